Source: an optimization exercise on an open RTL-to-GDS flow (aim: small area). Production flows keep margins and buffers that such runs may drop. At most, simulation tests tie the RTL to the original design; equivalence was not proved. The runs stand in the order in which they began. Some may have run side by side, so a run need not build on the results above it, and the first need not be the original design. Not every run is shown, and edits may drop behaviour that the tests do not exercise. Function not checked in run 3: the RTL went through the layout flow alone. Power figures rest on the tool's default switching activity, not on a simulated workload.

[design/flow/constraint.sdc]
create_clock -name core_clock -period 25.0 [get_ports {clock}]
set_input_delay 5.0000 -clock core_clock [delete_from_list [all_inputs] [get_ports {clock}]]
set_output_delay 5.0000 -clock core_clock [all_outputs]
set_load 0.01 [all_outputs]
[design/flow/config.mk]
export PLATFORM = sky130hd
export DESIGN_NAME = ysyx_23060336
export DESIGN_NICKNAME = ysyx_23060336
export VERILOG_FILES = /design/flow/design.v
export SDC_FILE = /design/flow/constraint.sdc
export NUM_CORES = 4
export LEC_CHECK = 0
export CAP_MARGIN = 20
export CORE_MARGIN = 2
export CORE_UTILIZATION = 40
export PLACE_DENSITY = 0.6
export SLEW_MARGIN = 20
[design/flow/design.v]
module ysyx_23060336_IFU(
  input         clock,
                reset,
                io_out_ready,
  output        io_out_valid,
  output [31:0] io_out_bits_pc,
                io_out_bits_inst,
  input         io_axi_arready,
  output        io_axi_arvalid,
  output [31:0] io_axi_araddr,
  output        io_axi_rready,
  input         io_axi_rvalid,
  input  [31:0] io_axi_rdata,
                io_dnpc,
  input         io_exu_valid,
                io_isRAW_control
);
  reg  [31:0] PC;
  reg  [31:0] finst;
  reg  [2:0]  state;
  wire        _PC_T_9 = state == 3'h2;
  wire        _io_axi_rready_T_5 = state == 3'h1;
  wire        _io_axi_arvalid_T_4 = state == 3'h4;
  wire        _PC_T_13 = state == 3'h3;
  wire        _io_axi_arvalid_T_6 = state == 3'h6;
  wire        _io_axi_arvalid_T_2 = state == 3'h5;
  wire [31:0] io_axi_araddr_0 =
    reset
      ? 32'h80000000
      : _io_axi_arvalid_T_2 | ~(_io_axi_arvalid_T_4 | _io_axi_arvalid_T_6 & io_exu_valid)
          ? PC
          : io_dnpc;
  wire        io_axi_arvalid_0 =
    ~reset
    & (~(|state) | _io_axi_arvalid_T_2 | _io_axi_arvalid_T_4 | _io_axi_arvalid_T_6
       & io_exu_valid);
  wire [31:0] _PC_T_16 = PC + 32'h4;
  wire [2:0]  _state_T_9 = io_out_ready ? 3'h0 : 3'h3;
  wire [2:0]  _state_T_10 = {1'h0, ~io_out_ready, 1'h0};
  always @(posedge clock) begin
    if (reset) begin
      PC <= 32'h80000000;
      finst <= 32'h0;
      state <= 3'h5;
    end
    else begin
      if (reset)
        PC <= 32'h80000000;
      else if (io_exu_valid & _io_axi_arvalid_T_6)
        PC <= io_dnpc;
      else if (_io_axi_arvalid_T_4 & io_axi_rvalid & io_out_ready)
        PC <= _PC_T_16;
      else if (_io_axi_arvalid_T_4)
        PC <= io_dnpc;
      else if ((_PC_T_9 | _io_axi_rready_T_5 & io_axi_rvalid | _PC_T_13) & io_out_ready)
        PC <= _PC_T_16;
      if (io_axi_rvalid)
        finst <= io_axi_rdata;
      if (state == 3'h2)
        state <= io_isRAW_control ? 3'h4 : _state_T_10;
      else if (state == 3'h3)
        state <= _state_T_9;
      else if (state == 3'h4)
        state <= io_axi_rvalid ? _state_T_9 : 3'h4;
      else if (state == 3'h1)
        state <= io_axi_rvalid ? (io_isRAW_control ? 3'h4 : _state_T_10) : 3'h1;
      else if (|state) begin
        if (state == 3'h6)
          state <= io_exu_valid ? 3'h1 : 3'h6;
        else if (state == 3'h5)
          state <= io_axi_arready ? 3'h6 : 3'h5;
        else
          state <= 3'h0;
      end
      else
        state <= io_axi_arready ? (io_axi_rvalid ? 3'h2 : 3'h1) : 3'h0;
    end
  end  
  assign io_out_valid =
    (_PC_T_9 | _io_axi_rready_T_5 & io_axi_rvalid & io_out_ready) & ~io_isRAW_control
    | _io_axi_arvalid_T_4 & io_axi_rvalid & io_out_ready | _PC_T_13 | _io_axi_arvalid_T_6
    & io_axi_rvalid;
  assign io_out_bits_pc = PC;
  assign io_out_bits_inst = io_axi_rvalid & io_out_ready ? io_axi_rdata : finst;
  assign io_axi_arvalid = io_axi_arvalid_0;
  assign io_axi_araddr = io_axi_araddr_0;
  assign io_axi_rready =
    ~(|state) | _io_axi_rready_T_5 | _io_axi_arvalid_T_6 | _io_axi_arvalid_T_4;
endmodule
module ysyx_23060336_IDU(
  input         clock,
                reset,
  output        io_in_ready,
  input         io_in_valid,
  input  [31:0] io_in_bits_pc,
                io_in_bits_inst,
  input         io_out_ready,
  output        io_out_valid,
  output [31:0] io_out_bits_pc,
                io_out_bits_src1,
                io_out_bits_rezimm,
                io_out_bits_rers1,
                io_out_bits_imm,
                io_out_bits_mtvec,
                io_out_bits_mepc,
  output [1:0]  io_out_bits_pcmux,
  output [3:0]  io_out_bits_AluSel,
                io_out_bits_AluMux,
  output        io_out_bits_branch,
                io_out_bits_mret,
                io_out_bits_lsu_MemWr,
                io_out_bits_lsu_MemtoReg,
  output [2:0]  io_out_bits_lsu_awsize,
                io_out_bits_lsu_arsize,
                io_out_bits_lsu_RegNum,
  output [3:0]  io_out_bits_lsu_wstrb,
  output [31:0] io_out_bits_lsu_src2,
                io_out_bits_lsu_csrdata,
  output        io_out_bits_lsu_wbu_ebreak,
                io_out_bits_lsu_wbu_ecall,
                io_out_bits_lsu_wbu_RegWr,
                io_out_bits_lsu_wbu_CsrWr,
                io_out_bits_lsu_wbu_isRAW_data,
  output [2:0]  io_out_bits_lsu_wbu_instType,
  output [4:0]  io_out_bits_lsu_wbu_rd,
  output [11:0] io_out_bits_lsu_wbu_csr,
  output [4:0]  io_reg_rs1,
                io_reg_rs2,
  input  [31:0] io_reg_src1,
                io_reg_src2,
                io_csr_mepc,
                io_csr_mtvec,
                io_csr_csrdata,
  output [11:0] io_csr_csr,
  input  [4:0]  io_exu_rd,
                io_lsu_rd,
                io_wbu_rd
);
  wire [2:0]  instType_plaOutput;
  reg         state;
  wire        _Imm_T = instType_plaOutput == 3'h0;
  wire        _Imm_T_1 = instType_plaOutput == 3'h1;
  wire        _Imm_T_2 = instType_plaOutput == 3'h2;
  wire        _isRAW_data_b_T_14 = instType_plaOutput == 3'h5;
  wire        isRAW_data =
    ((io_in_bits_inst[19:15] == io_exu_rd & (|(io_in_bits_inst[19:15]))
      | io_in_bits_inst[19:15] == io_lsu_rd & (|(io_in_bits_inst[19:15]))
      | io_in_bits_inst[19:15] == io_wbu_rd & (|(io_in_bits_inst[19:15])))
     & (_Imm_T | _Imm_T_1 | _Imm_T_2 | _isRAW_data_b_T_14)
     | (io_in_bits_inst[24:20] == io_exu_rd & (|(io_in_bits_inst[24:20]))
        | io_in_bits_inst[24:20] == io_lsu_rd & (|(io_in_bits_inst[24:20]))
        | io_in_bits_inst[24:20] == io_wbu_rd & (|(io_in_bits_inst[24:20])))
     & (_Imm_T_1 | _Imm_T_2 | _isRAW_data_b_T_14)) & state;
  wire [6:0]  immNum_invInputs = ~{io_in_bits_inst[13:12], io_in_bits_inst[6:2]};
  wire [4:0]  instType_invInputs = ~(io_in_bits_inst[6:2]);
  wire [5:0]  _instType_andMatrixOutputs_T_2 =
    {io_in_bits_inst[0],
     io_in_bits_inst[1],
     instType_invInputs[0],
     instType_invInputs[1],
     instType_invInputs[3],
     instType_invInputs[4]};
  wire [6:0]  _instType_andMatrixOutputs_T_3 =
    {io_in_bits_inst[0],
     io_in_bits_inst[1],
     io_in_bits_inst[2],
     io_in_bits_inst[3],
     instType_invInputs[2],
     instType_invInputs[3],
     instType_invInputs[4]};
  wire [5:0]  _instType_andMatrixOutputs_T_7 =
    {io_in_bits_inst[0],
     io_in_bits_inst[1],
     io_in_bits_inst[2],
     instType_invInputs[2],
     io_in_bits_inst[5],
     io_in_bits_inst[6]};
  wire        _instType_invMatrixOutputs_T_1 =
    {&_instType_andMatrixOutputs_T_2,
     &_instType_andMatrixOutputs_T_3,
     &{io_in_bits_inst[0],
       io_in_bits_inst[1],
       instType_invInputs[0],
       instType_invInputs[1],
       io_in_bits_inst[5],
       io_in_bits_inst[6]},
     &_instType_andMatrixOutputs_T_7} == 4'h0;
  wire        _instType_invMatrixOutputs_T_3 =
    {&{io_in_bits_inst[0],
       io_in_bits_inst[1],
       instType_invInputs[0],
       instType_invInputs[1],
       instType_invInputs[4]},
     &_instType_andMatrixOutputs_T_3,
     &_instType_andMatrixOutputs_T_7} == 3'h0;
  wire        _instType_invMatrixOutputs_T_5 =
    {&{io_in_bits_inst[0],
       io_in_bits_inst[1],
       instType_invInputs[0],
       instType_invInputs[1],
       instType_invInputs[2],
       instType_invInputs[4]},
     &_instType_andMatrixOutputs_T_2,
     &_instType_andMatrixOutputs_T_3,
     &{io_in_bits_inst[0],
       io_in_bits_inst[1],
       io_in_bits_inst[2],
       instType_invInputs[1],
       io_in_bits_inst[4],
       instType_invInputs[4]},
     &{io_in_bits_inst[0],
       io_in_bits_inst[1],
       instType_invInputs[1],
       instType_invInputs[2],
       io_in_bits_inst[5],
       io_in_bits_inst[6]}} == 5'h0;
  assign instType_plaOutput =
    {_instType_invMatrixOutputs_T_5,
     _instType_invMatrixOutputs_T_3,
     _instType_invMatrixOutputs_T_1};
  wire [4:0]  AluMuxa_invInputs = ~(io_in_bits_inst[6:2]);
  wire [5:0]  _AluMuxa_andMatrixOutputs_T_3 =
    {io_in_bits_inst[0],
     io_in_bits_inst[1],
     AluMuxa_invInputs[1],
     io_in_bits_inst[4],
     io_in_bits_inst[5],
     AluMuxa_invInputs[4]};
  wire [6:0]  _AluMuxa_andMatrixOutputs_T_5 =
    {io_in_bits_inst[0],
     io_in_bits_inst[1],
     AluMuxa_invInputs[0],
     AluMuxa_invInputs[1],
     AluMuxa_invInputs[2],
     io_in_bits_inst[5],
     io_in_bits_inst[6]};
  wire [7:0]  _GEN = {io_in_bits_inst[14:12], io_in_bits_inst[6:2]};
  wire [7:0]  AluMuxb_invInputs = ~_GEN;
  wire [8:0]  _AluMuxb_andMatrixOutputs_T_1 =
    {io_in_bits_inst[0],
     io_in_bits_inst[1],
     AluMuxb_invInputs[0],
     AluMuxb_invInputs[1],
     io_in_bits_inst[4],
     io_in_bits_inst[5],
     io_in_bits_inst[6],
     io_in_bits_inst[13],
     AluMuxb_invInputs[7]};
  wire [8:0]  _AluMuxb_andMatrixOutputs_T_3 =
    {io_in_bits_inst[0],
     io_in_bits_inst[1],
     AluMuxb_invInputs[0],
     AluMuxb_invInputs[1],
     io_in_bits_inst[4],
     io_in_bits_inst[5],
     io_in_bits_inst[6],
     io_in_bits_inst[13],
     io_in_bits_inst[14]};
  wire [14:0] AluSela_invInputs =
    ~{io_in_bits_inst[31:25], io_in_bits_inst[14:12], io_in_bits_inst[6:2]};
  wire [15:0] _AluSela_andMatrixOutputs_T =
    {io_in_bits_inst[0],
     io_in_bits_inst[1],
     AluSela_invInputs[0],
     AluSela_invInputs[1],
     io_in_bits_inst[4],
     AluSela_invInputs[4],
     io_in_bits_inst[12],
     AluSela_invInputs[6],
     AluSela_invInputs[7],
     AluSela_invInputs[8],
     AluSela_invInputs[9],
     AluSela_invInputs[10],
     AluSela_invInputs[11],
     AluSela_invInputs[12],
     AluSela_invInputs[13],
     AluSela_invInputs[14]};
  wire [16:0] _AluSela_andMatrixOutputs_T_1 =
    {io_in_bits_inst[0],
     io_in_bits_inst[1],
     AluSela_invInputs[0],
     AluSela_invInputs[1],
     io_in_bits_inst[4],
     io_in_bits_inst[5],
     AluSela_invInputs[4],
     AluSela_invInputs[5],
     io_in_bits_inst[13],
     AluSela_invInputs[7],
     AluSela_invInputs[8],
     AluSela_invInputs[9],
     AluSela_invInputs[10],
     AluSela_invInputs[11],
     AluSela_invInputs[12],
     AluSela_invInputs[13],
     AluSela_invInputs[14]};
  wire [16:0] _AluSela_andMatrixOutputs_T_2 =
    {io_in_bits_inst[0],
     io_in_bits_inst[1],
     AluSela_invInputs[0],
     AluSela_invInputs[1],
     io_in_bits_inst[4],
     io_in_bits_inst[5],
     AluSela_invInputs[4],
     io_in_bits_inst[12],
     io_in_bits_inst[13],
     AluSela_invInputs[7],
     AluSela_invInputs[8],
     AluSela_invInputs[9],
     AluSela_invInputs[10],
     AluSela_invInputs[11],
     AluSela_invInputs[12],
     AluSela_invInputs[13],
     AluSela_invInputs[14]};
  wire [16:0] _AluSela_andMatrixOutputs_T_6 =
    {io_in_bits_inst[0],
     io_in_bits_inst[1],
     AluSela_invInputs[0],
     AluSela_invInputs[1],
     io_in_bits_inst[4],
     io_in_bits_inst[5],
     AluSela_invInputs[4],
     io_in_bits_inst[12],
     io_in_bits_inst[13],
     io_in_bits_inst[14],
     AluSela_invInputs[8],
     AluSela_invInputs[9],
     AluSela_invInputs[10],
     AluSela_invInputs[11],
     AluSela_invInputs[12],
     AluSela_invInputs[13],
     AluSela_invInputs[14]};
  wire [15:0] _AluSela_andMatrixOutputs_T_8 =
    {io_in_bits_inst[0],
     io_in_bits_inst[1],
     AluSela_invInputs[0],
     AluSela_invInputs[1],
     io_in_bits_inst[4],
     AluSela_invInputs[4],
     io_in_bits_inst[12],
     AluSela_invInputs[6],
     io_in_bits_inst[14],
     AluSela_invInputs[8],
     AluSela_invInputs[9],
     AluSela_invInputs[10],
     AluSela_invInputs[11],
     AluSela_invInputs[12],
     io_in_bits_inst[30],
     AluSela_invInputs[14]};
  wire [7:0]  AluSelb_invInputs = ~_GEN;
  wire [8:0]  _AluSelb_andMatrixOutputs_T_1 =
    {io_in_bits_inst[0],
     io_in_bits_inst[1],
     AluSelb_invInputs[0],
     AluSelb_invInputs[1],
     AluSelb_invInputs[2],
     io_in_bits_inst[5],
     io_in_bits_inst[6],
     AluSelb_invInputs[6],
     AluSelb_invInputs[7]};
  wire [9:0]  _AluSelb_andMatrixOutputs_T_3 =
    {io_in_bits_inst[0],
     io_in_bits_inst[1],
     AluSelb_invInputs[0],
     AluSelb_invInputs[1],
     io_in_bits_inst[4],
     AluSelb_invInputs[3],
     AluSelb_invInputs[4],
     AluSelb_invInputs[5],
     io_in_bits_inst[13],
     AluSelb_invInputs[7]};
  wire [9:0]  _AluSelb_andMatrixOutputs_T_5 =
    {io_in_bits_inst[0],
     io_in_bits_inst[1],
     AluSelb_invInputs[0],
     AluSelb_invInputs[1],
     io_in_bits_inst[4],
     AluSelb_invInputs[3],
     AluSelb_invInputs[4],
     io_in_bits_inst[12],
     io_in_bits_inst[13],
     AluSelb_invInputs[7]};
  wire [8:0]  _AluSelb_andMatrixOutputs_T_6 =
    {io_in_bits_inst[0],
     io_in_bits_inst[1],
     AluSelb_invInputs[0],
     AluSelb_invInputs[1],
     io_in_bits_inst[4],
     io_in_bits_inst[5],
     io_in_bits_inst[6],
     io_in_bits_inst[12],
     io_in_bits_inst[13]};
  wire [8:0]  _AluSelb_andMatrixOutputs_T_9 =
    {io_in_bits_inst[0],
     io_in_bits_inst[1],
     AluSelb_invInputs[0],
     AluSelb_invInputs[1],
     AluSelb_invInputs[2],
     io_in_bits_inst[5],
     io_in_bits_inst[6],
     AluSelb_invInputs[6],
     io_in_bits_inst[14]};
  wire [9:0]  _AluSelb_andMatrixOutputs_T_10 =
    {io_in_bits_inst[0],
     io_in_bits_inst[1],
     AluSelb_invInputs[0],
     AluSelb_invInputs[1],
     AluSelb_invInputs[2],
     io_in_bits_inst[5],
     io_in_bits_inst[6],
     AluSelb_invInputs[5],
     io_in_bits_inst[13],
     io_in_bits_inst[14]};
  wire [9:0]  _AluSelb_andMatrixOutputs_T_11 =
    {io_in_bits_inst[0],
     io_in_bits_inst[1],
     AluSelb_invInputs[0],
     AluSelb_invInputs[1],
     io_in_bits_inst[4],
     AluSelb_invInputs[3],
     AluSelb_invInputs[4],
     io_in_bits_inst[12],
     io_in_bits_inst[13],
     io_in_bits_inst[14]};
  wire [9:0]  _AluSelb_andMatrixOutputs_T_12 =
    {io_in_bits_inst[0],
     io_in_bits_inst[1],
     AluSelb_invInputs[0],
     AluSelb_invInputs[1],
     AluSelb_invInputs[2],
     io_in_bits_inst[5],
     io_in_bits_inst[6],
     io_in_bits_inst[12],
     io_in_bits_inst[13],
     io_in_bits_inst[14]};
  wire [1:0]  recsr_invInputs = ~(io_in_bits_inst[3:2]);
  wire [8:0]  _recsr_andMatrixOutputs_T =
    {io_in_bits_inst[0],
     io_in_bits_inst[1],
     recsr_invInputs[0],
     recsr_invInputs[1],
     io_in_bits_inst[4],
     io_in_bits_inst[5],
     io_in_bits_inst[6],
     io_in_bits_inst[12],
     io_in_bits_inst[13]};
  wire [2:0]  branch_invInputs = ~(io_in_bits_inst[4:2]);
  wire [2:0]  pcmux_invInputs = ~(io_in_bits_inst[4:2]);
  wire [29:0] mret_invInputs = ~(io_in_bits_inst[31:2]);
  wire [2:0]  _GEN_0 =
    {_instType_invMatrixOutputs_T_5,
     _instType_invMatrixOutputs_T_3,
     _instType_invMatrixOutputs_T_1};
  wire [31:0] Imm =
    _Imm_T
      ? {{20{io_in_bits_inst[31]}}, io_in_bits_inst[31:20]}
      : _Imm_T_1
          ? {{20{io_in_bits_inst[31]}}, io_in_bits_inst[31:25], io_in_bits_inst[11:7]}
          : _Imm_T_2
              ? {{20{io_in_bits_inst[31]}},
                 io_in_bits_inst[7],
                 io_in_bits_inst[30:25],
                 io_in_bits_inst[11:8],
                 1'h0}
              : _GEN_0 == 3'h3
                  ? {io_in_bits_inst[31:12], 12'h0}
                  : _GEN_0 == 3'h4
                      ? {{12{io_in_bits_inst[31]}},
                         io_in_bits_inst[19:12],
                         io_in_bits_inst[20],
                         io_in_bits_inst[30:21],
                         1'h0}
                      : 32'h0;
  wire [4:0]  io_out_bits_lsu_MemWr_invInputs = ~(io_in_bits_inst[6:2]);
  wire [4:0]  io_out_bits_lsu_MemtoReg_invInputs = ~(io_in_bits_inst[6:2]);
  wire [7:0]  io_out_bits_lsu_wstrb_invInputs = ~_GEN;
  wire [8:0]  _io_out_bits_lsu_wstrb_andMatrixOutputs_T =
    {io_in_bits_inst[0],
     io_in_bits_inst[1],
     io_out_bits_lsu_wstrb_invInputs[0],
     io_out_bits_lsu_wstrb_invInputs[1],
     io_out_bits_lsu_wstrb_invInputs[2],
     io_in_bits_inst[5],
     io_out_bits_lsu_wstrb_invInputs[4],
     io_out_bits_lsu_wstrb_invInputs[6],
     io_out_bits_lsu_wstrb_invInputs[7]};
  wire [7:0]  io_out_bits_lsu_awsize_invInputs = ~_GEN;
  wire [8:0]  _io_out_bits_lsu_awsize_andMatrixOutputs_T =
    {io_in_bits_inst[0],
     io_in_bits_inst[1],
     io_out_bits_lsu_awsize_invInputs[0],
     io_out_bits_lsu_awsize_invInputs[1],
     io_out_bits_lsu_awsize_invInputs[2],
     io_in_bits_inst[5],
     io_out_bits_lsu_awsize_invInputs[4],
     io_out_bits_lsu_awsize_invInputs[5],
     io_out_bits_lsu_awsize_invInputs[7]};
  wire [8:0]  _io_out_bits_lsu_awsize_andMatrixOutputs_T_1 =
    {io_in_bits_inst[0],
     io_in_bits_inst[1],
     io_out_bits_lsu_awsize_invInputs[0],
     io_out_bits_lsu_awsize_invInputs[1],
     io_out_bits_lsu_awsize_invInputs[2],
     io_in_bits_inst[5],
     io_out_bits_lsu_awsize_invInputs[4],
     io_out_bits_lsu_awsize_invInputs[6],
     io_out_bits_lsu_awsize_invInputs[7]};
  wire [7:0]  io_out_bits_lsu_arsize_invInputs = ~_GEN;
  wire [7:0]  _io_out_bits_lsu_arsize_andMatrixOutputs_T =
    {io_in_bits_inst[0],
     io_in_bits_inst[1],
     io_out_bits_lsu_arsize_invInputs[0],
     io_out_bits_lsu_arsize_invInputs[1],
     io_out_bits_lsu_arsize_invInputs[2],
     io_out_bits_lsu_arsize_invInputs[3],
     io_out_bits_lsu_arsize_invInputs[4],
     io_out_bits_lsu_arsize_invInputs[6]};
  wire [8:0]  _io_out_bits_lsu_arsize_andMatrixOutputs_T_2 =
    {io_in_bits_inst[0],
     io_in_bits_inst[1],
     io_out_bits_lsu_arsize_invInputs[0],
     io_out_bits_lsu_arsize_invInputs[1],
     io_out_bits_lsu_arsize_invInputs[2],
     io_out_bits_lsu_arsize_invInputs[3],
     io_out_bits_lsu_arsize_invInputs[4],
     io_out_bits_lsu_arsize_invInputs[5],
     io_out_bits_lsu_arsize_invInputs[7]};
  wire [7:0]  io_out_bits_lsu_RegNum_invInputs = ~_GEN;
  wire [8:0]  _io_out_bits_lsu_RegNum_andMatrixOutputs_T_1 =
    {io_in_bits_inst[0],
     io_in_bits_inst[1],
     io_out_bits_lsu_RegNum_invInputs[0],
     io_out_bits_lsu_RegNum_invInputs[1],
     io_out_bits_lsu_RegNum_invInputs[2],
     io_out_bits_lsu_RegNum_invInputs[3],
     io_out_bits_lsu_RegNum_invInputs[4],
     io_out_bits_lsu_RegNum_invInputs[5],
     io_out_bits_lsu_RegNum_invInputs[7]};
  wire [8:0]  _io_out_bits_lsu_RegNum_andMatrixOutputs_T_2 =
    {io_in_bits_inst[0],
     io_in_bits_inst[1],
     io_out_bits_lsu_RegNum_invInputs[0],
     io_out_bits_lsu_RegNum_invInputs[1],
     io_out_bits_lsu_RegNum_invInputs[2],
     io_out_bits_lsu_RegNum_invInputs[3],
     io_out_bits_lsu_RegNum_invInputs[4],
     io_out_bits_lsu_RegNum_invInputs[6],
     io_out_bits_lsu_RegNum_invInputs[7]};
  wire [9:0]  _io_out_bits_lsu_RegNum_andMatrixOutputs_T_3 =
    {io_in_bits_inst[0],
     io_in_bits_inst[1],
     io_out_bits_lsu_RegNum_invInputs[0],
     io_out_bits_lsu_RegNum_invInputs[1],
     io_out_bits_lsu_RegNum_invInputs[2],
     io_out_bits_lsu_RegNum_invInputs[3],
     io_out_bits_lsu_RegNum_invInputs[4],
     io_in_bits_inst[12],
     io_out_bits_lsu_RegNum_invInputs[6],
     io_in_bits_inst[14]};
  wire [29:0] io_out_bits_lsu_wbu_ecall_invInputs = ~(io_in_bits_inst[31:2]);
  wire [29:0] io_out_bits_lsu_wbu_ebreak_invInputs = ~(io_in_bits_inst[31:2]);
  wire [4:0]  io_out_bits_lsu_wbu_RegWr_invInputs = ~(io_in_bits_inst[6:2]);
  wire [1:0]  io_out_bits_lsu_wbu_RegWr_invInputs_1 = ~(io_in_bits_inst[3:2]);
  wire [1:0]  io_out_bits_lsu_wbu_CsrWr_invInputs = ~(io_in_bits_inst[3:2]);
  always @(posedge clock) begin
    if (reset)
      state <= 1'h0;
    else if (state)
      state <= isRAW_data | ~io_out_ready;
    else
      state <= io_in_valid;
  end  
  assign io_in_ready = ~state;
  assign io_out_valid = state;
  assign io_out_bits_pc = io_in_bits_pc;
  assign io_out_bits_src1 = io_reg_src1;
  assign io_out_bits_rezimm =
    (&_recsr_andMatrixOutputs_T)
      ? {27'h7FFFFFF, ~(io_in_bits_inst[19:15])}
      : {27'h0, io_in_bits_inst[19:15]};
  assign io_out_bits_rers1 = {32{&_recsr_andMatrixOutputs_T}} ^ io_reg_src1;
  assign io_out_bits_imm =
    (&{io_in_bits_inst[0],
       io_in_bits_inst[1],
       immNum_invInputs[0],
       immNum_invInputs[1],
       io_in_bits_inst[4],
       immNum_invInputs[3],
       immNum_invInputs[4],
       io_in_bits_inst[12],
       immNum_invInputs[6]})
      ? {{27{Imm[4]}}, Imm[4:0]}
      : Imm;
  assign io_out_bits_mtvec = io_csr_mtvec;
  assign io_out_bits_mepc = io_csr_mepc;
  assign io_out_bits_pcmux =
    {&{io_in_bits_inst[0],
       io_in_bits_inst[1],
       io_in_bits_inst[2],
       pcmux_invInputs[1],
       pcmux_invInputs[2],
       io_in_bits_inst[5],
       io_in_bits_inst[6]},
     |{&{io_in_bits_inst[0],
         io_in_bits_inst[1],
         pcmux_invInputs[0],
         pcmux_invInputs[1],
         pcmux_invInputs[2],
         io_in_bits_inst[5],
         io_in_bits_inst[6]},
       &{io_in_bits_inst[0],
         io_in_bits_inst[1],
         io_in_bits_inst[2],
         io_in_bits_inst[3],
         pcmux_invInputs[2],
         io_in_bits_inst[5],
         io_in_bits_inst[6]}}};
  assign io_out_bits_AluSel =
    {|{&_AluSela_andMatrixOutputs_T_1,
       &_AluSela_andMatrixOutputs_T_2,
       &{io_in_bits_inst[0],
         io_in_bits_inst[1],
         AluSela_invInputs[0],
         AluSela_invInputs[1],
         io_in_bits_inst[4],
         AluSela_invInputs[4],
         io_in_bits_inst[12],
         AluSela_invInputs[6],
         io_in_bits_inst[14],
         AluSela_invInputs[8],
         AluSela_invInputs[9],
         AluSela_invInputs[10],
         AluSela_invInputs[11],
         AluSela_invInputs[12],
         AluSela_invInputs[13],
         AluSela_invInputs[14]}},
     |{&_AluSela_andMatrixOutputs_T,
       &{io_in_bits_inst[0],
         io_in_bits_inst[1],
         AluSela_invInputs[0],
         AluSela_invInputs[1],
         io_in_bits_inst[4],
         io_in_bits_inst[5],
         AluSela_invInputs[4],
         AluSela_invInputs[5],
         io_in_bits_inst[14],
         AluSela_invInputs[8],
         AluSela_invInputs[9],
         AluSela_invInputs[10],
         AluSela_invInputs[11],
         AluSela_invInputs[12],
         AluSela_invInputs[13],
         AluSela_invInputs[14]},
       &_AluSela_andMatrixOutputs_T_8},
     |{&_AluSela_andMatrixOutputs_T,
       &_AluSela_andMatrixOutputs_T_2,
       &_AluSela_andMatrixOutputs_T_6,
       &_AluSela_andMatrixOutputs_T_8},
     |{&_AluSela_andMatrixOutputs_T,
       &_AluSela_andMatrixOutputs_T_1,
       &{io_in_bits_inst[0],
         io_in_bits_inst[1],
         AluSela_invInputs[0],
         AluSela_invInputs[1],
         io_in_bits_inst[4],
         io_in_bits_inst[5],
         AluSela_invInputs[4],
         AluSela_invInputs[5],
         AluSela_invInputs[6],
         io_in_bits_inst[14],
         AluSela_invInputs[8],
         AluSela_invInputs[9],
         AluSela_invInputs[10],
         AluSela_invInputs[11],
         AluSela_invInputs[12],
         AluSela_invInputs[13],
         AluSela_invInputs[14]},
       &_AluSela_andMatrixOutputs_T_6,
       &{io_in_bits_inst[0],
         io_in_bits_inst[1],
         AluSela_invInputs[0],
         AluSela_invInputs[1],
         io_in_bits_inst[4],
         io_in_bits_inst[5],
         AluSela_invInputs[4],
         AluSela_invInputs[5],
         AluSela_invInputs[6],
         AluSela_invInputs[7],
         AluSela_invInputs[8],
         AluSela_invInputs[9],
         AluSela_invInputs[10],
         AluSela_invInputs[11],
         AluSela_invInputs[12],
         io_in_bits_inst[30],
         AluSela_invInputs[14]}}}
    | {|{&_AluSelb_andMatrixOutputs_T_1,
         &_AluSelb_andMatrixOutputs_T_3,
         &_AluSelb_andMatrixOutputs_T_5,
         &_AluSelb_andMatrixOutputs_T_9,
         &_AluSelb_andMatrixOutputs_T_10,
         &_AluSelb_andMatrixOutputs_T_12},
       |{&_AluSelb_andMatrixOutputs_T_1,
         &{io_in_bits_inst[0],
           io_in_bits_inst[1],
           AluSelb_invInputs[0],
           AluSelb_invInputs[1],
           io_in_bits_inst[4],
           io_in_bits_inst[5],
           io_in_bits_inst[6],
           AluSelb_invInputs[5],
           io_in_bits_inst[13]},
         &{io_in_bits_inst[0],
           io_in_bits_inst[1],
           AluSelb_invInputs[0],
           AluSelb_invInputs[1],
           io_in_bits_inst[4],
           AluSelb_invInputs[3],
           AluSelb_invInputs[4],
           AluSelb_invInputs[5],
           io_in_bits_inst[14]},
         &_AluSelb_andMatrixOutputs_T_12},
       |{&{io_in_bits_inst[0],
           io_in_bits_inst[1],
           AluSelb_invInputs[0],
           AluSelb_invInputs[1],
           AluSelb_invInputs[2],
           io_in_bits_inst[5],
           io_in_bits_inst[6],
           io_in_bits_inst[12],
           AluSelb_invInputs[6]},
         &_AluSelb_andMatrixOutputs_T_5,
         &_AluSelb_andMatrixOutputs_T_6,
         &_AluSelb_andMatrixOutputs_T_10,
         &_AluSelb_andMatrixOutputs_T_11},
       |{&{io_in_bits_inst[0],
           io_in_bits_inst[1],
           AluSelb_invInputs[0],
           AluSelb_invInputs[1],
           AluSelb_invInputs[2],
           io_in_bits_inst[5],
           io_in_bits_inst[6],
           AluSelb_invInputs[5],
           AluSelb_invInputs[6]},
         &_AluSelb_andMatrixOutputs_T_3,
         &_AluSelb_andMatrixOutputs_T_6,
         &{io_in_bits_inst[0],
           io_in_bits_inst[1],
           AluSelb_invInputs[0],
           AluSelb_invInputs[1],
           io_in_bits_inst[4],
           AluSelb_invInputs[3],
           AluSelb_invInputs[4],
           AluSelb_invInputs[5],
           AluSelb_invInputs[6],
           io_in_bits_inst[14]},
         &_AluSelb_andMatrixOutputs_T_9,
         &_AluSelb_andMatrixOutputs_T_11}};
  assign io_out_bits_AluMux =
    {&{io_in_bits_inst[0],
       io_in_bits_inst[1],
       AluMuxb_invInputs[0],
       AluMuxb_invInputs[1],
       io_in_bits_inst[4],
       io_in_bits_inst[5],
       io_in_bits_inst[6],
       io_in_bits_inst[12],
       AluMuxb_invInputs[6]},
     (|{&{io_in_bits_inst[0],
          io_in_bits_inst[1],
          io_in_bits_inst[2],
          AluMuxa_invInputs[1],
          io_in_bits_inst[4],
          AluMuxa_invInputs[3],
          AluMuxa_invInputs[4]},
        &{io_in_bits_inst[0],
          io_in_bits_inst[1],
          AluMuxa_invInputs[0],
          AluMuxa_invInputs[1],
          io_in_bits_inst[4],
          io_in_bits_inst[5],
          AluMuxa_invInputs[4]},
        &_AluMuxa_andMatrixOutputs_T_5})
       | (|{&_AluMuxb_andMatrixOutputs_T_1, &_AluMuxb_andMatrixOutputs_T_3}),
     (|{&_AluMuxa_andMatrixOutputs_T_3,
        &_AluMuxa_andMatrixOutputs_T_5,
        &{io_in_bits_inst[0],
          io_in_bits_inst[1],
          io_in_bits_inst[2],
          AluMuxa_invInputs[2],
          io_in_bits_inst[5],
          io_in_bits_inst[6]}}) | (&_AluMuxb_andMatrixOutputs_T_3),
     (|{&{io_in_bits_inst[0],
          io_in_bits_inst[1],
          AluMuxa_invInputs[0],
          AluMuxa_invInputs[1],
          AluMuxa_invInputs[4]},
        &{io_in_bits_inst[0],
          io_in_bits_inst[1],
          io_in_bits_inst[2],
          io_in_bits_inst[3],
          AluMuxa_invInputs[2],
          AluMuxa_invInputs[3],
          AluMuxa_invInputs[4]},
        &_AluMuxa_andMatrixOutputs_T_3,
        &_AluMuxa_andMatrixOutputs_T_5})
       | (|{&_AluMuxb_andMatrixOutputs_T_1,
            &{io_in_bits_inst[0],
              io_in_bits_inst[1],
              AluMuxb_invInputs[0],
              AluMuxb_invInputs[1],
              io_in_bits_inst[4],
              io_in_bits_inst[5],
              io_in_bits_inst[6],
              io_in_bits_inst[12],
              AluMuxb_invInputs[6],
              io_in_bits_inst[14]}})};
  assign io_out_bits_branch =
    &{io_in_bits_inst[0],
      io_in_bits_inst[1],
      branch_invInputs[0],
      branch_invInputs[1],
      branch_invInputs[2],
      io_in_bits_inst[5],
      io_in_bits_inst[6]};
  assign io_out_bits_mret =
    &{io_in_bits_inst[0],
      io_in_bits_inst[1],
      mret_invInputs[0],
      mret_invInputs[1],
      io_in_bits_inst[4],
      io_in_bits_inst[5],
      io_in_bits_inst[6],
      mret_invInputs[5],
      mret_invInputs[6],
      mret_invInputs[7],
      mret_invInputs[8],
      mret_invInputs[9],
      mret_invInputs[10],
      mret_invInputs[11],
      mret_invInputs[12],
      mret_invInputs[13],
      mret_invInputs[14],
      mret_invInputs[15],
      mret_invInputs[16],
      mret_invInputs[17],
      mret_invInputs[18],
      io_in_bits_inst[21],
      mret_invInputs[20],
      mret_invInputs[21],
      mret_invInputs[22],
      mret_invInputs[23],
      mret_invInputs[24],
      mret_invInputs[25],
      io_in_bits_inst[28],
      io_in_bits_inst[29],
      mret_invInputs[28],
      mret_invInputs[29]};
  assign io_out_bits_lsu_MemWr =
    ~isRAW_data
    & (&{io_in_bits_inst[0],
         io_in_bits_inst[1],
         io_out_bits_lsu_MemWr_invInputs[0],
         io_out_bits_lsu_MemWr_invInputs[1],
         io_out_bits_lsu_MemWr_invInputs[2],
         io_in_bits_inst[5],
         io_out_bits_lsu_MemWr_invInputs[4]});
  assign io_out_bits_lsu_MemtoReg =
    ~isRAW_data
    & (&{io_in_bits_inst[0],
         io_in_bits_inst[1],
         io_out_bits_lsu_MemtoReg_invInputs[0],
         io_out_bits_lsu_MemtoReg_invInputs[1],
         io_out_bits_lsu_MemtoReg_invInputs[2],
         io_out_bits_lsu_MemtoReg_invInputs[3],
         io_out_bits_lsu_MemtoReg_invInputs[4]});
  assign io_out_bits_lsu_awsize =
    {{&_io_out_bits_lsu_awsize_andMatrixOutputs_T,
      &_io_out_bits_lsu_awsize_andMatrixOutputs_T_1} == 2'h0,
     ~(&_io_out_bits_lsu_awsize_andMatrixOutputs_T_1),
     ~(&_io_out_bits_lsu_awsize_andMatrixOutputs_T)};
  assign io_out_bits_lsu_arsize =
    {{&_io_out_bits_lsu_arsize_andMatrixOutputs_T,
      &_io_out_bits_lsu_arsize_andMatrixOutputs_T_2} == 2'h0,
     ~(&_io_out_bits_lsu_arsize_andMatrixOutputs_T),
     {&{io_in_bits_inst[0],
        io_in_bits_inst[1],
        io_out_bits_lsu_arsize_invInputs[0],
        io_out_bits_lsu_arsize_invInputs[1],
        io_out_bits_lsu_arsize_invInputs[2],
        io_out_bits_lsu_arsize_invInputs[3],
        io_out_bits_lsu_arsize_invInputs[4],
        io_out_bits_lsu_arsize_invInputs[5],
        io_out_bits_lsu_arsize_invInputs[6]},
      &_io_out_bits_lsu_arsize_andMatrixOutputs_T_2} == 2'h0};
  assign io_out_bits_lsu_RegNum =
    {{&{io_in_bits_inst[0],
        io_in_bits_inst[1],
        io_out_bits_lsu_RegNum_invInputs[0],
        io_out_bits_lsu_RegNum_invInputs[1],
        io_out_bits_lsu_RegNum_invInputs[2],
        io_out_bits_lsu_RegNum_invInputs[3],
        io_out_bits_lsu_RegNum_invInputs[4],
        io_out_bits_lsu_RegNum_invInputs[5],
        io_out_bits_lsu_RegNum_invInputs[6]},
      &_io_out_bits_lsu_RegNum_andMatrixOutputs_T_1,
      &_io_out_bits_lsu_RegNum_andMatrixOutputs_T_2} == 3'h0,
     {&_io_out_bits_lsu_RegNum_andMatrixOutputs_T_2,
      &_io_out_bits_lsu_RegNum_andMatrixOutputs_T_3} == 2'h0,
     {&_io_out_bits_lsu_RegNum_andMatrixOutputs_T_1,
      &_io_out_bits_lsu_RegNum_andMatrixOutputs_T_3} == 2'h0};
  assign io_out_bits_lsu_wstrb =
    {~(&_io_out_bits_lsu_wstrb_andMatrixOutputs_T),
     ~(&_io_out_bits_lsu_wstrb_andMatrixOutputs_T),
     {io_in_bits_inst[0],
      io_in_bits_inst[1],
      io_out_bits_lsu_wstrb_invInputs[0],
      io_out_bits_lsu_wstrb_invInputs[1],
      io_out_bits_lsu_wstrb_invInputs[2],
      io_in_bits_inst[5],
      io_out_bits_lsu_wstrb_invInputs[4],
      io_out_bits_lsu_wstrb_invInputs[5],
      io_out_bits_lsu_wstrb_invInputs[6],
      io_out_bits_lsu_wstrb_invInputs[7]} != 10'h3FF,
     1'h1};
  assign io_out_bits_lsu_src2 = io_reg_src2;
  assign io_out_bits_lsu_csrdata = io_csr_csrdata;
  assign io_out_bits_lsu_wbu_ebreak =
    ~isRAW_data
    & (&{io_in_bits_inst[0],
         io_in_bits_inst[1],
         io_out_bits_lsu_wbu_ebreak_invInputs[0],
         io_out_bits_lsu_wbu_ebreak_invInputs[1],
         io_in_bits_inst[4],
         io_in_bits_inst[5],
         io_in_bits_inst[6],
         io_out_bits_lsu_wbu_ebreak_invInputs[5],
         io_out_bits_lsu_wbu_ebreak_invInputs[6],
         io_out_bits_lsu_wbu_ebreak_invInputs[7],
         io_out_bits_lsu_wbu_ebreak_invInputs[8],
         io_out_bits_lsu_wbu_ebreak_invInputs[9],
         io_out_bits_lsu_wbu_ebreak_invInputs[10],
         io_out_bits_lsu_wbu_ebreak_invInputs[11],
         io_out_bits_lsu_wbu_ebreak_invInputs[12],
         io_out_bits_lsu_wbu_ebreak_invInputs[13],
         io_out_bits_lsu_wbu_ebreak_invInputs[14],
         io_out_bits_lsu_wbu_ebreak_invInputs[15],
         io_out_bits_lsu_wbu_ebreak_invInputs[16],
         io_out_bits_lsu_wbu_ebreak_invInputs[17],
         io_in_bits_inst[20],
         io_out_bits_lsu_wbu_ebreak_invInputs[19],
         io_out_bits_lsu_wbu_ebreak_invInputs[20],
         io_out_bits_lsu_wbu_ebreak_invInputs[21],
         io_out_bits_lsu_wbu_ebreak_invInputs[22],
         io_out_bits_lsu_wbu_ebreak_invInputs[23],
         io_out_bits_lsu_wbu_ebreak_invInputs[24],
         io_out_bits_lsu_wbu_ebreak_invInputs[25],
         io_out_bits_lsu_wbu_ebreak_invInputs[26],
         io_out_bits_lsu_wbu_ebreak_invInputs[27],
         io_out_bits_lsu_wbu_ebreak_invInputs[28],
         io_out_bits_lsu_wbu_ebreak_invInputs[29]});
  assign io_out_bits_lsu_wbu_ecall =
    ~isRAW_data
    & (&{io_in_bits_inst[0],
         io_in_bits_inst[1],
         io_out_bits_lsu_wbu_ecall_invInputs[0],
         io_out_bits_lsu_wbu_ecall_invInputs[1],
         io_in_bits_inst[4],
         io_in_bits_inst[5],
         io_in_bits_inst[6],
         io_out_bits_lsu_wbu_ecall_invInputs[5],
         io_out_bits_lsu_wbu_ecall_invInputs[6],
         io_out_bits_lsu_wbu_ecall_invInputs[7],
         io_out_bits_lsu_wbu_ecall_invInputs[8],
         io_out_bits_lsu_wbu_ecall_invInputs[9],
         io_out_bits_lsu_wbu_ecall_invInputs[10],
         io_out_bits_lsu_wbu_ecall_invInputs[11],
         io_out_bits_lsu_wbu_ecall_invInputs[12],
         io_out_bits_lsu_wbu_ecall_invInputs[13],
         io_out_bits_lsu_wbu_ecall_invInputs[14],
         io_out_bits_lsu_wbu_ecall_invInputs[15],
         io_out_bits_lsu_wbu_ecall_invInputs[16],
         io_out_bits_lsu_wbu_ecall_invInputs[17],
         io_out_bits_lsu_wbu_ecall_invInputs[18],
         io_out_bits_lsu_wbu_ecall_invInputs[19],
         io_out_bits_lsu_wbu_ecall_invInputs[20],
         io_out_bits_lsu_wbu_ecall_invInputs[21],
         io_out_bits_lsu_wbu_ecall_invInputs[22],
         io_out_bits_lsu_wbu_ecall_invInputs[23],
         io_out_bits_lsu_wbu_ecall_invInputs[24],
         io_out_bits_lsu_wbu_ecall_invInputs[25],
         io_out_bits_lsu_wbu_ecall_invInputs[26],
         io_out_bits_lsu_wbu_ecall_invInputs[27],
         io_out_bits_lsu_wbu_ecall_invInputs[28],
         io_out_bits_lsu_wbu_ecall_invInputs[29]});
  assign io_out_bits_lsu_wbu_RegWr =
    ~isRAW_data
    & ((|{&{io_in_bits_inst[0],
            io_in_bits_inst[1],
            io_out_bits_lsu_wbu_RegWr_invInputs[0],
            io_out_bits_lsu_wbu_RegWr_invInputs[1],
            io_out_bits_lsu_wbu_RegWr_invInputs[3],
            io_out_bits_lsu_wbu_RegWr_invInputs[4]},
          &{io_in_bits_inst[0],
            io_in_bits_inst[1],
            io_out_bits_lsu_wbu_RegWr_invInputs[1],
            io_in_bits_inst[4],
            io_out_bits_lsu_wbu_RegWr_invInputs[4]},
          &{io_in_bits_inst[0],
            io_in_bits_inst[1],
            io_in_bits_inst[2],
            io_out_bits_lsu_wbu_RegWr_invInputs[2],
            io_in_bits_inst[5],
            io_in_bits_inst[6]}})
       | (|{&{io_in_bits_inst[0],
              io_in_bits_inst[1],
              io_out_bits_lsu_wbu_RegWr_invInputs_1[0],
              io_out_bits_lsu_wbu_RegWr_invInputs_1[1],
              io_in_bits_inst[4],
              io_in_bits_inst[5],
              io_in_bits_inst[6],
              io_in_bits_inst[12]},
            &{io_in_bits_inst[0],
              io_in_bits_inst[1],
              io_out_bits_lsu_wbu_RegWr_invInputs_1[0],
              io_out_bits_lsu_wbu_RegWr_invInputs_1[1],
              io_in_bits_inst[4],
              io_in_bits_inst[5],
              io_in_bits_inst[6],
              io_in_bits_inst[13]}}));
  assign io_out_bits_lsu_wbu_CsrWr =
    ~isRAW_data
    & (|{&{io_in_bits_inst[0],
           io_in_bits_inst[1],
           io_out_bits_lsu_wbu_CsrWr_invInputs[0],
           io_out_bits_lsu_wbu_CsrWr_invInputs[1],
           io_in_bits_inst[4],
           io_in_bits_inst[5],
           io_in_bits_inst[6],
           io_in_bits_inst[12]},
         &{io_in_bits_inst[0],
           io_in_bits_inst[1],
           io_out_bits_lsu_wbu_CsrWr_invInputs[0],
           io_out_bits_lsu_wbu_CsrWr_invInputs[1],
           io_in_bits_inst[4],
           io_in_bits_inst[5],
           io_in_bits_inst[6],
           io_in_bits_inst[13]}});
  assign io_out_bits_lsu_wbu_isRAW_data = isRAW_data;
  assign io_out_bits_lsu_wbu_instType =
    {_instType_invMatrixOutputs_T_5,
     _instType_invMatrixOutputs_T_3,
     _instType_invMatrixOutputs_T_1};
  assign io_out_bits_lsu_wbu_rd = isRAW_data ? 5'h0 : io_in_bits_inst[11:7];
  assign io_out_bits_lsu_wbu_csr = io_in_bits_inst[31:20];
  assign io_reg_rs1 = io_in_bits_inst[19:15];
  assign io_reg_rs2 = io_in_bits_inst[24:20];
  assign io_csr_csr = io_in_bits_inst[31:20];
endmodule
module ysyx_23060336_AddSub(
  input         io_cin,
  input  [31:0] io_ina,
                io_inb,
  output [31:0] io_result,
  output        io_zero,
                io_carry,
                io_overflow
);
  wire [31:0] t_no_cin = {32{io_cin}} ^ io_inb;
  wire [32:0] _sum_T_1 = {1'h0, io_ina} + {1'h0, t_no_cin} + {32'h0, io_cin};
  assign io_result = _sum_T_1[31:0];
  assign io_zero = _sum_T_1[31:0] == 32'h0;
  assign io_carry = _sum_T_1[32];
  assign io_overflow = io_ina[31] == t_no_cin[31] & _sum_T_1[31] != io_ina[31];
endmodule
module ysyx_23060336_SHIFT(
  input  [31:0] io_in,
  input  [4:0]  io_shamt,
  input         io_isLeft,
                io_izArith,
  output [31:0] io_out
);
  wire       leftIn = io_izArith & io_in[31];
  wire [1:0] io_out_sel = {io_isLeft, io_shamt[4]};
  wire [1:0] io_out_sel_1 = {io_isLeft, io_shamt[3]};
  reg        casez_tmp;
  always_comb begin
    casez (io_out_sel)
      2'b00:
        casez_tmp = io_in[0];
      2'b01:
        casez_tmp = io_in[16];
      2'b10:
        casez_tmp = io_in[0];
      default:
        casez_tmp = 1'h0;
    endcase
  end  
  reg        casez_tmp_0;
  always_comb begin
    casez (io_out_sel)
      2'b00:
        casez_tmp_0 = io_in[8];
      2'b01:
        casez_tmp_0 = io_in[24];
      2'b10:
        casez_tmp_0 = io_in[8];
      default:
        casez_tmp_0 = 1'h0;
    endcase
  end  
  reg        casez_tmp_1;
  always_comb begin
    casez (io_out_sel)
      2'b00:
        casez_tmp_1 = io_in[1];
      2'b01:
        casez_tmp_1 = io_in[17];
      2'b10:
        casez_tmp_1 = io_in[1];
      default:
        casez_tmp_1 = 1'h0;
    endcase
  end  
  reg        casez_tmp_2;
  always_comb begin
    casez (io_out_sel)
      2'b00:
        casez_tmp_2 = io_in[9];
      2'b01:
        casez_tmp_2 = io_in[25];
      2'b10:
        casez_tmp_2 = io_in[9];
      default:
        casez_tmp_2 = 1'h0;
    endcase
  end  
  reg        casez_tmp_3;
  always_comb begin
    casez (io_out_sel)
      2'b00:
        casez_tmp_3 = io_in[2];
      2'b01:
        casez_tmp_3 = io_in[18];
      2'b10:
        casez_tmp_3 = io_in[2];
      default:
        casez_tmp_3 = 1'h0;
    endcase
  end  
  reg        casez_tmp_4;
  always_comb begin
    casez (io_out_sel)
      2'b00:
        casez_tmp_4 = io_in[10];
      2'b01:
        casez_tmp_4 = io_in[26];
      2'b10:
        casez_tmp_4 = io_in[10];
      default:
        casez_tmp_4 = 1'h0;
    endcase
  end  
  reg        casez_tmp_5;
  always_comb begin
    casez (io_out_sel)
      2'b00:
        casez_tmp_5 = io_in[3];
      2'b01:
        casez_tmp_5 = io_in[19];
      2'b10:
        casez_tmp_5 = io_in[3];
      default:
        casez_tmp_5 = 1'h0;
    endcase
  end  
  reg        casez_tmp_6;
  always_comb begin
    casez (io_out_sel)
      2'b00:
        casez_tmp_6 = io_in[11];
      2'b01:
        casez_tmp_6 = io_in[27];
      2'b10:
        casez_tmp_6 = io_in[11];
      default:
        casez_tmp_6 = 1'h0;
    endcase
  end  
  reg        casez_tmp_7;
  always_comb begin
    casez (io_out_sel)
      2'b00:
        casez_tmp_7 = io_in[4];
      2'b01:
        casez_tmp_7 = io_in[20];
      2'b10:
        casez_tmp_7 = io_in[4];
      default:
        casez_tmp_7 = 1'h0;
    endcase
  end  
  reg        casez_tmp_8;
  always_comb begin
    casez (io_out_sel)
      2'b00:
        casez_tmp_8 = io_in[12];
      2'b01:
        casez_tmp_8 = io_in[28];
      2'b10:
        casez_tmp_8 = io_in[12];
      default:
        casez_tmp_8 = 1'h0;
    endcase
  end  
  reg        casez_tmp_9;
  always_comb begin
    casez (io_out_sel)
      2'b00:
        casez_tmp_9 = io_in[5];
      2'b01:
        casez_tmp_9 = io_in[21];
      2'b10:
        casez_tmp_9 = io_in[5];
      default:
        casez_tmp_9 = 1'h0;
    endcase
  end  
  reg        casez_tmp_10;
  always_comb begin
    casez (io_out_sel)
      2'b00:
        casez_tmp_10 = io_in[13];
      2'b01:
        casez_tmp_10 = io_in[29];
      2'b10:
        casez_tmp_10 = io_in[13];
      default:
        casez_tmp_10 = 1'h0;
    endcase
  end  
  reg        casez_tmp_11;
  always_comb begin
    casez (io_out_sel)
      2'b00:
        casez_tmp_11 = io_in[6];
      2'b01:
        casez_tmp_11 = io_in[22];
      2'b10:
        casez_tmp_11 = io_in[6];
      default:
        casez_tmp_11 = 1'h0;
    endcase
  end  
  reg        casez_tmp_12;
  always_comb begin
    casez (io_out_sel)
      2'b00:
        casez_tmp_12 = io_in[14];
      2'b01:
        casez_tmp_12 = io_in[30];
      2'b10:
        casez_tmp_12 = io_in[14];
      default:
        casez_tmp_12 = 1'h0;
    endcase
  end  
  reg        casez_tmp_13;
  always_comb begin
    casez (io_out_sel)
      2'b00:
        casez_tmp_13 = io_in[7];
      2'b01:
        casez_tmp_13 = io_in[23];
      2'b10:
        casez_tmp_13 = io_in[7];
      default:
        casez_tmp_13 = 1'h0;
    endcase
  end  
  reg        casez_tmp_14;
  always_comb begin
    casez (io_out_sel)
      2'b00:
        casez_tmp_14 = io_in[15];
      2'b01:
        casez_tmp_14 = io_in[31];
      2'b10:
        casez_tmp_14 = io_in[15];
      default:
        casez_tmp_14 = 1'h0;
    endcase
  end  
  reg        casez_tmp_15;
  always_comb begin
    casez (io_out_sel)
      2'b00:
        casez_tmp_15 = io_in[16];
      2'b01:
        casez_tmp_15 = leftIn;
      2'b10:
        casez_tmp_15 = io_in[16];
      default:
        casez_tmp_15 = io_in[0];
    endcase
  end  
  reg        casez_tmp_16;
  always_comb begin
    casez (io_out_sel)
      2'b00:
        casez_tmp_16 = io_in[17];
      2'b01:
        casez_tmp_16 = leftIn;
      2'b10:
        casez_tmp_16 = io_in[17];
      default:
        casez_tmp_16 = io_in[1];
    endcase
  end  
  reg        casez_tmp_17;
  always_comb begin
    casez (io_out_sel)
      2'b00:
        casez_tmp_17 = io_in[18];
      2'b01:
        casez_tmp_17 = leftIn;
      2'b10:
        casez_tmp_17 = io_in[18];
      default:
        casez_tmp_17 = io_in[2];
    endcase
  end  
  reg        casez_tmp_18;
  always_comb begin
    casez (io_out_sel)
      2'b00:
        casez_tmp_18 = io_in[19];
      2'b01:
        casez_tmp_18 = leftIn;
      2'b10:
        casez_tmp_18 = io_in[19];
      default:
        casez_tmp_18 = io_in[3];
    endcase
  end  
  reg        casez_tmp_19;
  always_comb begin
    casez (io_out_sel)
      2'b00:
        casez_tmp_19 = io_in[20];
      2'b01:
        casez_tmp_19 = leftIn;
      2'b10:
        casez_tmp_19 = io_in[20];
      default:
        casez_tmp_19 = io_in[4];
    endcase
  end  
  reg        casez_tmp_20;
  always_comb begin
    casez (io_out_sel)
      2'b00:
        casez_tmp_20 = io_in[21];
      2'b01:
        casez_tmp_20 = leftIn;
      2'b10:
        casez_tmp_20 = io_in[21];
      default:
        casez_tmp_20 = io_in[5];
    endcase
  end  
  reg        casez_tmp_21;
  always_comb begin
    casez (io_out_sel)
      2'b00:
        casez_tmp_21 = io_in[22];
      2'b01:
        casez_tmp_21 = leftIn;
      2'b10:
        casez_tmp_21 = io_in[22];
      default:
        casez_tmp_21 = io_in[6];
    endcase
  end  
  reg        casez_tmp_22;
  always_comb begin
    casez (io_out_sel)
      2'b00:
        casez_tmp_22 = io_in[23];
      2'b01:
        casez_tmp_22 = leftIn;
      2'b10:
        casez_tmp_22 = io_in[23];
      default:
        casez_tmp_22 = io_in[7];
    endcase
  end  
  reg        casez_tmp_23;
  always_comb begin
    casez (io_out_sel)
      2'b00:
        casez_tmp_23 = io_in[24];
      2'b01:
        casez_tmp_23 = leftIn;
      2'b10:
        casez_tmp_23 = io_in[24];
      default:
        casez_tmp_23 = io_in[8];
    endcase
  end  
  reg        casez_tmp_24;
  always_comb begin
    casez (io_out_sel)
      2'b00:
        casez_tmp_24 = io_in[25];
      2'b01:
        casez_tmp_24 = leftIn;
      2'b10:
        casez_tmp_24 = io_in[25];
      default:
        casez_tmp_24 = io_in[9];
    endcase
  end  
  reg        casez_tmp_25;
  always_comb begin
    casez (io_out_sel)
      2'b00:
        casez_tmp_25 = io_in[26];
      2'b01:
        casez_tmp_25 = leftIn;
      2'b10:
        casez_tmp_25 = io_in[26];
      default:
        casez_tmp_25 = io_in[10];
    endcase
  end  
  reg        casez_tmp_26;
  always_comb begin
    casez (io_out_sel)
      2'b00:
        casez_tmp_26 = io_in[27];
      2'b01:
        casez_tmp_26 = leftIn;
      2'b10:
        casez_tmp_26 = io_in[27];
      default:
        casez_tmp_26 = io_in[11];
    endcase
  end  
  reg        casez_tmp_27;
  always_comb begin
    casez (io_out_sel)
      2'b00:
        casez_tmp_27 = io_in[28];
      2'b01:
        casez_tmp_27 = leftIn;
      2'b10:
        casez_tmp_27 = io_in[28];
      default:
        casez_tmp_27 = io_in[12];
    endcase
  end  
  reg        casez_tmp_28;
  always_comb begin
    casez (io_out_sel)
      2'b00:
        casez_tmp_28 = io_in[29];
      2'b01:
        casez_tmp_28 = leftIn;
      2'b10:
        casez_tmp_28 = io_in[29];
      default:
        casez_tmp_28 = io_in[13];
    endcase
  end  
  reg        casez_tmp_29;
  always_comb begin
    casez (io_out_sel)
      2'b00:
        casez_tmp_29 = io_in[30];
      2'b01:
        casez_tmp_29 = leftIn;
      2'b10:
        casez_tmp_29 = io_in[30];
      default:
        casez_tmp_29 = io_in[14];
    endcase
  end  
  reg        casez_tmp_30;
  always_comb begin
    casez (io_out_sel)
      2'b00:
        casez_tmp_30 = io_in[31];
      2'b01:
        casez_tmp_30 = leftIn;
      2'b10:
        casez_tmp_30 = io_in[31];
      default:
        casez_tmp_30 = io_in[15];
    endcase
  end  
  wire [1:0] io_out_sel_2 = {io_isLeft, io_shamt[2]};
  reg        casez_tmp_31;
  always_comb begin
    casez (io_out_sel_1)
      2'b00:
        casez_tmp_31 = casez_tmp;
      2'b01:
        casez_tmp_31 = casez_tmp_0;
      2'b10:
        casez_tmp_31 = casez_tmp;
      default:
        casez_tmp_31 = 1'h0;
    endcase
  end  
  reg        casez_tmp_32;
  always_comb begin
    casez (io_out_sel_1)
      2'b00:
        casez_tmp_32 = casez_tmp_7;
      2'b01:
        casez_tmp_32 = casez_tmp_8;
      2'b10:
        casez_tmp_32 = casez_tmp_7;
      default:
        casez_tmp_32 = 1'h0;
    endcase
  end  
  reg        casez_tmp_33;
  always_comb begin
    casez (io_out_sel_1)
      2'b00:
        casez_tmp_33 = casez_tmp_1;
      2'b01:
        casez_tmp_33 = casez_tmp_2;
      2'b10:
        casez_tmp_33 = casez_tmp_1;
      default:
        casez_tmp_33 = 1'h0;
    endcase
  end  
  reg        casez_tmp_34;
  always_comb begin
    casez (io_out_sel_1)
      2'b00:
        casez_tmp_34 = casez_tmp_9;
      2'b01:
        casez_tmp_34 = casez_tmp_10;
      2'b10:
        casez_tmp_34 = casez_tmp_9;
      default:
        casez_tmp_34 = 1'h0;
    endcase
  end  
  reg        casez_tmp_35;
  always_comb begin
    casez (io_out_sel_1)
      2'b00:
        casez_tmp_35 = casez_tmp_3;
      2'b01:
        casez_tmp_35 = casez_tmp_4;
      2'b10:
        casez_tmp_35 = casez_tmp_3;
      default:
        casez_tmp_35 = 1'h0;
    endcase
  end  
  reg        casez_tmp_36;
  always_comb begin
    casez (io_out_sel_1)
      2'b00:
        casez_tmp_36 = casez_tmp_11;
      2'b01:
        casez_tmp_36 = casez_tmp_12;
      2'b10:
        casez_tmp_36 = casez_tmp_11;
      default:
        casez_tmp_36 = 1'h0;
    endcase
  end  
  reg        casez_tmp_37;
  always_comb begin
    casez (io_out_sel_1)
      2'b00:
        casez_tmp_37 = casez_tmp_5;
      2'b01:
        casez_tmp_37 = casez_tmp_6;
      2'b10:
        casez_tmp_37 = casez_tmp_5;
      default:
        casez_tmp_37 = 1'h0;
    endcase
  end  
  reg        casez_tmp_38;
  always_comb begin
    casez (io_out_sel_1)
      2'b00:
        casez_tmp_38 = casez_tmp_13;
      2'b01:
        casez_tmp_38 = casez_tmp_14;
      2'b10:
        casez_tmp_38 = casez_tmp_13;
      default:
        casez_tmp_38 = 1'h0;
    endcase
  end  
  reg        casez_tmp_39;
  always_comb begin
    casez (io_out_sel_1)
      2'b00:
        casez_tmp_39 = casez_tmp_0;
      2'b01:
        casez_tmp_39 = casez_tmp_15;
      2'b10:
        casez_tmp_39 = casez_tmp_0;
      default:
        casez_tmp_39 = casez_tmp;
    endcase
  end  
  reg        casez_tmp_40;
  always_comb begin
    casez (io_out_sel_1)
      2'b00:
        casez_tmp_40 = casez_tmp_2;
      2'b01:
        casez_tmp_40 = casez_tmp_16;
      2'b10:
        casez_tmp_40 = casez_tmp_2;
      default:
        casez_tmp_40 = casez_tmp_1;
    endcase
  end  
  reg        casez_tmp_41;
  always_comb begin
    casez (io_out_sel_1)
      2'b00:
        casez_tmp_41 = casez_tmp_4;
      2'b01:
        casez_tmp_41 = casez_tmp_17;
      2'b10:
        casez_tmp_41 = casez_tmp_4;
      default:
        casez_tmp_41 = casez_tmp_3;
    endcase
  end  
  reg        casez_tmp_42;
  always_comb begin
    casez (io_out_sel_1)
      2'b00:
        casez_tmp_42 = casez_tmp_6;
      2'b01:
        casez_tmp_42 = casez_tmp_18;
      2'b10:
        casez_tmp_42 = casez_tmp_6;
      default:
        casez_tmp_42 = casez_tmp_5;
    endcase
  end  
  reg        casez_tmp_43;
  always_comb begin
    casez (io_out_sel_1)
      2'b00:
        casez_tmp_43 = casez_tmp_8;
      2'b01:
        casez_tmp_43 = casez_tmp_19;
      2'b10:
        casez_tmp_43 = casez_tmp_8;
      default:
        casez_tmp_43 = casez_tmp_7;
    endcase
  end  
  reg        casez_tmp_44;
  always_comb begin
    casez (io_out_sel_1)
      2'b00:
        casez_tmp_44 = casez_tmp_10;
      2'b01:
        casez_tmp_44 = casez_tmp_20;
      2'b10:
        casez_tmp_44 = casez_tmp_10;
      default:
        casez_tmp_44 = casez_tmp_9;
    endcase
  end  
  reg        casez_tmp_45;
  always_comb begin
    casez (io_out_sel_1)
      2'b00:
        casez_tmp_45 = casez_tmp_12;
      2'b01:
        casez_tmp_45 = casez_tmp_21;
      2'b10:
        casez_tmp_45 = casez_tmp_12;
      default:
        casez_tmp_45 = casez_tmp_11;
    endcase
  end  
  reg        casez_tmp_46;
  always_comb begin
    casez (io_out_sel_1)
      2'b00:
        casez_tmp_46 = casez_tmp_14;
      2'b01:
        casez_tmp_46 = casez_tmp_22;
      2'b10:
        casez_tmp_46 = casez_tmp_14;
      default:
        casez_tmp_46 = casez_tmp_13;
    endcase
  end  
  reg        casez_tmp_47;
  always_comb begin
    casez (io_out_sel_1)
      2'b00:
        casez_tmp_47 = casez_tmp_15;
      2'b01:
        casez_tmp_47 = casez_tmp_23;
      2'b10:
        casez_tmp_47 = casez_tmp_15;
      default:
        casez_tmp_47 = casez_tmp_0;
    endcase
  end  
  reg        casez_tmp_48;
  always_comb begin
    casez (io_out_sel_1)
      2'b00:
        casez_tmp_48 = casez_tmp_16;
      2'b01:
        casez_tmp_48 = casez_tmp_24;
      2'b10:
        casez_tmp_48 = casez_tmp_16;
      default:
        casez_tmp_48 = casez_tmp_2;
    endcase
  end  
  reg        casez_tmp_49;
  always_comb begin
    casez (io_out_sel_1)
      2'b00:
        casez_tmp_49 = casez_tmp_17;
      2'b01:
        casez_tmp_49 = casez_tmp_25;
      2'b10:
        casez_tmp_49 = casez_tmp_17;
      default:
        casez_tmp_49 = casez_tmp_4;
    endcase
  end  
  reg        casez_tmp_50;
  always_comb begin
    casez (io_out_sel_1)
      2'b00:
        casez_tmp_50 = casez_tmp_18;
      2'b01:
        casez_tmp_50 = casez_tmp_26;
      2'b10:
        casez_tmp_50 = casez_tmp_18;
      default:
        casez_tmp_50 = casez_tmp_6;
    endcase
  end  
  reg        casez_tmp_51;
  always_comb begin
    casez (io_out_sel_1)
      2'b00:
        casez_tmp_51 = casez_tmp_19;
      2'b01:
        casez_tmp_51 = casez_tmp_27;
      2'b10:
        casez_tmp_51 = casez_tmp_19;
      default:
        casez_tmp_51 = casez_tmp_8;
    endcase
  end  
  reg        casez_tmp_52;
  always_comb begin
    casez (io_out_sel_1)
      2'b00:
        casez_tmp_52 = casez_tmp_20;
      2'b01:
        casez_tmp_52 = casez_tmp_28;
      2'b10:
        casez_tmp_52 = casez_tmp_20;
      default:
        casez_tmp_52 = casez_tmp_10;
    endcase
  end  
  reg        casez_tmp_53;
  always_comb begin
    casez (io_out_sel_1)
      2'b00:
        casez_tmp_53 = casez_tmp_21;
      2'b01:
        casez_tmp_53 = casez_tmp_29;
      2'b10:
        casez_tmp_53 = casez_tmp_21;
      default:
        casez_tmp_53 = casez_tmp_12;
    endcase
  end  
  reg        casez_tmp_54;
  always_comb begin
    casez (io_out_sel_1)
      2'b00:
        casez_tmp_54 = casez_tmp_22;
      2'b01:
        casez_tmp_54 = casez_tmp_30;
      2'b10:
        casez_tmp_54 = casez_tmp_22;
      default:
        casez_tmp_54 = casez_tmp_14;
    endcase
  end  
  reg        casez_tmp_55;
  always_comb begin
    casez (io_out_sel_1)
      2'b00:
        casez_tmp_55 = casez_tmp_23;
      2'b01:
        casez_tmp_55 = leftIn;
      2'b10:
        casez_tmp_55 = casez_tmp_23;
      default:
        casez_tmp_55 = casez_tmp_15;
    endcase
  end  
  reg        casez_tmp_56;
  always_comb begin
    casez (io_out_sel_1)
      2'b00:
        casez_tmp_56 = casez_tmp_24;
      2'b01:
        casez_tmp_56 = leftIn;
      2'b10:
        casez_tmp_56 = casez_tmp_24;
      default:
        casez_tmp_56 = casez_tmp_16;
    endcase
  end  
  reg        casez_tmp_57;
  always_comb begin
    casez (io_out_sel_1)
      2'b00:
        casez_tmp_57 = casez_tmp_25;
      2'b01:
        casez_tmp_57 = leftIn;
      2'b10:
        casez_tmp_57 = casez_tmp_25;
      default:
        casez_tmp_57 = casez_tmp_17;
    endcase
  end  
  reg        casez_tmp_58;
  always_comb begin
    casez (io_out_sel_1)
      2'b00:
        casez_tmp_58 = casez_tmp_26;
      2'b01:
        casez_tmp_58 = leftIn;
      2'b10:
        casez_tmp_58 = casez_tmp_26;
      default:
        casez_tmp_58 = casez_tmp_18;
    endcase
  end  
  reg        casez_tmp_59;
  always_comb begin
    casez (io_out_sel_1)
      2'b00:
        casez_tmp_59 = casez_tmp_27;
      2'b01:
        casez_tmp_59 = leftIn;
      2'b10:
        casez_tmp_59 = casez_tmp_27;
      default:
        casez_tmp_59 = casez_tmp_19;
    endcase
  end  
  reg        casez_tmp_60;
  always_comb begin
    casez (io_out_sel_1)
      2'b00:
        casez_tmp_60 = casez_tmp_28;
      2'b01:
        casez_tmp_60 = leftIn;
      2'b10:
        casez_tmp_60 = casez_tmp_28;
      default:
        casez_tmp_60 = casez_tmp_20;
    endcase
  end  
  reg        casez_tmp_61;
  always_comb begin
    casez (io_out_sel_1)
      2'b00:
        casez_tmp_61 = casez_tmp_29;
      2'b01:
        casez_tmp_61 = leftIn;
      2'b10:
        casez_tmp_61 = casez_tmp_29;
      default:
        casez_tmp_61 = casez_tmp_21;
    endcase
  end  
  reg        casez_tmp_62;
  always_comb begin
    casez (io_out_sel_1)
      2'b00:
        casez_tmp_62 = casez_tmp_30;
      2'b01:
        casez_tmp_62 = leftIn;
      2'b10:
        casez_tmp_62 = casez_tmp_30;
      default:
        casez_tmp_62 = casez_tmp_22;
    endcase
  end  
  wire [1:0] io_out_sel_3 = {io_isLeft, io_shamt[1]};
  reg        casez_tmp_63;
  always_comb begin
    casez (io_out_sel_2)
      2'b00:
        casez_tmp_63 = casez_tmp_31;
      2'b01:
        casez_tmp_63 = casez_tmp_32;
      2'b10:
        casez_tmp_63 = casez_tmp_31;
      default:
        casez_tmp_63 = 1'h0;
    endcase
  end  
  reg        casez_tmp_64;
  always_comb begin
    casez (io_out_sel_2)
      2'b00:
        casez_tmp_64 = casez_tmp_35;
      2'b01:
        casez_tmp_64 = casez_tmp_36;
      2'b10:
        casez_tmp_64 = casez_tmp_35;
      default:
        casez_tmp_64 = 1'h0;
    endcase
  end  
  reg        casez_tmp_65;
  always_comb begin
    casez (io_out_sel_2)
      2'b00:
        casez_tmp_65 = casez_tmp_33;
      2'b01:
        casez_tmp_65 = casez_tmp_34;
      2'b10:
        casez_tmp_65 = casez_tmp_33;
      default:
        casez_tmp_65 = 1'h0;
    endcase
  end  
  reg        casez_tmp_66;
  always_comb begin
    casez (io_out_sel_2)
      2'b00:
        casez_tmp_66 = casez_tmp_37;
      2'b01:
        casez_tmp_66 = casez_tmp_38;
      2'b10:
        casez_tmp_66 = casez_tmp_37;
      default:
        casez_tmp_66 = 1'h0;
    endcase
  end  
  reg        casez_tmp_67;
  always_comb begin
    casez (io_out_sel_2)
      2'b00:
        casez_tmp_67 = casez_tmp_32;
      2'b01:
        casez_tmp_67 = casez_tmp_39;
      2'b10:
        casez_tmp_67 = casez_tmp_32;
      default:
        casez_tmp_67 = casez_tmp_31;
    endcase
  end  
  reg        casez_tmp_68;
  always_comb begin
    casez (io_out_sel_2)
      2'b00:
        casez_tmp_68 = casez_tmp_34;
      2'b01:
        casez_tmp_68 = casez_tmp_40;
      2'b10:
        casez_tmp_68 = casez_tmp_34;
      default:
        casez_tmp_68 = casez_tmp_33;
    endcase
  end  
  reg        casez_tmp_69;
  always_comb begin
    casez (io_out_sel_2)
      2'b00:
        casez_tmp_69 = casez_tmp_36;
      2'b01:
        casez_tmp_69 = casez_tmp_41;
      2'b10:
        casez_tmp_69 = casez_tmp_36;
      default:
        casez_tmp_69 = casez_tmp_35;
    endcase
  end  
  reg        casez_tmp_70;
  always_comb begin
    casez (io_out_sel_2)
      2'b00:
        casez_tmp_70 = casez_tmp_38;
      2'b01:
        casez_tmp_70 = casez_tmp_42;
      2'b10:
        casez_tmp_70 = casez_tmp_38;
      default:
        casez_tmp_70 = casez_tmp_37;
    endcase
  end  
  reg        casez_tmp_71;
  always_comb begin
    casez (io_out_sel_2)
      2'b00:
        casez_tmp_71 = casez_tmp_39;
      2'b01:
        casez_tmp_71 = casez_tmp_43;
      2'b10:
        casez_tmp_71 = casez_tmp_39;
      default:
        casez_tmp_71 = casez_tmp_32;
    endcase
  end  
  reg        casez_tmp_72;
  always_comb begin
    casez (io_out_sel_2)
      2'b00:
        casez_tmp_72 = casez_tmp_40;
      2'b01:
        casez_tmp_72 = casez_tmp_44;
      2'b10:
        casez_tmp_72 = casez_tmp_40;
      default:
        casez_tmp_72 = casez_tmp_34;
    endcase
  end  
  reg        casez_tmp_73;
  always_comb begin
    casez (io_out_sel_2)
      2'b00:
        casez_tmp_73 = casez_tmp_41;
      2'b01:
        casez_tmp_73 = casez_tmp_45;
      2'b10:
        casez_tmp_73 = casez_tmp_41;
      default:
        casez_tmp_73 = casez_tmp_36;
    endcase
  end  
  reg        casez_tmp_74;
  always_comb begin
    casez (io_out_sel_2)
      2'b00:
        casez_tmp_74 = casez_tmp_42;
      2'b01:
        casez_tmp_74 = casez_tmp_46;
      2'b10:
        casez_tmp_74 = casez_tmp_42;
      default:
        casez_tmp_74 = casez_tmp_38;
    endcase
  end  
  reg        casez_tmp_75;
  always_comb begin
    casez (io_out_sel_2)
      2'b00:
        casez_tmp_75 = casez_tmp_43;
      2'b01:
        casez_tmp_75 = casez_tmp_47;
      2'b10:
        casez_tmp_75 = casez_tmp_43;
      default:
        casez_tmp_75 = casez_tmp_39;
    endcase
  end  
  reg        casez_tmp_76;
  always_comb begin
    casez (io_out_sel_2)
      2'b00:
        casez_tmp_76 = casez_tmp_44;
      2'b01:
        casez_tmp_76 = casez_tmp_48;
      2'b10:
        casez_tmp_76 = casez_tmp_44;
      default:
        casez_tmp_76 = casez_tmp_40;
    endcase
  end  
  reg        casez_tmp_77;
  always_comb begin
    casez (io_out_sel_2)
      2'b00:
        casez_tmp_77 = casez_tmp_45;
      2'b01:
        casez_tmp_77 = casez_tmp_49;
      2'b10:
        casez_tmp_77 = casez_tmp_45;
      default:
        casez_tmp_77 = casez_tmp_41;
    endcase
  end  
  reg        casez_tmp_78;
  always_comb begin
    casez (io_out_sel_2)
      2'b00:
        casez_tmp_78 = casez_tmp_46;
      2'b01:
        casez_tmp_78 = casez_tmp_50;
      2'b10:
        casez_tmp_78 = casez_tmp_46;
      default:
        casez_tmp_78 = casez_tmp_42;
    endcase
  end  
  reg        casez_tmp_79;
  always_comb begin
    casez (io_out_sel_2)
      2'b00:
        casez_tmp_79 = casez_tmp_47;
      2'b01:
        casez_tmp_79 = casez_tmp_51;
      2'b10:
        casez_tmp_79 = casez_tmp_47;
      default:
        casez_tmp_79 = casez_tmp_43;
    endcase
  end  
  reg        casez_tmp_80;
  always_comb begin
    casez (io_out_sel_2)
      2'b00:
        casez_tmp_80 = casez_tmp_48;
      2'b01:
        casez_tmp_80 = casez_tmp_52;
      2'b10:
        casez_tmp_80 = casez_tmp_48;
      default:
        casez_tmp_80 = casez_tmp_44;
    endcase
  end  
  reg        casez_tmp_81;
  always_comb begin
    casez (io_out_sel_2)
      2'b00:
        casez_tmp_81 = casez_tmp_49;
      2'b01:
        casez_tmp_81 = casez_tmp_53;
      2'b10:
        casez_tmp_81 = casez_tmp_49;
      default:
        casez_tmp_81 = casez_tmp_45;
    endcase
  end  
  reg        casez_tmp_82;
  always_comb begin
    casez (io_out_sel_2)
      2'b00:
        casez_tmp_82 = casez_tmp_50;
      2'b01:
        casez_tmp_82 = casez_tmp_54;
      2'b10:
        casez_tmp_82 = casez_tmp_50;
      default:
        casez_tmp_82 = casez_tmp_46;
    endcase
  end  
  reg        casez_tmp_83;
  always_comb begin
    casez (io_out_sel_2)
      2'b00:
        casez_tmp_83 = casez_tmp_51;
      2'b01:
        casez_tmp_83 = casez_tmp_55;
      2'b10:
        casez_tmp_83 = casez_tmp_51;
      default:
        casez_tmp_83 = casez_tmp_47;
    endcase
  end  
  reg        casez_tmp_84;
  always_comb begin
    casez (io_out_sel_2)
      2'b00:
        casez_tmp_84 = casez_tmp_52;
      2'b01:
        casez_tmp_84 = casez_tmp_56;
      2'b10:
        casez_tmp_84 = casez_tmp_52;
      default:
        casez_tmp_84 = casez_tmp_48;
    endcase
  end  
  reg        casez_tmp_85;
  always_comb begin
    casez (io_out_sel_2)
      2'b00:
        casez_tmp_85 = casez_tmp_53;
      2'b01:
        casez_tmp_85 = casez_tmp_57;
      2'b10:
        casez_tmp_85 = casez_tmp_53;
      default:
        casez_tmp_85 = casez_tmp_49;
    endcase
  end  
  reg        casez_tmp_86;
  always_comb begin
    casez (io_out_sel_2)
      2'b00:
        casez_tmp_86 = casez_tmp_54;
      2'b01:
        casez_tmp_86 = casez_tmp_58;
      2'b10:
        casez_tmp_86 = casez_tmp_54;
      default:
        casez_tmp_86 = casez_tmp_50;
    endcase
  end  
  reg        casez_tmp_87;
  always_comb begin
    casez (io_out_sel_2)
      2'b00:
        casez_tmp_87 = casez_tmp_55;
      2'b01:
        casez_tmp_87 = casez_tmp_59;
      2'b10:
        casez_tmp_87 = casez_tmp_55;
      default:
        casez_tmp_87 = casez_tmp_51;
    endcase
  end  
  reg        casez_tmp_88;
  always_comb begin
    casez (io_out_sel_2)
      2'b00:
        casez_tmp_88 = casez_tmp_56;
      2'b01:
        casez_tmp_88 = casez_tmp_60;
      2'b10:
        casez_tmp_88 = casez_tmp_56;
      default:
        casez_tmp_88 = casez_tmp_52;
    endcase
  end  
  reg        casez_tmp_89;
  always_comb begin
    casez (io_out_sel_2)
      2'b00:
        casez_tmp_89 = casez_tmp_57;
      2'b01:
        casez_tmp_89 = casez_tmp_61;
      2'b10:
        casez_tmp_89 = casez_tmp_57;
      default:
        casez_tmp_89 = casez_tmp_53;
    endcase
  end  
  reg        casez_tmp_90;
  always_comb begin
    casez (io_out_sel_2)
      2'b00:
        casez_tmp_90 = casez_tmp_58;
      2'b01:
        casez_tmp_90 = casez_tmp_62;
      2'b10:
        casez_tmp_90 = casez_tmp_58;
      default:
        casez_tmp_90 = casez_tmp_54;
    endcase
  end  
  reg        casez_tmp_91;
  always_comb begin
    casez (io_out_sel_2)
      2'b00:
        casez_tmp_91 = casez_tmp_59;
      2'b01:
        casez_tmp_91 = leftIn;
      2'b10:
        casez_tmp_91 = casez_tmp_59;
      default:
        casez_tmp_91 = casez_tmp_55;
    endcase
  end  
  reg        casez_tmp_92;
  always_comb begin
    casez (io_out_sel_2)
      2'b00:
        casez_tmp_92 = casez_tmp_60;
      2'b01:
        casez_tmp_92 = leftIn;
      2'b10:
        casez_tmp_92 = casez_tmp_60;
      default:
        casez_tmp_92 = casez_tmp_56;
    endcase
  end  
  reg        casez_tmp_93;
  always_comb begin
    casez (io_out_sel_2)
      2'b00:
        casez_tmp_93 = casez_tmp_61;
      2'b01:
        casez_tmp_93 = leftIn;
      2'b10:
        casez_tmp_93 = casez_tmp_61;
      default:
        casez_tmp_93 = casez_tmp_57;
    endcase
  end  
  reg        casez_tmp_94;
  always_comb begin
    casez (io_out_sel_2)
      2'b00:
        casez_tmp_94 = casez_tmp_62;
      2'b01:
        casez_tmp_94 = leftIn;
      2'b10:
        casez_tmp_94 = casez_tmp_62;
      default:
        casez_tmp_94 = casez_tmp_58;
    endcase
  end  
  wire [1:0] io_out_sel_4 = {io_isLeft, io_shamt[0]};
  reg        casez_tmp_95;
  always_comb begin
    casez (io_out_sel_3)
      2'b00:
        casez_tmp_95 = casez_tmp_63;
      2'b01:
        casez_tmp_95 = casez_tmp_64;
      2'b10:
        casez_tmp_95 = casez_tmp_63;
      default:
        casez_tmp_95 = 1'h0;
    endcase
  end  
  reg        casez_tmp_96;
  always_comb begin
    casez (io_out_sel_3)
      2'b00:
        casez_tmp_96 = casez_tmp_65;
      2'b01:
        casez_tmp_96 = casez_tmp_66;
      2'b10:
        casez_tmp_96 = casez_tmp_65;
      default:
        casez_tmp_96 = 1'h0;
    endcase
  end  
  reg        casez_tmp_97;
  always_comb begin
    casez (io_out_sel_3)
      2'b00:
        casez_tmp_97 = casez_tmp_64;
      2'b01:
        casez_tmp_97 = casez_tmp_67;
      2'b10:
        casez_tmp_97 = casez_tmp_64;
      default:
        casez_tmp_97 = casez_tmp_63;
    endcase
  end  
  reg        casez_tmp_98;
  always_comb begin
    casez (io_out_sel_3)
      2'b00:
        casez_tmp_98 = casez_tmp_66;
      2'b01:
        casez_tmp_98 = casez_tmp_68;
      2'b10:
        casez_tmp_98 = casez_tmp_66;
      default:
        casez_tmp_98 = casez_tmp_65;
    endcase
  end  
  reg        casez_tmp_99;
  always_comb begin
    casez (io_out_sel_3)
      2'b00:
        casez_tmp_99 = casez_tmp_67;
      2'b01:
        casez_tmp_99 = casez_tmp_69;
      2'b10:
        casez_tmp_99 = casez_tmp_67;
      default:
        casez_tmp_99 = casez_tmp_64;
    endcase
  end  
  reg        casez_tmp_100;
  always_comb begin
    casez (io_out_sel_3)
      2'b00:
        casez_tmp_100 = casez_tmp_68;
      2'b01:
        casez_tmp_100 = casez_tmp_70;
      2'b10:
        casez_tmp_100 = casez_tmp_68;
      default:
        casez_tmp_100 = casez_tmp_66;
    endcase
  end  
  reg        casez_tmp_101;
  always_comb begin
    casez (io_out_sel_3)
      2'b00:
        casez_tmp_101 = casez_tmp_69;
      2'b01:
        casez_tmp_101 = casez_tmp_71;
      2'b10:
        casez_tmp_101 = casez_tmp_69;
      default:
        casez_tmp_101 = casez_tmp_67;
    endcase
  end  
  reg        casez_tmp_102;
  always_comb begin
    casez (io_out_sel_3)
      2'b00:
        casez_tmp_102 = casez_tmp_70;
      2'b01:
        casez_tmp_102 = casez_tmp_72;
      2'b10:
        casez_tmp_102 = casez_tmp_70;
      default:
        casez_tmp_102 = casez_tmp_68;
    endcase
  end  
  reg        casez_tmp_103;
  always_comb begin
    casez (io_out_sel_3)
      2'b00:
        casez_tmp_103 = casez_tmp_71;
      2'b01:
        casez_tmp_103 = casez_tmp_73;
      2'b10:
        casez_tmp_103 = casez_tmp_71;
      default:
        casez_tmp_103 = casez_tmp_69;
    endcase
  end  
  reg        casez_tmp_104;
  always_comb begin
    casez (io_out_sel_3)
      2'b00:
        casez_tmp_104 = casez_tmp_72;
      2'b01:
        casez_tmp_104 = casez_tmp_74;
      2'b10:
        casez_tmp_104 = casez_tmp_72;
      default:
        casez_tmp_104 = casez_tmp_70;
    endcase
  end  
  reg        casez_tmp_105;
  always_comb begin
    casez (io_out_sel_3)
      2'b00:
        casez_tmp_105 = casez_tmp_73;
      2'b01:
        casez_tmp_105 = casez_tmp_75;
      2'b10:
        casez_tmp_105 = casez_tmp_73;
      default:
        casez_tmp_105 = casez_tmp_71;
    endcase
  end  
  reg        casez_tmp_106;
  always_comb begin
    casez (io_out_sel_3)
      2'b00:
        casez_tmp_106 = casez_tmp_74;
      2'b01:
        casez_tmp_106 = casez_tmp_76;
      2'b10:
        casez_tmp_106 = casez_tmp_74;
      default:
        casez_tmp_106 = casez_tmp_72;
    endcase
  end  
  reg        casez_tmp_107;
  always_comb begin
    casez (io_out_sel_3)
      2'b00:
        casez_tmp_107 = casez_tmp_75;
      2'b01:
        casez_tmp_107 = casez_tmp_77;
      2'b10:
        casez_tmp_107 = casez_tmp_75;
      default:
        casez_tmp_107 = casez_tmp_73;
    endcase
  end  
  reg        casez_tmp_108;
  always_comb begin
    casez (io_out_sel_3)
      2'b00:
        casez_tmp_108 = casez_tmp_76;
      2'b01:
        casez_tmp_108 = casez_tmp_78;
      2'b10:
        casez_tmp_108 = casez_tmp_76;
      default:
        casez_tmp_108 = casez_tmp_74;
    endcase
  end  
  reg        casez_tmp_109;
  always_comb begin
    casez (io_out_sel_3)
      2'b00:
        casez_tmp_109 = casez_tmp_77;
      2'b01:
        casez_tmp_109 = casez_tmp_79;
      2'b10:
        casez_tmp_109 = casez_tmp_77;
      default:
        casez_tmp_109 = casez_tmp_75;
    endcase
  end  
  reg        casez_tmp_110;
  always_comb begin
    casez (io_out_sel_3)
      2'b00:
        casez_tmp_110 = casez_tmp_78;
      2'b01:
        casez_tmp_110 = casez_tmp_80;
      2'b10:
        casez_tmp_110 = casez_tmp_78;
      default:
        casez_tmp_110 = casez_tmp_76;
    endcase
  end  
  reg        casez_tmp_111;
  always_comb begin
    casez (io_out_sel_3)
      2'b00:
        casez_tmp_111 = casez_tmp_79;
      2'b01:
        casez_tmp_111 = casez_tmp_81;
      2'b10:
        casez_tmp_111 = casez_tmp_79;
      default:
        casez_tmp_111 = casez_tmp_77;
    endcase
  end  
  reg        casez_tmp_112;
  always_comb begin
    casez (io_out_sel_3)
      2'b00:
        casez_tmp_112 = casez_tmp_80;
      2'b01:
        casez_tmp_112 = casez_tmp_82;
      2'b10:
        casez_tmp_112 = casez_tmp_80;
      default:
        casez_tmp_112 = casez_tmp_78;
    endcase
  end  
  reg        casez_tmp_113;
  always_comb begin
    casez (io_out_sel_3)
      2'b00:
        casez_tmp_113 = casez_tmp_81;
      2'b01:
        casez_tmp_113 = casez_tmp_83;
      2'b10:
        casez_tmp_113 = casez_tmp_81;
      default:
        casez_tmp_113 = casez_tmp_79;
    endcase
  end  
  reg        casez_tmp_114;
  always_comb begin
    casez (io_out_sel_3)
      2'b00:
        casez_tmp_114 = casez_tmp_82;
      2'b01:
        casez_tmp_114 = casez_tmp_84;
      2'b10:
        casez_tmp_114 = casez_tmp_82;
      default:
        casez_tmp_114 = casez_tmp_80;
    endcase
  end  
  reg        casez_tmp_115;
  always_comb begin
    casez (io_out_sel_3)
      2'b00:
        casez_tmp_115 = casez_tmp_83;
      2'b01:
        casez_tmp_115 = casez_tmp_85;
      2'b10:
        casez_tmp_115 = casez_tmp_83;
      default:
        casez_tmp_115 = casez_tmp_81;
    endcase
  end  
  reg        casez_tmp_116;
  always_comb begin
    casez (io_out_sel_3)
      2'b00:
        casez_tmp_116 = casez_tmp_84;
      2'b01:
        casez_tmp_116 = casez_tmp_86;
      2'b10:
        casez_tmp_116 = casez_tmp_84;
      default:
        casez_tmp_116 = casez_tmp_82;
    endcase
  end  
  reg        casez_tmp_117;
  always_comb begin
    casez (io_out_sel_3)
      2'b00:
        casez_tmp_117 = casez_tmp_85;
      2'b01:
        casez_tmp_117 = casez_tmp_87;
      2'b10:
        casez_tmp_117 = casez_tmp_85;
      default:
        casez_tmp_117 = casez_tmp_83;
    endcase
  end  
  reg        casez_tmp_118;
  always_comb begin
    casez (io_out_sel_3)
      2'b00:
        casez_tmp_118 = casez_tmp_86;
      2'b01:
        casez_tmp_118 = casez_tmp_88;
      2'b10:
        casez_tmp_118 = casez_tmp_86;
      default:
        casez_tmp_118 = casez_tmp_84;
    endcase
  end  
  reg        casez_tmp_119;
  always_comb begin
    casez (io_out_sel_3)
      2'b00:
        casez_tmp_119 = casez_tmp_87;
      2'b01:
        casez_tmp_119 = casez_tmp_89;
      2'b10:
        casez_tmp_119 = casez_tmp_87;
      default:
        casez_tmp_119 = casez_tmp_85;
    endcase
  end  
  reg        casez_tmp_120;
  always_comb begin
    casez (io_out_sel_3)
      2'b00:
        casez_tmp_120 = casez_tmp_88;
      2'b01:
        casez_tmp_120 = casez_tmp_90;
      2'b10:
        casez_tmp_120 = casez_tmp_88;
      default:
        casez_tmp_120 = casez_tmp_86;
    endcase
  end  
  reg        casez_tmp_121;
  always_comb begin
    casez (io_out_sel_3)
      2'b00:
        casez_tmp_121 = casez_tmp_89;
      2'b01:
        casez_tmp_121 = casez_tmp_91;
      2'b10:
        casez_tmp_121 = casez_tmp_89;
      default:
        casez_tmp_121 = casez_tmp_87;
    endcase
  end  
  reg        casez_tmp_122;
  always_comb begin
    casez (io_out_sel_3)
      2'b00:
        casez_tmp_122 = casez_tmp_90;
      2'b01:
        casez_tmp_122 = casez_tmp_92;
      2'b10:
        casez_tmp_122 = casez_tmp_90;
      default:
        casez_tmp_122 = casez_tmp_88;
    endcase
  end  
  reg        casez_tmp_123;
  always_comb begin
    casez (io_out_sel_3)
      2'b00:
        casez_tmp_123 = casez_tmp_91;
      2'b01:
        casez_tmp_123 = casez_tmp_93;
      2'b10:
        casez_tmp_123 = casez_tmp_91;
      default:
        casez_tmp_123 = casez_tmp_89;
    endcase
  end  
  reg        casez_tmp_124;
  always_comb begin
    casez (io_out_sel_3)
      2'b00:
        casez_tmp_124 = casez_tmp_92;
      2'b01:
        casez_tmp_124 = casez_tmp_94;
      2'b10:
        casez_tmp_124 = casez_tmp_92;
      default:
        casez_tmp_124 = casez_tmp_90;
    endcase
  end  
  reg        casez_tmp_125;
  always_comb begin
    casez (io_out_sel_3)
      2'b00:
        casez_tmp_125 = casez_tmp_93;
      2'b01:
        casez_tmp_125 = leftIn;
      2'b10:
        casez_tmp_125 = casez_tmp_93;
      default:
        casez_tmp_125 = casez_tmp_91;
    endcase
  end  
  reg        casez_tmp_126;
  always_comb begin
    casez (io_out_sel_3)
      2'b00:
        casez_tmp_126 = casez_tmp_94;
      2'b01:
        casez_tmp_126 = leftIn;
      2'b10:
        casez_tmp_126 = casez_tmp_94;
      default:
        casez_tmp_126 = casez_tmp_92;
    endcase
  end  
  reg        casez_tmp_127;
  always_comb begin
    casez (io_out_sel_4)
      2'b00:
        casez_tmp_127 = casez_tmp_96;
      2'b01:
        casez_tmp_127 = casez_tmp_97;
      2'b10:
        casez_tmp_127 = casez_tmp_96;
      default:
        casez_tmp_127 = casez_tmp_95;
    endcase
  end  
  reg        casez_tmp_128;
  always_comb begin
    casez (io_out_sel_4)
      2'b00:
        casez_tmp_128 = casez_tmp_95;
      2'b01:
        casez_tmp_128 = casez_tmp_96;
      2'b10:
        casez_tmp_128 = casez_tmp_95;
      default:
        casez_tmp_128 = 1'h0;
    endcase
  end  
  reg        casez_tmp_129;
  always_comb begin
    casez (io_out_sel_4)
      2'b00:
        casez_tmp_129 = casez_tmp_98;
      2'b01:
        casez_tmp_129 = casez_tmp_99;
      2'b10:
        casez_tmp_129 = casez_tmp_98;
      default:
        casez_tmp_129 = casez_tmp_97;
    endcase
  end  
  reg        casez_tmp_130;
  always_comb begin
    casez (io_out_sel_4)
      2'b00:
        casez_tmp_130 = casez_tmp_97;
      2'b01:
        casez_tmp_130 = casez_tmp_98;
      2'b10:
        casez_tmp_130 = casez_tmp_97;
      default:
        casez_tmp_130 = casez_tmp_96;
    endcase
  end  
  reg        casez_tmp_131;
  always_comb begin
    casez (io_out_sel_4)
      2'b00:
        casez_tmp_131 = casez_tmp_100;
      2'b01:
        casez_tmp_131 = casez_tmp_101;
      2'b10:
        casez_tmp_131 = casez_tmp_100;
      default:
        casez_tmp_131 = casez_tmp_99;
    endcase
  end  
  reg        casez_tmp_132;
  always_comb begin
    casez (io_out_sel_4)
      2'b00:
        casez_tmp_132 = casez_tmp_99;
      2'b01:
        casez_tmp_132 = casez_tmp_100;
      2'b10:
        casez_tmp_132 = casez_tmp_99;
      default:
        casez_tmp_132 = casez_tmp_98;
    endcase
  end  
  reg        casez_tmp_133;
  always_comb begin
    casez (io_out_sel_4)
      2'b00:
        casez_tmp_133 = casez_tmp_102;
      2'b01:
        casez_tmp_133 = casez_tmp_103;
      2'b10:
        casez_tmp_133 = casez_tmp_102;
      default:
        casez_tmp_133 = casez_tmp_101;
    endcase
  end  
  reg        casez_tmp_134;
  always_comb begin
    casez (io_out_sel_4)
      2'b00:
        casez_tmp_134 = casez_tmp_101;
      2'b01:
        casez_tmp_134 = casez_tmp_102;
      2'b10:
        casez_tmp_134 = casez_tmp_101;
      default:
        casez_tmp_134 = casez_tmp_100;
    endcase
  end  
  reg        casez_tmp_135;
  always_comb begin
    casez (io_out_sel_4)
      2'b00:
        casez_tmp_135 = casez_tmp_104;
      2'b01:
        casez_tmp_135 = casez_tmp_105;
      2'b10:
        casez_tmp_135 = casez_tmp_104;
      default:
        casez_tmp_135 = casez_tmp_103;
    endcase
  end  
  reg        casez_tmp_136;
  always_comb begin
    casez (io_out_sel_4)
      2'b00:
        casez_tmp_136 = casez_tmp_103;
      2'b01:
        casez_tmp_136 = casez_tmp_104;
      2'b10:
        casez_tmp_136 = casez_tmp_103;
      default:
        casez_tmp_136 = casez_tmp_102;
    endcase
  end  
  reg        casez_tmp_137;
  always_comb begin
    casez (io_out_sel_4)
      2'b00:
        casez_tmp_137 = casez_tmp_106;
      2'b01:
        casez_tmp_137 = casez_tmp_107;
      2'b10:
        casez_tmp_137 = casez_tmp_106;
      default:
        casez_tmp_137 = casez_tmp_105;
    endcase
  end  
  reg        casez_tmp_138;
  always_comb begin
    casez (io_out_sel_4)
      2'b00:
        casez_tmp_138 = casez_tmp_105;
      2'b01:
        casez_tmp_138 = casez_tmp_106;
      2'b10:
        casez_tmp_138 = casez_tmp_105;
      default:
        casez_tmp_138 = casez_tmp_104;
    endcase
  end  
  reg        casez_tmp_139;
  always_comb begin
    casez (io_out_sel_4)
      2'b00:
        casez_tmp_139 = casez_tmp_108;
      2'b01:
        casez_tmp_139 = casez_tmp_109;
      2'b10:
        casez_tmp_139 = casez_tmp_108;
      default:
        casez_tmp_139 = casez_tmp_107;
    endcase
  end  
  reg        casez_tmp_140;
  always_comb begin
    casez (io_out_sel_4)
      2'b00:
        casez_tmp_140 = casez_tmp_107;
      2'b01:
        casez_tmp_140 = casez_tmp_108;
      2'b10:
        casez_tmp_140 = casez_tmp_107;
      default:
        casez_tmp_140 = casez_tmp_106;
    endcase
  end  
  reg        casez_tmp_141;
  always_comb begin
    casez (io_out_sel_4)
      2'b00:
        casez_tmp_141 = casez_tmp_110;
      2'b01:
        casez_tmp_141 = casez_tmp_111;
      2'b10:
        casez_tmp_141 = casez_tmp_110;
      default:
        casez_tmp_141 = casez_tmp_109;
    endcase
  end  
  reg        casez_tmp_142;
  always_comb begin
    casez (io_out_sel_4)
      2'b00:
        casez_tmp_142 = casez_tmp_109;
      2'b01:
        casez_tmp_142 = casez_tmp_110;
      2'b10:
        casez_tmp_142 = casez_tmp_109;
      default:
        casez_tmp_142 = casez_tmp_108;
    endcase
  end  
  reg        casez_tmp_143;
  always_comb begin
    casez (io_out_sel_4)
      2'b00:
        casez_tmp_143 = casez_tmp_112;
      2'b01:
        casez_tmp_143 = casez_tmp_113;
      2'b10:
        casez_tmp_143 = casez_tmp_112;
      default:
        casez_tmp_143 = casez_tmp_111;
    endcase
  end  
  reg        casez_tmp_144;
  always_comb begin
    casez (io_out_sel_4)
      2'b00:
        casez_tmp_144 = casez_tmp_111;
      2'b01:
        casez_tmp_144 = casez_tmp_112;
      2'b10:
        casez_tmp_144 = casez_tmp_111;
      default:
        casez_tmp_144 = casez_tmp_110;
    endcase
  end  
  reg        casez_tmp_145;
  always_comb begin
    casez (io_out_sel_4)
      2'b00:
        casez_tmp_145 = casez_tmp_114;
      2'b01:
        casez_tmp_145 = casez_tmp_115;
      2'b10:
        casez_tmp_145 = casez_tmp_114;
      default:
        casez_tmp_145 = casez_tmp_113;
    endcase
  end  
  reg        casez_tmp_146;
  always_comb begin
    casez (io_out_sel_4)
      2'b00:
        casez_tmp_146 = casez_tmp_113;
      2'b01:
        casez_tmp_146 = casez_tmp_114;
      2'b10:
        casez_tmp_146 = casez_tmp_113;
      default:
        casez_tmp_146 = casez_tmp_112;
    endcase
  end  
  reg        casez_tmp_147;
  always_comb begin
    casez (io_out_sel_4)
      2'b00:
        casez_tmp_147 = casez_tmp_116;
      2'b01:
        casez_tmp_147 = casez_tmp_117;
      2'b10:
        casez_tmp_147 = casez_tmp_116;
      default:
        casez_tmp_147 = casez_tmp_115;
    endcase
  end  
  reg        casez_tmp_148;
  always_comb begin
    casez (io_out_sel_4)
      2'b00:
        casez_tmp_148 = casez_tmp_115;
      2'b01:
        casez_tmp_148 = casez_tmp_116;
      2'b10:
        casez_tmp_148 = casez_tmp_115;
      default:
        casez_tmp_148 = casez_tmp_114;
    endcase
  end  
  reg        casez_tmp_149;
  always_comb begin
    casez (io_out_sel_4)
      2'b00:
        casez_tmp_149 = casez_tmp_118;
      2'b01:
        casez_tmp_149 = casez_tmp_119;
      2'b10:
        casez_tmp_149 = casez_tmp_118;
      default:
        casez_tmp_149 = casez_tmp_117;
    endcase
  end  
  reg        casez_tmp_150;
  always_comb begin
    casez (io_out_sel_4)
      2'b00:
        casez_tmp_150 = casez_tmp_117;
      2'b01:
        casez_tmp_150 = casez_tmp_118;
      2'b10:
        casez_tmp_150 = casez_tmp_117;
      default:
        casez_tmp_150 = casez_tmp_116;
    endcase
  end  
  reg        casez_tmp_151;
  always_comb begin
    casez (io_out_sel_4)
      2'b00:
        casez_tmp_151 = casez_tmp_120;
      2'b01:
        casez_tmp_151 = casez_tmp_121;
      2'b10:
        casez_tmp_151 = casez_tmp_120;
      default:
        casez_tmp_151 = casez_tmp_119;
    endcase
  end  
  reg        casez_tmp_152;
  always_comb begin
    casez (io_out_sel_4)
      2'b00:
        casez_tmp_152 = casez_tmp_119;
      2'b01:
        casez_tmp_152 = casez_tmp_120;
      2'b10:
        casez_tmp_152 = casez_tmp_119;
      default:
        casez_tmp_152 = casez_tmp_118;
    endcase
  end  
  reg        casez_tmp_153;
  always_comb begin
    casez (io_out_sel_4)
      2'b00:
        casez_tmp_153 = casez_tmp_122;
      2'b01:
        casez_tmp_153 = casez_tmp_123;
      2'b10:
        casez_tmp_153 = casez_tmp_122;
      default:
        casez_tmp_153 = casez_tmp_121;
    endcase
  end  
  reg        casez_tmp_154;
  always_comb begin
    casez (io_out_sel_4)
      2'b00:
        casez_tmp_154 = casez_tmp_121;
      2'b01:
        casez_tmp_154 = casez_tmp_122;
      2'b10:
        casez_tmp_154 = casez_tmp_121;
      default:
        casez_tmp_154 = casez_tmp_120;
    endcase
  end  
  reg        casez_tmp_155;
  always_comb begin
    casez (io_out_sel_4)
      2'b00:
        casez_tmp_155 = casez_tmp_124;
      2'b01:
        casez_tmp_155 = casez_tmp_125;
      2'b10:
        casez_tmp_155 = casez_tmp_124;
      default:
        casez_tmp_155 = casez_tmp_123;
    endcase
  end  
  reg        casez_tmp_156;
  always_comb begin
    casez (io_out_sel_4)
      2'b00:
        casez_tmp_156 = casez_tmp_123;
      2'b01:
        casez_tmp_156 = casez_tmp_124;
      2'b10:
        casez_tmp_156 = casez_tmp_123;
      default:
        casez_tmp_156 = casez_tmp_122;
    endcase
  end  
  reg        casez_tmp_157;
  always_comb begin
    casez (io_out_sel_4)
      2'b00:
        casez_tmp_157 = casez_tmp_126;
      2'b01:
        casez_tmp_157 = leftIn;
      2'b10:
        casez_tmp_157 = casez_tmp_126;
      default:
        casez_tmp_157 = casez_tmp_125;
    endcase
  end  
  reg        casez_tmp_158;
  always_comb begin
    casez (io_out_sel_4)
      2'b00:
        casez_tmp_158 = casez_tmp_125;
      2'b01:
        casez_tmp_158 = casez_tmp_126;
      2'b10:
        casez_tmp_158 = casez_tmp_125;
      default:
        casez_tmp_158 = casez_tmp_124;
    endcase
  end  
  assign io_out =
    {casez_tmp_157,
     casez_tmp_158,
     casez_tmp_155,
     casez_tmp_156,
     casez_tmp_153,
     casez_tmp_154,
     casez_tmp_151,
     casez_tmp_152,
     casez_tmp_149,
     casez_tmp_150,
     casez_tmp_147,
     casez_tmp_148,
     casez_tmp_145,
     casez_tmp_146,
     casez_tmp_143,
     casez_tmp_144,
     casez_tmp_141,
     casez_tmp_142,
     casez_tmp_139,
     casez_tmp_140,
     casez_tmp_137,
     casez_tmp_138,
     casez_tmp_135,
     casez_tmp_136,
     casez_tmp_133,
     casez_tmp_134,
     casez_tmp_131,
     casez_tmp_132,
     casez_tmp_129,
     casez_tmp_130,
     casez_tmp_127,
     casez_tmp_128};
endmodule
module ysyx_23060336_ALU(
  input  [3:0]  io_sel,
  input  [31:0] io_ina,
                io_inb,
  output [31:0] io_result
);
  wire [31:0] _shift_io_out;
  wire [31:0] _addsub_io_result;
  wire        _addsub_io_zero;
  wire        _addsub_io_carry;
  wire        _addsub_io_overflow;
  wire        cin = io_sel[0] | io_sel[3];
  wire        _out13_T_1 = cin ^ _addsub_io_carry;
  ysyx_23060336_AddSub addsub (
    .io_cin      (cin),
    .io_ina      (io_ina),
    .io_inb      (io_inb),
    .io_result   (_addsub_io_result),
    .io_zero     (_addsub_io_zero),
    .io_carry    (_addsub_io_carry),
    .io_overflow (_addsub_io_overflow)
  );
  ysyx_23060336_SHIFT shift (
    .io_in      (io_ina),
    .io_shamt   (io_inb[4:0]),
    .io_isLeft  (io_sel[0]),
    .io_izArith (io_sel[1]),
    .io_out     (_shift_io_out)
  );
  assign io_result =
    io_sel == 4'h0 | io_sel == 4'h1
      ? _addsub_io_result
      : io_sel == 4'h2
          ? ~io_ina
          : io_sel == 4'h3
              ? io_ina & io_inb
              : io_sel == 4'h4
                  ? io_ina | io_inb
                  : io_sel == 4'h5
                      ? io_ina ^ io_inb
                      : io_sel == 4'h6 | io_sel == 4'h7 | io_sel == 4'h8
                          ? _shift_io_out
                          : {31'h0,
                             io_sel == 4'h9
                               ? _addsub_io_result[31] ^ _addsub_io_overflow
                               : io_sel == 4'hA
                                   ? _out13_T_1
                                   : io_sel == 4'hB
                                       ? _addsub_io_result[31] ^ ~_addsub_io_overflow
                                         | _addsub_io_zero
                                       : io_sel == 4'hC
                                           ? ~_out13_T_1
                                           : _addsub_io_zero ^ io_sel != 4'hD};
endmodule
module ysyx_23060336_EXU(
  input         clock,
                reset,
  output        io_in_ready,
  input         io_in_valid,
  input  [31:0] io_in_bits_pc,
                io_in_bits_src1,
                io_in_bits_rezimm,
                io_in_bits_rers1,
                io_in_bits_imm,
                io_in_bits_mtvec,
                io_in_bits_mepc,
  input  [1:0]  io_in_bits_pcmux,
  input  [3:0]  io_in_bits_AluSel,
                io_in_bits_AluMux,
  input         io_in_bits_branch,
                io_in_bits_mret,
                io_in_bits_lsu_MemWr,
                io_in_bits_lsu_MemtoReg,
  input  [2:0]  io_in_bits_lsu_awsize,
                io_in_bits_lsu_arsize,
                io_in_bits_lsu_RegNum,
  input  [3:0]  io_in_bits_lsu_wstrb,
  input  [31:0] io_in_bits_lsu_src2,
                io_in_bits_lsu_csrdata,
  input         io_in_bits_lsu_wbu_ebreak,
                io_in_bits_lsu_wbu_ecall,
                io_in_bits_lsu_wbu_RegWr,
                io_in_bits_lsu_wbu_CsrWr,
                io_in_bits_lsu_wbu_isRAW_data,
  input  [2:0]  io_in_bits_lsu_wbu_instType,
  input  [4:0]  io_in_bits_lsu_wbu_rd,
  input  [11:0] io_in_bits_lsu_wbu_csr,
  input         io_out_ready,
  output        io_out_valid,
  output [31:0] io_out_bits_result,
  output        io_out_bits_lsu_MemWr,
                io_out_bits_lsu_MemtoReg,
  output [2:0]  io_out_bits_lsu_awsize,
                io_out_bits_lsu_arsize,
                io_out_bits_lsu_RegNum,
  output [3:0]  io_out_bits_lsu_wstrb,
  output [31:0] io_out_bits_lsu_src2,
                io_out_bits_lsu_csrdata,
  output        io_out_bits_lsu_wbu_ebreak,
                io_out_bits_lsu_wbu_ecall,
                io_out_bits_lsu_wbu_RegWr,
                io_out_bits_lsu_wbu_CsrWr,
                io_out_bits_lsu_wbu_isRAW_data,
  output [2:0]  io_out_bits_lsu_wbu_instType,
  output [4:0]  io_out_bits_lsu_wbu_rd,
  output [11:0] io_out_bits_lsu_wbu_csr,
  output [31:0] io_out_bits_exu_pc,
                io_out_bits_exu_dnpc,
                io_dnpc,
  output [4:0]  io_exu_rd,
  output        io_exu_valid,
                io_isRAW_control
);
  wire [31:0] _alu_io_result;
  reg         state;
  wire        _inb_T = io_in_bits_AluMux == 4'h7;
  wire        _inb_T_1 = io_in_bits_AluMux == 4'h1;
  wire        _inb_T_2 = io_in_bits_AluMux == 4'h2;
  wire        _inb_T_3 = io_in_bits_AluMux == 4'h3;
  wire        _inb_T_6 = io_in_bits_AluMux == 4'h4;
  wire        _inb_T_4 = io_in_bits_AluMux == 4'h5;
  wire        _inb_T_5 = io_in_bits_AluMux == 4'h6;
  wire [3:0]  PCMux = {io_in_bits_branch, _alu_io_result[0], io_in_bits_pcmux};
  wire        _pcb_T = PCMux == 4'h2;
  wire        _pcb_T_1 = PCMux == 4'h6;
  wire [31:0] io_dnpc_0 =
    reset
      ? 32'h80000000
      : io_in_bits_lsu_wbu_ecall
          ? io_in_bits_mtvec
          : io_in_bits_mret
              ? io_in_bits_mepc
              : (_pcb_T | _pcb_T_1 ? io_in_bits_src1 : io_in_bits_pc)
                + (_pcb_T | _pcb_T_1 | PCMux == 4'h1 | PCMux == 4'h5 | PCMux == 4'hD
                     ? io_in_bits_imm
                     : 32'h4);
  always @(posedge clock) begin
    if (reset)
      state <= 1'h0;
    else if (state)
      state <= ~io_out_ready;
    else
      state <= io_in_valid;
  end  
  ysyx_23060336_ALU alu (
    .io_sel    (io_in_bits_AluSel),
    .io_ina
      (_inb_T | _inb_T_1
         ? io_in_bits_src1
         : _inb_T_2
             ? io_in_bits_pc
             : _inb_T_3
                 ? 32'h0
                 : _inb_T_6
                     ? io_in_bits_pc
                     : _inb_T_4 | io_in_bits_AluMux == 4'h8
                         ? io_in_bits_rers1
                         : io_in_bits_AluMux == 4'h9 | _inb_T_5
                             ? io_in_bits_rezimm
                             : 32'h0),
    .io_inb
      (_inb_T
         ? io_in_bits_lsu_src2
         : _inb_T_1
             ? io_in_bits_imm
             : _inb_T_2
                 ? 32'h4
                 : _inb_T_3
                     ? io_in_bits_imm
                     : _inb_T_4 | _inb_T_5
                         ? io_in_bits_lsu_csrdata
                         : _inb_T_6 ? io_in_bits_imm : 32'h0),
    .io_result (_alu_io_result)
  );
  assign io_in_ready = ~state;
  assign io_out_valid = state;
  assign io_out_bits_result = _alu_io_result;
  assign io_out_bits_lsu_MemWr = io_in_bits_lsu_MemWr;
  assign io_out_bits_lsu_MemtoReg = io_in_bits_lsu_MemtoReg;
  assign io_out_bits_lsu_awsize = io_in_bits_lsu_awsize;
  assign io_out_bits_lsu_arsize = io_in_bits_lsu_arsize;
  assign io_out_bits_lsu_RegNum = io_in_bits_lsu_RegNum;
  assign io_out_bits_lsu_wstrb = io_in_bits_lsu_wstrb;
  assign io_out_bits_lsu_src2 = io_in_bits_lsu_src2;
  assign io_out_bits_lsu_csrdata = io_in_bits_lsu_csrdata;
  assign io_out_bits_lsu_wbu_ebreak = io_in_bits_lsu_wbu_ebreak;
  assign io_out_bits_lsu_wbu_ecall = io_in_bits_lsu_wbu_ecall;
  assign io_out_bits_lsu_wbu_RegWr = io_in_bits_lsu_wbu_RegWr;
  assign io_out_bits_lsu_wbu_CsrWr = io_in_bits_lsu_wbu_CsrWr;
  assign io_out_bits_lsu_wbu_isRAW_data = io_in_bits_lsu_wbu_isRAW_data;
  assign io_out_bits_lsu_wbu_instType = io_in_bits_lsu_wbu_instType;
  assign io_out_bits_lsu_wbu_rd = io_in_bits_lsu_wbu_rd;
  assign io_out_bits_lsu_wbu_csr = io_in_bits_lsu_wbu_csr;
  assign io_out_bits_exu_pc = io_in_bits_pc;
  assign io_out_bits_exu_dnpc = io_dnpc_0;
  assign io_dnpc = io_dnpc_0;
  assign io_exu_rd = io_in_bits_lsu_wbu_rd;
  assign io_exu_valid = state;
  assign io_isRAW_control = io_in_bits_pc + 32'h4 != io_dnpc_0;
endmodule
module ysyx_23060336_LSU(
  input         clock,
                reset,
                io_axi_awready,
  output        io_axi_awvalid,
  output [31:0] io_axi_awaddr,
  output [2:0]  io_axi_awsize,
  input         io_axi_wready,
  output        io_axi_wvalid,
  output [31:0] io_axi_wdata,
  output [3:0]  io_axi_wstrb,
  output        io_axi_wlast,
  input         io_axi_bvalid,
                io_axi_arready,
  output        io_axi_arvalid,
  output [31:0] io_axi_araddr,
  output [2:0]  io_axi_arsize,
  output        io_axi_rready,
  input         io_axi_rvalid,
  input  [31:0] io_axi_rdata,
  output        io_in_ready,
  input         io_in_valid,
  input  [31:0] io_in_bits_result,
  input         io_in_bits_lsu_MemWr,
                io_in_bits_lsu_MemtoReg,
  input  [2:0]  io_in_bits_lsu_awsize,
                io_in_bits_lsu_arsize,
                io_in_bits_lsu_RegNum,
  input  [3:0]  io_in_bits_lsu_wstrb,
  input  [31:0] io_in_bits_lsu_src2,
                io_in_bits_lsu_csrdata,
  input         io_in_bits_lsu_wbu_ebreak,
                io_in_bits_lsu_wbu_ecall,
                io_in_bits_lsu_wbu_RegWr,
                io_in_bits_lsu_wbu_CsrWr,
                io_in_bits_lsu_wbu_isRAW_data,
  input  [2:0]  io_in_bits_lsu_wbu_instType,
  input  [4:0]  io_in_bits_lsu_wbu_rd,
  input  [11:0] io_in_bits_lsu_wbu_csr,
  input  [31:0] io_in_bits_exu_pc,
                io_in_bits_exu_dnpc,
  input         io_out_ready,
  output        io_out_valid,
  output [31:0] io_out_bits_regdata,
                io_out_bits_csrdata,
  output        io_out_bits_wbu_ebreak,
                io_out_bits_wbu_ecall,
                io_out_bits_wbu_RegWr,
                io_out_bits_wbu_CsrWr,
                io_out_bits_wbu_isRAW_data,
  output [2:0]  io_out_bits_wbu_instType,
  output [4:0]  io_out_bits_wbu_rd,
  output [11:0] io_out_bits_wbu_csr,
  output [31:0] io_out_bits_exu_pc,
                io_out_bits_exu_dnpc,
  output [4:0]  io_lsu_rd
);
  wire [31:0] rdata;
  wire        prepare;
  reg  [31:0] regdata;
  reg  [2:0]  state;
  reg  [2:0]  casez_tmp;
  wire [2:0]  _state_T_8 = io_out_ready ? 3'h0 : 3'h3;
  wire [2:0]  _state_T_10 = ~(|state) & io_in_valid ? 3'h5 : 3'h0;
  always_comb begin
    casez (state)
      3'b000:
        casez_tmp = _state_T_10;
      3'b001:
        casez_tmp = io_axi_arready ? (io_axi_rvalid ? 3'h3 : 3'h4) : 3'h1;
      3'b010:
        casez_tmp = io_axi_wready ? 3'h4 : 3'h2;
      3'b011:
        casez_tmp = _state_T_8;
      3'b100:
        casez_tmp = prepare ? _state_T_8 : 3'h4;
      3'b101:
        casez_tmp = io_in_bits_lsu_MemtoReg ? 3'h1 : {2'h1, ~io_in_bits_lsu_MemWr};
      3'b110:
        casez_tmp = _state_T_10;
      default:
        casez_tmp = _state_T_10;
    endcase
  end  
  wire        _io_axi_rready_T_3 = state == 3'h4;
  wire [31:0] _GEN = {16'h0, io_axi_rdata[31:16]};
  reg  [31:0] casez_tmp_0;
  always_comb begin
    casez (io_in_bits_result[1:0])
      2'b00:
        casez_tmp_0 = io_axi_rdata;
      2'b01:
        casez_tmp_0 = {8'h0, io_axi_rdata[31:8]};
      2'b10:
        casez_tmp_0 = _GEN;
      default:
        casez_tmp_0 = {24'h0, io_axi_rdata[31:24]};
    endcase
  end  
  reg  [31:0] casez_tmp_1;
  always_comb begin
    casez (io_in_bits_result[1:0])
      2'b00:
        casez_tmp_1 = {24'h0, io_in_bits_lsu_src2[7:0]};
      2'b01:
        casez_tmp_1 = {16'h0, io_in_bits_lsu_src2[7:0], 8'h0};
      2'b10:
        casez_tmp_1 = {8'h0, io_in_bits_lsu_src2[7:0], 16'h0};
      default:
        casez_tmp_1 = {io_in_bits_lsu_src2[7:0], 24'h0};
    endcase
  end  
  wire [3:0]  _GEN_0 = {io_in_bits_lsu_wstrb[1:0], 2'h0};
  reg  [3:0]  casez_tmp_2;
  always_comb begin
    casez (io_in_bits_result[1:0])
      2'b00:
        casez_tmp_2 = io_in_bits_lsu_wstrb;
      2'b01:
        casez_tmp_2 = {io_in_bits_lsu_wstrb[2:0], 1'h0};
      2'b10:
        casez_tmp_2 = _GEN_0;
      default:
        casez_tmp_2 = {io_in_bits_lsu_wstrb[0], 3'h0};
    endcase
  end  
  assign prepare =
    io_in_bits_lsu_MemtoReg & io_axi_rvalid | io_in_bits_lsu_MemWr & io_axi_bvalid;
  wire [31:0] DataOut =
    io_in_bits_lsu_MemtoReg
      ? (io_in_bits_lsu_arsize == 3'h0
           ? casez_tmp_0
           : io_in_bits_lsu_arsize == 3'h1
               ? (io_in_bits_result[1:0] == 2'h2
                    ? _GEN
                    : (|(io_in_bits_result[1:0])) ? 32'h0 : io_axi_rdata)
               : io_axi_rdata)
      : io_in_bits_result;
  wire        _io_axi_rready_T_1 = state == 3'h1;
  assign rdata =
    io_in_bits_lsu_wbu_CsrWr
      ? io_in_bits_lsu_csrdata
      : io_in_bits_lsu_RegNum == 3'h2 | io_in_bits_lsu_RegNum == 3'h5
          ? DataOut
          : io_in_bits_lsu_RegNum == 3'h3
              ? {24'h0, DataOut[7:0]}
              : io_in_bits_lsu_RegNum == 3'h4
                  ? {16'h0, DataOut[15:0]}
                  : io_in_bits_lsu_RegNum == 3'h0
                      ? {{24{DataOut[7]}}, DataOut[7:0]}
                      : io_in_bits_lsu_RegNum == 3'h1
                          ? {{16{DataOut[15]}}, DataOut[15:0]}
                          : DataOut;
  wire        _io_axi_wlast_T = state == 3'h2;
  wire        io_axi_awvalid_0 = ~reset & io_in_bits_lsu_MemWr & _io_axi_wlast_T;
  wire        _io_axi_wstrb_T = io_in_bits_lsu_awsize == 3'h0;
  wire        _io_axi_wstrb_T_1 = io_in_bits_lsu_awsize == 3'h1;
  wire [31:0] io_axi_wdata_0 =
    _io_axi_wstrb_T
      ? casez_tmp_1
      : _io_axi_wstrb_T_1
          ? (io_in_bits_result[1:0] == 2'h2
               ? {io_in_bits_lsu_src2[15:0], 16'h0}
               : (|(io_in_bits_result[1:0])) ? 32'h0 : io_in_bits_lsu_src2)
          : io_in_bits_lsu_src2;
  wire        io_axi_arvalid_0 = ~reset & _io_axi_rready_T_1 & io_in_bits_lsu_MemtoReg;
  wire        io_axi_rready_0 = ~(|state) | _io_axi_rready_T_1 | _io_axi_rready_T_3;
  always @(posedge clock) begin
    if (reset) begin
      regdata <= 32'h0;
      state <= 3'h0;
    end
    else begin
      if (io_axi_rvalid & io_axi_rready_0)
        regdata <= rdata;
      state <= casez_tmp;
    end
  end  
  assign io_axi_awvalid = io_axi_awvalid_0;
  assign io_axi_awaddr = io_in_bits_result;
  assign io_axi_awsize = io_in_bits_lsu_awsize;
  assign io_axi_wvalid = ~reset & io_in_bits_lsu_MemWr & _io_axi_wlast_T;
  assign io_axi_wdata = io_axi_wdata_0;
  assign io_axi_wstrb =
    _io_axi_wstrb_T
      ? casez_tmp_2
      : _io_axi_wstrb_T_1
          ? (io_in_bits_result[1:0] == 2'h2
               ? _GEN_0
               : (|(io_in_bits_result[1:0])) ? 4'h0 : io_in_bits_lsu_wstrb)
          : io_in_bits_lsu_wstrb;
  assign io_axi_wlast = io_in_bits_lsu_MemWr & _io_axi_wlast_T;
  assign io_axi_arvalid = io_axi_arvalid_0;
  assign io_axi_araddr = io_in_bits_result;
  assign io_axi_arsize = io_in_bits_lsu_arsize;
  assign io_axi_rready = io_axi_rready_0;
  assign io_in_ready = ~(|state);
  assign io_out_valid = state == 3'h3 | _io_axi_rready_T_3 & prepare & io_out_ready;
  assign io_out_bits_regdata =
    _io_axi_rready_T_1 | ~io_in_bits_lsu_MemtoReg & ~io_in_bits_lsu_MemWr
      ? rdata
      : regdata;
  assign io_out_bits_csrdata = io_in_bits_result;
  assign io_out_bits_wbu_ebreak = io_in_bits_lsu_wbu_ebreak;
  assign io_out_bits_wbu_ecall = io_in_bits_lsu_wbu_ecall;
  assign io_out_bits_wbu_RegWr = io_in_bits_lsu_wbu_RegWr;
  assign io_out_bits_wbu_CsrWr = io_in_bits_lsu_wbu_CsrWr;
  assign io_out_bits_wbu_isRAW_data = io_in_bits_lsu_wbu_isRAW_data;
  assign io_out_bits_wbu_instType = io_in_bits_lsu_wbu_instType;
  assign io_out_bits_wbu_rd = io_in_bits_lsu_wbu_rd;
  assign io_out_bits_wbu_csr = io_in_bits_lsu_wbu_csr;
  assign io_out_bits_exu_pc = io_in_bits_exu_pc;
  assign io_out_bits_exu_dnpc = io_in_bits_exu_dnpc;
  assign io_lsu_rd = io_in_bits_lsu_wbu_rd;
endmodule
module ysyx_23060336_WBU(
  input         clock,
                io_in_next_CsrWr,
                reset,
  output        io_in_ready,
  input         io_in_valid,
  input  [31:0] io_in_bits_regdata,
                io_in_bits_csrdata,
  input         io_in_bits_wbu_ebreak,
                io_in_bits_wbu_ecall,
                io_in_bits_wbu_RegWr,
                io_in_bits_wbu_CsrWr,
                io_in_bits_wbu_isRAW_data,
  input  [2:0]  io_in_bits_wbu_instType,
  input  [4:0]  io_in_bits_wbu_rd,
  input  [11:0] io_in_bits_wbu_csr,
  input  [31:0] io_in_bits_exu_pc,
                io_in_bits_exu_dnpc,
  output        io_reg_wen,
  output [4:0]  io_reg_waddr,
  output [31:0] io_reg_wdata,
  output        io_csr_wen,
                io_csr_ecall,
  output [31:0] io_csr_waddr,
                io_csr_wdata,
                io_csr_mepc,
  output [4:0]  io_wbu_rd
);
  reg  [1:0] state;
  wire       _io_reg_wen_T = state == 2'h2;
  always @(posedge clock) begin
    if (reset)
      state <= 2'h0;
    else if (state == 2'h2)
      state <= 2'h0;
    else if (state == 2'h1)
      state <= 2'h2;
    else if (~(|state) & io_in_valid)
      state <= io_in_next_CsrWr ? 2'h1 : 2'h2;
    else
      state <= 2'h0;
  end  
  assign io_in_ready = ~(|state);
  assign io_reg_wen = io_in_bits_wbu_RegWr & _io_reg_wen_T;
  assign io_reg_waddr = io_in_bits_wbu_rd;
  assign io_reg_wdata = io_in_bits_regdata;
  assign io_csr_wen = io_in_bits_wbu_CsrWr & state == 2'h1;
  assign io_csr_ecall = io_in_bits_wbu_ecall & _io_reg_wen_T;
  assign io_csr_waddr = {20'h0, io_in_bits_wbu_csr};
  assign io_csr_wdata = io_in_bits_csrdata;
  assign io_csr_mepc = io_in_bits_exu_pc;
  assign io_wbu_rd = io_in_bits_wbu_rd;
endmodule
module ysyx_23060336_regs_16x32(
  input  [3:0]  R0_addr,
  input         R0_en,
                R0_clk,
  output [31:0] R0_data,
  input  [3:0]  R1_addr,
  input         R1_en,
                R1_clk,
  output [31:0] R1_data,
  input  [3:0]  W0_addr,
  input         W0_en,
                W0_clk,
  input  [31:0] W0_data
);
  reg [31:0] Memory[0:15];
  always @(posedge W0_clk) begin
    if (W0_en & 1'h1)
      Memory[W0_addr] <= W0_data;
  end  
  assign R0_data = R0_en ? Memory[R0_addr] : 32'bx;
  assign R1_data = R1_en ? Memory[R1_addr] : 32'bx;
endmodule
module ysyx_23060336_REG(
  input         clock,
  input  [4:0]  io_reg_idu_data_rs1,
                io_reg_idu_data_rs2,
  output [31:0] io_reg_idu_data_src1,
                io_reg_idu_data_src2,
  input         io_reg_wbu_data_wen,
  input  [4:0]  io_reg_wbu_data_waddr,
  input  [31:0] io_reg_wbu_data_wdata
);
  wire [31:0] _ysyx_23060336_regs_ext_R0_data;
  wire [31:0] _ysyx_23060336_regs_ext_R1_data;
  ysyx_23060336_regs_16x32 ysyx_23060336_regs_ext (
    .R0_addr (io_reg_idu_data_rs2[3:0]),
    .R0_en   (1'h1),
    .R0_clk  (clock),
    .R0_data (_ysyx_23060336_regs_ext_R0_data),
    .R1_addr (io_reg_idu_data_rs1[3:0]),
    .R1_en   (1'h1),
    .R1_clk  (clock),
    .R1_data (_ysyx_23060336_regs_ext_R1_data),
    .W0_addr (io_reg_wbu_data_waddr[3:0]),
    .W0_en   (io_reg_wbu_data_wen & (|io_reg_wbu_data_waddr)),
    .W0_clk  (clock),
    .W0_data (io_reg_wbu_data_wdata)
  );
  assign io_reg_idu_data_src1 =
    (|io_reg_idu_data_rs1) ? _ysyx_23060336_regs_ext_R1_data : 32'h0;
  assign io_reg_idu_data_src2 =
    (|io_reg_idu_data_rs2) ? _ysyx_23060336_regs_ext_R0_data : 32'h0;
endmodule
module ysyx_23060336_CSR(
  input         clock,
                reset,
  output [31:0] io_csr_idu_data_mepc,
                io_csr_idu_data_mtvec,
                io_csr_idu_data_csrdata,
  input  [11:0] io_csr_idu_data_csr,
  input         io_csr_wbu_data_wen,
                io_csr_wbu_data_ecall,
  input  [31:0] io_csr_wbu_data_waddr,
                io_csr_wbu_data_wdata,
                io_csr_wbu_data_mepc
);
  reg  [31:0] mstatus;
  reg  [31:0] mtvec;
  reg  [31:0] mepc;
  reg  [31:0] mcause;
  wire        _GEN = io_csr_wbu_data_waddr == 32'h305;
  wire        _GEN_0 = io_csr_wbu_data_waddr == 32'h300;
  wire        _GEN_1 = io_csr_wbu_data_waddr == 32'h341;
  always @(posedge clock) begin
    if (reset) begin
      mstatus <= 32'h1800;
      mtvec <= 32'h0;
      mepc <= 32'h0;
      mcause <= 32'h0;
    end
    else begin
      if (~io_csr_wbu_data_wen | _GEN | ~_GEN_0) begin
      end
      else
        mstatus <= io_csr_wbu_data_wdata;
      if (io_csr_wbu_data_wen & _GEN)
        mtvec <= io_csr_wbu_data_wdata;
      if (~io_csr_wbu_data_wen | _GEN | _GEN_0 | ~_GEN_1) begin
        if (io_csr_wbu_data_ecall)
          mepc <= io_csr_wbu_data_mepc;
      end
      else
        mepc <= io_csr_wbu_data_wdata;
      if (~io_csr_wbu_data_wen | _GEN | _GEN_0 | _GEN_1
          | io_csr_wbu_data_waddr != 32'h342) begin
        if (io_csr_wbu_data_ecall)
          mcause <= 32'hB;
      end
      else
        mcause <= io_csr_wbu_data_wdata;
    end
  end  
  assign io_csr_idu_data_mepc = mepc;
  assign io_csr_idu_data_mtvec = mtvec;
  assign io_csr_idu_data_csrdata =
    io_csr_idu_data_csr == 12'h341
      ? mepc
      : io_csr_idu_data_csr == 12'h342
          ? mcause
          : io_csr_idu_data_csr == 12'h300
              ? mstatus
              : {22'h0, {20'h0, io_csr_idu_data_csr} == mtvec ? 10'h305 : 10'h0};
endmodule
module ysyx_23060336_ARBITER(
  input         clock,
                reset,
  output        io_ifu_arready,
  input         io_ifu_arvalid,
  input  [31:0] io_ifu_araddr,
  input         io_ifu_rready,
  output        io_ifu_rvalid,
  output [31:0] io_ifu_rdata,
  output        io_lsu_awready,
  input         io_lsu_awvalid,
  input  [31:0] io_lsu_awaddr,
  input  [2:0]  io_lsu_awsize,
  output        io_lsu_wready,
  input         io_lsu_wvalid,
  input  [31:0] io_lsu_wdata,
  input  [3:0]  io_lsu_wstrb,
  input         io_lsu_wlast,
  output        io_lsu_bvalid,
                io_lsu_arready,
  input         io_lsu_arvalid,
  input  [31:0] io_lsu_araddr,
  input  [2:0]  io_lsu_arsize,
  input         io_lsu_rready,
  output        io_lsu_rvalid,
  output [31:0] io_lsu_rdata,
  input         io_axi_awready,
  output        io_axi_awvalid,
  output [31:0] io_axi_awaddr,
  output [2:0]  io_axi_awsize,
  input         io_axi_wready,
  output        io_axi_wvalid,
  output [31:0] io_axi_wdata,
  output [3:0]  io_axi_wstrb,
  output        io_axi_wlast,
  input         io_axi_bvalid,
                io_axi_arready,
  output        io_axi_arvalid,
  output [31:0] io_axi_araddr,
  output [3:0]  io_axi_arid,
  output [2:0]  io_axi_arsize,
  output        io_axi_rready,
  input         io_axi_rvalid,
  input  [31:0] io_axi_rdata
);
  reg  [1:0] state;
  wire       _GEN = ~(|state) | state == 2'h2 & io_lsu_arvalid;
  always @(posedge clock) begin
    if (reset)
      state <= 2'h1;
    else if (state == 2'h1)
      state <= io_axi_rvalid ? 2'h2 : 2'h1;
    else if (|state) begin
      if (state == 2'h2)
        state <= io_lsu_arvalid ? 2'h0 : io_ifu_arvalid ? 2'h1 : 2'h2;
      else
        state <= 2'h2;
    end
    else
      state <= {io_axi_rvalid, 1'h0};
  end  
  assign io_ifu_arready = io_axi_arready & state == 2'h1;
  assign io_ifu_rvalid = ~_GEN & io_axi_rvalid;
  assign io_ifu_rdata = io_axi_rdata;
  assign io_lsu_awready = io_axi_awready;
  assign io_lsu_wready = io_axi_wready;
  assign io_lsu_bvalid = io_axi_bvalid;
  assign io_lsu_arready = io_axi_arready & ~(|state);
  assign io_lsu_rvalid = _GEN & io_axi_rvalid;
  assign io_lsu_rdata = io_axi_rdata;
  assign io_axi_awvalid = io_lsu_awvalid;
  assign io_axi_awaddr = io_lsu_awaddr;
  assign io_axi_awsize = io_lsu_awsize;
  assign io_axi_wvalid = io_lsu_wvalid;
  assign io_axi_wdata = io_lsu_wdata;
  assign io_axi_wstrb = io_lsu_wstrb;
  assign io_axi_wlast = io_lsu_wlast;
  assign io_axi_arvalid = ~(|state) & io_lsu_arvalid | state == 2'h1 & io_ifu_arvalid;
  assign io_axi_araddr = _GEN ? io_lsu_araddr : io_ifu_araddr;
  assign io_axi_arid = _GEN ? 4'h2 : 4'h1;
  assign io_axi_arsize = _GEN ? io_lsu_arsize : 3'h2;
  assign io_axi_rready = _GEN ? io_lsu_rready : io_ifu_rready;
endmodule
module ysyx_23060336_XBAR(
  output        io_slave_awready,
  input         io_slave_awvalid,
  input  [31:0] io_slave_awaddr,
  input  [2:0]  io_slave_awsize,
  output        io_slave_wready,
  input         io_slave_wvalid,
  input  [31:0] io_slave_wdata,
  input  [3:0]  io_slave_wstrb,
  input         io_slave_wlast,
  output        io_slave_bvalid,
                io_slave_arready,
  input         io_slave_arvalid,
  input  [31:0] io_slave_araddr,
  input  [3:0]  io_slave_arid,
  input  [2:0]  io_slave_arsize,
  input         io_slave_rready,
  output        io_slave_rvalid,
  output [31:0] io_slave_rdata,
  input         io_master_awready,
  output        io_master_awvalid,
  output [31:0] io_master_awaddr,
  output [2:0]  io_master_awsize,
  input         io_master_wready,
  output        io_master_wvalid,
  output [31:0] io_master_wdata,
  output [3:0]  io_master_wstrb,
  output        io_master_wlast,
  input         io_master_bvalid,
                io_master_arready,
  output        io_master_arvalid,
  output [31:0] io_master_araddr,
  output [3:0]  io_master_arid,
  output [2:0]  io_master_arsize,
  output        io_master_rready,
  input         io_master_rvalid,
  input  [31:0] io_master_rdata,
  input         io_clint_arready,
  output        io_clint_arvalid,
  output [31:0] io_clint_araddr,
  input         io_clint_rvalid,
  input  [31:0] io_clint_rdata
);
  wire _GEN = (|(io_slave_araddr[31:25])) & io_slave_araddr < 32'h2010000;
  assign io_slave_awready = io_master_awready;
  assign io_slave_wready = io_master_wready;
  assign io_slave_bvalid = io_master_bvalid;
  assign io_slave_arready = _GEN ? io_clint_arready : io_master_arready;
  assign io_slave_rvalid = _GEN ? io_clint_rvalid : io_master_rvalid;
  assign io_slave_rdata = _GEN ? io_clint_rdata : io_master_rdata;
  assign io_master_awvalid = io_slave_awvalid;
  assign io_master_awaddr = io_slave_awaddr;
  assign io_master_awsize = io_slave_awsize;
  assign io_master_wvalid = io_slave_wvalid;
  assign io_master_wdata = io_slave_wdata;
  assign io_master_wstrb = io_slave_wstrb;
  assign io_master_wlast = io_slave_wlast;
  assign io_master_arvalid = ~_GEN & io_slave_arvalid;
  assign io_master_araddr = io_slave_araddr;
  assign io_master_arid = io_slave_arid;
  assign io_master_arsize = io_slave_arsize;
  assign io_master_rready = io_slave_rready;
  assign io_clint_arvalid = _GEN & io_slave_arvalid;
  assign io_clint_araddr = io_slave_araddr;
endmodule
module ysyx_23060336_CLINT(
  input         clock,
                reset,
  output        io_axi_arready,
  input         io_axi_arvalid,
  input  [31:0] io_axi_araddr,
  output        io_axi_rvalid,
  output [31:0] io_axi_rdata
);
  reg [31:0] mtimel;
  reg [31:0] mtimeh;
  always @(posedge clock) begin
    if (reset) begin
      mtimel <= 32'h0;
      mtimeh <= 32'h0;
    end
    else begin
      mtimel <= mtimel + 32'h1;
      if (&mtimel)
        mtimeh <= mtimeh + 32'h1;
    end
  end  
  assign io_axi_arready = ~reset;
  assign io_axi_rvalid = io_axi_arvalid;
  assign io_axi_rdata = io_axi_araddr == 32'h2000000 ? mtimel : mtimeh;
endmodule
module ysyx_23060336_tag_16x26(
  input  [3:0]  R0_addr,
  input         R0_en,
                R0_clk,
  output [25:0] R0_data,
  input  [3:0]  W0_addr,
  input         W0_en,
                W0_clk,
  input  [25:0] W0_data
);
  reg [25:0] Memory[0:15];
  always @(posedge W0_clk) begin
    if (W0_en & 1'h1)
      Memory[W0_addr] <= W0_data;
  end  
  assign R0_data = R0_en ? Memory[R0_addr] : 26'bx;
endmodule
module ysyx_23060336_data_16x32(
  input  [3:0]  R0_addr,
  input         R0_en,
                R0_clk,
  output [31:0] R0_data,
  input  [3:0]  W0_addr,
  input         W0_en,
                W0_clk,
  input  [31:0] W0_data
);
  reg [31:0] Memory[0:15];
  always @(posedge W0_clk) begin
    if (W0_en & 1'h1)
      Memory[W0_addr] <= W0_data;
  end  
  assign R0_data = R0_en ? Memory[R0_addr] : 32'bx;
endmodule
module ysyx_23060336_valid_16x1(
  input  [3:0] R0_addr,
  input        R0_en,
               R0_clk,
  output       R0_data,
  input  [3:0] W0_addr,
  input        W0_en,
               W0_clk,
               W0_data,
  input        reset
);
  reg [15:0] Memory;
  always @(posedge W0_clk) begin
    if (reset)
      Memory <= 16'h0;
    else if (W0_en & 1'h1)
      Memory[W0_addr] <= W0_data;
  end  
  assign R0_data = Memory[R0_addr];
endmodule
module ysyx_23060336_ICACHE_METADATA(
  input         clock,
                reset,
                io_wen,
  input  [15:0] io_in_index,
  input  [31:0] io_in_data,
  input  [25:0] io_in_tag,
  input         io_in_valid,
  output [31:0] io_out_data,
  output [25:0] io_out_tag,
  output        io_out_valid
);
  ysyx_23060336_tag_16x26 ysyx_23060336_tag_ext (
    .R0_addr (io_in_index[3:0]),
    .R0_en   (1'h1),
    .R0_clk  (clock),
    .R0_data (io_out_tag),
    .W0_addr (io_in_index[3:0]),
    .W0_en   (io_wen),
    .W0_clk  (clock),
    .W0_data (io_in_tag)
  );
  ysyx_23060336_data_16x32 ysyx_23060336_data_ext (
    .R0_addr (io_in_index[3:0]),
    .R0_en   (1'h1),
    .R0_clk  (clock),
    .R0_data (io_out_data),
    .W0_addr (io_in_index[3:0]),
    .W0_en   (io_wen),
    .W0_clk  (clock),
    .W0_data (io_in_data)
  );
  ysyx_23060336_valid_16x1 ysyx_23060336_valid_ext (
    .R0_addr (io_in_index[3:0]),
    .R0_en   (1'h1),
    .R0_clk  (clock),
    .R0_data (io_out_valid),
    .W0_addr (io_in_index[3:0]),
    .W0_en   (io_wen),
    .W0_clk  (clock),
    .W0_data (io_in_valid),
    .reset   (reset)
  );
endmodule
module ysyx_23060336_ICACHE(
  input         clock,
                reset,
                io_master_arready,
  output        io_master_arvalid,
  output [31:0] io_master_araddr,
  output        io_master_rready,
  input         io_master_rvalid,
  input  [31:0] io_master_rdata,
  output        io_slave_arready,
  input         io_slave_arvalid,
  input  [31:0] io_slave_araddr,
  input         io_slave_rready,
  output        io_slave_rvalid,
  output [31:0] io_slave_rdata,
  input         io_awvalid,
  input  [31:0] io_awaddr
);
  wire [25:0] slave_tag;
  wire [31:0] _icache_io_out_data;
  wire [25:0] _icache_io_out_tag;
  wire        _icache_io_out_valid;
  reg  [31:0] araddr;
  wire        skip_addr = io_slave_araddr > 32'hEFFFFFF & io_slave_araddr < 32'h10000001;
  reg  [2:0]  state;
  reg  [2:0]  casez_tmp;
  wire [2:0]  _state_T_9 = {~io_slave_rready, 2'h0};
  wire [2:0]  _state_T_11 = ~(|state) & io_slave_arvalid ? {skip_addr, 2'h1} : 3'h0;
  always_comb begin
    casez (state)
      3'b000:
        casez_tmp = _state_T_11;
      3'b001:
        casez_tmp = slave_tag == _icache_io_out_tag & _icache_io_out_valid ? 3'h4 : 3'h2;
      3'b010:
        casez_tmp = io_master_arready ? (io_master_rvalid ? _state_T_9 : 3'h3) : 3'h2;
      3'b011:
        casez_tmp = io_master_rvalid ? _state_T_9 : 3'h3;
      3'b100:
        casez_tmp = _state_T_9;
      3'b101:
        casez_tmp = io_master_rvalid ? 3'h0 : 3'h5;
      3'b110:
        casez_tmp = _state_T_11;
      default:
        casez_tmp = _state_T_11;
    endcase
  end  
  wire        _io_master_rready_T = state == 3'h2;
  wire        _io_master_rready_T_3 = io_slave_arvalid & skip_addr;
  wire        io_master_arvalid_0 = _io_master_rready_T | _io_master_rready_T_3;
  wire        _io_master_rready_T_1 = state == 3'h3;
  wire        _io_master_rready_T_5 = state == 3'h5;
  wire        _io_slave_rdata_T = state == 3'h4;
  assign slave_tag = araddr[31:6];
  wire        _GEN = _io_master_rready_T_1 & io_master_rvalid;
  wire        io_slave_rvalid_0 =
    _io_slave_rdata_T
    | (_io_master_rready_T_5 | _io_master_rready_T_1 | _io_master_rready_T)
    & io_master_rvalid & io_slave_rready;
  always @(posedge clock) begin
    if (reset) begin
      araddr <= 32'h0;
      state <= 3'h0;
    end
    else begin
      if (io_slave_arvalid)
        araddr <= io_slave_araddr;
      state <= casez_tmp;
    end
  end  
  ysyx_23060336_ICACHE_METADATA icache (
    .clock        (clock),
    .reset        (reset),
    .io_wen       (_GEN | io_awvalid),
    .io_in_index  ({12'h0, io_awvalid & ~_GEN ? io_awaddr[5:2] : araddr[5:2]}),
    .io_in_data   (io_master_rdata),
    .io_in_tag    (_GEN | ~io_awvalid ? slave_tag : io_awaddr[31:6]),
    .io_in_valid  (_GEN | ~io_awvalid),
    .io_out_data  (_icache_io_out_data),
    .io_out_tag   (_icache_io_out_tag),
    .io_out_valid (_icache_io_out_valid)
  );
  assign io_master_arvalid = io_master_arvalid_0;
  assign io_master_araddr = araddr;
  assign io_master_rready =
    _io_master_rready_T | _io_master_rready_T_1 | _io_master_rready_T_3
    | _io_master_rready_T_5;
  assign io_slave_arready = ~(|state);
  assign io_slave_rvalid = io_slave_rvalid_0;
  assign io_slave_rdata = _io_slave_rdata_T ? _icache_io_out_data : io_master_rdata;
endmodule
module ysyx_23060336(
  input         clock,
                reset,
                io_interrupt,
                io_master_awready,
  output        io_master_awvalid,
  output [31:0] io_master_awaddr,
  output [3:0]  io_master_awid,
  output [7:0]  io_master_awlen,
  output [2:0]  io_master_awsize,
  output [1:0]  io_master_awburst,
  input         io_master_wready,
  output        io_master_wvalid,
  output [31:0] io_master_wdata,
  output [3:0]  io_master_wstrb,
  output        io_master_wlast,
                io_master_bready,
  input         io_master_bvalid,
  input  [1:0]  io_master_bresp,
  input  [3:0]  io_master_bid,
  input         io_master_arready,
  output        io_master_arvalid,
  output [31:0] io_master_araddr,
  output [3:0]  io_master_arid,
  output [7:0]  io_master_arlen,
  output [2:0]  io_master_arsize,
  output [1:0]  io_master_arburst,
  output        io_master_rready,
  input         io_master_rvalid,
  input  [1:0]  io_master_rresp,
  input  [31:0] io_master_rdata,
  input         io_master_rlast,
  input  [3:0]  io_master_rid,
  output        io_slave_awready,
  input         io_slave_awvalid,
  input  [31:0] io_slave_awaddr,
  input  [3:0]  io_slave_awid,
  input  [7:0]  io_slave_awlen,
  input  [2:0]  io_slave_awsize,
  input  [1:0]  io_slave_awburst,
  output        io_slave_wready,
  input         io_slave_wvalid,
  input  [31:0] io_slave_wdata,
  input  [3:0]  io_slave_wstrb,
  input         io_slave_wlast,
                io_slave_bready,
  output        io_slave_bvalid,
  output [1:0]  io_slave_bresp,
  output [3:0]  io_slave_bid,
  output        io_slave_arready,
  input         io_slave_arvalid,
  input  [31:0] io_slave_araddr,
  input  [3:0]  io_slave_arid,
  input  [7:0]  io_slave_arlen,
  input  [2:0]  io_slave_arsize,
  input  [1:0]  io_slave_arburst,
  input         io_slave_rready,
  output        io_slave_rvalid,
  output [1:0]  io_slave_rresp,
  output [31:0] io_slave_rdata,
  output [3:0]  io_slave_rid,
  output        io_slave_rlast
);
  wire        _icache_io_master_arvalid;
  wire [31:0] _icache_io_master_araddr;
  wire        _icache_io_master_rready;
  wire        _icache_io_slave_arready;
  wire        _icache_io_slave_rvalid;
  wire [31:0] _icache_io_slave_rdata;
  wire        _clint_io_axi_arready;
  wire        _clint_io_axi_rvalid;
  wire [31:0] _clint_io_axi_rdata;
  wire        _xbar_io_slave_awready;
  wire        _xbar_io_slave_wready;
  wire        _xbar_io_slave_bvalid;
  wire        _xbar_io_slave_arready;
  wire        _xbar_io_slave_rvalid;
  wire [31:0] _xbar_io_slave_rdata;
  wire        _xbar_io_master_awvalid;
  wire [31:0] _xbar_io_master_awaddr;
  wire [2:0]  _xbar_io_master_awsize;
  wire        _xbar_io_master_wvalid;
  wire [31:0] _xbar_io_master_wdata;
  wire [3:0]  _xbar_io_master_wstrb;
  wire        _xbar_io_master_wlast;
  wire        _xbar_io_master_arvalid;
  wire [31:0] _xbar_io_master_araddr;
  wire [3:0]  _xbar_io_master_arid;
  wire [2:0]  _xbar_io_master_arsize;
  wire        _xbar_io_master_rready;
  wire        _xbar_io_clint_arvalid;
  wire [31:0] _xbar_io_clint_araddr;
  wire        _arbiter_io_ifu_arready;
  wire        _arbiter_io_ifu_rvalid;
  wire [31:0] _arbiter_io_ifu_rdata;
  wire        _arbiter_io_lsu_awready;
  wire        _arbiter_io_lsu_wready;
  wire        _arbiter_io_lsu_bvalid;
  wire        _arbiter_io_lsu_arready;
  wire        _arbiter_io_lsu_rvalid;
  wire [31:0] _arbiter_io_lsu_rdata;
  wire        _arbiter_io_axi_awvalid;
  wire [31:0] _arbiter_io_axi_awaddr;
  wire [2:0]  _arbiter_io_axi_awsize;
  wire        _arbiter_io_axi_wvalid;
  wire [31:0] _arbiter_io_axi_wdata;
  wire [3:0]  _arbiter_io_axi_wstrb;
  wire        _arbiter_io_axi_wlast;
  wire        _arbiter_io_axi_arvalid;
  wire [31:0] _arbiter_io_axi_araddr;
  wire [3:0]  _arbiter_io_axi_arid;
  wire [2:0]  _arbiter_io_axi_arsize;
  wire        _arbiter_io_axi_rready;
  wire [31:0] _csr_io_csr_idu_data_mepc;
  wire [31:0] _csr_io_csr_idu_data_mtvec;
  wire [31:0] _csr_io_csr_idu_data_csrdata;
  wire [31:0] _reg_io_reg_idu_data_src1;
  wire [31:0] _reg_io_reg_idu_data_src2;
  wire        _wbu_io_in_ready;
  wire        _wbu_io_reg_wen;
  wire [4:0]  _wbu_io_reg_waddr;
  wire [31:0] _wbu_io_reg_wdata;
  wire        _wbu_io_csr_wen;
  wire        _wbu_io_csr_ecall;
  wire [31:0] _wbu_io_csr_waddr;
  wire [31:0] _wbu_io_csr_wdata;
  wire [31:0] _wbu_io_csr_mepc;
  wire [4:0]  _wbu_io_wbu_rd;
  wire        _lsu_io_axi_awvalid;
  wire [31:0] _lsu_io_axi_awaddr;
  wire [2:0]  _lsu_io_axi_awsize;
  wire        _lsu_io_axi_wvalid;
  wire [31:0] _lsu_io_axi_wdata;
  wire [3:0]  _lsu_io_axi_wstrb;
  wire        _lsu_io_axi_wlast;
  wire        _lsu_io_axi_arvalid;
  wire [31:0] _lsu_io_axi_araddr;
  wire [2:0]  _lsu_io_axi_arsize;
  wire        _lsu_io_axi_rready;
  wire        _lsu_io_in_ready;
  wire        _lsu_io_out_valid;
  wire [31:0] _lsu_io_out_bits_regdata;
  wire [31:0] _lsu_io_out_bits_csrdata;
  wire        _lsu_io_out_bits_wbu_ebreak;
  wire        _lsu_io_out_bits_wbu_ecall;
  wire        _lsu_io_out_bits_wbu_RegWr;
  wire        _lsu_io_out_bits_wbu_CsrWr;
  wire        _lsu_io_out_bits_wbu_isRAW_data;
  wire [2:0]  _lsu_io_out_bits_wbu_instType;
  wire [4:0]  _lsu_io_out_bits_wbu_rd;
  wire [11:0] _lsu_io_out_bits_wbu_csr;
  wire [31:0] _lsu_io_out_bits_exu_pc;
  wire [31:0] _lsu_io_out_bits_exu_dnpc;
  wire [4:0]  _lsu_io_lsu_rd;
  wire        _exu_io_in_ready;
  wire        _exu_io_out_valid;
  wire [31:0] _exu_io_out_bits_result;
  wire        _exu_io_out_bits_lsu_MemWr;
  wire        _exu_io_out_bits_lsu_MemtoReg;
  wire [2:0]  _exu_io_out_bits_lsu_awsize;
  wire [2:0]  _exu_io_out_bits_lsu_arsize;
  wire [2:0]  _exu_io_out_bits_lsu_RegNum;
  wire [3:0]  _exu_io_out_bits_lsu_wstrb;
  wire [31:0] _exu_io_out_bits_lsu_src2;
  wire [31:0] _exu_io_out_bits_lsu_csrdata;
  wire        _exu_io_out_bits_lsu_wbu_ebreak;
  wire        _exu_io_out_bits_lsu_wbu_ecall;
  wire        _exu_io_out_bits_lsu_wbu_RegWr;
  wire        _exu_io_out_bits_lsu_wbu_CsrWr;
  wire        _exu_io_out_bits_lsu_wbu_isRAW_data;
  wire [2:0]  _exu_io_out_bits_lsu_wbu_instType;
  wire [4:0]  _exu_io_out_bits_lsu_wbu_rd;
  wire [11:0] _exu_io_out_bits_lsu_wbu_csr;
  wire [31:0] _exu_io_out_bits_exu_pc;
  wire [31:0] _exu_io_out_bits_exu_dnpc;
  wire [31:0] _exu_io_dnpc;
  wire [4:0]  _exu_io_exu_rd;
  wire        _exu_io_exu_valid;
  wire        _exu_io_isRAW_control;
  wire        _idu_io_in_ready;
  wire        _idu_io_out_valid;
  wire [31:0] _idu_io_out_bits_pc;
  wire [31:0] _idu_io_out_bits_src1;
  wire [31:0] _idu_io_out_bits_rezimm;
  wire [31:0] _idu_io_out_bits_rers1;
  wire [31:0] _idu_io_out_bits_imm;
  wire [31:0] _idu_io_out_bits_mtvec;
  wire [31:0] _idu_io_out_bits_mepc;
  wire [1:0]  _idu_io_out_bits_pcmux;
  wire [3:0]  _idu_io_out_bits_AluSel;
  wire [3:0]  _idu_io_out_bits_AluMux;
  wire        _idu_io_out_bits_branch;
  wire        _idu_io_out_bits_mret;
  wire        _idu_io_out_bits_lsu_MemWr;
  wire        _idu_io_out_bits_lsu_MemtoReg;
  wire [2:0]  _idu_io_out_bits_lsu_awsize;
  wire [2:0]  _idu_io_out_bits_lsu_arsize;
  wire [2:0]  _idu_io_out_bits_lsu_RegNum;
  wire [3:0]  _idu_io_out_bits_lsu_wstrb;
  wire [31:0] _idu_io_out_bits_lsu_src2;
  wire [31:0] _idu_io_out_bits_lsu_csrdata;
  wire        _idu_io_out_bits_lsu_wbu_ebreak;
  wire        _idu_io_out_bits_lsu_wbu_ecall;
  wire        _idu_io_out_bits_lsu_wbu_RegWr;
  wire        _idu_io_out_bits_lsu_wbu_CsrWr;
  wire        _idu_io_out_bits_lsu_wbu_isRAW_data;
  wire [2:0]  _idu_io_out_bits_lsu_wbu_instType;
  wire [4:0]  _idu_io_out_bits_lsu_wbu_rd;
  wire [11:0] _idu_io_out_bits_lsu_wbu_csr;
  wire [4:0]  _idu_io_reg_rs1;
  wire [4:0]  _idu_io_reg_rs2;
  wire [11:0] _idu_io_csr_csr;
  wire        _ifu_io_out_valid;
  wire [31:0] _ifu_io_out_bits_pc;
  wire [31:0] _ifu_io_out_bits_inst;
  wire        _ifu_io_axi_arvalid;
  wire [31:0] _ifu_io_axi_araddr;
  wire        _ifu_io_axi_rready;
  reg  [31:0] idu_io_in_bits_r_pc;
  reg  [31:0] idu_io_in_bits_r_inst;
  reg  [31:0] exu_io_in_bits_r_pc;
  reg  [31:0] exu_io_in_bits_r_src1;
  reg  [31:0] exu_io_in_bits_r_rezimm;
  reg  [31:0] exu_io_in_bits_r_rers1;
  reg  [31:0] exu_io_in_bits_r_imm;
  reg  [31:0] exu_io_in_bits_r_mtvec;
  reg  [31:0] exu_io_in_bits_r_mepc;
  reg  [1:0]  exu_io_in_bits_r_pcmux;
  reg  [3:0]  exu_io_in_bits_r_AluSel;
  reg  [3:0]  exu_io_in_bits_r_AluMux;
  reg         exu_io_in_bits_r_branch;
  reg         exu_io_in_bits_r_mret;
  reg         exu_io_in_bits_r_lsu_MemWr;
  reg         exu_io_in_bits_r_lsu_MemtoReg;
  reg  [2:0]  exu_io_in_bits_r_lsu_awsize;
  reg  [2:0]  exu_io_in_bits_r_lsu_arsize;
  reg  [2:0]  exu_io_in_bits_r_lsu_RegNum;
  reg  [3:0]  exu_io_in_bits_r_lsu_wstrb;
  reg  [31:0] exu_io_in_bits_r_lsu_src2;
  reg  [31:0] exu_io_in_bits_r_lsu_csrdata;
  reg         exu_io_in_bits_r_lsu_wbu_ebreak;
  reg         exu_io_in_bits_r_lsu_wbu_ecall;
  reg         exu_io_in_bits_r_lsu_wbu_RegWr;
  reg         exu_io_in_bits_r_lsu_wbu_CsrWr;
  reg         exu_io_in_bits_r_lsu_wbu_isRAW_data;
  reg  [2:0]  exu_io_in_bits_r_lsu_wbu_instType;
  reg  [4:0]  exu_io_in_bits_r_lsu_wbu_rd;
  reg  [11:0] exu_io_in_bits_r_lsu_wbu_csr;
  reg  [31:0] lsu_io_in_bits_r_result;
  reg         lsu_io_in_bits_r_lsu_MemWr;
  reg         lsu_io_in_bits_r_lsu_MemtoReg;
  reg  [2:0]  lsu_io_in_bits_r_lsu_awsize;
  reg  [2:0]  lsu_io_in_bits_r_lsu_arsize;
  reg  [2:0]  lsu_io_in_bits_r_lsu_RegNum;
  reg  [3:0]  lsu_io_in_bits_r_lsu_wstrb;
  reg  [31:0] lsu_io_in_bits_r_lsu_src2;
  reg  [31:0] lsu_io_in_bits_r_lsu_csrdata;
  reg         lsu_io_in_bits_r_lsu_wbu_ebreak;
  reg         lsu_io_in_bits_r_lsu_wbu_ecall;
  reg         lsu_io_in_bits_r_lsu_wbu_RegWr;
  reg         lsu_io_in_bits_r_lsu_wbu_CsrWr;
  reg         lsu_io_in_bits_r_lsu_wbu_isRAW_data;
  reg  [2:0]  lsu_io_in_bits_r_lsu_wbu_instType;
  reg  [4:0]  lsu_io_in_bits_r_lsu_wbu_rd;
  reg  [11:0] lsu_io_in_bits_r_lsu_wbu_csr;
  reg  [31:0] lsu_io_in_bits_r_exu_pc;
  reg  [31:0] lsu_io_in_bits_r_exu_dnpc;
  reg  [31:0] wbu_io_in_bits_r_regdata;
  reg  [31:0] wbu_io_in_bits_r_csrdata;
  reg         wbu_io_in_bits_r_wbu_ebreak;
  reg         wbu_io_in_bits_r_wbu_ecall;
  reg         wbu_io_in_bits_r_wbu_RegWr;
  reg         wbu_io_in_bits_r_wbu_CsrWr;
  reg         wbu_io_in_bits_r_wbu_isRAW_data;
  reg  [2:0]  wbu_io_in_bits_r_wbu_instType;
  reg  [4:0]  wbu_io_in_bits_r_wbu_rd;
  reg  [11:0] wbu_io_in_bits_r_wbu_csr;
  reg  [31:0] wbu_io_in_bits_r_exu_pc;
  reg  [31:0] wbu_io_in_bits_r_exu_dnpc;
  always @(posedge clock) begin
    if (_ifu_io_out_valid & _idu_io_in_ready) begin
      idu_io_in_bits_r_pc <= _ifu_io_out_bits_pc;
      idu_io_in_bits_r_inst <= _ifu_io_out_bits_inst;
    end
    if (_idu_io_out_valid & _exu_io_in_ready) begin
      exu_io_in_bits_r_pc <= _idu_io_out_bits_pc;
      exu_io_in_bits_r_src1 <= _idu_io_out_bits_src1;
      exu_io_in_bits_r_rezimm <= _idu_io_out_bits_rezimm;
      exu_io_in_bits_r_rers1 <= _idu_io_out_bits_rers1;
      exu_io_in_bits_r_imm <= _idu_io_out_bits_imm;
      exu_io_in_bits_r_mtvec <= _idu_io_out_bits_mtvec;
      exu_io_in_bits_r_mepc <= _idu_io_out_bits_mepc;
      exu_io_in_bits_r_pcmux <= _idu_io_out_bits_pcmux;
      exu_io_in_bits_r_AluSel <= _idu_io_out_bits_AluSel;
      exu_io_in_bits_r_AluMux <= _idu_io_out_bits_AluMux;
      exu_io_in_bits_r_branch <= _idu_io_out_bits_branch;
      exu_io_in_bits_r_mret <= _idu_io_out_bits_mret;
      exu_io_in_bits_r_lsu_MemWr <= _idu_io_out_bits_lsu_MemWr;
      exu_io_in_bits_r_lsu_MemtoReg <= _idu_io_out_bits_lsu_MemtoReg;
      exu_io_in_bits_r_lsu_awsize <= _idu_io_out_bits_lsu_awsize;
      exu_io_in_bits_r_lsu_arsize <= _idu_io_out_bits_lsu_arsize;
      exu_io_in_bits_r_lsu_RegNum <= _idu_io_out_bits_lsu_RegNum;
      exu_io_in_bits_r_lsu_wstrb <= _idu_io_out_bits_lsu_wstrb;
      exu_io_in_bits_r_lsu_src2 <= _idu_io_out_bits_lsu_src2;
      exu_io_in_bits_r_lsu_csrdata <= _idu_io_out_bits_lsu_csrdata;
      exu_io_in_bits_r_lsu_wbu_ebreak <= _idu_io_out_bits_lsu_wbu_ebreak;
      exu_io_in_bits_r_lsu_wbu_ecall <= _idu_io_out_bits_lsu_wbu_ecall;
      exu_io_in_bits_r_lsu_wbu_RegWr <= _idu_io_out_bits_lsu_wbu_RegWr;
      exu_io_in_bits_r_lsu_wbu_CsrWr <= _idu_io_out_bits_lsu_wbu_CsrWr;
      exu_io_in_bits_r_lsu_wbu_isRAW_data <= _idu_io_out_bits_lsu_wbu_isRAW_data;
      exu_io_in_bits_r_lsu_wbu_instType <= _idu_io_out_bits_lsu_wbu_instType;
      exu_io_in_bits_r_lsu_wbu_rd <= _idu_io_out_bits_lsu_wbu_rd;
      exu_io_in_bits_r_lsu_wbu_csr <= _idu_io_out_bits_lsu_wbu_csr;
    end
    if (_exu_io_out_valid & _lsu_io_in_ready) begin
      lsu_io_in_bits_r_result <= _exu_io_out_bits_result;
      lsu_io_in_bits_r_lsu_MemWr <= _exu_io_out_bits_lsu_MemWr;
      lsu_io_in_bits_r_lsu_MemtoReg <= _exu_io_out_bits_lsu_MemtoReg;
      lsu_io_in_bits_r_lsu_awsize <= _exu_io_out_bits_lsu_awsize;
      lsu_io_in_bits_r_lsu_arsize <= _exu_io_out_bits_lsu_arsize;
      lsu_io_in_bits_r_lsu_RegNum <= _exu_io_out_bits_lsu_RegNum;
      lsu_io_in_bits_r_lsu_wstrb <= _exu_io_out_bits_lsu_wstrb;
      lsu_io_in_bits_r_lsu_src2 <= _exu_io_out_bits_lsu_src2;
      lsu_io_in_bits_r_lsu_csrdata <= _exu_io_out_bits_lsu_csrdata;
      lsu_io_in_bits_r_lsu_wbu_ebreak <= _exu_io_out_bits_lsu_wbu_ebreak;
      lsu_io_in_bits_r_lsu_wbu_ecall <= _exu_io_out_bits_lsu_wbu_ecall;
      lsu_io_in_bits_r_lsu_wbu_RegWr <= _exu_io_out_bits_lsu_wbu_RegWr;
      lsu_io_in_bits_r_lsu_wbu_CsrWr <= _exu_io_out_bits_lsu_wbu_CsrWr;
      lsu_io_in_bits_r_lsu_wbu_isRAW_data <= _exu_io_out_bits_lsu_wbu_isRAW_data;
      lsu_io_in_bits_r_lsu_wbu_instType <= _exu_io_out_bits_lsu_wbu_instType;
      lsu_io_in_bits_r_lsu_wbu_rd <= _exu_io_out_bits_lsu_wbu_rd;
      lsu_io_in_bits_r_lsu_wbu_csr <= _exu_io_out_bits_lsu_wbu_csr;
      lsu_io_in_bits_r_exu_pc <= _exu_io_out_bits_exu_pc;
      lsu_io_in_bits_r_exu_dnpc <= _exu_io_out_bits_exu_dnpc;
    end
    if (_lsu_io_out_valid & _wbu_io_in_ready) begin
      wbu_io_in_bits_r_regdata <= _lsu_io_out_bits_regdata;
      wbu_io_in_bits_r_csrdata <= _lsu_io_out_bits_csrdata;
      wbu_io_in_bits_r_wbu_ebreak <= _lsu_io_out_bits_wbu_ebreak;
      wbu_io_in_bits_r_wbu_ecall <= _lsu_io_out_bits_wbu_ecall;
      wbu_io_in_bits_r_wbu_RegWr <= _lsu_io_out_bits_wbu_RegWr;
      wbu_io_in_bits_r_wbu_CsrWr <= _lsu_io_out_bits_wbu_CsrWr;
      wbu_io_in_bits_r_wbu_isRAW_data <= _lsu_io_out_bits_wbu_isRAW_data;
      wbu_io_in_bits_r_wbu_instType <= _lsu_io_out_bits_wbu_instType;
      wbu_io_in_bits_r_wbu_rd <= _lsu_io_out_bits_wbu_rd;
      wbu_io_in_bits_r_wbu_csr <= _lsu_io_out_bits_wbu_csr;
      wbu_io_in_bits_r_exu_pc <= _lsu_io_out_bits_exu_pc;
      wbu_io_in_bits_r_exu_dnpc <= _lsu_io_out_bits_exu_dnpc;
    end
  end  
  ysyx_23060336_IFU ifu (
    .clock            (clock),
    .reset            (reset),
    .io_out_ready     (_idu_io_in_ready),
    .io_out_valid     (_ifu_io_out_valid),
    .io_out_bits_pc   (_ifu_io_out_bits_pc),
    .io_out_bits_inst (_ifu_io_out_bits_inst),
    .io_axi_arready   (_icache_io_slave_arready),
    .io_axi_arvalid   (_ifu_io_axi_arvalid),
    .io_axi_araddr    (_ifu_io_axi_araddr),
    .io_axi_rready    (_ifu_io_axi_rready),
    .io_axi_rvalid    (_icache_io_slave_rvalid),
    .io_axi_rdata     (_icache_io_slave_rdata),
    .io_dnpc          (_exu_io_dnpc),
    .io_exu_valid     (_exu_io_exu_valid),
    .io_isRAW_control (_exu_io_isRAW_control)
  );
  ysyx_23060336_IDU idu (
    .clock                          (clock),
    .reset                          (reset),
    .io_in_ready                    (_idu_io_in_ready),
    .io_in_valid                    (_ifu_io_out_valid),
    .io_in_bits_pc                  (idu_io_in_bits_r_pc),
    .io_in_bits_inst                (idu_io_in_bits_r_inst),
    .io_out_ready                   (_exu_io_in_ready),
    .io_out_valid                   (_idu_io_out_valid),
    .io_out_bits_pc                 (_idu_io_out_bits_pc),
    .io_out_bits_src1               (_idu_io_out_bits_src1),
    .io_out_bits_rezimm             (_idu_io_out_bits_rezimm),
    .io_out_bits_rers1              (_idu_io_out_bits_rers1),
    .io_out_bits_imm                (_idu_io_out_bits_imm),
    .io_out_bits_mtvec              (_idu_io_out_bits_mtvec),
    .io_out_bits_mepc               (_idu_io_out_bits_mepc),
    .io_out_bits_pcmux              (_idu_io_out_bits_pcmux),
    .io_out_bits_AluSel             (_idu_io_out_bits_AluSel),
    .io_out_bits_AluMux             (_idu_io_out_bits_AluMux),
    .io_out_bits_branch             (_idu_io_out_bits_branch),
    .io_out_bits_mret               (_idu_io_out_bits_mret),
    .io_out_bits_lsu_MemWr          (_idu_io_out_bits_lsu_MemWr),
    .io_out_bits_lsu_MemtoReg       (_idu_io_out_bits_lsu_MemtoReg),
    .io_out_bits_lsu_awsize         (_idu_io_out_bits_lsu_awsize),
    .io_out_bits_lsu_arsize         (_idu_io_out_bits_lsu_arsize),
    .io_out_bits_lsu_RegNum         (_idu_io_out_bits_lsu_RegNum),
    .io_out_bits_lsu_wstrb          (_idu_io_out_bits_lsu_wstrb),
    .io_out_bits_lsu_src2           (_idu_io_out_bits_lsu_src2),
    .io_out_bits_lsu_csrdata        (_idu_io_out_bits_lsu_csrdata),
    .io_out_bits_lsu_wbu_ebreak     (_idu_io_out_bits_lsu_wbu_ebreak),
    .io_out_bits_lsu_wbu_ecall      (_idu_io_out_bits_lsu_wbu_ecall),
    .io_out_bits_lsu_wbu_RegWr      (_idu_io_out_bits_lsu_wbu_RegWr),
    .io_out_bits_lsu_wbu_CsrWr      (_idu_io_out_bits_lsu_wbu_CsrWr),
    .io_out_bits_lsu_wbu_isRAW_data (_idu_io_out_bits_lsu_wbu_isRAW_data),
    .io_out_bits_lsu_wbu_instType   (_idu_io_out_bits_lsu_wbu_instType),
    .io_out_bits_lsu_wbu_rd         (_idu_io_out_bits_lsu_wbu_rd),
    .io_out_bits_lsu_wbu_csr        (_idu_io_out_bits_lsu_wbu_csr),
    .io_reg_rs1                     (_idu_io_reg_rs1),
    .io_reg_rs2                     (_idu_io_reg_rs2),
    .io_reg_src1                    (_reg_io_reg_idu_data_src1),
    .io_reg_src2                    (_reg_io_reg_idu_data_src2),
    .io_csr_mepc                    (_csr_io_csr_idu_data_mepc),
    .io_csr_mtvec                   (_csr_io_csr_idu_data_mtvec),
    .io_csr_csrdata                 (_csr_io_csr_idu_data_csrdata),
    .io_csr_csr                     (_idu_io_csr_csr),
    .io_exu_rd                      (_exu_io_exu_rd),
    .io_lsu_rd                      (_lsu_io_lsu_rd),
    .io_wbu_rd                      (_wbu_io_wbu_rd)
  );
  ysyx_23060336_EXU exu (
    .clock                          (clock),
    .reset                          (reset),
    .io_in_ready                    (_exu_io_in_ready),
    .io_in_valid                    (_idu_io_out_valid),
    .io_in_bits_pc                  (exu_io_in_bits_r_pc),
    .io_in_bits_src1                (exu_io_in_bits_r_src1),
    .io_in_bits_rezimm              (exu_io_in_bits_r_rezimm),
    .io_in_bits_rers1               (exu_io_in_bits_r_rers1),
    .io_in_bits_imm                 (exu_io_in_bits_r_imm),
    .io_in_bits_mtvec               (exu_io_in_bits_r_mtvec),
    .io_in_bits_mepc                (exu_io_in_bits_r_mepc),
    .io_in_bits_pcmux               (exu_io_in_bits_r_pcmux),
    .io_in_bits_AluSel              (exu_io_in_bits_r_AluSel),
    .io_in_bits_AluMux              (exu_io_in_bits_r_AluMux),
    .io_in_bits_branch              (exu_io_in_bits_r_branch),
    .io_in_bits_mret                (exu_io_in_bits_r_mret),
    .io_in_bits_lsu_MemWr           (exu_io_in_bits_r_lsu_MemWr),
    .io_in_bits_lsu_MemtoReg        (exu_io_in_bits_r_lsu_MemtoReg),
    .io_in_bits_lsu_awsize          (exu_io_in_bits_r_lsu_awsize),
    .io_in_bits_lsu_arsize          (exu_io_in_bits_r_lsu_arsize),
    .io_in_bits_lsu_RegNum          (exu_io_in_bits_r_lsu_RegNum),
    .io_in_bits_lsu_wstrb           (exu_io_in_bits_r_lsu_wstrb),
    .io_in_bits_lsu_src2            (exu_io_in_bits_r_lsu_src2),
    .io_in_bits_lsu_csrdata         (exu_io_in_bits_r_lsu_csrdata),
    .io_in_bits_lsu_wbu_ebreak      (exu_io_in_bits_r_lsu_wbu_ebreak),
    .io_in_bits_lsu_wbu_ecall       (exu_io_in_bits_r_lsu_wbu_ecall),
    .io_in_bits_lsu_wbu_RegWr       (exu_io_in_bits_r_lsu_wbu_RegWr),
    .io_in_bits_lsu_wbu_CsrWr       (exu_io_in_bits_r_lsu_wbu_CsrWr),
    .io_in_bits_lsu_wbu_isRAW_data  (exu_io_in_bits_r_lsu_wbu_isRAW_data),
    .io_in_bits_lsu_wbu_instType    (exu_io_in_bits_r_lsu_wbu_instType),
    .io_in_bits_lsu_wbu_rd          (exu_io_in_bits_r_lsu_wbu_rd),
    .io_in_bits_lsu_wbu_csr         (exu_io_in_bits_r_lsu_wbu_csr),
    .io_out_ready                   (_lsu_io_in_ready),
    .io_out_valid                   (_exu_io_out_valid),
    .io_out_bits_result             (_exu_io_out_bits_result),
    .io_out_bits_lsu_MemWr          (_exu_io_out_bits_lsu_MemWr),
    .io_out_bits_lsu_MemtoReg       (_exu_io_out_bits_lsu_MemtoReg),
    .io_out_bits_lsu_awsize         (_exu_io_out_bits_lsu_awsize),
    .io_out_bits_lsu_arsize         (_exu_io_out_bits_lsu_arsize),
    .io_out_bits_lsu_RegNum         (_exu_io_out_bits_lsu_RegNum),
    .io_out_bits_lsu_wstrb          (_exu_io_out_bits_lsu_wstrb),
    .io_out_bits_lsu_src2           (_exu_io_out_bits_lsu_src2),
    .io_out_bits_lsu_csrdata        (_exu_io_out_bits_lsu_csrdata),
    .io_out_bits_lsu_wbu_ebreak     (_exu_io_out_bits_lsu_wbu_ebreak),
    .io_out_bits_lsu_wbu_ecall      (_exu_io_out_bits_lsu_wbu_ecall),
    .io_out_bits_lsu_wbu_RegWr      (_exu_io_out_bits_lsu_wbu_RegWr),
    .io_out_bits_lsu_wbu_CsrWr      (_exu_io_out_bits_lsu_wbu_CsrWr),
    .io_out_bits_lsu_wbu_isRAW_data (_exu_io_out_bits_lsu_wbu_isRAW_data),
    .io_out_bits_lsu_wbu_instType   (_exu_io_out_bits_lsu_wbu_instType),
    .io_out_bits_lsu_wbu_rd         (_exu_io_out_bits_lsu_wbu_rd),
    .io_out_bits_lsu_wbu_csr        (_exu_io_out_bits_lsu_wbu_csr),
    .io_out_bits_exu_pc             (_exu_io_out_bits_exu_pc),
    .io_out_bits_exu_dnpc           (_exu_io_out_bits_exu_dnpc),
    .io_dnpc                        (_exu_io_dnpc),
    .io_exu_rd                      (_exu_io_exu_rd),
    .io_exu_valid                   (_exu_io_exu_valid),
    .io_isRAW_control               (_exu_io_isRAW_control)
  );
  ysyx_23060336_LSU lsu (
    .clock                         (clock),
    .reset                         (reset),
    .io_axi_awready                (_arbiter_io_lsu_awready),
    .io_axi_awvalid                (_lsu_io_axi_awvalid),
    .io_axi_awaddr                 (_lsu_io_axi_awaddr),
    .io_axi_awsize                 (_lsu_io_axi_awsize),
    .io_axi_wready                 (_arbiter_io_lsu_wready),
    .io_axi_wvalid                 (_lsu_io_axi_wvalid),
    .io_axi_wdata                  (_lsu_io_axi_wdata),
    .io_axi_wstrb                  (_lsu_io_axi_wstrb),
    .io_axi_wlast                  (_lsu_io_axi_wlast),
    .io_axi_bvalid                 (_arbiter_io_lsu_bvalid),
    .io_axi_arready                (_arbiter_io_lsu_arready),
    .io_axi_arvalid                (_lsu_io_axi_arvalid),
    .io_axi_araddr                 (_lsu_io_axi_araddr),
    .io_axi_arsize                 (_lsu_io_axi_arsize),
    .io_axi_rready                 (_lsu_io_axi_rready),
    .io_axi_rvalid                 (_arbiter_io_lsu_rvalid),
    .io_axi_rdata                  (_arbiter_io_lsu_rdata),
    .io_in_ready                   (_lsu_io_in_ready),
    .io_in_valid                   (_exu_io_out_valid),
    .io_in_bits_result             (lsu_io_in_bits_r_result),
    .io_in_bits_lsu_MemWr          (lsu_io_in_bits_r_lsu_MemWr),
    .io_in_bits_lsu_MemtoReg       (lsu_io_in_bits_r_lsu_MemtoReg),
    .io_in_bits_lsu_awsize         (lsu_io_in_bits_r_lsu_awsize),
    .io_in_bits_lsu_arsize         (lsu_io_in_bits_r_lsu_arsize),
    .io_in_bits_lsu_RegNum         (lsu_io_in_bits_r_lsu_RegNum),
    .io_in_bits_lsu_wstrb          (lsu_io_in_bits_r_lsu_wstrb),
    .io_in_bits_lsu_src2           (lsu_io_in_bits_r_lsu_src2),
    .io_in_bits_lsu_csrdata        (lsu_io_in_bits_r_lsu_csrdata),
    .io_in_bits_lsu_wbu_ebreak     (lsu_io_in_bits_r_lsu_wbu_ebreak),
    .io_in_bits_lsu_wbu_ecall      (lsu_io_in_bits_r_lsu_wbu_ecall),
    .io_in_bits_lsu_wbu_RegWr      (lsu_io_in_bits_r_lsu_wbu_RegWr),
    .io_in_bits_lsu_wbu_CsrWr      (lsu_io_in_bits_r_lsu_wbu_CsrWr),
    .io_in_bits_lsu_wbu_isRAW_data (lsu_io_in_bits_r_lsu_wbu_isRAW_data),
    .io_in_bits_lsu_wbu_instType   (lsu_io_in_bits_r_lsu_wbu_instType),
    .io_in_bits_lsu_wbu_rd         (lsu_io_in_bits_r_lsu_wbu_rd),
    .io_in_bits_lsu_wbu_csr        (lsu_io_in_bits_r_lsu_wbu_csr),
    .io_in_bits_exu_pc             (lsu_io_in_bits_r_exu_pc),
    .io_in_bits_exu_dnpc           (lsu_io_in_bits_r_exu_dnpc),
    .io_out_ready                  (_wbu_io_in_ready),
    .io_out_valid                  (_lsu_io_out_valid),
    .io_out_bits_regdata           (_lsu_io_out_bits_regdata),
    .io_out_bits_csrdata           (_lsu_io_out_bits_csrdata),
    .io_out_bits_wbu_ebreak        (_lsu_io_out_bits_wbu_ebreak),
    .io_out_bits_wbu_ecall         (_lsu_io_out_bits_wbu_ecall),
    .io_out_bits_wbu_RegWr         (_lsu_io_out_bits_wbu_RegWr),
    .io_out_bits_wbu_CsrWr         (_lsu_io_out_bits_wbu_CsrWr),
    .io_out_bits_wbu_isRAW_data    (_lsu_io_out_bits_wbu_isRAW_data),
    .io_out_bits_wbu_instType      (_lsu_io_out_bits_wbu_instType),
    .io_out_bits_wbu_rd            (_lsu_io_out_bits_wbu_rd),
    .io_out_bits_wbu_csr           (_lsu_io_out_bits_wbu_csr),
    .io_out_bits_exu_pc            (_lsu_io_out_bits_exu_pc),
    .io_out_bits_exu_dnpc          (_lsu_io_out_bits_exu_dnpc),
    .io_lsu_rd                     (_lsu_io_lsu_rd)
  );
  ysyx_23060336_WBU wbu (
    .clock                     (clock),
    .io_in_next_CsrWr (_lsu_io_out_bits_wbu_CsrWr),
    .reset                     (reset),
    .io_in_ready               (_wbu_io_in_ready),
    .io_in_valid               (_lsu_io_out_valid),
    .io_in_bits_regdata        (wbu_io_in_bits_r_regdata),
    .io_in_bits_csrdata        (wbu_io_in_bits_r_csrdata),
    .io_in_bits_wbu_ebreak     (wbu_io_in_bits_r_wbu_ebreak),
    .io_in_bits_wbu_ecall      (wbu_io_in_bits_r_wbu_ecall),
    .io_in_bits_wbu_RegWr      (wbu_io_in_bits_r_wbu_RegWr),
    .io_in_bits_wbu_CsrWr      (wbu_io_in_bits_r_wbu_CsrWr),
    .io_in_bits_wbu_isRAW_data (wbu_io_in_bits_r_wbu_isRAW_data),
    .io_in_bits_wbu_instType   (wbu_io_in_bits_r_wbu_instType),
    .io_in_bits_wbu_rd         (wbu_io_in_bits_r_wbu_rd),
    .io_in_bits_wbu_csr        (wbu_io_in_bits_r_wbu_csr),
    .io_in_bits_exu_pc         (wbu_io_in_bits_r_exu_pc),
    .io_in_bits_exu_dnpc       (wbu_io_in_bits_r_exu_dnpc),
    .io_reg_wen                (_wbu_io_reg_wen),
    .io_reg_waddr              (_wbu_io_reg_waddr),
    .io_reg_wdata              (_wbu_io_reg_wdata),
    .io_csr_wen                (_wbu_io_csr_wen),
    .io_csr_ecall              (_wbu_io_csr_ecall),
    .io_csr_waddr              (_wbu_io_csr_waddr),
    .io_csr_wdata              (_wbu_io_csr_wdata),
    .io_csr_mepc               (_wbu_io_csr_mepc),
    .io_wbu_rd                 (_wbu_io_wbu_rd)
  );
  ysyx_23060336_REG reg_0 (
    .clock                 (clock),
    .io_reg_idu_data_rs1   (_idu_io_reg_rs1),
    .io_reg_idu_data_rs2   (_idu_io_reg_rs2),
    .io_reg_idu_data_src1  (_reg_io_reg_idu_data_src1),
    .io_reg_idu_data_src2  (_reg_io_reg_idu_data_src2),
    .io_reg_wbu_data_wen   (_wbu_io_reg_wen),
    .io_reg_wbu_data_waddr (_wbu_io_reg_waddr),
    .io_reg_wbu_data_wdata (_wbu_io_reg_wdata)
  );
  ysyx_23060336_CSR csr (
    .clock                   (clock),
    .reset                   (reset),
    .io_csr_idu_data_mepc    (_csr_io_csr_idu_data_mepc),
    .io_csr_idu_data_mtvec   (_csr_io_csr_idu_data_mtvec),
    .io_csr_idu_data_csrdata (_csr_io_csr_idu_data_csrdata),
    .io_csr_idu_data_csr     (_idu_io_csr_csr),
    .io_csr_wbu_data_wen     (_wbu_io_csr_wen),
    .io_csr_wbu_data_ecall   (_wbu_io_csr_ecall),
    .io_csr_wbu_data_waddr   (_wbu_io_csr_waddr),
    .io_csr_wbu_data_wdata   (_wbu_io_csr_wdata),
    .io_csr_wbu_data_mepc    (_wbu_io_csr_mepc)
  );
  ysyx_23060336_ARBITER arbiter (
    .clock          (clock),
    .reset          (reset),
    .io_ifu_arready (_arbiter_io_ifu_arready),
    .io_ifu_arvalid (_icache_io_master_arvalid),
    .io_ifu_araddr  (_icache_io_master_araddr),
    .io_ifu_rready  (_icache_io_master_rready),
    .io_ifu_rvalid  (_arbiter_io_ifu_rvalid),
    .io_ifu_rdata   (_arbiter_io_ifu_rdata),
    .io_lsu_awready (_arbiter_io_lsu_awready),
    .io_lsu_awvalid (_lsu_io_axi_awvalid),
    .io_lsu_awaddr  (_lsu_io_axi_awaddr),
    .io_lsu_awsize  (_lsu_io_axi_awsize),
    .io_lsu_wready  (_arbiter_io_lsu_wready),
    .io_lsu_wvalid  (_lsu_io_axi_wvalid),
    .io_lsu_wdata   (_lsu_io_axi_wdata),
    .io_lsu_wstrb   (_lsu_io_axi_wstrb),
    .io_lsu_wlast   (_lsu_io_axi_wlast),
    .io_lsu_bvalid  (_arbiter_io_lsu_bvalid),
    .io_lsu_arready (_arbiter_io_lsu_arready),
    .io_lsu_arvalid (_lsu_io_axi_arvalid),
    .io_lsu_araddr  (_lsu_io_axi_araddr),
    .io_lsu_arsize  (_lsu_io_axi_arsize),
    .io_lsu_rready  (_lsu_io_axi_rready),
    .io_lsu_rvalid  (_arbiter_io_lsu_rvalid),
    .io_lsu_rdata   (_arbiter_io_lsu_rdata),
    .io_axi_awready (_xbar_io_slave_awready),
    .io_axi_awvalid (_arbiter_io_axi_awvalid),
    .io_axi_awaddr  (_arbiter_io_axi_awaddr),
    .io_axi_awsize  (_arbiter_io_axi_awsize),
    .io_axi_wready  (_xbar_io_slave_wready),
    .io_axi_wvalid  (_arbiter_io_axi_wvalid),
    .io_axi_wdata   (_arbiter_io_axi_wdata),
    .io_axi_wstrb   (_arbiter_io_axi_wstrb),
    .io_axi_wlast   (_arbiter_io_axi_wlast),
    .io_axi_bvalid  (_xbar_io_slave_bvalid),
    .io_axi_arready (_xbar_io_slave_arready),
    .io_axi_arvalid (_arbiter_io_axi_arvalid),
    .io_axi_araddr  (_arbiter_io_axi_araddr),
    .io_axi_arid    (_arbiter_io_axi_arid),
    .io_axi_arsize  (_arbiter_io_axi_arsize),
    .io_axi_rready  (_arbiter_io_axi_rready),
    .io_axi_rvalid  (_xbar_io_slave_rvalid),
    .io_axi_rdata   (_xbar_io_slave_rdata)
  );
  ysyx_23060336_XBAR xbar (
    .io_slave_awready  (_xbar_io_slave_awready),
    .io_slave_awvalid  (_arbiter_io_axi_awvalid),
    .io_slave_awaddr   (_arbiter_io_axi_awaddr),
    .io_slave_awsize   (_arbiter_io_axi_awsize),
    .io_slave_wready   (_xbar_io_slave_wready),
    .io_slave_wvalid   (_arbiter_io_axi_wvalid),
    .io_slave_wdata    (_arbiter_io_axi_wdata),
    .io_slave_wstrb    (_arbiter_io_axi_wstrb),
    .io_slave_wlast    (_arbiter_io_axi_wlast),
    .io_slave_bvalid   (_xbar_io_slave_bvalid),
    .io_slave_arready  (_xbar_io_slave_arready),
    .io_slave_arvalid  (_arbiter_io_axi_arvalid),
    .io_slave_araddr   (_arbiter_io_axi_araddr),
    .io_slave_arid     (_arbiter_io_axi_arid),
    .io_slave_arsize   (_arbiter_io_axi_arsize),
    .io_slave_rready   (_arbiter_io_axi_rready),
    .io_slave_rvalid   (_xbar_io_slave_rvalid),
    .io_slave_rdata    (_xbar_io_slave_rdata),
    .io_master_awready (io_master_awready),
    .io_master_awvalid (_xbar_io_master_awvalid),
    .io_master_awaddr  (_xbar_io_master_awaddr),
    .io_master_awsize  (_xbar_io_master_awsize),
    .io_master_wready  (io_master_wready),
    .io_master_wvalid  (_xbar_io_master_wvalid),
    .io_master_wdata   (_xbar_io_master_wdata),
    .io_master_wstrb   (_xbar_io_master_wstrb),
    .io_master_wlast   (_xbar_io_master_wlast),
    .io_master_bvalid  (io_master_bvalid),
    .io_master_arready (io_master_arready),
    .io_master_arvalid (_xbar_io_master_arvalid),
    .io_master_araddr  (_xbar_io_master_araddr),
    .io_master_arid    (_xbar_io_master_arid),
    .io_master_arsize  (_xbar_io_master_arsize),
    .io_master_rready  (_xbar_io_master_rready),
    .io_master_rvalid  (io_master_rvalid),
    .io_master_rdata   (io_master_rdata),
    .io_clint_arready  (_clint_io_axi_arready),
    .io_clint_arvalid  (_xbar_io_clint_arvalid),
    .io_clint_araddr   (_xbar_io_clint_araddr),
    .io_clint_rvalid   (_clint_io_axi_rvalid),
    .io_clint_rdata    (_clint_io_axi_rdata)
  );
  ysyx_23060336_CLINT clint (
    .clock          (clock),
    .reset          (reset),
    .io_axi_arready (_clint_io_axi_arready),
    .io_axi_arvalid (_xbar_io_clint_arvalid),
    .io_axi_araddr  (_xbar_io_clint_araddr),
    .io_axi_rvalid  (_clint_io_axi_rvalid),
    .io_axi_rdata   (_clint_io_axi_rdata)
  );
  ysyx_23060336_ICACHE icache (
    .clock             (clock),
    .reset             (reset),
    .io_master_arready (_arbiter_io_ifu_arready),
    .io_master_arvalid (_icache_io_master_arvalid),
    .io_master_araddr  (_icache_io_master_araddr),
    .io_master_rready  (_icache_io_master_rready),
    .io_master_rvalid  (_arbiter_io_ifu_rvalid),
    .io_master_rdata   (_arbiter_io_ifu_rdata),
    .io_slave_arready  (_icache_io_slave_arready),
    .io_slave_arvalid  (_ifu_io_axi_arvalid),
    .io_slave_araddr   (_ifu_io_axi_araddr),
    .io_slave_rready   (_ifu_io_axi_rready),
    .io_slave_rvalid   (_icache_io_slave_rvalid),
    .io_slave_rdata    (_icache_io_slave_rdata),
    .io_awvalid        (_lsu_io_axi_awvalid),
    .io_awaddr         (_lsu_io_axi_awaddr)
  );
  assign io_master_awvalid = _xbar_io_master_awvalid;
  assign io_master_awaddr = _xbar_io_master_awaddr;
  assign io_master_awid = 4'h2;
  assign io_master_awlen = 8'h0;
  assign io_master_awsize = _xbar_io_master_awsize;
  assign io_master_awburst = 2'h1;
  assign io_master_wvalid = _xbar_io_master_wvalid;
  assign io_master_wdata = _xbar_io_master_wdata;
  assign io_master_wstrb = _xbar_io_master_wstrb;
  assign io_master_wlast = _xbar_io_master_wlast;
  assign io_master_bready = 1'h1;
  assign io_master_arvalid = _xbar_io_master_arvalid;
  assign io_master_araddr = _xbar_io_master_araddr;
  assign io_master_arid = _xbar_io_master_arid;
  assign io_master_arlen = 8'h0;
  assign io_master_arsize = _xbar_io_master_arsize;
  assign io_master_arburst = 2'h1;
  assign io_master_rready = _xbar_io_master_rready;
  assign io_slave_awready = 1'h0;
  assign io_slave_wready = 1'h0;
  assign io_slave_bvalid = 1'h0;
  assign io_slave_bresp = 2'h0;
  assign io_slave_bid = 4'h0;
  assign io_slave_arready = 1'h0;
  assign io_slave_rvalid = 1'h0;
  assign io_slave_rresp = 2'h0;
  assign io_slave_rdata = 32'h0;
  assign io_slave_rid = 4'h0;
  assign io_slave_rlast = 1'h0;
endmodule
[design/flow/run.sh]
#!/bin/bash
# synth_recipe.tcl (not shown) runs the flow's synth.tcl, then flattens the netlist and writes it again
# the make line also repeats each setting of config.mk as NAME=value (left out here)
make -C /OpenROAD-flow-scripts/flow DESIGN_CONFIG=/design/flow/config.mk WORK_HOME=/design/flow/orfs CLKGATE_MAP_FILE= SYNTH_SCRIPT=/design/flow/synth_recipe.tcl finish
==> metrics.md, run 1 <==
| Metric | Value |
|---|---|
| Status | complete, no violations |
| # setup viols final | 0 |
| Gr usage total | 0.2772 |
| Count of cell types in the netlist | 126 |
| Post-layout util | 0.4517 |
| Routed vias | 88140 |
| Critical path class | register to primary output |
| Dominant cells by area after synthesis | edfxtp_1, mux4_2, dfxtp_1 |
| Vias in the first global route | 81700 |
| Hold_buf cts | 0 |
| TNS Setup | 0 ps |
| Cell Rows | 200 |
| Worst slew pin tran | 1223 ps |
| Post-synth top flop | edfxtp_1 |
| Area leader, netlist | edfxtp_1 |
| Pleak | 45.41 nW |
| R2R Setup Slk | 6910 ps |
| Post-DRT Antenna Nets | 0 |
| Die Y | 549.0 um |
| Input/output buffers | 150 |
| Total Routed Length | 430200 um |
| Power Dens Cells | 86.17 nW/um2 |
| Initial antenna violation count | 50 |
| CTS H-tree depth | 5 |
| CTS sink count | 2441 |
| Slew headroom | 0.1775 |
| Most frequent cells in the layout | edfxtp_1, nand2_1, nor2_1 |
| Cell Area, Synth | 118800 um2 |
| Critical path endpoint category | primary output |
| Most common cell after layout, fill and taps aside | edfxtp_1 |
| Max Root-Sink Buffers | 4 |
| Final hold vios | 0 |
| # DRC | 0 |
| Worst VDD drop | 0.00005442 V |
| Critical Path Max Stage Delay | 910 ps |
| Post-CTS setup buffers | 0 |
| Async S/R FF share, synth | 0 |
| RSZ-0062 raised after global routing | no |
| Core area | 296300 um2 |
| Tcrit/Tclk final | 0.8051 |
| IO Pins | 383 |
| Syn Area/Cell | 11.75 um2 |
| Largest net degree at the start of global routing | 182 |
| Post-synth EDFFs | 2086 |
| Post-Layout Cell Count | 14290 |
| Crit path DAT | 15130 ps |
| Post-synthesis register bit count | 2441 |
| Min Hold Slack | 388.7 ps |
| # nets final | 10450 |
| Max Cap Viol | 0 |
| Share of layout cells above drive strength 1 | 0.1238 |
| GRT overflow | 0 |
| Clk root buf | clkbuf_16 |
| Fin crit period | 20130 ps |
| Final slew viol count | 0 |
| TritonRoute pass-1 iters | 7 |
| Global-route wire length before repair | 604600 um |
| Yosys Warn Count | 15 |
| Area grow syn2layout | 12.63% |
| Drt initial violations | 12010 |
| Hold WC Path Type | register to register |
| Slowest library cell on the worst path | a211oi_1 |
| Dpl hpwl | 283200 um |
| Placed cells | 13780 |
| Die width | 549.0 um |
| Clk latency of the worst-skew pair | 870 ps |
| Vias per inst | 6.168 |
| GP Congestion | 0.9874 |
| # resized after CTS | 0 |
| DIE AREA | 301500 um2 |
| FMAX | 49.68 MHz |
| Num CTS Buffers | 277 |
| Startpoint types | register |
| Share of the synthesized area in the top cell type | 0.5271 |
| Synth Instances | 10120 |
| Sequential cell area fraction in the yosys report | 0.5870 |
| Critical path peak fanout | 82 |
| CTS tree | built |
| Crit path required time | 20000 ps |
| Clock skew | 50.16 ps |
| Clk slew on worst S/H paths | 60 ps |
| Drt wl/cell | 30.11 um |
| Initial Utilization | 0.4011 |
layer usage:
layer  wire length, um  track usage
met1            176700       0.3915
met2            187800       0.4113
met3             46270      0.05922
met4             19300       0.1195
met5                95            0
cell usage after synthesis, types with 48 or more instances:
library cell  number
o21ai_0          502
nor2_1           714
o211ai_1         100
nand4_1           66
mux4_2           321
nand2_1         1447
buf_1            126
a21o_1            48
a31oi_1           51
o22ai_1           62
dfxtp_1          355
xor2_1           107
buf_4            100
nor3_1           156
and2_1            82
nor2b_1          114
ha_1             138
nand3_1          508
a211oi_1         197
mux2i_1          272
clkbuf_1         446
buf_2            108
or3_1             59
mux2_2            87
edfxtp_1        2086
a21oi_1          569
xnor2_1          164
inv_1            200
a22oi_1           91
per-stage QoR:
step	instance area (um2)	setup WS (ps)	power [mW]
after global routing	133800	4492	11.89
after global placement	124800	5911	7.436
after floorplan	119100	9968	6.528
after detailed placement	124800	5784	7.463
final	133800	4872	11.53
after CTS	133700	4823	11.51
cells by family (layout without fill, tap and decap cells):
| group | count (synthesis) | count (layout) | synth area share |
|---|---|---|---|
| buffers and inverters | 998 | 1135 | 0.03659 |
| other | 2 | 101 | 0.00006320 |
| DFF | 2441 | 2441 | 0.5870 |
| AOI/OAI and AO/OA | 2169 | 2169 | 0.1198 |
| and+or+nand+nor | 3407 | 3407 | 0.1292 |
| adders and majority gates | 145 | 145 | 0.01529 |
| xor gates and xnor gates | 271 | 271 | 0.01997 |
| muxes | 682 | 682 | 0.09222 |
critical path, delay by kind of cell, from the launching register on:
family / cells / cell delay, ps
XOR/XNOR: 1 / 140
flip-flops: 1 / 350
adder cells (fa/ha/maj): 3 / 1150
AO/OA/AOI/OAI: 16 / 6250
buffers and inverters: 5 / 1390
AND/OR/NAND/NOR: 13 / 4130
multiplexers: 2 / 760
layout make-up:
| class | count | area (um2) |
|---|---|---|
| sequential | 2441 | 69760 |
| tap | 3939 | 4928 |
| clock buffer | 356 | 7604 |
| inverter | 207 | 797.0 |
| multi-input combinational | 6751 | 45570 |
| antenna | 24 | 60.06 |
| clock inverter | 132 | 1364 |
| timing repair buffer | 440 | 3761 |
| fill | 26780 | 162400 |
power by group:
part | switching, mW | internal [mW] | total, mW
Sequential | 0.183 | 4.64 | 4.83
Clock | 1.69 | 2.39 | 4.08
Combinational | 1.77 | 0.849 | 2.62
worst paths after layout:
check	from	endpoint	cells after the start
worst min-delay path	lsu_io_in_bits_r_lsu_wbu_csr[2]	wbu_io_in_bits_r_wbu_csr[2]	0
worst max-delay path	exu_io_in_bits_r_AluMux[0]	io_master_arvalid	40
worst max register to register	exu_io_in_bits_r_AluMux[0]	register	42
worst min register to register	lsu_io_in_bits_r_lsu_wbu_csr[2]	wbu_io_in_bits_r_wbu_csr[2]	0
==> inputs of run 2 (changes only) <==
--- a/design/flow/design.v
+++ b/design/flow/design.v
@@ -3253,531 +3253,4 @@
                                            : _addsub_io_zero ^ io_sel != 4'hD};
 endmodule
-module ysyx_23060336_EXU(
-  input         clock,
-                reset,
-  output        io_in_ready,
-  input         io_in_valid,
-  input  [31:0] io_in_bits_pc,
-                io_in_bits_src1,
-                io_in_bits_rezimm,
-                io_in_bits_rers1,
-                io_in_bits_imm,
-                io_in_bits_mtvec,
-                io_in_bits_mepc,
-  input  [1:0]  io_in_bits_pcmux,
-  input  [3:0]  io_in_bits_AluSel,
-                io_in_bits_AluMux,
-  input         io_in_bits_branch,
-                io_in_bits_mret,
-                io_in_bits_lsu_MemWr,
-                io_in_bits_lsu_MemtoReg,
-  input  [2:0]  io_in_bits_lsu_awsize,
-                io_in_bits_lsu_arsize,
-                io_in_bits_lsu_RegNum,
-  input  [3:0]  io_in_bits_lsu_wstrb,
-  input  [31:0] io_in_bits_lsu_src2,
-                io_in_bits_lsu_csrdata,
-  input         io_in_bits_lsu_wbu_ebreak,
-                io_in_bits_lsu_wbu_ecall,
-                io_in_bits_lsu_wbu_RegWr,
-                io_in_bits_lsu_wbu_CsrWr,
-                io_in_bits_lsu_wbu_isRAW_data,
-  input  [2:0]  io_in_bits_lsu_wbu_instType,
-  input  [4:0]  io_in_bits_lsu_wbu_rd,
-  input  [11:0] io_in_bits_lsu_wbu_csr,
-  input         io_out_ready,
-  output        io_out_valid,
-  output [31:0] io_out_bits_result,
-  output        io_out_bits_lsu_MemWr,
-                io_out_bits_lsu_MemtoReg,
-  output [2:0]  io_out_bits_lsu_awsize,
-                io_out_bits_lsu_arsize,
-                io_out_bits_lsu_RegNum,
-  output [3:0]  io_out_bits_lsu_wstrb,
-  output [31:0] io_out_bits_lsu_src2,
-                io_out_bits_lsu_csrdata,
-  output        io_out_bits_lsu_wbu_ebreak,
-                io_out_bits_lsu_wbu_ecall,
-                io_out_bits_lsu_wbu_RegWr,
-                io_out_bits_lsu_wbu_CsrWr,
-                io_out_bits_lsu_wbu_isRAW_data,
-  output [2:0]  io_out_bits_lsu_wbu_instType,
-  output [4:0]  io_out_bits_lsu_wbu_rd,
-  output [11:0] io_out_bits_lsu_wbu_csr,
-  output [31:0] io_out_bits_exu_pc,
-                io_out_bits_exu_dnpc,
-                io_dnpc,
-  output [4:0]  io_exu_rd,
-  output        io_exu_valid,
-                io_isRAW_control
-);
-  wire [31:0] _alu_io_result;
-  reg         state;
-  wire        _inb_T = io_in_bits_AluMux == 4'h7;
-  wire        _inb_T_1 = io_in_bits_AluMux == 4'h1;
-  wire        _inb_T_2 = io_in_bits_AluMux == 4'h2;
-  wire        _inb_T_3 = io_in_bits_AluMux == 4'h3;
-  wire        _inb_T_6 = io_in_bits_AluMux == 4'h4;
-  wire        _inb_T_4 = io_in_bits_AluMux == 4'h5;
-  wire        _inb_T_5 = io_in_bits_AluMux == 4'h6;
-  wire [3:0]  PCMux = {io_in_bits_branch, _alu_io_result[0], io_in_bits_pcmux};
-  wire        _pcb_T = PCMux == 4'h2;
-  wire        _pcb_T_1 = PCMux == 4'h6;
-  wire [31:0] io_dnpc_0 =
-    reset
-      ? 32'h80000000
-      : io_in_bits_lsu_wbu_ecall
-          ? io_in_bits_mtvec
-          : io_in_bits_mret
-              ? io_in_bits_mepc
-              : (_pcb_T | _pcb_T_1 ? io_in_bits_src1 : io_in_bits_pc)
-                + (_pcb_T | _pcb_T_1 | PCMux == 4'h1 | PCMux == 4'h5 | PCMux == 4'hD
-                     ? io_in_bits_imm
-                     : 32'h4);
-  always @(posedge clock) begin
-    if (reset)
-      state <= 1'h0;
-    else if (state)
-      state <= ~io_out_ready;
-    else
-      state <= io_in_valid;
-  end  
-  ysyx_23060336_ALU alu (
-    .io_sel    (io_in_bits_AluSel),
-    .io_ina
-      (_inb_T | _inb_T_1
-         ? io_in_bits_src1
-         : _inb_T_2
-             ? io_in_bits_pc
-             : _inb_T_3
-                 ? 32'h0
-                 : _inb_T_6
-                     ? io_in_bits_pc
-                     : _inb_T_4 | io_in_bits_AluMux == 4'h8
-                         ? io_in_bits_rers1
-                         : io_in_bits_AluMux == 4'h9 | _inb_T_5
-                             ? io_in_bits_rezimm
-                             : 32'h0),
-    .io_inb
-      (_inb_T
-         ? io_in_bits_lsu_src2
-         : _inb_T_1
-             ? io_in_bits_imm
-             : _inb_T_2
-                 ? 32'h4
-                 : _inb_T_3
-                     ? io_in_bits_imm
-                     : _inb_T_4 | _inb_T_5
-                         ? io_in_bits_lsu_csrdata
-                         : _inb_T_6 ? io_in_bits_imm : 32'h0),
-    .io_result (_alu_io_result)
-  );
-  assign io_in_ready = ~state;
-  assign io_out_valid = state;
-  assign io_out_bits_result = _alu_io_result;
-  assign io_out_bits_lsu_MemWr = io_in_bits_lsu_MemWr;
-  assign io_out_bits_lsu_MemtoReg = io_in_bits_lsu_MemtoReg;
-  assign io_out_bits_lsu_awsize = io_in_bits_lsu_awsize;
-  assign io_out_bits_lsu_arsize = io_in_bits_lsu_arsize;
-  assign io_out_bits_lsu_RegNum = io_in_bits_lsu_RegNum;
-  assign io_out_bits_lsu_wstrb = io_in_bits_lsu_wstrb;
-  assign io_out_bits_lsu_src2 = io_in_bits_lsu_src2;
-  assign io_out_bits_lsu_csrdata = io_in_bits_lsu_csrdata;
-  assign io_out_bits_lsu_wbu_ebreak = io_in_bits_lsu_wbu_ebreak;
-  assign io_out_bits_lsu_wbu_ecall = io_in_bits_lsu_wbu_ecall;
-  assign io_out_bits_lsu_wbu_RegWr = io_in_bits_lsu_wbu_RegWr;
-  assign io_out_bits_lsu_wbu_CsrWr = io_in_bits_lsu_wbu_CsrWr;
-  assign io_out_bits_lsu_wbu_isRAW_data = io_in_bits_lsu_wbu_isRAW_data;
-  assign io_out_bits_lsu_wbu_instType = io_in_bits_lsu_wbu_instType;
-  assign io_out_bits_lsu_wbu_rd = io_in_bits_lsu_wbu_rd;
-  assign io_out_bits_lsu_wbu_csr = io_in_bits_lsu_wbu_csr;
-  assign io_out_bits_exu_pc = io_in_bits_pc;
-  assign io_out_bits_exu_dnpc = io_dnpc_0;
-  assign io_dnpc = io_dnpc_0;
-  assign io_exu_rd = io_in_bits_lsu_wbu_rd;
-  assign io_exu_valid = state;
-  assign io_isRAW_control = io_in_bits_pc + 32'h4 != io_dnpc_0;
-endmodule
-module ysyx_23060336_LSU(
-  input         clock,
-                reset,
-                io_axi_awready,
-  output        io_axi_awvalid,
-  output [31:0] io_axi_awaddr,
-  output [2:0]  io_axi_awsize,
-  input         io_axi_wready,
-  output        io_axi_wvalid,
-  output [31:0] io_axi_wdata,
-  output [3:0]  io_axi_wstrb,
-  output        io_axi_wlast,
-  input         io_axi_bvalid,
-                io_axi_arready,
-  output        io_axi_arvalid,
-  output [31:0] io_axi_araddr,
-  output [2:0]  io_axi_arsize,
-  output        io_axi_rready,
-  input         io_axi_rvalid,
-  input  [31:0] io_axi_rdata,
-  output        io_in_ready,
-  input         io_in_valid,
-  input  [31:0] io_in_bits_result,
-  input         io_in_bits_lsu_MemWr,
-                io_in_bits_lsu_MemtoReg,
-  input  [2:0]  io_in_bits_lsu_awsize,
-                io_in_bits_lsu_arsize,
-                io_in_bits_lsu_RegNum,
-  input  [3:0]  io_in_bits_lsu_wstrb,
-  input  [31:0] io_in_bits_lsu_src2,
-                io_in_bits_lsu_csrdata,
-  input         io_in_bits_lsu_wbu_ebreak,
-                io_in_bits_lsu_wbu_ecall,
-                io_in_bits_lsu_wbu_RegWr,
-                io_in_bits_lsu_wbu_CsrWr,
-                io_in_bits_lsu_wbu_isRAW_data,
-  input  [2:0]  io_in_bits_lsu_wbu_instType,
-  input  [4:0]  io_in_bits_lsu_wbu_rd,
-  input  [11:0] io_in_bits_lsu_wbu_csr,
-  input  [31:0] io_in_bits_exu_pc,
-                io_in_bits_exu_dnpc,
-  input         io_out_ready,
-  output        io_out_valid,
-  output [31:0] io_out_bits_regdata,
-                io_out_bits_csrdata,
-  output        io_out_bits_wbu_ebreak,
-                io_out_bits_wbu_ecall,
-                io_out_bits_wbu_RegWr,
-                io_out_bits_wbu_CsrWr,
-                io_out_bits_wbu_isRAW_data,
-  output [2:0]  io_out_bits_wbu_instType,
-  output [4:0]  io_out_bits_wbu_rd,
-  output [11:0] io_out_bits_wbu_csr,
-  output [31:0] io_out_bits_exu_pc,
-                io_out_bits_exu_dnpc,
-  output [4:0]  io_lsu_rd
-);
-  wire [31:0] rdata;
-  wire        prepare;
-  reg  [31:0] regdata;
-  reg  [2:0]  state;
-  reg  [2:0]  casez_tmp;
-  wire [2:0]  _state_T_8 = io_out_ready ? 3'h0 : 3'h3;
-  wire [2:0]  _state_T_10 = ~(|state) & io_in_valid ? 3'h5 : 3'h0;
-  always_comb begin
-    casez (state)
-      3'b000:
-        casez_tmp = _state_T_10;
-      3'b001:
-        casez_tmp = io_axi_arready ? (io_axi_rvalid ? 3'h3 : 3'h4) : 3'h1;
-      3'b010:
-        casez_tmp = io_axi_wready ? 3'h4 : 3'h2;
-      3'b011:
-        casez_tmp = _state_T_8;
-      3'b100:
-        casez_tmp = prepare ? _state_T_8 : 3'h4;
-      3'b101:
-        casez_tmp = io_in_bits_lsu_MemtoReg ? 3'h1 : {2'h1, ~io_in_bits_lsu_MemWr};
-      3'b110:
-        casez_tmp = _state_T_10;
-      default:
-        casez_tmp = _state_T_10;
-    endcase
-  end  
-  wire        _io_axi_rready_T_3 = state == 3'h4;
-  wire [31:0] _GEN = {16'h0, io_axi_rdata[31:16]};
-  reg  [31:0] casez_tmp_0;
-  always_comb begin
-    casez (io_in_bits_result[1:0])
-      2'b00:
-        casez_tmp_0 = io_axi_rdata;
-      2'b01:
-        casez_tmp_0 = {8'h0, io_axi_rdata[31:8]};
-      2'b10:
-        casez_tmp_0 = _GEN;
-      default:
-        casez_tmp_0 = {24'h0, io_axi_rdata[31:24]};
-    endcase
-  end  
-  reg  [31:0] casez_tmp_1;
-  always_comb begin
-    casez (io_in_bits_result[1:0])
-      2'b00:
-        casez_tmp_1 = {24'h0, io_in_bits_lsu_src2[7:0]};
-      2'b01:
-        casez_tmp_1 = {16'h0, io_in_bits_lsu_src2[7:0], 8'h0};
-      2'b10:
-        casez_tmp_1 = {8'h0, io_in_bits_lsu_src2[7:0], 16'h0};
-      default:
-        casez_tmp_1 = {io_in_bits_lsu_src2[7:0], 24'h0};
-    endcase
-  end  
-  wire [3:0]  _GEN_0 = {io_in_bits_lsu_wstrb[1:0], 2'h0};
-  reg  [3:0]  casez_tmp_2;
-  always_comb begin
-    casez (io_in_bits_result[1:0])
-      2'b00:
-        casez_tmp_2 = io_in_bits_lsu_wstrb;
-      2'b01:
-        casez_tmp_2 = {io_in_bits_lsu_wstrb[2:0], 1'h0};
-      2'b10:
-        casez_tmp_2 = _GEN_0;
-      default:
-        casez_tmp_2 = {io_in_bits_lsu_wstrb[0], 3'h0};
-    endcase
-  end  
-  assign prepare =
-    io_in_bits_lsu_MemtoReg & io_axi_rvalid | io_in_bits_lsu_MemWr & io_axi_bvalid;
-  wire [31:0] DataOut =
-    io_in_bits_lsu_MemtoReg
-      ? (io_in_bits_lsu_arsize == 3'h0
-           ? casez_tmp_0
-           : io_in_bits_lsu_arsize == 3'h1
-               ? (io_in_bits_result[1:0] == 2'h2
-                    ? _GEN
-                    : (|(io_in_bits_result[1:0])) ? 32'h0 : io_axi_rdata)
-               : io_axi_rdata)
-      : io_in_bits_result;
-  wire        _io_axi_rready_T_1 = state == 3'h1;
-  assign rdata =
-    io_in_bits_lsu_wbu_CsrWr
-      ? io_in_bits_lsu_csrdata
-      : io_in_bits_lsu_RegNum == 3'h2 | io_in_bits_lsu_RegNum == 3'h5
-          ? DataOut
-          : io_in_bits_lsu_RegNum == 3'h3
-              ? {24'h0, DataOut[7:0]}
-              : io_in_bits_lsu_RegNum == 3'h4
-                  ? {16'h0, DataOut[15:0]}
-                  : io_in_bits_lsu_RegNum == 3'h0
-                      ? {{24{DataOut[7]}}, DataOut[7:0]}
-                      : io_in_bits_lsu_RegNum == 3'h1
-                          ? {{16{DataOut[15]}}, DataOut[15:0]}
-                          : DataOut;
-  wire        _io_axi_wlast_T = state == 3'h2;
-  wire        io_axi_awvalid_0 = ~reset & io_in_bits_lsu_MemWr & _io_axi_wlast_T;
-  wire        _io_axi_wstrb_T = io_in_bits_lsu_awsize == 3'h0;
-  wire        _io_axi_wstrb_T_1 = io_in_bits_lsu_awsize == 3'h1;
-  wire [31:0] io_axi_wdata_0 =
-    _io_axi_wstrb_T
-      ? casez_tmp_1
-      : _io_axi_wstrb_T_1
-          ? (io_in_bits_result[1:0] == 2'h2
-               ? {io_in_bits_lsu_src2[15:0], 16'h0}
-               : (|(io_in_bits_result[1:0])) ? 32'h0 : io_in_bits_lsu_src2)
-          : io_in_bits_lsu_src2;
-  wire        io_axi_arvalid_0 = ~reset & _io_axi_rready_T_1 & io_in_bits_lsu_MemtoReg;
-  wire        io_axi_rready_0 = ~(|state) | _io_axi_rready_T_1 | _io_axi_rready_T_3;
-  always @(posedge clock) begin
-    if (reset) begin
-      regdata <= 32'h0;
-      state <= 3'h0;
-    end
-    else begin
-      if (io_axi_rvalid & io_axi_rready_0)
-        regdata <= rdata;
-      state <= casez_tmp;
-    end
-  end  
-  assign io_axi_awvalid = io_axi_awvalid_0;
-  assign io_axi_awaddr = io_in_bits_result;
-  assign io_axi_awsize = io_in_bits_lsu_awsize;
-  assign io_axi_wvalid = ~reset & io_in_bits_lsu_MemWr & _io_axi_wlast_T;
-  assign io_axi_wdata = io_axi_wdata_0;
-  assign io_axi_wstrb =
-    _io_axi_wstrb_T
-      ? casez_tmp_2
-      : _io_axi_wstrb_T_1
-          ? (io_in_bits_result[1:0] == 2'h2
-               ? _GEN_0
-               : (|(io_in_bits_result[1:0])) ? 4'h0 : io_in_bits_lsu_wstrb)
-          : io_in_bits_lsu_wstrb;
-  assign io_axi_wlast = io_in_bits_lsu_MemWr & _io_axi_wlast_T;
-  assign io_axi_arvalid = io_axi_arvalid_0;
-  assign io_axi_araddr = io_in_bits_result;
-  assign io_axi_arsize = io_in_bits_lsu_arsize;
-  assign io_axi_rready = io_axi_rready_0;
-  assign io_in_ready = ~(|state);
-  assign io_out_valid = state == 3'h3 | _io_axi_rready_T_3 & prepare & io_out_ready;
-  assign io_out_bits_regdata =
-    _io_axi_rready_T_1 | ~io_in_bits_lsu_MemtoReg & ~io_in_bits_lsu_MemWr
-      ? rdata
-      : regdata;
-  assign io_out_bits_csrdata = io_in_bits_result;
-  assign io_out_bits_wbu_ebreak = io_in_bits_lsu_wbu_ebreak;
-  assign io_out_bits_wbu_ecall = io_in_bits_lsu_wbu_ecall;
-  assign io_out_bits_wbu_RegWr = io_in_bits_lsu_wbu_RegWr;
-  assign io_out_bits_wbu_CsrWr = io_in_bits_lsu_wbu_CsrWr;
-  assign io_out_bits_wbu_isRAW_data = io_in_bits_lsu_wbu_isRAW_data;
-  assign io_out_bits_wbu_instType = io_in_bits_lsu_wbu_instType;
-  assign io_out_bits_wbu_rd = io_in_bits_lsu_wbu_rd;
-  assign io_out_bits_wbu_csr = io_in_bits_lsu_wbu_csr;
-  assign io_out_bits_exu_pc = io_in_bits_exu_pc;
-  assign io_out_bits_exu_dnpc = io_in_bits_exu_dnpc;
-  assign io_lsu_rd = io_in_bits_lsu_wbu_rd;
-endmodule
-module ysyx_23060336_WBU(
-  input         clock,
-                io_in_next_CsrWr,
-                reset,
-  output        io_in_ready,
-  input         io_in_valid,
-  input  [31:0] io_in_bits_regdata,
-                io_in_bits_csrdata,
-  input         io_in_bits_wbu_ebreak,
-                io_in_bits_wbu_ecall,
-                io_in_bits_wbu_RegWr,
-                io_in_bits_wbu_CsrWr,
-                io_in_bits_wbu_isRAW_data,
-  input  [2:0]  io_in_bits_wbu_instType,
-  input  [4:0]  io_in_bits_wbu_rd,
-  input  [11:0] io_in_bits_wbu_csr,
-  input  [31:0] io_in_bits_exu_pc,
-                io_in_bits_exu_dnpc,
-  output        io_reg_wen,
-  output [4:0]  io_reg_waddr,
-  output [31:0] io_reg_wdata,
-  output        io_csr_wen,
-                io_csr_ecall,
-  output [31:0] io_csr_waddr,
-                io_csr_wdata,
-                io_csr_mepc,
-  output [4:0]  io_wbu_rd
-);
-  reg  [1:0] state;
-  wire       _io_reg_wen_T = state == 2'h2;
-  always @(posedge clock) begin
-    if (reset)
-      state <= 2'h0;
-    else if (state == 2'h2)
-      state <= 2'h0;
-    else if (state == 2'h1)
-      state <= 2'h2;
-    else if (~(|state) & io_in_valid)
-      state <= io_in_next_CsrWr ? 2'h1 : 2'h2;
-    else
-      state <= 2'h0;
-  end  
-  assign io_in_ready = ~(|state);
-  assign io_reg_wen = io_in_bits_wbu_RegWr & _io_reg_wen_T;
-  assign io_reg_waddr = io_in_bits_wbu_rd;
-  assign io_reg_wdata = io_in_bits_regdata;
-  assign io_csr_wen = io_in_bits_wbu_CsrWr & state == 2'h1;
-  assign io_csr_ecall = io_in_bits_wbu_ecall & _io_reg_wen_T;
-  assign io_csr_waddr = {20'h0, io_in_bits_wbu_csr};
-  assign io_csr_wdata = io_in_bits_csrdata;
-  assign io_csr_mepc = io_in_bits_exu_pc;
-  assign io_wbu_rd = io_in_bits_wbu_rd;
-endmodule
-module ysyx_23060336_regs_16x32(
-  input  [3:0]  R0_addr,
-  input         R0_en,
-                R0_clk,
-  output [31:0] R0_data,
-  input  [3:0]  R1_addr,
-  input         R1_en,
-                R1_clk,
-  output [31:0] R1_data,
-  input  [3:0]  W0_addr,
-  input         W0_en,
-                W0_clk,
-  input  [31:0] W0_data
-);
-  reg [31:0] Memory[0:15];
-  always @(posedge W0_clk) begin
-    if (W0_en & 1'h1)
-      Memory[W0_addr] <= W0_data;
-  end  
-  assign R0_data = R0_en ? Memory[R0_addr] : 32'bx;
-  assign R1_data = R1_en ? Memory[R1_addr] : 32'bx;
-endmodule
-module ysyx_23060336_REG(
-  input         clock,
-  input  [4:0]  io_reg_idu_data_rs1,
-                io_reg_idu_data_rs2,
-  output [31:0] io_reg_idu_data_src1,
-                io_reg_idu_data_src2,
-  input         io_reg_wbu_data_wen,
-  input  [4:0]  io_reg_wbu_data_waddr,
-  input  [31:0] io_reg_wbu_data_wdata
-);
-  wire [31:0] _ysyx_23060336_regs_ext_R0_data;
-  wire [31:0] _ysyx_23060336_regs_ext_R1_data;
-  ysyx_23060336_regs_16x32 ysyx_23060336_regs_ext (
-    .R0_addr (io_reg_idu_data_rs2[3:0]),
-    .R0_en   (1'h1),
-    .R0_clk  (clock),
-    .R0_data (_ysyx_23060336_regs_ext_R0_data),
-    .R1_addr (io_reg_idu_data_rs1[3:0]),
-    .R1_en   (1'h1),
-    .R1_clk  (clock),
-    .R1_data (_ysyx_23060336_regs_ext_R1_data),
-    .W0_addr (io_reg_wbu_data_waddr[3:0]),
-    .W0_en   (io_reg_wbu_data_wen & (|io_reg_wbu_data_waddr)),
-    .W0_clk  (clock),
-    .W0_data (io_reg_wbu_data_wdata)
-  );
-  assign io_reg_idu_data_src1 =
-    (|io_reg_idu_data_rs1) ? _ysyx_23060336_regs_ext_R1_data : 32'h0;
-  assign io_reg_idu_data_src2 =
-    (|io_reg_idu_data_rs2) ? _ysyx_23060336_regs_ext_R0_data : 32'h0;
-endmodule
-module ysyx_23060336_CSR(
-  input         clock,
-                reset,
-  output [31:0] io_csr_idu_data_mepc,
-                io_csr_idu_data_mtvec,
-                io_csr_idu_data_csrdata,
-  input  [11:0] io_csr_idu_data_csr,
-  input         io_csr_wbu_data_wen,
-                io_csr_wbu_data_ecall,
-  input  [31:0] io_csr_wbu_data_waddr,
-                io_csr_wbu_data_wdata,
-                io_csr_wbu_data_mepc
-);
-  reg  [31:0] mstatus;
-  reg  [31:0] mtvec;
-  reg  [31:0] mepc;
-  reg  [31:0] mcause;
-  wire        _GEN = io_csr_wbu_data_waddr == 32'h305;
-  wire        _GEN_0 = io_csr_wbu_data_waddr == 32'h300;
-  wire        _GEN_1 = io_csr_wbu_data_waddr == 32'h341;
-  always @(posedge clock) begin
-    if (reset) begin
-      mstatus <= 32'h1800;
-      mtvec <= 32'h0;
-      mepc <= 32'h0;
-      mcause <= 32'h0;
-    end
-    else begin
-      if (~io_csr_wbu_data_wen | _GEN | ~_GEN_0) begin
-      end
-      else
-        mstatus <= io_csr_wbu_data_wdata;
-      if (io_csr_wbu_data_wen & _GEN)
-        mtvec <= io_csr_wbu_data_wdata;
-      if (~io_csr_wbu_data_wen | _GEN | _GEN_0 | ~_GEN_1) begin
-        if (io_csr_wbu_data_ecall)
-          mepc <= io_csr_wbu_data_mepc;
-      end
-      else
-        mepc <= io_csr_wbu_data_wdata;
-      if (~io_csr_wbu_data_wen | _GEN | _GEN_0 | _GEN_1
-          | io_csr_wbu_data_waddr != 32'h342) begin
-        if (io_csr_wbu_data_ecall)
-          mcause <= 32'hB;
-      end
-      else
-        mcause <= io_csr_wbu_data_wdata;
-    end
-  end  
-  assign io_csr_idu_data_mepc = mepc;
-  assign io_csr_idu_data_mtvec = mtvec;
-  assign io_csr_idu_data_csrdata =
-    io_csr_idu_data_csr == 12'h341
-      ? mepc
-      : io_csr_idu_data_csr == 12'h342
-          ? mcause
-          : io_csr_idu_data_csr == 12'h300
-              ? mstatus
-              : {22'h0, {20'h0, io_csr_idu_data_csr} == mtvec ? 10'h305 : 10'h0};
-endmodule
 module ysyx_23060336_ARBITER(
   input         clock,
@@ -3954,101 +3427,302 @@
   assign io_axi_rdata = io_axi_araddr == 32'h2000000 ? mtimel : mtimeh;
 endmodule
-module ysyx_23060336_tag_16x26(
-  input  [3:0]  R0_addr,
-  input         R0_en,
-                R0_clk,
-  output [25:0] R0_data,
-  input  [3:0]  W0_addr,
-  input         W0_en,
-                W0_clk,
-  input  [25:0] W0_data
+module ysyx_23060336_EXU(
+  input         clock,
+                reset,
+  output        io_in_ready,
+  input         io_in_valid,
+  input  [31:0] io_in_bits_pc,
+                io_in_bits_src1,
+                io_in_bits_imm,
+                io_in_bits_d2,
+  input  [1:0]  io_in_bits_pcmux,
+  input  [3:0]  io_in_bits_AluSel,
+                io_in_bits_AluMux,
+  input         io_in_bits_branch,
+                io_in_bits_mret,
+                io_in_bits_ecall,
+  input         io_out_ready,
+  output        io_out_valid,
+  output [31:0] io_out_bits_result,
+                io_dnpc,
+  output        io_exu_valid,
+                io_isRAW_control
 );
-  reg [25:0] Memory[0:15];
-  always @(posedge W0_clk) begin
-    if (W0_en & 1'h1)
-      Memory[W0_addr] <= W0_data;
-  end  
-  assign R0_data = R0_en ? Memory[R0_addr] : 26'bx;
+  wire [31:0] _alu_io_result;
+  reg         state;
+  wire        recsr = (io_in_bits_AluMux == 4'h5 | io_in_bits_AluMux == 4'h6)
+                      & io_in_bits_AluSel == 4'h3;
+  wire [31:0] rers1 = {32{recsr}} ^ io_in_bits_src1;
+  wire [31:0] rezimm = {32{recsr}} ^ io_in_bits_imm;
+  wire        _inb_T = io_in_bits_AluMux == 4'h7;
+  wire        _inb_T_1 = io_in_bits_AluMux == 4'h1;
+  wire        _inb_T_2 = io_in_bits_AluMux == 4'h2;
+  wire        _inb_T_3 = io_in_bits_AluMux == 4'h3;
+  wire        _inb_T_6 = io_in_bits_AluMux == 4'h4;
+  wire        _inb_T_4 = io_in_bits_AluMux == 4'h5;
+  wire        _inb_T_5 = io_in_bits_AluMux == 4'h6;
+  wire [3:0]  PCMux = {io_in_bits_branch, _alu_io_result[0], io_in_bits_pcmux};
+  wire        _pcb_T = PCMux == 4'h2;
+  wire        _pcb_T_1 = PCMux == 4'h6;
+  wire [31:0] io_dnpc_0 =
+    io_in_bits_ecall | io_in_bits_mret
+      ? io_in_bits_d2
+      : (_pcb_T | _pcb_T_1 ? io_in_bits_src1 : io_in_bits_pc)
+        + (_pcb_T | _pcb_T_1 | PCMux == 4'h1 | PCMux == 4'h5 | PCMux == 4'hD
+             ? io_in_bits_imm
+             : 32'h4);
+  always @(posedge clock) begin
+    if (reset)
+      state <= 1'h0;
+    else if (state)
+      state <= ~io_out_ready;
+    else
+      state <= io_in_valid;
+  end
+  ysyx_23060336_ALU alu (
+    .io_sel    (io_in_bits_AluSel),
+    .io_ina
+      (_inb_T | _inb_T_1
+         ? io_in_bits_src1
+         : _inb_T_2 | _inb_T_6
+             ? io_in_bits_pc
+             : _inb_T_4 | io_in_bits_AluMux == 4'h8
+                 ? rers1
+                 : io_in_bits_AluMux == 4'h9 | _inb_T_5
+                     ? rezimm
+                     : 32'h0),
+    .io_inb
+      (_inb_T | _inb_T_4 | _inb_T_5
+         ? io_in_bits_d2
+         : _inb_T_1 | _inb_T_3 | _inb_T_6
+             ? io_in_bits_imm
+             : _inb_T_2
+                 ? 32'h4
+                 : 32'h0),
+    .io_result (_alu_io_result)
+  );
+  assign io_in_ready = ~state;
+  assign io_out_valid = state;
+  assign io_out_bits_result = _alu_io_result;
+  assign io_dnpc = io_dnpc_0;
+  assign io_exu_valid = state;
+  assign io_isRAW_control = io_in_bits_pc + 32'h4 != io_dnpc_0;
 endmodule
-module ysyx_23060336_data_16x32(
-  input  [3:0]  R0_addr,
-  input         R0_en,
-                R0_clk,
-  output [31:0] R0_data,
-  input  [3:0]  W0_addr,
-  input         W0_en,
-                W0_clk,
-  input  [31:0] W0_data
+module ysyx_23060336_LSU(
+  input         clock,
+                reset,
+  output        io_axi_awvalid,
+  output [31:0] io_axi_awaddr,
+  output [2:0]  io_axi_awsize,
+  input         io_axi_wready,
+  output        io_axi_wvalid,
+  output [31:0] io_axi_wdata,
+  output [3:0]  io_axi_wstrb,
+  output        io_axi_wlast,
+  input         io_axi_bvalid,
+                io_axi_arready,
+  output        io_axi_arvalid,
+  output [31:0] io_axi_araddr,
+  output [2:0]  io_axi_arsize,
+  output        io_axi_rready,
+  input         io_axi_rvalid,
+  input  [31:0] io_axi_rdata,
+  output        io_in_ready,
+  input         io_in_valid,
+  input  [31:0] io_in_bits_result,
+  input         io_in_bits_MemWr,
+                io_in_bits_MemtoReg,
+  input  [2:0]  io_in_bits_fn,
+  input  [31:0] io_in_bits_data,
+  input         io_in_bits_CsrWr,
+  input         io_out_ready,
+  output        io_out_valid,
+  output [31:0] io_out_bits_regdata
 );
-  reg [31:0] Memory[0:15];
-  always @(posedge W0_clk) begin
-    if (W0_en & 1'h1)
-      Memory[W0_addr] <= W0_data;
-  end  
-  assign R0_data = R0_en ? Memory[R0_addr] : 32'bx;
+  wire        prepare;
+  reg  [31:0] regdata;
+  reg  [2:0]  state;
+  reg  [2:0]  casez_tmp;
+  wire [1:0]  a = io_in_bits_result[1:0];
+  wire [1:0]  size = io_in_bits_fn[1:0];
+  wire [2:0]  _state_T_8 = io_out_ready ? 3'h0 : 3'h3;
+  wire [2:0]  _state_T_10 = ~(|state) & io_in_valid ? 3'h5 : 3'h0;
+  always_comb begin
+    casez (state)
+      3'b000:
+        casez_tmp = _state_T_10;
+      3'b001:
+        casez_tmp = io_axi_arready ? (io_axi_rvalid ? 3'h3 : 3'h4) : 3'h1;
+      3'b010:
+        casez_tmp = io_axi_wready ? 3'h4 : 3'h2;
+      3'b011:
+        casez_tmp = _state_T_8;
+      3'b100:
+        casez_tmp = prepare ? _state_T_8 : 3'h4;
+      3'b101:
+        casez_tmp = io_in_bits_MemtoReg ? 3'h1 : {2'h1, ~io_in_bits_MemWr};
+      default:
+        casez_tmp = _state_T_10;
+    endcase
+  end
+  wire        _io_axi_rready_T_3 = state == 3'h4;
+  wire        _io_axi_rready_T_1 = state == 3'h1;
+  wire        _io_axi_wlast_T = state == 3'h2;
+  assign prepare =
+    io_in_bits_MemtoReg & io_axi_rvalid | io_in_bits_MemWr & io_axi_bvalid;
+  wire [31:0] sh = io_axi_rdata >> {a, 3'b000};
+  wire [31:0] DataOut =
+    size == 2'h0 ? sh
+    : size == 2'h1 ? (a == 2'h2 ? sh : (|a) ? 32'h0 : io_axi_rdata)
+    : io_axi_rdata;
+  wire        sext = ~io_in_bits_fn[2];
+  wire [31:0] ldata =
+    size == 2'h0 ? {{24{sext & DataOut[7]}}, DataOut[7:0]}
+    : size == 2'h1 ? {{16{sext & DataOut[15]}}, DataOut[15:0]}
+    : DataOut;
+  wire [31:0] rdata =
+    io_in_bits_CsrWr
+      ? io_in_bits_data
+      : io_in_bits_MemtoReg ? ldata : io_in_bits_result;
+  wire [31:0] src2 = io_in_bits_data;
+  wire [31:0] io_axi_wdata_0 =
+    size == 2'h0
+      ? {24'h0, src2[7:0]} << {a, 3'b000}
+      : size == 2'h1
+          ? (a == 2'h2 ? {src2[15:0], 16'h0} : (|a) ? 32'h0 : src2)
+          : src2;
+  wire [3:0]  wstrb = size == 2'h0 ? 4'h1 : size == 2'h1 ? 4'h3 : 4'hF;
+  wire        io_axi_rready_0 = ~(|state) | _io_axi_rready_T_1 | _io_axi_rready_T_3;
+  always @(posedge clock) begin
+    if (reset) begin
+      regdata <= 32'h0;
+      state <= 3'h0;
+    end
+    else begin
+      if (io_axi_rvalid & io_axi_rready_0)
+        regdata <= rdata;
+      state <= casez_tmp;
+    end
+  end
+  assign io_axi_awvalid = ~reset & io_in_bits_MemWr & _io_axi_wlast_T;
+  assign io_axi_awaddr = io_in_bits_result;
+  assign io_axi_awsize = {1'b0, size};
+  assign io_axi_wvalid = ~reset & io_in_bits_MemWr & _io_axi_wlast_T;
+  assign io_axi_wdata = io_axi_wdata_0;
+  assign io_axi_wstrb =
+    size == 2'h0
+      ? wstrb << a
+      : size == 2'h1
+          ? (a == 2'h2 ? 4'hC : (|a) ? 4'h0 : 4'h3)
+          : 4'hF;
+  assign io_axi_wlast = io_in_bits_MemWr & _io_axi_wlast_T;
+  assign io_axi_arvalid = ~reset & _io_axi_rready_T_1 & io_in_bits_MemtoReg;
+  assign io_axi_araddr = io_in_bits_result;
+  assign io_axi_arsize = {1'b0, size};
+  assign io_axi_rready = io_axi_rready_0;
+  assign io_in_ready = ~(|state);
+  assign io_out_valid = state == 3'h3 | _io_axi_rready_T_3 & prepare & io_out_ready;
+  assign io_out_bits_regdata =
+    _io_axi_rready_T_1 | ~io_in_bits_MemtoReg & ~io_in_bits_MemWr
+      ? rdata
+      : regdata;
 endmodule
-module ysyx_23060336_valid_16x1(
-  input  [3:0] R0_addr,
-  input        R0_en,
-               R0_clk,
-  output       R0_data,
-  input  [3:0] W0_addr,
-  input        W0_en,
-               W0_clk,
-               W0_data,
-  input        reset
+module ysyx_23060336_WBU(
+  input         clock,
+                io_in_next_CsrWr,
+                reset,
+  output        io_in_ready,
+  input         io_in_valid,
+  input         io_in_bits_ecall,
+                io_in_bits_RegWr,
+                io_in_bits_CsrWr,
+  output        io_reg_wen,
+                io_csr_wen,
+                io_csr_ecall
 );
-  reg [15:0] Memory;
-  always @(posedge W0_clk) begin
+  reg  [1:0] state;
+  wire       _io_reg_wen_T = state == 2'h2;
+  always @(posedge clock) begin
     if (reset)
-      Memory <= 16'h0;
-    else if (W0_en & 1'h1)
-      Memory[W0_addr] <= W0_data;
-  end  
-  assign R0_data = Memory[R0_addr];
+      state <= 2'h0;
+    else if (state == 2'h2)
+      state <= 2'h0;
+    else if (state == 2'h1)
+      state <= 2'h2;
+    else if (~(|state) & io_in_valid)
+      state <= io_in_next_CsrWr ? 2'h1 : 2'h2;
+    else
+      state <= 2'h0;
+  end
+  assign io_in_ready = ~(|state);
+  assign io_reg_wen = io_in_bits_RegWr & _io_reg_wen_T;
+  assign io_csr_wen = io_in_bits_CsrWr & state == 2'h1;
+  assign io_csr_ecall = io_in_bits_ecall & _io_reg_wen_T;
 endmodule
-module ysyx_23060336_ICACHE_METADATA(
+module ysyx_23060336_REG(
+  input         clock,
+  input  [4:0]  io_rs1,
+                io_rs2,
+  output [31:0] io_src1,
+                io_src2,
+  input         io_wen,
+  input  [3:0]  io_waddr,
+  input  [31:0] io_wdata
+);
+  reg [31:0] rf [1:15];
+  always @(posedge clock) begin
+    if (io_wen & (|io_waddr))
+      rf[io_waddr] <= io_wdata;
+  end
+  assign io_src1 = (|io_rs1) ? rf[io_rs1[3:0]] : 32'h0;
+  assign io_src2 = (|io_rs2) ? rf[io_rs2[3:0]] : 32'h0;
+endmodule
+module ysyx_23060336_CSR(
   input         clock,
                 reset,
-                io_wen,
-  input  [15:0] io_in_index,
-  input  [31:0] io_in_data,
-  input  [25:0] io_in_tag,
-  input         io_in_valid,
-  output [31:0] io_out_data,
-  output [25:0] io_out_tag,
-  output        io_out_valid
+  output [31:0] io_mepc,
+                io_mtvec,
+                io_csrdata,
+  input  [11:0] io_csr,
+  input         io_wen,
+                io_ecall,
+  input  [2:0]  io_wsel,
+  input  [31:0] io_wdata
 );
-  ysyx_23060336_tag_16x26 ysyx_23060336_tag_ext (
-    .R0_addr (io_in_index[3:0]),
-    .R0_en   (1'h1),
-    .R0_clk  (clock),
-    .R0_data (io_out_tag),
-    .W0_addr (io_in_index[3:0]),
-    .W0_en   (io_wen),
-    .W0_clk  (clock),
-    .W0_data (io_in_tag)
-  );
-  ysyx_23060336_data_16x32 ysyx_23060336_data_ext (
-    .R0_addr (io_in_index[3:0]),
-    .R0_en   (1'h1),
-    .R0_clk  (clock),
-    .R0_data (io_out_data),
-    .W0_addr (io_in_index[3:0]),
-    .W0_en   (io_wen),
-    .W0_clk  (clock),
-    .W0_data (io_in_data)
-  );
-  ysyx_23060336_valid_16x1 ysyx_23060336_valid_ext (
-    .R0_addr (io_in_index[3:0]),
-    .R0_en   (1'h1),
-    .R0_clk  (clock),
-    .R0_data (io_out_valid),
-    .W0_addr (io_in_index[3:0]),
-    .W0_en   (io_wen),
-    .W0_clk  (clock),
-    .W0_data (io_in_valid),
-    .reset   (reset)
-  );
+  reg  [31:0] mstatus;
+  reg  [31:0] mtvec;
+  reg  [31:0] mepc;
+  reg  [31:0] mcause;
+  wire        w = io_wen & io_wsel[2];
+  always @(posedge clock) begin
+    if (reset) begin
+      mstatus <= 32'h1800;
+      mtvec <= 32'h0;
+      mepc <= 32'h0;
+      mcause <= 32'h0;
+    end
+    else begin
+      if (w & io_wsel[1:0] == 2'h1)
+        mstatus <= io_wdata;
+      if (w & io_wsel[1:0] == 2'h0)
+        mtvec <= io_wdata;
+      if (w & io_wsel[1:0] == 2'h2 | io_ecall)
+        mepc <= io_wdata;
+      if (w & io_wsel[1:0] == 2'h3)
+        mcause <= io_wdata;
+      else if (io_ecall)
+        mcause <= 32'hB;
+    end
+  end
+  assign io_mepc = mepc;
+  assign io_mtvec = mtvec;
+  assign io_csrdata =
+    io_csr == 12'h341
+      ? mepc
+      : io_csr == 12'h342
+          ? mcause
+          : io_csr == 12'h300
+              ? mstatus
+              : {22'h0, {20'h0, io_csr} == mtvec ? 10'h305 : 10'h0};
 endmodule
 module ysyx_23060336_ICACHE(
@@ -4070,12 +3744,18 @@
   input  [31:0] io_awaddr
 );
-  wire [25:0] slave_tag;
-  wire [31:0] _icache_io_out_data;
-  wire [25:0] _icache_io_out_tag;
-  wire        _icache_io_out_valid;
+  reg  [25:0] tags [0:15];
+  reg  [31:0] datas [0:15];
+  reg  [15:0] valids;
   reg  [31:0] araddr;
+  wire [25:0] slave_tag = araddr[31:6];
   wire        skip_addr = io_slave_araddr > 32'hEFFFFFF & io_slave_araddr < 32'h10000001;
   reg  [2:0]  state;
   reg  [2:0]  casez_tmp;
+  wire        refill = state == 3'h3 & io_master_rvalid;
+  wire        inval = io_awvalid & ~refill;
+  wire [3:0]  idx = inval ? io_awaddr[5:2] : araddr[5:2];
+  wire [25:0] out_tag = tags[idx];
+  wire [31:0] out_data = datas[idx];
+  wire        out_valid = valids[idx];
   wire [2:0]  _state_T_9 = {~io_slave_rready, 2'h0};
   wire [2:0]  _state_T_11 = ~(|state) & io_slave_arvalid ? {skip_addr, 2'h1} : 3'h0;
@@ -4085,5 +3765,5 @@
         casez_tmp = _state_T_11;
       3'b001:
-        casez_tmp = slave_tag == _icache_io_out_tag & _icache_io_out_valid ? 3'h4 : 3'h2;
+        casez_tmp = slave_tag == out_tag & out_valid ? 3'h4 : 3'h2;
       3'b010:
         casez_tmp = io_master_arready ? (io_master_rvalid ? _state_T_9 : 3'h3) : 3'h2;
@@ -4094,26 +3774,18 @@
       3'b101:
         casez_tmp = io_master_rvalid ? 3'h0 : 3'h5;
-      3'b110:
-        casez_tmp = _state_T_11;
       default:
         casez_tmp = _state_T_11;
     endcase
-  end  
+  end
   wire        _io_master_rready_T = state == 3'h2;
   wire        _io_master_rready_T_3 = io_slave_arvalid & skip_addr;
-  wire        io_master_arvalid_0 = _io_master_rready_T | _io_master_rready_T_3;
   wire        _io_master_rready_T_1 = state == 3'h3;
   wire        _io_master_rready_T_5 = state == 3'h5;
   wire        _io_slave_rdata_T = state == 3'h4;
-  assign slave_tag = araddr[31:6];
-  wire        _GEN = _io_master_rready_T_1 & io_master_rvalid;
-  wire        io_slave_rvalid_0 =
-    _io_slave_rdata_T
-    | (_io_master_rready_T_5 | _io_master_rready_T_1 | _io_master_rready_T)
-    & io_master_rvalid & io_slave_rready;
   always @(posedge clock) begin
     if (reset) begin
       araddr <= 32'h0;
       state <= 3'h0;
+      valids <= 16'h0;
     end
     else begin
@@ -4121,19 +3793,15 @@
         araddr <= io_slave_araddr;
       state <= casez_tmp;
+      if (refill | io_awvalid)
+        valids[idx] <= ~inval;
     end
-  end  
-  ysyx_23060336_ICACHE_METADATA icache (
-    .clock        (clock),
-    .reset        (reset),
-    .io_wen       (_GEN | io_awvalid),
-    .io_in_index  ({12'h0, io_awvalid & ~_GEN ? io_awaddr[5:2] : araddr[5:2]}),
-    .io_in_data   (io_master_rdata),
-    .io_in_tag    (_GEN | ~io_awvalid ? slave_tag : io_awaddr[31:6]),
-    .io_in_valid  (_GEN | ~io_awvalid),
-    .io_out_data  (_icache_io_out_data),
-    .io_out_tag   (_icache_io_out_tag),
-    .io_out_valid (_icache_io_out_valid)
-  );
-  assign io_master_arvalid = io_master_arvalid_0;
+  end
+  always @(posedge clock) begin
+    if (refill)
+      tags[araddr[5:2]] <= slave_tag;
+    if (refill | io_awvalid)
+      datas[idx] <= io_master_rdata;
+  end
+  assign io_master_arvalid = _io_master_rready_T | _io_master_rready_T_3;
   assign io_master_araddr = araddr;
   assign io_master_rready =
@@ -4141,6 +3809,9 @@
     | _io_master_rready_T_5;
   assign io_slave_arready = ~(|state);
-  assign io_slave_rvalid = io_slave_rvalid_0;
-  assign io_slave_rdata = _io_slave_rdata_T ? _icache_io_out_data : io_master_rdata;
+  assign io_slave_rvalid =
+    _io_slave_rdata_T
+    | (_io_master_rready_T_5 | _io_master_rready_T_1 | _io_master_rready_T)
+    & io_master_rvalid & io_slave_rready;
+  assign io_slave_rdata = _io_slave_rdata_T ? out_data : io_master_rdata;
 endmodule
 module ysyx_23060336(
@@ -4207,4 +3878,10 @@
   output        io_slave_rlast
 );
+  wire        _ifu_io_out_valid;
+  wire [31:0] _ifu_io_out_bits_pc;
+  wire [31:0] _ifu_io_out_bits_inst;
+  wire        _ifu_io_axi_arvalid;
+  wire [31:0] _ifu_io_axi_araddr;
+  wire        _ifu_io_axi_rready;
   wire        _icache_io_master_arvalid;
   wire [31:0] _icache_io_master_araddr;
@@ -4213,123 +3890,7 @@
   wire        _icache_io_slave_rvalid;
   wire [31:0] _icache_io_slave_rdata;
-  wire        _clint_io_axi_arready;
-  wire        _clint_io_axi_rvalid;
-  wire [31:0] _clint_io_axi_rdata;
-  wire        _xbar_io_slave_awready;
-  wire        _xbar_io_slave_wready;
-  wire        _xbar_io_slave_bvalid;
-  wire        _xbar_io_slave_arready;
-  wire        _xbar_io_slave_rvalid;
-  wire [31:0] _xbar_io_slave_rdata;
-  wire        _xbar_io_master_awvalid;
-  wire [31:0] _xbar_io_master_awaddr;
-  wire [2:0]  _xbar_io_master_awsize;
-  wire        _xbar_io_master_wvalid;
-  wire [31:0] _xbar_io_master_wdata;
-  wire [3:0]  _xbar_io_master_wstrb;
-  wire        _xbar_io_master_wlast;
-  wire        _xbar_io_master_arvalid;
-  wire [31:0] _xbar_io_master_araddr;
-  wire [3:0]  _xbar_io_master_arid;
-  wire [2:0]  _xbar_io_master_arsize;
-  wire        _xbar_io_master_rready;
-  wire        _xbar_io_clint_arvalid;
-  wire [31:0] _xbar_io_clint_araddr;
-  wire        _arbiter_io_ifu_arready;
-  wire        _arbiter_io_ifu_rvalid;
-  wire [31:0] _arbiter_io_ifu_rdata;
-  wire        _arbiter_io_lsu_awready;
-  wire        _arbiter_io_lsu_wready;
-  wire        _arbiter_io_lsu_bvalid;
-  wire        _arbiter_io_lsu_arready;
-  wire        _arbiter_io_lsu_rvalid;
-  wire [31:0] _arbiter_io_lsu_rdata;
-  wire        _arbiter_io_axi_awvalid;
-  wire [31:0] _arbiter_io_axi_awaddr;
-  wire [2:0]  _arbiter_io_axi_awsize;
-  wire        _arbiter_io_axi_wvalid;
-  wire [31:0] _arbiter_io_axi_wdata;
-  wire [3:0]  _arbiter_io_axi_wstrb;
-  wire        _arbiter_io_axi_wlast;
-  wire        _arbiter_io_axi_arvalid;
-  wire [31:0] _arbiter_io_axi_araddr;
-  wire [3:0]  _arbiter_io_axi_arid;
-  wire [2:0]  _arbiter_io_axi_arsize;
-  wire        _arbiter_io_axi_rready;
-  wire [31:0] _csr_io_csr_idu_data_mepc;
-  wire [31:0] _csr_io_csr_idu_data_mtvec;
-  wire [31:0] _csr_io_csr_idu_data_csrdata;
-  wire [31:0] _reg_io_reg_idu_data_src1;
-  wire [31:0] _reg_io_reg_idu_data_src2;
-  wire        _wbu_io_in_ready;
-  wire        _wbu_io_reg_wen;
-  wire [4:0]  _wbu_io_reg_waddr;
-  wire [31:0] _wbu_io_reg_wdata;
-  wire        _wbu_io_csr_wen;
-  wire        _wbu_io_csr_ecall;
-  wire [31:0] _wbu_io_csr_waddr;
-  wire [31:0] _wbu_io_csr_wdata;
-  wire [31:0] _wbu_io_csr_mepc;
-  wire [4:0]  _wbu_io_wbu_rd;
-  wire        _lsu_io_axi_awvalid;
-  wire [31:0] _lsu_io_axi_awaddr;
-  wire [2:0]  _lsu_io_axi_awsize;
-  wire        _lsu_io_axi_wvalid;
-  wire [31:0] _lsu_io_axi_wdata;
-  wire [3:0]  _lsu_io_axi_wstrb;
-  wire        _lsu_io_axi_wlast;
-  wire        _lsu_io_axi_arvalid;
-  wire [31:0] _lsu_io_axi_araddr;
-  wire [2:0]  _lsu_io_axi_arsize;
-  wire        _lsu_io_axi_rready;
-  wire        _lsu_io_in_ready;
-  wire        _lsu_io_out_valid;
-  wire [31:0] _lsu_io_out_bits_regdata;
-  wire [31:0] _lsu_io_out_bits_csrdata;
-  wire        _lsu_io_out_bits_wbu_ebreak;
-  wire        _lsu_io_out_bits_wbu_ecall;
-  wire        _lsu_io_out_bits_wbu_RegWr;
-  wire        _lsu_io_out_bits_wbu_CsrWr;
-  wire        _lsu_io_out_bits_wbu_isRAW_data;
-  wire [2:0]  _lsu_io_out_bits_wbu_instType;
-  wire [4:0]  _lsu_io_out_bits_wbu_rd;
-  wire [11:0] _lsu_io_out_bits_wbu_csr;
-  wire [31:0] _lsu_io_out_bits_exu_pc;
-  wire [31:0] _lsu_io_out_bits_exu_dnpc;
-  wire [4:0]  _lsu_io_lsu_rd;
-  wire        _exu_io_in_ready;
-  wire        _exu_io_out_valid;
-  wire [31:0] _exu_io_out_bits_result;
-  wire        _exu_io_out_bits_lsu_MemWr;
-  wire        _exu_io_out_bits_lsu_MemtoReg;
-  wire [2:0]  _exu_io_out_bits_lsu_awsize;
-  wire [2:0]  _exu_io_out_bits_lsu_arsize;
-  wire [2:0]  _exu_io_out_bits_lsu_RegNum;
-  wire [3:0]  _exu_io_out_bits_lsu_wstrb;
-  wire [31:0] _exu_io_out_bits_lsu_src2;
-  wire [31:0] _exu_io_out_bits_lsu_csrdata;
-  wire        _exu_io_out_bits_lsu_wbu_ebreak;
-  wire        _exu_io_out_bits_lsu_wbu_ecall;
-  wire        _exu_io_out_bits_lsu_wbu_RegWr;
-  wire        _exu_io_out_bits_lsu_wbu_CsrWr;
-  wire        _exu_io_out_bits_lsu_wbu_isRAW_data;
-  wire [2:0]  _exu_io_out_bits_lsu_wbu_instType;
-  wire [4:0]  _exu_io_out_bits_lsu_wbu_rd;
-  wire [11:0] _exu_io_out_bits_lsu_wbu_csr;
-  wire [31:0] _exu_io_out_bits_exu_pc;
-  wire [31:0] _exu_io_out_bits_exu_dnpc;
-  wire [31:0] _exu_io_dnpc;
-  wire [4:0]  _exu_io_exu_rd;
-  wire        _exu_io_exu_valid;
-  wire        _exu_io_isRAW_control;
   wire        _idu_io_in_ready;
   wire        _idu_io_out_valid;
-  wire [31:0] _idu_io_out_bits_pc;
-  wire [31:0] _idu_io_out_bits_src1;
-  wire [31:0] _idu_io_out_bits_rezimm;
-  wire [31:0] _idu_io_out_bits_rers1;
   wire [31:0] _idu_io_out_bits_imm;
-  wire [31:0] _idu_io_out_bits_mtvec;
-  wire [31:0] _idu_io_out_bits_mepc;
   wire [1:0]  _idu_io_out_bits_pcmux;
   wire [3:0]  _idu_io_out_bits_AluSel;
@@ -4339,159 +3900,150 @@
   wire        _idu_io_out_bits_lsu_MemWr;
   wire        _idu_io_out_bits_lsu_MemtoReg;
-  wire [2:0]  _idu_io_out_bits_lsu_awsize;
-  wire [2:0]  _idu_io_out_bits_lsu_arsize;
-  wire [2:0]  _idu_io_out_bits_lsu_RegNum;
-  wire [3:0]  _idu_io_out_bits_lsu_wstrb;
-  wire [31:0] _idu_io_out_bits_lsu_src2;
-  wire [31:0] _idu_io_out_bits_lsu_csrdata;
-  wire        _idu_io_out_bits_lsu_wbu_ebreak;
   wire        _idu_io_out_bits_lsu_wbu_ecall;
   wire        _idu_io_out_bits_lsu_wbu_RegWr;
   wire        _idu_io_out_bits_lsu_wbu_CsrWr;
-  wire        _idu_io_out_bits_lsu_wbu_isRAW_data;
   wire [2:0]  _idu_io_out_bits_lsu_wbu_instType;
   wire [4:0]  _idu_io_out_bits_lsu_wbu_rd;
-  wire [11:0] _idu_io_out_bits_lsu_wbu_csr;
-  wire [4:0]  _idu_io_reg_rs1;
-  wire [4:0]  _idu_io_reg_rs2;
-  wire [11:0] _idu_io_csr_csr;
-  wire        _ifu_io_out_valid;
-  wire [31:0] _ifu_io_out_bits_pc;
-  wire [31:0] _ifu_io_out_bits_inst;
-  wire        _ifu_io_axi_arvalid;
-  wire [31:0] _ifu_io_axi_araddr;
-  wire        _ifu_io_axi_rready;
-  reg  [31:0] idu_io_in_bits_r_pc;
-  reg  [31:0] idu_io_in_bits_r_inst;
-  reg  [31:0] exu_io_in_bits_r_pc;
-  reg  [31:0] exu_io_in_bits_r_src1;
-  reg  [31:0] exu_io_in_bits_r_rezimm;
-  reg  [31:0] exu_io_in_bits_r_rers1;
-  reg  [31:0] exu_io_in_bits_r_imm;
-  reg  [31:0] exu_io_in_bits_r_mtvec;
-  reg  [31:0] exu_io_in_bits_r_mepc;
-  reg  [1:0]  exu_io_in_bits_r_pcmux;
-  reg  [3:0]  exu_io_in_bits_r_AluSel;
-  reg  [3:0]  exu_io_in_bits_r_AluMux;
-  reg         exu_io_in_bits_r_branch;
-  reg         exu_io_in_bits_r_mret;
-  reg         exu_io_in_bits_r_lsu_MemWr;
-  reg         exu_io_in_bits_r_lsu_MemtoReg;
-  reg  [2:0]  exu_io_in_bits_r_lsu_awsize;
-  reg  [2:0]  exu_io_in_bits_r_lsu_arsize;
-  reg  [2:0]  exu_io_in_bits_r_lsu_RegNum;
-  reg  [3:0]  exu_io_in_bits_r_lsu_wstrb;
-  reg  [31:0] exu_io_in_bits_r_lsu_src2;
-  reg  [31:0] exu_io_in_bits_r_lsu_csrdata;
-  reg         exu_io_in_bits_r_lsu_wbu_ebreak;
-  reg         exu_io_in_bits_r_lsu_wbu_ecall;
-  reg         exu_io_in_bits_r_lsu_wbu_RegWr;
-  reg         exu_io_in_bits_r_lsu_wbu_CsrWr;
-  reg         exu_io_in_bits_r_lsu_wbu_isRAW_data;
-  reg  [2:0]  exu_io_in_bits_r_lsu_wbu_instType;
-  reg  [4:0]  exu_io_in_bits_r_lsu_wbu_rd;
-  reg  [11:0] exu_io_in_bits_r_lsu_wbu_csr;
-  reg  [31:0] lsu_io_in_bits_r_result;
-  reg         lsu_io_in_bits_r_lsu_MemWr;
-  reg         lsu_io_in_bits_r_lsu_MemtoReg;
-  reg  [2:0]  lsu_io_in_bits_r_lsu_awsize;
-  reg  [2:0]  lsu_io_in_bits_r_lsu_arsize;
-  reg  [2:0]  lsu_io_in_bits_r_lsu_RegNum;
-  reg  [3:0]  lsu_io_in_bits_r_lsu_wstrb;
-  reg  [31:0] lsu_io_in_bits_r_lsu_src2;
-  reg  [31:0] lsu_io_in_bits_r_lsu_csrdata;
-  reg         lsu_io_in_bits_r_lsu_wbu_ebreak;
-  reg         lsu_io_in_bits_r_lsu_wbu_ecall;
-  reg         lsu_io_in_bits_r_lsu_wbu_RegWr;
-  reg         lsu_io_in_bits_r_lsu_wbu_CsrWr;
-  reg         lsu_io_in_bits_r_lsu_wbu_isRAW_data;
-  reg  [2:0]  lsu_io_in_bits_r_lsu_wbu_instType;
-  reg  [4:0]  lsu_io_in_bits_r_lsu_wbu_rd;
-  reg  [11:0] lsu_io_in_bits_r_lsu_wbu_csr;
-  reg  [31:0] lsu_io_in_bits_r_exu_pc;
-  reg  [31:0] lsu_io_in_bits_r_exu_dnpc;
-  reg  [31:0] wbu_io_in_bits_r_regdata;
-  reg  [31:0] wbu_io_in_bits_r_csrdata;
-  reg         wbu_io_in_bits_r_wbu_ebreak;
-  reg         wbu_io_in_bits_r_wbu_ecall;
-  reg         wbu_io_in_bits_r_wbu_RegWr;
-  reg         wbu_io_in_bits_r_wbu_CsrWr;
-  reg         wbu_io_in_bits_r_wbu_isRAW_data;
-  reg  [2:0]  wbu_io_in_bits_r_wbu_instType;
-  reg  [4:0]  wbu_io_in_bits_r_wbu_rd;
-  reg  [11:0] wbu_io_in_bits_r_wbu_csr;
-  reg  [31:0] wbu_io_in_bits_r_exu_pc;
-  reg  [31:0] wbu_io_in_bits_r_exu_dnpc;
+  wire [31:0] _reg_src1;
+  wire [31:0] _reg_src2;
+  wire [31:0] _csr_mepc;
+  wire [31:0] _csr_mtvec;
+  wire [31:0] _csr_csrdata;
+  wire        _exu_io_in_ready;
+  wire        _exu_io_out_valid;
+  wire [31:0] _exu_io_out_bits_result;
+  wire [31:0] _exu_io_dnpc;
+  wire        _exu_io_exu_valid;
+  wire        _exu_io_isRAW_control;
+  wire        _lsu_io_in_ready;
+  wire        _lsu_io_out_valid;
+  wire [31:0] _lsu_io_out_bits_regdata;
+  wire        _lsu_io_axi_awvalid;
+  wire [31:0] _lsu_io_axi_awaddr;
+  wire [2:0]  _lsu_io_axi_awsize;
+  wire        _lsu_io_axi_wvalid;
+  wire [31:0] _lsu_io_axi_wdata;
+  wire [3:0]  _lsu_io_axi_wstrb;
+  wire        _lsu_io_axi_wlast;
+  wire        _lsu_io_axi_arvalid;
+  wire [31:0] _lsu_io_axi_araddr;
+  wire [2:0]  _lsu_io_axi_arsize;
+  wire        _lsu_io_axi_rready;
+  wire        _wbu_io_in_ready;
+  wire        _wbu_io_reg_wen;
+  wire        _wbu_io_csr_wen;
+  wire        _wbu_io_csr_ecall;
+  wire        _arbiter_io_ifu_arready;
+  wire        _arbiter_io_ifu_rvalid;
+  wire [31:0] _arbiter_io_ifu_rdata;
+  wire        _arbiter_io_lsu_wready;
+  wire        _arbiter_io_lsu_bvalid;
+  wire        _arbiter_io_lsu_arready;
+  wire        _arbiter_io_lsu_rvalid;
+  wire [31:0] _arbiter_io_lsu_rdata;
+  wire        _arbiter_io_axi_arvalid;
+  wire [31:0] _arbiter_io_axi_araddr;
+  wire [3:0]  _arbiter_io_axi_arid;
+  wire [2:0]  _arbiter_io_axi_arsize;
+  wire        _arbiter_io_axi_rready;
+  wire        _xbar_io_slave_arready;
+  wire        _xbar_io_slave_rvalid;
+  wire [31:0] _xbar_io_slave_rdata;
+  wire        _clint_io_axi_arready;
+  wire        _clint_io_axi_rvalid;
+  wire [31:0] _clint_io_axi_rdata;
+  wire        _xbar_io_clint_arvalid;
+  wire [31:0] _xbar_io_clint_araddr;
+  reg  [31:0] idu_pc;
+  reg  [31:0] idu_inst;
+  reg  [31:0] exu_pc;
+  reg  [31:0] exu_src1;
+  reg  [31:0] exu_imm;
+  reg  [31:0] exu_d2;
+  reg  [1:0]  exu_pcmux;
+  reg  [3:0]  exu_AluSel;
+  reg  [3:0]  exu_AluMux;
+  reg         exu_branch;
+  reg         exu_mret;
+  reg         exu_MemWr;
+  reg         exu_MemtoReg;
+  reg  [2:0]  exu_fn;
+  reg         exu_ecall;
+  reg         exu_RegWr;
+  reg         exu_CsrWr;
+  reg  [3:0]  exu_rd;
+  reg  [2:0]  exu_csrsel;
+  reg  [31:0] lsu_result;
+  reg  [31:0] lsu_data;
+  reg         lsu_MemWr;
+  reg         lsu_MemtoReg;
+  reg  [2:0]  lsu_fn;
+  reg         lsu_ecall;
+  reg         lsu_RegWr;
+  reg         lsu_CsrWr;
+  reg  [3:0]  lsu_rd;
+  reg  [2:0]  lsu_csrsel;
+  reg  [31:0] wbu_regdata;
+  reg  [31:0] wbu_csrdata;
+  reg         wbu_ecall;
+  reg         wbu_RegWr;
+  reg         wbu_CsrWr;
+  reg  [3:0]  wbu_rd;
+  reg  [2:0]  wbu_csrsel;
+  wire [11:0] csr = idu_inst[31:20];
+  wire        sys = _idu_io_out_bits_lsu_wbu_instType == 3'h6;
+  wire [31:0] sysdata =
+    (|idu_inst[14:12]) ? _csr_csrdata : idu_inst[21] ? _csr_mepc : _csr_mtvec;
+  wire [2:0]  csrsel =
+    csr == 12'h305 ? 3'h4
+    : csr == 12'h300 ? 3'h5
+    : csr == 12'h341 ? 3'h6
+    : csr == 12'h342 ? 3'h7 : 3'h0;
   always @(posedge clock) begin
     if (_ifu_io_out_valid & _idu_io_in_ready) begin
-      idu_io_in_bits_r_pc <= _ifu_io_out_bits_pc;
-      idu_io_in_bits_r_inst <= _ifu_io_out_bits_inst;
+      idu_pc <= _ifu_io_out_bits_pc;
+      idu_inst <= _ifu_io_out_bits_inst;
     end
     if (_idu_io_out_valid & _exu_io_in_ready) begin
-      exu_io_in_bits_r_pc <= _idu_io_out_bits_pc;
-      exu_io_in_bits_r_src1 <= _idu_io_out_bits_src1;
-      exu_io_in_bits_r_rezimm <= _idu_io_out_bits_rezimm;
-      exu_io_in_bits_r_rers1 <= _idu_io_out_bits_rers1;
-      exu_io_in_bits_r_imm <= _idu_io_out_bits_imm;
-      exu_io_in_bits_r_mtvec <= _idu_io_out_bits_mtvec;
-      exu_io_in_bits_r_mepc <= _idu_io_out_bits_mepc;
-      exu_io_in_bits_r_pcmux <= _idu_io_out_bits_pcmux;
-      exu_io_in_bits_r_AluSel <= _idu_io_out_bits_AluSel;
-      exu_io_in_bits_r_AluMux <= _idu_io_out_bits_AluMux;
-      exu_io_in_bits_r_branch <= _idu_io_out_bits_branch;
-      exu_io_in_bits_r_mret <= _idu_io_out_bits_mret;
-      exu_io_in_bits_r_lsu_MemWr <= _idu_io_out_bits_lsu_MemWr;
-      exu_io_in_bits_r_lsu_MemtoReg <= _idu_io_out_bits_lsu_MemtoReg;
-      exu_io_in_bits_r_lsu_awsize <= _idu_io_out_bits_lsu_awsize;
-      exu_io_in_bits_r_lsu_arsize <= _idu_io_out_bits_lsu_arsize;
-      exu_io_in_bits_r_lsu_RegNum <= _idu_io_out_bits_lsu_RegNum;
-      exu_io_in_bits_r_lsu_wstrb <= _idu_io_out_bits_lsu_wstrb;
-      exu_io_in_bits_r_lsu_src2 <= _idu_io_out_bits_lsu_src2;
-      exu_io_in_bits_r_lsu_csrdata <= _idu_io_out_bits_lsu_csrdata;
-      exu_io_in_bits_r_lsu_wbu_ebreak <= _idu_io_out_bits_lsu_wbu_ebreak;
-      exu_io_in_bits_r_lsu_wbu_ecall <= _idu_io_out_bits_lsu_wbu_ecall;
-      exu_io_in_bits_r_lsu_wbu_RegWr <= _idu_io_out_bits_lsu_wbu_RegWr;
-      exu_io_in_bits_r_lsu_wbu_CsrWr <= _idu_io_out_bits_lsu_wbu_CsrWr;
-      exu_io_in_bits_r_lsu_wbu_isRAW_data <= _idu_io_out_bits_lsu_wbu_isRAW_data;
-      exu_io_in_bits_r_lsu_wbu_instType <= _idu_io_out_bits_lsu_wbu_instType;
-      exu_io_in_bits_r_lsu_wbu_rd <= _idu_io_out_bits_lsu_wbu_rd;
-      exu_io_in_bits_r_lsu_wbu_csr <= _idu_io_out_bits_lsu_wbu_csr;
+      exu_pc <= idu_pc;
+      exu_src1 <= _reg_src1;
+      exu_imm <= _idu_io_out_bits_imm | {27'h0, sys ? idu_inst[19:15] : 5'h0};
+      exu_d2 <= sys ? sysdata : _reg_src2;
+      exu_pcmux <= _idu_io_out_bits_pcmux;
+      exu_AluSel <= _idu_io_out_bits_AluSel;
+      exu_AluMux <= _idu_io_out_bits_lsu_wbu_ecall ? 4'h4 : _idu_io_out_bits_AluMux;
+      exu_branch <= _idu_io_out_bits_branch;
+      exu_mret <= _idu_io_out_bits_mret;
+      exu_MemWr <= _idu_io_out_bits_lsu_MemWr;
+      exu_MemtoReg <= _idu_io_out_bits_lsu_MemtoReg;
+      exu_fn <= idu_inst[14:12];
+      exu_ecall <= _idu_io_out_bits_lsu_wbu_ecall;
+      exu_RegWr <= _idu_io_out_bits_lsu_wbu_RegWr;
+      exu_CsrWr <= _idu_io_out_bits_lsu_wbu_CsrWr;
+      exu_rd <= _idu_io_out_bits_lsu_wbu_rd[4] ? 4'h0 : _idu_io_out_bits_lsu_wbu_rd[3:0];
+      exu_csrsel <= csrsel;
     end
     if (_exu_io_out_valid & _lsu_io_in_ready) begin
-      lsu_io_in_bits_r_result <= _exu_io_out_bits_result;
-      lsu_io_in_bits_r_lsu_MemWr <= _exu_io_out_bits_lsu_MemWr;
-      lsu_io_in_bits_r_lsu_MemtoReg <= _exu_io_out_bits_lsu_MemtoReg;
-      lsu_io_in_bits_r_lsu_awsize <= _exu_io_out_bits_lsu_awsize;
-      lsu_io_in_bits_r_lsu_arsize <= _exu_io_out_bits_lsu_arsize;
-      lsu_io_in_bits_r_lsu_RegNum <= _exu_io_out_bits_lsu_RegNum;
-      lsu_io_in_bits_r_lsu_wstrb <= _exu_io_out_bits_lsu_wstrb;
-      lsu_io_in_bits_r_lsu_src2 <= _exu_io_out_bits_lsu_src2;
-      lsu_io_in_bits_r_lsu_csrdata <= _exu_io_out_bits_lsu_csrdata;
-      lsu_io_in_bits_r_lsu_wbu_ebreak <= _exu_io_out_bits_lsu_wbu_ebreak;
-      lsu_io_in_bits_r_lsu_wbu_ecall <= _exu_io_out_bits_lsu_wbu_ecall;
-      lsu_io_in_bits_r_lsu_wbu_RegWr <= _exu_io_out_bits_lsu_wbu_RegWr;
-      lsu_io_in_bits_r_lsu_wbu_CsrWr <= _exu_io_out_bits_lsu_wbu_CsrWr;
-      lsu_io_in_bits_r_lsu_wbu_isRAW_data <= _exu_io_out_bits_lsu_wbu_isRAW_data;
-      lsu_io_in_bits_r_lsu_wbu_instType <= _exu_io_out_bits_lsu_wbu_instType;
-      lsu_io_in_bits_r_lsu_wbu_rd <= _exu_io_out_bits_lsu_wbu_rd;
-      lsu_io_in_bits_r_lsu_wbu_csr <= _exu_io_out_bits_lsu_wbu_csr;
-      lsu_io_in_bits_r_exu_pc <= _exu_io_out_bits_exu_pc;
-      lsu_io_in_bits_r_exu_dnpc <= _exu_io_out_bits_exu_dnpc;
+      lsu_result <= _exu_io_out_bits_result;
+      lsu_data <= exu_d2;
+      lsu_MemWr <= exu_MemWr;
+      lsu_MemtoReg <= exu_MemtoReg;
+      lsu_fn <= exu_fn;
+      lsu_ecall <= exu_ecall;
+      lsu_RegWr <= exu_RegWr;
+      lsu_CsrWr <= exu_CsrWr;
+      lsu_rd <= exu_rd;
+      lsu_csrsel <= exu_csrsel;
     end
     if (_lsu_io_out_valid & _wbu_io_in_ready) begin
-      wbu_io_in_bits_r_regdata <= _lsu_io_out_bits_regdata;
-      wbu_io_in_bits_r_csrdata <= _lsu_io_out_bits_csrdata;
-      wbu_io_in_bits_r_wbu_ebreak <= _lsu_io_out_bits_wbu_ebreak;
-      wbu_io_in_bits_r_wbu_ecall <= _lsu_io_out_bits_wbu_ecall;
-      wbu_io_in_bits_r_wbu_RegWr <= _lsu_io_out_bits_wbu_RegWr;
-      wbu_io_in_bits_r_wbu_CsrWr <= _lsu_io_out_bits_wbu_CsrWr;
-      wbu_io_in_bits_r_wbu_isRAW_data <= _lsu_io_out_bits_wbu_isRAW_data;
-      wbu_io_in_bits_r_wbu_instType <= _lsu_io_out_bits_wbu_instType;
-      wbu_io_in_bits_r_wbu_rd <= _lsu_io_out_bits_wbu_rd;
-      wbu_io_in_bits_r_wbu_csr <= _lsu_io_out_bits_wbu_csr;
-      wbu_io_in_bits_r_exu_pc <= _lsu_io_out_bits_exu_pc;
-      wbu_io_in_bits_r_exu_dnpc <= _lsu_io_out_bits_exu_dnpc;
+      wbu_regdata <= _lsu_io_out_bits_regdata;
+      wbu_csrdata <= lsu_result;
+      wbu_ecall <= lsu_ecall;
+      wbu_RegWr <= lsu_RegWr;
+      wbu_CsrWr <= lsu_CsrWr;
+      wbu_rd <= lsu_rd;
+      wbu_csrsel <= lsu_csrsel;
     end
-  end  
+  end
   ysyx_23060336_IFU ifu (
     .clock            (clock),
@@ -4516,15 +4068,15 @@
     .io_in_ready                    (_idu_io_in_ready),
     .io_in_valid                    (_ifu_io_out_valid),
-    .io_in_bits_pc                  (idu_io_in_bits_r_pc),
-    .io_in_bits_inst                (idu_io_in_bits_r_inst),
+    .io_in_bits_pc                  (idu_pc),
+    .io_in_bits_inst                (idu_inst),
     .io_out_ready                   (_exu_io_in_ready),
     .io_out_valid                   (_idu_io_out_valid),
-    .io_out_bits_pc                 (_idu_io_out_bits_pc),
-    .io_out_bits_src1               (_idu_io_out_bits_src1),
-    .io_out_bits_rezimm             (_idu_io_out_bits_rezimm),
-    .io_out_bits_rers1              (_idu_io_out_bits_rers1),
+    .io_out_bits_pc                 (),
+    .io_out_bits_src1               (),
+    .io_out_bits_rezimm             (),
+    .io_out_bits_rers1              (),
     .io_out_bits_imm                (_idu_io_out_bits_imm),
-    .io_out_bits_mtvec              (_idu_io_out_bits_mtvec),
-    .io_out_bits_mepc               (_idu_io_out_bits_mepc),
+    .io_out_bits_mtvec              (),
+    .io_out_bits_mepc               (),
     .io_out_bits_pcmux              (_idu_io_out_bits_pcmux),
     .io_out_bits_AluSel             (_idu_io_out_bits_AluSel),
@@ -4534,196 +4086,117 @@
     .io_out_bits_lsu_MemWr          (_idu_io_out_bits_lsu_MemWr),
     .io_out_bits_lsu_MemtoReg       (_idu_io_out_bits_lsu_MemtoReg),
-    .io_out_bits_lsu_awsize         (_idu_io_out_bits_lsu_awsize),
-    .io_out_bits_lsu_arsize         (_idu_io_out_bits_lsu_arsize),
-    .io_out_bits_lsu_RegNum         (_idu_io_out_bits_lsu_RegNum),
-    .io_out_bits_lsu_wstrb          (_idu_io_out_bits_lsu_wstrb),
-    .io_out_bits_lsu_src2           (_idu_io_out_bits_lsu_src2),
-    .io_out_bits_lsu_csrdata        (_idu_io_out_bits_lsu_csrdata),
-    .io_out_bits_lsu_wbu_ebreak     (_idu_io_out_bits_lsu_wbu_ebreak),
+    .io_out_bits_lsu_awsize         (),
+    .io_out_bits_lsu_arsize         (),
+    .io_out_bits_lsu_RegNum         (),
+    .io_out_bits_lsu_wstrb          (),
+    .io_out_bits_lsu_src2           (),
+    .io_out_bits_lsu_csrdata        (),
+    .io_out_bits_lsu_wbu_ebreak     (),
     .io_out_bits_lsu_wbu_ecall      (_idu_io_out_bits_lsu_wbu_ecall),
     .io_out_bits_lsu_wbu_RegWr      (_idu_io_out_bits_lsu_wbu_RegWr),
     .io_out_bits_lsu_wbu_CsrWr      (_idu_io_out_bits_lsu_wbu_CsrWr),
-    .io_out_bits_lsu_wbu_isRAW_data (_idu_io_out_bits_lsu_wbu_isRAW_data),
+    .io_out_bits_lsu_wbu_isRAW_data (),
     .io_out_bits_lsu_wbu_instType   (_idu_io_out_bits_lsu_wbu_instType),
     .io_out_bits_lsu_wbu_rd         (_idu_io_out_bits_lsu_wbu_rd),
-    .io_out_bits_lsu_wbu_csr        (_idu_io_out_bits_lsu_wbu_csr),
-    .io_reg_rs1                     (_idu_io_reg_rs1),
-    .io_reg_rs2                     (_idu_io_reg_rs2),
-    .io_reg_src1                    (_reg_io_reg_idu_data_src1),
-    .io_reg_src2                    (_reg_io_reg_idu_data_src2),
-    .io_csr_mepc                    (_csr_io_csr_idu_data_mepc),
-    .io_csr_mtvec                   (_csr_io_csr_idu_data_mtvec),
-    .io_csr_csrdata                 (_csr_io_csr_idu_data_csrdata),
-    .io_csr_csr                     (_idu_io_csr_csr),
-    .io_exu_rd                      (_exu_io_exu_rd),
-    .io_lsu_rd                      (_lsu_io_lsu_rd),
-    .io_wbu_rd                      (_wbu_io_wbu_rd)
+    .io_out_bits_lsu_wbu_csr        (),
+    .io_reg_rs1                     (),
+    .io_reg_rs2                     (),
+    .io_reg_src1                    (32'h0),
+    .io_reg_src2                    (32'h0),
+    .io_csr_mepc                    (32'h0),
+    .io_csr_mtvec                   (32'h0),
+    .io_csr_csrdata                 (32'h0),
+    .io_csr_csr                     (),
+    .io_exu_rd                      ({1'b0, exu_rd}),
+    .io_lsu_rd                      ({1'b0, lsu_rd}),
+    .io_wbu_rd                      ({1'b0, wbu_rd})
   );
   ysyx_23060336_EXU exu (
-    .clock                          (clock),
-    .reset                          (reset),
-    .io_in_ready                    (_exu_io_in_ready),
-    .io_in_valid                    (_idu_io_out_valid),
-    .io_in_bits_pc                  (exu_io_in_bits_r_pc),
-    .io_in_bits_src1                (exu_io_in_bits_r_src1),
-    .io_in_bits_rezimm              (exu_io_in_bits_r_rezimm),
-    .io_in_bits_rers1               (exu_io_in_bits_r_rers1),
-    .io_in_bits_imm                 (exu_io_in_bits_r_imm),
-    .io_in_bits_mtvec               (exu_io_in_bits_r_mtvec),
-    .io_in_bits_mepc                (exu_io_in_bits_r_mepc),
-    .io_in_bits_pcmux               (exu_io_in_bits_r_pcmux),
-    .io_in_bits_AluSel              (exu_io_in_bits_r_AluSel),
-    .io_in_bits_AluMux              (exu_io_in_bits_r_AluMux),
-    .io_in_bits_branch              (exu_io_in_bits_r_branch),
-    .io_in_bits_mret                (exu_io_in_bits_r_mret),
-    .io_in_bits_lsu_MemWr           (exu_io_in_bits_r_lsu_MemWr),
-    .io_in_bits_lsu_MemtoReg        (exu_io_in_bits_r_lsu_MemtoReg),
-    .io_in_bits_lsu_awsize          (exu_io_in_bits_r_lsu_awsize),
-    .io_in_bits_lsu_arsize          (exu_io_in_bits_r_lsu_arsize),
-    .io_in_bits_lsu_RegNum          (exu_io_in_bits_r_lsu_RegNum),
-    .io_in_bits_lsu_wstrb           (exu_io_in_bits_r_lsu_wstrb),
-    .io_in_bits_lsu_src2            (exu_io_in_bits_r_lsu_src2),
-    .io_in_bits_lsu_csrdata         (exu_io_in_bits_r_lsu_csrdata),
-    .io_in_bits_lsu_wbu_ebreak      (exu_io_in_bits_r_lsu_wbu_ebreak),
-    .io_in_bits_lsu_wbu_ecall       (exu_io_in_bits_r_lsu_wbu_ecall),
-    .io_in_bits_lsu_wbu_RegWr       (exu_io_in_bits_r_lsu_wbu_RegWr),
-    .io_in_bits_lsu_wbu_CsrWr       (exu_io_in_bits_r_lsu_wbu_CsrWr),
-    .io_in_bits_lsu_wbu_isRAW_data  (exu_io_in_bits_r_lsu_wbu_isRAW_data),
-    .io_in_bits_lsu_wbu_instType    (exu_io_in_bits_r_lsu_wbu_instType),
-    .io_in_bits_lsu_wbu_rd          (exu_io_in_bits_r_lsu_wbu_rd),
-    .io_in_bits_lsu_wbu_csr         (exu_io_in_bits_r_lsu_wbu_csr),
-    .io_out_ready                   (_lsu_io_in_ready),
-    .io_out_valid                   (_exu_io_out_valid),
-    .io_out_bits_result             (_exu_io_out_bits_result),
-    .io_out_bits_lsu_MemWr          (_exu_io_out_bits_lsu_MemWr),
-    .io_out_bits_lsu_MemtoReg       (_exu_io_out_bits_lsu_MemtoReg),
-    .io_out_bits_lsu_awsize         (_exu_io_out_bits_lsu_awsize),
-    .io_out_bits_lsu_arsize         (_exu_io_out_bits_lsu_arsize),
-    .io_out_bits_lsu_RegNum         (_exu_io_out_bits_lsu_RegNum),
-    .io_out_bits_lsu_wstrb          (_exu_io_out_bits_lsu_wstrb),
-    .io_out_bits_lsu_src2           (_exu_io_out_bits_lsu_src2),
-    .io_out_bits_lsu_csrdata        (_exu_io_out_bits_lsu_csrdata),
-    .io_out_bits_lsu_wbu_ebreak     (_exu_io_out_bits_lsu_wbu_ebreak),
-    .io_out_bits_lsu_wbu_ecall      (_exu_io_out_bits_lsu_wbu_ecall),
-    .io_out_bits_lsu_wbu_RegWr      (_exu_io_out_bits_lsu_wbu_RegWr),
-    .io_out_bits_lsu_wbu_CsrWr      (_exu_io_out_bits_lsu_wbu_CsrWr),
-    .io_out_bits_lsu_wbu_isRAW_data (_exu_io_out_bits_lsu_wbu_isRAW_data),
-    .io_out_bits_lsu_wbu_instType   (_exu_io_out_bits_lsu_wbu_instType),
-    .io_out_bits_lsu_wbu_rd         (_exu_io_out_bits_lsu_wbu_rd),
-    .io_out_bits_lsu_wbu_csr        (_exu_io_out_bits_lsu_wbu_csr),
-    .io_out_bits_exu_pc             (_exu_io_out_bits_exu_pc),
-    .io_out_bits_exu_dnpc           (_exu_io_out_bits_exu_dnpc),
-    .io_dnpc                        (_exu_io_dnpc),
-    .io_exu_rd                      (_exu_io_exu_rd),
-    .io_exu_valid                   (_exu_io_exu_valid),
-    .io_isRAW_control               (_exu_io_isRAW_control)
+    .clock              (clock),
+    .reset              (reset),
+    .io_in_ready        (_exu_io_in_ready),
+    .io_in_valid        (_idu_io_out_valid),
+    .io_in_bits_pc      (exu_pc),
+    .io_in_bits_src1    (exu_src1),
+    .io_in_bits_imm     (exu_imm),
+    .io_in_bits_d2      (exu_d2),
+    .io_in_bits_pcmux   (exu_pcmux),
+    .io_in_bits_AluSel  (exu_AluSel),
+    .io_in_bits_AluMux  (exu_AluMux),
+    .io_in_bits_branch  (exu_branch),
+    .io_in_bits_mret    (exu_mret),
+    .io_in_bits_ecall   (exu_ecall),
+    .io_out_ready       (_lsu_io_in_ready),
+    .io_out_valid       (_exu_io_out_valid),
+    .io_out_bits_result (_exu_io_out_bits_result),
+    .io_dnpc            (_exu_io_dnpc),
+    .io_exu_valid       (_exu_io_exu_valid),
+    .io_isRAW_control   (_exu_io_isRAW_control)
   );
   ysyx_23060336_LSU lsu (
-    .clock                         (clock),
-    .reset                         (reset),
-    .io_axi_awready                (_arbiter_io_lsu_awready),
-    .io_axi_awvalid                (_lsu_io_axi_awvalid),
-    .io_axi_awaddr                 (_lsu_io_axi_awaddr),
-    .io_axi_awsize                 (_lsu_io_axi_awsize),
-    .io_axi_wready                 (_arbiter_io_lsu_wready),
-    .io_axi_wvalid                 (_lsu_io_axi_wvalid),
-    .io_axi_wdata                  (_lsu_io_axi_wdata),
-    .io_axi_wstrb                  (_lsu_io_axi_wstrb),
-    .io_axi_wlast                  (_lsu_io_axi_wlast),
-    .io_axi_bvalid                 (_arbiter_io_lsu_bvalid),
-    .io_axi_arready                (_arbiter_io_lsu_arready),
-    .io_axi_arvalid                (_lsu_io_axi_arvalid),
-    .io_axi_araddr                 (_lsu_io_axi_araddr),
-    .io_axi_arsize                 (_lsu_io_axi_arsize),
-    .io_axi_rready                 (_lsu_io_axi_rready),
-    .io_axi_rvalid                 (_arbiter_io_lsu_rvalid),
-    .io_axi_rdata                  (_arbiter_io_lsu_rdata),
-    .io_in_ready                   (_lsu_io_in_ready),
-    .io_in_valid                   (_exu_io_out_valid),
-    .io_in_bits_result             (lsu_io_in_bits_r_result),
-    .io_in_bits_lsu_MemWr          (lsu_io_in_bits_r_lsu_MemWr),
-    .io_in_bits_lsu_MemtoReg       (lsu_io_in_bits_r_lsu_MemtoReg),
-    .io_in_bits_lsu_awsize         (lsu_io_in_bits_r_lsu_awsize),
-    .io_in_bits_lsu_arsize         (lsu_io_in_bits_r_lsu_arsize),
-    .io_in_bits_lsu_RegNum         (lsu_io_in_bits_r_lsu_RegNum),
-    .io_in_bits_lsu_wstrb          (lsu_io_in_bits_r_lsu_wstrb),
-    .io_in_bits_lsu_src2           (lsu_io_in_bits_r_lsu_src2),
-    .io_in_bits_lsu_csrdata        (lsu_io_in_bits_r_lsu_csrdata),
-    .io_in_bits_lsu_wbu_ebreak     (lsu_io_in_bits_r_lsu_wbu_ebreak),
-    .io_in_bits_lsu_wbu_ecall      (lsu_io_in_bits_r_lsu_wbu_ecall),
-    .io_in_bits_lsu_wbu_RegWr      (lsu_io_in_bits_r_lsu_wbu_RegWr),
-    .io_in_bits_lsu_wbu_CsrWr      (lsu_io_in_bits_r_lsu_wbu_CsrWr),
-    .io_in_bits_lsu_wbu_isRAW_data (lsu_io_in_bits_r_lsu_wbu_isRAW_data),
-    .io_in_bits_lsu_wbu_instType   (lsu_io_in_bits_r_lsu_wbu_instType),
-    .io_in_bits_lsu_wbu_rd         (lsu_io_in_bits_r_lsu_wbu_rd),
-    .io_in_bits_lsu_wbu_csr        (lsu_io_in_bits_r_lsu_wbu_csr),
-    .io_in_bits_exu_pc             (lsu_io_in_bits_r_exu_pc),
-    .io_in_bits_exu_dnpc           (lsu_io_in_bits_r_exu_dnpc),
-    .io_out_ready                  (_wbu_io_in_ready),
-    .io_out_valid                  (_lsu_io_out_valid),
-    .io_out_bits_regdata           (_lsu_io_out_bits_regdata),
-    .io_out_bits_csrdata           (_lsu_io_out_bits_csrdata),
-    .io_out_bits_wbu_ebreak        (_lsu_io_out_bits_wbu_ebreak),
-    .io_out_bits_wbu_ecall         (_lsu_io_out_bits_wbu_ecall),
-    .io_out_bits_wbu_RegWr         (_lsu_io_out_bits_wbu_RegWr),
-    .io_out_bits_wbu_CsrWr         (_lsu_io_out_bits_wbu_CsrWr),
-    .io_out_bits_wbu_isRAW_data    (_lsu_io_out_bits_wbu_isRAW_data),
-    .io_out_bits_wbu_instType      (_lsu_io_out_bits_wbu_instType),
-    .io_out_bits_wbu_rd            (_lsu_io_out_bits_wbu_rd),
-    .io_out_bits_wbu_csr           (_lsu_io_out_bits_wbu_csr),
-    .io_out_bits_exu_pc            (_lsu_io_out_bits_exu_pc),
-    .io_out_bits_exu_dnpc          (_lsu_io_out_bits_exu_dnpc),
-    .io_lsu_rd                     (_lsu_io_lsu_rd)
+    .clock               (clock),
+    .reset               (reset),
+    .io_axi_awvalid      (_lsu_io_axi_awvalid),
+    .io_axi_awaddr       (_lsu_io_axi_awaddr),
+    .io_axi_awsize       (_lsu_io_axi_awsize),
+    .io_axi_wready       (_arbiter_io_lsu_wready),
+    .io_axi_wvalid       (_lsu_io_axi_wvalid),
+    .io_axi_wdata        (_lsu_io_axi_wdata),
+    .io_axi_wstrb        (_lsu_io_axi_wstrb),
+    .io_axi_wlast        (_lsu_io_axi_wlast),
+    .io_axi_bvalid       (_arbiter_io_lsu_bvalid),
+    .io_axi_arready      (_arbiter_io_lsu_arready),
+    .io_axi_arvalid      (_lsu_io_axi_arvalid),
+    .io_axi_araddr       (_lsu_io_axi_araddr),
+    .io_axi_arsize       (_lsu_io_axi_arsize),
+    .io_axi_rready       (_lsu_io_axi_rready),
+    .io_axi_rvalid       (_arbiter_io_lsu_rvalid),
+    .io_axi_rdata        (_arbiter_io_lsu_rdata),
+    .io_in_ready         (_lsu_io_in_ready),
+    .io_in_valid         (_exu_io_out_valid),
+    .io_in_bits_result   (lsu_result),
+    .io_in_bits_MemWr    (lsu_MemWr),
+    .io_in_bits_MemtoReg (lsu_MemtoReg),
+    .io_in_bits_fn       (lsu_fn),
+    .io_in_bits_data     (lsu_data),
+    .io_in_bits_CsrWr    (lsu_CsrWr),
+    .io_out_ready        (_wbu_io_in_ready),
+    .io_out_valid        (_lsu_io_out_valid),
+    .io_out_bits_regdata (_lsu_io_out_bits_regdata)
   );
   ysyx_23060336_WBU wbu (
-    .clock                     (clock),
-    .io_in_next_CsrWr (_lsu_io_out_bits_wbu_CsrWr),
-    .reset                     (reset),
-    .io_in_ready               (_wbu_io_in_ready),
-    .io_in_valid               (_lsu_io_out_valid),
-    .io_in_bits_regdata        (wbu_io_in_bits_r_regdata),
-    .io_in_bits_csrdata        (wbu_io_in_bits_r_csrdata),
-    .io_in_bits_wbu_ebreak     (wbu_io_in_bits_r_wbu_ebreak),
-    .io_in_bits_wbu_ecall      (wbu_io_in_bits_r_wbu_ecall),
-    .io_in_bits_wbu_RegWr      (wbu_io_in_bits_r_wbu_RegWr),
-    .io_in_bits_wbu_CsrWr      (wbu_io_in_bits_r_wbu_CsrWr),
-    .io_in_bits_wbu_isRAW_data (wbu_io_in_bits_r_wbu_isRAW_data),
-    .io_in_bits_wbu_instType   (wbu_io_in_bits_r_wbu_instType),
-    .io_in_bits_wbu_rd         (wbu_io_in_bits_r_wbu_rd),
-    .io_in_bits_wbu_csr        (wbu_io_in_bits_r_wbu_csr),
-    .io_in_bits_exu_pc         (wbu_io_in_bits_r_exu_pc),
-    .io_in_bits_exu_dnpc       (wbu_io_in_bits_r_exu_dnpc),
-    .io_reg_wen                (_wbu_io_reg_wen),
-    .io_reg_waddr              (_wbu_io_reg_waddr),
-    .io_reg_wdata              (_wbu_io_reg_wdata),
-    .io_csr_wen                (_wbu_io_csr_wen),
-    .io_csr_ecall              (_wbu_io_csr_ecall),
-    .io_csr_waddr              (_wbu_io_csr_waddr),
-    .io_csr_wdata              (_wbu_io_csr_wdata),
-    .io_csr_mepc               (_wbu_io_csr_mepc),
-    .io_wbu_rd                 (_wbu_io_wbu_rd)
+    .clock            (clock),
+    .io_in_next_CsrWr (lsu_CsrWr),
+    .reset            (reset),
+    .io_in_ready      (_wbu_io_in_ready),
+    .io_in_valid      (_lsu_io_out_valid),
+    .io_in_bits_ecall (wbu_ecall),
+    .io_in_bits_RegWr (wbu_RegWr),
+    .io_in_bits_CsrWr (wbu_CsrWr),
+    .io_reg_wen       (_wbu_io_reg_wen),
+    .io_csr_wen       (_wbu_io_csr_wen),
+    .io_csr_ecall     (_wbu_io_csr_ecall)
   );
   ysyx_23060336_REG reg_0 (
-    .clock                 (clock),
-    .io_reg_idu_data_rs1   (_idu_io_reg_rs1),
-    .io_reg_idu_data_rs2   (_idu_io_reg_rs2),
-    .io_reg_idu_data_src1  (_reg_io_reg_idu_data_src1),
-    .io_reg_idu_data_src2  (_reg_io_reg_idu_data_src2),
-    .io_reg_wbu_data_wen   (_wbu_io_reg_wen),
-    .io_reg_wbu_data_waddr (_wbu_io_reg_waddr),
-    .io_reg_wbu_data_wdata (_wbu_io_reg_wdata)
+    .clock    (clock),
+    .io_rs1   (idu_inst[19:15]),
+    .io_rs2   (idu_inst[24:20]),
+    .io_src1  (_reg_src1),
+    .io_src2  (_reg_src2),
+    .io_wen   (_wbu_io_reg_wen),
+    .io_waddr (wbu_rd),
+    .io_wdata (wbu_regdata)
   );
-  ysyx_23060336_CSR csr (
-    .clock                   (clock),
-    .reset                   (reset),
-    .io_csr_idu_data_mepc    (_csr_io_csr_idu_data_mepc),
-    .io_csr_idu_data_mtvec   (_csr_io_csr_idu_data_mtvec),
-    .io_csr_idu_data_csrdata (_csr_io_csr_idu_data_csrdata),
-    .io_csr_idu_data_csr     (_idu_io_csr_csr),
-    .io_csr_wbu_data_wen     (_wbu_io_csr_wen),
-    .io_csr_wbu_data_ecall   (_wbu_io_csr_ecall),
-    .io_csr_wbu_data_waddr   (_wbu_io_csr_waddr),
-    .io_csr_wbu_data_wdata   (_wbu_io_csr_wdata),
-    .io_csr_wbu_data_mepc    (_wbu_io_csr_mepc)
+  ysyx_23060336_CSR csr_0 (
+    .clock      (clock),
+    .reset      (reset),
+    .io_mepc    (_csr_mepc),
+    .io_mtvec   (_csr_mtvec),
+    .io_csrdata (_csr_csrdata),
+    .io_csr     (csr),
+    .io_wen     (_wbu_io_csr_wen),
+    .io_ecall   (_wbu_io_csr_ecall),
+    .io_wsel    (wbu_csrsel),
+    .io_wdata   (wbu_csrdata)
   );
   ysyx_23060336_ARBITER arbiter (
@@ -4736,5 +4209,5 @@
     .io_ifu_rvalid  (_arbiter_io_ifu_rvalid),
     .io_ifu_rdata   (_arbiter_io_ifu_rdata),
-    .io_lsu_awready (_arbiter_io_lsu_awready),
+    .io_lsu_awready (),
     .io_lsu_awvalid (_lsu_io_axi_awvalid),
     .io_lsu_awaddr  (_lsu_io_axi_awaddr),
@@ -4753,14 +4226,14 @@
     .io_lsu_rvalid  (_arbiter_io_lsu_rvalid),
     .io_lsu_rdata   (_arbiter_io_lsu_rdata),
-    .io_axi_awready (_xbar_io_slave_awready),
-    .io_axi_awvalid (_arbiter_io_axi_awvalid),
-    .io_axi_awaddr  (_arbiter_io_axi_awaddr),
-    .io_axi_awsize  (_arbiter_io_axi_awsize),
-    .io_axi_wready  (_xbar_io_slave_wready),
-    .io_axi_wvalid  (_arbiter_io_axi_wvalid),
-    .io_axi_wdata   (_arbiter_io_axi_wdata),
-    .io_axi_wstrb   (_arbiter_io_axi_wstrb),
-    .io_axi_wlast   (_arbiter_io_axi_wlast),
-    .io_axi_bvalid  (_xbar_io_slave_bvalid),
+    .io_axi_awready (io_master_awready),
+    .io_axi_awvalid (),
+    .io_axi_awaddr  (),
+    .io_axi_awsize  (),
+    .io_axi_wready  (io_master_wready),
+    .io_axi_wvalid  (),
+    .io_axi_wdata   (),
+    .io_axi_wstrb   (),
+    .io_axi_wlast   (),
+    .io_axi_bvalid  (io_master_bvalid),
     .io_axi_arready (_xbar_io_slave_arready),
     .io_axi_arvalid (_arbiter_io_axi_arvalid),
@@ -4773,14 +4246,14 @@
   );
   ysyx_23060336_XBAR xbar (
-    .io_slave_awready  (_xbar_io_slave_awready),
-    .io_slave_awvalid  (_arbiter_io_axi_awvalid),
-    .io_slave_awaddr   (_arbiter_io_axi_awaddr),
-    .io_slave_awsize   (_arbiter_io_axi_awsize),
-    .io_slave_wready   (_xbar_io_slave_wready),
-    .io_slave_wvalid   (_arbiter_io_axi_wvalid),
-    .io_slave_wdata    (_arbiter_io_axi_wdata),
-    .io_slave_wstrb    (_arbiter_io_axi_wstrb),
-    .io_slave_wlast    (_arbiter_io_axi_wlast),
-    .io_slave_bvalid   (_xbar_io_slave_bvalid),
+    .io_slave_awready  (),
+    .io_slave_awvalid  (1'b0),
+    .io_slave_awaddr   (32'h0),
+    .io_slave_awsize   (3'h0),
+    .io_slave_wready   (),
+    .io_slave_wvalid   (1'b0),
+    .io_slave_wdata    (32'h0),
+    .io_slave_wstrb    (4'h0),
+    .io_slave_wlast    (1'b0),
+    .io_slave_bvalid   (),
     .io_slave_arready  (_xbar_io_slave_arready),
     .io_slave_arvalid  (_arbiter_io_axi_arvalid),
@@ -4792,19 +4265,19 @@
     .io_slave_rdata    (_xbar_io_slave_rdata),
     .io_master_awready (io_master_awready),
-    .io_master_awvalid (_xbar_io_master_awvalid),
-    .io_master_awaddr  (_xbar_io_master_awaddr),
-    .io_master_awsize  (_xbar_io_master_awsize),
+    .io_master_awvalid (),
+    .io_master_awaddr  (),
+    .io_master_awsize  (),
     .io_master_wready  (io_master_wready),
-    .io_master_wvalid  (_xbar_io_master_wvalid),
-    .io_master_wdata   (_xbar_io_master_wdata),
-    .io_master_wstrb   (_xbar_io_master_wstrb),
-    .io_master_wlast   (_xbar_io_master_wlast),
+    .io_master_wvalid  (),
+    .io_master_wdata   (),
+    .io_master_wstrb   (),
+    .io_master_wlast   (),
     .io_master_bvalid  (io_master_bvalid),
     .io_master_arready (io_master_arready),
-    .io_master_arvalid (_xbar_io_master_arvalid),
-    .io_master_araddr  (_xbar_io_master_araddr),
-    .io_master_arid    (_xbar_io_master_arid),
-    .io_master_arsize  (_xbar_io_master_arsize),
-    .io_master_rready  (_xbar_io_master_rready),
+    .io_master_arvalid (io_master_arvalid),
+    .io_master_araddr  (io_master_araddr),
+    .io_master_arid    (io_master_arid),
+    .io_master_arsize  (io_master_arsize),
+    .io_master_rready  (io_master_rready),
     .io_master_rvalid  (io_master_rvalid),
     .io_master_rdata   (io_master_rdata),
@@ -4842,22 +4315,17 @@
     .io_awaddr         (_lsu_io_axi_awaddr)
   );
-  assign io_master_awvalid = _xbar_io_master_awvalid;
-  assign io_master_awaddr = _xbar_io_master_awaddr;
+  assign io_master_awvalid = _lsu_io_axi_awvalid;
+  assign io_master_awaddr = _lsu_io_axi_awaddr;
   assign io_master_awid = 4'h2;
   assign io_master_awlen = 8'h0;
-  assign io_master_awsize = _xbar_io_master_awsize;
+  assign io_master_awsize = _lsu_io_axi_awsize;
   assign io_master_awburst = 2'h1;
-  assign io_master_wvalid = _xbar_io_master_wvalid;
-  assign io_master_wdata = _xbar_io_master_wdata;
-  assign io_master_wstrb = _xbar_io_master_wstrb;
-  assign io_master_wlast = _xbar_io_master_wlast;
+  assign io_master_wvalid = _lsu_io_axi_wvalid;
+  assign io_master_wdata = _lsu_io_axi_wdata;
+  assign io_master_wstrb = _lsu_io_axi_wstrb;
+  assign io_master_wlast = _lsu_io_axi_wlast;
   assign io_master_bready = 1'h1;
-  assign io_master_arvalid = _xbar_io_master_arvalid;
-  assign io_master_araddr = _xbar_io_master_araddr;
-  assign io_master_arid = _xbar_io_master_arid;
   assign io_master_arlen = 8'h0;
-  assign io_master_arsize = _xbar_io_master_arsize;
   assign io_master_arburst = 2'h1;
-  assign io_master_rready = _xbar_io_master_rready;
   assign io_slave_awready = 1'h0;
   assign io_slave_wready = 1'h0;
==> run 2 against run 1 <==
Against the previous run:
- still clean
- cell area shrank 9.9%
- combinational power about the same
- core utilization shrank 0.077 points
- non-clock buffer count fell by 25
- maximum frequency shrank 0.96%
- die area shrank 9.6%
- global-route usage increased by 1.1 points
- routed wire length decreased by 6.2%
- largest cell class unchanged
- critical path type unchanged
- clock skew up 69 ps
- total power shrank 10%
- first-iteration DRC count is 8.5% lower
- via count fell by 6.6%
==> metrics.md, run 2 <==
| Metric | Value |
|---|---|
| Status | complete, no violations |
| RSZ-0062 raised after global routing | no |
| Crit path DAT | 15320 ps (+190 ps) |
| Tot Pwr | 10.33 mW (-10%) |
| Hold_buf cts | 0 (unchanged) |
| Final hold vios | 0 (unchanged) |
| Drt wl/cell | 30.58 um (+1.6%) |
| FMAX | 49.20 MHz (-0.96%) |
| TNS Setup | 0 ps (unchanged) |
| Syn Area/Cell | 11.29 um2 (-3.9%) |
| Clk latency of the worst-skew pair | 940 ps (+70 ps) |
| Slowest library cell on the worst path | a21oi_1 |
| Hold WC Path Type | register to register |
| Pleak | 40.75 nW (-10%) |
| Cell with the most instances after synthesis | edfxtp_1 |
| Post-synth top flop | edfxtp_1 |
| Placed cell area | 112800 um2 (-9.6%) |
| Initial Utilization | 0.4012 (about the same) |
| Register share of total power | 0.406 (-0.013) |
| # nets final | 9754 (-6.7%) |
| Gr usage total | 0.2883 (+0.01109) |
| # setup viols final | 0 (unchanged) |
| Critical path peak fanout | 41 (-50%) |
| Global-route wire length before repair | 568500 um (-6.0%) |
| Critical path class | register to primary output |
| Slew headroom | 0.1685 (-0.008927) |
| Async S/R FF share, synth | 0 (unchanged) |
| Most frequent CP cell | nor2b_1 |
| Worst slew pin tran | 1236 ps (+12.96 ps) |
| Core area | 267400 um2 (-9.7%) |
| Input/output buffers | 148 (-1.3%) |
| CTS tree | built |
| Num CTS Buffers | 218 (-21%) |
| Die Y | 521.9 um (-4.9%) |
| Int Power | 6.916 mW (-12%) |
| Min Hold Slack | 392.1 ps (+3.365 ps) |
| Total Routed Length | 403400 um (-6.2%) |
| Die width | 521.9 um (-4.9%) |
| Most frequent cells in the layout | edfxtp_1, nand2_1, nor2_1 |
| Worst VDD drop | 0.00008310 V (+53%) |
| Area grow syn2layout | 12.40% |
| Cell Area, Synth | 107300 um2 (-9.7%) |
| Clk pwr share | 0.338 (-0.016) |
| GRT overflow | 0 (unchanged) |
| Post-CTS setup buffers | 0 (unchanged) |
| Max Root-Sink Buffers | 3 (-1) |
| Dpl hpwl | 262600 um (-7.3%) |
| Sequential cell area fraction in the yosys report | 0.5644 (-0.02259) |
| # resized after CTS | 0 (unchanged) |
| IO Pins | 383 (unchanged) |
| Post-synthesis register bit count | 2135 (-13%) |
| TritonRoute pass-1 iters | 8 (+1) |
| Crit path required time | 20000 ps (about the same) |
| Area leader, netlist | edfxtp_1 |
| Most common cell after layout, fill and taps aside | edfxtp_1 |
| Switching power total | 3.414 mW (-6.3%) |
| Cell Rows | 190 (-5.0%) |
| Count of cell types in the netlist | 120 (-4.8%) |
| Fin crit period | 20320 ps (+196.0 ps) |
| Drt initial violations | 10980 (-8.5%) |
| Tcrit/Tclk final | 0.8129 (+0.007840) |
| Max Cap Viol | 0 (unchanged) |
| Clock skew | 119.0 ps (+68.88 ps) |
| # DRC | 0 (unchanged) |
| Power share of the combinational group | 0.257 (+0.030) |
| Routed vias | 82360 (-6.6%) |
| Switching Share | 0.3305 (+0.01447) |
| Startpoint types | register |
| Largest net degree at the start of global routing | 170 (-6.6%) |
| GP Congestion | 0.9929 (+0.56%) |
| Synth Instances | 9503 (-6.1%) |
| CTS H-tree depth | 4 (-1) |
| Post-synth EDFFs | 1780 (-15%) |
| Share of layout cells above drive strength 1 | 0.1178 (-0.005959) |
| Power Dens Cells | 85.66 nW/um2 (-0.60%) |
| Vias per inst | 6.243 (+1.2%) |
| Post-DRT Antenna Nets | 0 (unchanged) |
| Share of the synthesized area in the top cell type | 0.4981 (-0.02901) |
| Vias in the first global route | 76670 (-6.2%) |
| Clk root buf | clkbuf_16 |
| DIE AREA | 272400 um2 (-9.6%) |
| Critical path endpoint category | primary output |
| Reg with most FFs | icache.datas |
| Dominant cells by area after synthesis | edfxtp_1, dfxtp_1, mux4_2 |
| Cell area after layout | 120600 um2 (-9.9%) |
| Critical Path Max Stage Delay | 850 ps (-60 ps) |
| Max reg flops | 512 |
| Yosys Warn Count | 12 (-3) |
| Initial antenna violation count | 27 (-46%) |
| Clk slew on worst S/H paths | 60 ps (about the same) |
| Final slew viol count | 0 (unchanged) |
| Top cells by count, synth | edfxtp_1, nand2_1, nor2_1 |
| CTS sink count | 2135 (-13%) |
## run 2: area by class of cell
cell class / count / area (um2)
Fill cell: 24120 / 146800
Sequential cell: 2135 / 60570
Multi-Input combinational cell: 6467 / 43480
Clock buffer: 271 / 5886
Tap cell: 3552 / 4444
Timing Repair Buffer: 415 / 3581
Clock inverter: 138 / 1866
Inverter: 184 / 703.2
Antenna cell: 29 / 72.57
## run 2: path summary, 6_finish.rpt
kind / start / endpoint / slack (ps) / cells past startpoint
max: exu_AluMux[2] / io_master_arvalid / 4680 / 38
min: idu_pc[17] / exu_pc[17] / 390 / 0
max reg2reg: exu_AluMux[2] / idu_inst[19] / 6420 / 47
min reg2reg: idu_pc[17] / exu_pc[17] / 390 / 0
## run 2: metrics by stage
step	worst slack [ps]	utilization	std cells
2_1_floorplan	10920	-	9580
3_3_place_gp	5880	0.4215	12750
5_1_grt	4187	0.4508	13170
6_report	4676	0.4510	13190
3_5_place_dp	5998	0.4216	12750
4_1_cts	5001	0.4506	13160
## run 2: logic make-up after synthesis
| family | count (synthesis) | synth area share |
|---|---|---|
| fa+ha+maj | 140 | 0.01646 |
| xor+xnor | 240 | 0.01973 |
| buf+inv | 978 | 0.03987 |
| flops | 2135 | 0.5644 |
| compound gates | 2347 | 0.1465 |
| other cells | 2 | 0.00006999 |
| simple gates | 3092 | 0.1307 |
| mux | 569 | 0.08231 |
## run 2: power by group through the flow
stage | Combinational (mW) | Clock [mW] | Sequential [mW]
final | 2.65 | 3.49 | 4.19
after global routing | 2.84 | 3.67 | 4.20
after CTS | 2.63 | 3.53 | 4.18
after detailed placement | 2.62 | 0 | 4.26
after global placement | 2.59 | 0 | 4.26
after floorplan | 1.72 | 0 | 4.21
## run 2: critical path, delay by kind of cell (launching register included)
kind	cells	cell delay, ps
AOI/OAI and AO/OA	19	7310
xor gates and xnor gates	1	190
adders and majority gates	2	910
buffers and inverters	4	1920
DFF	1	670
muxes	1	300
and+or+nand+nor	11	3070
## run 2: layer usage
metal | vias to the layer above | global-route usage | part of all wire | wire length (um)
li1 | 35640 | - | - | -
met1 | 41370 | 0.3881 | 0.40 | 162300
met2 | 4477 | 0.4378 | 0.44 | 179400
met3 | 854 | 0.04532 | 0.085 | 34280
met4 | 16 | 0.1758 | 0.068 | 27290
met5 | - | 0 | 0.00026 | 104
==> inputs of run 3 (changes only) <==
--- a/design/flow/design.v
+++ b/design/flow/design.v
@@ -35,5 +35,12 @@
     & (~(|state) | _io_axi_arvalid_T_2 | _io_axi_arvalid_T_4 | _io_axi_arvalid_T_6
        & io_exu_valid);
-  wire [31:0] _PC_T_16 = PC + 32'h4;
+  wire [31:0] _PC_T_16;
+  assign _PC_T_16[1:0] = PC[1:0];
+  ysyx_23060336_INC #(30) pcinc (
+    .a  (PC[31:2]),
+    .ci (1'h1),
+    .s  (_PC_T_16[31:2]),
+    .co ()
+  );
   wire [2:0]  _state_T_9 = io_out_ready ? 3'h0 : 3'h3;
   wire [2:0]  _state_T_10 = {1'h0, ~io_out_ready, 1'h0};
@@ -1056,4 +1063,39 @@
   assign io_csr_csr = io_in_bits_inst[31:20];
 endmodule
+module ysyx_23060336_RCA #(parameter W = 32) (
+  input  [W-1:0] a,
+                 b,
+  input          ci,
+  output [W-1:0] s,
+  output         co
+);
+  wire [W:0] c;
+  assign c[0] = ci;
+  genvar i;
+  generate
+    for (i = 0; i < W; i = i + 1) begin : g
+      assign s[i] = a[i] ^ b[i] ^ c[i];
+      assign c[i+1] = a[i] & b[i] | c[i] & (a[i] ^ b[i]);
+    end
+  endgenerate
+  assign co = c[W];
+endmodule
+module ysyx_23060336_INC #(parameter W = 30) (
+  input  [W-1:0] a,
+  input          ci,
+  output [W-1:0] s,
+  output         co
+);
+  wire [W:0] c;
+  assign c[0] = ci;
+  genvar i;
+  generate
+    for (i = 0; i < W; i = i + 1) begin : g
+      assign s[i] = a[i] ^ c[i];
+      assign c[i+1] = a[i] & c[i];
+    end
+  endgenerate
+  assign co = c[W];
+endmodule
 module ysyx_23060336_AddSub(
   input         io_cin,
@@ -1066,5 +1108,12 @@
 );
   wire [31:0] t_no_cin = {32{io_cin}} ^ io_inb;
-  wire [32:0] _sum_T_1 = {1'h0, io_ina} + {1'h0, t_no_cin} + {32'h0, io_cin};
+  wire [32:0] _sum_T_1;
+  ysyx_23060336_RCA #(32) rca (
+    .a  (io_ina),
+    .b  (t_no_cin),
+    .ci (io_cin),
+    .s  (_sum_T_1[31:0]),
+    .co (_sum_T_1[32])
+  );
   assign io_result = _sum_T_1[31:0];
   assign io_zero = _sum_T_1[31:0] == 32'h0;
@@ -3379,5 +3428,5 @@
   input  [31:0] io_clint_rdata
 );
-  wire _GEN = (|(io_slave_araddr[31:25])) & io_slave_araddr < 32'h2010000;
+  wire _GEN = io_slave_araddr[31:16] == 16'h0200;
   assign io_slave_awready = io_master_awready;
   assign io_slave_wready = io_master_wready;
@@ -3412,4 +3461,11 @@
   reg [31:0] mtimel;
   reg [31:0] mtimeh;
+  wire [63:0] mtime_inc;
+  ysyx_23060336_INC #(64) inc (
+    .a  ({mtimeh, mtimel}),
+    .ci (1'h1),
+    .s  (mtime_inc),
+    .co ()
+  );
   always @(posedge clock) begin
     if (reset) begin
@@ -3418,7 +3474,6 @@
     end
     else begin
-      mtimel <= mtimel + 32'h1;
-      if (&mtimel)
-        mtimeh <= mtimeh + 32'h1;
+      mtimel <= mtime_inc[31:0];
+      mtimeh <= mtime_inc[63:32];
     end
   end  
@@ -3462,14 +3517,26 @@
   wire        _inb_T_4 = io_in_bits_AluMux == 4'h5;
   wire        _inb_T_5 = io_in_bits_AluMux == 4'h6;
-  wire [3:0]  PCMux = {io_in_bits_branch, _alu_io_result[0], io_in_bits_pcmux};
-  wire        _pcb_T = PCMux == 4'h2;
-  wire        _pcb_T_1 = PCMux == 4'h6;
+  wire [31:0] pc4;
+  assign pc4[1:0] = io_in_bits_pc[1:0];
+  ysyx_23060336_INC #(30) pcinc (
+    .a  (io_in_bits_pc[31:2]),
+    .ci (1'h1),
+    .s  (pc4[31:2]),
+    .co ()
+  );
+  wire [31:0] target;
+  ysyx_23060336_RCA #(32) tadd (
+    .a  (io_in_bits_pcmux[1] ? io_in_bits_src1 : io_in_bits_pc),
+    .b  (io_in_bits_imm),
+    .ci (1'h0),
+    .s  (target),
+    .co ()
+  );
+  wire        useimm =
+    io_in_bits_pcmux[1] | io_in_bits_pcmux[0] & (~io_in_bits_branch | _alu_io_result[0]);
   wire [31:0] io_dnpc_0 =
     io_in_bits_ecall | io_in_bits_mret
       ? io_in_bits_d2
-      : (_pcb_T | _pcb_T_1 ? io_in_bits_src1 : io_in_bits_pc)
-        + (_pcb_T | _pcb_T_1 | PCMux == 4'h1 | PCMux == 4'h5 | PCMux == 4'hD
-             ? io_in_bits_imm
-             : 32'h4);
+      : useimm ? target : pc4;
   always @(posedge clock) begin
     if (reset)
@@ -3507,5 +3574,5 @@
   assign io_dnpc = io_dnpc_0;
   assign io_exu_valid = state;
-  assign io_isRAW_control = io_in_bits_pc + 32'h4 != io_dnpc_0;
+  assign io_isRAW_control = pc4 != io_dnpc_0;
 endmodule
 module ysyx_23060336_LSU(
@@ -3675,6 +3742,16 @@
       rf[io_waddr] <= io_wdata;
   end
-  assign io_src1 = (|io_rs1) ? rf[io_rs1[3:0]] : 32'h0;
-  assign io_src2 = (|io_rs2) ? rf[io_rs2[3:0]] : 32'h0;
+  reg [31:0] r1, r2;
+  integer i;
+  always @(*) begin
+    r1 = 32'h0;
+    r2 = 32'h0;
+    for (i = 1; i < 16; i = i + 1) begin
+      r1 = r1 | {32{io_rs1 == i}} & rf[i];
+      r2 = r2 | {32{io_rs2 == i}} & rf[i];
+    end
+  end
+  assign io_src1 = r1;
+  assign io_src2 = r2;
 endmodule
 module ysyx_23060336_CSR(
@@ -3749,5 +3826,5 @@
   reg  [31:0] araddr;
   wire [25:0] slave_tag = araddr[31:6];
-  wire        skip_addr = io_slave_araddr > 32'hEFFFFFF & io_slave_araddr < 32'h10000001;
+  wire        skip_addr = io_slave_araddr[31:24] == 8'h0F | io_slave_araddr == 32'h10000000;
   reg  [2:0]  state;
   reg  [2:0]  casez_tmp;
@@ -3755,6 +3832,15 @@
   wire        inval = io_awvalid & ~refill;
   wire [3:0]  idx = inval ? io_awaddr[5:2] : araddr[5:2];
-  wire [25:0] out_tag = tags[idx];
-  wire [31:0] out_data = datas[idx];
+  reg  [25:0] out_tag;
+  reg  [31:0] out_data;
+  integer i;
+  always @(*) begin
+    out_tag = 26'h0;
+    out_data = 32'h0;
+    for (i = 0; i < 16; i = i + 1) begin
+      out_tag = out_tag | {26{idx == i}} & tags[i];
+      out_data = out_data | {32{idx == i}} & datas[i];
+    end
+  end
   wire        out_valid = valids[idx];
   wire [2:0]  _state_T_9 = {~io_slave_rready, 2'h0};
==> design/flow/flow/run.sh (new file) <==
#!/bin/bash
# Standard ORFS layout, except: synthesis maps the logic with an area-oriented
# abc script (flow/abc_area.script, via flow/mysynth.tcl), and CTS uses
# smaller clock buffers and no dummy loads.  Each step's output goes to a log
# file in this folder.
set -euo pipefail
W=$(pwd)
export MY_ABC_SCRIPT=$W/flow/abc_area.script
CTS="-sink_clustering_enable -repair_clock_nets -dont_use_dummy_load -buf_list sky130_fd_sc_hd__clkbuf_8 -sink_clustering_size 15 -sink_clustering_max_diameter 50"
M=(make -C "$FLOW_HOME" DESIGN_CONFIG=$W/config.mk WORK_HOME=$W/orfs CLKGATE_MAP_FILE= SYNTH_SCRIPT=$W/flow/mysynth.tcl)
"${M[@]}" synth > $W/synth.log 2>&1
CTS_ARGS="$CTS" "${M[@]}" CTS_ARGS="$CTS" finish > $W/layout.log 2>&1
R=$W/orfs/results/$FLOW_PLATFORM/ysyx_23060336/base
: # left out here: write the final layout as DEF
==> design/flow/flow/abc_area.script (new file) <==
strash
&get -n
&fraig -x
&put
scorr
dc2
dc2
strash
&get -n
&dch -f
&nf
&put
==> design/flow/flow/mysynth.tcl (new file) <==
proc synth {args} { yosys synth -nofsm -noshare {*}$args }
# technology mapping with an area-oriented abc script and no delay target
proc abc {args} {
  set out {}
  set i 0
  while {$i < [llength $args]} {
    set a [lindex $args $i]
    if {$a eq "-script"} {
      lappend out -script $::env(MY_ABC_SCRIPT)
      incr i 2
    } elseif {$a eq "-D" || $a eq "-constr"} {
      incr i 2
    } else {
      lappend out $a
      incr i
    }
  }
  yosys abc {*}$out
}
source $::env(SCRIPTS_DIR)/synth.tcl
# left out here: clear keep_hierarchy, flatten, clean up, hide names made inside functions, write 1_2_yosys.v
==> design/flow/standard.sh (new file) <==
#!/bin/bash
# synth_recipe.tcl (not shown) runs the flow's synth.tcl, then flattens the netlist and writes it again
# the make line also repeats each setting of config.mk as NAME=value (left out here)
make -C /OpenROAD-flow-scripts/flow DESIGN_CONFIG=/design/flow/config.mk WORK_HOME=/design/flow/orfs CLKGATE_MAP_FILE= SYNTH_SCRIPT=/design/flow/synth_recipe.tcl "${@:-finish}"
removed: design/flow/run.sh
==> run 3 against run 2 <==
Against the previous run:
- hold slack got worse by 62 ps
- still clean
- sequential power decreased by 1%
- clock skew increased by 84 ps
- sequential cell count decreased by 4
- total power decreased by 27%
- routed wire length decreased by 10%
- count of clock-buffer cells in the layout decreased by 68
- register-to-register slack got worse by 4300 ps
- non-clock buffer count increased by 46
==> metrics.md, run 3 <==
| Metric | Value |
|---|---|
| Status | complete, no violations |
| Pleak | 33.65 nW (-17%) |
| Hold WC Path Type | register to register |
| Total Routed Length | 362100 um (-10%) |
| Cell area after layout | 103800 um2 (-14%) |
| Critical path peak fanout | 12 (-71%) |
| Input/output buffers | 148 (unchanged) |
| # nets final | 8040 (-18%) |
| Global-route wire length before repair | 502100 um (-12%) |
| GRT overflow | 0 (unchanged) |
| Clock skew | 202.9 ps (+83.91 ps) |
| Die width | 484.1 um (-7.3%) |
| Worst VDD drop | 0.00005006 V (-40%) |
| Wl on met1 | 144400 um (-11%) |
| Cell with the most instances after synthesis | edfxtp_1 |
| Yosys Warn Count | 12 (unchanged) |
| Hold_buf cts | 0 (unchanged) |
| Die Y | 484.1 um (-7.3%) |
| Area grow syn2layout | 12.63% |
| Sequential cell area fraction in the yosys report | 0.6560 (+0.09162) |
| Initial Utilization | 0.4014 (about the same) |
| # DRC | 0 (unchanged) |
| Drt initial violations | 12550 (+14%) |
| DIE AREA | 234300 um2 (-14%) |
| Startpoint types | register |
| Num CTS Buffers | 203 (-6.9%) |
| Routed wl met3 | 46630 um (+36%) |
| Post-Layout Cell Count | 10640 (-19%) |
| CTS tree | built |
| GP Congestion | 0.9646 (-2.9%) |
| Reg with most FFs | icache.datas |
| TritonRoute pass-1 iters | 12 (+4) |
| Power Dens Cells | 73.01 nW/um2 (-15%) |
| Clk slew on worst S/H paths | 90 ps (+30 ps) |
| Count of cell types in the netlist | 70 (-42%) |
| Placed cell area | 100800 um2 (-11%) |
| Gr usage total | 0.2985 (+0.01024) |
| Crit path DAT | 19470 ps (+4150 ps) |
| Post-synth top flop | edfxtp_1 |
| Worst slack, placed | 551.9 ps (-5446 ps) |
| Initial antenna violation count | 27 (unchanged) |
| Final worst setup slack | 531.7 ps (-4145 ps) |
| Syn Area/Cell | 13.29 um2 (+18%) |
| Tcrit/Tclk final | 0.9787 (+0.1658) |
| Share of the synthesized area in the top cell type | 0.5798 (+0.08164) |
| Crit path required time | 20000 ps (about the same) |
| Cell Area, Synth | 92190 um2 (-14%) |
| Most frequent cells in the layout | edfxtp_1, nand2_1, nor2_1 |
| Core area | 229700 um2 (-14%) |
| Crit path depth | 68 (+79%) |
| FF-to-FF path depth | 80 (+70%) |
| Post-synthesis register bit count | 2131 (-0.19%) |
| TNS Setup | 0 ps (unchanged) |
| Slew headroom | 0.1906 (+0.02210) |
| Placed cells | 10410 (-18%) |
| Post-DRT Antenna Nets | 0 (unchanged) |
| Top cells by count, synth | edfxtp_1, nand2_1, nor2_1 |
| Clk root buf | clkbuf_8 |
| Final hold vios | 0 (unchanged) |
| IO Pins | 383 (unchanged) |
| Min Hold Slack | 329.6 ps (-62.46 ps) |
| Drt wl/cell | 34.05 um (+11%) |
| Area leader, netlist | edfxtp_1 |
| WL met2 | 153100 um (-15%) |
| Max reg flops | 512 (unchanged) |
| CP bufs+invs | 9 (+5) |
| # setup viols final | 0 (unchanged) |
| FMAX | 40.87 MHz (-17%) |
| Synth Instances | 6939 (-27%) |
| Highest metal used | met5 |
| Dpl hpwl | 225900 um (-14%) |
| CTS sink count | 2131 (-0.19%) |
| Async S/R FF share, synth | 0 (unchanged) |
| Cell Rows | 176 (-7.4%) |
| Final slew viol count | 0 (unchanged) |
| Routed vias | 70570 (-14%) |
| Post-synth EDFFs | 1780 (unchanged) |
| Fill count | 20620 (-14%) |
| CTS H-tree depth | 4 (unchanged) |
| Clk latency of the worst-skew pair | 1080 ps (+140 ps) |
| Most frequent CP cell | fa_2 |
| Worst slew pin tran | 1214 ps (-21.75 ps) |
| Vias in the first global route | 66030 (-14%) |
| Critical path's top delay family | adder cells |
| Critical path endpoint category | primary output |
| Share of layout cells above drive strength 1 | 0.09570 (-0.02210) |
| Dominant cells by area after synthesis | edfxtp_1, dfxtp_1, a22oi_1 |
| Vias per inst | 6.636 (+6.3%) |
| Max Cap Viol | 0 (unchanged) |
| Hold depth | 0 (unchanged) |
| Most common cell after layout, fill and taps aside | edfxtp_1 |
| Max Root-Sink Buffers | 3 (unchanged) |
| Critical Path Max Stage Delay | 640 ps (-210 ps) |
| Largest net degree at the start of global routing | 156 (-8.2%) |
| Slowest library cell on the worst path | nor4bb_4 |
| Fin crit period | 24470 ps (+4145 ps) |
| Critical path class | register to primary output |
==> run 3: cell types whose count changed after synthesis, sizes merged, moves of 219 or more <==
cell,delta
a222oi,+324
a21oi,-256
nand2,-677
buf,-219
a22oi,+383
clkbuf,-492
mux4,-238
==> run 3: kinds of logic (layout without fill, tap and decap cells) <==
family                   after synthesis  in the layout  share of synthesized area
adder cells (fa/ha/maj)              248            248                    0.03862
AND/OR/NAND/NOR                     1894           1894                    0.09552
buffers and inverters                248            829                    0.01348
flip-flops                          2131           2131                     0.6560
AO/OA/AOI/OAI                       2196           2196                     0.1733
multiplexers                         103            103                    0.01192
other                                  2             91                 0.00008146
XOR/XNOR                             117            117                    0.01112
==> run 3: where the power goes <==
part / switching [mW] / total [mW] / internal (mW)
Clock: 1.13 / 1.85 / 0.716
Sequential: 0.145 / 4.13 / 3.99
Combinational: 1.07 / 1.60 / 0.529
==> run 3: path summary, 6_finish.rpt <==
| path | start | slack, ps | endpoint |
|---|---|---|---|
| hold / removal | exu_RegWr | 330 | lsu_RegWr |
| hold reg to reg | exu_RegWr | 330 | lsu_RegWr |
| setup / recovery | exu_AluSel[2] | 530 | io_master_arvalid |
| setup reg to reg | exu_AluSel[2] | 2130 | icache.state[2] |
==> run 3: layout make-up <==
class,instances,area [um2],area share
clock buffers,203,2794,0.02691
flip-flops and latches,2131,60480,0.5824
diodes,12,30.03,0.0002892
well taps,3026,3786,0.03646
multi-input cells,4637,31990,0.3080
repair buffers,461,4130,0.03978
inverters,165,630.6,0.006073
==> run 3: timing repair <==
item / CTS / global route
resized for setup: 9 / 20
setup buffers: 4 / 6
setup endpoints to repair: 2 / 2
pin swaps: 1 / 14
==> run 3: metrics by stage <==
step           power (mW)  utilization
6_report            7.581       0.4521
5_1_grt             7.830       0.4520
4_1_cts             7.558       0.4514
3_5_place_dp        5.765       0.4389
3_3_place_gp        5.739       0.4385
2_1_floorplan       5.036            -
==> run 3: layer usage <==
metal,vias to the layer above,global-route usage
li1,29340,-
met1,35210,0.4215
met2,5169,0.4324
met3,850,0.07843
met4,10,0.1285
met5,-,0.001021
==> inputs of run 4 (changes only) <==
--- a/design/flow/design.v
+++ b/design/flow/design.v
@@ -26,9 +26,7 @@
   wire        _io_axi_arvalid_T_2 = state == 3'h5;
   wire [31:0] io_axi_araddr_0 =
-    reset
-      ? 32'h80000000
-      : _io_axi_arvalid_T_2 | ~(_io_axi_arvalid_T_4 | _io_axi_arvalid_T_6 & io_exu_valid)
-          ? PC
-          : io_dnpc;
+    _io_axi_arvalid_T_2 | ~(_io_axi_arvalid_T_4 | _io_axi_arvalid_T_6 & io_exu_valid)
+      ? PC
+      : io_dnpc;
   wire        io_axi_arvalid_0 =
     ~reset
@@ -46,7 +44,10 @@
   wire [2:0]  _state_T_10 = {1'h0, ~io_out_ready, 1'h0};
   always @(posedge clock) begin
+    if (io_axi_rvalid)
+      finst <= io_axi_rdata;
+  end
+  always @(posedge clock) begin
     if (reset) begin
       PC <= 32'h80000000;
-      finst <= 32'h0;
       state <= 3'h5;
     end
@@ -62,6 +63,4 @@
       else if ((_PC_T_9 | _io_axi_rready_T_5 & io_axi_rvalid | _PC_T_13) & io_out_ready)
         PC <= _PC_T_16;
-      if (io_axi_rvalid)
-        finst <= io_axi_rdata;
       if (state == 3'h2)
         state <= io_isRAW_control ? 3'h4 : _state_T_10;
@@ -3639,8 +3638,5 @@
     io_in_bits_MemtoReg & io_axi_rvalid | io_in_bits_MemWr & io_axi_bvalid;
   wire [31:0] sh = io_axi_rdata >> {a, 3'b000};
-  wire [31:0] DataOut =
-    size == 2'h0 ? sh
-    : size == 2'h1 ? (a == 2'h2 ? sh : (|a) ? 32'h0 : io_axi_rdata)
-    : io_axi_rdata;
+  wire [31:0] DataOut = size[1] ? io_axi_rdata : sh;
   wire        sext = ~io_in_bits_fn[2];
   wire [31:0] ldata =
@@ -3654,10 +3650,8 @@
   wire [31:0] src2 = io_in_bits_data;
   wire [31:0] io_axi_wdata_0 =
-    size == 2'h0
-      ? {24'h0, src2[7:0]} << {a, 3'b000}
-      : size == 2'h1
-          ? (a == 2'h2 ? {src2[15:0], 16'h0} : (|a) ? 32'h0 : src2)
-          : src2;
-  wire [3:0]  wstrb = size == 2'h0 ? 4'h1 : size == 2'h1 ? 4'h3 : 4'hF;
+    {size[1] ? src2[31:24] : size[0] ? src2[15:8] : src2[7:0],
+     size[1] ? src2[23:16] : src2[7:0],
+     size[0] | size[1] ? src2[15:8] : src2[7:0],
+     src2[7:0]};
   wire        io_axi_rready_0 = ~(|state) | _io_axi_rready_T_1 | _io_axi_rready_T_3;
   always @(posedge clock) begin
@@ -3678,9 +3672,7 @@
   assign io_axi_wdata = io_axi_wdata_0;
   assign io_axi_wstrb =
-    size == 2'h0
-      ? wstrb << a
-      : size == 2'h1
-          ? (a == 2'h2 ? 4'hC : (|a) ? 4'h0 : 4'h3)
-          : 4'hF;
+    size[1] ? 4'hF
+    : size[0] ? {a[1], a[1], ~a[1], ~a[1]}
+    : {a == 2'h3, a == 2'h2, a == 2'h1, a == 2'h0};
   assign io_axi_wlast = io_in_bits_MemWr & _io_axi_wlast_T;
   assign io_axi_arvalid = ~reset & _io_axi_rready_T_1 & io_in_bits_MemtoReg;
@@ -3729,5 +3721,8 @@
 module ysyx_23060336_REG(
   input         clock,
-  input  [4:0]  io_rs1,
+  input         io_load,
+                io_busy,
+  input  [4:0]  io_rs1_in,
+                io_rs1,
                 io_rs2,
   output [31:0] io_src1,
@@ -3738,20 +3733,26 @@
 );
   reg [31:0] rf [1:15];
+  reg [31:0] shadow;
+  wire       wr = io_wen & (|io_waddr);
   always @(posedge clock) begin
-    if (io_wen & (|io_waddr))
+    if (wr)
       rf[io_waddr] <= io_wdata;
   end
-  reg [31:0] r1, r2;
+  wire [4:0] raddr = io_busy ? io_rs2 : io_rs1_in;
+  reg [31:0] rd;
   integer i;
   always @(*) begin
-    r1 = 32'h0;
-    r2 = 32'h0;
-    for (i = 1; i < 16; i = i + 1) begin
-      r1 = r1 | {32{io_rs1 == i}} & rf[i];
-      r2 = r2 | {32{io_rs2 == i}} & rf[i];
-    end
+    rd = 32'h0;
+    for (i = 1; i < 16; i = i + 1)
+      rd = rd | {32{raddr == i}} & rf[i];
   end
-  assign io_src1 = r1;
-  assign io_src2 = r2;
+  always @(posedge clock) begin
+    if (io_load)
+      shadow <= wr & {1'b0, io_waddr} == io_rs1_in ? io_wdata : rd;
+    else if (wr & {1'b0, io_waddr} == io_rs1)
+      shadow <= io_wdata;
+  end
+  assign io_src1 = shadow;
+  assign io_src2 = rd;
 endmodule
 module ysyx_23060336_CSR(
@@ -3871,11 +3872,8 @@
   always @(posedge clock) begin
     if (reset) begin
-      araddr <= 32'h0;
       state <= 3'h0;
       valids <= 16'h0;
     end
     else begin
-      if (io_slave_arvalid)
-        araddr <= io_slave_araddr;
       state <= casez_tmp;
       if (refill | io_awvalid)
@@ -3884,4 +3882,8 @@
   end
   always @(posedge clock) begin
+    if (io_slave_arvalid)
+      araddr <= io_slave_araddr;
+  end
+  always @(posedge clock) begin
     if (refill)
       tags[araddr[5:2]] <= slave_tag;
@@ -4266,4 +4268,7 @@
   ysyx_23060336_REG reg_0 (
     .clock    (clock),
+    .io_load  (_ifu_io_out_valid & _idu_io_in_ready),
+    .io_busy  (~_idu_io_in_ready),
+    .io_rs1_in(_ifu_io_out_bits_inst[19:15]),
     .io_rs1   (idu_inst[19:15]),
     .io_rs2   (idu_inst[24:20]),
==> design/flow/run.sh (new file) <==
#!/bin/bash
# synth_recipe.tcl (not shown) runs the flow's synth.tcl, then flattens the netlist and writes it again
# the make line also repeats each setting of config.mk as NAME=value (left out here)
make -C /OpenROAD-flow-scripts/flow DESIGN_CONFIG=/design/flow/config.mk WORK_HOME=/design/flow/orfs CLKGATE_MAP_FILE= SYNTH_SCRIPT=/design/flow/synth_recipe.tcl finish
--- a/design/flow/config.mk
+++ b/design/flow/config.mk
@@ -6,7 +6,11 @@
 export NUM_CORES = 4
 export LEC_CHECK = 0
+export ABC_AREA = 1
 export CAP_MARGIN = 20
 export CORE_MARGIN = 2
 export CORE_UTILIZATION = 40
+export CTS_BUF_LIST = sky130_fd_sc_hd__clkbuf_8
+export CTS_CLUSTER_DIAMETER = 50
+export CTS_CLUSTER_SIZE = 15
 export PLACE_DENSITY = 0.6
 export SLEW_MARGIN = 20
removed: design/flow/flow/run.sh
removed: design/flow/flow/abc_area.script
removed: design/flow/flow/mysynth.tcl
removed: design/flow/standard.sh
==> run 4 against run 3 <==
Against the previous run:
- count of clock-buffer cells in the layout up 11
- register-to-register slack better by 420 ps
- clock power is 31% higher
- combinational power is 43% higher
- critical endpoint unchanged
- still clean on timing, DRC and antenna
- routed wire length is 1.8% lower
- core utilization shrank 0.62 points
- sequential share of layout area fell by 2.2 points
- synthesized area is 8.2% higher
- maximum frequency is 1.1% higher
- via count is 6.6% higher
- cell area rose by 6.6%
- largest power group unchanged
- sequential power grew 6.3%
==> metrics.md, run 4 <==
| Metric | Value |
|---|---|
| Status | complete, no violations |
| Dominant cells by area after synthesis | edfxtp_1, nand2_1, dfxtp_1 |
| Dpl hpwl | 238100 um (+5.4%) |
| Slowest library cell on the worst path | fa_2 |
| Post-synth top flop | edfxtp_1 |
| Input/output buffers | 148 (unchanged) |
| CTS tree | built |
| Share of layout cells above drive strength 1 | 0.09251 (-0.003188) |
| Most common cell after layout, fill and taps aside | nand2_1 |
| Die Y | 503.3 um (+4.0%) |
| Core area | 248200 um2 (+8.1%) |
| Hold_buf cts | 0 (unchanged) |
| R2R Setup Slk | 2550 ps (+420 ps) |
| Reg with most FFs | icache.datas |
| TritonRoute pass-1 iters | 6 (-6) |
| Async S/R FF share, synth | 0 (unchanged) |
| RSZ-0062 raised after global routing | no |
| Global-route wire length before repair | 502200 um (about the same) |
| Fin crit period | 24210 ps (-262.3 ps) |
| CTS H-tree depth | 4 (unchanged) |
| Synth Instances | 9703 (+40%) |
| Most frequent cells in the layout | nand2_1, edfxtp_1, nand3_1 |
| Startpoint types | register |
| Max reg flops | 512 (unchanged) |
| Initial Utilization | 0.4018 (+0.0004118) |
| Sequential cell area fraction in the yosys report | 0.6225 (-0.03352) |
| Xor and xnor fraction of the mapped netlist area | 0.008606 (-0.002509) |
| Crit path required time | 20000 ps (about the same) |
| Total Routed Length | 355600 um (-1.8%) |
| Max Cap Viol | 0 (unchanged) |
| # nets final | 10300 (+28%) |
| Hold WC Path Type | register to register |
| Num CTS Buffers | 209 (+3.0%) |
| GRT overflow | 0 (unchanged) |
| Area leader, netlist | edfxtp_1 |
| # DRC | 0 (unchanged) |
| Min Hold Slack | 386.2 ps (+56.59 ps) |
| Top cells by count, synth | nand2_1, edfxtp_1, nand3_1 |
| Vias per inst | 5.633 (-15%) |
| Routed vias | 75240 (+6.6%) |
| Vias in the first global route | 69500 (+5.3%) |
| Multiplexer area fraction after synthesis | 0 (-0.01192) |
| Crit path DAT | 19210 ps (-260 ps) |
| Cell Area, Synth | 99730 um2 (+8.2%) |
| Register area | 62080 um2 (+2.6%) |
| Max Root-Sink Buffers | 3 (unchanged) |
| Cell with the most instances after synthesis | nand2_1 |
| Worst slew pin tran | 1232 ps (+18.02 ps) |
| Final hold vios | 0 (unchanged) |
| Worst slack, placed | -149.0 ps (-700.9 ps) |
| Drt wl/cell | 26.62 um (-22%) |
| Fill count | 23260 (+13%) |
| Cell area after layout | 110700 um2 (+6.6%) |
| Initial antenna violation count | 29 (+7.4%) |
| Yosys Warn Count | 12 (unchanged) |
| FMAX | 41.31 MHz (+1.1%) |
| Clk root buf | clkbuf_8 |
| Post-synthesis register bit count | 2163 (+1.5%) |
| Adder and majority gate portion of the synthesized area | 0.03571 (-0.002919) |
| Syn Area/Cell | 10.28 um2 (-23%) |
| Cell Rows | 183 (+4.0%) |
| Die width | 503.3 um (+4.0%) |
| Post-synth EDFFs | 1876 (+5.4%) |
| Area grow syn2layout | 10.98% |
| Area of the multi-input gates | 32690 um2 (+2.2%) |
| IO Pins | 383 (unchanged) |
| Final worst setup slack | 793.9 ps (+262.3 ps) |
| Drt initial violations | 9525 (-24%) |
| Final slew viol count | 0 (unchanged) |
| Largest net degree at the start of global routing | 115 (-26%) |
| Count of cell types in the netlist | 71 (+1.4%) |
| Clk latency of the worst-skew pair | 1090 ps (about the same) |
| # setup viols final | 0 (unchanged) |
| Most frequent CP cell | fa_2 |
| Slew headroom | 0.1699 (-0.02069) |
| DIE AREA | 253300 um2 (+8.1%) |
| Area share of and/or/nand/nor cells after synthesis | 0.1944 (+0.09889) |
| Compound-Gate Fraction of Synth Area | 0.07953 (-0.09375) |
| Clk slew on worst S/H paths | 90 ps (about the same) |
| Critical Path Max Stage Delay | 500 ps (-140 ps) |
| Largest family of logic cells by synthesized area | simple AND/OR/NAND/NOR gates |
| Placed cell area | 105700 um2 (+4.8%) |
| Worst VDD drop | 0.00004720 V (-5.7%) |
| Tcrit/Tclk final | 0.9682 (-0.01049) |
| Gr usage total | 0.2751 (-0.02337) |
| Clock skew | 108.5 ps (-94.43 ps) |
| GP Congestion | 1.044 (+8.3%) |
| Power Dens Cells | 82.25 nW/um2 (+13%) |
| Share of the synthesized area in the top cell type | 0.5649 (-0.01491) |
| Pleak | 41.70 nW (+24%) |
| Critical path endpoint category | primary output |
| Critical path peak fanout | 9 (-3) |
| Critical path class | register to primary output |
| Post-DRT Antenna Nets | 0 (unchanged) |
| CTS sink count | 2163 (+1.5%) |
[run 4: changes by cell type in the layout (fill, tap and decap cells not counted), sizes merged, moves of 96 or more]
cell,delta
nand3,+719
inv,+870
a222oi,-337
nand2,+1935
clkinv,-103
nor2b,-101
a22oi,-472
a21oi,-158
o21ai,+210
nor2,+196
edfxtp,+96
[run 4: worst max-delay path: cells and delay by family, from the launching register on]
kind / cells / cell delay [ps]
buf+inv: 11 / 1360
flops: 1 / 430
fa+ha+maj: 31 / 12490
compound gates: 3 / 370
simple gates: 34 / 3510
[run 4: path summary, 6_finish.rpt]
kind / from / endpoint / cells past startpoint
max: exu_AluMux[1] / io_master_arvalid / 79
min: idu_pc[4] / exu_pc[4] / 0
max reg2reg: exu_AluMux[1] / exu_d2[25] / 102
min reg2reg: idu_pc[4] / exu_pc[4] / 0
[run 4: per-layer routing]
metal,vias up,GRT usage,part of all wire
met3,767,0.05894,0.096
met4,14,0.1497,0.062
met5,-,0,0.00027
met1,36920,0.3799,0.41
li1,33680,-,-
met2,3868,0.4040,0.43
[run 4: final cells by class]
class / instances / area share
clock buffers: 214 / 0.02661
repair buffers: 443 / 0.03685
inverters: 812 / 0.02762
flip-flops and latches: 2163 / 0.5609
diodes: 18 / 0.0004070
clock inverters: 153 / 0.01464
multi-input cells: 6225 / 0.2953
well taps: 3330 / 0.03765
[run 4: power breakdown]
part	total, mW	leakage (nW)	internal [mW]	switching [mW]
Sequential	4.39	19.3	4.16	0.228
Clock	2.42	2.41	1.06	1.36
Combinational	2.29	20.0	0.704	1.59
[run 4: per-stage QoR]
step / cells / setup TNS, ps / total power, mW / util
2_1_floorplan: 9780 / 0 / 5.665 / -
3_3_place_gp: 12960 / -111.1 / 6.661 / 0.4255
3_5_place_dp: 12960 / -149.0 / 6.687 / 0.4258
4_1_cts: 13330 / 0 / 9.075 / 0.4445
5_1_grt: 13350 / 0 / 9.449 / 0.4458
6_report: 13360 / 0 / 9.103 / 0.4459
[run 4: kinds of logic (layout without fill, tap and decap cells)]
kind of cell | count (synthesis) | count (layout)
XOR/XNOR | 98 | 98
other | 2 | 97
AND/OR/NAND/NOR | 4524 | 4524
AO/OA/AOI/OAI | 1276 | 1276
flip-flops | 2163 | 2163
buffers and inverters | 1392 | 1622
adder cells (fa/ha/maj) | 248 | 248
[run 4: repair_timing]
action / CTS / global route
resized for setup: 25 / 20
setup buffers: 1 / 1
pin swaps: 6 / 9
hold endpoints to repair: 0 / 0
endpoints found under the setup margin: 2 / 2
==> inputs of run 5 (changes only) <==
--- a/design/flow/design.v
+++ b/design/flow/design.v
@@ -13,4 +13,6 @@
   input  [31:0] io_axi_rdata,
                 io_dnpc,
+  input         io_dnpc_skip,
+  output        io_axi_araddr_skip,
   input         io_exu_valid,
                 io_isRAW_control
@@ -25,8 +27,9 @@
   wire        _io_axi_arvalid_T_6 = state == 3'h6;
   wire        _io_axi_arvalid_T_2 = state == 3'h5;
-  wire [31:0] io_axi_araddr_0 =
-    _io_axi_arvalid_T_2 | ~(_io_axi_arvalid_T_4 | _io_axi_arvalid_T_6 & io_exu_valid)
-      ? PC
-      : io_dnpc;
+  wire        araddr_pc =
+    _io_axi_arvalid_T_2 | ~(_io_axi_arvalid_T_4 | _io_axi_arvalid_T_6 & io_exu_valid);
+  wire [31:0] io_axi_araddr_0 = araddr_pc ? PC : io_dnpc;
+  assign io_axi_araddr_skip =
+    araddr_pc ? PC[31:24] == 8'h0F | PC == 32'h10000000 : io_dnpc_skip;
   wire        io_axi_arvalid_0 =
     ~reset
@@ -1108,13 +1111,31 @@
   wire [31:0] t_no_cin = {32{io_cin}} ^ io_inb;
   wire [32:0] _sum_T_1;
-  ysyx_23060336_RCA #(32) rca (
-    .a  (io_ina),
-    .b  (t_no_cin),
+  wire        c16;
+  wire [16:0] hi0;
+  wire [16:0] hi1;
+  ysyx_23060336_RCA #(16) rca_lo (
+    .a  (io_ina[15:0]),
+    .b  (t_no_cin[15:0]),
     .ci (io_cin),
-    .s  (_sum_T_1[31:0]),
-    .co (_sum_T_1[32])
+    .s  (_sum_T_1[15:0]),
+    .co (c16)
   );
+  ysyx_23060336_RCA #(16) rca_hi0 (
+    .a  (io_ina[31:16]),
+    .b  (t_no_cin[31:16]),
+    .ci (1'h0),
+    .s  (hi0[15:0]),
+    .co (hi0[16])
+  );
+  ysyx_23060336_RCA #(16) rca_hi1 (
+    .a  (io_ina[31:16]),
+    .b  (t_no_cin[31:16]),
+    .ci (1'h1),
+    .s  (hi1[15:0]),
+    .co (hi1[16])
+  );
+  assign _sum_T_1[32:16] = c16 ? hi1 : hi0;
   assign io_result = _sum_T_1[31:0];
-  assign io_zero = _sum_T_1[31:0] == 32'h0;
+  assign io_zero = io_ina == io_inb;
   assign io_carry = _sum_T_1[32];
   assign io_overflow = io_ina[31] == t_no_cin[31] & _sum_T_1[31] != io_ina[31];
@@ -3500,5 +3521,6 @@
   output [31:0] io_out_bits_result,
                 io_dnpc,
-  output        io_exu_valid,
+  output        io_dnpc_skip,
+                io_exu_valid,
                 io_isRAW_control
 );
@@ -3574,4 +3596,10 @@
   assign io_exu_valid = state;
   assign io_isRAW_control = pc4 != io_dnpc_0;
+  assign io_dnpc_skip =
+    io_in_bits_ecall | io_in_bits_mret
+      ? io_in_bits_d2[31:24] == 8'h0F | io_in_bits_d2 == 32'h10000000
+      : useimm
+          ? target[31:24] == 8'h0F | target == 32'h10000000
+          : pc4[31:24] == 8'h0F | pc4 == 32'h10000000;
 endmodule
 module ysyx_23060336_LSU(
@@ -3820,5 +3848,6 @@
   output [31:0] io_slave_rdata,
   input         io_awvalid,
-  input  [31:0] io_awaddr
+  input  [31:0] io_awaddr,
+  input         io_slave_skip
 );
   reg  [25:0] tags [0:15];
@@ -3827,5 +3856,5 @@
   reg  [31:0] araddr;
   wire [25:0] slave_tag = araddr[31:6];
-  wire        skip_addr = io_slave_araddr[31:24] == 8'h0F | io_slave_araddr == 32'h10000000;
+  wire        skip_addr = io_slave_skip;
   reg  [2:0]  state;
   reg  [2:0]  casez_tmp;
@@ -4002,4 +4031,6 @@
   wire [31:0] _exu_io_out_bits_result;
   wire [31:0] _exu_io_dnpc;
+  wire        _exu_io_dnpc_skip;
+  wire        _ifu_io_axi_araddr_skip;
   wire        _exu_io_exu_valid;
   wire        _exu_io_isRAW_control;
@@ -4148,4 +4179,6 @@
     .io_axi_rdata     (_icache_io_slave_rdata),
     .io_dnpc          (_exu_io_dnpc),
+    .io_dnpc_skip     (_exu_io_dnpc_skip),
+    .io_axi_araddr_skip (_ifu_io_axi_araddr_skip),
     .io_exu_valid     (_exu_io_exu_valid),
     .io_isRAW_control (_exu_io_isRAW_control)
@@ -4219,4 +4252,5 @@
     .io_out_bits_result (_exu_io_out_bits_result),
     .io_dnpc            (_exu_io_dnpc),
+    .io_dnpc_skip       (_exu_io_dnpc_skip),
     .io_exu_valid       (_exu_io_exu_valid),
     .io_isRAW_control   (_exu_io_isRAW_control)
@@ -4404,5 +4438,6 @@
     .io_slave_rdata    (_icache_io_slave_rdata),
     .io_awvalid        (_lsu_io_axi_awvalid),
-    .io_awaddr         (_lsu_io_axi_awaddr)
+    .io_awaddr         (_lsu_io_axi_awaddr),
+    .io_slave_skip     (_ifu_io_axi_araddr_skip)
   );
   assign io_master_awvalid = _lsu_io_axi_awvalid;
==> design/flow/flow/run.sh (new file) <==
#!/bin/bash
# Standard ORFS layout, except: synthesis maps the logic with an area-oriented
# abc script (flow/abc_area.script, via flow/mysynth.tcl), and CTS uses
# clkbuf_8 clock buffers, small clusters and no dummy loads.  Each step's
# output goes to a log file in this folder.
set -euo pipefail
W=$(pwd)
export MY_ABC_SCRIPT=$W/flow/abc_area.script
CTS="-sink_clustering_enable -repair_clock_nets -dont_use_dummy_load -buf_list sky130_fd_sc_hd__clkbuf_8 -root_buf sky130_fd_sc_hd__clkbuf_16 -sink_clustering_size 15 -sink_clustering_max_diameter 50"
M=(make -C "$FLOW_HOME" DESIGN_CONFIG=$W/config.mk WORK_HOME=$W/orfs CLKGATE_MAP_FILE= SYNTH_SCRIPT=$W/flow/mysynth.tcl)
"${M[@]}" synth > $W/synth.log 2>&1
CTS_ARGS="$CTS" "${M[@]}" CTS_ARGS="$CTS" finish > $W/layout.log 2>&1
R=$W/orfs/results/$FLOW_PLATFORM/ysyx_23060336/base
: # left out here: write the final layout as DEF
==> design/flow/flow/abc_area.script (new file) <==
strash
&get -n
&fraig -x
&put
scorr
dc2
dc2
strash
&get -n
&dch -f
&nf
&put
==> design/flow/flow/mysynth.tcl (new file) <==
proc synth {args} { yosys synth -nofsm -noshare {*}$args }
# technology mapping with an area-oriented abc script and no delay target
proc abc {args} {
  set out {}
  set i 0
  while {$i < [llength $args]} {
    set a [lindex $args $i]
    if {$a eq "-script"} {
      lappend out -script $::env(MY_ABC_SCRIPT)
      incr i 2
    } elseif {$a eq "-D" || $a eq "-constr"} {
      incr i 2
    } else {
      lappend out $a
      incr i
    }
  }
  yosys abc {*}$out
}
source $::env(SCRIPTS_DIR)/synth.tcl
# left out here: clear keep_hierarchy, flatten, clean up, hide names made inside functions, write 1_2_yosys.v
==> design/flow/standard.sh (new file) <==
#!/bin/bash
# synth_recipe.tcl (not shown) runs the flow's synth.tcl, then flattens the netlist and writes it again
# the make line also repeats each setting of config.mk as NAME=value (left out here)
make -C /OpenROAD-flow-scripts/flow DESIGN_CONFIG=/design/flow/config.mk WORK_HOME=/design/flow/orfs CLKGATE_MAP_FILE= SYNTH_SCRIPT=/design/flow/synth_recipe.tcl "${@:-finish}"
==> design/flow/config.mk (replaced) <==
export PLATFORM = sky130hd
export DESIGN_NAME = ysyx_23060336
export DESIGN_NICKNAME = ysyx_23060336
export VERILOG_FILES = /design/flow/design.v
export SDC_FILE = /design/flow/constraint.sdc
export NUM_CORES = 4
export LEC_CHECK = 0
export CAP_MARGIN = 5
export CORE_MARGIN = 2
export CORE_UTILIZATION = 40
export PLACE_DENSITY = 0.6
export SLEW_MARGIN = 5
removed: design/flow/run.sh
==> run 5 against run 4 <==
Against the previous run:
- still clean
- die area down 8.1%
- critical path depth fell by 23
- setup slack improved by 34 ps
- synthesized area is 8.1% lower
- register-to-register slack worse by 1000 ps
- first-iteration DRC count up 10%
- combinational power shrank 8%
- core utilization increased by 0.48 points
- sequential share of layout area up 4.4 points
- largest power group unchanged
==> metrics.md, run 5 <==
| Metric | Value |
|---|---|
| Share of the synthesized area in the top cell type | 0.6148 (+0.04993) |
| Most frequent CP cell | fa_1 |
| Yosys Warn Count | 12 (unchanged) |
| Area grow syn2layout | 11.91% |
| Post-synth top flop | edfxtp_1 |
| Cell Rows | 175 (-4.4%) |
| Dpl hpwl | 220200 um (-7.5%) |
| Share of layout cells above drive strength 1 | 0.08680 (-0.005704) |
| Drt initial violations | 10500 (+10%) |
| Largest net degree at the start of global routing | 156 (+36%) |
| Post-DRT Antenna Nets | 0 (unchanged) |
| Area leader, netlist | edfxtp_1 |
| GP Congestion | 0.9838 (-5.8%) |
| Hold WC Path Type | register to register |
| Post-synth EDFFs | 1876 (unchanged) |
| RSZ-0062 raised after global routing | no |
| Vias in the first global route | 63340 (-8.9%) |
| Slew headroom | 0.1989 (+0.02894) |
| Critical Path Max Stage Delay | 550 ps (+50 ps) |
| Worst VDD drop | 0.00006266 V (+33%) |
| Final slew viol count | 0 (unchanged) |
| Final hold vios | 0 (unchanged) |
| WL met2 | 152200 um (-0.14%) |
| Syn Area/Cell | 13.59 um2 (+32%) |
| Sequential cell area fraction in the yosys report | 0.6775 (+0.05502) |
| Hold_buf cts | 0 (unchanged) |
| Worst slew pin tran | 1199 ps (-33.29 ps) |
| Dominant cells by area after synthesis | edfxtp_1, dfxtp_1, a222oi_1 |
| Highest metal used | met5 |
| Routed wl met3 | 36430 um (+6.2%) |
| Fin crit period | 24170 ps (-34.41 ps) |
| Initial Utilization | 0.4028 (+0.0009667) |
| Post-synthesis register bit count | 2163 (unchanged) |
| Critical path class | register to primary output |
| Min Hold Slack | 311.4 ps (-74.78 ps) |
| Wl on met1 | 137300 um (-6.5%) |
| Core area | 227500 um2 (-8.3%) |
| Cell with the most instances after synthesis | edfxtp_1 |
| CTS tree | built |
| Crit path DAT | 19170 ps (-40 ps) |
| GRT overflow | 0 (unchanged) |
| Total Routed Length | 343300 um (-3.4%) |
| Synth Instances | 6743 (-31%) |
| Input/output buffers | 148 (unchanged) |
| FMAX | 41.37 MHz (+0.14%) |
| TritonRoute pass-1 iters | 9 (+3) |
| Worst slack, placed | 468.8 ps (+617.8 ps) |
| Top cells by count, synth | edfxtp_1, nand2_1, nor2_1 |
| Clk slew on worst S/H paths | 100 ps (about the same) |
| # DRC | 0 (unchanged) |
| CTS sink count | 2163 (unchanged) |
| Startpoint types | register |
| Max Cap Viol | 0 (unchanged) |
| Max reg flops | 512 (unchanged) |
| Critical path peak fanout | 8 (-1) |
| Num CTS Buffers | 201 (-3.8%) |
| IO Pins | 383 (unchanged) |
| Global-route wire length before repair | 479000 um (-4.6%) |
| Die Y | 482.6 um (-4.1%) |
| Clock skew | 175.8 ps (+67.25 ps) |
| Vias per inst | 6.423 (+14%) |
| Die width | 482.6 um (-4.1%) |
| Max Root-Sink Buffers | 3 (unchanged) |
| Cell Area, Synth | 91630 um2 (-8.1%) |
| Reg with most FFs | icache.datas |
| Power Dens Cells | 82.16 nW/um2 (-0.10%) |
| Tot Pwr | 8.425 mW (-7.4%) |
| Slowest library cell on the worst path | clkdlybuf4s50_1 |
| Drt wl/cell | 33.02 um (+24%) |
| Most frequent cells in the layout | edfxtp_1, nand2_1, nor2_1 |
| Pleak | 33.48 nW (-20%) |
| # nets final | 7819 (-24%) |
| Initial antenna violation count | 21 (-28%) |
| DIE AREA | 232900 um2 (-8.1%) |
| CTS H-tree depth | 4 (unchanged) |
| Routed vias | 66780 (-11%) |
| Tcrit/Tclk final | 0.9669 (-0.001377) |
| Clk latency of the worst-skew pair | 880 ps (-210 ps) |
| Count of cell types in the netlist | 67 (-5.6%) |
| # setup viols final | 0 (unchanged) |
| Gr usage total | 0.2882 (+0.01309) |
| TNS Setup | 0 ps (unchanged) |
| Crit path required time | 20000 ps (about the same) |
| Status | complete, no violations |
| Most common cell after layout, fill and taps aside | edfxtp_1 |
| Async S/R FF share, synth | 0 (unchanged) |
| Clk root buf | clkbuf_16 |
| Final worst setup slack | 828.3 ps (+34.41 ps) |
| Critical path endpoint category | primary output |
run 5: cell count changes in the layout (fill, tap and decap cells not counted), moves of 67 or more:
| cell | change |
|---|---|
| nand3_1 | -708 |
| o21ai_0 | -175 |
| inv_1 | -781 |
| nor2b_1 | +80 |
| nand2_1 | -1842 |
| nor2_1 | -159 |
| or2_2 | -67 |
| a222oi_1 | +280 |
| a22oi_1 | +302 |
| a21oi_1 | +196 |
| clkinv_1 | +164 |
run 5: cell families (layout without fill, tap and decap cells):
logic type,Yosys count,in the layout,synth area share
XOR/XNOR,97,97,0.009272
AND/OR/NAND/NOR,1871,1871,0.09341
multiplexers,116,116,0.01342
adder cells (fa/ha/maj),251,251,0.03919
AO/OA/AOI/OAI,1961,1961,0.1519
flip-flops,2163,2163,0.6775
buffers and inverters,282,835,0.01528
other,2,94,0.00008196
run 5: final cells by class:
class                   count  area (um2)
fillers                 20270      125000
diodes                     15       37.54
multi-input cells        4375       29250
inverters                 191       718.2
flip-flops and latches   2163       62080
well taps                3009        3765
repair buffers            443        3913
clock buffers             201        2778
run 5: layer usage:
| layer | vias to the layer above | global-route usage |
|---|---|---|
| li1 | 28060 | - |
| met1 | 33890 | 0.3971 |
| met2 | 4123 | 0.4398 |
| met3 | 701 | 0.05979 |
| met4 | 8 | 0.1288 |
| met5 | - | 0 |
run 5: path summary, 6_finish.rpt:
kind	startpoint	to	slack, ps	cells past startpoint
setup / recovery	exu_AluSel[3]	io_master_rready	830	56
hold / removal	idu_pc[1]	exu_pc[1]	310	0
setup reg to reg	exu_AluSel[3]	reg_0.shadow[16]	1520	75
hold reg to reg	idu_pc[1]	exu_pc[1]	310	0
run 5: worst max-delay path: cells and delay by family (launching register included):
family	cells	cell delay (ps)
adders and majority gates	30	12610
DFF	1	430
and+or+nand+nor	4	1070
buffers and inverters	8	1500
AOI/OAI and AO/OA	14	2770
run 5: timing repair:
action,CTS,global route
buffers inserted,1,7
gates resized for setup,7,23
setup endpoints to repair,2,63
pin swaps,1,6
run 5: power by group:
part           switching, mW  total (mW)  internal, mW
clock network           1.14        1.85         0.715
logic                   1.40        2.11         0.705
registers              0.275        4.46          4.19
total                   2.82        8.43          5.61
run 5: metrics by stage:
step	util	instance area, um2	cells
detailed placement	0.4376	99560	10170
CTS	0.4499	102400	10380
finish	0.4507	102500	10400
global placement	0.4376	99560	10170
global route	0.4506	102500	10390
floorplan	-	91980	6820
==> inputs of run 6 (changes only) <==
--- a/design/flow/design.v
+++ b/design/flow/design.v
@@ -3744,5 +3744,5 @@
   assign io_in_ready = ~(|state);
   assign io_reg_wen = io_in_bits_RegWr & _io_reg_wen_T;
-  assign io_csr_wen = io_in_bits_CsrWr & state == 2'h1;
+  assign io_csr_wen = state == 2'h1;
   assign io_csr_ecall = io_in_bits_ecall & _io_reg_wen_T;
 endmodule
@@ -4021,4 +4021,5 @@
   wire        _idu_io_out_bits_lsu_wbu_CsrWr;
   wire [2:0]  _idu_io_out_bits_lsu_wbu_instType;
+  wire        _idu_io_out_bits_lsu_wbu_isRAW_data;
   wire [4:0]  _idu_io_out_bits_lsu_wbu_rd;
   wire [31:0] _reg_src1;
@@ -4078,19 +4079,22 @@
   reg  [31:0] exu_pc;
   reg  [31:0] exu_src1;
-  reg  [31:0] exu_imm;
   reg  [31:0] exu_d2;
-  reg  [1:0]  exu_pcmux;
-  reg  [3:0]  exu_AluSel;
-  reg  [3:0]  exu_AluMux;
-  reg         exu_branch;
-  reg         exu_mret;
-  reg         exu_MemWr;
-  reg         exu_MemtoReg;
-  reg  [2:0]  exu_fn;
-  reg         exu_ecall;
-  reg         exu_RegWr;
-  reg         exu_CsrWr;
-  reg  [3:0]  exu_rd;
-  reg  [2:0]  exu_csrsel;
+  reg  [31:2] exu_inst;
+  reg         exu_v;
+  reg         exu_bub;
+  wire [31:0] exu_imm;
+  wire [1:0]  exu_pcmux;
+  wire [3:0]  exu_AluSel;
+  wire [3:0]  exu_AluMux;
+  wire        exu_branch;
+  wire        exu_mret;
+  wire        exu_MemWr;
+  wire        exu_MemtoReg;
+  wire [2:0]  exu_fn;
+  wire        exu_ecall;
+  wire        exu_RegWr;
+  wire        exu_CsrWr;
+  wire [3:0]  exu_rd;
+  wire [2:0]  exu_csrsel;
   reg  [31:0] lsu_result;
   reg  [31:0] lsu_data;
@@ -4104,19 +4108,83 @@
   reg  [2:0]  lsu_csrsel;
   reg  [31:0] wbu_regdata;
-  reg  [31:0] wbu_csrdata;
   reg         wbu_ecall;
   reg         wbu_RegWr;
-  reg         wbu_CsrWr;
   reg  [3:0]  wbu_rd;
-  reg  [2:0]  wbu_csrsel;
   wire [11:0] csr = idu_inst[31:20];
   wire        sys = _idu_io_out_bits_lsu_wbu_instType == 3'h6;
   wire [31:0] sysdata =
     (|idu_inst[14:12]) ? _csr_csrdata : idu_inst[21] ? _csr_mepc : _csr_mtvec;
-  wire [2:0]  csrsel =
-    csr == 12'h305 ? 3'h4
-    : csr == 12'h300 ? 3'h5
-    : csr == 12'h341 ? 3'h6
-    : csr == 12'h342 ? 3'h7 : 3'h0;
+  wire [11:0] xcsr = exu_inst[31:20];
+  assign exu_csrsel =
+    xcsr == 12'h305 ? 3'h4
+    : xcsr == 12'h300 ? 3'h5
+    : xcsr == 12'h341 ? 3'h6
+    : xcsr == 12'h342 ? 3'h7 : 3'h0;
+  wire [31:0] _x_imm;
+  wire [3:0]  _x_AluMux;
+  wire        _x_MemWr;
+  wire        _x_MemtoReg;
+  wire        _x_ecall;
+  wire        _x_RegWr;
+  wire        _x_CsrWr;
+  wire [2:0]  _x_instType;
+  ysyx_23060336_IDU xdec (
+    .clock                          (clock),
+    .reset                          (reset),
+    .io_in_ready                    (),
+    .io_in_valid                    (1'b0),
+    .io_in_bits_pc                  (32'h0),
+    .io_in_bits_inst                ({exu_inst, exu_v, exu_v}),
+    .io_out_ready                   (1'b1),
+    .io_out_valid                   (),
+    .io_out_bits_pc                 (),
+    .io_out_bits_src1               (),
+    .io_out_bits_rezimm             (),
+    .io_out_bits_rers1              (),
+    .io_out_bits_imm                (_x_imm),
+    .io_out_bits_mtvec              (),
+    .io_out_bits_mepc               (),
+    .io_out_bits_pcmux              (exu_pcmux),
+    .io_out_bits_AluSel             (exu_AluSel),
+    .io_out_bits_AluMux             (_x_AluMux),
+    .io_out_bits_branch             (exu_branch),
+    .io_out_bits_mret               (exu_mret),
+    .io_out_bits_lsu_MemWr          (_x_MemWr),
+    .io_out_bits_lsu_MemtoReg       (_x_MemtoReg),
+    .io_out_bits_lsu_awsize         (),
+    .io_out_bits_lsu_arsize         (),
+    .io_out_bits_lsu_RegNum         (),
+    .io_out_bits_lsu_wstrb          (),
+    .io_out_bits_lsu_src2           (),
+    .io_out_bits_lsu_csrdata        (),
+    .io_out_bits_lsu_wbu_ebreak     (),
+    .io_out_bits_lsu_wbu_ecall      (_x_ecall),
+    .io_out_bits_lsu_wbu_RegWr      (_x_RegWr),
+    .io_out_bits_lsu_wbu_CsrWr      (_x_CsrWr),
+    .io_out_bits_lsu_wbu_isRAW_data (),
+    .io_out_bits_lsu_wbu_instType   (_x_instType),
+    .io_out_bits_lsu_wbu_rd         (),
+    .io_out_bits_lsu_wbu_csr        (),
+    .io_reg_rs1                     (),
+    .io_reg_rs2                     (),
+    .io_reg_src1                    (32'h0),
+    .io_reg_src2                    (32'h0),
+    .io_csr_mepc                    (32'h0),
+    .io_csr_mtvec                   (32'h0),
+    .io_csr_csrdata                 (32'h0),
+    .io_csr_csr                     (),
+    .io_exu_rd                      (5'h0),
+    .io_lsu_rd                      (5'h0),
+    .io_wbu_rd                      (5'h0)
+  );
+  assign exu_MemWr = _x_MemWr & ~exu_bub;
+  assign exu_MemtoReg = _x_MemtoReg & ~exu_bub;
+  assign exu_ecall = _x_ecall & ~exu_bub;
+  assign exu_RegWr = _x_RegWr & ~exu_bub;
+  assign exu_CsrWr = _x_CsrWr & ~exu_bub;
+  assign exu_rd = exu_bub | exu_inst[11] ? 4'h0 : exu_inst[10:7];
+  assign exu_fn = exu_inst[14:12];
+  assign exu_imm = _x_imm | {27'h0, _x_instType == 3'h6 ? exu_inst[19:15] : 5'h0};
+  assign exu_AluMux = exu_ecall ? 4'h4 : _x_AluMux;
   always @(posedge clock) begin
     if (_ifu_io_out_valid & _idu_io_in_ready) begin
@@ -4127,19 +4195,8 @@
       exu_pc <= idu_pc;
       exu_src1 <= _reg_src1;
-      exu_imm <= _idu_io_out_bits_imm | {27'h0, sys ? idu_inst[19:15] : 5'h0};
       exu_d2 <= sys ? sysdata : _reg_src2;
-      exu_pcmux <= _idu_io_out_bits_pcmux;
-      exu_AluSel <= _idu_io_out_bits_AluSel;
-      exu_AluMux <= _idu_io_out_bits_lsu_wbu_ecall ? 4'h4 : _idu_io_out_bits_AluMux;
-      exu_branch <= _idu_io_out_bits_branch;
-      exu_mret <= _idu_io_out_bits_mret;
-      exu_MemWr <= _idu_io_out_bits_lsu_MemWr;
-      exu_MemtoReg <= _idu_io_out_bits_lsu_MemtoReg;
-      exu_fn <= idu_inst[14:12];
-      exu_ecall <= _idu_io_out_bits_lsu_wbu_ecall;
-      exu_RegWr <= _idu_io_out_bits_lsu_wbu_RegWr;
-      exu_CsrWr <= _idu_io_out_bits_lsu_wbu_CsrWr;
-      exu_rd <= _idu_io_out_bits_lsu_wbu_rd[4] ? 4'h0 : _idu_io_out_bits_lsu_wbu_rd[3:0];
-      exu_csrsel <= csrsel;
+      exu_inst <= idu_inst[31:2];
+      exu_v <= &idu_inst[1:0];
+      exu_bub <= _idu_io_out_bits_lsu_wbu_isRAW_data;
     end
     if (_exu_io_out_valid & _lsu_io_in_ready) begin
@@ -4157,10 +4214,7 @@
     if (_lsu_io_out_valid & _wbu_io_in_ready) begin
       wbu_regdata <= _lsu_io_out_bits_regdata;
-      wbu_csrdata <= lsu_result;
       wbu_ecall <= lsu_ecall;
       wbu_RegWr <= lsu_RegWr;
-      wbu_CsrWr <= lsu_CsrWr;
       wbu_rd <= lsu_rd;
-      wbu_csrsel <= lsu_csrsel;
     end
   end
@@ -4217,5 +4271,5 @@
     .io_out_bits_lsu_wbu_RegWr      (_idu_io_out_bits_lsu_wbu_RegWr),
     .io_out_bits_lsu_wbu_CsrWr      (_idu_io_out_bits_lsu_wbu_CsrWr),
-    .io_out_bits_lsu_wbu_isRAW_data (),
+    .io_out_bits_lsu_wbu_isRAW_data (_idu_io_out_bits_lsu_wbu_isRAW_data),
     .io_out_bits_lsu_wbu_instType   (_idu_io_out_bits_lsu_wbu_instType),
     .io_out_bits_lsu_wbu_rd         (_idu_io_out_bits_lsu_wbu_rd),
@@ -4295,5 +4349,5 @@
     .io_in_bits_ecall (wbu_ecall),
     .io_in_bits_RegWr (wbu_RegWr),
-    .io_in_bits_CsrWr (wbu_CsrWr),
+    .io_in_bits_CsrWr (1'b1),
     .io_reg_wen       (_wbu_io_reg_wen),
     .io_csr_wen       (_wbu_io_csr_wen),
@@ -4322,6 +4376,6 @@
     .io_wen     (_wbu_io_csr_wen),
     .io_ecall   (_wbu_io_csr_ecall),
-    .io_wsel    (wbu_csrsel),
-    .io_wdata   (wbu_csrdata)
+    .io_wsel    (lsu_csrsel),
+    .io_wdata   (lsu_result)
   );
   ysyx_23060336_ARBITER arbiter (
==> run 6 against run 5 <==
Against the previous run:
- clock skew down 8.3 ps
- die area down 1.7%
- largest cell class unchanged
- largest power group unchanged
- maximum frequency down 0.59%
- critical path depth up 8
- routed wire length down 0.80%
- total power down 6.5%
- via count up 0.61%
- core utilization up 0.53 points
==> metrics.md, run 6 <==
| Metric | Value |
|---|---|
| Hold_buf cts | 0 (unchanged) |
| DIE AREA | 228900 um2 (-1.7%) |
| Die Y | 478.4 um (-0.87%) |
| Critical path class | register to primary output |
| Pleak | 34.04 nW (+1.7%) |
| Critical Path Max Stage Delay | 480 ps (-70 ps) |
| CTS H-tree depth | 4 (unchanged) |
| Clk root buf | clkbuf_16 |
| Switching Share | 0.3166 (-0.01765) |
| Clk latency of the worst-skew pair | 870 ps (about the same) |
| # DRC | 0 (unchanged) |
| Worst VDD drop | 0.00007161 V (+14%) |
| Fin crit period | 24320 ps (+144.1 ps) |
| Input/output buffers | 148 (unchanged) |
| Vias in the first global route | 63790 (+0.71%) |
| R2R Setup Slk | 1410 ps (-110 ps) |
| Initial Utilization | 0.4015 (-0.001243) |
| Compound-Gate Fraction of Synth Area | 0.1508 (-0.001012) |
| Most frequent CP cell | fa_2 |
| Placed cell area | 99330 um2 (-0.23%) |
| Slowest library cell on the worst path | fa_1 |
| Top cells by count, synth | edfxtp_1, nand2_1, nor2_1 |
| Clk slew on worst S/H paths | 100 ps (about the same) |
| Worst slack, placed | -22.92 ps (-491.7 ps) |
| CTS sink count | 2100 (-2.9%) |
| Hold WC Path Type | register to register |
| Fill count | 20160 (-0.51%) |
| Async S/R FF share, synth | 0 (unchanged) |
| Cell Rows | 174 (-0.57%) |
| Switching power total | 2.494 mW (-11%) |
| Synth Instances | 6712 (-0.46%) |
| Core area | 224200 um2 (-1.4%) |
| RSZ-0062 raised after global routing | no |
| Crit path required time | 20000 ps (about the same) |
| Area grow syn2layout | 13.57% |
| # nets final | 7940 (+1.5%) |
| Yosys Warn Count | 12 (unchanged) |
| Min Hold Slack | 397.9 ps (+86.52 ps) |
| Placed cells | 10280 (+1.1%) |
| Initial antenna violation count | 18 (-14%) |
| Most frequent cells in the layout | edfxtp_1, nand2_1, nor2_1 |
| Dominant cells by area after synthesis | edfxtp_1, dfxtp_1, a222oi_1 |
| Crit path DAT | 19320 ps (+150 ps) |
| Final hold vios | 0 (unchanged) |
| Cell with the most instances after synthesis | edfxtp_1 |
| Largest net degree at the start of global routing | 89 (-43%) |
| Post-synthesis register bit count | 2100 (-2.9%) |
| Int Power | 5.383 mW (-4.0%) |
| Tot Pwr | 7.877 mW (-6.5%) |
| IO Pins | 383 (unchanged) |
| FMAX | 41.13 MHz (-0.59%) |
| Clk pwr share | 0.231 (+0.011) |
| Count of cell types in the netlist | 72 (+7.5%) |
| Register share of total power | 0.547 (+0.017) |
| Max reg flops | 512 (unchanged) |
| TritonRoute pass-1 iters | 9 (unchanged) |
| Total Routed Length | 340600 um (-0.80%) |
| Post-Layout Cell Count | 10500 (+0.94%) |
| Die width | 478.4 um (-0.87%) |
| Status | complete, no violations |
| Cell Area, Synth | 90040 um2 (-1.7%) |
| Post-DRT Antenna Nets | 0 (unchanged) |
| Cell area after layout | 102300 um2 (-0.28%) |
| Final worst setup slack | 684.2 ps (-144.1 ps) |
| Startpoint types | register |
| Critical path endpoint category | primary output |
| Post-synth top flop | edfxtp_1 |
| Power Dens Cells | 77.03 nW/um2 (-6.2%) |
| GRT overflow | 0 (unchanged) |
| Drt initial violations | 10490 (-0.095%) |
| Sequential cell area fraction in the yosys report | 0.6685 (-0.009036) |
| Max Root-Sink Buffers | 3 (unchanged) |
| Share of the synthesized area in the top cell type | 0.6046 (-0.01014) |
| Largest family of logic cells by synthesized area | compound AO/OA/AOI/OAI gates |
| Final slew viol count | 0 (unchanged) |
| Xor and xnor fraction of the mapped netlist area | 0.009435 (+0.0001639) |
| # setup viols final | 0 (unchanged) |
| CTS tree | built |
| Area leader, netlist | edfxtp_1 |
| Reg with most FFs | icache.datas |
| Global-route wire length before repair | 475600 um (-0.71%) |
| Gr usage total | 0.2894 (+0.001161) |
| Area share of and/or/nand/nor cells after synthesis | 0.1012 (+0.007765) |
| Syn Area/Cell | 13.41 um2 (-1.3%) |
| Worst slew pin tran | 1242 ps (+42.97 ps) |
| Clock skew | 167.5 ps (-8.280 ps) |
| Max Cap Viol | 0 (unchanged) |
| Vias per inst | 6.402 (-0.33%) |
| Critical path peak fanout | 3 (-5) |
| Routed vias | 67190 (+0.61%) |
| Multiplexer area fraction after synthesis | 0.01508 (+0.001655) |
| Power share of the combinational group | 0.222 (-0.028) |
| Num CTS Buffers | 201 (unchanged) |
| Share of layout cells above drive strength 1 | 0.1062 (+0.01942) |
| GP Congestion | 1.012 (+2.8%) |
| Drt wl/cell | 32.45 um (-1.7%) |
| Most common cell after layout, fill and taps aside | edfxtp_1 |
| Tcrit/Tclk final | 0.9726 (+0.005766) |
| Post-synth EDFFs | 1813 (-3.4%) |
| Adder and majority gate portion of the synthesized area | 0.03988 (+0.0006927) |
| Dpl hpwl | 222200 um (+0.89%) |
| Slew headroom | 0.1691 (-0.02977) |
==> run 6: logic make-up after synthesis <==
logic type / Yosys count
AO/OA/AOI/OAI: 1869
other: 2
buffers and inverters: 270
flip-flops: 2100
multiplexers: 129
XOR/XNOR: 97
AND/OR/NAND/NOR: 1994
adder cells (fa/ha/maj): 251
==> run 6: timing repair <==
item,4_1_cts,5_1_grt
pin swaps,6,8
buffers inserted,1,3
resized for setup,17,17
setup endpoints to repair,2,5
==> run 6: path summary, 6_finish.rpt <==
check / from / to / cells after the start
setup / recovery: exu_inst[25] / io_master_rready / 64
hold reg to reg: idu_pc[10] / exu_pc[10] / 0
setup reg to reg: exu_inst[25] / reg_0.shadow[20] / 81
hold / removal: idu_pc[10] / exu_pc[10] / 0
==> run 6: power groups by stage <==
stage | logic, mW | clock network [mW] | registers [mW]
2_1_floorplan | 0.927 | 0 | 4.26
3_3_place_gp | 1.69 | 0 | 4.37
3_5_place_dp | 1.71 | 0 | 4.38
4_1_cts | 1.71 | 1.84 | 4.30
5_1_grt | 1.85 | 1.95 | 4.32
6_report | 1.75 | 1.82 | 4.31
==> run 6: area by class of cell <==
| cell class | count | area, um2 | area share |
|---|---|---|---|
| clock buffers | 201 | 2778 | 0.02716 |
| inverters | 179 | 681.9 | 0.006668 |
| diodes | 9 | 22.52 | 0.0002202 |
| well taps | 2992 | 3744 | 0.03661 |
| flip-flops and latches | 2100 | 60190 | 0.5886 |
| repair buffers | 595 | 5279 | 0.05162 |
| multi-input cells | 4419 | 29570 | 0.2891 |
==> run 6: worst max-delay path, delay by kind of cell, from the launching register on <==
kind                     cells  cell delay (ps)
flip-flops                   1              400
buffers and inverters       10             1490
adder cells (fa/ha/maj)     30            11740
XOR/XNOR                     2              330
AND/OR/NAND/NOR              9             2380
multiplexers                 1              160
AO/OA/AOI/OAI               12             1960
==> run 6: metrics by stage <==
stage	util	TNS, ps
2_1_floorplan	-	0
3_3_place_gp	0.4430	0
3_5_place_dp	0.4430	-22.92
4_1_cts	0.4556	0
5_1_grt	0.4559	0
6_report	0.4560	0
==> run 6: layer usage <==
layer | share of wire | track usage
met3 | 0.11 | 0.06488
met2 | 0.45 | 0.4436
met4 | 0.050 | 0.1313
met1 | 0.39 | 0.3923
met5 | 0.00019 | 0
==> inputs of run 7 (changes only) <==
--- a/design/flow/design.v
+++ b/design/flow/design.v
@@ -19,5 +19,5 @@
 );
   reg  [31:0] PC;
-  reg  [31:0] finst;
+  reg  [31:1] finst;
   reg  [2:0]  state;
   wire        _PC_T_9 = state == 3'h2;
@@ -48,5 +48,5 @@
   always @(posedge clock) begin
     if (io_axi_rvalid)
-      finst <= io_axi_rdata;
+      finst <= {io_axi_rdata[31:2], &io_axi_rdata[1:0]};
   end
   always @(posedge clock) begin
@@ -91,5 +91,6 @@
     & io_axi_rvalid;
   assign io_out_bits_pc = PC;
-  assign io_out_bits_inst = io_axi_rvalid & io_out_ready ? io_axi_rdata : finst;
+  assign io_out_bits_inst =
+    io_axi_rvalid & io_out_ready ? io_axi_rdata : {finst[31:2], finst[1], finst[1]};
   assign io_axi_arvalid = io_axi_arvalid_0;
   assign io_axi_araddr = io_axi_araddr_0;
@@ -3852,5 +3853,5 @@
 );
   reg  [25:0] tags [0:15];
-  reg  [31:0] datas [0:15];
+  reg  [31:1] datas [0:15];
   reg  [15:0] valids;
   reg  [31:0] araddr;
@@ -3870,5 +3871,5 @@
     for (i = 0; i < 16; i = i + 1) begin
       out_tag = out_tag | {26{idx == i}} & tags[i];
-      out_data = out_data | {32{idx == i}} & datas[i];
+      out_data = out_data | {32{idx == i}} & {datas[i], datas[i][1]};
     end
   end
@@ -3918,5 +3919,5 @@
       tags[araddr[5:2]] <= slave_tag;
     if (refill | io_awvalid)
-      datas[idx] <= io_master_rdata;
+      datas[idx] <= {io_master_rdata[31:2], &io_master_rdata[1:0]};
   end
   assign io_master_arvalid = _io_master_rready_T | _io_master_rready_T_3;
@@ -4076,5 +4077,6 @@
   wire [31:0] _xbar_io_clint_araddr;
   reg  [31:0] idu_pc;
-  reg  [31:0] idu_inst;
+  reg  [31:1] idu_inst;
+  wire [31:0] idu_instw = {idu_inst[31:2], idu_inst[1], idu_inst[1]};
   reg  [31:0] exu_pc;
   reg  [31:0] exu_src1;
@@ -4190,5 +4192,5 @@
     if (_ifu_io_out_valid & _idu_io_in_ready) begin
       idu_pc <= _ifu_io_out_bits_pc;
-      idu_inst <= _ifu_io_out_bits_inst;
+      idu_inst <= {_ifu_io_out_bits_inst[31:2], &_ifu_io_out_bits_inst[1:0]};
     end
     if (_idu_io_out_valid & _exu_io_in_ready) begin
@@ -4197,5 +4199,5 @@
       exu_d2 <= sys ? sysdata : _reg_src2;
       exu_inst <= idu_inst[31:2];
-      exu_v <= &idu_inst[1:0];
+      exu_v <= idu_inst[1];
       exu_bub <= _idu_io_out_bits_lsu_wbu_isRAW_data;
     end
@@ -4244,5 +4246,5 @@
     .io_in_valid                    (_ifu_io_out_valid),
     .io_in_bits_pc                  (idu_pc),
-    .io_in_bits_inst                (idu_inst),
+    .io_in_bits_inst                (idu_instw),
     .io_out_ready                   (_exu_io_in_ready),
     .io_out_valid                   (_idu_io_out_valid),
==> design/flow/flow/abc_area.script (replaced) <==
strash
&get -n
&fraig -x
&put
scorr
dc2
dc2
strash
&get -n
&dch -f
&nf -R 1000 -p -F 8 -a -A 4
&put
==> run 7 against run 6 <==
Against the previous run:
- clock skew fell by 74 ps
- routed wire length fell by 2.9%
- non-clock buffer count rose by 35
- total power fell by 5.3%
- critical path type unchanged
- still clean on timing, DRC and antenna
- clock power barely moved
- critical endpoint unchanged
- maximum frequency barely moved
- largest power group unchanged
==> metrics.md, run 7 <==
| Metric | Value |
|---|---|
| Initial antenna violation count | 30 (+12) |
| CTS sink count | 2082 (-0.86%) |
| FMAX | 41.14 MHz (about the same) |
| Share of the synthesized area in the top cell type | 0.6084 (+0.003788) |
| # setup viols final | 0 (unchanged) |
| R2r startpoint | exu_inst[11] |
| CTS H-tree depth | 4 (unchanged) |
| Reg with most FFs | icache.datas |
| Vias per inst | 6.331 (-1.1%) |
| Total Routed Length | 330900 um (-2.9%) |
| Drt wl/cell | 32.17 um (-0.87%) |
| Num CTS Buffers | 196 (-2.5%) |
| Critical path endpoint category | primary output |
| Dpl hpwl | 219000 um (-1.4%) |
| Clk root buf | clkbuf_16 |
| IO Pins | 383 (unchanged) |
| Hold WC Path Type | register to register |
| Critical Path Max Stage Delay | 540 ps (+60 ps) |
| Drt initial violations | 10120 (-3.6%) |
| Slowest library cell on the worst path | clkdlybuf4s50_1 |
| TritonRoute pass-1 iters | 9 (unchanged) |
| Int Power | 5.215 mW (-3.1%) |
| Yosys Warn Count | 12 (unchanged) |
| Area leader, netlist | edfxtp_1 |
| Initial Utilization | 0.4028 (+0.001261) |
| Post-synth EDFFs | 1795 (-0.99%) |
| Cell with the most instances after synthesis | edfxtp_1 |
| Clk slew on worst S/H paths | 100 ps (about the same) |
| Max Root-Sink Buffers | 3 (unchanged) |
| Worst slew pin tran | 1368 ps (+126.5 ps) |
| Global-route wire length before repair | 462200 um (-2.8%) |
| Fill count | 19740 (-2.1%) |
| Final slew viol count | 0 (unchanged) |
| CTS tree | built |
| Placed cells | 10070 (-2.0%) |
| Async S/R FF share, synth | 0 (unchanged) |
| Cell area after layout | 101100 um2 (-1.1%) |
| Post-Layout Cell Count | 10290 (-2.0%) |
| Final hold vios | 0 (unchanged) |
| Dominant cells by area after synthesis | edfxtp_1, dfxtp_1, a222oi_1 |
| Tot Pwr | 7.461 mW (-5.3%) |
| Switching power total | 2.246 mW (-9.9%) |
| Routed vias | 65110 (-3.1%) |
| Pleak | 33.51 nW (-1.6%) |
| Hold depth | 0 (unchanged) |
| Startpoint types | register |
| Post-DRT Antenna Nets | 0 (unchanged) |
| DIE AREA | 225300 um2 (-1.6%) |
| Critical path class | register to primary output |
| Clock skew | 93.17 ps (-74.31 ps) |
| GP Congestion | 0.9794 (-3.2%) |
| Hold_buf cts | 0 (unchanged) |
| Power share of the combinational group | 0.199 (-0.023) |
| Count of cell types in the netlist | 62 (-14%) |
| Sequential cell area fraction in the yosys report | 0.6733 (+0.004831) |
| Worst VDD drop | 0.00006975 V (-2.6%) |
| GRT overflow | 0 (unchanged) |
| Worst setup path endpoint | io_master_rready |
| Syn Area/Cell | 13.63 um2 (+1.6%) |
| Most frequent CP cell | fa_2 |
| Share of layout cells above drive strength 1 | 0.1133 (+0.007126) |
| Largest net degree at the start of global routing | 148 (+66%) |
| Most common cell after layout, fill and taps aside | edfxtp_1 |
| Most frequent cells in the layout | edfxtp_1, nand2_1, buf_4 |
| FF-to-FF path depth | 90 (+11%) |
| Top cells by count, synth | edfxtp_1, nand2_1, nor2_1 |
| Register share of total power | 0.561 (+0.014) |
| Tcrit/Tclk final | 0.9722 (about the same) |
| Register area | 59650 um2 (-0.90%) |
| Die Y | 474.6 um (-0.80%) |
| Crit path DAT | 19300 ps (-20 ps) |
| Clk pwr share | 0.240 (+0.009) |
| Switching Share | 0.3010 (-0.01558) |
| Area grow syn2layout | 14.14% |
| Post-synth top flop | edfxtp_1 |
| Critical path peak fanout | 28 (+25) |
| Input/output buffers | 148 (unchanged) |
| Gr usage total | 0.2877 (-0.001720) |
| R2R Path End | reg_0.shadow[13] |
| Post-synthesis register bit count | 2082 (-0.86%) |
| Cell Rows | 172 (-1.1%) |
| Slew headroom | 0.08003 (-0.08907) |
| Max reg flops | 496 (-3.1%) |
| Cell Area, Synth | 88590 um2 (-1.6%) |
| Critical Path Source | exu_inst[11] |
| # DRC | 0 (unchanged) |
| Final worst setup slack | 695.3 ps (+11.12 ps) |
| Clk latency of the worst-skew pair | 860 ps (about the same) |
| # nets final | 7760 (-2.3%) |
| Power Dens Cells | 73.78 nW/um2 (-4.2%) |
| Die width | 474.6 um (-0.80%) |
| R2R Setup Slk | 950 ps (-460 ps) |
| Max Cap Viol | 0 (unchanged) |
| Synth Instances | 6502 (-3.1%) |
| Fin crit period | 24300 ps (-11.12 ps) |
| Area of the multi-input gates | 28780 um2 (-2.7%) |
| Vias in the first global route | 61560 (-3.5%) |
| Core area | 219900 um2 (-1.9%) |
| Worst slack, placed | -46.84 ps (-23.92 ps) |
| Crit path required time | 20000 ps (about the same) |
| Placed cell area | 98230 um2 (-1.1%) |
| Status | complete, no violations |
==> run 7: layout make-up <==
type / instances / area share
Clock buffer: 196 / 0.02679
Timing Repair Buffer: 630 / 0.05514
Tap cell: 2958 / 0.03660
Multi-Input combinational cell: 4227 / 0.2846
Inverter: 179 / 0.006645
Antenna cell: 13 / 0.0003217
Sequential cell: 2082 / 0.5899
==> run 7: cells by family after synthesis <==
group,after synthesis,share of synthesized area
AO/OA/AOI/OAI,1929,0.1539
multiplexers,163,0.01973
buffers and inverters,270,0.01530
flip-flops,2082,0.6733
other,2,0.00008477
AND/OR/NAND/NOR,1710,0.08780
adder cells (fa/ha/maj),251,0.04053
XOR/XNOR,95,0.009392
==> run 7: power groups by stage <==
| stage | Sequential, mW | Clock, mW | Combinational (mW) |
|---|---|---|---|
| after floorplan | 4.15 | 0 | 0.778 |
| after global placement | 4.25 | 0 | 1.44 |
| after detailed placement | 4.26 | 0 | 1.46 |
| after CTS | 4.19 | 1.82 | 1.46 |
| after global routing | 4.20 | 1.94 | 1.57 |
| final | 4.19 | 1.79 | 1.48 |
==> run 7: critical path, delay by kind of cell, from the launching register on <==
kind            cells  cell delay (ps)
fa+ha+maj          28            11330
simple gates       12             2080
flops               1              470
xor+xnor            1              160
buf+inv            11             2000
compound gates     14             2440
==> run 7: timing repair <==
action,CTS,global route
pin swaps,6,3
resized for setup,24,17
hold endpoints to repair,0,0
endpoints found under the setup margin,18,68
buffers inserted,3,1
==> run 7: worst min path at each step <==
stage	start	end	slack, ps
global route	idu_pc[30]	exu_pc[30]	370
detailed placement	reg_0.shadow[5]	exu_src1[5]	400
floorplan	idu_inst[10]	exu_inst[10]	400
finish	idu_pc[30]	exu_pc[30]	360
CTS	idu_pc[30]	exu_pc[30]	350
global placement	reg_0.shadow[26]	exu_src1[26]	400
==> run 7: layer usage <==
layer  wire [um]  track usage  vias to the layer above
met5          69            0                        -
met4       14010       0.1113                       10
met3       35510      0.05350                      647
met2      149500       0.4496                     4019
met1      131800       0.3974                    32900
li1            -            -                    27530
==> run 7: stage by stage <==
stage | util | hold WS, ps | setup TNS, ps
after detailed placement | 0.4466 | 404.5 | -50.62
after global placement | 0.4466 | 401.7 | 0
final | 0.4597 | 361.4 | 0
after floorplan | - | 400.3 | 0
after CTS | 0.4594 | 354.3 | 0
after global routing | 0.4596 | 370.3 | -14.05
==> inputs of run 8 (changes only) <==
--- a/design/flow/config.mk
+++ b/design/flow/config.mk
@@ -9,4 +9,4 @@
 export CORE_MARGIN = 2
 export CORE_UTILIZATION = 40
-export PLACE_DENSITY = 0.6
+export PLACE_DENSITY = 0.7
 export SLEW_MARGIN = 5
==> run 8 against run 7 <==
Against the previous run:
- still clean on timing, DRC and antenna
- cell count fell by 0.73%
- global-route usage down 1.0 points
- routed wire length decreased by 3.0%
- via count is 1.2% higher
- clock power down 3%
- clock skew up 85 ps
- critical path type unchanged
- highest routed layer unchanged
==> metrics.md, run 8 <==
| Metric | Value |
|---|---|
| Worst slew pin tran | 1374 ps (+5.626 ps) |
| RSZ-0062 raised after global routing | no |
| GP Congestion | 1.025 (+4.6%) |
| Most frequent CP cell | fa_2 |
| TNS Setup | 0 ps (unchanged) |
| Critical path class | register to primary output |
| Status | complete, no violations |
| Critical path peak fanout | 8 (-71%) |
| Share of layout cells above drive strength 1 | 0.1036 (-0.009724) |
| Input/output buffers | 148 (unchanged) |
| Post-synthesis register bit count | 2082 (unchanged) |
| CTS H-tree depth | 4 (unchanged) |
| Die Y | 474.6 um (unchanged) |
| Syn Area/Cell | 13.63 um2 (unchanged) |
| Dominant cells by area after synthesis | edfxtp_1, dfxtp_1, a222oi_1 |
| TritonRoute pass-1 iters | 12 (+3) |
| Hold EP | exu_src1[1] |
| Most common cell after layout, fill and taps aside | edfxtp_1 |
| Power Dens Cells | 73.35 nW/um2 (-0.59%) |
| Routed vias | 65900 (+1.2%) |
| Cell Area, Synth | 88590 um2 (unchanged) |
| Post-synth EDFFs | 1795 (unchanged) |
| Cell Rows | 172 (unchanged) |
| Drt initial violations | 11560 (+14%) |
| Count of cell types in the netlist | 62 (unchanged) |
| Crit path depth | 68 (+3.0%) |
| Global-route wire length before repair | 450700 um (-2.5%) |
| Area leader, netlist | edfxtp_1 |
| # nets final | 7684 (-0.98%) |
| Final hold vios | 0 (unchanged) |
| Startpoint types | register |
| Fill count | 19470 (-1.4%) |
| Slew headroom | 0.07440 (-0.005632) |
| CTS tree | built |
| # setup viols final | 0 (unchanged) |
| Most frequent cells in the layout | edfxtp_1, nand2_1, a21oi_1 |
| Final slew viol count | 0 (unchanged) |
| Yosys Warn Count | 12 (unchanged) |
| Total Routed Length | 321000 um (-3.0%) |
| Critical Path Max Stage Delay | 830 ps (+290 ps) |
| Clk latency of the worst-skew pair | 870 ps (about the same) |
| Max Root-Sink Buffers | 3 (unchanged) |
| Drt wl/cell | 31.44 um (-2.3%) |
| Pleak | 33.06 nW (-1.3%) |
| Hold WC Path Type | register to register |
| Post-Layout Cell Count | 10210 (-0.73%) |
| Die width | 474.6 um (unchanged) |
| Max Cap Viol | 0 (unchanged) |
| Reg with most FFs | icache.datas |
| Core area | 219900 um2 (unchanged) |
| Clk root buf | clkbuf_16 |
| Hold depth | 0 (unchanged) |
| Area of the multi-input gates | 28720 um2 (-0.20%) |
| Tcrit/Tclk final | 0.9723 (about the same) |
| Clk slew on worst S/H paths | 100 ps (about the same) |
| Initial Utilization | 0.4028 (unchanged) |
| Gr usage total | 0.2775 (-0.01017) |
| Worst hold start | reg_0.shadow[1] |
| Cell with the most instances after synthesis | edfxtp_1 |
| Worst VDD drop | 0.00004834 V (-31%) |
| Hold_buf cts | 0 (unchanged) |
| R2R Path End | reg_0.shadow[27] |
| Initial antenna violation count | 27 (-10%) |
| Crit path DAT | 19310 ps (about the same) |
| Top cells by count, synth | edfxtp_1, nand2_1, nor2_1 |
| DIE AREA | 225300 um2 (unchanged) |
| Vias per inst | 6.455 (+2.0%) |
| Synth Instances | 6502 (unchanged) |
| IO Pins | 383 (unchanged) |
| Slowest library cell on the worst path | nor3_1 |
| Cell area after layout | 100400 um2 (-0.74%) |
| Crit path required time | 20000 ps (about the same) |
| Post-DRT Antenna Nets | 0 (unchanged) |
| # DRC | 0 (unchanged) |
| Placed cell area | 97590 um2 (-0.65%) |
| Sequential cell area fraction in the yosys report | 0.6733 (unchanged) |
| Async S/R FF share, synth | 0 (unchanged) |
| Dpl hpwl | 212600 um (-2.9%) |
| Largest net degree at the start of global routing | 176 (+19%) |
| Clock skew | 178.7 ps (+85.49 ps) |
| Critical path endpoint category | primary output |
| Post-synth top flop | edfxtp_1 |
| FF-to-FF path depth | 90 (unchanged) |
| Placed cells | 10000 (-0.68%) |
| Num CTS Buffers | 188 (-4.1%) |
| Area grow syn2layout | 13.30% |
| Vias in the first global route | 61850 (+0.47%) |
| CTS sink count | 2082 (unchanged) |
| Register area | 59650 um2 (unchanged) |
| Critical path's top delay family | adder cells |
| Fin crit period | 24310 ps (+2.991 ps) |
| R2R Setup Slk | 1250 ps (+300 ps) |
| GRT overflow | 0 (unchanged) |
| Share of the synthesized area in the top cell type | 0.6084 (unchanged) |
| CP bufs+invs | 9 (-2) |
| FMAX | 41.14 MHz (about the same) |
| R2r startpoint | exu_inst[6] |
| Max reg flops | 496 (unchanged) |
==> run 8: cell counts after synthesis <==
No cell type changed its count.
==> run 8: cell families (layout without fill, tap and decap cells) <==
family	after synthesis	after routing	synth area share
compound gates	1929	1929	0.1539
xor+xnor	95	95	0.009392
fa+ha+maj	251	251	0.04053
buf+inv	270	929	0.01530
flops	2082	2082	0.6733
mux	163	163	0.01973
other cells	2	93	0.00008477
simple gates	1710	1710	0.08780
==> run 8: worst register-to-register path: cells and delay by family (launching register included) <==
| kind | cells | cell delay [ps] |
|---|---|---|
| adders and majority gates | 30 | 12030 |
| DFF | 1 | 380 |
| xor gates and xnor gates | 2 | 430 |
| muxes | 3 | 990 |
| and+or+nand+nor | 22 | 4130 |
| buffers and inverters | 11 | 1610 |
| AOI/OAI and AO/OA | 22 | 4010 |
==> run 8: power breakdown <==
group | switching (mW) | internal (mW) | total, mW | leakage, nW
clock | 1.07 | 0.670 | 1.74 | 1.36
sequential | 0.209 | 3.97 | 4.18 | 18.5
combinational | 0.930 | 0.515 | 1.44 | 13.2
total | 2.20 | 5.16 | 7.36 | 33.1
==> run 8: what timing repair did <==
action                                  4_1_cts  5_1_grt
endpoints found under the setup margin        2       66
resized for setup                            21       19
cloned                                        0        0
setup buffers                                 2        2
pin swaps                                     4        6
==> run 8: cell type report <==
type / instances / share of cell area
Tap cell: 2958 / 0.03687
Sequential cell: 2082 / 0.5943
Clock buffer: 188 / 0.02589
Timing Repair Buffer: 562 / 0.04978
Multi-Input combinational cell: 4227 / 0.2861
Antenna cell: 14 / 0.0003490
Inverter: 179 / 0.006694
==> run 8: worst max path at each step <==
stage	startpoint	endpoint	slack, ps
6_report	exu_inst[6]	io_master_arvalid	690
3_5_place_dp	exu_inst[9]	io_master_arvalid	110
5_1_grt	exu_inst[25]	io_master_arvalid	20
4_1_cts	exu_inst[25]	io_master_rready	50
3_3_place_gp	exu_inst[8]	io_master_arvalid	90
2_1_floorplan	exu_inst[2]	reg_0.shadow[15]	90
==> run 8: stage by stage <==
| step | setup slack (ps) | hold slack (ps) | total power [mW] | util |
|---|---|---|---|---|
| after global routing | 17.24 | 395.7 | 7.574 | 0.4562 |
| after global placement | 85.82 | 404.0 | 5.614 | 0.4437 |
| after CTS | 46.48 | 395.8 | 7.323 | 0.4559 |
| after floorplan | 93.74 | 400.3 | 4.931 | - |
| after detailed placement | 111.7 | 404.5 | 5.645 | 0.4437 |
| final | 692.3 | 377.7 | 7.362 | 0.4564 |
==> run 8: routing by layer <==
layer,track usage,vias up,share of wire
met5,0,-,0.00036
met3,0.06738,805,0.14
li1,-,27360,-
met4,0.1207,16,0.050
met2,0.4185,5102,0.44
met1,0.3808,32620,0.38
==> inputs of run 9 (changes only) <==
==> design/flow/flow/abc_area.script (replaced) <==
strash
&get -n
&fraig -x
&put
scorr
dc2
dc2
strash
&get -n
&dch -f
&nf -R 1000 -p -F 8 -a -A 4 -C 32
&put
--- a/design/flow/config.mk
+++ b/design/flow/config.mk
@@ -9,4 +9,4 @@
 export CORE_MARGIN = 2
 export CORE_UTILIZATION = 40
-export PLACE_DENSITY = 0.7
+export PLACE_DENSITY = 0.8
 export SLEW_MARGIN = 5
==> run 9 against run 8 <==
Against the previous run:
- largest cell class unchanged
- via count is 0.52% lower
- synthesized area decreased by 0.29%
- first-iteration DRC count is 6.2% higher
- synthesized cell count down 2.0%
- count of clock-buffer cells in the layout down 10
- non-clock buffer count decreased by 5
- clock skew is 33 ps lower
==> metrics.md, run 9 <==
| Metric | Value |
|---|---|
| Gr usage total | 0.2752 (-0.002280) |
| CTS sink count | 2082 (unchanged) |
| Area grow syn2layout | 12.87% |
| Hold_buf cts | 0 (unchanged) |
| Reg with most FFs | icache.datas |
| Drt initial violations | 12270 (+6.2%) |
| Compound-Gate Fraction of Synth Area | 0.1503 (-0.003614) |
| Cell with the most instances after synthesis | edfxtp_1 |
| Switching power total | 2.345 mW (+6.3%) |
| Register share of total power | 0.563 (-0.005) |
| Die width | 473.9 um (-0.15%) |
| Routed vias | 65560 (-0.52%) |
| Total Routed Length | 317900 um (-0.97%) |
| CP bufs+invs | 10 (+1) |
| Fill count | 18800 (-3.4%) |
| Most frequent CP cell | fa_2 |
| Clk latency of the worst-skew pair | 850 ps (-20 ps) |
| Final slew viol count | 0 (unchanged) |
| Max reg flops | 496 (unchanged) |
| Clk root buf | clkbuf_16 |
| Largest family of logic cells by synthesized area | compound AO/OA/AOI/OAI gates |
| Largest net degree at the start of global routing | 153 (-13%) |
| Max Root-Sink Buffers | 3 (unchanged) |
| Worst VDD drop | 0.00006539 V (+35%) |
| # DRC | 0 (unchanged) |
| CTS tree | built |
| Drt wl/cell | 31.86 um (+1.3%) |
| Cell Rows | 172 (unchanged) |
| Slowest library cell on the worst path | edfxtp_1 |
| Hold WC Path Type | register to register |
| Crit path required time | 20000 ps (about the same) |
| Synth Instances | 6374 (-2.0%) |
| Slew headroom | 0.1192 (+0.04476) |
| Post-synthesis register bit count | 2082 (unchanged) |
| Clk pwr share | 0.222 (-0.014) |
| Worst slack, placed | 372.2 ps (+260.5 ps) |
| Worst slew pin tran | 1307 ps (-66.43 ps) |
| Yosys Warn Count | 12 (unchanged) |
| Post-DRT Antenna Nets | 0 (unchanged) |
| GP Congestion | 1.026 (+0.18%) |
| Post-synth EDFFs | 1795 (unchanged) |
| Syn Area/Cell | 13.86 um2 (+1.7%) |
| Met2 Use GR | 0.4135 (-0.004908) |
| Most frequent cells in the layout | edfxtp_1, nand2_1, nor2_1 |
| Area share of and/or/nand/nor cells after synthesis | 0.08329 (-0.004516) |
| Post-synth top flop | edfxtp_1 |
| Met3 GRT Util | 0.07187 (+0.004489) |
| Power Dens Cells | 75.80 nW/um2 (+3.3%) |
| Count of cell types in the netlist | 62 (unchanged) |
| Crit path DAT | 19330 ps (+20 ps) |
| Top cells by count, synth | edfxtp_1, nand2_1, nor2_1 |
| Hold depth | 0 (unchanged) |
| Num CTS Buffers | 178 (-5.3%) |
| Power share of the combinational group | 0.215 (+0.019) |
| Vias per inst | 6.571 (+1.8%) |
| Clk slew on worst S/H paths | 90 ps (about the same) |
| Async S/R FF share, synth | 0 (unchanged) |
| Input/output buffers | 148 (unchanged) |
| Critical path's top delay family | adder cells |
| Int Power | 5.213 mW (+1.1%) |
| Vias in the first global route | 62210 (+0.58%) |
| Met1 Resource Use GR | 0.3645 (-0.01627) |
| Initial antenna violation count | 22 (-19%) |
| Cell Area, Synth | 88330 um2 (-0.29%) |
| Core area | 219500 um2 (-0.20%) |
| # nets final | 7541 (-1.9%) |
| Post-layout util | 0.4542 (-0.002143) |
| Sequential cell area fraction in the yosys report | 0.6753 (+0.001974) |
| Critical path endpoint category | primary output |
| Critical path peak fanout | 12 (+4) |
| Switching Share | 0.3102 (+0.01076) |
| Initial Utilization | 0.4024 (about the same) |
| Global-route wire length before repair | 447800 um (-0.66%) |
| Clock skew | 145.9 ps (-32.79 ps) |
| Pleak | 32.44 nW (-1.9%) |
| Tot Pwr | 7.558 mW (+2.7%) |
| Startpoint types | register |
| Dominant cells by area after synthesis | edfxtp_1, dfxtp_1, a222oi_1 |
| DIE AREA | 224600 um2 (-0.29%) |
| Most common cell after layout, fill and taps aside | edfxtp_1 |
| Status | complete, no violations |
| Area leader, netlist | edfxtp_1 |
| Share of layout cells above drive strength 1 | 0.1039 (+0.0002562) |
| Final hold vios | 0 (unchanged) |
| FMAX | 41.10 MHz (about the same) |
| CTS H-tree depth | 4 (unchanged) |
| Crit path depth | 71 (+4.4%) |
| Max Cap Viol | 0 (unchanged) |
| GRT overflow | 0 (unchanged) |
| Most Crowded Layer GR | met2 |
| FF-to-FF path depth | 90 (unchanged) |
| IO Pins | 383 (unchanged) |
| Xor and xnor fraction of the mapped netlist area | 0.01081 (+0.001416) |
| Critical Path Max Stage Delay | 500 ps (-330 ps) |
| Tcrit/Tclk final | 0.9732 (about the same) |
| Dpl hpwl | 208800 um (-1.8%) |
| Final worst setup slack | 669.2 ps (-23.07 ps) |
| # setup viols final | 0 (unchanged) |
| Adder and majority gate portion of the synthesized area | 0.04065 (+0.0001188) |
| Multiplexer area fraction after synthesis | 0.02439 (+0.004661) |
| Critical path class | register to primary output |
| Share of the synthesized area in the top cell type | 0.6102 (+0.001784) |
| TritonRoute pass-1 iters | 10 (-2) |
| Die Y | 473.9 um (-0.15%) |
| Fin crit period | 24330 ps (+23.07 ps) |
## run 9: per-stage QoR
stage | std cells | hold WS (ps) | setup TNS [ps] | area (um2)
after global routing | 9967 | 360.8 | -137.4 | 99680
after detailed placement | 9772 | 404.5 | 0 | 97000
after CTS | 9959 | 334.8 | 0 | 99560
final | 9978 | 347.2 | 0 | 99700
after floorplan | 6451 | 399.6 | 0 | 89010
after global placement | 9772 | 402.1 | 0 | 96990
## run 9: cells by family after synthesis
group	count (synthesis)
AO/OA/AOI/OAI	1827
AND/OR/NAND/NOR	1634
other	2
buffers and inverters	268
flip-flops	2082
adder cells (fa/ha/maj)	251
XOR/XNOR	109
multiplexers	201
## run 9: final timing paths
check | startpoint | end | slack [ps]
setup / recovery | exu_v | io_master_arvalid | 670
setup reg to reg | exu_v | reg_0.shadow[26] | 1040
hold reg to reg | idu_pc[28] | exu_pc[28] | 350
hold / removal | idu_pc[28] | exu_pc[28] | 350
## run 9: cell type report
| class | count | area [um2] | area share |
|---|---|---|---|
| Antenna cell | 12 | 30.03 | 0.0003012 |
| Clock buffer | 178 | 2461 | 0.02468 |
| Inverter | 177 | 664.4 | 0.006664 |
| Multi-Input combinational cell | 4101 | 28480 | 0.2857 |
| Sequential cell | 2082 | 59650 | 0.5982 |
| Tap cell | 2871 | 3592 | 0.03603 |
| Timing Repair Buffer | 557 | 4825 | 0.04839 |
## run 9: timing repair
action	CTS	global route
resized for setup	11	16
endpoints found under the setup margin	2	9
pin swaps	3	6
setup buffers	9	7
## run 9: power by group through the flow
stage / registers (mW) / logic (mW) / clock network, mW
6_report: 4.25 / 1.63 / 1.68
3_5_place_dp: 4.32 / 1.56 / 0
5_1_grt: 4.27 / 1.71 / 1.80
3_3_place_gp: 4.31 / 1.53 / 0
4_1_cts: 4.24 / 1.57 / 1.68
2_1_floorplan: 4.21 / 0.869 / 0
## run 9: layer usage
metal	wire length, um	part of all wire
met4	20190	0.064
met5	43	0.00014
met1	114300	0.36
met2	138500	0.44
met3	44940	0.14
## run 9: worst reg2reg max path, delay by kind of cell, from the launching register on
family	cells	cell delay [ps]
buffers and inverters	10	1390
and+or+nand+nor	23	4940
adders and majority gates	30	11700
DFF	1	500
muxes	4	810
xor gates and xnor gates	1	190
AOI/OAI and AO/OA	22	4080

static timing again, ports no longer ideal:
In the flow no input, the clock included, has a driving cell. The finished layouts below were timed again as built, in two steps.
Step 1 (the two cells are an assumption about what drives the block):
set clk [get_ports {clock}]
set_driving_cell -lib_cell sky130_fd_sc_hd__clkbuf_16 $clk
set_driving_cell -lib_cell sky130_fd_sc_hd__buf_2 [delete_from_list [all_inputs] $clk]
Step 2 also shifts input and output timing later by t, the mid clock arrival at the registers, as if the neighbouring blocks saw the same clock.
Three values: ideal ports, drivers, drivers and shift; two values: the first two.
run | t, ns | setup WS [ns] | worst setup path after step 2
run 1 | 0.940 | 4.872 / 4.778 / 5.718 | register to output
run 2 | 0.970 | 4.676 / 4.583 / 5.552 | register to output
run 3 | 1.076 | 0.532 / 0.437 / 1.513 | register to output
run 4 | 1.117 | 0.794 / 0.709 / 1.826 | register to output
run 5 | 0.885 | 0.828 / 0.735 / 1.522 | register to register
run 6 | 0.885 | 0.684 / 0.598 / 1.410 | register to register
run 7 | 0.893 | 0.695 / 0.610 / 0.948 | register to register
run 8 | 0.867 | 0.692 / 0.607 / 1.252 | register to register
run 9 | 0.862 | 0.669 / 0.588 / 1.035 | register to register
After both steps every run listed still meets setup and hold.
